From an optimization exercise on the open Yosys and OpenROAD flow, aimed at small area, a short achievable clock period and few clock cycles; shortcuts taken in it are not production practice. At most, simulation tests tie the RTL to the original design; equivalence was not proved. The runs stand in the order in which they began. Some may have run side by side, so a run need not build on the results above it, and the first need not be the original design. The series may have gaps, and a smaller design here may also do less where the tests do not look. No functional check of the RTL was part of runs 4 to 6, 10, 11, 14, 18 to 21, 23, 25, 26, 28 to 30, 40, 45, 47 and 53.

**design.v**
```verilog
module goldschmidt_divider_q4_4 (
    input wire clk,
    input wire rst_n,
    input wire start,
    input wire signed [7:0] numerator,       
    input wire signed [7:0] denominator,     
    output reg signed [7:0] quotient,        
    output reg valid,
    output reg error
);
    localparam [3:0]
        IDLE              = 4'h0,
        VALIDATE_INPUT    = 4'h1,
        NORMALIZE_DENOM   = 4'h2,
        LOOKUP_INIT_APPROX= 4'h3,
        CONVERT           = 4'h4,
        FIRST_MULT        = 4'h5,
        FACTOR_CALC       = 4'hB,
        GOLDSCHMIDT_ITER  = 4'h6,
        APPLY_CORRECTION  = 4'h7,
        ROUND_RESULT      = 4'h8,
        OUTPUT_RESULT     = 4'h9,
        ERROR_STATE       = 4'hF;
    localparam signed [15:0] Q8_8_ONE = 16'sh0100;
    localparam signed [15:0] Q8_8_TWO = 16'sh0200;
    localparam signed [7:0]  Q4_4_ONE = 8'sh10;
    localparam signed [7:0]  Q4_4_HALF = 8'sh08;
    localparam signed [7:0]  Q4_4_MAX = 8'sh7F;
    localparam signed [7:0]  Q4_4_MIN = -8'sh80;
    localparam MAX_ITERATIONS = 3;
    reg [3:0] state, next_state;
    reg [2:0] iteration_counter;
    reg signed [15:0] num_q8_8;
    reg signed [15:0] denom_q8_8;
    reg signed [15:0] factor_q8_8;
    reg signed [31:0] mul_temp_32;
    reg signed [7:0] num_reg, denom_reg;
    reg signed [7:0] denom_norm_reg;
    reg [4:0] p;
    reg signed [5:0] shift;
    reg [7:0] factor_0;
    reg [2:0] index;
    reg result_sign;
    reg [1:0] fmult_count;
    reg [1:0] iter_mult_count;
    always @(*) begin
        if      (denom_reg[7]) p = 7;
        else if (denom_reg[6]) p = 6;
        else if (denom_reg[5]) p = 5;
        else if (denom_reg[4]) p = 4;
        else if (denom_reg[3]) p = 3;
        else if (denom_reg[2]) p = 2;
        else if (denom_reg[1]) p = 1;
        else if (denom_reg[0]) p = 0;
        else                   p = 0;
        shift = $signed(3 - p);
    end
    always @(*) begin
        case (index)
            3'd0: factor_0 = 8'd32;
            3'd1: factor_0 = 8'd28;
            3'd2: factor_0 = 8'd26;
            3'd3: factor_0 = 8'd23;
            3'd4: factor_0 = 8'd21;
            3'd5: factor_0 = 8'd20;
            3'd6: factor_0 = 8'd18;
            3'd7: factor_0 = 8'd17;
            default: factor_0 = 8'd0;
        endcase
    end
    always @(*) begin
        next_state = state;
        case (state)
            IDLE: if (start) next_state = VALIDATE_INPUT;
            VALIDATE_INPUT: begin
                if (denom_reg == 0)
                    next_state = ERROR_STATE;
                else if (num_reg == 0 || denom_reg == Q4_4_ONE || num_reg == denom_reg)
                    next_state = OUTPUT_RESULT;
                else
                    next_state = NORMALIZE_DENOM;
            end
            NORMALIZE_DENOM:     next_state = LOOKUP_INIT_APPROX;
            LOOKUP_INIT_APPROX:  next_state = CONVERT;
            CONVERT:             next_state = FIRST_MULT;
            FIRST_MULT:
                next_state = (fmult_count == 2'd2) ? FACTOR_CALC : FIRST_MULT;
            FACTOR_CALC:         next_state = GOLDSCHMIDT_ITER;
            GOLDSCHMIDT_ITER: begin
                if (iter_mult_count == 2'd2)
                    next_state = (iteration_counter == MAX_ITERATIONS - 1) ? APPLY_CORRECTION : FACTOR_CALC;
                else
                    next_state = GOLDSCHMIDT_ITER;
            end
            APPLY_CORRECTION:    next_state = ROUND_RESULT;
            ROUND_RESULT:        next_state = OUTPUT_RESULT;
            OUTPUT_RESULT,
            ERROR_STATE:         next_state = IDLE;
            default:             next_state = IDLE;
        endcase
    end
    always @(posedge clk) begin
        case (state)
            IDLE: begin
                if (start)
                    result_sign <= numerator[7] ^ denominator[7];
            end
            NORMALIZE_DENOM: begin
                denom_norm_reg <= (shift >= 0) ? (denom_reg <<< shift) : (denom_reg >>> -shift);
            end
            LOOKUP_INIT_APPROX: begin
                index <= denom_norm_reg[3:1];
            end
            FIRST_MULT: begin
                case (fmult_count)
                    2'd0: mul_temp_32 <= num_q8_8 * factor_q8_8;
                    2'd1: mul_temp_32 <= denom_q8_8 * factor_q8_8;
                    default: ;
                endcase
            end
            GOLDSCHMIDT_ITER: begin
                case (iter_mult_count)
                    2'd0: mul_temp_32 <= num_q8_8 * factor_q8_8;
                    2'd1: mul_temp_32 <= denom_q8_8 * factor_q8_8;
                    default: ;
                endcase
            end
            default: ;
        endcase
    end
    always @(posedge clk or negedge rst_n) begin
        if (!rst_n) begin
            state <= IDLE;
            valid <= 0;
            error <= 0;
            quotient <= 0;
            iteration_counter <= 0;
            num_reg <= 0;
            denom_reg <= 0;
            num_q8_8 <= 0;
            denom_q8_8 <= 0;
            factor_q8_8 <= 0;
            fmult_count <= 0;
            iter_mult_count <= 0;
        end else begin
            state <= next_state;
            case (state)
                IDLE: begin
                    valid <= 0;
                    error <= 0;
                    fmult_count <= 0;
                    iter_mult_count <= 0;
                    if (start) begin
                        num_reg <= (numerator[7]) ? -numerator : numerator;
                        denom_reg <= (denominator[7]) ? -denominator : denominator;
                        iteration_counter <= 0;
                    end
                end
                VALIDATE_INPUT: begin
                    if (num_reg == 0)
                        quotient <= 0;
                    else if (denom_reg == Q4_4_ONE)
                        quotient <= result_sign ? -num_reg : num_reg;
                    else if (num_reg == denom_reg)
                        quotient <= result_sign ? -Q4_4_ONE : Q4_4_ONE;
                end
                CONVERT: begin
                    denom_q8_8 <= {denom_norm_reg, 4'b0};
                    num_q8_8   <= {num_reg, 4'b0};
                    factor_q8_8 <= factor_0 <<< 4;
                end
                FIRST_MULT: begin
                    case (fmult_count)
                        2'd0: begin
                            fmult_count <= 2'd1;
                        end
                        2'd1: begin
                            num_q8_8 <= mul_temp_32[23:8];
                            fmult_count <= 2'd2;
                        end
                        2'd2: begin
                            denom_q8_8 <= mul_temp_32[23:8];
                            fmult_count <= 2'd0;
                        end
                    endcase
                end
                FACTOR_CALC: begin
                    factor_q8_8 <= Q8_8_TWO - denom_q8_8;
                end
                GOLDSCHMIDT_ITER: begin
                    case (iter_mult_count)
                        2'd0: begin
                            iter_mult_count <= 2'd1;
                        end
                        2'd1: begin
                            num_q8_8 <= mul_temp_32[23:8];
                            iter_mult_count <= 2'd2;
                        end
                        2'd2: begin
                            denom_q8_8 <= mul_temp_32[23:8];
                            iter_mult_count <= 2'd0;
                            iteration_counter <= iteration_counter + 1;
                        end
                    endcase
                end
                APPLY_CORRECTION: begin
                    num_q8_8 <= (shift >= 0) ? (num_q8_8 <<< shift) : (num_q8_8 >>> -shift);
                end
                ROUND_RESULT: begin : round_blk
                    reg signed [7:0] rounded;
                    if (num_q8_8[3])
                        rounded = num_q8_8[11:4] + 1;
                    else
                        rounded = num_q8_8[11:4];
                    if (result_sign)
                        quotient <= -rounded;
                    else
                        quotient <= rounded;
                    if (quotient > Q4_4_MAX) quotient <= Q4_4_MAX;
                    else if (quotient < Q4_4_MIN) quotient <= Q4_4_MIN;
                end
                OUTPUT_RESULT: begin
                    valid <= 1;
                    error <= 0;
                end
                ERROR_STATE: begin
                    valid <= 1;
                    error <= 1;
                    quotient <= 0;
                end
            endcase
        end
    end
endmodule
```
**run.sh**
```bash
#!/bin/bash
# synth_recipe.tcl (not shown) runs the flow's synth.tcl, then flattens the netlist and writes it again
# the make line also repeats each setting of config.mk as NAME=value (left out here)
make -C /OpenROAD-flow-scripts/flow DESIGN_CONFIG=/design/flow/config.mk WORK_HOME=/design/flow/orfs CLKGATE_MAP_FILE= SYNTH_SCRIPT=/design/flow/synth_recipe.tcl finish
```
**config.mk**
```make
export PLATFORM = sky130hd
export DESIGN_NAME = goldschmidt_divider_q4_4
export DESIGN_NICKNAME = goldschmidt_divider_q4_4
export VERILOG_FILES = /design/flow/design.v
export SDC_FILE = /design/flow/constraint.sdc
export NUM_CORES = 4
export LEC_CHECK = 0
export CAP_MARGIN = 20
export CORE_MARGIN = 2
export CORE_UTILIZATION = 40
export SLEW_MARGIN = 20
```
**constraint.sdc**
```tcl
create_clock -name core_clock -period 8.0 [get_ports {clk}]
set_input_delay 1.6000 -clock core_clock [delete_from_list [all_inputs] [get_ports {clk}]]
set_output_delay 1.6000 -clock core_clock [all_outputs]
set_load 0.01 [all_outputs]
```
==> results of run 1 <==
## metrics by stage
stage / hold slack [ns] / cell area, um2 / instances
detailed placement: 0.479 / 23700 / 3274
floorplan: 0.447 / 22700 / 2607
global placement: 0.476 / 23700 / 3274
CTS: 0.502 / 24200 / 3306
finish: 0.498 / 24200 / 3306
global route: 0.519 / 24200 / 3306
## worst max-delay path: cells and delay by family, from the launching register on
| family | cells | cell delay (ns) |
|---|---|---|
| buf+inv | 4 | 0.34 |
| fa+ha+maj | 7 | 3.36 |
| simple gates | 3 | 0.47 |
| compound gates | 6 | 1.63 |
| flops | 1 | 1.04 |
## metal layers
metal	routed length [um]	vias to the layer above	track usage	share of wire
li1	-	7939	-	-
met1	28600	8945	0.315	0.44
met2	30100	632	0.374	0.47
met3	4040	124	0.0296	0.063
met4	1690	0	0.0621	0.026
met5	0	-	0	0
## final cells by class
type	instances	area [um2]	area share
Multi-Input combinational cell	1802	17100	0.704
Tap cell	756	946	0.0390
Clock buffer	20	479	0.0198
Clock inverter	12	90.1	0.00372
Timing Repair Buffer	72	608	0.0251
Sequential cell	119	3090	0.127
Inverter	525	1970	0.0814
## cell families (layout without fill, tap and decap cells)
kind of cell,count (synthesis),after routing,synth area share
flip-flops,119,119,0.136
AND/OR/NAND/NOR,795,795,0.170
AO/OA/AOI/OAI,312,312,0.0909
adder cells (fa/ha/maj),532,532,0.416
multiplexers,45,45,0.0274
buffers and inverters,686,629,0.115
XOR/XNOR,118,118,0.0455
## cell usage in the layout (no fill, tap or decap), types with 5 or more instances in the layout
| master | instances |
|---|---|
| a21oi_1 | 58 |
| and2_1 | 225 |
| and3_1 | 6 |
| nand2_1 | 336 |
| edfxtp_1 | 28 |
| a21o_1 | 15 |
| clkinv_2 | 5 |
| ha_1 | 160 |
| nor3_1 | 12 |
| o221ai_1 | 12 |
| or3_1 | 9 |
| mux2i_1 | 27 |
| o31ai_1 | 11 |
| o21a_1 | 16 |
| a221oi_1 | 7 |
| fa_1 | 372 |
| o22ai_1 | 14 |
| clkinv_4 | 5 |
| dfxtp_1 | 6 |
| xnor2_1 | 68 |
| dfrtp_1 | 84 |
| clkbuf_16 | 19 |
| nor4_1 | 8 |
| or2_2 | 6 |
| o32ai_1 | 5 |
| o21ai_0 | 93 |
| nor2b_1 | 8 |
| o21ai_1 | 5 |
| nand3_1 | 36 |
| mux4_2 | 7 |
| inv_1 | 520 |
| a22oi_1 | 7 |
| a31oi_1 | 11 |
| nand4_1 | 23 |
| buf_4 | 45 |
| a211oi_1 | 7 |
| nor2_1 | 100 |
| nand2b_1 | 11 |
| xor2_1 | 50 |
| clkdlybuf4s50_1 | 27 |
## path summary, 6_finish.rpt
kind	end	slack, ns	cells after the start
hold reg to reg	quotient[7]	0.50	1
setup reg to reg	mul_temp_32[21]	0.91	20
max in group asynchronous	num_q8_8[2]	5.74	2
setup / recovery	mul_temp_32[21]	0.91	20
min in group asynchronous	num_q8_8[12]	1.18	1
hold / removal	quotient[7]	0.50	1
## cell usage after synthesis (7+ instances only)
cell      count
nand2b_1     11
a31oi_1      11
nor4_1        8
nand2_1     336
buf_1         7
mux4_2        7
a221oi_1      7
o21a_1       16
a21o_1       15
clkbuf_1    142
edfxtp_1     28
and2_1      225
a211oi_1      7
a21oi_1      59
o221ai_1     12
nor3_1       12
inv_1       520
dfrtp_1      85
o31ai_1      11
a22oi_1       7
mux2i_1      28
or3_1         9
xor2_1       50
nor2_1      100
ha_1        160
xnor2_1      68
nand4_1      23
nor2b_1       8
o21ai_0      94
nand3_1      36
o22ai_1      14
buf_2         9
fa_1        372
==> results_dict.tcl, run 1 <==
set metrics [dict create \
    drt_iter0_markers 1454 \
    critPathKind "flip-flop to flip-flop" \
    final_util 0.431 \
    insertion_delay_ns 0.43 \
    vias 17640 \
    slew_headroom 0.295 \
    drv_cap 0 \
    worst_pin_slew_ns 1.06 \
    yosysUniqueCellTypes 85 \
    place_congestion 0.934 \
    grt_antenna_before_repair 1 \
    post-place-ws_ns 0.991 \
    crit_start "factor_q8_8[2]" \
    yosys-top-cells-area "fa_1, dfrtp_1, ha_1" \
    setup_violations 0 \
    cts_resized 0 \
    grt.total_usage 0.227 \
    place_hpwl_mm 49.4 \
    drive_gt1_frac 0.0459 \
    period_share 0.887 \
    async_flop_share 0.714 \
    synth.cell_area_um2 22700 \
    diodes 0 \
    ctsHoldBuffers 0 \
    worstPathRequired_ns 8.18 \
    cp_slowest_cell "dfrtp_1" \
    grt_pass1_vias 18824 \
    rsz0062_at_grt "false" \
    cpPeakStageDelay_ns 1.04 \
    cts_tree "yes" \
    die_area_um2 58700 \
    slew_viol_final 0 \
    cp_common_cell "fa_1" \
    synth_cells 2607 \
    synth_enable_flop_cells 28 \
    min_from "quotient[7]" \
    tns_ns 0 \
    root_buffer "clkbuf_16" \
    hold_class "flip-flop to flip-flop" \
    status "timing/DRC/antenna clean" \
    ys_ff_latch 119 \
    path_cells "nand2_1, fa_1, fa_1, fa_1, fa_1, inv_1, fa_1, inv_1, fa_1, inv_1, ha_1, and3_1, a221oi_1, o21ai_0, buf_4, a211oi_1, o31ai_1, a211oi_1, nor4_1, a21o_1" \
    ant_nets 0 \
    first_pass_iters 6 \
    r2r_start "factor_q8_8[2]" \
    setup_ws_ns 0.907 \
    start_util 0.404 \
    wl_per_cell_um 19.5 \
    syn_avg_cell_area_um2 8.72 \
    clockBufferDepth 2 \
    grt_pass1_wl_mm 106 \
    crit_fanout 25 \
    cts.htree.levels 4 \
    grt_max_degree 48 \
    drc 0 \
    worstPathArrival_ns 7.27 \
    fillers 5542 \
    wl_mm 64.5 \
    rows 87 \
    yosysSeqAreaShare 0.136 \
    cts.sinks 119 \
    areaGrowthSynthToFinish_pct 6.66 \
    path_clk_slew_ns 0.07 \
    max_clock_freq_mhz 141 \
    numCtsBuffers 17 \
    via_per_inst 5.34 \
    ys.flop_type "dfrtp_1" \
    postCtsSetupRepairBufs 0 \
    core_um2 56300 \
    nets 3088 \
    die_w_um 242 \
    boundaryPins 29 \
    yosys.area.top_type_share 0.328 \
    cp-end-kind "flip-flop" \
    period_minus_slack_ns 7.09 \
    setup.worst_path.start_class "flip-flop" \
    ys.warnings.count 1 \
    clock_skew_ns 0.0131 \
    portBuffers 28 \
    report.final.hold_viol_count 0 \
    grt-ovfl-total 0 \
    yosysTopAreaCell "fa_1" \
    fp.dieH_um 242 \
]
Testbench counts, summed over its fixed seeds: cycles 360,440.
Power of run 1 is not shown: default switching activity piles up to over one toggle a cycle in this logic, so the estimate is an artifact.
--- run 2: outline of the changes from run 1 ---
design.v: 234 -> 685 lines; modules unchanged: 0
  goldschmidt_divider_q4_4: edited, 234 -> 685 lines, shown in part
==> module goldschmidt_divider_q4_4, changes in run 2, first 37 of 907 lines <==
@@ -1,234 +1,685 @@
 module goldschmidt_divider_q4_4 (
-    input wire clk,
-    input wire rst_n,
-    input wire start,
-    input wire signed [7:0] numerator,       
-    input wire signed [7:0] denominator,     
-    output reg signed [7:0] quotient,        
-    output reg valid,
-    output reg error
+    input  wire       clk,
+    input  wire       rst_n,
+    input  wire       start,
+    input  wire [7:0] numerator,
+    input  wire [7:0] denominator,
+    output wire [7:0] quotient,
+    output reg        valid,
+    output reg        error
 );
-    localparam [3:0]
-        IDLE              = 4'h0,
-        VALIDATE_INPUT    = 4'h1,
-        NORMALIZE_DENOM   = 4'h2,
-        LOOKUP_INIT_APPROX= 4'h3,
-        CONVERT           = 4'h4,
-        FIRST_MULT        = 4'h5,
-        FACTOR_CALC       = 4'hB,
-        GOLDSCHMIDT_ITER  = 4'h6,
-        APPLY_CORRECTION  = 4'h7,
-        ROUND_RESULT      = 4'h8,
-        OUTPUT_RESULT     = 4'h9,
-        ERROR_STATE       = 4'hF;
-    localparam signed [15:0] Q8_8_ONE = 16'sh0100;
-    localparam signed [15:0] Q8_8_TWO = 16'sh0200;
-    localparam signed [7:0]  Q4_4_ONE = 8'sh10;
-    localparam signed [7:0]  Q4_4_HALF = 8'sh08;
-    localparam signed [7:0]  Q4_4_MAX = 8'sh7F;
==> results_dict.tcl, run 2 <==
set metrics [dict create \
    wl_mm 27.4 \
    clock_skew_ns 0.0119 \
    start_util 0.406 \
    period_minus_slack_ns 7.83 \
    core_um2 24200 \
    synthSimpleGateAreaFrac 0.212 \
    grt_pass1_wl_mm 44.5 \
    cpPeakStageDelay_ns 0.56 \
    synth.cell_area_um2 9840 \
    hold_ws_ns 0.323 \
    synth-adder-area-share 0.284 \
    yosys.area.top_type_share 0.232 \
    post-place-ws_ns -0.174 \
    status "timing/DRC/antenna clean" \
    largest_reg_flops 12 \
    worstPathRequired_ns 8.26 \
    r2r_slack_ns 0.17 \
    areaGrowthSynthToFinish_pct 20.9 \
    drc 0 \
    synth_enable_flop_cells 0 \
    vias 9214 \
    syn_avg_cell_area_um2 7.78 \
    worstPathArrival_ns 8.09 \
    path_clk_slew_ns 0.05 \
    synthMuxAreaShare 0.0273 \
    grt_pass1_vias 8810 \
    wl_per_cell_um 16.4 \
    ys.warnings.count 1 \
    final_cell_count_no_fill 1666 \
    fillers 2341 \
    worst_pin_slew_ns 0.981 \
    yosysSeqAreaShare 0.117 \
    diodes 0 \
    setup_ws_ns 0.169 \
    report.final.hold_viol_count 0 \
    largest_register "n3b" \
    nets 1511 \
    async_flop_share 0.0351 \
    synth-compound-area-share 0.213 \
    yosys-top-cells-area "fa_1, dfxtp_1, nand2_1" \
    rows 57 \
    first_pass_iters 5 \
    die_w_um 161 \
    grt.total_usage 0.211 \
    placed_cells 1634 \
    ctsHoldBuffers 0 \
    cts.htree.levels 3 \
    cts.sinks 57 \
    slew_viol_final 0 \
    slew_headroom 0.345 \
    yosysMostFrequentCell "nand2_1" \
    drive_gt1_frac 0.183 \
    setup.worst_path.start_class "flip-flop" \
    final_common_cell "nand2_1" \
    numCtsBuffers 9 \
    cts_tree "yes" \
    boundaryPins 29 \
    fp.dieH_um 161 \
    drv_cap 0 \
    post_dp_cell_area_um2 11000 \
    portBuffers 28 \
    grt_max_degree 60 \
    setup_violations 0 \
    place_congestion 0.918 \
    insertion_delay_ns 0.34 \
    synth_top_family_by_area "adder cells" \
    max_clock_freq_mhz 128 \
    place_hpwl_mm 21.0 \
    cp-end-kind "flip-flop" \
    ys.flop_type "dfxtp_1" \
    critPathKind "flip-flop to flip-flop" \
    final_cell_mix "nand2_1, inv_1, buf_4" \
    cp_slowest_cell "fa_1" \
    crit_fanout 5 \
    synth_commonest_cells "nand2_1, inv_1, fa_1" \
    root_buffer "clkbuf_16" \
    hold_class "flip-flop to flip-flop" \
    drt_iter0_markers 775 \
    grt_antenna_before_repair 0 \
    clockBufferDepth 2 \
    yosysTopAreaCell "fa_1" \
    synth-xor-area-share 0.0567 \
    die_area_um2 25900 \
    yosysUniqueCellTypes 87 \
    via_per_inst 5.53 \
    rsz0062_at_grt "true" \
    grt-ovfl-total 0 \
    ant_nets 0 \
    synth_cells 1265 \
    ys_ff_latch 57 \
    fin_area_um2 11900 \
    period_share 0.979 \
]
run 2: worst paths after layout:
path / from / to / cells past startpoint
min in group asynchronous: rst_n / valid / 1
min reg2reg: pa[2] / pb[2] / 0
max reg2reg: cls[2] / n3b[11] / 34
min: pa[2] / pb[2] / 0
max: cls[2] / n3b[11] / 34
max in group asynchronous: rst_n / busy / 1
run 2: kinds of logic after synthesis:
logic type	Yosys count
muxes	23
adders and majority gates	155
xor gates and xnor gates	62
DFF	57
and+or+nand+nor	437
buffers and inverters	230
AOI/OAI and AO/OA	301
run 2: critical path: cells and delay by family (launching register included):
family                   cells  cell delay, ns
XOR/XNOR                     2            0.24
flip-flops                   1            0.36
AO/OA/AOI/OAI                7            1.35
AND/OR/NAND/NOR              8            1.20
buffers and inverters        7            0.65
adder cells (fa/ha/maj)     10            3.94
run 2: per-layer routing:
| layer | wire length, um | GRT usage |
|---|---|---|
| met3 | 1230 | 0.0209 |
| met2 | 13200 | 0.352 |
| met5 | 0 | 0 |
| met1 | 12300 | 0.289 |
| met4 | 593 | 0.0645 |
run 2: final cells by class:
| class | instances | area, um2 | share of cell area |
|---|---|---|---|
| clock buffer | 10 | 239 | 0.0201 |
| clock inverter | 6 | 88.8 | 0.00746 |
| inverter | 147 | 552 | 0.0464 |
| multi-input combinational | 978 | 8260 | 0.694 |
| sequential | 57 | 1160 | 0.0977 |
| tap | 324 | 405 | 0.0341 |
| timing repair buffer | 144 | 1200 | 0.101 |
run 2: per-stage QoR:
step                      utilization  TNS (ns)
after floorplan                     -         0
after global placement          0.455   -0.0134
after detailed placement        0.455    -0.306
after CTS                       0.471         0
after global routing            0.491    -0.121
final                           0.491         0
run 2: repair_timing:
action	in CTS	in global routing
endpoints found under the setup margin	3	12
resized for setup	15	89
buffers inserted	2	14
pin swaps	7	42
Testbench counts for the RTL of run 2, summed over its fixed seeds: cycles 32,000.
Power of run 2 is left out for the same reason.
## Run 3: large edit since run 2, in outline
design.v: 685 -> 655 lines; modules unchanged: 0
  goldschmidt_divider_q4_4: edited, 685 -> 655 lines, shown in part
==> module goldschmidt_divider_q4_4, changes in run 3, first 39 of 658 lines <==
@@ -34,34 +34,178 @@
             default:     begin p0 = 3'd0; cls0 = 3'd0; end
         endcase
     end
-    reg [7:0] nr;
-    reg [2:0] pa, cls;
-    reg       sgna, dza, eq, d16, d128;
-    always @(posedge clk) begin
-        nr   <= nr0;
-        pa   <= p0;
-        cls  <= cls0;
-        sgna <= sgn0;
-        dza  <= (denominator == 8'd0);
-        eq   <= (nr0 == dr0);
-        d16  <= (dr0 == 8'h10);
-        d128 <= (denominator == 8'h80);
+    reg [11:0] k1a0;
+    always @(*) begin
+        case (cls0)
+            3'd0: k1a0 = 12'd3128;
+            3'd1: k1a0 = 12'd2687;
+            3'd2: k1a0 = 12'd2144;
+            3'd3: k1a0 = 12'd1744;
+            3'd4: k1a0 = 12'd1232;
+            3'd5: k1a0 = 12'd908;
+            3'd6: k1a0 = 12'd562;
+            3'd7: k1a0 = 12'd273;
+        endcase
     end
-    reg [12:0] k1;
-    reg [4:0]  d2;
-    reg [1:0]  s3a;    
+    reg [7:0] rom0;
     always @(*) begin
-        case (cls)
-            3'd0:    begin k1 = 13'd7224; d2 = 5'd31; s3a = 2'd0; end
-            3'd1:    begin k1 = 13'd6783; d2 = 5'd18; s3a = 2'd1; end
-            3'd2:    begin k1 = 13'd6240; d2 = 5'd13; s3a = 2'd2; end
-            3'd3:    begin k1 = 13'd5840; d2 = 5'd6; s3a = 2'd2; end
==> results_dict.tcl, run 3 <==
set metrics [dict create \
    insertion_delay_ns 0.33 \
    cts.htree.levels 3 \
    period_share 0.961 \
    ctsHoldBuffers 0 \
    ys_ff_latch 70 \
    reg2regPathDepth 23 \
    fp.dieH_um 167 \
    synth_enable_flop_cells 0 \
    start_util 0.407 \
    ant_nets 0 \
    ys.warnings.count 1 \
    cp-end-kind "output port" \
    die_area_um2 27800 \
    areaGrowthSynthToFinish_pct 7.79 \
    syn_avg_cell_area_um2 8.07 \
    place_hpwl_mm 21.0 \
    slew_viol_final 0 \
    period_minus_slack_ns 7.69 \
    ys.flop_type "dfxtp_1" \
    via_per_inst 5.70 \
    slew_headroom 0.399 \
    drive_gt1_frac 0.0742 \
    synth_commonest_cells "inv_1, nand2_1, fa_1" \
    yosys-top-cells-area "fa_1, dfxtp_1, ha_1" \
    grt_pass1_wl_mm 47.4 \
    min_to "error" \
    grt.total_usage 0.204 \
    synth.cell_area_um2 10600 \
    async_flop_share 0.0286 \
    report.final.hold_viol_count 0 \
    cts.sinks 70 \
    nets 1472 \
    wl_per_cell_um 17.2 \
    portBuffers 28 \
    drt_iter0_markers 980 \
    grt_max_degree 45 \
    clockBufferDepth 2 \
    wl_mm 28.0 \
    diodes 0 \
    worstPathArrival_ns 6.09 \
    critPathKind "flip-flop to output port" \
    die_w_um 167 \
    cts_tree "yes" \
    postCtsSetupRepairBufs 0 \
    grt-ovfl-total 0 \
    crit_fanout 5 \
    root_buffer "clkbuf_16" \
    synth_cells 1314 \
    final_cell_mix "inv_1, nand2_1, fa_1" \
    max_clock_freq_mhz 130 \
    final_common_cell "inv_1" \
    core_um2 26100 \
    r2r_slack_ns 0.76 \
    path_clk_slew_ns 0.06 \
    yosysUniqueCellTypes 86 \
    grt_pass1_vias 9266 \
    hold_ws_ns 0.330 \
    vias 9276 \
    setup.worst_path.start_class "flip-flop" \
    yosys.area.top_type_share 0.206 \
    worst_pin_slew_ns 0.901 \
    grt_antenna_before_repair 0 \
    top_regs "k1 x12, ysb x12" \
    hold_class "flip-flop to flip-flop" \
    yosysMostFrequentCell "inv_1" \
    drc 0 \
    r2r_start "nr[2]" \
    clock_skew_ns 0.00950 \
    cts_resized 0 \
    numCtsBuffers 9 \
    setup_violations 0 \
    rows 59 \
    hold_depth 0 \
    yosysTopAreaCell "fa_1" \
    drv_cap 0 \
    fillers 2618 \
    place_congestion 0.945 \
    boundaryPins 29 \
    worstPathRequired_ns 6.40 \
    reg2reg_to "ysb[4]" \
    yosysSeqAreaShare 0.133 \
    first_pass_iters 6 \
    status "timing/DRC/antenna clean" \
    min_from "dza" \
]
run 3: metrics by stage:
step | cells | setup TNS, ns | utilization | cell area [um2] | setup slack, ns
floorplan | 1314 | 0 | - | 10600 | 1.45
global placement | 1612 | 0 | 0.425 | 11100 | 0.757
detailed placement | 1612 | 0 | 0.425 | 11100 | 0.656
CTS | 1628 | 0 | 0.436 | 11400 | 0.280
global route | 1628 | -0.0177 | 0.438 | 11400 | -0.0114
finish | 1628 | 0 | 0.438 | 11400 | 0.310
run 3: how the worst max path moves through the flow:
stage | from | to | slack (ns)
after floorplan | nr[0] | ysb[4] | 1.45
after global placement | ysb[0] | quotient[6] | 0.76
after detailed placement | ysb[0] | quotient[6] | 0.66
after CTS | ysb[0] | quotient[6] | 0.28
after global routing | ysb[0] | quotient[6] | -0.01
final | ysb[0] | quotient[6] | 0.31
run 3: area by class of cell:
| class | count | area (um2) | share of cell area |
|---|---|---|---|
| clock inverters | 7 | 66.3 | 0.00581 |
| clock buffers | 9 | 225 | 0.0197 |
| multi-input cells | 1025 | 8380 | 0.734 |
| flip-flops and latches | 70 | 1410 | 0.124 |
| repair buffers | 44 | 400 | 0.0350 |
| well taps | 335 | 419 | 0.0367 |
| inverters | 138 | 518 | 0.0453 |
run 3: layer usage:
metal	routed length [um]	share of wire	GRT usage
met5	0	0	0
met3	1410	0.050	0.0173
met2	13300	0.47	0.343
met4	680	0.024	0.0573
met1	12600	0.45	0.283
run 3: cells by family after synthesis:
family                     after synthesis  synth area share
AOI/OAI and AO/OA                      326             0.209
xor gates and xnor gates                69            0.0623
adders and majority gates              165             0.272
buffers and inverters                  219            0.0818
DFF                                     70             0.133
muxes                                   37            0.0384
and+or+nand+nor                        428             0.204
run 3: worst max-delay path, stage by stage (launching register included):
cell,delay (ns)
dfxtp_1,0.30
ha_1,0.21
fa_1,0.40
a21o_1,0.21
a21oi_1,0.16
o21ai_0,0.18
a211oi_2,0.29
nor3_2,0.10
mux2_2,0.27
o22ai_1,0.16
xor2_1,0.26
fa_1,0.45
ha_1,0.37
nor3_1,0.06
o21a_1,0.16
a31o_2,0.26
o21a_1,0.24
a311o_1,0.40
a2111oi_4,0.36
a21oi_1,0.14
o221a_2,0.29
clkdlybuf4s50_1,0.48
Testbench counts for the RTL of run 3, summed over its fixed seeds: cycles 32,000.
Power of run 3 is left out for the same reason.
--- run 4: outline of the changes from run 3 ---
design.v: 655 -> 655 lines; modules unchanged: 0
  goldschmidt_divider_q4_4: edited, 655 -> 655 lines, shown in part
==> module goldschmidt_divider_q4_4 as of run 4, first 30 of 655 lines <==
module goldschmidt_divider_q4_4 (
    input  wire       clk,
    input  wire       rst_n,
    input  wire       start,
    input  wire [7:0] numerator,
    input  wire [7:0] denominator,
    output wire [7:0] quotient,
    output reg        valid,
    output reg        error
);
    reg busy;
    always @(posedge clk or negedge rst_n) begin
        if (!rst_n) begin
            busy  <= 1'b0;
            valid <= 1'b0;
        end else begin
            busy  <= start;
            valid <= busy;
        end
    end
    wire       sgn0 = numerator[7] ^ denominator[7];
    wire [7:0] nr0  = numerator[7]   ? -numerator   : numerator;
    wire [7:0] dr0  = denominator[7] ? -denominator : denominator;
    reg [2:0] p0, cls0;
    always @(*) begin
        casez (dr0)
            8'b1???????: begin p0 = 3'd7; cls0 = dr0[6:4]; end
            8'b01??????: begin p0 = 3'd6; cls0 = dr0[5:3]; end
            8'b001?????: begin p0 = 3'd5; cls0 = dr0[4:2]; end
            8'b0001????: begin p0 = 3'd4; cls0 = dr0[3:1]; end
--- a/config.mk
+++ b/config.mk
@@ -7,5 +7,6 @@
 export LEC_CHECK = 0
 export CAP_MARGIN = 20
 export CORE_MARGIN = 2
-export CORE_UTILIZATION = 40
+export CORE_UTILIZATION = 60
+export SETUP_SLACK_MARGIN = 1.5
 export SLEW_MARGIN = 20
==> results_dict.tcl, run 4 <==
set metrics [dict create \
    status "timing/DRC/antenna clean" \
    reg2reg_to "c8b" \
    path_cells "fa_2, inv_2, fa_2, nor2b_2, o31a_1, or2_4, a211o_1, nand3_2, a31oi_2, xnor2_1, fa_1, nand2_1, fa_2, nand2b_4, a21o_1, a211oi_4, or4_4, o211ai_1, mux4_2, mux2_4, buf_6" \
    setup.worst_path.start_class "flip-flop" \
    post_dp_cell_area_um2 11300 \
    cts_tree "yes" \
    core_um2 18000 \
    synth-xor-area-share 0.0478 \
    path_clk_slew_ns 0.06 \
    grt_max_degree 53 \
    grt_use_met3 0.0549 \
    ant_nets 0 \
    yosys-top-cells-area "fa_1, dfxtp_1, ha_1" \
    hold_depth 0 \
    synth_commonest_cells "inv_1, nand2_1, fa_1" \
    final_util 0.680 \
    ys.flop_type "dfxtp_1" \
    insertion_delay_ns 0.35 \
    via_per_inst 6.39 \
    grt_use_met2 0.489 \
    grt.total_usage 0.301 \
    r2r_slack_ns 1.71 \
    top_regs "k1 x12, ysb x12, ycb x9" \
    portBuffers 28 \
    wl_per_cell_um 18.9 \
    synthSimpleGateAreaFrac 0.216 \
    synth_cells 1332 \
    async_flop_share 0.0278 \
    synth-compound-area-share 0.210 \
    root_buffer "clkbuf_16" \
    worst_pin_slew_ns 0.904 \
    max_clock_freq_mhz 143 \
    die_w_um 139 \
    synth.cell_area_um2 11000 \
    place_hpwl_mm 21.1 \
    yosysMostFrequentCell "inv_1" \
    min_to "sg" \
    grt_util_met1 0.418 \
    worstPathRequired_ns 6.40 \
    cts.htree.levels 3 \
    period_share 0.876 \
    period_minus_slack_ns 7.01 \
    fp.dieH_um 139 \
    drive_gt1_frac 0.145 \
    report.final.hold_viol_count 0 \
    drt_iter0_markers 963 \
    cts.sinks 72 \
    synth_top_family_by_area "adder cells" \
    yosysSeqAreaShare 0.132 \
    rsz0062_at_grt "true" \
    clock_skew_ns 0.0198 \
    wl_mm 29.4 \
    slew_headroom 0.380 \
    nets 1514 \
    grt_busiest_layer "met2" \
    grt-ovfl-total 0 \
    ys_ff_latch 72 \
    grt_pass1_wl_mm 47.9 \
    fin_area_um2 12200 \
    tns_ns 0 \
    rows 49 \
    final_common_cell "inv_1" \
    hold_class "flip-flop to flip-flop" \
    yosysUniqueCellTypes 92 \
    start_util 0.610 \
    die_area_um2 19400 \
    yosysTopAreaCell "fa_1" \
    slew_viol_final 0 \
    critPathKind "flip-flop to output port" \
    cpPeakStageDelay_ns 0.54 \
    diodes 0 \
    synth-adder-area-share 0.268 \
    clockBufferDepth 2 \
    min_from "sgna" \
    drc 0 \
    post-place-ws_ns 0.610 \
    boundaryPins 29 \
    syn_avg_cell_area_um2 8.23 \
    ys.warnings.count 1 \
    crit_fanout 4 \
    synth_enable_flop_cells 0 \
    worstPathArrival_ns 5.41 \
    yosys.area.top_type_share 0.181 \
    cp_common_cell "fa_2" \
    reg2regPathDepth 21 \
    crit_start "c8b" \
    setup_violations 0 \
    first_pass_iters 6 \
    drv_cap 0 \
    setup_ws_ns 0.990 \
    areaGrowthSynthToFinish_pct 11.4 \
    cp-end-kind "output port" \
    numCtsBuffers 9 \
    grt_antenna_before_repair 0 \
    synthMuxAreaShare 0.0483 \
    final_cell_mix "inv_1, nand2_1, fa_1" \
    grt_pass1_vias 9407 \
    cp_slowest_cell "fa_1" \
    r2r_start "nr[0]" \
    place_congestion 0.936 \
    vias 9929 \
]
[run 4: changes by cell type after synthesis, moves of 8 or more]
cell / previous run / this run
a21oi_1: 84 / 68
clkbuf_1: 47 / 59
fa_1: 109 / 99
ha_1: 56 / 76
inv_1: 132 / 121
nand2b_1: 9 / 17
nand3_1: 13 / 25
nor2_1: 92 / 57
nor2b_1: 18 / 31
nor3b_1: 6 / 14
o211ai_1: 8 / 22
o22ai_1: 12 / 3
[run 4: cell type report]
cell class | count | area [um2]
Clock buffer | 10 | 239
Clock inverter | 5 | 81.3
Fill cell | 1549 | 5760
Inverter | 128 | 480
Multi-Input combinational cell | 1044 | 9100
Sequential cell | 72 | 1480
Tap cell | 229 | 287
Timing Repair Buffer | 65 | 543
[run 4: per-stage QoR]
stage,hold WS (ns),std cells
finish,0.325,1553
CTS,0.325,1538
global route,0.342,1553
floorplan,0.310,1332
global placement,0.310,1512
detailed placement,0.312,1512
[run 4: metal layers]
metal / vias to the layer above / part of all wire
met4: 0 / 0.023
met5: - / 0
met2: 404 / 0.47
met3: 58 / 0.070
met1: 4809 / 0.44
li1: 4658 / -
[run 4: worst max path at each step]
stage               slack [ns]          end
detailed placement        0.61  quotient[3]
CTS                       0.99  quotient[3]
finish                    0.99  quotient[3]
global placement          0.82  quotient[3]
global route              0.79  quotient[3]
floorplan                 1.53  quotient[3]
[run 4: what timing repair did]
item	CTS	global route
setup endpoints to repair	16	19
pin swaps	20	38
resized for setup	73	62
buffers inserted	11	15
hold buffers	0	0
[run 4: cells by family after synthesis]
logic type	count (synthesis)
DFF	72
AOI/OAI and AO/OA	324
buffers and inverters	216
adders and majority gates	175
xor gates and xnor gates	59
muxes	43
and+or+nand+nor	443
[run 4: worst max-delay path, delay by kind of cell, from the launching register on]
kind | cells | cell delay, ns
adder cells (fa/ha/maj) | 4 | 1.52
AO/OA/AOI/OAI | 6 | 1.27
AND/OR/NAND/NOR | 6 | 0.83
multiplexers | 2 | 0.79
flip-flops | 1 | 0.32
buffers and inverters | 2 | 0.19
XOR/XNOR | 1 | 0.15
Power of run 4 is left out for the same reason.
==> run 5, diff against run 4 <==
--- a/config.mk
+++ b/config.mk
@@ -8,5 +8,5 @@
 export CAP_MARGIN = 20
 export CORE_MARGIN = 2
 export CORE_UTILIZATION = 60
-export SETUP_SLACK_MARGIN = 1.5
+export SETUP_SLACK_MARGIN = 2.5
 export SLEW_MARGIN = 20
==> results_dict.tcl, run 5 <==
set metrics [dict create \
    status "timing/DRC/antenna clean" \
    wl_mm 31.7 \
    wl_per_cell_um 19.8 \
    nets 1562 \
    min_from "sgna" \
    yosysUniqueCellTypes 92 \
    portBuffers 28 \
    numCtsBuffers 9 \
    hold_ws_ns 0.326 \
    first_pass_iters 6 \
    reg2regPathDepth 21 \
    synth-compound-area-share 0.210 \
    cts.sinks 72 \
    synth_enable_flop_cells 0 \
    areaGrowthSynthToFinish_pct 19.8 \
    final_common_cell "inv_1" \
    insertion_delay_ns 0.35 \
    boundaryPins 29 \
    report.final.hold_viol_count 0 \
    worstPathRequired_ns 6.40 \
    synth_top_family_by_area "adder cells" \
    grt_max_degree 53 \
    grt.total_usage 0.321 \
    drive_gt1_frac 0.249 \
    synth_cells 1332 \
    final_util 0.731 \
    synthMuxAreaShare 0.0483 \
    drt_iter0_markers 1192 \
    slew_viol_final 0 \
    ys.warnings.count 1 \
    top_regs "k1 x12, ysb x12, ycb x9" \
    hold_depth 0 \
    max_clock_freq_mhz 143 \
    fin_area_um2 13100 \
    setup.worst_path.start_class "flip-flop" \
    final_cell_count_no_fill 1602 \
    critPathKind "flip-flop to output port" \
    grt-ovfl-total 0 \
    place_congestion 0.910 \
    setup_violations 0 \
    crit_fanout 4 \
    cp.buffers_inverters 2 \
    ys_ff_latch 72 \
    cts.htree.levels 3 \
    final_cell_mix "inv_1, nand2_1, and2_1" \
    hold_class "flip-flop to flip-flop" \
    synth-adder-area-share 0.268 \
    yosysMostFrequentCell "inv_1" \
    post-place-ws_ns 0.859 \
    placed_cells 1511 \
    period_minus_slack_ns 7.00 \
    yosys-top-cells-area "fa_1, dfxtp_1, ha_1" \
    start_util 0.610 \
    ant_nets 0 \
    rsz0062_at_grt "true" \
    reg2reg_to "ysb[3]" \
    root_buffer "clkbuf_16" \
    clock_skew_ns 0.0149 \
    cts_tree "yes" \
    clockBufferDepth 2 \
    synth.cell_area_um2 11000 \
    period_share 0.875 \
    die_w_um 139 \
    worstPathArrival_ns 5.40 \
    rows 49 \
    worst_pin_slew_ns 0.941 \
    ctsHoldBuffers 0 \
    cpPeakStageDelay_ns 0.58 \
    yosysSeqAreaShare 0.132 \
    synth-xor-area-share 0.0478 \
    async_flop_share 0.0278 \
    drc 0 \
    synthSimpleGateAreaFrac 0.216 \
    r2r_slack_ns 1.83 \
    post_dp_cell_area_um2 11400 \
    r2r_start "nr[0]" \
    grt_pass1_vias 10002 \
    ys.flop_type "dfxtp_1" \
    grt_pass1_wl_mm 51.1 \
    cpLargestDelayFamily "adder cells" \
    die_area_um2 19400 \
    fillers 1352 \
    fp.dieH_um 139 \
    cp_common_cell "fa_2" \
    grt_antenna_before_repair 1 \
    core_um2 18000 \
    setup_ws_ns 0.996 \
    syn_avg_cell_area_um2 8.23 \
    place_hpwl_mm 21.5 \
    tns_ns 0 \
    synth_commonest_cells "inv_1, nand2_1, fa_1" \
    slew_headroom 0.355 \
    vias 10249 \
    cp_slowest_cell "fa_1" \
    yosys.area.top_type_share 0.181 \
    yosysTopAreaCell "fa_1" \
    path_clk_slew_ns 0.05 \
    path_cells "fa_2, inv_2, fa_2, nor2b_2, o31a_1, or2_4, a211o_1, nand3_1, a31oi_1, xnor2_1, fa_1, nand2_1, fa_2, nand2b_4, a21o_1, a211oi_4, or4_4, o211ai_1, mux4_2, mux2_4, buf_6" \
    cp-end-kind "output port" \
    drv_cap 0 \
    min_to "sg" \
    via_per_inst 6.40 \
]
[run 5: cell counts after synthesis]
Identical to the previous run, type by type.
[run 5: routing by layer]
layer | track usage | vias to the layer above | wire length [um]
li1 | - | 4751 | -
met1 | 0.443 | 4964 | 13600
met2 | 0.523 | 463 | 15200
met3 | 0.0546 | 71 | 2160
met4 | 0.0914 | 0 | 741
met5 | 0 | - | 0
[run 5: worst max-delay path by stage]
stage / start / to / slack, ns / depth (start not counted)
final: ysb[0] / quotient[3] / 1.0 / 21
after global routing: ysb[0] / quotient[2] / 0.72 / 22
after CTS: ysb[0] / quotient[3] / 1.05 / 21
after detailed placement: c8b / quotient[1] / 0.86 / 21
after global placement: c8b / quotient[1] / 0.96 / 21
after floorplan: c8b / quotient[1] / 1.64 / 20
[run 5: repair_timing]
action,in CTS,in global routing
cloned,0,0
buffers inserted,50,25
setup endpoints to repair,28,31
pin swaps,80,57
gates resized for setup,159,76
[run 5: layout make-up]
type | instances | area (um2) | area share
Inverter | 128 | 480 | 0.0366
Timing Repair Buffer | 113 | 963 | 0.0734
Multi-Input combinational cell | 1044 | 9610 | 0.732
Clock buffer | 12 | 246 | 0.0188
Clock inverter | 3 | 42.5 | 0.00324
Antenna cell | 1 | 2.50 | 0.000191
Sequential cell | 72 | 1490 | 0.114
Tap cell | 229 | 287 | 0.0218
[run 5: cells by family (layout without fill, tap and decap cells)]
family	Yosys count	count (layout)
other	0	1
flip-flops	72	72
AO/OA/AOI/OAI	324	324
AND/OR/NAND/NOR	443	443
buffers and inverters	216	256
multiplexers	43	43
XOR/XNOR	59	59
adder cells (fa/ha/maj)	175	175
[run 5: worst reg2reg max path, cell delays in order (launching register included)]
cell	delay [ns]
dfxtp_4	0.36
buf_6	0.13
and2_4	0.15
fa_1	0.53
inv_1	0.05
fa_2	0.33
inv_1	0.09
fa_1	0.45
fa_1	0.51
ha_4	0.21
a2111oi_4	0.38
nor2b_1	0.12
a221oi_2	0.32
buf_4	0.17
a31o_4	0.20
o21bai_4	0.09
xor2_4	0.19
and2_4	0.19
fa_2	0.34
fa_2	0.55
fa_2	0.43
mux2_2	0.26
Power of run 5 is left out for the same reason.
## Run 6: large edit since run 5, in outline
design.v: 655 -> 477 lines; modules unchanged: 0
  goldschmidt_divider_q4_4: edited, 655 -> 477 lines, shown in part
==> module goldschmidt_divider_q4_4, changes in run 6, first 29 of 593 lines <==
@@ -34,18 +34,31 @@
             default:     begin p0 = 3'd0; cls0 = 3'd0; end
         endcase
     end
-    reg [11:0] k1a0;
+    reg [4:0] bd0, bd1;
+    reg [2:0] bd2;
     always @(*) begin
-        case (cls0)
-            3'd0: k1a0 = 12'd3128;
-            3'd1: k1a0 = 12'd2687;
-            3'd2: k1a0 = 12'd2144;
-            3'd3: k1a0 = 12'd1744;
-            3'd4: k1a0 = 12'd1232;
-            3'd5: k1a0 = 12'd908;
-            3'd6: k1a0 = 12'd562;
-            3'd7: k1a0 = 12'd273;
+        case ({nr0[2:0], 1'b0})
+            4'b0000:          bd0 = 5'b00000;
+            4'b0010:          bd0 = 5'b00001;
+            4'b0100:          bd0 = 5'b00010;
+            4'b0110:          bd0 = 5'b00100;
+            4'b1000:          bd0 = 5'b11000;
+            4'b1010:          bd0 = 5'b10100;
+            4'b1100:          bd0 = 5'b10010;
+            default:          bd0 = 5'b10001;
         endcase
+        case (nr0[5:2])
+            4'b0000, 4'b1111: bd1 = 5'b00000;
--- a/config.mk
+++ b/config.mk
@@ -7,6 +7,5 @@
 export LEC_CHECK = 0
 export CAP_MARGIN = 20
 export CORE_MARGIN = 2
-export CORE_UTILIZATION = 60
-export SETUP_SLACK_MARGIN = 2.5
+export CORE_UTILIZATION = 40
 export SLEW_MARGIN = 20
==> results_dict.tcl, run 6 <==
set metrics [dict create \
    endpoint "n3lo[5]" \
    synth_enable_flop_cells 0 \
    setup_ws_ns 0.457 \
    cts.htree.levels 3 \
    areaGrowthSynthToFinish_pct 8.82 \
    grt-ovfl-total 0 \
    diodes 0 \
    synthSimpleGateAreaFrac 0.196 \
    boundaryPins 29 \
    vias 10507 \
    min_from "dza" \
    yosysTopAreaCell "dfxtp_1" \
    synth-adder-area-share 0.175 \
    r2r_start "cls[1]" \
    nets 1490 \
    via_per_inst 6.24 \
    place_congestion 0.928 \
    tns_ns 0 \
    final_common_cell "nand2_1" \
    wl_per_cell_um 19.0 \
    period_share 0.943 \
    cts_tree "yes" \
    largest_register "speca" \
    largest_reg_flops 8 \
    cp_slowest_cell "fa_1" \
    yosysMostFrequentCell "nand2_1" \
    worstPathArrival_ns 7.78 \
    syn_avg_cell_area_um2 7.23 \
    report.final.hold_viol_count 0 \
    cp-end-kind "flip-flop" \
    grt_max_degree 59 \
    r2r_slack_ns 0.46 \
    drive_gt1_frac 0.0728 \
    yosys-top-cells-area "dfxtp_1, ha_1, fa_1" \
    period_minus_slack_ns 7.54 \
    ys.flop_type "dfxtp_1" \
    path_clk_slew_ns 0.05 \
    synth-xor-area-share 0.0904 \
    drv_cap 0 \
    numCtsBuffers 9 \
    slew_headroom 0.236 \
    postCtsSetupRepairBufs 0 \
    clock_skew_ns 0.00705 \
    reg2regPathDepth 30 \
    cts.sinks 61 \
    ys.warnings.count 1 \
    critPathKind "flip-flop to flip-flop" \
    grt.total_usage 0.240 \
    worstPathRequired_ns 8.23 \
    die_area_um2 26300 \
    yosysUniqueCellTypes 92 \
    die_w_um 162 \
    max_clock_freq_mhz 133 \
    portBuffers 28 \
    top_regs "speca x8, ph x7" \
    clockBufferDepth 2 \
    yosys.area.top_type_share 0.118 \
    status "timing/DRC/antenna clean" \
    post-place-ws_ns 0.350 \
    synth_commonest_cells "nand2_1, nor2_1, a21oi_1, o21ai_0, ha_1" \
    wl_mm 31.9 \
    grt_antenna_before_repair 0 \
    crit_start "cls[1]" \
    synth-compound-area-share 0.332 \
    insertion_delay_ns 0.32 \
    fp.dieH_um 162 \
    drt_iter0_markers 1489 \
    grt_pass1_vias 9696 \
    final_util 0.446 \
    rows 57 \
    synth_cells 1387 \
    rsz0062_at_grt "false" \
    worst_pin_slew_ns 1.14 \
    synthMuxAreaShare 0.0130 \
    ant_nets 0 \
    drc 0 \
    slew_viol_final 0 \
    final_cell_mix "nand2_1, nor2_1, o21ai_0" \
    setup_violations 0 \
    core_um2 24500 \
    synth.cell_area_um2 10000 \
    crit_fanout 22 \
    synth_top_family_by_area "compound AO/OA/AOI/OAI gates" \
    reg2reg_to "n3lo[5]" \
    place_hpwl_mm 23.5 \
    yosysSeqAreaShare 0.123 \
    start_util 0.410 \
    async_flop_share 0.0328 \
    ys_ff_latch 61 \
    root_buffer "clkbuf_16" \
    setup.worst_path.start_class "flip-flop" \
    grt_pass1_wl_mm 51.6 \
    hold_class "flip-flop to flip-flop" \
    first_pass_iters 6 \
    cpPeakStageDelay_ns 0.50 \
]
==> run 6: timing repair <==
action,in CTS,in global routing
hold buffers,0,0
resized for setup,0,7
endpoints found under the setup margin,0,7
==> run 6: worst min-delay path by stage <==
| stage | end | slack [ns] | depth (start not counted) |
|---|---|---|---|
| floorplan | error | 0.31 | 0 |
| global placement | sg | 0.31 | 0 |
| detailed placement | error | 0.32 | 0 |
| CTS | error | 0.33 | 0 |
| global route | error | 0.33 | 0 |
| finish | error | 0.33 | 0 |
==> run 6: final cells by class <==
class	instances	area, um2
flip-flops and latches	61	1240
multi-input cells	1148	8150
clock inverters	5	35.0
inverters	68	255
well taps	324	405
repair buffers	67	586
fillers	2521	13600
clock buffers	11	243
==> run 6: logic make-up (layout without fill, tap and decap cells) <==
group                    count (synthesis)  in the layout
AO/OA/AOI/OAI                          490            490
XOR/XNOR                               100            100
adder cells (fa/ha/maj)                116            116
buffers and inverters                  178            151
flip-flops                              61             61
multiplexers                            11             11
AND/OR/NAND/NOR                        431            431
==> run 6: critical path, delay by kind of cell (launching register included) <==
kind / cells / cell delay, ns
compound gates: 14 / 2.80
xor+xnor: 2 / 0.51
fa+ha+maj: 5 / 2.14
buf+inv: 4 / 0.69
flops: 1 / 0.32
simple gates: 5 / 0.97
==> run 6: routing by layer <==
metal	part of all wire	vias up	global-route usage	wire, um
met5	0	-	0	0
met4	0.028	0	0.0768	898
met3	0.077	81	0.0312	2450
met2	0.45	550	0.377	14400
met1	0.44	4895	0.340	14100
li1	-	4981	-	-
==> run 6: through the flow <==
stage	hold WS, ns	instance area, um2	std cells
after floorplan	0.310	10000	1387
after global placement	0.313	10600	1668
after detailed placement	0.315	10600	1668
after CTS	0.326	10900	1684
after global routing	0.330	10900	1684
final	0.326	10900	1684
Power of run 6 is left out for the same reason.
==> run 7, diff against run 6 <==
--- a/design.v
+++ b/design.v
@@ -449,22 +449,21 @@
     assign m2_54 = n2[11] & c2[19];
     wire [19:0] y_a = {m2_53, m2_51, m2_49, m2_47, m2_45, m2_43, m2_41, m2_39, m2_37, m2_35, m2_33, m2_31, m2_29, m2_27, m2_25, m2_23, m2_21, m2_19, (es_0 ^ ((e1_0 & n2[1]) | (e2_0 & n2[0]))), c2[0]};
     wire [19:0] y_b = {m2_52, m2_50, m2_48, m2_46, m2_44, m2_42, m2_40, m2_38, m2_36, m2_34, m2_32, m2_30, m2_28, m2_26, m2_24, m2_22, m2_20, (es_1 ^ ((e1_1 & n2[0]))), 1'b0, (es_0 ^ ((e1_0 & n2[0])))};
-    wire [14:0] ylo = {1'b0, y_a[13:0]} + {1'b0, y_b[13:0]};
-    reg [5:0]  yha, yhb, n3lo;
-    reg        c14, sg;
+    wire [8:0] ylo = {1'b0, y_a[7:0]} + {1'b0, y_b[7:0]};
+    reg [11:0] ysb, ycb;
+    reg        c8b, sg;
     reg [6:0]  ph;
     reg [1:0]  sb;
     always @(posedge clk) begin
-        yha   <= usespa ? {3'd0, speca[7:5]} : y_a[19:14];
-        yhb   <= usespa ? 6'd0 : y_b[19:14];
-        n3lo  <= usespa ? {speca[4:0], 1'b0} : ylo[13:8];
-        c14   <= ~usespa & ylo[14];
+        ysb   <= usespa ? {3'd0, speca, 1'b0} : y_a[19:8];
+        ycb   <= usespa ? 12'd0 : y_b[19:8];
+        c8b   <= ~usespa & ylo[8];
         ph    <= usespa ? 7'd1 : (7'd1 << pa);
         sb    <= usespa ? 2'd3 : s3;
         sg    <= sgna;
         error <= dza;
     end
-    wire [11:0] n3 = {yha + yhb + {5'd0, c14}, n3lo};
+    wire [11:0] n3 = ysb + ycb + {11'd0, c8b};
     wire [11:0] n3s = (sb == 2'd0) ? {6'd0, n3[11:6]} :
                       (sb == 2'd1) ? {7'd0, n3[11:7]} :
                       (sb == 2'd2) ? {8'd0, n3[11:8]} : 12'd0;
==> results_dict.tcl, run 7 <==
set metrics [dict create \
    status "timing/DRC/antenna clean" \
    cp-end-kind "output port" \
    period_share 0.947 \
    areaGrowthSynthToFinish_pct 7.03 \
    ys.flop_type "dfxtp_1" \
    diodes 0 \
    synthSimpleGateAreaFrac 0.195 \
    slew_headroom 0.353 \
    setup_ws_ns 0.421 \
    numCtsBuffers 9 \
    drc 0 \
    yosysUniqueCellTypes 89 \
    place_hpwl_mm 22.5 \
    reg2regPathDepth 22 \
    wl_mm 31.2 \
    setup.worst_path.start_class "flip-flop" \
    syn_avg_cell_area_um2 7.28 \
    vias 10675 \
    synth_cells 1431 \
    final_common_cell "nand2_1" \
    grt_pass1_wl_mm 50.7 \
    hold_ws_ns 0.341 \
    grt_antenna_before_repair 0 \
    drv_cap 0 \
    cts.htree.levels 3 \
    die_area_um2 27400 \
    cp_common_cell "fa_1" \
    cts.sinks 67 \
    ant_nets 0 \
    max_clock_freq_mhz 132 \
    min_from "dza" \
    synth-compound-area-share 0.324 \
    ff_latch_area_um2 1360 \
    via_per_inst 6.24 \
    insertion_delay_ns 0.33 \
    place_congestion 0.862 \
    fp.dieH_um 165 \
    r2r_start "cls[2]" \
    post-place-ws_ns 0.462 \
    multi_input_area_um2 8390 \
    worst_pin_slew_ns 0.970 \
    drive_gt1_frac 0.0632 \
    synthMuxAreaShare 0.0233 \
    r2r_slack_ns 1.29 \
    die_w_um 165 \
    hold_class "flip-flop to flip-flop" \
    cpLargestDelayFamily "compound AO/OA/AOI/OAI gates" \
    yosysSeqAreaShare 0.130 \
    yosys-top-cells-area "dfxtp_1, ha_1, fa_1" \
    grt_pass1_vias 9651 \
    root_buffer "clkbuf_16" \
    clock_skew_ns 0.00659 \
    ys.warnings.count 1 \
    synth.cell_area_um2 10400 \
    cp_slowest_cell "fa_1" \
    reg2reg_to "c8b" \
    hold_depth 0 \
    first_pass_iters 8 \
    rows 59 \
    fillers 2655 \
    core_um2 25800 \
    grt-ovfl-total 0 \
    grt.total_usage 0.226 \
    ys_ff_latch 67 \
    start_util 0.403 \
    postCtsSetupRepairBufs 0 \
    yosys.area.top_type_share 0.125 \
    grt_max_degree 61 \
    wl_per_cell_um 18.2 \
    worstPathArrival_ns 5.98 \
    yosysTopAreaCell "dfxtp_1" \
    period_minus_slack_ns 7.58 \
    drt_iter0_markers 1324 \
    synth-adder-area-share 0.170 \
    cpPeakStageDelay_ns 0.56 \
    crit_fanout 3 \
    report.final.hold_viol_count 0 \
    slew_viol_final 0 \
    min_to "error" \
    synth_top_family_by_area "compound AO/OA/AOI/OAI gates" \
    synth_commonest_cells "nand2_1, a21oi_1, nor2_1" \
    async_flop_share 0.0299 \
    nets 1507 \
    critPathKind "flip-flop to output port" \
    top_regs "ycb x12, ysb x12, speca x8" \
    cp.buffers_inverters 2 \
    final_cell_mix "nand2_1, nor2_1, a21oi_1" \
    setup_violations 0 \
    yosysMostFrequentCell "nand2_1" \
    synth_enable_flop_cells 0 \
    boundaryPins 29 \
    worstPathRequired_ns 6.40 \
    cts_tree "yes" \
    path_clk_slew_ns 0.06 \
    clockBufferDepth 2 \
    synth-xor-area-share 0.0873 \
    portBuffers 28 \
]
## run 7: worst max path at each step
stage                  endpoint  slack (ns)    from  cells after the start
floorplan           quotient[7]        1.39  ysb[0]                     24
global placement    quotient[7]        0.55  ysb[0]                     25
detailed placement  quotient[7]        0.46  ysb[0]                     24
CTS                 quotient[7]        0.08  ysb[0]                     24
global route        quotient[7]       -0.02  ycb[0]                     26
finish              quotient[5]        0.42  ysb[0]                     25
## run 7: worst reg2reg max path: stages (launching register included)
cell and delay (ns):
dfxtp_2 0.34, buf_4 0.53, nand2_1 0.52, o32a_1 0.46, a21oi_1 0.23, xor2_1 0.13
fa_1 0.54, inv_1 0.04, ha_1 0.36, a21o_1 0.21, a21o_1 0.21, a21oi_1 0.33
o21ai_4 0.14, xnor2_1 0.61, nand2_1 0.20, o211ai_1 0.14, o211ai_1 0.15, fa_1 0.50
ha_1 0.31, nand4_1 0.09, nor3_1 0.17, o221ai_1 0.17, a211oi_1 0.25
## run 7: stage by stage
stage          cells  utilization  instance area, um2  setup TNS (ns)
2_1_floorplan   1431            -               10400               0
3_3_place_gp    1696        0.420               10800               0
3_5_place_dp    1696        0.420               10800               0
4_1_cts         1712        0.430               11100               0
5_1_grt         1712        0.432               11200         -0.0346
6_report        1712        0.432               11200               0
## run 7: cell families (layout without fill, tap and decap cells)
group,count (synthesis),count (layout)
fa+ha+maj,117,117
compound gates,504,504
xor+xnor,99,99
mux,19,19
flops,67,67
simple gates,436,436
buf+inv,189,135
## run 7: what timing repair did
| item | CTS | global route |
|---|---|---|
| resized for setup | 0 | 9 |
| hold buffers | 0 | 0 |
| endpoints found under the setup margin | 0 | 8 |
## run 7: per-layer routing
metal / global-route usage / vias up / routed length (um)
met5: 0 / - / 0
met4: 0.0470 / 0 / 444
met3: 0.0250 / 49 / 1990
met2: 0.373 / 452 / 14700
met1: 0.320 / 5051 / 14100
li1: - / 5123 / -
## run 7: cell type report
cell class                 count  area share
tap                          335      0.0376
multi-input combinational   1175       0.752
clock inverter                 5     0.00348
clock buffer                  11      0.0218
sequential                    67       0.121
inverter                      66      0.0222
timing repair buffer          53      0.0419
Testbench counts for the RTL of run 7, summed over its fixed seeds: cycles 32,000.
Power of run 7 is left out for the same reason.
==> run 8, diff against run 7 <==
==> flow/run.sh (new file) <==
#!/bin/bash
set -euo pipefail
bash standard.sh MATCH_CELL_FOOTPRINT=0 finish > standard.log 2>&1
==> standard.sh (new file) <==
#!/bin/bash
# synth_recipe.tcl (not shown) runs the flow's synth.tcl, then flattens the netlist and writes it again
# the make line also repeats each setting of config.mk as NAME=value (left out here)
make -C /OpenROAD-flow-scripts/flow DESIGN_CONFIG=/design/flow/config.mk WORK_HOME=/design/flow/orfs CLKGATE_MAP_FILE= SYNTH_SCRIPT=/design/flow/synth_recipe.tcl "${@:-finish}"
--- a/config.mk
+++ b/config.mk
@@ -8,4 +8,5 @@
 export CAP_MARGIN = 20
 export CORE_MARGIN = 2
 export CORE_UTILIZATION = 40
+export SETUP_SLACK_MARGIN = 1.5
 export SLEW_MARGIN = 20
removed: run.sh
==> results_dict.tcl, run 8 <==
set metrics [dict create \
    synth_enable_flop_cells 0 \
    boundaryPins 29 \
    areaGrowthSynthToFinish_pct 11.9 \
    cts.sinks 67 \
    status "timing/DRC/antenna clean" \
    syn_avg_cell_area_um2 7.28 \
    insertion_delay_ns 0.33 \
    clock_skew_ns 0.00859 \
    drv_cap 0 \
    synth.cell_area_um2 10400 \
    drc 0 \
    max_clock_freq_mhz 143 \
    grt_pass1_vias 10051 \
    cpPeakStageDelay_ns 0.57 \
    die_w_um 165 \
    ant_nets 0 \
    die_area_um2 27400 \
    root_buffer "clkbuf_16" \
    slew_viol_final 0 \
    yosysUniqueCellTypes 89 \
    rows 59 \
    clockBufferDepth 2 \
    cts.htree.levels 3 \
    period_minus_slack_ns 7.01 \
    yosysTopAreaCell "dfxtp_1" \
    cp.buffers_inverters 4 \
    ys.warnings.count 1 \
    cts_tree "yes" \
    critPathKind "flip-flop to output port" \
    final_cell_count_no_fill 1736 \
    path_clk_slew_ns 0.06 \
    cp_slowest_cell "fa_1" \
    report.final.hold_viol_count 0 \
    drive_gt1_frac 0.128 \
    hold_class "flip-flop to flip-flop" \
    period_share 0.876 \
    diodes 0 \
    nets 1531 \
    via_per_inst 6.19 \
    grt_max_degree 61 \
    yosysSeqAreaShare 0.130 \
    grt_pass1_wl_mm 52.5 \
    tns_ns 0 \
    grt_antenna_before_repair 0 \
    worst_pin_slew_ns 0.996 \
    rsz0062_at_grt "true" \
    synth_cells 1431 \
    yosys-top-cells-area "dfxtp_1, ha_1, fa_1" \
    crit_fanout 3 \
    hold_ws_ns 0.330 \
    wl_per_cell_um 18.4 \
    vias 10739 \
    setup.worst_path.start_class "flip-flop" \
    async_flop_share 0.0299 \
    final_cell_mix "nand2_1, nor2_1, a21oi_1" \
    placed_cells 1695 \
    slew_headroom 0.333 \
    top_regs "ycb x12, ysb x12, speca x8" \
    place_hpwl_mm 22.5 \
    cpLargestDelayFamily "compound AO/OA/AOI/OAI gates" \
    synth_commonest_cells "nand2_1, a21oi_1, nor2_1" \
    first_pass_iters 6 \
    place_congestion 0.865 \
    cp-end-kind "output port" \
    fp.dieH_um 165 \
    start_util 0.403 \
    final_common_cell "nand2_1" \
    worstPathRequired_ns 6.40 \
    yosys.area.top_type_share 0.125 \
    setup_violations 0 \
    ys.flop_type "dfxtp_1" \
    portBuffers 28 \
    grt.total_usage 0.234 \
    yosysMostFrequentCell "nand2_1" \
    drt_iter0_markers 1224 \
    ys_ff_latch 67 \
    worstPathArrival_ns 5.41 \
    grt-ovfl-total 0 \
    numCtsBuffers 9 \
    wl_mm 32.0 \
    core_um2 25800 \
]
[run 8: final cells by class]
cell class / count / area (um2)
fill: 2602 / 14200
multi-input combinational: 1175 / 8720
sequential: 67 / 1360
timing repair buffer: 77 / 622
tap: 335 / 419
inverter: 66 / 258
clock buffer: 9 / 225
clock inverter: 7 / 52.6
[run 8: cells by family after synthesis]
| logic type | after synthesis | synth area share |
|---|---|---|
| AO/OA/AOI/OAI | 504 | 0.324 |
| AND/OR/NAND/NOR | 436 | 0.195 |
| buffers and inverters | 189 | 0.0714 |
| adder cells (fa/ha/maj) | 117 | 0.170 |
| XOR/XNOR | 99 | 0.0873 |
| flip-flops | 67 | 0.130 |
| multiplexers | 19 | 0.0233 |
[run 8: metal layers]
metal | wire length (um) | part of all wire | track usage | vias to the layer above
met5 | 0 | 0 | 0 | -
met4 | 597 | 0.019 | 0.0541 | 0
met3 | 2110 | 0.066 | 0.0270 | 59
met2 | 14800 | 0.46 | 0.383 | 455
met1 | 14500 | 0.45 | 0.331 | 5066
li1 | - | - | - | 5159
[run 8: worst paths after layout]
kind	start	endpoint	slack (ns)	depth (start not counted)
setup / recovery	c8b	quotient[5]	0.99	27
hold / removal	dza	error	0.33	0
setup reg to reg	cls[2]	ysb[3]	1.80	21
hold reg to reg	dza	error	0.33	0
max in group asynchronous	rst_n	busy	6.46	1
min in group asynchronous	rst_n	valid	1.43	1
[run 8: through the flow]
stage,utilization,instance area [um2],worst slack [ns]
3_3_place_gp,0.420,10800,0.713
6_report,0.451,11700,0.995
5_1_grt,0.451,11700,0.706
2_1_floorplan,-,10400,1.54
3_5_place_dp,0.420,10800,0.614
4_1_cts,0.445,11500,0.936
[run 8: worst register-to-register path, delay by kind of cell (launching register included)]
kind	cells	cell delay, ns
AO/OA/AOI/OAI	7	1.82
adder cells (fa/ha/maj)	4	1.77
AND/OR/NAND/NOR	4	0.96
buffers and inverters	4	0.71
flip-flops	1	0.37
multiplexers	1	0.27
XOR/XNOR	1	0.20
[run 8: repair_timing]
item                                    in CTS  in global routing
buffers inserted                            17                  8
hold buffers                                 0                  0
pin swaps                                   36                 27
cloned                                       0                  0
endpoints found under the setup margin      15                 17
resized for setup                           83                 34
Power of run 8 is left out for the same reason.
==> run 9, diff against run 8 <==
==> flow/run.sh (replaced) <==
#!/bin/bash
# Standard layout, but let timing repair swap cells across footprints
# (sky130hd's platform default restricts it to same-footprint sizes).
set -euo pipefail
bash standard.sh MATCH_CELL_FOOTPRINT=0 finish > standard.log 2>&1
--- a/config.mk
+++ b/config.mk
@@ -8,5 +8,4 @@
 export CAP_MARGIN = 20
 export CORE_MARGIN = 2
 export CORE_UTILIZATION = 40
-export SETUP_SLACK_MARGIN = 1.5
 export SLEW_MARGIN = 20
==> results_dict.tcl, run 9 <==
set metrics [dict create \
    ctsHoldBuffers 0 \
    core_um2 25800 \
    min_to "error" \
    critPathKind "flip-flop to output port" \
    yosysUniqueCellTypes 89 \
    rows 59 \
    die_w_um 165 \
    ant_nets 0 \
    min_from "dza" \
    slew_viol_final 0 \
    post-place-ws_ns 0.462 \
    yosys.area.top_type_share 0.125 \
    via_per_inst 6.24 \
    grt.total_usage 0.226 \
    drt_iter0_markers 1324 \
    ys.warnings.count 1 \
    areaGrowthSynthToFinish_pct 7.03 \
    r2r_slack_ns 1.29 \
    worstPathRequired_ns 6.40 \
    period_share 0.947 \
    yosysMostFrequentCell "nand2_1" \
    cts_tree "yes" \
    grt-ovfl-total 0 \
    yosys-top-cells-area "dfxtp_1, ha_1, fa_1" \
    yosysSeqAreaShare 0.130 \
    clockBufferDepth 2 \
    final_cell_count_no_fill 1712 \
    wl_mm 31.2 \
    syn_avg_cell_area_um2 7.28 \
    grt_max_degree 61 \
    first_pass_iters 8 \
    synth.cell_area_um2 10400 \
    die_area_um2 27400 \
    fp.dieH_um 165 \
    numCtsBuffers 9 \
    path_clk_slew_ns 0.06 \
    drive_gt1_frac 0.0632 \
    insertion_delay_ns 0.33 \
    hold_class "flip-flop to flip-flop" \
    crit_fanout 3 \
    cts.htree.levels 3 \
    start_util 0.403 \
    status "timing/DRC/antenna clean" \
    drc 0 \
    report.final.hold_viol_count 0 \
    reg2regPathDepth 22 \
    hold_ws_ns 0.341 \
    period_minus_slack_ns 7.58 \
    grt_antenna_before_repair 0 \
    final_cell_mix "nand2_1, nor2_1, a21oi_1" \
    setup.worst_path.start_class "flip-flop" \
    async_flop_share 0.0299 \
    portBuffers 28 \
    synth_enable_flop_cells 0 \
    setup_violations 0 \
    cp-end-kind "output port" \
    grt_pass1_vias 9651 \
    placed_cells 1696 \
    cts_resized 0 \
    synth_commonest_cells "nand2_1, a21oi_1, nor2_1" \
    wl_per_cell_um 18.2 \
    drv_cap 0 \
    synth_cells 1431 \
    cts.sinks 67 \
    diodes 0 \
    top_regs "ycb x12, ysb x12, speca x8" \
    place_congestion 0.862 \
    ys_ff_latch 67 \
    slew_headroom 0.353 \
    root_buffer "clkbuf_16" \
    worst_pin_slew_ns 0.970 \
    r2r_start "cls[2]" \
    tns_ns 0 \
    vias 10675 \
    postCtsSetupRepairBufs 0 \
    clock_skew_ns 0.00659 \
    ys.flop_type "dfxtp_1" \
    grt_pass1_wl_mm 50.7 \
    final_common_cell "nand2_1" \
    yosysTopAreaCell "dfxtp_1" \
    nets 1507 \
    setup_ws_ns 0.421 \
    reg2reg_to "c8b" \
    max_clock_freq_mhz 132 \
    hold_depth 0 \
    worstPathArrival_ns 5.98 \
    place_hpwl_mm 22.5 \
    boundaryPins 29 \
]
[run 9: through the flow]
step / util / area (um2)
after CTS: 0.430 / 11100
after detailed placement: 0.420 / 10800
after global placement: 0.420 / 10800
final: 0.432 / 11200
after global routing: 0.432 / 11200
after floorplan: - / 10400
[run 9: worst max-delay path, stage by stage (launching register included)]
cell and delay [ns]:
dfxtp_1 0.31, fa_1 0.44, inv_1 0.08, fa_1 0.20, nor2b_1 0.06, o21ai_1 0.16, a21boi_0 0.12, o21ai_1 0.23
nor2b_2 0.19, xnor2_1 0.11, mux2_2 0.27, o21ai_0 0.20, xor2_1 0.12, fa_1 0.56, nor2b_1 0.06, fa_1 0.40
a21o_1 0.22, a221oi_2 0.27, o21ai_0 0.15, a21oi_2 0.19, o21ai_0 0.10, o211a_1 0.17, xor2_1 0.25, a22oi_1 0.14
nand3_1 0.11, clkdlybuf4s50_1 0.54
[run 9: worst max-delay path by stage]
stage,to,slack (ns),cells past startpoint,from
finish,quotient[5],0.42,25,ysb[0]
global route,quotient[7],-0.02,26,ycb[0]
CTS,quotient[7],0.08,24,ysb[0]
detailed placement,quotient[7],0.46,24,ysb[0]
global placement,quotient[7],0.55,25,ysb[0]
floorplan,quotient[7],1.39,24,ysb[0]
[run 9: cell type report]
cell class,count,area (um2)
fill,2655,14700
multi-input combinational,1175,8390
sequential,67,1360
timing repair buffer,53,468
tap,335,419
inverter,66,248
clock buffer,11,243
clock inverter,5,38.8
[run 9: cell families (layout without fill, tap and decap cells)]
kind of cell	Yosys count	after routing	share of synthesized area
AO/OA/AOI/OAI	504	504	0.324
AND/OR/NAND/NOR	436	436	0.195
buffers and inverters	189	135	0.0714
adder cells (fa/ha/maj)	117	117	0.170
XOR/XNOR	99	99	0.0873
flip-flops	67	67	0.130
multiplexers	19	19	0.0233
[run 9: per-layer routing]
metal,GRT usage,wire (um)
met1,0.320,14100
met2,0.373,14700
met3,0.0250,1990
met4,0.0470,444
met5,0,0
Power of run 9 is left out for the same reason.
## Run 10: large edit since run 9, in outline
design.v: 476 -> 703 lines; modules unchanged: 0
  goldschmidt_divider_q4_4: edited, 476 -> 703 lines, shown in part
==> module goldschmidt_divider_q4_4, changes in run 10, first 26 of 307 lines <==
@@ -333,9 +333,14 @@
         ({3{cls == 3'd4}} & 3'd2) |
         ({3{cls == 3'd5}} & 3'd1) |
         ({3{cls == 3'd6}} & 3'd1);
-    wire [19:0] c2 = ({20{cls == 3'd0}} & 20'd1040385) |
-        ({20{cls == 3'd2}} & 20'd1015812) |
-        ({20{cls == 3'd4}} & 20'd1040385);
+    wire [20:0] c2 = ({21{cls == 3'd0}} & 21'd57345) |
+        ({21{cls == 3'd1}} & 21'd65536) |
+        ({21{cls == 3'd2}} & 21'd32772) |
+        ({21{cls == 3'd3}} & 21'd65536) |
+        ({21{cls == 3'd4}} & 21'd57345) |
+        ({21{cls == 3'd5}} & 21'd65536) |
+        ({21{cls == 3'd6}} & 21'd65536) |
+        ({21{cls == 3'd7}} & 21'd65536);
     wire es_0 = es[0], es_1 = es[1];
     wire e1_0 = e1[0], e1_1 = e1[1], e1_2 = e1[2];
     wire e2_0 = e2[0], e2_1 = e2[1], e2_2 = e2[2];
@@ -389,10 +394,6 @@
     wire m2_48;
     wire m2_49;
     wire m2_50;
-    wire m2_51;
-    wire m2_52;
-    wire m2_53;
-    wire m2_54;
removed: flow/run.sh
removed: standard.sh
==> run.sh (new file) <==
#!/bin/bash
# synth_recipe.tcl (not shown) runs the flow's synth.tcl, then flattens the netlist and writes it again
# the make line also repeats each setting of config.mk as NAME=value (left out here)
make -C /OpenROAD-flow-scripts/flow DESIGN_CONFIG=/design/flow/config.mk WORK_HOME=/design/flow/orfs CLKGATE_MAP_FILE= SYNTH_SCRIPT=/design/flow/synth_recipe.tcl finish
==> results_dict.tcl, run 10 <==
set metrics [dict create \
    areaGrowthSynthToFinish_pct 8.27 \
    wl_mm 34.4 \
    period_minus_slack_ns 7.75 \
    grt_pass1_vias 10431 \
    cts.sinks 66 \
    grt-ovfl-total 0 \
    yosys.area.top_type_share 0.111 \
    wl_per_cell_um 18.4 \
    ant_nets 0 \
    clock_skew_ns 0.0103 \
    ys.warnings.count 1 \
    grt_max_degree 47 \
    critPathKind "flip-flop to output port" \
    cp_slowest_cell "clkdlybuf4s50_1" \
    grt_pass1_wl_mm 55.9 \
    nets 1660 \
    hold_class "flip-flop to flip-flop" \
    drive_gt1_frac 0.0948 \
    worstPathRequired_ns 6.40 \
    worstPathArrival_ns 6.15 \
    path_cells "inv_1, ha_1, fa_1, fa_1, a21o_1, a21oi_2, o21bai_1, a21o_1, a21oi_2, buf_4, nor3_1, ha_1, xnor2_1, fa_1, inv_1, fa_1, inv_1, ha_2, and2_1, a311oi_4, xnor2_2, a22oi_1, nand3_1, clkdlybuf4s50_1" \
    final_common_cell "nand2_1" \
    ys.flop_type "dfxtp_1" \
    die_w_um 174 \
    fillers 2967 \
    grt_antenna_before_repair 0 \
    synth.cell_area_um2 11500 \
    max_clock_freq_mhz 129 \
    ff_latch_area_um2 1340 \
    setup_violations 0 \
    hold_ws_ns 0.327 \
    grt.total_usage 0.224 \
    status "timing/DRC/antenna clean" \
    path_clk_slew_ns 0.06 \
    ys_ff_latch 66 \
    portBuffers 28 \
    setup.worst_path.start_class "flip-flop" \
    syn_avg_cell_area_um2 7.58 \
    worst_pin_slew_ns 0.971 \
    rows 62 \
    cts_tree "yes" \
    place_congestion 0.923 \
    cts.htree.levels 3 \
    slew_headroom 0.353 \
    diodes 0 \
    routedLengthMet1_mm 14.8 \
    ctsHoldBuffers 0 \
    crit_fanout 5 \
    multi_input_area_um2 9490 \
    yosysMostFrequentCell "nand2_1" \
    drt_iter0_markers 1336 \
    yosysTopAreaCell "dfxtp_1" \
    fp.dieH_um 174 \
    synth_cells 1524 \
    yosysUniqueCellTypes 96 \
    synth_commonest_cells "nand2_1, a21oi_1, nor2_1" \
    largest_register "ysb" \
    numCtsBuffers 9 \
    largest_reg_flops 12 \
    cp_common_cell "fa_1" \
    async_flop_share 0.0303 \
    place_hpwl_mm 25.1 \
    final_cell_mix "nand2_1, nor2_1, a21oi_1" \
    via_per_inst 6.02 \
    cp-end-kind "output port" \
    first_pass_iters 8 \
    dr_wl_met3_mm 2.60 \
    boundaryPins 29 \
    yosysSeqAreaShare 0.115 \
    drv_cap 0 \
    core_um2 28500 \
    period_share 0.969 \
    routed.top_layer "met4" \
    drc 0 \
    die_area_um2 30200 \
    top_regs "ysb x12, ycb x11, speca x8" \
    cpPeakStageDelay_ns 0.53 \
    slew_viol_final 0 \
    start_util 0.404 \
    clockBufferDepth 2 \
    wl_met2_mm 16.2 \
    synth_enable_flop_cells 0 \
    root_buffer "clkbuf_16" \
    yosys-top-cells-area "dfxtp_1, ha_1, fa_1" \
    report.final.hold_viol_count 0 \
    vias 11265 \
    insertion_delay_ns 0.33 \
]
run 10: cells by family after synthesis:
| group | count (synthesis) | share of synthesized area |
|---|---|---|
| AO/OA/AOI/OAI | 497 | 0.296 |
| XOR/XNOR | 134 | 0.109 |
| adder cells (fa/ha/maj) | 162 | 0.214 |
| buffers and inverters | 212 | 0.0738 |
| flip-flops | 66 | 0.115 |
| multiplexers | 21 | 0.0207 |
| other | 1 | 0.000325 |
| AND/OR/NAND/NOR | 431 | 0.171 |
run 10: area by class of cell:
cell class / count / share of cell area
tap: 384 / 0.0384
timing repair buffer: 63 / 0.0438
inverter: 96 / 0.0288
clock buffer: 12 / 0.0205
multi-input combinational: 1247 / 0.759
clock inverter: 4 / 0.00210
sequential: 66 / 0.107
run 10: repair_timing:
item                       in CTS  in global routing
setup endpoints to repair       4                  7
resized for setup               5                 15
pin swaps                       0                  6
buffers inserted                0                  1
run 10: path summary, 6_finish.rpt:
check	end	slack (ns)	cells past startpoint	startpoint
min in group asynchronous	busy	1.43	1	rst_n
setup / recovery	quotient[4]	0.25	24	sb[0]
hold / removal	error	0.33	0	dza
max in group asynchronous	valid	6.45	1	rst_n
setup reg to reg	ysb[2]	1.21	22	cls[2]
hold reg to reg	error	0.33	0	dza
run 10: critical path, delay by kind of cell, from the launching register on:
| kind | cells | cell delay (ns) |
|---|---|---|
| and+or+nand+nor | 3 | 0.34 |
| xor gates and xnor gates | 2 | 0.35 |
| buffers and inverters | 5 | 0.84 |
| AOI/OAI and AO/OA | 7 | 1.30 |
| DFF | 1 | 0.36 |
| adders and majority gates | 7 | 2.61 |
run 10: stage by stage:
| stage | cells | setup TNS [ns] | instance area (um2) | worst slack [ns] | utilization |
|---|---|---|---|---|---|
| after CTS | 1871 | 0 | 12400 | 0.0183 | 0.435 |
| final | 1872 | 0 | 12500 | 0.251 | 0.438 |
| after global routing | 1872 | -0.0405 | 12500 | -0.0210 | 0.438 |
| after floorplan | 1525 | 0 | 11600 | 0.437 | - |
| after detailed placement | 1855 | 0 | 12100 | 0.202 | 0.425 |
| after global placement | 1855 | 0 | 12100 | 0.348 | 0.425 |
run 10: routing by layer:
metal | global-route usage | vias up
met5 | 0 | -
met4 | 0.0648 | 0
met3 | 0.0317 | 64
met2 | 0.367 | 524
met1 | 0.305 | 5293
li1 | - | 5384
Power of run 10 is left out for the same reason.
==> run 11, diff against run 10 <==
==> flow/run.sh (new file) <==
#!/bin/bash
set -euo pipefail
bash standard.sh MATCH_CELL_FOOTPRINT=0 finish > standard.log 2>&1
==> standard.sh (new file) <==
#!/bin/bash
# synth_recipe.tcl (not shown) runs the flow's synth.tcl, then flattens the netlist and writes it again
# the make line also repeats each setting of config.mk as NAME=value (left out here)
make -C /OpenROAD-flow-scripts/flow DESIGN_CONFIG=/design/flow/config.mk WORK_HOME=/design/flow/orfs CLKGATE_MAP_FILE= SYNTH_SCRIPT=/design/flow/synth_recipe.tcl "${@:-finish}"
--- a/config.mk
+++ b/config.mk
@@ -8,4 +8,5 @@
 export CAP_MARGIN = 20
 export CORE_MARGIN = 2
 export CORE_UTILIZATION = 40
+export SETUP_SLACK_MARGIN = 1.5
 export SLEW_MARGIN = 20
removed: run.sh
==> results_dict.tcl, run 11 <==
set metrics [dict create \
    wl_per_cell_um 18.7 \
    yosysUniqueCellTypes 96 \
    min_to "sg" \
    period_share 0.916 \
    routedLengthMet1_mm 15.1 \
    boundaryPins 29 \
    vias 11563 \
    cp-end-kind "output port" \
    reg2reg_to "ysb[3]" \
    setup.worst_path.start_class "flip-flop" \
    yosys-top-cells-area "dfxtp_1, ha_1, fa_1" \
    drc 0 \
    cts.htree.levels 3 \
    tns_ns 0 \
    worstPathRequired_ns 6.40 \
    setup_violations 0 \
    synth.cell_area_um2 11500 \
    ys.warnings.count 1 \
    final_util 0.462 \
    ys.flop_type "dfxtp_1" \
    final_common_cell "nand2_1" \
    diodes 0 \
    root_buffer "clkbuf_16" \
    report.final.hold_viol_count 0 \
    synth_enable_flop_cells 0 \
    worstPathArrival_ns 5.73 \
    slew_viol_final 0 \
    clock_skew_ns 0.00638 \
    rsz0062_at_grt "true" \
    critPathKind "flip-flop to output port" \
    yosys.area.top_type_share 0.111 \
    die_w_um 174 \
    async_flop_share 0.0303 \
    grt_antenna_before_repair 0 \
    cts.sinks 66 \
    ant_nets 0 \
    routed.top_layer "met4" \
    post_dp_cell_area_um2 12200 \
    nets 1697 \
    r2r_start "cls[0]" \
    fillers 2908 \
    hold_class "flip-flop to flip-flop" \
    period_minus_slack_ns 7.33 \
    clockBufferDepth 2 \
    fin_area_um2 13200 \
    largest_register "ysb" \
    worst_pin_slew_ns 0.976 \
    synth_cells 1524 \
    wl_met2_mm 17.1 \
    r2r_slack_ns 1.76 \
    portBuffers 28 \
    ys_ff_latch 66 \
    reg2regPathDepth 23 \
    insertion_delay_ns 0.33 \
    synth_commonest_cells "nand2_1, a21oi_1, nor2_1" \
    grt_max_degree 75 \
    wl_mm 35.7 \
    rows 62 \
    top_regs "ysb x12, ycb x11, speca x8" \
    dr_wl_met3_mm 2.55 \
    place_congestion 0.945 \
    yosysTopAreaCell "dfxtp_1" \
    path_clk_slew_ns 0.06 \
    largest_reg_flops 12 \
    drive_gt1_frac 0.158 \
    final_cell_mix "nand2_1, a21oi_1, nor2_1" \
    start_util 0.404 \
    grt.total_usage 0.230 \
    ctsHoldBuffers 0 \
    yosysMostFrequentCell "nand2_1" \
    max_clock_freq_mhz 136 \
    areaGrowthSynthToFinish_pct 14.3 \
    drv_cap 0 \
    crit_fanout 4 \
    core_um2 28500 \
    syn_avg_cell_area_um2 7.58 \
    grt-ovfl-total 0 \
    drt_iter0_markers 1162 \
    first_pass_iters 6 \
    status "timing/DRC/antenna clean" \
    cts_tree "yes" \
    fp.dieH_um 174 \
    grt_pass1_wl_mm 57.7 \
    via_per_inst 6.06 \
    place_hpwl_mm 25.5 \
    die_area_um2 30200 \
    numCtsBuffers 9 \
    min_from "sgna" \
    slew_headroom 0.349 \
    hold_depth 0 \
    yosysSeqAreaShare 0.115 \
    grt_pass1_vias 11033 \
]
## run 11: logic make-up after synthesis
group / after synthesis / synth area share
fa+ha+maj: 162 / 0.214
mux: 21 / 0.0207
flops: 66 / 0.115
simple gates: 431 / 0.171
xor+xnor: 134 / 0.109
compound gates: 497 / 0.296
other cells: 1 / 0.000325
buf+inv: 212 / 0.0738
## run 11: critical path: stages (launching register included)
cell	delay [ns]
dfxtp_4	0.37
inv_4	0.05
ha_4	0.16
fa_2	0.40
fa_2	0.38
a21o_1	0.18
a21oi_2	0.16
o21bai_1	0.09
a21o_1	0.19
xnor2_1	0.14
ha_1	0.33
fa_1	0.57
fa_1	0.47
ha_4	0.32
nand3_4	0.09
o211ai_1	0.28
nand2_1	0.11
xnor2_1	0.13
buf_4	0.13
a222oi_1	0.34
a21boi_2	0.25
o2111ai_2	0.12
buf_2	0.15
## run 11: layer usage
metal	vias up	GRT usage
met3	78	0.0322
met2	541	0.387
met5	-	0
met1	5491	0.308
li1	5453	-
met4	0	0.0672
## run 11: per-stage QoR
step | instances | setup WS, ns | hold slack (ns)
2_1_floorplan | 1525 | 1.41 | 0.309
3_3_place_gp | 1849 | 0.621 | 0.313
3_5_place_dp | 1849 | 0.490 | 0.319
4_1_cts | 1891 | 0.668 | 0.329
5_1_grt | 1909 | 0.364 | 0.338
6_report | 1909 | 0.670 | 0.328
## run 11: worst max path at each step
stage               startpoint     endpoint  slack [ns]  cells after the start
floorplan                   sg  quotient[7]        1.41                     22
global placement         sb[0]  quotient[7]        0.62                     24
detailed placement       sb[0]  quotient[7]        0.49                     24
CTS                      sb[0]  quotient[7]        0.67                     24
global route             sb[0]  quotient[7]        0.36                     22
finish                   sb[0]  quotient[7]        0.67                     22
## run 11: cell type report
cell class | instances | area (um2) | share of cell area
inverter | 96 | 377 | 0.0285
sequential | 66 | 1350 | 0.102
clock buffer | 9 | 225 | 0.0171
timing repair buffer | 100 | 836 | 0.0633
multi-input combinational | 1247 | 9850 | 0.746
tap | 384 | 480 | 0.0364
clock inverter | 7 | 77.6 | 0.00588
## run 11: timing repair
action | in CTS | in global routing
setup endpoints to repair | 14 | 18
pin swaps | 38 | 37
hold endpoints to repair | 0 | 0
buffers inserted | 26 | 18
gates resized for setup | 63 | 41
Power of run 11 is left out for the same reason.
==> run 12, diff against run 11 <==
==> design.v: back to that of run 7 <==
--- a/config.mk
+++ b/config.mk
@@ -5,6 +5,7 @@
 export SDC_FILE = /design/flow/constraint.sdc
 export NUM_CORES = 4
 export LEC_CHECK = 0
+export ABC_AREA = 1
 export CAP_MARGIN = 20
 export CORE_MARGIN = 2
 export CORE_UTILIZATION = 40
==> results_dict.tcl, run 12 <==
set metrics [dict create \
    status "timing/DRC/antenna clean" \
    ctsHoldBuffers 0 \
    numCtsBuffers 9 \
    final_util 0.456 \
    cts.htree.levels 3 \
    setup.worst_path.start_class "flip-flop" \
    synth_cells 1587 \
    period_share 0.785 \
    clockBufferDepth 2 \
    cts_tree "yes" \
    critPathKind "flip-flop to output port" \
    yosys.area.top_type_share 0.156 \
    vias 10756 \
    diodes 0 \
    worstPathArrival_ns 4.68 \
    reg2reg_to "ysb[1]" \
    ys_ff_latch 67 \
    insertion_delay_ns 0.33 \
    crit_cells 24 \
    via_per_inst 5.59 \
    yosysUniqueCellTypes 54 \
    yosys-top-cells-area "nand2_1, dfxtp_1, ha_1" \
    multi_input_area_um2 7750 \
    cpLargestDelayFamily "adder cells" \
    die_area_um2 26200 \
    ys.flop_type "dfxtp_1" \
    die_w_um 162 \
    grt_pass1_vias 10059 \
    grt_antenna_before_repair 0 \
    yosysTopAreaCell "nand2_1" \
    ff_latch_area_um2 1360 \
    ant_nets 0 \
    portBuffers 28 \
    final_cell_mix "nand2_1, inv_1, nor2_1" \
    first_pass_iters 6 \
    fp.dieH_um 162 \
    rsz0062_at_grt "true" \
    max_clock_freq_mhz 159 \
    setup_violations 0 \
    grt_util_met1 0.332 \
    slew_viol_final 0 \
    cpPeakStageDelay_ns 0.58 \
    grt_max_degree 53 \
    r2r_start "cls[0]" \
    synth_enable_flop_cells 0 \
    nets 1731 \
    drive_gt1_frac 0.103 \
    wl_mm 31.2 \
    synth.cell_area_um2 9960 \
    top_regs "ycb x12, ysb x12, speca x8" \
    rows 57 \
    endpoint "quotient[4]" \
    place_hpwl_mm 24.3 \
    place_congestion 0.982 \
    crit_start "c8b" \
    grt_busiest_layer "met2" \
    report.final.hold_viol_count 0 \
    ys.warnings.count 1 \
    cp.buffers_inverters 7 \
    areaGrowthSynthToFinish_pct 11.5 \
    hold_class "flip-flop to flip-flop" \
    drc 0 \
    synth_commonest_cells "nand2_1, inv_1, nor2_1" \
    cp_slowest_cell "fa_1" \
    syn_avg_cell_area_um2 6.28 \
    wl_per_cell_um 16.2 \
    boundaryPins 29 \
    grt_use_met2 0.384 \
    yosysMostFrequentCell "nand2_1" \
    root_buffer "clkbuf_16" \
    worst_pin_slew_ns 0.988 \
    grt_use_met3 0.0260 \
    grt_pass1_wl_mm 51.2 \
    path_clk_slew_ns 0.06 \
    crit_fanout 4 \
    async_flop_share 0.0299 \
    worstPathRequired_ns 6.40 \
    final_common_cell "nand2_1" \
    path_cells "fa_2, inv_2, fa_2, inv_1, nand3_1, o2111ai_1, or2_2, nand3b_1, a21oi_1, xor2_1, inv_1, fa_1, ha_4, inv_1, o21ai_0, a21oi_2, o21ai_4, a21boi_4, o21ai_2, xor2_1, buf_4, buf_4, o211ai_1, clkbuf_2" \
    cp_common_cell "inv_1" \
    fillers 2618 \
    grt-ovfl-total 0 \
    reg2regPathDepth 29 \
    clock_skew_ns 0.00813 \
    drv_cap 0 \
    grt.total_usage 0.237 \
    slew_headroom 0.340 \
    cp-end-kind "output port" \
    cts.sinks 67 \
    core_um2 24400 \
    period_minus_slack_ns 6.28 \
    tns_ns 0 \
    yosysSeqAreaShare 0.136 \
    start_util 0.409 \
    drt_iter0_markers 1138 \
    r2r_slack_ns 1.98 \
]
run 12: kinds of logic after synthesis:
logic type | after synthesis | share of synthesized area
AND/OR/NAND/NOR | 755 | 0.327
AO/OA/AOI/OAI | 301 | 0.189
buffers and inverters | 279 | 0.110
adder cells (fa/ha/maj) | 116 | 0.177
XOR/XNOR | 69 | 0.0614
flip-flops | 67 | 0.136
run 12: timing repair:
item                       CTS  global route
setup endpoints to repair    8            21
buffers inserted             3            14
gates resized for setup     27            43
pin swaps                    2            17
run 12: layout make-up:
cell class / count / share of cell area
Sequential cell: 67 / 0.122
Multi-Input combinational cell: 1241 / 0.698
Clock buffer: 9 / 0.0203
Tap cell: 324 / 0.0365
Clock inverter: 7 / 0.00676
Timing Repair Buffer: 51 / 0.0399
Inverter: 226 / 0.0769
run 12: worst min path at each step:
stage,start,end,slack [ns],cells past startpoint
CTS,dza,error,0.32,0
finish,dza,error,0.32,0
floorplan,dza,error,0.31,0
detailed placement,dza,error,0.31,0
global route,dza,error,0.33,0
global placement,sgna,sg,0.31,0
run 12: layer usage:
layer  routed length [um]  share of wire  up-vias
met2                14200           0.46      464
met3                 1920          0.062       78
met5                    0              0        -
met1                14200           0.45     4949
met4                  887          0.028        0
li1                     -              -     5265
run 12: worst register-to-register path, delay by kind of cell, from the launching register on:
family                   cells  cell delay (ns)
flip-flops                   1             0.44
adder cells (fa/ha/maj)      4             1.81
buffers and inverters        7             1.19
AND/OR/NAND/NOR             17             2.20
AO/OA/AOI/OAI                1             0.27
run 12: through the flow:
step | instance area (um2) | std cells | hold WS, ns | setup WS (ns)
2_1_floorplan | 9960 | 1587 | 0.310 | 2.37
3_3_place_gp | 10400 | 1892 | 0.311 | 1.45
5_1_grt | 11100 | 1925 | 0.332 | 1.42
4_1_cts | 10900 | 1911 | 0.322 | 1.29
3_5_place_dp | 10400 | 1892 | 0.314 | 1.30
6_report | 11100 | 1925 | 0.322 | 1.72
Testbench counts for the RTL of run 12, summed over its fixed seeds: cycles 32,000.
Power of run 12 is left out for the same reason.
==> run 13, diff against run 12 <==
==> run.sh (new file) <==
#!/bin/bash
# synth_recipe.tcl (not shown) runs the flow's synth.tcl, then flattens the netlist and writes it again
# the make line also repeats each setting of config.mk as NAME=value (left out here)
make -C /OpenROAD-flow-scripts/flow DESIGN_CONFIG=/design/flow/config.mk WORK_HOME=/design/flow/orfs CLKGATE_MAP_FILE= SYNTH_SCRIPT=/design/flow/synth_recipe.tcl finish
--- a/config.mk
+++ b/config.mk
@@ -9,5 +9,4 @@
 export CAP_MARGIN = 20
 export CORE_MARGIN = 2
 export CORE_UTILIZATION = 40
-export SETUP_SLACK_MARGIN = 1.5
 export SLEW_MARGIN = 20
removed: flow/run.sh
removed: standard.sh
==> results_dict.tcl, run 13 <==
set metrics [dict create \
    status "timing/DRC/antenna clean" \
    worst_pin_slew_ns 1.01 \
    slew_headroom 0.327 \
    drt_iter0_markers 1109 \
    crit_fanout 6 \
    grt-ovfl-total 0 \
    synth_commonest_cells "nand2_1, inv_1, nor2_1" \
    period_share 0.878 \
    ys.flop_type "dfxtp_1" \
    via_per_inst 5.64 \
    ff_latch_area_um2 1350 \
    wl_mm 30.8 \
    path_clk_slew_ns 0.06 \
    report.final.hold_viol_count 0 \
    die_w_um 162 \
    numCtsBuffers 9 \
    yosys.area.top_type_share 0.156 \
    ys.warnings.count 1 \
    cts_resized 0 \
    tns_ns 0 \
    cts.htree.levels 3 \
    hold_class "flip-flop to flip-flop" \
    hold_ws_ns 0.323 \
    insertion_delay_ns 0.33 \
    grt_busiest_layer "met2" \
    period_minus_slack_ns 7.02 \
    synth_cells 1587 \
    ys_ff_latch 67 \
    top_regs "ycb x12, ysb x12, speca x8" \
    ctsHoldBuffers 0 \
    boundaryPins 29 \
    rows 57 \
    place_hpwl_mm 24.3 \
    drv_cap 0 \
    setup.worst_path.start_class "flip-flop" \
    drive_gt1_frac 0.0606 \
    cpPeakStageDelay_ns 0.53 \
    worstPathArrival_ns 5.42 \
    cts.sinks 67 \
    place_congestion 0.982 \
    yosys-top-cells-area "nand2_1, dfxtp_1, ha_1" \
    portBuffers 28 \
    syn_avg_cell_area_um2 6.28 \
    first_pass_iters 6 \
    ant_nets 0 \
    setup_violations 0 \
    final_common_cell "nand2_1" \
    slew_viol_final 0 \
    areaGrowthSynthToFinish_pct 7.85 \
    worstPathRequired_ns 6.40 \
    die_area_um2 26200 \
    grt_max_degree 53 \
    grt_use_met2 0.380 \
    cp_slowest_cell "clkdlybuf4s50_1" \
    critPathKind "flip-flop to output port" \
    fp.dieH_um 162 \
    diodes 0 \
    core_um2 24400 \
    synth.cell_area_um2 9960 \
    fillers 2661 \
    clock_skew_ns 0.00847 \
    grt_pass1_vias 10000 \
    clockBufferDepth 2 \
    yosysUniqueCellTypes 54 \
    max_clock_freq_mhz 142 \
    placed_cells 1892 \
    final_cell_count_no_fill 1908 \
    grt_antenna_before_repair 0 \
    start_util 0.409 \
    wl_per_cell_um 16.1 \
    cp_common_cell "nand2_1" \
    grt.total_usage 0.235 \
    grt_pass1_wl_mm 51.0 \
    yosysTopAreaCell "nand2_1" \
    final_cell_mix "nand2_1, inv_1, nor2_1" \
    grt_util_met1 0.332 \
    root_buffer "clkbuf_16" \
    cts_tree "yes" \
    async_flop_share 0.0299 \
    synth_enable_flop_cells 0 \
    yosysSeqAreaShare 0.136 \
    postCtsSetupRepairBufs 0 \
    drc 0 \
    cp-end-kind "output port" \
    multi_input_area_um2 7510 \
    yosysMostFrequentCell "nand2_1" \
    nets 1714 \
    rsz0062_at_grt "false" \
    grt_use_met3 0.0250 \
    vias 10767 \
]
[run 13: cell counts after synthesis]
Identical to the previous run, type by type.
[run 13: stage by stage]
stage | area, um2 | util | setup slack (ns)
floorplan | 9960 | - | 2.37
global placement | 10400 | 0.428 | 1.45
detailed placement | 10400 | 0.428 | 1.30
CTS | 10700 | 0.441 | 0.928
global route | 10700 | 0.441 | 0.325
finish | 10700 | 0.441 | 0.976
[run 13: final timing paths]
check | start | to | slack [ns] | cells past startpoint
setup / recovery | ysb[0] | quotient[6] | 0.98 | 30
hold / removal | dza | error | 0.32 | 0
setup reg to reg | cls[1] | ysb[4] | 1.50 | 29
hold reg to reg | dza | error | 0.32 | 0
max in group asynchronous | rst_n | busy | 6.45 | 1
min in group asynchronous | rst_n | valid | 1.43 | 1
[run 13: area by class of cell]
class                   count  share of cell area
inverters                 226              0.0792
clock buffers               9              0.0210
repair buffers             34              0.0303
well taps                 324              0.0377
multi-input cells        1241               0.699
clock inverters             7             0.00699
flip-flops and latches     67               0.126
[run 13: per-layer routing]
metal  wire length [um]  vias to the layer above
li1                   -                     5232
met1              14000                     4950
met2              13800                      494
met3               2060                       91
met4                897                        0
met5                  0                        -
[run 13: kinds of logic after synthesis]
group | synth area share
adder cells (fa/ha/maj) | 0.177
flip-flops | 0.136
AO/OA/AOI/OAI | 0.189
buffers and inverters | 0.110
XOR/XNOR | 0.0614
AND/OR/NAND/NOR | 0.327
[run 13: critical path, delay by kind of cell (launching register included)]
family                     cells  cell delay (ns)
AOI/OAI and AO/OA              7             1.12
adders and majority gates      3             1.27
buffers and inverters          2             0.59
xor gates and xnor gates       1             0.48
DFF                            1             0.31
and+or+nand+nor               17             1.33
Power of run 13 is left out for the same reason.
==> run 14, diff against run 13 <==
--- a/design.v
+++ b/design.v
@@ -463,14 +463,26 @@
         sg    <= sgna;
         error <= dza;
     end
-    wire [11:0] n3 = ysb + ycb + {11'd0, c8b};
-    wire [11:0] n3s = (sb == 2'd0) ? {6'd0, n3[11:6]} :
-                      (sb == 2'd1) ? {7'd0, n3[11:7]} :
-                      (sb == 2'd2) ? {8'd0, n3[11:8]} : 12'd0;
-    wire [14:0] v = ({3'd0, n3} ^ {15{sg}}) + ({3'd0, n3s} ^ {15{sg}}) +
-                    {8'd0, ph} + {14'd0, sg};
-    assign quotient = ({8{ph[0]}} & v[8:1])  | ({8{ph[1]}} & v[9:2])  |
-                      ({8{ph[2]}} & v[10:3]) | ({8{ph[3]}} & v[11:4]) |
-                      ({8{ph[4]}} & v[12:5]) | ({8{ph[5]}} & v[13:6]) |
-                      ({8{ph[6]}} & v[14:7]);
+    wire [11:0] a = ysb + ycb + {11'd0, c8b};
+    wire [5:0]  b = (sb == 2'd0) ? a[11:6] :
+                    (sb == 2'd1) ? {1'b0, a[11:7]} :
+                    (sb == 2'd2) ? {2'b0, a[11:8]} : 6'd0;
+    wire [7:0]  lo = {1'b0, a[6:0]} + {2'b0, b};
+    wire [7:0]  cin = {lo[7], lo[6:1] ^ a[6:1] ^ {1'b0, b[5:1]}};   
+    reg  [7:0]  t1, t2;
+    reg         c, r;
+    always @(*) begin
+        t1 = 8'd0; t2 = 8'd0; c = 1'b0; r = 1'b0;
+        case (1'b1)  
+            ph[0]: begin t1 = a[8:1];          t2 = {3'd0, b[5:1]}; c = cin[0]; r = lo[0]; end
+            ph[1]: begin t1 = a[9:2];          t2 = {4'd0, b[5:2]}; c = cin[1]; r = lo[1]; end
+            ph[2]: begin t1 = a[10:3];         t2 = {5'd0, b[5:3]}; c = cin[2]; r = lo[2]; end
+            ph[3]: begin t1 = a[11:4];         t2 = {6'd0, b[5:4]}; c = cin[3]; r = lo[3]; end
+            ph[4]: begin t1 = {1'd0, a[11:5]}; t2 = {7'd0, b[5]};   c = cin[4]; r = lo[4]; end
+            ph[5]: begin t1 = {2'd0, a[11:6]}; t2 = 8'd0;           c = cin[5]; r = lo[5]; end
+            ph[6]: begin t1 = {3'd0, a[11:7]}; t2 = 8'd0;           c = cin[6]; r = lo[6]; end
+            default: ;
+        endcase
+    end
+    assign quotient = (t1 ^ {8{sg}}) + (t2 ^ {8{sg}}) + {7'd0, c ^ sg} + {7'd0, r ^ sg};
 endmodule
==> flow/run.sh (new file) <==
#!/bin/bash
set -euo pipefail
bash standard.sh MATCH_CELL_FOOTPRINT=0 finish > standard.log 2>&1
==> standard.sh (new file) <==
#!/bin/bash
# synth_recipe.tcl (not shown) runs the flow's synth.tcl, then flattens the netlist and writes it again
# the make line also repeats each setting of config.mk as NAME=value (left out here)
make -C /OpenROAD-flow-scripts/flow DESIGN_CONFIG=/design/flow/config.mk WORK_HOME=/design/flow/orfs CLKGATE_MAP_FILE= SYNTH_SCRIPT=/design/flow/synth_recipe.tcl "${@:-finish}"
--- a/config.mk
+++ b/config.mk
@@ -9,4 +9,5 @@
 export CAP_MARGIN = 20
 export CORE_MARGIN = 2
 export CORE_UTILIZATION = 40
+export SETUP_SLACK_MARGIN = 1.5
 export SLEW_MARGIN = 20
removed: run.sh
==> results_dict.tcl, run 14 <==
set metrics [dict create \
    async_flop_share 0.0299 \
    ant_nets 0 \
    cpLargestDelayFamily "adder cells" \
    grt_pass1_vias 10596 \
    yosys-top-cells-area "nand2_1, dfxtp_1, ha_1" \
    cp.buffers_inverters 4 \
    yosys.area.top_type_share 0.177 \
    ys_ff_latch 67 \
    first_pass_iters 7 \
    cts.htree.levels 3 \
    cts_tree "yes" \
    nets 1825 \
    yosysSeqAreaShare 0.132 \
    multi_input_area_um2 7970 \
    yosysTopAreaCell "nand2_1" \
    fp.dieH_um 164 \
    final_cell_count_no_fill 2027 \
    core_um2 25200 \
    grt_use_met3 0.0290 \
    synth_enable_flop_cells 0 \
    tns_ns 0 \
    path_clk_slew_ns 0.06 \
    root_buffer "clkbuf_16" \
    grt_pass1_wl_mm 53.5 \
    ys.flop_type "dfxtp_1" \
    portBuffers 28 \
    grt-ovfl-total 0 \
    clockBufferDepth 2 \
    slew_viol_final 0 \
    numCtsBuffers 9 \
    die_area_um2 26900 \
    cts.sinks 67 \
    setup_violations 0 \
    wl_mm 32.6 \
    yosysUniqueCellTypes 57 \
    worstPathArrival_ns 5.52 \
    place_congestion 0.976 \
    cpPeakStageDelay_ns 0.47 \
    final_cell_mix "nand2_1, inv_1, nand3_1" \
    ys.warnings.count 1 \
    areaGrowthSynthToFinish_pct 13.0 \
    ff_latch_area_um2 1360 \
    fillers 2599 \
    die_w_um 164 \
    cp-end-kind "output port" \
    drive_gt1_frac 0.113 \
    cp_slowest_cell "fa_2" \
    fin_area_um2 11600 \
    wl_per_cell_um 16.1 \
    drt_iter0_markers 1206 \
    synth_commonest_cells "nand2_1, inv_1, nand3_1" \
    grt_antenna_before_repair 0 \
    worst_pin_slew_ns 0.945 \
    report.final.hold_viol_count 0 \
    period_minus_slack_ns 7.12 \
    grt_util_met1 0.338 \
    rsz0062_at_grt "true" \
    period_share 0.890 \
    vias 11354 \
    top_regs "ycb x12, ysb x12, speca x8" \
    post_dp_cell_area_um2 10800 \
    via_per_inst 5.60 \
    place_hpwl_mm 25.0 \
    crit_fanout 5 \
    final_common_cell "nand2_1" \
    start_util 0.406 \
    max_clock_freq_mhz 140 \
    drv_cap 0 \
    slew_headroom 0.369 \
    worstPathRequired_ns 6.40 \
    synth.cell_area_um2 10200 \
    synth_cells 1668 \
    diodes 0 \
    yosysMostFrequentCell "nand2_1" \
    hold_class "flip-flop to flip-flop" \
    grt_use_met2 0.395 \
    setup.worst_path.start_class "flip-flop" \
    status "timing/DRC/antenna clean" \
    critPathKind "flip-flop to output port" \
    grt_max_degree 49 \
    grt_busiest_layer "met2" \
    ctsHoldBuffers 0 \
    syn_avg_cell_area_um2 6.14 \
    placed_cells 1980 \
    drc 0 \
    clock_skew_ns 0.00629 \
    boundaryPins 29 \
    insertion_delay_ns 0.34 \
    rows 58 \
    grt.total_usage 0.245 \
]
run 14: cell families (layout without fill, tap and decap cells):
kind of cell	Yosys count	after routing	share of synthesized area
buffers and inverters	303	332	0.116
AO/OA/AOI/OAI	290	290	0.177
AND/OR/NAND/NOR	823	823	0.342
flip-flops	67	67	0.132
adder cells (fa/ha/maj)	114	114	0.167
XOR/XNOR	71	71	0.0659
run 14: layout make-up:
type,count,share of cell area
Tap cell,330,0.0357
Inverter,249,0.0815
Clock buffer,9,0.0195
Clock inverter,7,0.00714
Sequential cell,67,0.117
Timing Repair Buffer,67,0.0492
Multi-Input combinational cell,1298,0.689
run 14: per-layer routing:
metal  vias up  routed length [um]  share of wire
li1       5560                   -              -
met1      5203               14500           0.44
met2       507               15100           0.46
met3        84                2120          0.065
met4         0                 888          0.027
met5         -                   0              0
run 14: per-stage QoR:
stage / hold slack [ns] / utilization / worst slack (ns)
floorplan: 0.310 / - / 1.51
global placement: 0.312 / 0.429 / 0.607
detailed placement: 0.315 / 0.429 / 0.412
CTS: 0.330 / 0.452 / 0.838
global route: 0.349 / 0.459 / 0.610
finish: 0.327 / 0.459 / 0.882
run 14: final timing paths:
kind | from | endpoint | slack [ns] | cells past startpoint
worst min-delay path | dza | error | 0.33 | 0
worst max-delay path | ysb[0] | quotient[7] | 0.88 | 33
max in group asynchronous | rst_n | busy | 6.46 | 1
worst max register to register | cls[1] | c8b | 1.87 | 31
min in group asynchronous | rst_n | valid | 1.42 | 1
worst min register to register | dza | error | 0.33 | 0
run 14: worst register-to-register path: cells and delay by family, from the launching register on:
kind	cells	cell delay [ns]
xor gates and xnor gates	1	0.18
buffers and inverters	8	0.95
DFF	1	0.58
adders and majority gates	4	1.73
and+or+nand+nor	11	1.41
AOI/OAI and AO/OA	7	1.10
run 14: timing repair:
action | CTS | global route
setup endpoints to repair | 8 | 20
pin swaps | 30 | 23
resized for setup | 56 | 34
buffers inserted | 21 | 10
Power of run 14 is left out for the same reason.
==> run 15, diff against run 14 <==
--- a/design.v
+++ b/design.v
@@ -463,26 +463,14 @@
         sg    <= sgna;
         error <= dza;
     end
-    wire [11:0] a = ysb + ycb + {11'd0, c8b};
-    wire [5:0]  b = (sb == 2'd0) ? a[11:6] :
-                    (sb == 2'd1) ? {1'b0, a[11:7]} :
-                    (sb == 2'd2) ? {2'b0, a[11:8]} : 6'd0;
-    wire [7:0]  lo = {1'b0, a[6:0]} + {2'b0, b};
-    wire [7:0]  cin = {lo[7], lo[6:1] ^ a[6:1] ^ {1'b0, b[5:1]}};   
-    reg  [7:0]  t1, t2;
-    reg         c, r;
-    always @(*) begin
-        t1 = 8'd0; t2 = 8'd0; c = 1'b0; r = 1'b0;
-        case (1'b1)  
-            ph[0]: begin t1 = a[8:1];          t2 = {3'd0, b[5:1]}; c = cin[0]; r = lo[0]; end
-            ph[1]: begin t1 = a[9:2];          t2 = {4'd0, b[5:2]}; c = cin[1]; r = lo[1]; end
-            ph[2]: begin t1 = a[10:3];         t2 = {5'd0, b[5:3]}; c = cin[2]; r = lo[2]; end
-            ph[3]: begin t1 = a[11:4];         t2 = {6'd0, b[5:4]}; c = cin[3]; r = lo[3]; end
-            ph[4]: begin t1 = {1'd0, a[11:5]}; t2 = {7'd0, b[5]};   c = cin[4]; r = lo[4]; end
-            ph[5]: begin t1 = {2'd0, a[11:6]}; t2 = 8'd0;           c = cin[5]; r = lo[5]; end
-            ph[6]: begin t1 = {3'd0, a[11:7]}; t2 = 8'd0;           c = cin[6]; r = lo[6]; end
-            default: ;
-        endcase
-    end
-    assign quotient = (t1 ^ {8{sg}}) + (t2 ^ {8{sg}}) + {7'd0, c ^ sg} + {7'd0, r ^ sg};
+    wire [11:0] n3 = ysb + ycb + {11'd0, c8b};
+    wire [11:0] n3s = (sb == 2'd0) ? {6'd0, n3[11:6]} :
+                      (sb == 2'd1) ? {7'd0, n3[11:7]} :
+                      (sb == 2'd2) ? {8'd0, n3[11:8]} : 12'd0;
+    wire [14:0] v = ({3'd0, n3} ^ {15{sg}}) + ({3'd0, n3s} ^ {15{sg}}) +
+                    {8'd0, ph} + {14'd0, sg};
+    assign quotient = ({8{ph[0]}} & v[8:1])  | ({8{ph[1]}} & v[9:2])  |
+                      ({8{ph[2]}} & v[10:3]) | ({8{ph[3]}} & v[11:4]) |
+                      ({8{ph[4]}} & v[12:5]) | ({8{ph[5]}} & v[13:6]) |
+                      ({8{ph[6]}} & v[14:7]);
 endmodule
--- a/config.mk
+++ b/config.mk
@@ -8,6 +8,6 @@
 export ABC_AREA = 1
 export CAP_MARGIN = 20
 export CORE_MARGIN = 2
-export CORE_UTILIZATION = 40
-export SETUP_SLACK_MARGIN = 1.5
+export CORE_UTILIZATION = 60
+export SETUP_SLACK_MARGIN = 2.5
 export SLEW_MARGIN = 20
==> results_dict.tcl, run 15 <==
set metrics [dict create \
    ctsHoldBuffers 0 \
    grt_util_met1 0.494 \
    hold_depth 0 \
    max_clock_freq_mhz 159 \
    rows 47 \
    yosys.area.top_type_share 0.156 \
    cpLargestDelayFamily "simple AND/OR/NAND/NOR gates" \
    final_cell_count_no_fill 1858 \
    slew_viol_final 0 \
    cts.htree.levels 3 \
    clockBufferDepth 2 \
    first_pass_iters 9 \
    drive_gt1_frac 0.176 \
    final_cell_mix "nand2_1, inv_1, nor2_1" \
    ys.warnings.count 1 \
    die_area_um2 17700 \
    boundaryPins 29 \
    setup_violations 0 \
    insertion_delay_ns 0.33 \
    yosysUniqueCellTypes 54 \
    yosysSeqAreaShare 0.136 \
    wl_mm 32.9 \
    reg2regPathDepth 33 \
    critPathKind "flip-flop to output port" \
    grt.total_usage 0.357 \
    setup.worst_path.start_class "flip-flop" \
    clock_skew_ns 0.00669 \
    ys.flop_type "dfxtp_1" \
    async_flop_share 0.0299 \
    worst_pin_slew_ns 0.952 \
    drc 0 \
    start_util 0.607 \
    period_share 0.787 \
    slew_headroom 0.364 \
    cts_tree "yes" \
    synth_commonest_cells "nand2_1, inv_1, nor2_1" \
    place_congestion 1.01 \
    drt_iter0_markers 1216 \
    core_um2 16400 \
    path_cells "fa_2, inv_2, fa_2, inv_2, nand3_1, o2111ai_2, or2_2, nand2_1, o21ai_0, nand3_1, xor2_1, fa_1, ha_4, nand2_1, nor2_4, nand3_1, nand3_4, inv_2, o31ai_4, or2_4, nand3_1, o2111ai_1, buf_2" \
    grt_busiest_layer "met2" \
    drv_cap 0 \
    die_w_um 133 \
    grt_use_met3 0.0613 \
    crit_fanout 6 \
    synth_cells 1587 \
    areaGrowthSynthToFinish_pct 17.6 \
    cp-end-kind "output port" \
    r2r_start "cls[0]" \
    cpPeakStageDelay_ns 0.48 \
    numCtsBuffers 9 \
    yosysMostFrequentCell "nand2_1" \
    path_clk_slew_ns 0.06 \
    synth_enable_flop_cells 0 \
    placed_cells 1789 \
    final_common_cell "nand2_1" \
    place_hpwl_mm 24.1 \
    ys_ff_latch 67 \
    worstPathRequired_ns 6.40 \
    tns_ns 0 \
    cp_common_cell "nand3_1" \
    grt_pass1_wl_mm 51.6 \
    grt-ovfl-total 0 \
    report.final.hold_viol_count 0 \
    min_to "sg" \
    fp.dieH_um 133 \
    vias 11424 \
    grt_pass1_vias 10364 \
    cp.buffers_inverters 4 \
    syn_avg_cell_area_um2 6.28 \
    reg2reg_to "c8b" \
    status "timing/DRC/antenna clean" \
    root_buffer "clkbuf_16" \
    worstPathArrival_ns 4.70 \
    wl_per_cell_um 17.7 \
    final_util 0.714 \
    yosys-top-cells-area "nand2_1, dfxtp_1, ha_1" \
    yosysTopAreaCell "nand2_1" \
    fillers 1339 \
    top_regs "ycb x12, ysb x12, speca x8" \
    portBuffers 28 \
    min_from "sgna" \
    cp_slowest_cell "fa_1" \
    via_per_inst 6.15 \
    ant_nets 0 \
    grt_max_degree 53 \
    rsz0062_at_grt "true" \
    hold_class "flip-flop to flip-flop" \
    synth.cell_area_um2 9960 \
    grt_antenna_before_repair 0 \
    period_minus_slack_ns 6.30 \
    diodes 0 \
    grt_use_met2 0.558 \
    cts.sinks 67 \
    r2r_slack_ns 2.69 \
    nets 1768 \
]
-- run 15: metrics by stage --
stage          worst slack [ns]  cell area [um2]  hold slack, ns
2_1_floorplan              2.52            10000           0.310
3_3_place_gp               1.51            10400           0.313
3_5_place_dp               1.40            10400           0.321
4_1_cts                    1.69            11100           0.333
5_1_grt                    1.48            11700           0.335
6_report                   1.70            11700           0.330
-- run 15: worst max path at each step --
stage               depth (start not counted)    from  slack, ns           to
global route                               29  ysb[0]       1.48  quotient[6]
global placement                           28  ysb[2]       1.51  quotient[6]
floorplan                                  24  ysb[2]       2.52  quotient[0]
detailed placement                         28  ysb[2]       1.40  quotient[6]
CTS                                        28     c8b       1.69  quotient[6]
finish                                     23  ysb[0]       1.70  quotient[5]
-- run 15: final cells by class --
class                   instances  area [um2]  share of cell area
clock inverters                 5        58.8             0.00502
repair buffers                 87         704              0.0601
clock buffers                  11         253              0.0216
multi-input cells            1241        8170               0.698
inverters                     226         878              0.0750
well taps                     220         275              0.0235
repair inverters                1        5.00            0.000427
flip-flops and latches         67        1370               0.117
-- run 15: per-layer routing --
| layer | wire (um) | vias up |
|---|---|---|
| met4 | 1240 | 0 |
| met2 | 14800 | 731 |
| met1 | 13500 | 5218 |
| li1 | - | 5361 |
| met3 | 3350 | 114 |
| met5 | 0 | - |
-- run 15: cell families (layout without fill, tap and decap cells) --
family,Yosys count,after routing,share of synthesized area
AO/OA/AOI/OAI,301,301,0.189
XOR/XNOR,69,69,0.0614
adder cells (fa/ha/maj),116,116,0.177
buffers and inverters,279,330,0.110
flip-flops,67,67,0.136
AND/OR/NAND/NOR,755,755,0.327
-- run 15: repair_timing --
| item | 4_1_cts | 5_1_grt |
|---|---|---|
| cloned | 0 | 2 |
| setup endpoints to repair | 27 | 26 |
| pin swaps | 28 | 43 |
| gates resized for setup | 77 | 111 |
| setup buffers | 17 | 34 |
Testbench counts for the RTL of run 15, summed over its fixed seeds: cycles 32,000.
Power of run 15 is left out for the same reason.
==> run 16, diff against run 15 <==
==> flow/run.sh (replaced) <==
#!/bin/bash
# The standard layout (standard.sh: ORFS synthesis to the final
# layout, unchanged), with one setting changed: timing repair may swap a cell
# for one of another footprint (sky130hd's platform config restricts repair to
# same-footprint sizes). The whole ORFS run's output goes to standard.log.
set -euo pipefail
bash standard.sh MATCH_CELL_FOOTPRINT=0 finish > standard.log 2>&1
--- a/config.mk
+++ b/config.mk
@@ -8,6 +8,6 @@
 export ABC_AREA = 1
 export CAP_MARGIN = 20
 export CORE_MARGIN = 2
-export CORE_UTILIZATION = 60
-export SETUP_SLACK_MARGIN = 2.5
+export CORE_UTILIZATION = 40
+export SETUP_SLACK_MARGIN = 1.5
 export SLEW_MARGIN = 20
==> results_dict.tcl, run 16 <==
set metrics [dict create \
    status "timing/DRC/antenna clean" \
    synth_enable_flop_cells 0 \
    drc 0 \
    synth_commonest_cells "nand2_1, inv_1, nor2_1" \
    yosys.area.top_type_share 0.156 \
    worstPathRequired_ns 6.40 \
    rsz0062_at_grt "true" \
    ant_nets 0 \
    cts.sinks 67 \
    drv_cap 0 \
    root_buffer "clkbuf_16" \
    slew_headroom 0.340 \
    wl_mm 31.2 \
    slew_viol_final 0 \
    synth.cell_area_um2 9960 \
    grt_max_degree 53 \
    cts_tree "yes" \
    synthMuxAreaShare 0 \
    synth-adder-area-share 0.177 \
    final_common_cell "nand2_1" \
    first_pass_iters 6 \
    nets 1731 \
    cp-end-kind "output port" \
    diodes 0 \
    yosysUniqueCellTypes 54 \
    yosysTopAreaCell "nand2_1" \
    setup.worst_path.start_class "flip-flop" \
    top_regs "ycb x12, ysb x12, speca x8" \
    fp.dieH_um 162 \
    path_clk_slew_ns 0.06 \
    numCtsBuffers 9 \
    die_w_um 162 \
    portBuffers 28 \
    grt.total_usage 0.237 \
    async_flop_share 0.0299 \
    max_clock_freq_mhz 159 \
    r2r_slack_ns 1.98 \
    rows 57 \
    worst_pin_slew_ns 0.988 \
    syn_avg_cell_area_um2 6.28 \
    boundaryPins 29 \
    start_util 0.409 \
    synth_top_family_by_area "simple AND/OR/NAND/NOR gates" \
    drive_gt1_frac 0.103 \
    via_per_inst 5.59 \
    fillers 2618 \
    tns_ns 0 \
    grt_pass1_wl_mm 51.2 \
    place_hpwl_mm 24.3 \
    worstPathArrival_ns 4.68 \
    place_congestion 0.982 \
    synth-xor-area-share 0.0614 \
    clockBufferDepth 2 \
    grt_pass1_vias 10059 \
    ys.warnings.count 1 \
    period_minus_slack_ns 6.28 \
    grt_antenna_before_repair 0 \
    synth-compound-area-share 0.189 \
    hold_class "flip-flop to flip-flop" \
    vias 10756 \
    clock_skew_ns 0.00813 \
    cts.htree.levels 3 \
    ys_ff_latch 67 \
    yosysSeqAreaShare 0.136 \
    ctsHoldBuffers 0 \
    drt_iter0_markers 1138 \
    core_um2 24400 \
    synth_cells 1587 \
    period_share 0.785 \
    final_cell_mix "nand2_1, inv_1, nor2_1" \
    yosys-top-cells-area "nand2_1, dfxtp_1, ha_1" \
    synthSimpleGateAreaFrac 0.327 \
    crit_fanout 4 \
    grt-ovfl-total 0 \
    insertion_delay_ns 0.33 \
    wl_per_cell_um 16.2 \
    setup_violations 0 \
    critPathKind "flip-flop to output port" \
    areaGrowthSynthToFinish_pct 11.5 \
    die_area_um2 26200 \
    report.final.hold_viol_count 0 \
    final_util 0.456 \
    yosysMostFrequentCell "nand2_1" \
    ys.flop_type "dfxtp_1" \
]
==> run 16: cell types whose count changed in the layout (fill, tap and decap cells not counted), sizes merged <==
cell and delta:
dlymetal6s2s +4, clkinv +3, buf -41, clkinvlp -6, clkbuf -1, inv +4
==> run 16: logic make-up after synthesis <==
group           count (synthesis)
flops                          67
fa+ha+maj                     116
simple gates                  755
xor+xnor                       69
buf+inv                       279
compound gates                301
==> run 16: layout make-up <==
| cell class | instances | area (um2) | share of cell area |
|---|---|---|---|
| Sequential cell | 67 | 1360 | 0.122 |
| Clock buffer | 9 | 225 | 0.0203 |
| Multi-Input combinational cell | 1241 | 7750 | 0.698 |
| Tap cell | 324 | 405 | 0.0365 |
| Timing Repair Buffer | 51 | 443 | 0.0399 |
| Inverter | 226 | 855 | 0.0769 |
| Clock inverter | 7 | 75.1 | 0.00676 |
==> run 16: worst paths after layout <==
check / from / end / cells after the start
min in group asynchronous: rst_n / valid / 1
max: c8b / quotient[4] / 24
max in group asynchronous: rst_n / busy / 1
max reg2reg: cls[0] / ysb[1] / 29
min reg2reg: dza / error / 0
min: dza / error / 0
==> run 16: stage by stage <==
step	instances	setup slack, ns	cell area [um2]	hold WS, ns
finish	1925	1.72	11100	0.322
detailed placement	1892	1.30	10400	0.314
global placement	1892	1.45	10400	0.311
floorplan	1587	2.37	9960	0.310
CTS	1911	1.29	10900	0.322
global route	1925	1.42	11100	0.332
==> run 16: timing repair <==
item / in CTS / in global routing
pin swaps: 2 / 17
gates resized for setup: 27 / 43
buffers inserted: 3 / 14
endpoints found under the setup margin: 8 / 21
==> run 16: metal layers <==
layer,part of all wire,track usage,vias up
met2,0.46,0.384,464
met3,0.062,0.0260,78
met1,0.45,0.332,4949
met5,0,0,-
met4,0.028,0.0688,0
li1,-,-,5265
==> run 16: worst max-delay path: stages, from the launching register on <==
cell,delay (ns)
dfxtp_2,0.32
fa_2,0.39
inv_2,0.07
fa_2,0.22
inv_1,0.06
nand3_1,0.08
o2111ai_1,0.13
or2_2,0.31
nand3b_1,0.13
a21oi_1,0.09
xor2_1,0.13
inv_1,0.07
fa_1,0.58
ha_4,0.24
inv_1,0.10
o21ai_0,0.12
a21oi_2,0.21
o21ai_4,0.10
a21boi_4,0.19
o21ai_2,0.07
xor2_1,0.16
buf_4,0.14
buf_4,0.12
o211ai_1,0.16
clkbuf_2,0.16
Power of run 16 is left out for the same reason.
==> run 17, diff against run 16 <==
==> flow/run.sh (replaced) <==
#!/bin/bash
set -euo pipefail
bash standard.sh MATCH_CELL_FOOTPRINT=0 'BUFFER_PORTS_ARGS=-buffer_cell sky130_fd_sc_hd__buf_2' finish > standard.log 2>&1
==> results_dict.tcl, run 17 <==
set metrics [dict create \
    status "timing/DRC/antenna clean" \
    period_share 0.783 \
    cp-end-kind "output port" \
    place_congestion 1.04 \
    yosysUniqueCellTypes 54 \
    boundaryPins 29 \
    grt_pass1_wl_mm 51.7 \
    syn_avg_cell_area_um2 6.28 \
    synth.cell_area_um2 9960 \
    die_w_um 162 \
    cts.sinks 67 \
    fp.dieH_um 162 \
    yosys.area.top_type_share 0.156 \
    clockBufferDepth 2 \
    setup_violations 0 \
    die_area_um2 26200 \
    clock_skew_ns 0.00587 \
    setup.worst_path.start_class "flip-flop" \
    drive_gt1_frac 0.124 \
    synth_cells 1587 \
    cpPeakStageDelay_ns 0.50 \
    multi_input_area_um2 7820 \
    grt_max_degree 53 \
    drt_iter0_markers 1181 \
    yosysSeqAreaShare 0.136 \
    yosysMostFrequentCell "nand2_1" \
    wl_mm 31.0 \
    insertion_delay_ns 0.32 \
    slew_headroom 0.342 \
    min_to "error" \
    rsz0062_at_grt "true" \
    via_per_inst 5.60 \
    root_buffer "clkbuf_16" \
    r2r_slack_ns 1.95 \
    place_hpwl_mm 24.1 \
    final_common_cell "nand2_1" \
    period_minus_slack_ns 6.26 \
    crit_start "c8b" \
    worstPathArrival_ns 4.66 \
    max_clock_freq_mhz 160 \
    ctsHoldBuffers 0 \
    r2r_start "cls[0]" \
    top_regs "ycb x12, ysb x12, speca x8" \
    synth_enable_flop_cells 0 \
    final_cell_mix "nand2_1, inv_1, nor2_1" \
    async_flop_share 0.0299 \
    fin_area_um2 11000 \
    drc 0 \
    min_from "dza" \
    ys.warnings.count 1 \
    ys_ff_latch 67 \
    rows 57 \
    worstPathRequired_ns 6.40 \
    cts_tree "yes" \
    yosysTopAreaCell "nand2_1" \
    cts.htree.levels 3 \
    ff_latch_area_um2 1350 \
    critPathKind "flip-flop to output port" \
    drv_cap 0 \
    ant_nets 0 \
    core_um2 24400 \
    yosys-top-cells-area "nand2_1, dfxtp_1, ha_1" \
    reg2regPathDepth 27 \
    cp_common_cell "nand2_1" \
    slew_viol_final 0 \
    nets 1732 \
    hold_depth 0 \
    grt.total_usage 0.236 \
    grt_antenna_before_repair 0 \
    ys.flop_type "dfxtp_1" \
    report.final.hold_viol_count 0 \
    reg2reg_to "c8b" \
    cp_slowest_cell "fa_1" \
    numCtsBuffers 9 \
    grt_pass1_vias 10347 \
    tns_ns 0 \
    start_util 0.409 \
    vias 10795 \
    areaGrowthSynthToFinish_pct 10.8 \
    crit_fanout 3 \
    fillers 2631 \
    grt-ovfl-total 0 \
    hold_ws_ns 0.330 \
    wl_per_cell_um 16.1 \
    diodes 0 \
    portBuffers 28 \
    hold_class "flip-flop to flip-flop" \
    first_pass_iters 5 \
    path_clk_slew_ns 0.05 \
    post_dp_cell_area_um2 10300 \
    synth_commonest_cells "nand2_1, inv_1, nor2_1" \
    worst_pin_slew_ns 0.984 \
]
==> run 17: cell counts after synthesis <==
Identical to the previous run, type by type.
==> run 17: stage by stage <==
step,setup WS (ns),util,std cells
2_1_floorplan,2.37,-,1587
3_3_place_gp,1.09,0.423,1893
6_report,1.74,0.453,1926
3_5_place_dp,1.29,0.423,1893
5_1_grt,1.44,0.453,1926
4_1_cts,1.50,0.437,1910
==> run 17: area by class of cell <==
cell class / count / area share
clock inverters: 5 / 0.00499
well taps: 324 / 0.0367
multi-input cells: 1241 / 0.708
repair buffers: 52 / 0.0290
flip-flops and latches: 67 / 0.123
inverters: 226 / 0.0771
clock buffers: 11 / 0.0211
==> run 17: metal layers <==
layer / up-vias / part of all wire / GRT usage
li1: 5263 / - / -
met1: 4958 / 0.45 / 0.326
met2: 500 / 0.45 / 0.381
met3: 74 / 0.073 / 0.0340
met4: 0 / 0.025 / 0.0736
met5: - / 0 / 0
==> run 17: cell families after synthesis <==
kind of cell	Yosys count	synth area share
adders and majority gates	116	0.177
buffers and inverters	279	0.110
AOI/OAI and AO/OA	301	0.189
and+or+nand+nor	755	0.327
xor gates and xnor gates	69	0.0614
DFF	67	0.136
==> run 17: how the worst max path moves through the flow <==
stage / endpoint / slack, ns / depth (start not counted)
after global placement: ysb[4] / 1.09 / 26
after detailed placement: ysb[4] / 1.29 / 26
final: quotient[7] / 1.74 / 28
after floorplan: quotient[6] / 2.37 / 27
after CTS: quotient[5] / 1.50 / 25
after global routing: quotient[7] / 1.44 / 30
==> run 17: critical path, delay by kind of cell (launching register included) <==
kind                     cells  cell delay [ns]
AO/OA/AOI/OAI                7             1.11
XOR/XNOR                     2             0.39
adder cells (fa/ha/maj)      4             1.37
buffers and inverters        6             0.50
flip-flops                   1             0.32
AND/OR/NAND/NOR              9             0.61
==> run 17: what timing repair did <==
action,in CTS,in global routing
resized for setup,13,60
setup buffers,1,16
pin swaps,1,24
endpoints found under the setup margin,20,21
Power of run 17 is left out for the same reason.
==> run 18, diff against run 17 <==
--- a/design.v
+++ b/design.v
@@ -195,13 +195,13 @@
     end
     wire dz0   = (denominator == 8'd0);
     wire eq0   = (nr0 == dr0);
-    wire d160  = (dr0 == 8'h10);
+    wire d160  = (dr0 == 8'h10) & nr0[7];
     wire d1280 = (denominator == 8'h80);
     reg [7:0] spec0;
     always @(*) begin
         if (dz0)       spec0 = 8'h00;
         else if (eq0)  spec0 = 8'h10;
-        else if (d160) spec0 = nr0;
+        else if (d160) spec0 = 8'h80;
         else           spec0 = rom0;
     end
     reg [4:0]  bdg0, bdg1;
@@ -452,25 +452,26 @@
     wire [8:0] ylo = {1'b0, y_a[7:0]} + {1'b0, y_b[7:0]};
     reg [11:0] ysb, ycb;
     reg        c8b, sg;
-    reg [6:0]  ph;
+    reg [2:0]  pb;
     reg [1:0]  sb;
     always @(posedge clk) begin
         ysb   <= usespa ? {3'd0, speca, 1'b0} : y_a[19:8];
         ycb   <= usespa ? 12'd0 : y_b[19:8];
         c8b   <= ~usespa & ylo[8];
-        ph    <= usespa ? 7'd1 : (7'd1 << pa);
+        pb    <= usespa ? 3'd0 : pa;
         sb    <= usespa ? 2'd3 : s3;
         sg    <= sgna;
         error <= dza;
     end
-    wire [11:0] n3 = ysb + ycb + {11'd0, c8b};
-    wire [11:0] n3s = (sb == 2'd0) ? {6'd0, n3[11:6]} :
-                      (sb == 2'd1) ? {7'd0, n3[11:7]} :
-                      (sb == 2'd2) ? {8'd0, n3[11:8]} : 12'd0;
-    wire [14:0] v = ({3'd0, n3} ^ {15{sg}}) + ({3'd0, n3s} ^ {15{sg}}) +
-                    {8'd0, ph} + {14'd0, sg};
-    assign quotient = ({8{ph[0]}} & v[8:1])  | ({8{ph[1]}} & v[9:2])  |
-                      ({8{ph[2]}} & v[10:3]) | ({8{ph[3]}} & v[11:4]) |
-                      ({8{ph[4]}} & v[12:5]) | ({8{ph[5]}} & v[13:6]) |
-                      ({8{ph[6]}} & v[14:7]);
+    wire [11:0] n3  = ysb + ycb + {11'd0, c8b};
+    wire [5:0]  n3s = (sb == 2'd0) ? n3[11:6] :
+                      (sb == 2'd1) ? {1'b0, n3[11:7]} :
+                      (sb == 2'd2) ? {2'b0, n3[11:8]} : 6'd0;
+    wire [12:0] n4  = {1'b0, n3} + {7'd0, n3s};
+    wire [6:0]  ph = 7'd1 << pb;
+    wire [8:0]  t = ({9{ph[0]}} & n4[8:0])  | ({9{ph[1]}} & n4[9:1])  |
+                    ({9{ph[2]}} & n4[10:2]) | ({9{ph[3]}} & n4[11:3]) |
+                    ({9{ph[4]}} & n4[12:4]) | ({9{ph[5]}} & {1'b0, n4[12:5]}) |
+                    ({9{ph[6]}} & {2'b0, n4[12:6]});
+    assign quotient = (t[8:1] ^ {8{sg}}) + {7'd0, t[0] ^ sg};
 endmodule
==> results_dict.tcl, run 18 <==
set metrics [dict create \
    insertion_delay_ns 0.33 \
    nets 1688 \
    slew_headroom 0.448 \
    yosysSeqAreaShare 0.131 \
    grt.total_usage 0.227 \
    ys.warnings.count 1 \
    cts.htree.levels 3 \
    cts.sinks 63 \
    grt_pass1_vias 9562 \
    cp-end-kind "output port" \
    setup_ws_ns 1.56 \
    cpPeakStageDelay_ns 0.40 \
    report.final.hold_viol_count 0 \
    ys.flop_type "dfxtp_1" \
    routed.top_layer "met4" \
    die_area_um2 25500 \
    first_pass_iters 6 \
    period_minus_slack_ns 6.44 \
    boundaryPins 29 \
    worstPathRequired_ns 6.40 \
    die_w_um 160 \
    cp_common_cell "nand2_2" \
    clockBufferDepth 2 \
    yosys.area.top_type_share 0.134 \
    via_per_inst 5.47 \
    grt_pass1_wl_mm 48.6 \
    synthMuxAreaShare 0 \
    grt_max_degree 46 \
    synth-compound-area-share 0.194 \
    rows 56 \
    synth_top_family_by_area "simple AND/OR/NAND/NOR gates" \
    final_cell_mix "nand2_1, inv_1, nor2_1" \
    yosysTopAreaCell "nand2_1" \
    drc 0 \
    synth_commonest_cells "nand2_1, inv_1, nor2_1" \
    syn_avg_cell_area_um2 6.29 \
    numCtsBuffers 9 \
    ys_ff_latch 63 \
    critPathKind "flip-flop to output port" \
    grt-ovfl-total 0 \
    rsz0062_at_grt "true" \
    synthSimpleGateAreaFrac 0.341 \
    worstPathArrival_ns 4.84 \
    final_cell_count_no_fill 1892 \
    fp.dieH_um 160 \
    root_buffer "clkbuf_16" \
    diodes 0 \
    async_flop_share 0.0317 \
    period_share 0.805 \
    synth_enable_flop_cells 0 \
    top_regs "ycb x12, ysb x12, speca x8" \
    multi_input_area_um2 7500 \
    synth-adder-area-share 0.158 \
    fillers 2456 \
    grt_antenna_before_repair 0 \
    synth.cell_area_um2 9690 \
    areaGrowthSynthToFinish_pct 11.5 \
    start_util 0.410 \
    vias 10340 \
    worst_pin_slew_ns 0.822 \
    slew_viol_final 0 \
    final_common_cell "nand2_1" \
    max_clock_freq_mhz 155 \
    wl_met2_mm 13.5 \
    yosys-top-cells-area "nand2_1, dfxtp_1, inv_1" \
    status "timing/DRC/antenna clean" \
    ff_latch_area_um2 1280 \
    routedLengthMet1_mm 13.4 \
    drv_cap 0 \
    place_hpwl_mm 23.0 \
    yosysUniqueCellTypes 64 \
    placed_cells 1858 \
    wl_mm 29.5 \
    hold_class "flip-flop to flip-flop" \
    ant_nets 0 \
    drive_gt1_frac 0.145 \
    setup.worst_path.start_class "flip-flop" \
    drt_iter0_markers 988 \
    tns_ns 0 \
    portBuffers 28 \
    clock_skew_ns 0.00657 \
    ctsHoldBuffers 0 \
    cts_tree "yes" \
    place_congestion 0.951 \
    crit_fanout 6 \
    path_clk_slew_ns 0.06 \
    cp_slowest_cell "fa_2" \
    synth_cells 1541 \
    core_um2 23600 \
    dr_wl_met3_mm 1.75 \
    wl_per_cell_um 15.6 \
    setup_violations 0 \
    post-place-ws_ns 1.20 \
    yosysMostFrequentCell "nand2_1" \
    synth-xor-area-share 0.0593 \
]
run 18: cell types whose count changed after synthesis, moves of 10 or more:
| cell | change |
|---|---|
| o21ai_1 | -10 |
| nor2_1 | +14 |
| inv_1 | +15 |
| o21ai_0 | +11 |
| xor2_1 | -11 |
| nand2_1 | -67 |
| o22ai_1 | +10 |
run 18: layout make-up:
cell class,count,area share
clock buffers,9,0.0208
flip-flops and latches,63,0.118
well taps,319,0.0369
clock inverters,7,0.00903
repair buffers,58,0.0341
inverters,251,0.0874
multi-input cells,1185,0.694
run 18: kinds of logic after synthesis:
kind of cell / after synthesis
XOR/XNOR: 60
buffers and inverters: 293
flip-flops: 63
AO/OA/AOI/OAI: 300
AND/OR/NAND/NOR: 724
adder cells (fa/ha/maj): 101
run 18: per-layer routing:
metal / up-vias / track usage
met5: - / 0
met4: 0 / 0.0616
met3: 71 / 0.0260
met2: 372 / 0.376
met1: 4724 / 0.314
li1: 5173 / -
run 18: worst paths after layout:
path | to | startpoint | slack [ns] | depth (start not counted)
setup / recovery | quotient[6] | ysb[2] | 1.56 | 30
hold / removal | sg | sgna | 0.32 | 0
setup reg to reg | c8b | cls[1] | 2.12 | 26
hold reg to reg | sg | sgna | 0.32 | 0
max in group asynchronous | busy | rst_n | 6.86 | 1
min in group asynchronous | valid | rst_n | 1.05 | 1
run 18: critical path: cells and delay by family (launching register included):
kind	cells	cell delay, ns
adders and majority gates	5	1.33
DFF	1	0.30
xor gates and xnor gates	1	0.24
AOI/OAI and AO/OA	6	0.88
and+or+nand+nor	15	1.49
buffers and inverters	3	0.26
run 18: what timing repair did:
item	in CTS	in global routing
setup endpoints to repair	7	10
gates cloned	0	0
buffers inserted	6	12
pin swaps	12	28
resized for setup	20	41
run 18: through the flow:
step,cell area (um2),hold WS [ns],utilization
6_report,10800,0.324,0.458
5_1_grt,10800,0.345,0.458
4_1_cts,10600,0.321,0.447
3_5_place_dp,10100,0.312,0.429
3_3_place_gp,10100,0.310,0.429
2_1_floorplan,9690,0.310,-
Power of run 18 is left out for the same reason.
==> run 19, diff against run 18 <==
--- a/design.v
+++ b/design.v
@@ -60,6 +60,22 @@
         endcase
         bd2 = {1'b0, nr0[7] | (nr0[6] & nr0[5]), ~nr0[7] & (nr0[6] ^ nr0[5])};
     end
+    wire [12:0] k1a0 = ({13{cls0 == 3'd0}} & 13'd7224) |
+        ({13{cls0 == 3'd1}} & 13'd6783) |
+        ({13{cls0 == 3'd2}} & 13'd6240) |
+        ({13{cls0 == 3'd3}} & 13'd5840) |
+        ({13{cls0 == 3'd4}} & 13'd5328) |
+        ({13{cls0 == 3'd5}} & 13'd5004) |
+        ({13{cls0 == 3'd6}} & 13'd4658) |
+        ({13{cls0 == 3'd7}} & 13'd4369);
+    wire [14:0] k3a0 = ({15{cls0 == 3'd0}} & 15'd21672) |
+        ({15{cls0 == 3'd1}} & 15'd20349) |
+        ({15{cls0 == 3'd2}} & 15'd18720) |
+        ({15{cls0 == 3'd3}} & 15'd17520) |
+        ({15{cls0 == 3'd4}} & 15'd15984) |
+        ({15{cls0 == 3'd5}} & 15'd15012) |
+        ({15{cls0 == 3'd6}} & 15'd13974) |
+        ({15{cls0 == 3'd7}} & 15'd13107);
     reg [7:0] rom0;
     always @(*) begin
         case (nr0[6:0])
@@ -207,6 +223,8 @@
     reg [4:0]  bdg0, bdg1;
     reg [2:0]  bdg2;
     reg [2:0]  pa, cls;
+    reg [11:0] k1r;
+    reg [14:0] k3;
     reg        sgna, dza, usespa;
     reg [7:0]  speca;
     always @(posedge clk) begin
@@ -215,27 +233,14 @@
         bdg2   <= bd2;
         pa     <= p0;
         cls    <= cls0;
+        k1r    <= k1a0[11:0];
+        k3     <= k3a0;
         sgna   <= sgn0;
         dza    <= dz0;
         usespa <= dz0 | eq0 | d160 | d1280;
         speca  <= spec0;
     end
-    wire [12:0] k1 = ({13{cls == 3'd0}} & 13'd7224) |
-        ({13{cls == 3'd1}} & 13'd6783) |
-        ({13{cls == 3'd2}} & 13'd6240) |
-        ({13{cls == 3'd3}} & 13'd5840) |
-        ({13{cls == 3'd4}} & 13'd5328) |
-        ({13{cls == 3'd5}} & 13'd5004) |
-        ({13{cls == 3'd6}} & 13'd4658) |
-        ({13{cls == 3'd7}} & 13'd4369);
-    wire [14:0] k3 = ({15{cls == 3'd0}} & 15'd21672) |
-        ({15{cls == 3'd1}} & 15'd20349) |
-        ({15{cls == 3'd2}} & 15'd18720) |
-        ({15{cls == 3'd3}} & 15'd17520) |
-        ({15{cls == 3'd4}} & 15'd15984) |
-        ({15{cls == 3'd5}} & 15'd15012) |
-        ({15{cls == 3'd6}} & 15'd13974) |
-        ({15{cls == 3'd7}} & 15'd13107);
+    wire [12:0] k1 = {1'b1, k1r};
     wire       bs0 = bdg0[4], bs1 = bdg1[4];
     wire [4:1] bm0 = bdg0[3:0], bm1 = bdg1[3:0];
     wire [4:1] bm2 = {2'b00, bdg2[1:0]};
==> results_dict.tcl, run 19 <==
set metrics [dict create \
    status "timing/DRC/antenna clean" \
    synth_cells 1576 \
    cts.htree.levels 3 \
    synth.cell_area_um2 10100 \
    cp-end-kind "output port" \
    vias 10415 \
    start_util 0.404 \
    slew_viol_final 0 \
    hold_ws_ns 0.329 \
    cp_slowest_cell "fa_2" \
    top_regs "k3 x15, ycb x12, ysb x12" \
    grt_antenna_before_repair 0 \
    placed_cells 1899 \
    slew_headroom 0.315 \
    min_from "sgna" \
    tns_ns 0 \
    synth_enable_flop_cells 0 \
    cts.sinks 89 \
    drt_iter0_markers 832 \
    grt.total_usage 0.218 \
    yosysSeqAreaShare 0.177 \
    r2r_slack_ns 2.50 \
    grt-ovfl-total 0 \
    root_buffer "clkbuf_16" \
    via_per_inst 5.40 \
    wl_per_cell_um 15.0 \
    areaGrowthSynthToFinish_pct 10.1 \
    ys.warnings.count 1 \
    period_share 0.799 \
    period_minus_slack_ns 6.40 \
    clockBufferDepth 2 \
    first_pass_iters 5 \
    hold_depth 0 \
    numCtsBuffers 9 \
    cpLargestDelayFamily "adder cells" \
    ctsHoldBuffers 0 \
    grt_pass1_vias 9834 \
    grt_max_degree 45 \
    ant_nets 0 \
    largest_reg_flops 15 \
    fp.dieH_um 163 \
    die_area_um2 26600 \
    die_w_um 163 \
    worstPathArrival_ns 4.80 \
    syn_avg_cell_area_um2 6.42 \
    async_flop_share 0.0225 \
    cpPeakStageDelay_ns 0.37 \
    final_common_cell "nand2_1" \
    report.final.hold_viol_count 0 \
    ys_ff_latch 89 \
    cp_common_cell "nand2_2" \
    setup_ws_ns 1.60 \
    final_cell_count_no_fill 1930 \
    nets 1716 \
    portBuffers 28 \
    boundaryPins 29 \
    synth_commonest_cells "nand2_1, inv_1, nor2_1" \
    ys.flop_type "dfxtp_1" \
    core_um2 25000 \
    path_clk_slew_ns 0.06 \
    post-place-ws_ns 1.49 \
    setup.worst_path.start_class "flip-flop" \
    diodes 0 \
    cp.buffers_inverters 5 \
    yosysTopAreaCell "dfxtp_1" \
    insertion_delay_ns 0.34 \
    yosys.area.top_type_share 0.172 \
    reg2regPathDepth 22 \
    yosysMostFrequentCell "nand2_1" \
    grt_pass1_wl_mm 47.7 \
    cts_tree "yes" \
    drive_gt1_frac 0.118 \
    clock_skew_ns 0.00630 \
    r2r_start "bdg0[0]" \
    setup_violations 0 \
    yosysUniqueCellTypes 56 \
    reg2reg_to "c8b" \
    drv_cap 0 \
    place_congestion 0.970 \
    rows 58 \
    place_hpwl_mm 22.6 \
    critPathKind "flip-flop to output port" \
    largest_register "k3" \
    yosys-top-cells-area "dfxtp_1, nand2_1, inv_1" \
    worst_pin_slew_ns 1.02 \
    worstPathRequired_ns 6.40 \
    rsz0062_at_grt "true" \
    drc 0 \
    crit_fanout 6 \
    wl_mm 28.9 \
    min_to "sg" \
    hold_class "flip-flop to flip-flop" \
    max_clock_freq_mhz 156 \
    final_cell_mix "nand2_1, inv_1, nor2_1" \
]
==> run 19: cells by family after synthesis <==
kind of cell,Yosys count,synth area share
buffers and inverters,296,0.113
AO/OA/AOI/OAI,280,0.173
AND/OR/NAND/NOR,745,0.327
XOR/XNOR,64,0.0580
adder cells (fa/ha/maj),102,0.152
flip-flops,89,0.177
==> run 19: final cells by class <==
type	count	area (um2)
Fill cell	2627	13900
Clock buffer	10	229
Tap cell	330	413
Sequential cell	89	1790
Timing Repair Buffer	56	350
Clock inverter	6	68.8
Multi-Input combinational cell	1191	7360
Inverter	248	931
==> run 19: routing by layer <==
| metal | vias to the layer above | GRT usage | routed length [um] |
|---|---|---|---|
| met5 | - | 0 | 0 |
| met4 | 0 | 0.0764 | 801 |
| met2 | 371 | 0.366 | 13500 |
| met3 | 66 | 0.0292 | 1500 |
| met1 | 4731 | 0.289 | 13100 |
| li1 | 5247 | - | - |
==> run 19: worst register-to-register path, cell delays in order, from the launching register on <==
cell	delay (ns)
dfxtp_1	0.35
inv_1	0.32
o22ai_1	0.13
a221oi_1	0.37
xor2_1	0.17
fa_1	0.56
inv_1	0.04
ha_1	0.33
nand2_1	0.08
nor2_1	0.04
a211oi_1	0.15
o21ai_0	0.20
nand2_1	0.10
nand2_1	0.12
xnor2_1	0.73
o22ai_1	0.19
xor2_1	0.19
fa_1	0.49
ha_1	0.32
a21oi_1	0.13
nor2_1	0.05
a211oi_1	0.17
a21oi_1	0.12
==> run 19: worst max-delay path by stage <==
stage	from	endpoint	slack, ns	cells after the start
detailed placement	ysb[0]	quotient[6]	1.49	32
finish	c8b	quotient[6]	1.60	32
floorplan	ysb[0]	quotient[6]	2.12	29
global route	ycb[0]	quotient[6]	1.30	32
CTS	ysb[0]	quotient[6]	1.53	31
global placement	ysb[0]	quotient[6]	1.62	31
==> run 19: timing repair <==
action / 4_1_cts / 5_1_grt
setup endpoints to repair: 5 / 6
setup buffers: 3 / 12
resized for setup: 12 / 40
pin swaps: 6 / 31
==> run 19: metrics by stage <==
step / utilization / cell area [um2]
2_1_floorplan: - / 10100
3_3_place_gp: 0.422 / 10600
3_5_place_dp: 0.422 / 10600
4_1_cts: 0.436 / 10900
5_1_grt: 0.445 / 11100
6_report: 0.445 / 11100
Power of run 19 is left out for the same reason.
==> run 20, diff against run 19 <==
--- a/design.v
+++ b/design.v
@@ -60,22 +60,6 @@
         endcase
         bd2 = {1'b0, nr0[7] | (nr0[6] & nr0[5]), ~nr0[7] & (nr0[6] ^ nr0[5])};
     end
-    wire [12:0] k1a0 = ({13{cls0 == 3'd0}} & 13'd7224) |
-        ({13{cls0 == 3'd1}} & 13'd6783) |
-        ({13{cls0 == 3'd2}} & 13'd6240) |
-        ({13{cls0 == 3'd3}} & 13'd5840) |
-        ({13{cls0 == 3'd4}} & 13'd5328) |
-        ({13{cls0 == 3'd5}} & 13'd5004) |
-        ({13{cls0 == 3'd6}} & 13'd4658) |
-        ({13{cls0 == 3'd7}} & 13'd4369);
-    wire [14:0] k3a0 = ({15{cls0 == 3'd0}} & 15'd21672) |
-        ({15{cls0 == 3'd1}} & 15'd20349) |
-        ({15{cls0 == 3'd2}} & 15'd18720) |
-        ({15{cls0 == 3'd3}} & 15'd17520) |
-        ({15{cls0 == 3'd4}} & 15'd15984) |
-        ({15{cls0 == 3'd5}} & 15'd15012) |
-        ({15{cls0 == 3'd6}} & 15'd13974) |
-        ({15{cls0 == 3'd7}} & 15'd13107);
     reg [7:0] rom0;
     always @(*) begin
         case (nr0[6:0])
@@ -222,9 +206,8 @@
     end
     reg [4:0]  bdg0, bdg1;
     reg [2:0]  bdg2;
-    reg [2:0]  pa, cls;
-    reg [11:0] k1r;
-    reg [14:0] k3;
+    reg [2:0]  pa;
+    reg [7:0]  clsoh;    
     reg        sgna, dza, usespa;
     reg [7:0]  speca;
     always @(posedge clk) begin
@@ -232,15 +215,28 @@
         bdg1   <= bd1;
         bdg2   <= bd2;
         pa     <= p0;
-        cls    <= cls0;
-        k1r    <= k1a0[11:0];
-        k3     <= k3a0;
+        clsoh  <= 8'd1 << cls0;
         sgna   <= sgn0;
         dza    <= dz0;
         usespa <= dz0 | eq0 | d160 | d1280;
         speca  <= spec0;
     end
-    wire [12:0] k1 = {1'b1, k1r};
+    wire [12:0] k1 = ({13{clsoh[0]}} & 13'd7224) |
+        ({13{clsoh[1]}} & 13'd6783) |
+        ({13{clsoh[2]}} & 13'd6240) |
+        ({13{clsoh[3]}} & 13'd5840) |
+        ({13{clsoh[4]}} & 13'd5328) |
+        ({13{clsoh[5]}} & 13'd5004) |
+        ({13{clsoh[6]}} & 13'd4658) |
+        ({13{clsoh[7]}} & 13'd4369);
+    wire [14:0] k3 = ({15{clsoh[0]}} & 15'd21672) |
+        ({15{clsoh[1]}} & 15'd20349) |
+        ({15{clsoh[2]}} & 15'd18720) |
+        ({15{clsoh[3]}} & 15'd17520) |
+        ({15{clsoh[4]}} & 15'd15984) |
+        ({15{clsoh[5]}} & 15'd15012) |
+        ({15{clsoh[6]}} & 15'd13974) |
+        ({15{clsoh[7]}} & 15'd13107);
     wire       bs0 = bdg0[4], bs1 = bdg1[4];
     wire [4:1] bm0 = bdg0[3:0], bm1 = bdg1[3:0];
     wire [4:1] bm2 = {2'b00, bdg2[1:0]};
@@ -316,31 +312,31 @@
     wire [19:0] x_b = {m1_32, m1_30, m1_28, m1_26, m1_24, m1_22, m1_20, m1_18, m1_16, m1_14, m1_12, m1_10, m1_8, m1_6, m1_4, m1_2, (bs1 ^ ((bm1[1] & k1[0]) | (bm1[3] & k3[0]))), 1'b0, 1'b0, (bs0 ^ ((bm0[1] & k1[0]) | (bm0[3] & k3[0])))};
     wire [19:0] x  = x_a + x_b;
     wire [11:0] n2 = x[19:8];
-    wire [1:0] s3 = ({2{cls == 3'd1}} & 2'd1) |
-        ({2{cls == 3'd2}} & 2'd2) |
-        ({2{cls == 3'd3}} & 2'd2) |
-        ({2{cls == 3'd4}} & 2'd2) |
-        ({2{cls == 3'd5}} & 2'd2) |
-        ({2{cls == 3'd6}} & 2'd2) |
-        ({2{cls == 3'd7}} & 2'd2);
-    wire [1:0] es = ({2{cls == 3'd0}} & 2'd1) |
-        ({2{cls == 3'd2}} & 2'd2) |
-        ({2{cls == 3'd4}} & 2'd1);
-    wire [2:0] e1 = ({3{cls == 3'd0}} & 3'd1) |
-        ({3{cls == 3'd1}} & 3'd4) |
-        ({3{cls == 3'd2}} & 3'd7) |
-        ({3{cls == 3'd3}} & 3'd2) |
-        ({3{cls == 3'd4}} & 3'd1) |
-        ({3{cls == 3'd7}} & 3'd1);
-    wire [2:0] e2 = ({3{cls == 3'd0}} & 3'd4) |
-        ({3{cls == 3'd1}} & 3'd1) |
-        ({3{cls == 3'd3}} & 3'd1) |
-        ({3{cls == 3'd4}} & 3'd2) |
-        ({3{cls == 3'd5}} & 3'd1) |
-        ({3{cls == 3'd6}} & 3'd1);
-    wire [19:0] c2 = ({20{cls == 3'd0}} & 20'd1040385) |
-        ({20{cls == 3'd2}} & 20'd1015812) |
-        ({20{cls == 3'd4}} & 20'd1040385);
+    wire [1:0] s3 = ({2{clsoh[1]}} & 2'd1) |
+        ({2{clsoh[2]}} & 2'd2) |
+        ({2{clsoh[3]}} & 2'd2) |
+        ({2{clsoh[4]}} & 2'd2) |
+        ({2{clsoh[5]}} & 2'd2) |
+        ({2{clsoh[6]}} & 2'd2) |
+        ({2{clsoh[7]}} & 2'd2);
+    wire [1:0] es = ({2{clsoh[0]}} & 2'd1) |
+        ({2{clsoh[2]}} & 2'd2) |
+        ({2{clsoh[4]}} & 2'd1);
+    wire [2:0] e1 = ({3{clsoh[0]}} & 3'd1) |
+        ({3{clsoh[1]}} & 3'd4) |
+        ({3{clsoh[2]}} & 3'd7) |
+        ({3{clsoh[3]}} & 3'd2) |
+        ({3{clsoh[4]}} & 3'd1) |
+        ({3{clsoh[7]}} & 3'd1);
+    wire [2:0] e2 = ({3{clsoh[0]}} & 3'd4) |
+        ({3{clsoh[1]}} & 3'd1) |
+        ({3{clsoh[3]}} & 3'd1) |
+        ({3{clsoh[4]}} & 3'd2) |
+        ({3{clsoh[5]}} & 3'd1) |
+        ({3{clsoh[6]}} & 3'd1);
+    wire [19:0] c2 = ({20{clsoh[0]}} & 20'd1040385) |
+        ({20{clsoh[2]}} & 20'd1015812) |
+        ({20{clsoh[4]}} & 20'd1040385);
     wire es_0 = es[0], es_1 = es[1];
     wire e1_0 = e1[0], e1_1 = e1[1], e1_2 = e1[2];
     wire e2_0 = e2[0], e2_1 = e2[1], e2_2 = e2[2];
@@ -468,7 +464,8 @@
         sg    <= sgna;
         error <= dza;
     end
-    wire [11:0] n3  = ysb + ycb + {11'd0, c8b};
+    wire [12:0] n3c = {ysb, 1'b1} + {ycb, c8b};    
+    wire [11:0] n3  = n3c[12:1];
     wire [5:0]  n3s = (sb == 2'd0) ? n3[11:6] :
                       (sb == 2'd1) ? {1'b0, n3[11:7]} :
                       (sb == 2'd2) ? {2'b0, n3[11:8]} : 6'd0;
==> results_dict.tcl, run 20 <==
set metrics [dict create \
    status "timing/DRC/antenna clean" \
    fp.dieH_um 161 \
    critPathKind "flip-flop to output port" \
    areaGrowthSynthToFinish_pct 11.7 \
    grt_max_degree 47 \
    portBuffers 28 \
    synth_top_family_by_area "simple AND/OR/NAND/NOR gates" \
    crit_fanout 4 \
    yosysSeqAreaShare 0.140 \
    placed_cells 1889 \
    hold_class "flip-flop to flip-flop" \
    rows 57 \
    wl_per_cell_um 15.7 \
    grt_pass1_wl_mm 48.5 \
    drive_gt1_frac 0.116 \
    setup.worst_path.start_class "flip-flop" \
    boundaryPins 29 \
    ys_ff_latch 68 \
    cp-end-kind "output port" \
    insertion_delay_ns 0.33 \
    synth.cell_area_um2 9810 \
    cts_tree "yes" \
    drt_iter0_markers 1216 \
    cp_common_cell "nand2_1" \
    cts.htree.levels 3 \
    final_common_cell "nand2_1" \
    final_util 0.453 \
    grt_pass1_vias 9885 \
    clock_skew_ns 0.00438 \
    cpLargestDelayFamily "simple AND/OR/NAND/NOR gates" \
    period_share 0.773 \
    final_cell_mix "nand2_1, inv_1, nor2_1" \
    grt.total_usage 0.228 \
    drc 0 \
    rsz0062_at_grt "true" \
    die_w_um 161 \
    yosys.area.top_type_share 0.137 \
    period_minus_slack_ns 6.19 \
    synth_enable_flop_cells 0 \
    synthSimpleGateAreaFrac 0.335 \
    die_area_um2 25800 \
    worstPathArrival_ns 4.59 \
    fin_area_um2 11000 \
    cts.sinks 68 \
    yosysUniqueCellTypes 62 \
    synth-xor-area-share 0.0684 \
    grt-ovfl-total 0 \
    yosysMostFrequentCell "nand2_1" \
    r2r_slack_ns 1.95 \
    cp_slowest_cell "fa_2" \
    vias 10544 \
    start_util 0.406 \
    worst_pin_slew_ns 0.974 \
    synthMuxAreaShare 0 \
    cpPeakStageDelay_ns 0.40 \
    wl_mm 30.1 \
    synth-compound-area-share 0.178 \
    yosys-top-cells-area "nand2_1, dfxtp_1, ha_1" \
    tns_ns 0 \
    diodes 0 \
    async_flop_share 0.0294 \
    ant_nets 0 \
    yosysTopAreaCell "nand2_1" \
    drv_cap 0 \
    clockBufferDepth 2 \
    numCtsBuffers 9 \
    max_clock_freq_mhz 162 \
    cp.buffers_inverters 4 \
    ys.warnings.count 1 \
    report.final.hold_viol_count 0 \
    core_um2 24200 \
    synth_cells 1566 \
    place_congestion 0.976 \
    setup_violations 0 \
    post_dp_cell_area_um2 10300 \
    synth_commonest_cells "nand2_1, inv_1, nor2_1" \
    grt_antenna_before_repair 0 \
    worstPathRequired_ns 6.40 \
    place_hpwl_mm 23.9 \
    slew_headroom 0.345 \
    path_clk_slew_ns 0.05 \
    slew_viol_final 0 \
    nets 1716 \
    synth-adder-area-share 0.165 \
    via_per_inst 5.50 \
    syn_avg_cell_area_um2 6.26 \
    final_cell_count_no_fill 1917 \
    top_regs "ycb x12, ysb x12" \
    ys.flop_type "dfxtp_1" \
    root_buffer "clkbuf_16" \
    first_pass_iters 6 \
]
run 20: changes by cell type in the layout (fill, tap and decap cells not counted), moves of 9 or more:
cell      change
xor2_1        +9
ha_4         +10
nand2_2       -9
dfxtp_1      -20
o21ai_1       +9
nand3_1      -23
o22ai_1      -12
a221oi_1     -16
nor2_1       +24
nor3_1       +13
a22oi_1       +9
run 20: logic make-up (layout without fill, tap and decap cells):
kind of cell,Yosys count,after routing
and+or+nand+nor,744,744
buffers and inverters,290,317
AOI/OAI and AO/OA,281,281
adders and majority gates,109,109
xor gates and xnor gates,74,74
DFF,68,68
run 20: repair_timing:
item                       in CTS  in global routing
resized for setup              13                 35
pin swaps                       3                 15
setup buffers                   2                 10
setup endpoints to repair       4                 14
hold buffers                    0                  0
run 20: layout make-up:
class	instances	area, um2
multi-input cells	1208	7580
clock buffers	10	239
fillers	2498	13200
inverters	251	948
clock inverters	6	111
flip-flops and latches	68	1370
repair buffers	50	305
well taps	324	405
run 20: worst paths after layout:
check / startpoint / end / cells past startpoint
worst max-delay path: ysb[5] / quotient[7] / 31
worst min-delay path: dza / error / 0
worst max register to register: clsoh[2] / ysb[1] / 26
worst min register to register: dza / error / 0
max in group asynchronous: rst_n / valid / 1
min in group asynchronous: rst_n / busy / 1
run 20: through the flow:
step	hold slack, ns	setup WS [ns]
3_3_place_gp	0.311	1.59
5_1_grt	0.332	1.48
2_1_floorplan	0.310	2.29
3_5_place_dp	0.312	1.56
6_report	0.326	1.81
4_1_cts	0.325	1.51
run 20: routing by layer:
layer	GRT usage	wire [um]	up-vias
met1	0.292	13000	4774
met3	0.0341	2060	80
met5	0	0	-
met4	0.0889	881	0
met2	0.386	14100	475
li1	-	-	5215
Power of run 20 is left out for the same reason.
==> run 21, diff against run 20 <==
--- a/design.v
+++ b/design.v
@@ -60,6 +60,22 @@
         endcase
         bd2 = {1'b0, nr0[7] | (nr0[6] & nr0[5]), ~nr0[7] & (nr0[6] ^ nr0[5])};
     end
+    wire [12:0] k1a0 = ({13{cls0 == 3'd0}} & 13'd7224) |
+        ({13{cls0 == 3'd1}} & 13'd6783) |
+        ({13{cls0 == 3'd2}} & 13'd6240) |
+        ({13{cls0 == 3'd3}} & 13'd5840) |
+        ({13{cls0 == 3'd4}} & 13'd5328) |
+        ({13{cls0 == 3'd5}} & 13'd5004) |
+        ({13{cls0 == 3'd6}} & 13'd4658) |
+        ({13{cls0 == 3'd7}} & 13'd4369);
+    wire [14:0] k3a0 = ({15{cls0 == 3'd0}} & 15'd21672) |
+        ({15{cls0 == 3'd1}} & 15'd20349) |
+        ({15{cls0 == 3'd2}} & 15'd18720) |
+        ({15{cls0 == 3'd3}} & 15'd17520) |
+        ({15{cls0 == 3'd4}} & 15'd15984) |
+        ({15{cls0 == 3'd5}} & 15'd15012) |
+        ({15{cls0 == 3'd6}} & 15'd13974) |
+        ({15{cls0 == 3'd7}} & 15'd13107);
     reg [7:0] rom0;
     always @(*) begin
         case (nr0[6:0])
@@ -206,8 +222,9 @@
     end
     reg [4:0]  bdg0, bdg1;
     reg [2:0]  bdg2;
-    reg [2:0]  pa;
-    reg [7:0]  clsoh;    
+    reg [2:0]  pa, cls;
+    reg [11:0] k1r;
+    reg [14:0] k3;
     reg        sgna, dza, usespa;
     reg [7:0]  speca;
     always @(posedge clk) begin
@@ -215,28 +232,15 @@
         bdg1   <= bd1;
         bdg2   <= bd2;
         pa     <= p0;
-        clsoh  <= 8'd1 << cls0;
+        cls    <= cls0;
+        k1r    <= k1a0[11:0];
+        k3     <= k3a0;
         sgna   <= sgn0;
         dza    <= dz0;
         usespa <= dz0 | eq0 | d160 | d1280;
         speca  <= spec0;
     end
-    wire [12:0] k1 = ({13{clsoh[0]}} & 13'd7224) |
-        ({13{clsoh[1]}} & 13'd6783) |
-        ({13{clsoh[2]}} & 13'd6240) |
-        ({13{clsoh[3]}} & 13'd5840) |
-        ({13{clsoh[4]}} & 13'd5328) |
-        ({13{clsoh[5]}} & 13'd5004) |
-        ({13{clsoh[6]}} & 13'd4658) |
-        ({13{clsoh[7]}} & 13'd4369);
-    wire [14:0] k3 = ({15{clsoh[0]}} & 15'd21672) |
-        ({15{clsoh[1]}} & 15'd20349) |
-        ({15{clsoh[2]}} & 15'd18720) |
-        ({15{clsoh[3]}} & 15'd17520) |
-        ({15{clsoh[4]}} & 15'd15984) |
-        ({15{clsoh[5]}} & 15'd15012) |
-        ({15{clsoh[6]}} & 15'd13974) |
-        ({15{clsoh[7]}} & 15'd13107);
+    wire [12:0] k1 = {1'b1, k1r};
     wire       bs0 = bdg0[4], bs1 = bdg1[4];
     wire [4:1] bm0 = bdg0[3:0], bm1 = bdg1[3:0];
     wire [4:1] bm2 = {2'b00, bdg2[1:0]};
@@ -312,31 +316,31 @@
     wire [19:0] x_b = {m1_32, m1_30, m1_28, m1_26, m1_24, m1_22, m1_20, m1_18, m1_16, m1_14, m1_12, m1_10, m1_8, m1_6, m1_4, m1_2, (bs1 ^ ((bm1[1] & k1[0]) | (bm1[3] & k3[0]))), 1'b0, 1'b0, (bs0 ^ ((bm0[1] & k1[0]) | (bm0[3] & k3[0])))};
     wire [19:0] x  = x_a + x_b;
     wire [11:0] n2 = x[19:8];
-    wire [1:0] s3 = ({2{clsoh[1]}} & 2'd1) |
-        ({2{clsoh[2]}} & 2'd2) |
-        ({2{clsoh[3]}} & 2'd2) |
-        ({2{clsoh[4]}} & 2'd2) |
-        ({2{clsoh[5]}} & 2'd2) |
-        ({2{clsoh[6]}} & 2'd2) |
-        ({2{clsoh[7]}} & 2'd2);
-    wire [1:0] es = ({2{clsoh[0]}} & 2'd1) |
-        ({2{clsoh[2]}} & 2'd2) |
-        ({2{clsoh[4]}} & 2'd1);
-    wire [2:0] e1 = ({3{clsoh[0]}} & 3'd1) |
-        ({3{clsoh[1]}} & 3'd4) |
-        ({3{clsoh[2]}} & 3'd7) |
-        ({3{clsoh[3]}} & 3'd2) |
-        ({3{clsoh[4]}} & 3'd1) |
-        ({3{clsoh[7]}} & 3'd1);
-    wire [2:0] e2 = ({3{clsoh[0]}} & 3'd4) |
-        ({3{clsoh[1]}} & 3'd1) |
-        ({3{clsoh[3]}} & 3'd1) |
-        ({3{clsoh[4]}} & 3'd2) |
-        ({3{clsoh[5]}} & 3'd1) |
-        ({3{clsoh[6]}} & 3'd1);
-    wire [19:0] c2 = ({20{clsoh[0]}} & 20'd1040385) |
-        ({20{clsoh[2]}} & 20'd1015812) |
-        ({20{clsoh[4]}} & 20'd1040385);
+    wire [1:0] s3 = ({2{cls == 3'd1}} & 2'd1) |
+        ({2{cls == 3'd2}} & 2'd2) |
+        ({2{cls == 3'd3}} & 2'd2) |
+        ({2{cls == 3'd4}} & 2'd2) |
+        ({2{cls == 3'd5}} & 2'd2) |
+        ({2{cls == 3'd6}} & 2'd2) |
+        ({2{cls == 3'd7}} & 2'd2);
+    wire [1:0] es = ({2{cls == 3'd0}} & 2'd1) |
+        ({2{cls == 3'd2}} & 2'd2) |
+        ({2{cls == 3'd4}} & 2'd1);
+    wire [2:0] e1 = ({3{cls == 3'd0}} & 3'd1) |
+        ({3{cls == 3'd1}} & 3'd4) |
+        ({3{cls == 3'd2}} & 3'd7) |
+        ({3{cls == 3'd3}} & 3'd2) |
+        ({3{cls == 3'd4}} & 3'd1) |
+        ({3{cls == 3'd7}} & 3'd1);
+    wire [2:0] e2 = ({3{cls == 3'd0}} & 3'd4) |
+        ({3{cls == 3'd1}} & 3'd1) |
+        ({3{cls == 3'd3}} & 3'd1) |
+        ({3{cls == 3'd4}} & 3'd2) |
+        ({3{cls == 3'd5}} & 3'd1) |
+        ({3{cls == 3'd6}} & 3'd1);
+    wire [19:0] c2 = ({20{cls == 3'd0}} & 20'd1040385) |
+        ({20{cls == 3'd2}} & 20'd1015812) |
+        ({20{cls == 3'd4}} & 20'd1040385);
     wire es_0 = es[0], es_1 = es[1];
     wire e1_0 = e1[0], e1_1 = e1[1], e1_2 = e1[2];
     wire e2_0 = e2[0], e2_1 = e2[1], e2_2 = e2[2];
==> results_dict.tcl, run 21 <==
set metrics [dict create \
    status "timing/DRC/antenna clean" \
    path_clk_slew_ns 0.06 \
    grt_pass1_vias 9921 \
    post-place-ws_ns 1.79 \
    drive_gt1_frac 0.113 \
    die_w_um 165 \
    fp.dieH_um 165 \
    root_buffer "clkbuf_16" \
    worst_pin_slew_ns 0.984 \
    wl_per_cell_um 15.0 \
    cts.htree.levels 3 \
    min_to "error" \
    place_hpwl_mm 23.1 \
    ant_nets 0 \
    yosys.area.top_type_share 0.169 \
    core_um2 25300 \
    drc 0 \
    placed_cells 1937 \
    diodes 0 \
    period_minus_slack_ns 6.29 \
    clock_skew_ns 0.00864 \
    grt_pass1_wl_mm 48.4 \
    wl_mm 29.3 \
    rows 58 \
    synth_cells 1618 \
    insertion_delay_ns 0.34 \
    vias 10706 \
    cp_common_cell "nand2_2" \
    cp-end-kind "output port" \
    fillers 2701 \
    yosysSeqAreaShare 0.174 \
    final_cell_mix "nand2_1, inv_1, nor2_1" \
    yosysUniqueCellTypes 57 \
    areaGrowthSynthToFinish_pct 9.30 \
    start_util 0.409 \
    cts.sinks 89 \
    final_cell_count_no_fill 1959 \
    boundaryPins 29 \
    hold_class "flip-flop to flip-flop" \
    critPathKind "flip-flop to output port" \
    grt_max_degree 62 \
    report.final.hold_viol_count 0 \
    max_clock_freq_mhz 159 \
    grt.total_usage 0.217 \
    drv_cap 0 \
    synth_commonest_cells "nand2_1, inv_1, nor2_1" \
    yosysTopAreaCell "dfxtp_1" \
    ys.flop_type "dfxtp_1" \
    ctsHoldBuffers 0 \
    synth.cell_area_um2 10300 \
    synth_enable_flop_cells 0 \
    die_area_um2 27100 \
    cp_slowest_cell "fa_2" \
    ys.warnings.count 1 \
    cpPeakStageDelay_ns 0.43 \
    cts_tree "yes" \
    async_flop_share 0.0225 \
    crit_fanout 5 \
    numCtsBuffers 9 \
    period_share 0.787 \
    slew_headroom 0.340 \
    yosys-top-cells-area "dfxtp_1, nand2_1, inv_1" \
    yosysMostFrequentCell "nand2_1" \
    portBuffers 28 \
    drt_iter0_markers 842 \
    setup_violations 0 \
    worstPathArrival_ns 4.69 \
    final_common_cell "nand2_1" \
    ys_ff_latch 89 \
    nets 1744 \
    reg2regPathDepth 23 \
    clockBufferDepth 2 \
    setup.worst_path.start_class "flip-flop" \
    syn_avg_cell_area_um2 6.38 \
    tns_ns 0 \
    first_pass_iters 6 \
    grt-ovfl-total 0 \
    post_dp_cell_area_um2 10700 \
    r2r_start "bdg0[0]" \
    hold_depth 0 \
    worstPathRequired_ns 6.40 \
    r2r_slack_ns 2.63 \
    largest_reg_flops 15 \
    via_per_inst 5.47 \
    rsz0062_at_grt "false" \
    reg2reg_to "c8b" \
    largest_register "k3" \
    top_regs "k3 x15, ycb x12, ysb x12" \
    setup_ws_ns 1.71 \
    fin_area_um2 11300 \
    place_congestion 0.955 \
    grt_antenna_before_repair 0 \
    min_from "dza" \
    slew_viol_final 0 \
]
==> run 21: worst max path at each step <==
stage                start          end  slack, ns  cells after the start
floorplan           ysb[0]  quotient[6]       2.35                     31
global placement    ysb[0]  quotient[6]       1.88                     32
detailed placement  ysb[0]  quotient[6]       1.79                     32
CTS                 ysb[0]  quotient[6]       1.51                     32
global route           c8b  quotient[6]       1.42                     32
finish                 c8b  quotient[6]       1.71                     32
==> run 21: layer usage <==
| metal | GRT usage | up-vias | routed length (um) |
|---|---|---|---|
| met2 | 0.360 | 375 | 13500 |
| met3 | 0.0236 | 51 | 1720 |
| met5 | 0 | - | 0 |
| li1 | - | 5386 | - |
| met4 | 0.0577 | 0 | 587 |
| met1 | 0.301 | 4894 | 13500 |
==> run 21: layout make-up <==
cell class / instances / area, um2 / area share
Clock buffer: 11 / 253 / 0.0224
Clock inverter: 5 / 62.6 / 0.00555
Inverter: 251 / 947 / 0.0840
Multi-Input combinational cell: 1230 / 7560 / 0.670
Sequential cell: 89 / 1790 / 0.159
Tap cell: 330 / 413 / 0.0366
Timing Repair Buffer: 43 / 253 / 0.0224
==> run 21: stage by stage <==
step | util | hold WS (ns)
global placement | 0.425 | 0.312
global route | 0.447 | 0.340
finish | 0.447 | 0.327
CTS | 0.439 | 0.329
floorplan | - | 0.310
detailed placement | 0.425 | 0.314
==> run 21: critical path, delay by kind of cell, from the launching register on <==
family                     cells  cell delay (ns)
adders and majority gates      5             1.41
and+or+nand+nor               16             1.34
AOI/OAI and AO/OA              3             0.55
buffers and inverters          7             0.51
DFF                            1             0.34
xor gates and xnor gates       1             0.17
==> run 21: cells by family (layout without fill, tap and decap cells) <==
logic type               count (synthesis)  after routing  share of synthesized area
AO/OA/AOI/OAI                          314            314                      0.187
XOR/XNOR                                57             57                     0.0509
adder cells (fa/ha/maj)                101            101                      0.147
buffers and inverters                  299            310                      0.111
flip-flops                              89             89                      0.174
AND/OR/NAND/NOR                        758            758                      0.330
==> run 21: repair_timing <==
action / 4_1_cts / 5_1_grt
setup buffers: 1 / 5
pin swaps: 3 / 20
setup endpoints to repair: 1 / 6
resized for setup: 4 / 37
Power of run 21 is left out for the same reason.
==> run 22, diff against run 21 <==
--- a/design.v
+++ b/design.v
@@ -454,22 +454,23 @@
     assign m2_54 = n2[11] & c2[19];
     wire [19:0] y_a = {m2_53, m2_51, m2_49, m2_47, m2_45, m2_43, m2_41, m2_39, m2_37, m2_35, m2_33, m2_31, m2_29, m2_27, m2_25, m2_23, m2_21, m2_19, (es_0 ^ ((e1_0 & n2[1]) | (e2_0 & n2[0]))), c2[0]};
     wire [19:0] y_b = {m2_52, m2_50, m2_48, m2_46, m2_44, m2_42, m2_40, m2_38, m2_36, m2_34, m2_32, m2_30, m2_28, m2_26, m2_24, m2_22, m2_20, (es_1 ^ ((e1_1 & n2[0]))), 1'b0, (es_0 ^ ((e1_0 & n2[0])))};
-    wire [8:0] ylo = {1'b0, y_a[7:0]} + {1'b0, y_b[7:0]};
-    reg [11:0] ysb, ycb;
-    reg        c8b, sg;
+    wire [12:0] ylo = {1'b0, y_a[11:0]} + {1'b0, y_b[11:0]};
+    reg [7:0]  yha, yhb;
+    reg [3:0]  n3lo;
+    reg        cy, sg;
     reg [2:0]  pb;
     reg [1:0]  sb;
     always @(posedge clk) begin
-        ysb   <= usespa ? {3'd0, speca, 1'b0} : y_a[19:8];
-        ycb   <= usespa ? 12'd0 : y_b[19:8];
-        c8b   <= ~usespa & ylo[8];
+        {yha, n3lo} <= usespa ? {3'd0, speca, 1'b0} : {y_a[19:12], ylo[11:8]};
+        yhb   <= usespa ? 8'd0 : y_b[19:12];
+        cy    <= ~usespa & ylo[12];
         pb    <= usespa ? 3'd0 : pa;
         sb    <= usespa ? 2'd3 : s3;
         sg    <= sgna;
         error <= dza;
     end
-    wire [12:0] n3c = {ysb, 1'b1} + {ycb, c8b};    
-    wire [11:0] n3  = n3c[12:1];
+    wire [8:0]  n3c = {yha, 1'b1} + {yhb, cy};    
+    wire [11:0] n3  = {n3c[8:1], n3lo};
     wire [5:0]  n3s = (sb == 2'd0) ? n3[11:6] :
                       (sb == 2'd1) ? {1'b0, n3[11:7]} :
                       (sb == 2'd2) ? {2'b0, n3[11:8]} : 6'd0;
==> results_dict.tcl, run 22 <==
set metrics [dict create \
    status "timing/DRC/antenna clean" \
    fp.dieH_um 164 \
    synth_enable_flop_cells 0 \
    ys_ff_latch 85 \
    period_share 0.765 \
    top_regs "k3 x15, k1r x11" \
    core_um2 25100 \
    synth_commonest_cells "nand2_1, inv_1, nand3_1" \
    crit_start "yha[0]" \
    yosysTopAreaCell "dfxtp_1" \
    yosys-top-cells-area "dfxtp_1, nand2_1, ha_1" \
    hold_depth 0 \
    diodes 0 \
    tns_ns 0 \
    ys.flop_type "dfxtp_1" \
    reg2regPathDepth 30 \
    yosysSeqAreaShare 0.168 \
    numCtsBuffers 9 \
    cpPeakStageDelay_ns 0.49 \
    setup_violations 0 \
    grt-ovfl-total 0 \
    async_flop_share 0.0235 \
    yosys.area.top_type_share 0.163 \
    fillers 2694 \
    slew_viol_final 0 \
    grt_antenna_before_repair 0 \
    fin_area_um2 11000 \
    critPathKind "flip-flop to output port" \
    grt_max_degree 50 \
    wl_per_cell_um 15.0 \
    grt_pass1_vias 9667 \
    period_minus_slack_ns 6.12 \
    endpoint "quotient[6]" \
    root_buffer "clkbuf_16" \
    ant_nets 0 \
    drt_iter0_markers 1043 \
    post_dp_cell_area_um2 10600 \
    largest_reg_flops 15 \
    die_w_um 164 \
    worstPathRequired_ns 6.40 \
    areaGrowthSynthToFinish_pct 7.49 \
    syn_avg_cell_area_um2 6.55 \
    cts.htree.levels 3 \
    start_util 0.407 \
    cts.sinks 85 \
    worstPathArrival_ns 4.52 \
    reg2reg_to "n3lo[3]" \
    wl_mm 28.3 \
    yosysUniqueCellTypes 67 \
    first_pass_iters 5 \
    rows 58 \
    setup_ws_ns 1.88 \
    nets 1679 \
    drv_cap 0 \
    synth_cells 1560 \
    r2r_start "bdg0[0]" \
    worst_pin_slew_ns 0.985 \
    grt.total_usage 0.215 \
    clockBufferDepth 2 \
    r2r_slack_ns 2.11 \
    clock_skew_ns 0.00997 \
    final_common_cell "nand2_1" \
    cts_tree "yes" \
    post-place-ws_ns 1.97 \
    place_hpwl_mm 22.5 \
    largest_register "k3" \
    grt_pass1_wl_mm 47.4 \
    yosysMostFrequentCell "nand2_1" \
    max_clock_freq_mhz 163 \
    cp_slowest_cell "fa_1" \
    min_from "sgna" \
    final_util 0.437 \
    portBuffers 28 \
    via_per_inst 5.41 \
    die_area_um2 26800 \
    place_congestion 0.961 \
    path_clk_slew_ns 0.06 \
    boundaryPins 29 \
    vias 10247 \
    cp_common_cell "nand2_1" \
    setup.worst_path.start_class "flip-flop" \
    crit_fanout 7 \
    slew_headroom 0.338 \
    drc 0 \
    hold_class "flip-flop to flip-flop" \
    synth.cell_area_um2 10200 \
    rsz0062_at_grt "false" \
    drive_gt1_frac 0.115 \
    cp-end-kind "output port" \
    report.final.hold_viol_count 0 \
    final_cell_mix "nand2_1, inv_1, nand3_1" \
    insertion_delay_ns 0.35 \
    ys.warnings.count 1 \
]
[run 22: cell count changes after synthesis, sizes merged, moves of 5 or more]
cell   before  now
inv       247  225
nand3     138  130
o21ai     113   90
nor3       27   18
nand2     395  404
nor2      157  133
a21oi      66   59
a31oi       7   12
and2        0    5
[run 22: worst min path at each step]
stage	slack, ns	to
finish	0.33	sg
global route	0.35	sg
CTS	0.33	sg
floorplan	0.31	error
global placement	0.31	sg
detailed placement	0.31	sg
[run 22: per-layer routing]
| metal | part of all wire | track usage | up-vias |
|---|---|---|---|
| met4 | 0.024 | 0.0722 | 0 |
| met2 | 0.46 | 0.351 | 334 |
| li1 | - | - | 5210 |
| met1 | 0.47 | 0.293 | 4640 |
| met5 | 0 | 0 | - |
| met3 | 0.051 | 0.0290 | 63 |
[run 22: worst max-delay path, delay by kind of cell, from the launching register on]
family	cells	cell delay (ns)
xor+xnor	1	0.17
flops	1	0.33
fa+ha+maj	4	1.27
simple gates	20	1.88
buf+inv	2	0.21
compound gates	2	0.31
[run 22: logic make-up (layout without fill, tap and decap cells)]
family                   Yosys count  count (layout)  synth area share
AO/OA/AOI/OAI                    296             296             0.186
XOR/XNOR                          61              61            0.0571
adder cells (fa/ha/maj)          101             101             0.149
buffers and inverters            279             283             0.106
flip-flops                        85              85             0.168
AND/OR/NAND/NOR                  738             738             0.335
[run 22: layout make-up]
cell class | instances | area (um2) | share of cell area
Timing Repair Buffer | 36 | 200 | 0.0182
Multi-Input combinational cell | 1196 | 7480 | 0.681
Clock inverter | 6 | 72.6 | 0.00661
Tap cell | 330 | 413 | 0.0376
Sequential cell | 85 | 1710 | 0.156
Clock buffer | 10 | 229 | 0.0208
Inverter | 231 | 873 | 0.0795
[run 22: stage by stage]
step                      instances  hold WS, ns
final                          1894        0.327
after global routing           1894        0.350
after CTS                      1893        0.328
after detailed placement       1877        0.312
after global placement         1877        0.311
after floorplan                1560        0.310
[run 22: timing repair]
item | CTS | global route
buffers inserted | 0 | 1
endpoints found under the setup margin | 0 | 7
endpoints found under the hold margin | 0 | 0
gates resized for setup | 0 | 16
hold buffers | 0 | 0
Testbench counts for the RTL of run 22, summed over its fixed seeds: cycles 32,000.
Power of run 22 is left out for the same reason.
==> run 23, diff against run 22 <==
--- a/design.v
+++ b/design.v
@@ -454,23 +454,23 @@
     assign m2_54 = n2[11] & c2[19];
     wire [19:0] y_a = {m2_53, m2_51, m2_49, m2_47, m2_45, m2_43, m2_41, m2_39, m2_37, m2_35, m2_33, m2_31, m2_29, m2_27, m2_25, m2_23, m2_21, m2_19, (es_0 ^ ((e1_0 & n2[1]) | (e2_0 & n2[0]))), c2[0]};
     wire [19:0] y_b = {m2_52, m2_50, m2_48, m2_46, m2_44, m2_42, m2_40, m2_38, m2_36, m2_34, m2_32, m2_30, m2_28, m2_26, m2_24, m2_22, m2_20, (es_1 ^ ((e1_1 & n2[0]))), 1'b0, (es_0 ^ ((e1_0 & n2[0])))};
-    wire [12:0] ylo = {1'b0, y_a[11:0]} + {1'b0, y_b[11:0]};
-    reg [7:0]  yha, yhb;
-    reg [3:0]  n3lo;
+    wire [14:0] ylo = {1'b0, y_a[13:0]} + {1'b0, y_b[13:0]};
+    reg [5:0]  yha, yhb;
+    reg [5:0]  n3lo;
     reg        cy, sg;
     reg [2:0]  pb;
     reg [1:0]  sb;
     always @(posedge clk) begin
-        {yha, n3lo} <= usespa ? {3'd0, speca, 1'b0} : {y_a[19:12], ylo[11:8]};
-        yhb   <= usespa ? 8'd0 : y_b[19:12];
-        cy    <= ~usespa & ylo[12];
+        {yha, n3lo} <= usespa ? {3'd0, speca, 1'b0} : {y_a[19:14], ylo[13:8]};
+        yhb   <= usespa ? 6'd0 : y_b[19:14];
+        cy    <= ~usespa & ylo[14];
         pb    <= usespa ? 3'd0 : pa;
         sb    <= usespa ? 2'd3 : s3;
         sg    <= sgna;
         error <= dza;
     end
-    wire [8:0]  n3c = {yha, 1'b1} + {yhb, cy};    
-    wire [11:0] n3  = {n3c[8:1], n3lo};
+    wire [6:0]  n3c = {yha, 1'b1} + {yhb, cy};    
+    wire [11:0] n3  = {n3c[6:1], n3lo};
     wire [5:0]  n3s = (sb == 2'd0) ? n3[11:6] :
                       (sb == 2'd1) ? {1'b0, n3[11:7]} :
                       (sb == 2'd2) ? {2'b0, n3[11:8]} : 6'd0;
==> results_dict.tcl, run 23 <==
set metrics [dict create \
    cts_tree "yes" \
    largest_register "k3" \
    grt-ovfl-total 0 \
    cp_common_cell "nand2_1" \
    wl_per_cell_um 14.9 \
    syn_avg_cell_area_um2 6.37 \
    worst_pin_slew_ns 0.919 \
    synth.cell_area_um2 10200 \
    clockBufferDepth 2 \
    hold_class "flip-flop to flip-flop" \
    place_congestion 0.947 \
    post-place-ws_ns 1.93 \
    worstPathRequired_ns 6.40 \
    fp.dieH_um 164 \
    grt_use_met3 0.0278 \
    cp-end-kind "output port" \
    drc 0 \
    ff_latch_area_um2 1670 \
    top_regs "k3 x15, k1r x11, speca x8" \
    grt_pass1_wl_mm 48.4 \
    wl_mm 28.9 \
    first_pass_iters 6 \
    diodes 0 \
    place_hpwl_mm 23.1 \
    start_util 0.407 \
    boundaryPins 29 \
    yosysUniqueCellTypes 62 \
    period_minus_slack_ns 6.01 \
    rows 58 \
    crit_fanout 4 \
    yosysTopAreaCell "dfxtp_1" \
    drive_gt1_frac 0.0834 \
    grt_antenna_before_repair 0 \
    async_flop_share 0.0241 \
    numCtsBuffers 9 \
    slew_viol_final 0 \
    period_share 0.751 \
    cp.buffers_inverters 4 \
    tns_ns 0 \
    ctsHoldBuffers 0 \
    yosys-top-cells-area "dfxtp_1, nand2_1, ha_1" \
    grt_max_degree 50 \
    multi_input_area_um2 7430 \
    synth_enable_flop_cells 0 \
    drt_iter0_markers 941 \
    report.final.hold_viol_count 0 \
    insertion_delay_ns 0.35 \
    setup_violations 0 \
    core_um2 25100 \
    cts.htree.levels 3 \
    grt_pass1_vias 9991 \
    setup.worst_path.start_class "flip-flop" \
    areaGrowthSynthToFinish_pct 7.13 \
    final_common_cell "nand2_1" \
    setup_ws_ns 1.99 \
    portBuffers 28 \
    largest_reg_flops 15 \
    cts.sinks 83 \
    grt_use_met2 0.359 \
    path_clk_slew_ns 0.06 \
    yosysSeqAreaShare 0.164 \
    synth_cells 1604 \
    grt.total_usage 0.220 \
    nets 1723 \
    ant_nets 0 \
    cp_slowest_cell "fa_2" \
    via_per_inst 5.49 \
    critPathKind "flip-flop to output port" \
    worstPathArrival_ns 4.41 \
    yosys.area.top_type_share 0.159 \
    synth_commonest_cells "nand2_1, inv_1, nand3_1" \
    rsz0062_at_grt "false" \
    grt_util_met1 0.293 \
    vias 10633 \
    root_buffer "clkbuf_16" \
    ys.flop_type "dfxtp_1" \
    die_w_um 164 \
    grt_busiest_layer "met2" \
    slew_headroom 0.383 \
    cpLargestDelayFamily "adder cells" \
    fillers 2729 \
    ys_ff_latch 83 \
    die_area_um2 26800 \
    yosysMostFrequentCell "nand2_1" \
    ys.warnings.count 1 \
    status "timing/DRC/antenna clean" \
    clock_skew_ns 0.0135 \
    max_clock_freq_mhz 166 \
    final_cell_mix "nand2_1, inv_1, nand3_1" \
    drv_cap 0 \
    cpPeakStageDelay_ns 0.42 \
]
[run 23: per-stage QoR]
step                 util  area [um2]  hold slack [ns]  instances
finish              0.436       10900            0.326       1937
detailed placement  0.422       10600            0.312       1921
floorplan               -       10200            0.310       1604
CTS                 0.434       10900            0.327       1937
global placement    0.422       10600            0.310       1921
global route        0.436       10900            0.344       1937
[run 23: path summary, 6_finish.rpt]
| kind | start | to | slack (ns) | cells past startpoint |
|---|---|---|---|---|
| min | sgna | sg | 0.33 | 0 |
| max in group asynchronous | rst_n | busy | 6.88 | 1 |
| min in group asynchronous | rst_n | valid | 1.03 | 1 |
| max | yha[0] | quotient[6] | 1.99 | 27 |
| max reg2reg | bdg1[1] | n3lo[5] | 2.01 | 30 |
| min reg2reg | sgna | sg | 0.33 | 0 |
[run 23: layout make-up]
cell class | instances | area share
inverter | 245 | 0.0860
timing repair buffer | 34 | 0.0169
clock buffer | 11 | 0.0213
clock inverter | 5 | 0.00583
sequential | 83 | 0.153
tap | 330 | 0.0377
multi-input combinational | 1229 | 0.679
[run 23: cell families (layout without fill, tap and decap cells)]
| family | Yosys count | after routing | synth area share |
|---|---|---|---|
| flip-flops | 83 | 83 | 0.164 |
| AO/OA/AOI/OAI | 284 | 284 | 0.174 |
| buffers and inverters | 292 | 295 | 0.112 |
| AND/OR/NAND/NOR | 787 | 787 | 0.349 |
| XOR/XNOR | 56 | 56 | 0.0513 |
| adder cells (fa/ha/maj) | 102 | 102 | 0.150 |
[run 23: metal layers]
metal	part of all wire	vias to the layer above
met5	0	-
met1	0.47	4806
li1	-	5354
met2	0.45	392
met3	0.053	81
met4	0.031	0
[run 23: repair_timing]
item | 4_1_cts | 5_1_grt
setup buffers | 0 | 0
endpoints found under the hold margin | 0 | 0
gates resized for setup | 0 | 15
endpoints found under the setup margin | 0 | 10
Power of run 23 is left out for the same reason.
==> run 24, diff against run 23 <==
--- a/design.v
+++ b/design.v
@@ -454,23 +454,23 @@
     assign m2_54 = n2[11] & c2[19];
     wire [19:0] y_a = {m2_53, m2_51, m2_49, m2_47, m2_45, m2_43, m2_41, m2_39, m2_37, m2_35, m2_33, m2_31, m2_29, m2_27, m2_25, m2_23, m2_21, m2_19, (es_0 ^ ((e1_0 & n2[1]) | (e2_0 & n2[0]))), c2[0]};
     wire [19:0] y_b = {m2_52, m2_50, m2_48, m2_46, m2_44, m2_42, m2_40, m2_38, m2_36, m2_34, m2_32, m2_30, m2_28, m2_26, m2_24, m2_22, m2_20, (es_1 ^ ((e1_1 & n2[0]))), 1'b0, (es_0 ^ ((e1_0 & n2[0])))};
-    wire [14:0] ylo = {1'b0, y_a[13:0]} + {1'b0, y_b[13:0]};
-    reg [5:0]  yha, yhb;
-    reg [5:0]  n3lo;
+    wire [12:0] ylo = {1'b0, y_a[11:0]} + {1'b0, y_b[11:0]};
+    reg [7:0]  yha, yhb;
+    reg [3:0]  n3lo;
     reg        cy, sg;
     reg [2:0]  pb;
     reg [1:0]  sb;
     always @(posedge clk) begin
-        {yha, n3lo} <= usespa ? {3'd0, speca, 1'b0} : {y_a[19:14], ylo[13:8]};
-        yhb   <= usespa ? 6'd0 : y_b[19:14];
-        cy    <= ~usespa & ylo[14];
+        {yha, n3lo} <= usespa ? {3'd0, speca, 1'b0} : {y_a[19:12], ylo[11:8]};
+        yhb   <= usespa ? 8'd0 : y_b[19:12];
+        cy    <= ~usespa & ylo[12];
         pb    <= usespa ? 3'd0 : pa;
         sb    <= usespa ? 2'd3 : s3;
         sg    <= sgna;
         error <= dza;
     end
-    wire [6:0]  n3c = {yha, 1'b1} + {yhb, cy};    
-    wire [11:0] n3  = {n3c[6:1], n3lo};
+    wire [8:0]  n3c = {yha, 1'b1} + {yhb, cy};    
+    wire [11:0] n3  = {n3c[8:1], n3lo};
     wire [5:0]  n3s = (sb == 2'd0) ? n3[11:6] :
                       (sb == 2'd1) ? {1'b0, n3[11:7]} :
                       (sb == 2'd2) ? {2'b0, n3[11:8]} : 6'd0;
==> flow/run.sh (replaced) <==
#!/bin/bash
# The standard layout (standard.sh: ORFS synthesis to the final
# layout, unchanged), with two settings changed: timing repair may swap a cell
# for one of another footprint (sky130hd's platform config restricts repair to
# same-footprint sizes), and the buffer put on every input and output port is
# a buf_2 rather than the resizer's default pick. The whole ORFS run's output
# goes to standard.log.
set -euo pipefail
bash standard.sh MATCH_CELL_FOOTPRINT=0 'BUFFER_PORTS_ARGS=-buffer_cell sky130_fd_sc_hd__buf_2' finish > standard.log 2>&1
==> results_dict.tcl, run 24 <==
set metrics [dict create \
    status "timing/DRC/antenna clean" \
    clock_skew_ns 0.00997 \
    synth_cells 1560 \
    rsz0062_at_grt "false" \
    slew_viol_final 0 \
    ys_ff_latch 85 \
    boundaryPins 29 \
    ys.flop_type "dfxtp_1" \
    post_dp_cell_area_um2 10600 \
    crit_fanout 7 \
    grt_pass1_vias 9667 \
    tns_ns 0 \
    grt-ovfl-total 0 \
    fillers 2694 \
    synth.cell_area_um2 10200 \
    nets 1679 \
    via_per_inst 5.41 \
    critPathKind "flip-flop to output port" \
    ctsHoldBuffers 0 \
    cpLargestDelayFamily "simple AND/OR/NAND/NOR gates" \
    rows 58 \
    areaGrowthSynthToFinish_pct 7.49 \
    grt.total_usage 0.215 \
    yosysMostFrequentCell "nand2_1" \
    drv_cap 0 \
    die_area_um2 26800 \
    async_flop_share 0.0235 \
    place_congestion 0.961 \
    grt_pass1_wl_mm 47.4 \
    synth_enable_flop_cells 0 \
    syn_avg_cell_area_um2 6.55 \
    yosysSeqAreaShare 0.168 \
    cp_slowest_cell "fa_1" \
    yosys.area.top_type_share 0.163 \
    first_pass_iters 5 \
    path_clk_slew_ns 0.06 \
    yosysTopAreaCell "dfxtp_1" \
    vias 10247 \
    drc 0 \
    worst_pin_slew_ns 0.985 \
    slew_headroom 0.338 \
    synthSimpleGateAreaFrac 0.335 \
    synth-xor-area-share 0.0571 \
    final_cell_mix "nand2_1, inv_1, nand3_1" \
    root_buffer "clkbuf_16" \
    insertion_delay_ns 0.35 \
    numCtsBuffers 9 \
    report.final.hold_viol_count 0 \
    portBuffers 28 \
    max_clock_freq_mhz 163 \
    synth_top_family_by_area "simple AND/OR/NAND/NOR gates" \
    cp.buffers_inverters 2 \
    period_minus_slack_ns 6.12 \
    cts_tree "yes" \
    cp-end-kind "output port" \
    start_util 0.407 \
    cts.htree.levels 3 \
    drt_iter0_markers 1043 \
    worstPathRequired_ns 6.40 \
    synth-compound-area-share 0.186 \
    yosysUniqueCellTypes 67 \
    synthMuxAreaShare 0 \
    synth-adder-area-share 0.149 \
    setup.worst_path.start_class "flip-flop" \
    synth_commonest_cells "nand2_1, inv_1, nand3_1" \
    final_common_cell "nand2_1" \
    largest_reg_flops 15 \
    place_hpwl_mm 22.5 \
    cts.sinks 85 \
    cpPeakStageDelay_ns 0.49 \
    ant_nets 0 \
    setup_violations 0 \
    worstPathArrival_ns 4.52 \
    fp.dieH_um 164 \
    die_w_um 164 \
    grt_max_degree 50 \
    hold_class "flip-flop to flip-flop" \
    wl_per_cell_um 15.0 \
    core_um2 25100 \
    top_regs "k3 x15, k1r x11" \
    grt_antenna_before_repair 0 \
    cp_common_cell "nand2_1" \
    period_share 0.765 \
    yosys-top-cells-area "dfxtp_1, nand2_1, ha_1" \
    clockBufferDepth 2 \
    wl_mm 28.3 \
    diodes 0 \
    ys.warnings.count 1 \
    drive_gt1_frac 0.115 \
    fin_area_um2 11000 \
    largest_register "k3" \
]
==> run 24: cell count changes after synthesis, sizes merged, moves of 7 or more <==
cell	change
nand3	-32
inv	-13
o21ai	+12
nand2	-17
nor2	+7
==> run 24: final timing paths <==
check / startpoint / endpoint / slack, ns / cells after the start
hold reg to reg: sgna / sg / 0.33 / 0
max in group asynchronous: rst_n / busy / 6.88 / 1
hold / removal: sgna / sg / 0.33 / 0
min in group asynchronous: rst_n / valid / 1.03 / 1
setup reg to reg: bdg0[0] / n3lo[3] / 2.11 / 30
setup / recovery: yha[0] / quotient[6] / 1.88 / 29
==> run 24: cells by family after synthesis <==
group / after synthesis
fa+ha+maj: 101
buf+inv: 279
compound gates: 296
flops: 85
simple gates: 738
xor+xnor: 61
==> run 24: metal layers <==
| layer | GRT usage | part of all wire | vias up |
|---|---|---|---|
| met2 | 0.351 | 0.46 | 334 |
| met5 | 0 | 0 | - |
| met3 | 0.0290 | 0.051 | 63 |
| li1 | - | - | 5210 |
| met4 | 0.0722 | 0.024 | 0 |
| met1 | 0.293 | 0.47 | 4640 |
==> run 24: stage by stage <==
| stage | util | instances | setup slack (ns) | hold WS (ns) |
|---|---|---|---|---|
| 2_1_floorplan | - | 1560 | 2.48 | 0.310 |
| 3_3_place_gp | 0.423 | 1877 | 2.08 | 0.311 |
| 3_5_place_dp | 0.423 | 1877 | 1.97 | 0.312 |
| 4_1_cts | 0.435 | 1893 | 1.64 | 0.328 |
| 5_1_grt | 0.437 | 1894 | 1.47 | 0.350 |
| 6_report | 0.437 | 1894 | 1.88 | 0.327 |
==> run 24: cell type report <==
cell class,count,area [um2],share of cell area
sequential,85,1710,0.156
tap,330,413,0.0376
timing repair buffer,36,200,0.0182
clock inverter,6,72.6,0.00661
multi-input combinational,1196,7480,0.681
clock buffer,10,229,0.0208
inverter,231,873,0.0795
==> run 24: timing repair <==
item,CTS,global route
setup endpoints to repair,0,7
gates resized for setup,0,16
hold endpoints to repair,0,0
buffers inserted,0,1
Testbench counts for the RTL of run 24, summed over its fixed seeds: cycles 32,000.
Power of run 24 is left out for the same reason.
==> run 25: too many edits to list; what changed since run 24 <==
design.v: 484 -> 529 lines; modules unchanged: 0
  goldschmidt_divider_q4_4: edited, 484 -> 529 lines, not shown
==> flow/run.sh (replaced) <==
#!/bin/bash
set -euo pipefail
bash standard.sh MATCH_CELL_FOOTPRINT=0 'BUFFER_PORTS_ARGS=-buffer_cell sky130_fd_sc_hd__buf_2' finish > standard.log 2>&1
==> results_dict.tcl, run 25 <==
set metrics [dict create \
    yosysUniqueCellTypes 57 \
    yosysSeqAreaShare 0.172 \
    drc 0 \
    ant_nets 0 \
    yosysMostFrequentCell "nand2_1" \
    cpPeakStageDelay_ns 0.48 \
    synth_enable_flop_cells 0 \
    period_share 0.762 \
    clock_skew_ns 0.00997 \
    critPathKind "flip-flop to output port" \
    max_clock_freq_mhz 164 \
    synth_cells 1711 \
    fillers 2806 \
    grt_pass1_wl_mm 51.4 \
    wl_mm 31.4 \
    place_congestion 0.952 \
    rsz0062_at_grt "false" \
    setup_ws_ns 1.91 \
    die_area_um2 28000 \
    slew_headroom 0.413 \
    root_buffer "clkbuf_16" \
    grt-ovfl-total 0 \
    top_regs "pp0 x15, pp1 x15, pp2 x14" \
    yosys.area.top_type_share 0.173 \
    min_from "sgna" \
    ys.warnings.count 1 \
    synth.cell_area_um2 10700 \
    synth_commonest_cells "nand2_1, inv_1, nand3_1" \
    wl_per_cell_um 15.3 \
    path_clk_slew_ns 0.07 \
    clockBufferDepth 2 \
    setup.worst_path.start_class "flip-flop" \
    setup_violations 0 \
    nets 1835 \
    multi_input_area_um2 7810 \
    cts.htree.levels 3 \
    drive_gt1_frac 0.0884 \
    rows 59 \
    fp.dieH_um 167 \
    cp_common_cell "nand2_1" \
    drt_iter0_markers 1118 \
    worstPathRequired_ns 6.40 \
    place_hpwl_mm 24.5 \
    tns_ns 0 \
    start_util 0.409 \
    first_pass_iters 6 \
    report.final.hold_viol_count 0 \
    ff_latch_area_um2 1830 \
    cts.sinks 91 \
    insertion_delay_ns 0.36 \
    hold_class "flip-flop to flip-flop" \
    worst_pin_slew_ns 0.874 \
    syn_avg_cell_area_um2 6.24 \
    final_util 0.438 \
    cp_slowest_cell "fa_1" \
    vias 11289 \
    worstPathArrival_ns 4.49 \
    crit_start "yha[0]" \
    portBuffers 28 \
    core_um2 26100 \
    drv_cap 0 \
    numCtsBuffers 9 \
    via_per_inst 5.49 \
    boundaryPins 29 \
    ys_ff_latch 91 \
    grt_pass1_vias 10272 \
    grt_max_degree 36 \
    crit_fanout 6 \
    final_cell_mix "nand2_1, inv_1, nand3_1" \
    r2r_start "pp0[12]" \
    cts_tree "yes" \
    yosysTopAreaCell "nand2_1" \
    grt_antenna_before_repair 0 \
    final_common_cell "nand2_1" \
    yosys-top-cells-area "nand2_1, dfxtp_1, nand3_1" \
    status "timing/DRC/antenna clean" \
    slew_viol_final 0 \
    areaGrowthSynthToFinish_pct 7.22 \
    async_flop_share 0.0220 \
    diodes 0 \
    die_w_um 167 \
    period_minus_slack_ns 6.09 \
    ctsHoldBuffers 0 \
    grt.total_usage 0.222 \
    post-place-ws_ns 2.11 \
    ys.flop_type "dfxtp_1" \
    cp-end-kind "output port" \
]
==> run 25: cell count changes in the layout (fill, tap and decap cells not counted), moves of 19 or more <==
cell,previous run,this run
nand4_1,22,41
o22ai_1,48,26
nand2_1,378,492
xor2_1,46,27
nand3_1,119,173
==> run 25: routing by layer <==
metal	vias to the layer above	wire, um	track usage
li1	5703	-	-
met1	5153	14900	0.310
met2	378	13900	0.354
met3	55	1790	0.0281
met4	0	741	0.0767
met5	-	0	0
==> run 25: area by class of cell <==
class,instances,share of cell area
repair buffers,39,0.0195
clock buffers,9,0.0197
flip-flops and latches,91,0.160
clock inverters,7,0.00743
inverters,226,0.0745
multi-input cells,1348,0.682
well taps,335,0.0366
==> run 25: kinds of logic after synthesis <==
kind of cell,after synthesis,synth area share
AO/OA/AOI/OAI,284,0.160
AND/OR/NAND/NOR,927,0.397
flip-flops,91,0.172
buffers and inverters,272,0.0995
XOR/XNOR,36,0.0302
adder cells (fa/ha/maj),101,0.142
==> run 25: critical path, delay by kind of cell, from the launching register on <==
kind,cells,cell delay [ns]
fa+ha+maj,4,1.21
flops,1,0.33
xor+xnor,1,0.17
simple gates,15,1.57
buf+inv,3,0.42
compound gates,3,0.41
==> run 25: path summary, 6_finish.rpt <==
path | to | slack [ns] | cells past startpoint
max | quotient[6] | 1.91 | 26
min | sg | 0.33 | 0
max reg2reg | n3lo[5] | 2.38 | 19
min reg2reg | sg | 0.33 | 0
max in group asynchronous | busy | 6.90 | 1
min in group asynchronous | valid | 1.01 | 1
==> run 25: metrics by stage <==
| stage | std cells | cell area, um2 | hold slack (ns) |
|---|---|---|---|
| final | 2055 | 11400 | 0.328 |
| after global routing | 2055 | 11400 | 0.341 |
| after CTS | 2053 | 11400 | 0.328 |
| after detailed placement | 2037 | 11100 | 0.312 |
| after global placement | 2037 | 11100 | 0.312 |
| after floorplan | 1711 | 10700 | 0.310 |
==> run 25: timing repair <==
action	in CTS	in global routing
setup buffers	0	2
hold endpoints to repair	0	0
setup endpoints to repair	0	6
resized for setup	0	8
Power of run 25 is left out for the same reason.
==> run 26: too many edits to list; what changed since run 25 <==
design.v: 529 -> 738 lines; modules unchanged: 0
  goldschmidt_divider_q4_4: edited, 529 -> 738 lines, shown in part
==> module goldschmidt_divider_q4_4, changes in run 26, first 37 of 482 lines <==
@@ -76,139 +76,348 @@
         ({15{cls0 == 3'd5}} & 15'd15012) |
         ({15{cls0 == 3'd6}} & 15'd13974) |
         ({15{cls0 == 3'd7}} & 15'd13107);
-    reg [7:0] rom0;
-    always @(*) begin
-        case (nr0[6:0])
-            7'd0: rom0 = 8'd0;
-            7'd1: rom0 = 8'd187;
-            7'd2: rom0 = 8'd229;
-            7'd3: rom0 = 8'd108;
-            7'd4: rom0 = 8'd242;
-            7'd5: rom0 = 8'd173;
-            7'd6: rom0 = 8'd215;
-            7'd7: rom0 = 8'd94;
-            7'd8: rom0 = 8'd229;
-            7'd9: rom0 = 8'd15;
-            7'd10: rom0 = 8'd202;
-            7'd11: rom0 = 8'd81;
-            7'd12: rom0 = 8'd122;
-            7'd13: rom0 = 8'd1;
-            7'd14: rom0 = 8'd188;
-            7'd15: rom0 = 8'd67;
-            7'd16: rom0 = 8'd109;
-            7'd17: rom0 = 8'd244;
-            7'd18: rom0 = 8'd123;
-            7'd19: rom0 = 8'd216;
-            7'd20: rom0 = 8'd95;
-            7'd21: rom0 = 8'd230;
-            7'd22: rom0 = 8'd16;
-            7'd23: rom0 = 8'd203;
-            7'd24: rom0 = 8'd82;
-            7'd25: rom0 = 8'd217;
-            7'd26: rom0 = 8'd3;
-            7'd27: rom0 = 8'd138;
-            7'd28: rom0 = 8'd68;
-            7'd29: rom0 = 8'd110;
==> results_dict.tcl, run 26 <==
set metrics [dict create \
    rows 55 \
    slew_viol_final 0 \
    synthSimpleGateAreaFrac 0.258 \
    slew_headroom 0.212 \
    synthMuxAreaShare 0 \
    final_cell_mix "nand2_1, inv_1, nor2_1" \
    via_per_inst 5.38 \
    grt_max_degree 21 \
    cts.htree.levels 3 \
    ctsHoldBuffers 0 \
    worstPathRequired_ns 6.40 \
    grt_pass1_wl_mm 41.3 \
    yosys-top-cells-area "dfxtp_1, nand2_1, ha_1" \
    cts_tree "yes" \
    fillers 2343 \
    synth_cells 1310 \
    critPathKind "flip-flop to output port" \
    wl_per_cell_um 15.2 \
    cp-end-kind "output port" \
    numCtsBuffers 9 \
    clock_skew_ns 0.00878 \
    synth.cell_area_um2 9160 \
    top_regs "pp0 x15, pp1 x15, pp2 x14" \
    synth-adder-area-share 0.154 \
    core_um2 22600 \
    setup.worst_path.start_class "flip-flop" \
    drv_cap 0 \
    cp_common_cell "buf_4" \
    cpPeakStageDelay_ns 0.39 \
    final_common_cell "nand2_1" \
    path_clk_slew_ns 0.06 \
    rsz0062_at_grt "true" \
    async_flop_share 0.0220 \
    period_share 0.794 \
    report.final.hold_viol_count 0 \
    period_minus_slack_ns 6.35 \
    hold_class "flip-flop to flip-flop" \
    yosysSeqAreaShare 0.200 \
    ys.flop_type "dfxtp_1" \
    synth-compound-area-share 0.191 \
    yosys.area.top_type_share 0.195 \
    worstPathArrival_ns 4.75 \
    die_area_um2 24100 \
    areaGrowthSynthToFinish_pct 11.7 \
    max_clock_freq_mhz 157 \
    drt_iter0_markers 711 \
    setup_violations 0 \
    fp.dieH_um 155 \
    syn_avg_cell_area_um2 6.99 \
    grt-ovfl-total 0 \
    drive_gt1_frac 0.173 \
    synth_commonest_cells "nand2_1, inv_1, nor2_1" \
    crit_fanout 4 \
    diodes 0 \
    multi_input_area_um2 6630 \
    ys.warnings.count 1 \
    drc 0 \
    synth_top_family_by_area "simple AND/OR/NAND/NOR gates" \
    wl_mm 24.7 \
    grt.total_usage 0.208 \
    yosysTopAreaCell "dfxtp_1" \
    start_util 0.406 \
    place_congestion 0.974 \
    synth-xor-area-share 0.0850 \
    cts.sinks 91 \
    insertion_delay_ns 0.35 \
    yosysUniqueCellTypes 64 \
    grt_pass1_vias 8486 \
    die_w_um 155 \
    synth_enable_flop_cells 0 \
    yosysMostFrequentCell "nand2_1" \
    ff_latch_area_um2 1830 \
    grt_antenna_before_repair 0 \
    ys_ff_latch 91 \
    place_hpwl_mm 19.5 \
    cp_slowest_cell "fa_2" \
    status "timing/DRC/antenna clean" \
    ant_nets 0 \
    tns_ns 0 \
    root_buffer "clkbuf_16" \
    clockBufferDepth 2 \
    worst_pin_slew_ns 1.17 \
    boundaryPins 29 \
    nets 1446 \
    portBuffers 28 \
    first_pass_iters 5 \
    vias 8750 \
]
run 26: path summary, 6_finish.rpt:
kind / from / to / slack (ns) / cells after the start
min in group asynchronous: rst_n / valid / 1.02 / 1
max reg2reg: pp0[6] / n3lo[4] / 2.27 / 40
min reg2reg: dza / error / 0.33 / 0
min: dza / error / 0.33 / 0
max: yha[0] / quotient[6] / 1.65 / 26
max in group asynchronous: rst_n / busy / 6.88 / 1
run 26: area by class of cell:
| cell class | count | share of cell area |
|---|---|---|
| flip-flops and latches | 91 | 0.179 |
| multi-input cells | 964 | 0.648 |
| well taps | 285 | 0.0348 |
| inverters | 222 | 0.0829 |
| clock buffers | 9 | 0.0220 |
| clock inverters | 7 | 0.00550 |
| repair buffers | 47 | 0.0276 |
run 26: cell families after synthesis:
group / Yosys count
adders and majority gates: 92
buffers and inverters: 255
and+or+nand+nor: 498
DFF: 91
xor gates and xnor gates: 88
AOI/OAI and AO/OA: 286
run 26: repair_timing:
action | 4_1_cts | 5_1_grt
hold endpoints to repair | 0 | 0
endpoints found under the setup margin | 7 | 9
gates resized for setup | 15 | 59
pin swaps | 8 | 31
setup buffers | 9 | 7
run 26: routing by layer:
layer | vias up | GRT usage | wire, um
li1 | 4405 | - | -
met2 | 243 | 0.354 | 11800
met1 | 4054 | 0.274 | 11200
met5 | - | 0 | 0
met3 | 48 | 0.0256 | 1050
met4 | 0 | 0.0695 | 622
run 26: through the flow:
stage | cell area [um2] | worst slack, ns | utilization | hold slack, ns | cells
3_5_place_dp | 9510 | 1.44 | 0.421 | 0.314 | 1593
4_1_cts | 9950 | 1.51 | 0.441 | 0.329 | 1618
5_1_grt | 10200 | 1.34 | 0.453 | 0.346 | 1625
2_1_floorplan | 9160 | 2.13 | - | 0.310 | 1310
6_report | 10200 | 1.65 | 0.453 | 0.328 | 1625
3_3_place_gp | 9500 | 1.72 | 0.421 | 0.312 | 1593
run 26: critical path: cells and delay by family (launching register included):
kind,cells,cell delay [ns]
flip-flops,1,0.33
AND/OR/NAND/NOR,7,0.92
AO/OA/AOI/OAI,7,0.86
adder cells (fa/ha/maj),2,0.74
buffers and inverters,6,0.74
XOR/XNOR,4,0.79
Power of run 26 is left out for the same reason.
==> run 27: too many edits to list; what changed since run 26 <==
design.v: 738 -> 693 lines; modules unchanged: 0
  goldschmidt_divider_q4_4: edited, 738 -> 693 lines, not shown
==> results_dict.tcl, run 27 <==
set metrics [dict create \
    crit_start "cy" \
    reg2reg_to "n3lo[5]" \
    cts.htree.levels 3 \
    crit_fanout 5 \
    fp.dieH_um 154 \
    synth_commonest_cells "nand2_1, inv_1, nor2_1" \
    yosysSeqAreaShare 0.185 \
    final_util 0.459 \
    final_cell_mix "nand2_1, inv_1, nor2_1" \
    grt_pass1_vias 8346 \
    rows 54 \
    drt_iter0_markers 848 \
    synth_cells 1308 \
    numCtsBuffers 9 \
    root_buffer "clkbuf_16" \
    diodes 0 \
    ctsHoldBuffers 0 \
    boundaryPins 29 \
    multi_input_area_um2 6580 \
    max_clock_freq_mhz 157 \
    cts.sinks 83 \
    worst_pin_slew_ns 0.929 \
    cp_slowest_cell "fa_2" \
    place_hpwl_mm 19.4 \
    setup.worst_path.start_class "flip-flop" \
    grt_max_degree 23 \
    portBuffers 28 \
    ys_ff_latch 83 \
    tns_ns 0 \
    grt_pass1_wl_mm 41.0 \
    die_w_um 154 \
    report.final.hold_viol_count 0 \
    clockBufferDepth 2 \
    ff_latch_area_um2 1680 \
    largest_register "k3" \
    top_regs "k3 x15, k1r x11, speca x8" \
    drv_cap 0 \
    drc 0 \
    min_to "sg" \
    period_minus_slack_ns 6.35 \
    insertion_delay_ns 0.35 \
    r2r_slack_ns 1.83 \
    hold_class "flip-flop to flip-flop" \
    ant_nets 0 \
    setup_violations 0 \
    ys.flop_type "dfxtp_1" \
    yosysUniqueCellTypes 58 \
    cpPeakStageDelay_ns 0.39 \
    areaGrowthSynthToFinish_pct 11.7 \
    yosysTopAreaCell "dfxtp_1" \
    status "timing/DRC/antenna clean" \
    wl_mm 24.8 \
    rsz0062_at_grt "true" \
    slew_viol_final 0 \
    clock_skew_ns 0.0128 \
    critPathKind "flip-flop to output port" \
    period_share 0.794 \
    yosys.area.top_type_share 0.180 \
    first_pass_iters 7 \
    cp_common_cell "nand2_1" \
    path_clk_slew_ns 0.06 \
    syn_avg_cell_area_um2 6.90 \
    min_from "sgna" \
    cts_tree "yes" \
    cp-end-kind "output port" \
    worstPathArrival_ns 4.75 \
    worstPathRequired_ns 6.40 \
    die_area_um2 23800 \
    vias 8795 \
    async_flop_share 0.0241 \
    fillers 2204 \
    yosysMostFrequentCell "nand2_1" \
    synth_enable_flop_cells 0 \
    ys.warnings.count 1 \
    r2r_start "bdg0[1]" \
    start_util 0.411 \
    grt.total_usage 0.208 \
    largest_reg_flops 15 \
    grt_antenna_before_repair 0 \
    yosys-top-cells-area "dfxtp_1, ha_1, nand2_1" \
    via_per_inst 5.43 \
    drive_gt1_frac 0.135 \
    hold_depth 0 \
    reg2regPathDepth 26 \
    final_common_cell "nand2_1" \
    core_um2 22000 \
    slew_headroom 0.378 \
    place_congestion 0.925 \
    nets 1459 \
    synth.cell_area_um2 9030 \
    wl_per_cell_um 15.3 \
    grt-ovfl-total 0 \
]
## run 27: cell types whose count changed after synthesis, sizes merged, moves of 8 or more
cell    change
a21oi      -11
a221oi     +25
dfxtp       -8
ha         +14
nor2       -15
## run 27: cells by family (layout without fill, tap and decap cells)
group | count (synthesis) | after routing | synth area share
simple gates | 479 | 479 | 0.236
fa+ha+maj | 106 | 106 | 0.175
compound gates | 288 | 288 | 0.199
flops | 83 | 83 | 0.185
buf+inv | 260 | 291 | 0.113
xor+xnor | 92 | 92 | 0.0916
## run 27: area by class of cell
class / count / area share
Multi-Input combinational cell: 965 / 0.652
Sequential cell: 83 / 0.166
Inverter: 227 / 0.0852
Tap cell: 280 / 0.0347
Timing Repair Buffer: 48 / 0.0291
Clock buffer: 10 / 0.0237
Clock inverter: 6 / 0.00943
## run 27: worst max-delay path, delay by kind of cell, from the launching register on
family                     cells  cell delay, ns
and+or+nand+nor               10            0.95
DFF                            1            0.33
xor gates and xnor gates       3            0.48
adders and majority gates      4            1.12
AOI/OAI and AO/OA              7            1.05
buffers and inverters          5            0.47
## run 27: timing repair
action                     CTS  global route
buffers inserted             0            15
setup endpoints to repair    5            13
pin swaps                    1            22
gates resized for setup     10            59
## run 27: per-layer routing
layer	share of wire	vias up	global-route usage	wire, um
met5	0	-	0	0
met4	0.026	0	0.0663	638
met3	0.056	62	0.0308	1400
met2	0.45	315	0.337	11200
met1	0.47	4005	0.286	11600
li1	-	4413	-	-
## run 27: metrics by stage
step	hold WS (ns)	cells	setup WS (ns)	cell area [um2]
2_1_floorplan	0.310	1308	2.00	9030
4_1_cts	0.331	1604	1.53	9760
6_report	0.331	1619	1.65	10100
3_5_place_dp	0.315	1588	1.57	9390
5_1_grt	0.345	1619	1.23	10100
3_3_place_gp	0.312	1588	1.58	9390
## run 27: how the worst max path moves through the flow
stage,end,slack (ns),depth (start not counted)
after floorplan,n3lo[5],2.00,31
after global placement,n3lo[5],1.58,30
after detailed placement,n3lo[5],1.57,30
after CTS,quotient[7],1.53,28
after global routing,quotient[6],1.23,28
final,quotient[6],1.65,29
Testbench counts for the RTL of run 27, summed over its fixed seeds: cycles 32,000.
Power of run 27 is left out for the same reason.
==> run 28, diff against run 27 <==
--- a/design.v
+++ b/design.v
@@ -663,23 +663,23 @@
     assign m2_54 = n2[11] & c2[19];
     wire [19:0] y_a = {m2_53, m2_51, m2_49, m2_47, m2_45, m2_43, m2_41, m2_39, m2_37, m2_35, m2_33, m2_31, m2_29, m2_27, m2_25, m2_23, m2_21, m2_19, (es_0 ^ ((e1_0 & n2[1]) | (e2_0 & n2[0]))), c2[0]};
     wire [19:0] y_b = {m2_52, m2_50, m2_48, m2_46, m2_44, m2_42, m2_40, m2_38, m2_36, m2_34, m2_32, m2_30, m2_28, m2_26, m2_24, m2_22, m2_20, (es_1 ^ ((e1_1 & n2[0]))), 1'b0, (es_0 ^ ((e1_0 & n2[0])))};
-    wire [14:0] ylo = {1'b0, y_a[13:0]} + {1'b0, y_b[13:0]};
-    reg [5:0]  yha, yhb;
-    reg [5:0]  n3lo;
+    wire [12:0] ylo = {1'b0, y_a[11:0]} + {1'b0, y_b[11:0]};
+    reg [7:0]  yha, yhb;
+    reg [3:0]  n3lo;
     reg        cy, sg;
     reg [2:0]  pb;
     reg [1:0]  sb;
     always @(posedge clk) begin
-        {yha, n3lo} <= usespa ? {3'd0, speca, 1'b0} : {y_a[19:14], ylo[13:8]};
-        yhb   <= usespa ? 6'd0 : y_b[19:14];
-        cy    <= ~usespa & ylo[14];
+        {yha, n3lo} <= usespa ? {3'd0, speca, 1'b0} : {y_a[19:12], ylo[11:8]};
+        yhb   <= usespa ? 8'd0 : y_b[19:12];
+        cy    <= ~usespa & ylo[12];
         pb    <= usespa ? 3'd0 : pa;
         sb    <= usespa ? 2'd3 : s3;
         sg    <= sgna;
         error <= dza;
     end
-    wire [6:0]  n3c = {yha, 1'b1} + {yhb, cy};    
-    wire [11:0] n3  = {n3c[6:1], n3lo};
+    wire [8:0]  n3c = {yha, 1'b1} + {yhb, cy};    
+    wire [11:0] n3  = {n3c[8:1], n3lo};
     wire [5:0]  n3s = (sb == 2'd0) ? n3[11:6] :
                       (sb == 2'd1) ? {1'b0, n3[11:7]} :
                       (sb == 2'd2) ? {2'b0, n3[11:8]} : 6'd0;
==> results_dict.tcl, run 28 <==
set metrics [dict create \
    grt_pass1_vias 8559 \
    first_pass_iters 6 \
    drive_gt1_frac 0.175 \
    rsz0062_at_grt "true" \
    multi_input_area_um2 6560 \
    synth_commonest_cells "nand2_1, inv_1, nor2_1" \
    synth_enable_flop_cells 0 \
    min_to "sg" \
    hold_class "flip-flop to flip-flop" \
    yosysUniqueCellTypes 63 \
    top_regs "k3 x15, k1r x11" \
    synth_cells 1289 \
    die_w_um 153 \
    yosys-top-cells-area "dfxtp_1, nand2_1, inv_1" \
    max_clock_freq_mhz 145 \
    worstPathRequired_ns 6.40 \
    cts.sinks 85 \
    areaGrowthSynthToFinish_pct 16.2 \
    ff_latch_area_um2 1720 \
    cpPeakStageDelay_ns 0.40 \
    period_share 0.861 \
    r2r_slack_ns 2.02 \
    clockBufferDepth 2 \
    ys.flop_type "dfxtp_1" \
    insertion_delay_ns 0.35 \
    drc 0 \
    worst_pin_slew_ns 1.06 \
    drv_cap 0 \
    cts.htree.levels 3 \
    syn_avg_cell_area_um2 6.88 \
    grt.total_usage 0.210 \
    fp.dieH_um 153 \
    period_minus_slack_ns 6.89 \
    via_per_inst 5.50 \
    cp_slowest_cell "fa_2" \
    final_common_cell "nand2_1" \
    portBuffers 28 \
    setup_violations 0 \
    final_util 0.473 \
    grt_max_degree 24 \
    crit_fanout 4 \
    async_flop_share 0.0235 \
    vias 8911 \
    boundaryPins 29 \
    grt_pass1_wl_mm 41.3 \
    reg2reg_to "n3lo[3]" \
    hold_ws_ns 0.326 \
    nets 1450 \
    numCtsBuffers 9 \
    min_from "sgna" \
    grt-ovfl-total 0 \
    fillers 2176 \
    yosysSeqAreaShare 0.193 \
    cts_tree "yes" \
    yosys.area.top_type_share 0.187 \
    place_hpwl_mm 18.7 \
    reg2regPathDepth 35 \
    die_area_um2 23400 \
    ys.warnings.count 1 \
    yosysTopAreaCell "dfxtp_1" \
    place_congestion 0.993 \
    yosysMostFrequentCell "nand2_1" \
    drt_iter0_markers 860 \
    tns_ns 0 \
    slew_headroom 0.291 \
    final_cell_mix "nand2_1, inv_1, nor2_1" \
    cpLargestDelayFamily "simple AND/OR/NAND/NOR gates" \
    synth.cell_area_um2 8860 \
    rows 54 \
    diodes 0 \
    status "timing/DRC/antenna clean" \
    largest_reg_flops 15 \
    cp.buffers_inverters 2 \
    path_clk_slew_ns 0.06 \
    core_um2 21800 \
    wl_mm 25.5 \
    root_buffer "clkbuf_16" \
    ant_nets 0 \
    grt_antenna_before_repair 0 \
    cp-end-kind "output port" \
    ys_ff_latch 85 \
    wl_per_cell_um 15.8 \
    largest_register "k3" \
    report.final.hold_viol_count 0 \
    worstPathArrival_ns 5.29 \
    critPathKind "flip-flop to output port" \
    setup.worst_path.start_class "flip-flop" \
    r2r_start "bdg0[0]" \
    clock_skew_ns 0.00672 \
    slew_viol_final 0 \
    hold_depth 0 \
    start_util 0.407 \
]
[run 28: metal layers]
layer / up-vias / track usage / wire (um) / part of all wire
met4: 0 / 0.0860 / 984 / 0.039
met2: 377 / 0.350 / 12000 / 0.47
li1: 4375 / - / - / -
met5: - / 0 / 0 / 0
met3: 80 / 0.0346 / 1650 / 0.065
met1: 4079 / 0.272 / 10900 / 0.43
[run 28: worst max path at each step]
stage	depth (start not counted)	slack, ns	startpoint	endpoint
floorplan	30	1.86	yha[0]	quotient[6]
global placement	31	1.46	yha[0]	quotient[6]
detailed placement	31	1.34	yha[0]	quotient[6]
CTS	31	1.39	yha[0]	quotient[6]
global route	30	0.90	cy	quotient[5]
finish	30	1.11	cy	quotient[5]
[run 28: what timing repair did]
action	CTS	global route
setup endpoints to repair	8	12
cloned	0	3
pin swaps	30	39
hold buffers	0	0
resized for setup	46	74
buffers inserted	16	16
[run 28: final cells by class]
type,count,area share
multi-input cells,939,0.637
flip-flops and latches,85,0.167
inverters,232,0.0876
repair buffers,65,0.0424
well taps,280,0.0340
clock buffers,10,0.0232
clock inverters,6,0.00693
repair inverters,3,0.00170
[run 28: worst register-to-register path: cells and delay by family, from the launching register on]
family | cells | cell delay [ns]
xor+xnor | 2 | 0.43
fa+ha+maj | 5 | 2.18
buf+inv | 4 | 0.38
compound gates | 7 | 0.94
simple gates | 17 | 1.48
flops | 1 | 0.43
[run 28: kinds of logic (layout without fill, tap and decap cells)]
| logic type | count (synthesis) | in the layout | synth area share |
|---|---|---|---|
| and+or+nand+nor | 481 | 481 | 0.241 |
| AOI/OAI and AO/OA | 276 | 276 | 0.196 |
| buffers and inverters | 265 | 316 | 0.117 |
| adders and majority gates | 96 | 96 | 0.164 |
| xor gates and xnor gates | 86 | 86 | 0.0875 |
| DFF | 85 | 85 | 0.193 |
[run 28: through the flow]
| step | area (um2) | worst slack [ns] | instances |
|---|---|---|---|
| final | 10300 | 1.11 | 1620 |
| after CTS | 9860 | 1.39 | 1601 |
| after global routing | 10300 | 0.896 | 1620 |
| after floorplan | 8860 | 1.86 | 1289 |
| after global placement | 9230 | 1.46 | 1569 |
| after detailed placement | 9230 | 1.34 | 1569 |
Power of run 28 is left out for the same reason.
==> run 29, diff against run 28 <==
--- a/design.v
+++ b/design.v
@@ -663,31 +663,31 @@
     assign m2_54 = n2[11] & c2[19];
     wire [19:0] y_a = {m2_53, m2_51, m2_49, m2_47, m2_45, m2_43, m2_41, m2_39, m2_37, m2_35, m2_33, m2_31, m2_29, m2_27, m2_25, m2_23, m2_21, m2_19, (es_0 ^ ((e1_0 & n2[1]) | (e2_0 & n2[0]))), c2[0]};
     wire [19:0] y_b = {m2_52, m2_50, m2_48, m2_46, m2_44, m2_42, m2_40, m2_38, m2_36, m2_34, m2_32, m2_30, m2_28, m2_26, m2_24, m2_22, m2_20, (es_1 ^ ((e1_1 & n2[0]))), 1'b0, (es_0 ^ ((e1_0 & n2[0])))};
-    wire [12:0] ylo = {1'b0, y_a[11:0]} + {1'b0, y_b[11:0]};
-    reg [7:0]  yha, yhb;
-    reg [3:0]  n3lo;
+    wire [14:0] ylo = {1'b0, y_a[13:0]} + {1'b0, y_b[13:0]};
+    reg [5:0]  yha, yhb;
+    reg [5:0]  n3lo;
     reg        cy, sg;
     reg [2:0]  pb;
     reg [1:0]  sb;
     always @(posedge clk) begin
-        {yha, n3lo} <= usespa ? {3'd0, speca, 1'b0} : {y_a[19:12], ylo[11:8]};
-        yhb   <= usespa ? 8'd0 : y_b[19:12];
-        cy    <= ~usespa & ylo[12];
+        {yha, n3lo} <= usespa ? {3'd0, speca, 1'b0} : {y_a[19:14], ylo[13:8]};
+        yhb   <= usespa ? 6'd0 : y_b[19:14];
+        cy    <= ~usespa & ylo[14];
         pb    <= usespa ? 3'd0 : pa;
         sb    <= usespa ? 2'd3 : s3;
         sg    <= sgna;
         error <= dza;
     end
-    wire [8:0]  n3c = {yha, 1'b1} + {yhb, cy};    
-    wire [11:0] n3  = {n3c[8:1], n3lo};
+    wire [6:0]  n3c = {yha, 1'b1} + {yhb, cy};    
+    wire [11:0] n3  = {n3c[6:1], n3lo};
     wire [5:0]  n3s = (sb == 2'd0) ? n3[11:6] :
                       (sb == 2'd1) ? {1'b0, n3[11:7]} :
                       (sb == 2'd2) ? {2'b0, n3[11:8]} : 6'd0;
-    wire [12:0] n4  = {1'b0, n3} + {7'd0, n3s};
     wire [6:0]  ph = 7'd1 << pb;
-    wire [8:0]  t = ({9{ph[0]}} & n4[8:0])  | ({9{ph[1]}} & n4[9:1])  |
-                    ({9{ph[2]}} & n4[10:2]) | ({9{ph[3]}} & n4[11:3]) |
-                    ({9{ph[4]}} & n4[12:4]) | ({9{ph[5]}} & {1'b0, n4[12:5]}) |
-                    ({9{ph[6]}} & {2'b0, n4[12:6]});
-    assign quotient = (t[8:1] ^ {8{sg}}) + {7'd0, t[0] ^ sg};
+    wire [14:0] v = ({3'd0, n3} ^ {15{sg}}) + ({9'd0, n3s} ^ {15{sg}}) +
+                    {8'd0, ph} + {14'd0, sg};
+    assign quotient = ({8{ph[0]}} & v[8:1])  | ({8{ph[1]}} & v[9:2])  |
+                      ({8{ph[2]}} & v[10:3]) | ({8{ph[3]}} & v[11:4]) |
+                      ({8{ph[4]}} & v[12:5]) | ({8{ph[5]}} & v[13:6]) |
+                      ({8{ph[6]}} & v[14:7]);
 endmodule
==> results_dict.tcl, run 29 <==
set metrics [dict create \
    status "timing/DRC/antenna clean" \
    yosys.area.top_type_share 0.172 \
    path_clk_slew_ns 0.06 \
    place_congestion 0.957 \
    synth.cell_area_um2 9420 \
    crit_cells 28 \
    placed_cells 1689 \
    portBuffers 28 \
    synth_cells 1373 \
    hold_class "flip-flop to flip-flop" \
    period_share 0.822 \
    root_buffer "clkbuf_16" \
    grt.total_usage 0.210 \
    ant_nets 0 \
    place_hpwl_mm 20.0 \
    crit_fanout 5 \
    final_cell_mix "nand2_1, inv_1, nor2_1" \
    max_clock_freq_mhz 152 \
    grt_busiest_layer "met2" \
    reg2regPathDepth 32 \
    wl_mm 25.4 \
    boundaryPins 29 \
    worstPathRequired_ns 6.40 \
    cp.buffers_inverters 4 \
    cts.htree.levels 3 \
    grt_use_met3 0.0240 \
    die_w_um 157 \
    synth_commonest_cells "nand2_1, inv_1, nor2_1" \
    syn_avg_cell_area_um2 6.86 \
    largest_register "k3" \
    rows 56 \
    via_per_inst 5.32 \
    period_minus_slack_ns 6.57 \
    slew_viol_final 0 \
    yosys-top-cells-area "dfxtp_1, nand2_1, ha_1" \
    insertion_delay_ns 0.35 \
    drv_cap 0 \
    grt_antenna_before_repair 1 \
    setup.worst_path.start_class "flip-flop" \
    drt_iter0_markers 677 \
    reg2reg_to "n3lo[5]" \
    setup_violations 0 \
    ys_ff_latch 83 \
    report.final.hold_viol_count 0 \
    fp.dieH_um 157 \
    final_cell_count_no_fill 1729 \
    ys.flop_type "dfxtp_1" \
    diodes 0 \
    clockBufferDepth 2 \
    critPathKind "flip-flop to output port" \
    grt_use_met2 0.366 \
    grt_max_degree 25 \
    areaGrowthSynthToFinish_pct 11.5 \
    grt_pass1_vias 8719 \
    largest_reg_flops 15 \
    rsz0062_at_grt "true" \
    numCtsBuffers 9 \
    nets 1542 \
    final_common_cell "nand2_1" \
    tns_ns 0 \
    core_um2 23300 \
    crit_start "yha[0]" \
    top_regs "k3 x15, k1r x11, speca x8" \
    drc 0 \
    final_util 0.451 \
    yosysUniqueCellTypes 55 \
    cp_slowest_cell "fa_1" \
    synth_enable_flop_cells 0 \
    die_area_um2 24800 \
    grt-ovfl-total 0 \
    yosysMostFrequentCell "nand2_1" \
    cpPeakStageDelay_ns 0.48 \
    multi_input_area_um2 6890 \
    endpoint "quotient[4]" \
    slew_headroom 0.340 \
    cp-end-kind "output port" \
    worstPathArrival_ns 4.97 \
    r2r_start "bdg0[0]" \
    first_pass_iters 6 \
    cts.sinks 83 \
    fillers 2474 \
    ys.warnings.count 1 \
    worst_pin_slew_ns 0.987 \
    grt_util_met1 0.273 \
    vias 9190 \
    clock_skew_ns 0.00991 \
    start_util 0.405 \
    ff_latch_area_um2 1680 \
    cpLargestDelayFamily "compound AO/OA/AOI/OAI gates" \
    cp_common_cell "a21oi_2" \
    cts_tree "yes" \
    r2r_slack_ns 1.92 \
    grt_pass1_wl_mm 42.5 \
    wl_per_cell_um 14.7 \
    drive_gt1_frac 0.133 \
    yosysSeqAreaShare 0.178 \
    async_flop_share 0.0241 \
    ctsHoldBuffers 0 \
    yosysTopAreaCell "dfxtp_1" \
]
-- run 29: cell types whose count changed after synthesis, moves of 6 or more --
cell and delta:
nand4_1 +8, nand2_1 +62, or2_2 +7, or2_1 -7, ha_1 +16, o211ai_1 +11, fa_1 +6, a21oi_1 +12
o22ai_1 -19, nor3_1 -6, nand3_1 -8
-- run 29: final cells by class --
type                            count  share of cell area
Clock inverter                      6             0.00477
Multi-Input combinational cell   1024               0.656
Tap cell                          319              0.0380
Clock buffer                       10              0.0218
Timing Repair Buffer               58              0.0348
Inverter                          229              0.0847
Sequential cell                    83               0.160
-- run 29: per-stage QoR --
step,instance area (um2),hold WS (ns),setup slack [ns]
finish,10500,0.327,1.43
global route,10500,0.330,1.10
floorplan,9420,0.310,1.82
detailed placement,9800,0.312,1.24
global placement,9790,0.313,1.39
CTS,10200,0.327,1.32
-- run 29: kinds of logic (layout without fill, tap and decap cells) --
logic type	Yosys count	after routing	synth area share
adder cells (fa/ha/maj)	118	118	0.189
buffers and inverters	266	303	0.115
AO/OA/AOI/OAI	284	284	0.188
flip-flops	83	83	0.178
AND/OR/NAND/NOR	534	534	0.249
XOR/XNOR	88	88	0.0819
-- run 29: worst min-delay path by stage --
stage               from  endpoint  cells past startpoint
floorplan            dza     error                      0
global placement     dza     error                      0
detailed placement   dza     error                      0
CTS                  dza     error                      0
global route         dza     error                      0
finish               dza     error                      0
-- run 29: layer usage --
layer | share of wire | wire length, um
met5 | 0.00071 | 18
met4 | 0.017 | 433
met3 | 0.047 | 1210
met2 | 0.48 | 12200
met1 | 0.45 | 11500
-- run 29: worst register-to-register path: cells and delay by family, from the launching register on --
| kind | cells | cell delay, ns |
|---|---|---|
| fa+ha+maj | 5 | 2.06 |
| compound gates | 12 | 1.81 |
| buf+inv | 3 | 0.41 |
| flops | 1 | 0.41 |
| simple gates | 11 | 1.01 |
| xor+xnor | 1 | 0.28 |
-- run 29: timing repair --
action,4_1_cts,5_1_grt
buffers inserted,6,18
pin swaps,20,26
endpoints found under the setup margin,12,14
gates resized for setup,28,36
Power of run 29 is left out for the same reason.
--- run 30: outline of the changes from run 29 ---
design.v: 693 -> 1088 lines; modules unchanged: 0
  goldschmidt_divider_q4_4: edited, 693 -> 1088 lines, not shown
==> results_dict.tcl, run 30 <==
set metrics [dict create \
    async_flop_share 0.0244 \
    ff_latch_area_um2 1680 \
    ant_nets 0 \
    rows 53 \
    path_clk_slew_ns 0.05 \
    cpPeakStageDelay_ns 0.45 \
    place_congestion 0.986 \
    diodes 0 \
    r2r_start "bdg1[1]" \
    hold_depth 0 \
    synth.cell_area_um2 8710 \
    ys.warnings.count 1 \
    largest_reg_flops 15 \
    worstPathArrival_ns 5.46 \
    boundaryPins 29 \
    slew_headroom 0.271 \
    drt_iter0_markers 587 \
    grt_antenna_before_repair 0 \
    via_per_inst 5.45 \
    yosys-top-cells-area "dfxtp_1, ha_1, fa_1" \
    grt_max_degree 27 \
    max_clock_freq_mhz 142 \
    numCtsBuffers 9 \
    fin_area_um2 9950 \
    yosys.area.top_type_share 0.184 \
    wl_mm 24.2 \
    die_w_um 152 \
    wl_per_cell_um 15.8 \
    largest_register "k3" \
    synth_cells 1230 \
    hold_ws_ns 0.326 \
    root_buffer "clkbuf_16" \
    top_regs "k3 x15, k1r x11, speca x8" \
    post_dp_cell_area_um2 8980 \
    worstPathRequired_ns 6.40 \
    reg2regPathDepth 34 \
    status "timing/DRC/antenna clean" \
    fillers 2175 \
    ys_ff_latch 82 \
    yosysSeqAreaShare 0.190 \
    multi_input_area_um2 6360 \
    start_util 0.410 \
    setup.worst_path.start_class "flip-flop" \
    drive_gt1_frac 0.174 \
    yosysUniqueCellTypes 60 \
    r2r_slack_ns 1.81 \
    place_hpwl_mm 18.4 \
    placed_cells 1494 \
    clockBufferDepth 2 \
    report.final.hold_viol_count 0 \
    synth_enable_flop_cells 0 \
    vias 8388 \
    portBuffers 28 \
    yosysTopAreaCell "dfxtp_1" \
    core_um2 21200 \
    min_to "sg" \
    setup_violations 0 \
    final_cell_count_no_fill 1538 \
    cp-end-kind "output port" \
    period_minus_slack_ns 7.06 \
    die_area_um2 23000 \
    setup_ws_ns 0.939 \
    final_common_cell "nand2_1" \
    slew_viol_final 0 \
    cts_tree "yes" \
    grt_pass1_vias 7932 \
    grt_pass1_wl_mm 39.2 \
    cts.htree.levels 3 \
    grt.total_usage 0.211 \
    drv_cap 0 \
    ys.flop_type "dfxtp_1" \
    final_cell_mix "nand2_1, inv_1, nor2_1" \
    areaGrowthSynthToFinish_pct 14.3 \
    cts.sinks 82 \
    critPathKind "flip-flop to output port" \
    hold_class "flip-flop to flip-flop" \
    cp_slowest_cell "fa_2" \
    first_pass_iters 5 \
    clock_skew_ns 0.0151 \
    insertion_delay_ns 0.35 \
    crit_fanout 4 \
    final_util 0.469 \
    cp_common_cell "xor2_1" \
    worst_pin_slew_ns 1.09 \
    nets 1387 \
    synth_commonest_cells "inv_1, nand2_1, nor2_1" \
    drc 0 \
    rsz0062_at_grt "true" \
    post-place-ws_ns 1.01 \
    syn_avg_cell_area_um2 7.08 \
    tns_ns 0 \
    reg2reg_to "n3lo[5]" \
    period_share 0.883 \
    min_from "sgna" \
    fp.dieH_um 152 \
    grt-ovfl-total 0 \
]
## run 30: cell types whose count changed in the layout (fill, tap and decap cells not counted), moves of 7 or more
cell / change
nand2_1: -81
a21oi_1: -24
a221oi_1: -17
ha_1: -17
o21ai_0: -13
a221oi_2: +11
inv_2: +11
o211ai_1: -11
dfxtp_1: -10
inv_1: -8
or2_2: -8
o22ai_1: +7
xor2_1: -7
## run 30: kinds of logic after synthesis
family / Yosys count / share of synthesized area
adders and majority gates: 110 / 0.194
muxes: 1 / 0.00115
AOI/OAI and AO/OA: 243 / 0.179
and+or+nand+nor: 444 / 0.228
xor gates and xnor gates: 79 / 0.0803
buffers and inverters: 271 / 0.128
DFF: 82 / 0.190
## run 30: final cells by class
type / instances / share of cell area
Sequential cell: 82 / 0.169
Inverter: 230 / 0.0885
Timing Repair inverter: 2 / 0.00151
Timing Repair Buffer: 56 / 0.0383
Clock buffer: 12 / 0.0238
Clock inverter: 4 / 0.00528
Multi-Input combinational cell: 877 / 0.639
Tap cell: 275 / 0.0346
## run 30: per-layer routing
| layer | track usage | up-vias | share of wire |
|---|---|---|---|
| met5 | 0 | - | 0 |
| met4 | 0.0690 | 0 | 0.023 |
| met3 | 0.0323 | 45 | 0.059 |
| met2 | 0.349 | 307 | 0.47 |
| met1 | 0.284 | 3906 | 0.45 |
| li1 | - | 4130 | - |
## run 30: repair_timing
item,4_1_cts,5_1_grt
pin swaps,22,38
cloned,1,1
endpoints found under the hold margin,0,0
setup endpoints to repair,12,17
hold buffers,0,0
resized for setup,50,77
buffers inserted,8,18
## run 30: worst max path at each step
stage,depth (start not counted),slack (ns),to,from
4_1_cts,30,0.82,quotient[7],cy
3_3_place_gp,30,1.08,quotient[7],yha[0]
6_report,29,0.94,quotient[7],yhb[0]
3_5_place_dp,30,1.01,quotient[7],yha[0]
5_1_grt,32,0.58,quotient[7],cy
2_1_floorplan,30,1.50,quotient[7],yha[0]
## run 30: critical path, delay by kind of cell, from the launching register on
family | cells | cell delay (ns)
buffers and inverters | 5 | 0.46
adder cells (fa/ha/maj) | 7 | 2.06
AND/OR/NAND/NOR | 6 | 0.48
flip-flops | 1 | 0.34
AO/OA/AOI/OAI | 7 | 0.95
XOR/XNOR | 4 | 0.84
Power of run 30 is left out for the same reason.
==> run 31, diff against run 30 <==
==> design.v: back to that of run 27 <==
==> flow/run.sh (replaced) <==
#!/bin/bash
# The standard layout (standard.sh: ORFS synthesis to the final
# layout, unchanged), with two settings changed: timing repair may swap a cell
# for one of another footprint (sky130hd's platform config restricts repair to
# same-footprint sizes), and the buffer put on every input and output port is
# a buf_2 rather than the resizer's default pick. The whole ORFS run's output
# goes to standard.log.
set -euo pipefail
bash standard.sh MATCH_CELL_FOOTPRINT=0 'BUFFER_PORTS_ARGS=-buffer_cell sky130_fd_sc_hd__buf_2' finish > standard.log 2>&1
==> results_dict.tcl, run 31 <==
set metrics [dict create \
    final_util 0.459 \
    insertion_delay_ns 0.35 \
    crit_fanout 5 \
    ys_ff_latch 83 \
    post-place-ws_ns 1.57 \
    start_util 0.411 \
    ys.flop_type "dfxtp_1" \
    synth_commonest_cells "nand2_1, inv_1, nor2_1" \
    rsz0062_at_grt "true" \
    yosys.area.top_type_share 0.180 \
    max_clock_freq_mhz 157 \
    synth_cells 1308 \
    yosys-top-cells-area "dfxtp_1, ha_1, nand2_1" \
    final_common_cell "nand2_1" \
    setup_violations 0 \
    ctsHoldBuffers 0 \
    clockBufferDepth 2 \
    nets 1459 \
    cts.htree.levels 3 \
    reg2reg_to "n3lo[5]" \
    status "timing/DRC/antenna clean" \
    first_pass_iters 7 \
    largest_register "k3" \
    boundaryPins 29 \
    synth.cell_area_um2 9030 \
    ant_nets 0 \
    grt_pass1_wl_mm 41.0 \
    core_um2 22000 \
    root_buffer "clkbuf_16" \
    period_share 0.794 \
    reg2regPathDepth 26 \
    wl_per_cell_um 15.3 \
    final_cell_count_no_fill 1619 \
    worstPathRequired_ns 6.40 \
    final_cell_mix "nand2_1, inv_1, nor2_1" \
    yosysTopAreaCell "dfxtp_1" \
    cp_slowest_cell "fa_2" \
    yosysSeqAreaShare 0.185 \
    r2r_slack_ns 1.83 \
    cts.sinks 83 \
    die_area_um2 23800 \
    largest_reg_flops 15 \
    cpPeakStageDelay_ns 0.39 \
    place_hpwl_mm 19.4 \
    grt-ovfl-total 0 \
    cp-end-kind "output port" \
    setup.worst_path.start_class "flip-flop" \
    min_to "sg" \
    grt.total_usage 0.208 \
    rows 54 \
    min_from "sgna" \
    drt_iter0_markers 848 \
    fillers 2204 \
    diodes 0 \
    cp_common_cell "nand2_1" \
    grt_antenna_before_repair 0 \
    cp.buffers_inverters 5 \
    critPathKind "flip-flop to output port" \
    setup_ws_ns 1.65 \
    grt_max_degree 23 \
    top_regs "k3 x15, k1r x11, speca x8" \
    yosysMostFrequentCell "nand2_1" \
    slew_headroom 0.378 \
    drv_cap 0 \
    cts_tree "yes" \
    tns_ns 0 \
    period_minus_slack_ns 6.35 \
    areaGrowthSynthToFinish_pct 11.7 \
    grt_pass1_vias 8346 \
    fin_area_um2 10100 \
    syn_avg_cell_area_um2 6.90 \
    vias 8795 \
    place_congestion 0.925 \
    r2r_start "bdg0[1]" \
    report.final.hold_viol_count 0 \
    async_flop_share 0.0241 \
    placed_cells 1588 \
    cpLargestDelayFamily "adder cells" \
    hold_ws_ns 0.331 \
    fp.dieH_um 154 \
    drive_gt1_frac 0.135 \
    post_dp_cell_area_um2 9390 \
    yosysUniqueCellTypes 58 \
    hold_class "flip-flop to flip-flop" \
    worstPathArrival_ns 4.75 \
    via_per_inst 5.43 \
    ys.warnings.count 1 \
    wl_mm 24.8 \
    numCtsBuffers 9 \
    synth_enable_flop_cells 0 \
    hold_depth 0 \
    drc 0 \
    portBuffers 28 \
    die_w_um 154 \
    path_clk_slew_ns 0.06 \
    clock_skew_ns 0.0128 \
    worst_pin_slew_ns 0.929 \
    slew_viol_final 0 \
]
==> run 31: changes by cell type after synthesis, moves of 6 or more <==
cell | before | now
a21oi_1 | 40 | 66
nand2_1 | 212 | 237
o21ai_0 | 56 | 72
xor2_1 | 65 | 74
fa_1 | 42 | 34
nand4_1 | 17 | 10
a221oi_1 | 23 | 29
buf_4 | 9 | 3
o22ai_1 | 62 | 56
==> run 31: worst max path at each step <==
| stage | from | endpoint | slack (ns) | cells past startpoint |
|---|---|---|---|---|
| after global routing | cy | quotient[6] | 1.23 | 28 |
| after CTS | yha[0] | quotient[7] | 1.53 | 28 |
| after floorplan | bdg1[1] | n3lo[5] | 2.00 | 31 |
| final | cy | quotient[6] | 1.65 | 29 |
| after global placement | bdg0[0] | n3lo[5] | 1.58 | 30 |
| after detailed placement | bdg0[1] | n3lo[5] | 1.57 | 30 |
==> run 31: cells by family (layout without fill, tap and decap cells) <==
| logic type | count (synthesis) | count (layout) | synth area share |
|---|---|---|---|
| adders and majority gates | 106 | 106 | 0.175 |
| buffers and inverters | 260 | 291 | 0.113 |
| and+or+nand+nor | 479 | 479 | 0.236 |
| AOI/OAI and AO/OA | 288 | 288 | 0.199 |
| DFF | 83 | 83 | 0.185 |
| xor gates and xnor gates | 92 | 92 | 0.0916 |
==> run 31: worst reg2reg max path: cells and delay by family (launching register included) <==
family,cells,cell delay (ns)
XOR/XNOR,3,0.85
buffers and inverters,4,0.43
AND/OR/NAND/NOR,5,0.59
flip-flops,1,0.40
adder cells (fa/ha/maj),5,2.20
AO/OA/AOI/OAI,9,1.61
==> run 31: timing repair <==
item	CTS	global route
endpoints found under the setup margin	5	13
pin swaps	1	22
setup buffers	0	15
gates resized for setup	10	59
==> run 31: cell type report <==
| type | count | area (um2) | area share |
|---|---|---|---|
| Inverter | 227 | 860 | 0.0852 |
| Sequential cell | 83 | 1680 | 0.166 |
| Tap cell | 280 | 350 | 0.0347 |
| Timing Repair Buffer | 48 | 294 | 0.0291 |
| Multi-Input combinational cell | 965 | 6580 | 0.652 |
| Clock buffer | 10 | 239 | 0.0237 |
| Clock inverter | 6 | 95.1 | 0.00943 |
==> run 31: layer usage <==
layer,up-vias,wire length (um),track usage
met2,315,11200,0.337
met1,4005,11600,0.286
li1,4413,-,-
met5,-,0,0
met4,0,638,0.0663
met3,62,1400,0.0308
Testbench counts for the RTL of run 31, summed over its fixed seeds: cycles 32,000.
Power of run 31 is left out for the same reason.
==> run 32, diff against run 31 <==
==> flow/run.sh (replaced) <==
#!/bin/bash
set -euo pipefail
bash standard.sh MATCH_CELL_FOOTPRINT=0 'BUFFER_PORTS_ARGS=-buffer_cell sky130_fd_sc_hd__buf_2' finish > standard.log 2>&1
--- a/config.mk
+++ b/config.mk
@@ -9,5 +9,5 @@
 export CAP_MARGIN = 20
 export CORE_MARGIN = 2
 export CORE_UTILIZATION = 40
-export SETUP_SLACK_MARGIN = 1.5
+export SETUP_SLACK_MARGIN = 1.0
 export SLEW_MARGIN = 20
==> results_dict.tcl, run 32 <==
set metrics [dict create \
    drc 0 \
    grt_pass1_wl_mm 40.9 \
    cp-end-kind "output port" \
    boundaryPins 29 \
    report.final.hold_viol_count 0 \
    max_clock_freq_mhz 154 \
    syn_avg_cell_area_um2 6.90 \
    grt_max_degree 23 \
    cp.buffers_inverters 3 \
    root_buffer "clkbuf_16" \
    async_flop_share 0.0241 \
    fin_area_um2 9760 \
    setup_violations 0 \
    place_congestion 0.925 \
    worstPathRequired_ns 6.40 \
    yosys.area.top_type_share 0.180 \
    synth_commonest_cells "nand2_1, inv_1, nor2_1" \
    grt_antenna_before_repair 0 \
    place_hpwl_mm 19.4 \
    largest_register "k3" \
    tns_ns 0 \
    nets 1444 \
    diodes 0 \
    ys.flop_type "dfxtp_1" \
    postCtsSetupRepairBufs 0 \
    start_util 0.411 \
    fp.dieH_um 154 \
    wl_mm 24.2 \
    portBuffers 28 \
    worst_pin_slew_ns 0.975 \
    final_cell_mix "nand2_1, inv_1, nor2_1" \
    numCtsBuffers 9 \
    post_dp_cell_area_um2 9390 \
    core_um2 22000 \
    die_w_um 154 \
    ys_ff_latch 83 \
    critPathKind "flip-flop to output port" \
    yosysTopAreaCell "dfxtp_1" \
    rsz0062_at_grt "false" \
    drive_gt1_frac 0.0891 \
    period_share 0.809 \
    cp_common_cell "nand2_1" \
    largest_reg_flops 15 \
    drt_iter0_markers 854 \
    ant_nets 0 \
    slew_viol_final 0 \
    cp_slowest_cell "fa_1" \
    yosysUniqueCellTypes 58 \
    path_clk_slew_ns 0.06 \
    grt_pass1_vias 8329 \
    first_pass_iters 6 \
    synth_cells 1308 \
    rows 54 \
    worstPathArrival_ns 4.87 \
    synth.cell_area_um2 9030 \
    vias 8672 \
    via_per_inst 5.41 \
    insertion_delay_ns 0.35 \
    yosysMostFrequentCell "nand2_1" \
    grt.total_usage 0.207 \
    yosysSeqAreaShare 0.185 \
    final_common_cell "nand2_1" \
    clockBufferDepth 2 \
    cts.sinks 83 \
    cts.htree.levels 3 \
    grt-ovfl-total 0 \
    clock_skew_ns 0.0129 \
    cts_tree "yes" \
    crit_fanout 6 \
    hold_ws_ns 0.331 \
    hold_class "flip-flop to flip-flop" \
    cpLargestDelayFamily "compound AO/OA/AOI/OAI gates" \
    top_regs "k3 x15, k1r x11, speca x8" \
    status "timing/DRC/antenna clean" \
    die_area_um2 23800 \
    ys.warnings.count 1 \
    areaGrowthSynthToFinish_pct 8.09 \
    slew_headroom 0.348 \
    wl_per_cell_um 15.1 \
    cpPeakStageDelay_ns 0.46 \
    synth_enable_flop_cells 0 \
    setup.worst_path.start_class "flip-flop" \
    period_minus_slack_ns 6.47 \
    drv_cap 0 \
    yosys-top-cells-area "dfxtp_1, ha_1, nand2_1" \
]
run 32: changes by cell type in the layout (fill, tap and decap cells not counted), sizes merged:
| cell | before | now |
|---|---|---|
| clkinvlp | 2 | 1 |
| buf | 48 | 33 |
| inv | 224 | 225 |
run 32: kinds of logic (layout without fill, tap and decap cells):
family | after synthesis | count (layout) | synth area share
adder cells (fa/ha/maj) | 106 | 106 | 0.175
AO/OA/AOI/OAI | 288 | 288 | 0.199
buffers and inverters | 260 | 276 | 0.113
flip-flops | 83 | 83 | 0.185
XOR/XNOR | 92 | 92 | 0.0916
AND/OR/NAND/NOR | 479 | 479 | 0.236
run 32: through the flow:
step	std cells	utilization	setup slack [ns]
after global routing	1604	0.444	1.01
after global placement	1588	0.428	1.58
after floorplan	1308	-	2.00
final	1604	0.444	1.53
after CTS	1604	0.443	1.23
after detailed placement	1588	0.428	1.57
run 32: what timing repair did:
item | 4_1_cts | 5_1_grt
setup endpoints to repair | 0 | 7
hold buffers | 0 | 0
gates resized for setup | 0 | 11
run 32: final cells by class:
type                       count  area [um2]
inverter                     227         856
multi-input combinational    965        6370
clock inverter                 6        95.1
fill                        2233       12200
clock buffer                  10         239
sequential                    83        1670
timing repair buffer          33         178
tap                          280         350
run 32: path summary, 6_finish.rpt:
kind                          from     endpoint  slack (ns)  depth (start not counted)
max                         yha[0]  quotient[7]        1.53                         28
min                           sgna           sg        0.33                          0
max reg2reg                bdg0[4]      n3lo[5]        1.62                         28
min reg2reg                   sgna           sg        0.33                          0
max in group asynchronous    rst_n         busy        6.88                          1
min in group asynchronous    rst_n        valid        1.03                          1
run 32: metal layers:
metal | track usage | up-vias | part of all wire
met5 | 0 | - | 0
met4 | 0.0663 | 0 | 0.026
met3 | 0.0308 | 63 | 0.061
met2 | 0.334 | 316 | 0.44
met1 | 0.286 | 3910 | 0.47
li1 | - | 4383 | -
Power of run 32 is left out for the same reason.
==> run 33, diff against run 32 <==
--- a/config.mk
+++ b/config.mk
@@ -9,5 +9,5 @@
 export CAP_MARGIN = 20
 export CORE_MARGIN = 2
 export CORE_UTILIZATION = 40
-export SETUP_SLACK_MARGIN = 1.0
+export SETUP_SLACK_MARGIN = 0.5
 export SLEW_MARGIN = 20
==> results_dict.tcl, run 33 <==
set metrics [dict create \
    ctsHoldBuffers 0 \
    synth-adder-area-share 0.175 \
    cts.sinks 83 \
    cpPeakStageDelay_ns 0.46 \
    place_hpwl_mm 19.4 \
    wl_mm 24.2 \
    crit_start "yha[0]" \
    largest_reg_flops 15 \
    yosysSeqAreaShare 0.185 \
    ys.warnings.count 1 \
    drv_cap 0 \
    async_flop_share 0.0241 \
    synth_commonest_cells "nand2_1, inv_1, nor2_1" \
    setup.worst_path.start_class "flip-flop" \
    grt_max_degree 23 \
    post-place-ws_ns 1.57 \
    place_congestion 0.925 \
    grt_pass1_vias 8329 \
    synthSimpleGateAreaFrac 0.236 \
    synth-xor-area-share 0.0916 \
    top_regs "k3 x15, k1r x11, speca x8" \
    crit_fanout 6 \
    max_clock_freq_mhz 149 \
    path_clk_slew_ns 0.06 \
    cp-end-kind "output port" \
    fp.dieH_um 154 \
    period_share 0.842 \
    critPathKind "flip-flop to output port" \
    insertion_delay_ns 0.35 \
    wl_per_cell_um 15.1 \
    boundaryPins 29 \
    cp_slowest_cell "fa_1" \
    clockBufferDepth 2 \
    synth.cell_area_um2 9030 \
    yosysMostFrequentCell "nand2_1" \
    via_per_inst 5.39 \
    drt_iter0_markers 902 \
    diodes 0 \
    slew_viol_final 0 \
    grt_antenna_before_repair 0 \
    nets 1444 \
    final_common_cell "nand2_1" \
    cts.htree.levels 3 \
    post_dp_cell_area_um2 9390 \
    hold_class "flip-flop to flip-flop" \
    clock_skew_ns 0.0129 \
    final_cell_mix "nand2_1, inv_1, nor2_1" \
    period_minus_slack_ns 6.73 \
    first_pass_iters 6 \
    fin_area_um2 9720 \
    synthMuxAreaShare 0 \
    portBuffers 28 \
    worst_pin_slew_ns 0.976 \
    worstPathArrival_ns 5.13 \
    grt-ovfl-total 0 \
    numCtsBuffers 9 \
    slew_headroom 0.347 \
    syn_avg_cell_area_um2 6.90 \
    drc 0 \
    yosysUniqueCellTypes 58 \
    ys.flop_type "dfxtp_1" \
    drive_gt1_frac 0.0831 \
    setup_violations 0 \
    yosys-top-cells-area "dfxtp_1, ha_1, nand2_1" \
    cts_resized 0 \
    report.final.hold_viol_count 0 \
    synth_cells 1308 \
    rows 54 \
    setup_ws_ns 1.27 \
    synth_enable_flop_cells 0 \
    min_from "sgna" \
    ys_ff_latch 83 \
    yosysTopAreaCell "dfxtp_1" \
    cp_common_cell "nand2_1" \
    synth-compound-area-share 0.199 \
    areaGrowthSynthToFinish_pct 7.68 \
    die_area_um2 23800 \
    tns_ns 0 \
    grt.total_usage 0.207 \
    postCtsSetupRepairBufs 0 \
    ant_nets 0 \
    cts_tree "yes" \
    root_buffer "clkbuf_16" \
    synth_top_family_by_area "simple AND/OR/NAND/NOR gates" \
    rsz0062_at_grt "false" \
    r2r_start "bdg0[0]" \
    vias 8649 \
    grt_pass1_wl_mm 40.9 \
    status "timing/DRC/antenna clean" \
    largest_register "k3" \
    start_util 0.411 \
    core_um2 22000 \
    worstPathRequired_ns 6.40 \
    die_w_um 154 \
    yosys.area.top_type_share 0.180 \
]
-- run 33: routing by layer --
layer,vias up,share of wire,GRT usage
li1,4385,-,-
met1,3885,0.47,0.286
met2,322,0.44,0.334
met3,57,0.064,0.0308
met4,0,0.025,0.0663
met5,-,0,0
-- run 33: worst max-delay path, delay by kind of cell, from the launching register on --
kind / cells / cell delay, ns
compound gates: 10 / 1.69
xor+xnor: 3 / 0.73
flops: 1 / 0.33
fa+ha+maj: 2 / 0.83
simple gates: 10 / 0.92
buf+inv: 3 / 0.30
-- run 33: worst paths after layout --
kind,end,slack (ns),cells past startpoint
worst min-delay path,sg,0.33,0
worst min register to register,sg,0.33,0
worst max register to register,n3lo[5],1.54,30
max in group asynchronous,busy,6.88,1
worst max-delay path,quotient[7],1.27,28
min in group asynchronous,valid,1.03,1
-- run 33: kinds of logic (layout without fill, tap and decap cells) --
group	count (synthesis)	count (layout)
fa+ha+maj	106	106
flops	83	83
simple gates	479	479
xor+xnor	92	92
buf+inv	260	276
compound gates	288	288
-- run 33: per-stage QoR --
stage          std cells  hold WS [ns]   util
2_1_floorplan       1308         0.310      -
3_3_place_gp        1588         0.312  0.428
3_5_place_dp        1588         0.315  0.428
4_1_cts             1604         0.331  0.443
5_1_grt             1604         0.345  0.443
6_report            1604         0.331  0.443
-- run 33: area by class of cell --
class	instances	area, um2
fill	2234	12200
multi-input combinational	965	6340
sequential	83	1670
inverter	227	852
tap	280	350
clock buffer	10	239
timing repair buffer	33	178
clock inverter	6	95.1
Power of run 33 is left out for the same reason.
==> run 34, diff against run 33 <==
--- a/config.mk
+++ b/config.mk
@@ -9,5 +9,4 @@
 export CAP_MARGIN = 20
 export CORE_MARGIN = 2
 export CORE_UTILIZATION = 40
-export SETUP_SLACK_MARGIN = 0.5
 export SLEW_MARGIN = 20
==> results_dict.tcl, run 34 <==
set metrics [dict create \
    period_share 0.842 \
    cts.htree.levels 3 \
    cpPeakStageDelay_ns 0.46 \
    root_buffer "clkbuf_16" \
    cts_resized 0 \
    grt.total_usage 0.207 \
    final_common_cell "nand2_1" \
    report.final.hold_viol_count 0 \
    slew_headroom 0.347 \
    postCtsSetupRepairBufs 0 \
    wl_per_cell_um 15.1 \
    start_util 0.411 \
    portBuffers 28 \
    hold_class "flip-flop to flip-flop" \
    worstPathArrival_ns 5.13 \
    grt_pass1_vias 8329 \
    areaGrowthSynthToFinish_pct 7.68 \
    cts_tree "yes" \
    grt_pass1_wl_mm 40.9 \
    period_minus_slack_ns 6.73 \
    cpLargestDelayFamily "compound AO/OA/AOI/OAI gates" \
    status "timing/DRC/antenna clean" \
    cp.buffers_inverters 3 \
    fp.dieH_um 154 \
    cp_common_cell "nand2_1" \
    path_clk_slew_ns 0.06 \
    yosysSeqAreaShare 0.185 \
    final_cell_mix "nand2_1, inv_1, nor2_1" \
    top_regs "k3 x15, k1r x11, speca x8" \
    wl_mm 24.2 \
    place_hpwl_mm 19.4 \
    yosysMostFrequentCell "nand2_1" \
    largest_register "k3" \
    grt-ovfl-total 0 \
    syn_avg_cell_area_um2 6.90 \
    first_pass_iters 6 \
    yosys.area.top_type_share 0.180 \
    ys_ff_latch 83 \
    rows 54 \
    clockBufferDepth 2 \
    yosys-top-cells-area "dfxtp_1, ha_1, nand2_1" \
    place_congestion 0.925 \
    clock_skew_ns 0.0129 \
    tns_ns 0 \
    slew_viol_final 0 \
    diodes 0 \
    drv_cap 0 \
    critPathKind "flip-flop to output port" \
    worstPathRequired_ns 6.40 \
    ant_nets 0 \
    die_w_um 154 \
    grt_max_degree 23 \
    cp-end-kind "output port" \
    nets 1444 \
    max_clock_freq_mhz 149 \
    drive_gt1_frac 0.0831 \
    crit_fanout 6 \
    synth_enable_flop_cells 0 \
    setup.worst_path.start_class "flip-flop" \
    yosysTopAreaCell "dfxtp_1" \
    boundaryPins 29 \
    cts.sinks 83 \
    largest_reg_flops 15 \
    core_um2 22000 \
    drt_iter0_markers 902 \
    insertion_delay_ns 0.35 \
    cp_slowest_cell "fa_1" \
    ys.warnings.count 1 \
    worst_pin_slew_ns 0.976 \
    synth_cells 1308 \
    via_per_inst 5.39 \
    yosysUniqueCellTypes 58 \
    die_area_um2 23800 \
    rsz0062_at_grt "false" \
    numCtsBuffers 9 \
    setup_violations 0 \
    vias 8649 \
    synth.cell_area_um2 9030 \
    synth_commonest_cells "nand2_1, inv_1, nor2_1" \
    grt_antenna_before_repair 0 \
    ys.flop_type "dfxtp_1" \
    drc 0 \
    ctsHoldBuffers 0 \
    async_flop_share 0.0241 \
]
## run 34: cell counts in the layout (fill, tap and decap cells not counted)
Identical to the previous run, type by type.
## run 34: cells by family after synthesis
logic type / synth area share
buffers and inverters: 0.113
AO/OA/AOI/OAI: 0.199
adder cells (fa/ha/maj): 0.175
AND/OR/NAND/NOR: 0.236
flip-flops: 0.185
XOR/XNOR: 0.0916
## run 34: final timing paths
kind                               from          end  slack (ns)  cells past startpoint
worst min register to register     sgna           sg        0.33                      0
worst min-delay path               sgna           sg        0.33                      0
worst max register to register  bdg0[0]      n3lo[5]        1.54                     30
worst max-delay path             yha[0]  quotient[7]        1.27                     28
max in group asynchronous         rst_n         busy        6.88                      1
min in group asynchronous         rst_n        valid        1.03                      1
## run 34: final cells by class
cell class                 instances  area (um2)
tap                              280         350
clock inverter                     6        95.1
fill                            2234       12200
inverter                         227         852
multi-input combinational        965        6340
sequential                        83        1670
timing repair buffer              33         178
clock buffer                      10         239
## run 34: metrics by stage
stage / instances / hold slack (ns) / instance area (um2) / setup slack [ns] / utilization
after floorplan: 1308 / 0.310 / 9030 / 2.00 / -
after global placement: 1588 / 0.312 / 9390 / 1.58 / 0.428
after detailed placement: 1588 / 0.315 / 9390 / 1.57 / 0.428
after CTS: 1604 / 0.331 / 9720 / 1.23 / 0.443
after global routing: 1604 / 0.345 / 9720 / 0.615 / 0.443
final: 1604 / 0.331 / 9720 / 1.27 / 0.443
## run 34: metal layers
| layer | part of all wire | vias up | global-route usage |
|---|---|---|---|
| met3 | 0.064 | 57 | 0.0308 |
| met2 | 0.44 | 322 | 0.334 |
| met1 | 0.47 | 3885 | 0.286 |
| li1 | - | 4385 | - |
| met5 | 0 | - | 0 |
| met4 | 0.025 | 0 | 0.0663 |
Power of run 34 is left out for the same reason.
==> run 35, diff against run 34 <==
--- a/config.mk
+++ b/config.mk
@@ -8,5 +8,6 @@
 export ABC_AREA = 1
 export CAP_MARGIN = 20
 export CORE_MARGIN = 2
-export CORE_UTILIZATION = 40
+export CORE_UTILIZATION = 55
+export SETUP_SLACK_MARGIN = 1.0
 export SLEW_MARGIN = 20
==> results_dict.tcl, run 35 <==
set metrics [dict create \
    setup_violations 0 \
    status "timing/DRC/antenna clean" \
    numCtsBuffers 9 \
    wl_mm 23.8 \
    synth_commonest_cells "nand2_1, inv_1, nor2_1" \
    drc 0 \
    crit_fanout 6 \
    top_regs "k3 x15, k1r x11, speca x8" \
    cts.sinks 83 \
    largest_register "k3" \
    grt_antenna_before_repair 0 \
    fin_area_um2 9610 \
    cp_common_cell "nand2_1" \
    final_common_cell "nand2_1" \
    async_flop_share 0.0241 \
    report.final.hold_viol_count 0 \
    synth_enable_flop_cells 0 \
    synth.cell_area_um2 9030 \
    cts.htree.levels 3 \
    syn_avg_cell_area_um2 6.90 \
    tns_ns 0 \
    hold_class "flip-flop to flip-flop" \
    yosysSeqAreaShare 0.185 \
    period_minus_slack_ns 6.47 \
    grt.total_usage 0.271 \
    wl_per_cell_um 15.5 \
    nets 1442 \
    post_dp_cell_area_um2 9290 \
    grt_pass1_vias 7990 \
    die_w_um 132 \
    clockBufferDepth 2 \
    worstPathRequired_ns 6.40 \
    worst_pin_slew_ns 1.09 \
    synth_cells 1308 \
    start_util 0.566 \
    grt-ovfl-total 0 \
    yosys-top-cells-area "dfxtp_1, ha_1, nand2_1" \
    yosysUniqueCellTypes 58 \
    max_clock_freq_mhz 154 \
    cpLargestDelayFamily "compound AO/OA/AOI/OAI gates" \
    clock_skew_ns 0.00841 \
    worstPathArrival_ns 4.87 \
    place_congestion 0.968 \
    cp-end-kind "output port" \
    rsz0062_at_grt "false" \
    post-place-ws_ns 1.52 \
    drive_gt1_frac 0.0862 \
    vias 8710 \
    hold_ws_ns 0.330 \
    grt_pass1_wl_mm 39.3 \
    yosysTopAreaCell "dfxtp_1" \
    first_pass_iters 6 \
    setup.worst_path.start_class "flip-flop" \
    boundaryPins 29 \
    root_buffer "clkbuf_16" \
    final_cell_mix "nand2_1, inv_1, nor2_1" \
    insertion_delay_ns 0.34 \
    slew_viol_final 0 \
    critPathKind "flip-flop to output port" \
    ant_nets 0 \
    drv_cap 0 \
    largest_reg_flops 15 \
    core_um2 15900 \
    cp_slowest_cell "fa_1" \
    path_clk_slew_ns 0.06 \
    rows 46 \
    via_per_inst 5.66 \
    ys.flop_type "dfxtp_1" \
    yosys.area.top_type_share 0.180 \
    period_share 0.809 \
    fp.dieH_um 132 \
    drt_iter0_markers 768 \
    cpPeakStageDelay_ns 0.45 \
    portBuffers 28 \
    ctsHoldBuffers 0 \
    slew_headroom 0.269 \
    cts_tree "yes" \
    areaGrowthSynthToFinish_pct 6.46 \
    die_area_um2 17500 \
    cp.buffers_inverters 3 \
    diodes 0 \
    ys_ff_latch 83 \
    yosysMostFrequentCell "nand2_1" \
    setup_ws_ns 1.53 \
    ys.warnings.count 1 \
    grt_max_degree 24 \
    place_hpwl_mm 18.8 \
]
run 35: stage by stage:
| step | utilization | instances |
|---|---|---|
| 4_1_cts | 0.600 | 1538 |
| 6_report | 0.603 | 1538 |
| 5_1_grt | 0.603 | 1538 |
| 2_1_floorplan | - | 1308 |
| 3_5_place_dp | 0.583 | 1522 |
| 3_3_place_gp | 0.583 | 1522 |
run 35: layer usage:
| layer | GRT usage | part of all wire | wire length [um] | vias to the layer above |
|---|---|---|---|---|
| met2 | 0.431 | 0.45 | 10700 | 305 |
| met1 | 0.386 | 0.48 | 11300 | 4009 |
| met5 | 0 | 0 | 0 | - |
| met4 | 0.0688 | 0.014 | 332 | 0 |
| li1 | - | - | - | 4361 |
| met3 | 0.0392 | 0.059 | 1410 | 35 |
run 35: worst paths after layout:
kind	startpoint	to	slack, ns	depth (start not counted)
setup reg to reg	bdg0[4]	n3lo[5]	1.62	28
max in group asynchronous	rst_n	valid	6.87	1
min in group asynchronous	rst_n	busy	1.04	1
hold reg to reg	sgna	sg	0.33	0
setup / recovery	yha[0]	quotient[6]	1.53	27
hold / removal	sgna	sg	0.33	0
run 35: cell type report:
cell class / instances / area (um2)
multi-input cells: 965 / 6380
fillers: 1580 / 6330
flip-flops and latches: 83 / 1670
inverters: 227 / 852
well taps: 216 / 270
clock buffers: 14 / 264
repair buffers: 31 / 163
clock inverters: 2 / 10.0
run 35: cells by family after synthesis:
group           synth area share
buf+inv                    0.113
flops                      0.185
fa+ha+maj                  0.175
simple gates               0.236
xor+xnor                  0.0916
compound gates             0.199
run 35: what timing repair did:
| action | in CTS | in global routing |
|---|---|---|
| buffers inserted | 0 | 0 |
| endpoints found under the setup margin | 0 | 7 |
| resized for setup | 0 | 10 |
Power of run 35 is left out for the same reason.
==> run 36, diff against run 35 <==
--- a/config.mk
+++ b/config.mk
@@ -8,6 +8,7 @@
 export ABC_AREA = 1
 export CAP_MARGIN = 20
 export CORE_MARGIN = 2
-export CORE_UTILIZATION = 55
+export CORE_UTILIZATION = 40
+export GPL_TIMING_DRIVEN = 1
 export SETUP_SLACK_MARGIN = 1.0
 export SLEW_MARGIN = 20
==> results_dict.tcl, run 36 <==
set metrics [dict create \
    ys.flop_type "dfxtp_1" \
    fp.dieH_um 154 \
    cp_common_cell "nand2_1" \
    portBuffers 28 \
    synth_commonest_cells "nand2_1, inv_1, nor2_1" \
    synthMuxAreaShare 0 \
    synth_enable_flop_cells 0 \
    critPathKind "flip-flop to output port" \
    numCtsBuffers 9 \
    async_flop_share 0.0241 \
    setup_violations 0 \
    yosysUniqueCellTypes 58 \
    largest_reg_flops 15 \
    top_regs "k3 x15, k1r x11, speca x8" \
    grt_antenna_before_repair 0 \
    setup.worst_path.start_class "flip-flop" \
    ys_ff_latch 83 \
    synthSimpleGateAreaFrac 0.236 \
    areaGrowthSynthToFinish_pct 8.09 \
    first_pass_iters 6 \
    wl_met2_mm 10.8 \
    final_cell_mix "nand2_1, inv_1, nor2_1" \
    synth-adder-area-share 0.175 \
    worst_pin_slew_ns 0.975 \
    report.final.hold_viol_count 0 \
    cts_tree "yes" \
    synth-compound-area-share 0.199 \
    period_share 0.809 \
    synth_top_family_by_area "simple AND/OR/NAND/NOR gates" \
    ys.warnings.count 1 \
    postCtsSetupRepairBufs 0 \
    cpPeakStageDelay_ns 0.46 \
    final_common_cell "nand2_1" \
    via_per_inst 5.41 \
    yosysMostFrequentCell "nand2_1" \
    hold_class "flip-flop to flip-flop" \
    rows 54 \
    routedLengthMet1_mm 11.3 \
    start_util 0.411 \
    grt_pass1_vias 8329 \
    wl_per_cell_um 15.1 \
    wl_mm 24.2 \
    cp-end-kind "output port" \
    boundaryPins 29 \
    insertion_delay_ns 0.35 \
    grt.total_usage 0.207 \
    yosysTopAreaCell "dfxtp_1" \
    cp_slowest_cell "fa_1" \
    root_buffer "clkbuf_16" \
    drc 0 \
    nets 1444 \
    place_hpwl_mm 19.4 \
    clock_skew_ns 0.0129 \
    slew_headroom 0.348 \
    syn_avg_cell_area_um2 6.90 \
    yosys.area.top_type_share 0.180 \
    die_w_um 154 \
    rsz0062_at_grt "false" \
    clockBufferDepth 2 \
    synth_cells 1308 \
    vias 8672 \
    max_clock_freq_mhz 154 \
    dr_wl_met3_mm 1.48 \
    yosys-top-cells-area "dfxtp_1, ha_1, nand2_1" \
    crit_fanout 6 \
    drv_cap 0 \
    synth-xor-area-share 0.0916 \
    die_area_um2 23800 \
    r2r_slack_ns 1.62 \
    yosysSeqAreaShare 0.185 \
    cts.htree.levels 3 \
    diodes 0 \
    status "timing/DRC/antenna clean" \
    worstPathArrival_ns 4.87 \
    slew_viol_final 0 \
    period_minus_slack_ns 6.47 \
    ant_nets 0 \
    path_clk_slew_ns 0.06 \
    grt_pass1_wl_mm 40.9 \
    synth.cell_area_um2 9030 \
    tns_ns 0 \
    grt_max_degree 23 \
    grt-ovfl-total 0 \
    largest_register "k3" \
    worstPathRequired_ns 6.40 \
    cts.sinks 83 \
    drt_iter0_markers 854 \
    place_congestion 0.925 \
    routed.top_layer "met4" \
    drive_gt1_frac 0.0891 \
    fillers 2233 \
    core_um2 22000 \
]
[run 36: layer usage]
layer | up-vias | global-route usage
met3 | 63 | 0.0308
met5 | - | 0
met2 | 316 | 0.334
met4 | 0 | 0.0663
li1 | 4383 | -
met1 | 3910 | 0.286
[run 36: cells by family (layout without fill, tap and decap cells)]
kind of cell	after synthesis	in the layout
flip-flops	83	83
AO/OA/AOI/OAI	288	288
adder cells (fa/ha/maj)	106	106
buffers and inverters	260	276
XOR/XNOR	92	92
AND/OR/NAND/NOR	479	479
[run 36: repair_timing]
action                     in CTS  in global routing
resized for setup               0                 11
setup endpoints to repair       0                  7
hold buffers                    0                  0
[run 36: worst paths after layout]
path	startpoint	endpoint	cells after the start
min in group asynchronous	rst_n	valid	1
max in group asynchronous	rst_n	busy	1
setup reg to reg	bdg0[4]	n3lo[5]	28
hold reg to reg	sgna	sg	0
hold / removal	sgna	sg	0
setup / recovery	yha[0]	quotient[7]	28
[run 36: area by class of cell]
class | count | area (um2) | area share
clock inverters | 6 | 95.1 | 0.00974
multi-input cells | 965 | 6370 | 0.653
inverters | 227 | 856 | 0.0877
well taps | 280 | 350 | 0.0359
clock buffers | 10 | 239 | 0.0245
repair buffers | 33 | 178 | 0.0182
flip-flops and latches | 83 | 1670 | 0.171
[run 36: critical path, delay by kind of cell (launching register included)]
family,cells,cell delay [ns]
adders and majority gates,2,0.85
buffers and inverters,3,0.29
xor gates and xnor gates,3,0.51
and+or+nand+nor,10,1.02
AOI/OAI and AO/OA,10,1.54
DFF,1,0.33
[run 36: per-stage QoR]
stage	setup WS [ns]	instance area (um2)	cells	hold WS, ns	util
finish	1.53	9760	1604	0.331	0.444
floorplan	2.00	9030	1308	0.310	-
global route	1.01	9760	1604	0.345	0.444
CTS	1.23	9720	1604	0.331	0.443
global placement	1.58	9390	1588	0.312	0.428
detailed placement	1.57	9390	1588	0.315	0.428
Power of run 36 is left out for the same reason.
==> run 37: too many edits to list; what changed since run 36 <==
design.v: 693 -> 733 lines; modules unchanged: 0
  goldschmidt_divider_q4_4: edited, 693 -> 733 lines, not shown
--- a/config.mk
+++ b/config.mk
@@ -8,7 +8,6 @@
 export ABC_AREA = 1
 export CAP_MARGIN = 20
 export CORE_MARGIN = 2
-export CORE_UTILIZATION = 40
-export GPL_TIMING_DRIVEN = 1
+export CORE_UTILIZATION = 55
 export SETUP_SLACK_MARGIN = 1.0
 export SLEW_MARGIN = 20
==> results_dict.tcl, run 37 <==
set metrics [dict create \
    status "timing/DRC/antenna clean" \
    final_common_cell "nand2_1" \
    slew_viol_final 0 \
    insertion_delay_ns 0.34 \
    fillers 1630 \
    cts_tree "yes" \
    min_from "sgna" \
    via_per_inst 5.70 \
    synth_cells 1358 \
    reg2reg_to "n3[8]" \
    rows 47 \
    cts.htree.levels 3 \
    setup.worst_path.start_class "flip-flop" \
    worstPathArrival_ns 6.40 \
    drive_gt1_frac 0.0957 \
    synth_commonest_cells "nand2_1, inv_1, nor2_1" \
    critPathKind "flip-flop to flip-flop" \
    r2r_slack_ns 1.82 \
    drv_cap 0 \
    cts_resized 0 \
    crit_fanout 7 \
    hold_class "flip-flop to flip-flop" \
    cp_common_cell "nand2_1" \
    yosysTopAreaCell "dfxtp_1" \
    clockBufferDepth 2 \
    ys_ff_latch 84 \
    cts.sinks 84 \
    core_um2 16300 \
    ys.flop_type "dfxtp_1" \
    drc 0 \
    postCtsSetupRepairBufs 0 \
    cp-end-kind "flip-flop" \
    path_clk_slew_ns 0.06 \
    fp.dieH_um 133 \
    period_share 0.772 \
    numCtsBuffers 9 \
    wl_mm 24.7 \
    worstPathRequired_ns 8.23 \
    synth.cell_area_um2 9100 \
    top_regs "pp0 x15, pp1 x15, pp2 x14" \
    grt_antenna_before_repair 0 \
    slew_headroom 0.292 \
    max_clock_freq_mhz 162 \
    final_cell_mix "nand2_1, inv_1, nor2_1" \
    cp_slowest_cell "fa_1" \
    areaGrowthSynthToFinish_pct 7.19 \
    grt.total_usage 0.281 \
    yosys.area.top_type_share 0.180 \
    syn_avg_cell_area_um2 6.70 \
    vias 9118 \
    reg2regPathDepth 40 \
    place_congestion 0.971 \
    cpLargestDelayFamily "simple AND/OR/NAND/NOR gates" \
    ctsHoldBuffers 0 \
    nets 1486 \
    drt_iter0_markers 650 \
    synth_enable_flop_cells 0 \
    setup_violations 0 \
    place_hpwl_mm 19.6 \
    tns_ns 0 \
    min_to "sg" \
    portBuffers 28 \
    root_buffer "clkbuf_16" \
    report.final.hold_viol_count 0 \
    cpPeakStageDelay_ns 0.49 \
    period_minus_slack_ns 6.18 \
    boundaryPins 29 \
    yosys-top-cells-area "dfxtp_1, nand2_1, ha_1" \
    grt_pass1_vias 8444 \
    cp.buffers_inverters 4 \
    ys.warnings.count 1 \
    yosysSeqAreaShare 0.186 \
    grt_max_degree 21 \
    grt_pass1_wl_mm 40.9 \
    yosysUniqueCellTypes 59 \
    yosysMostFrequentCell "nand2_1" \
    start_util 0.556 \
    clock_skew_ns 0.00783 \
    hold_depth 0 \
    die_area_um2 17600 \
    worst_pin_slew_ns 1.06 \
    async_flop_share 0.0238 \
    diodes 0 \
    grt-ovfl-total 0 \
    rsz0062_at_grt "false" \
    ant_nets 0 \
    first_pass_iters 5 \
    r2r_start "pp0[4]" \
    wl_per_cell_um 15.4 \
    die_w_um 133 \
]
-- run 37: changes by cell type after synthesis, sizes merged, moves of 5 or more --
cell	previous run	this run
a21oi	68	78
xor2	75	70
o221ai	8	18
clkbuf	22	13
or2	8	17
nor2	112	123
nand2	255	282
a221oi	29	10
nand3	59	73
o22ai	56	49
ha	72	60
a22oi	1	8
o21ai	78	90
-- run 37: worst max path at each step --
stage | slack (ns) | cells past startpoint | end | from
after detailed placement | 1.89 | 40 | n3[8] | pp0[4]
after global placement | 2.07 | 40 | n3[8] | pp0[5]
final | 1.82 | 40 | n3[8] | pp0[4]
after CTS | 1.87 | 40 | n3[8] | pp0[4]
after floorplan | 2.46 | 38 | n3[6] | pp0[4]
after global routing | 1.22 | 40 | n3[8] | pp0[4]
-- run 37: logic make-up after synthesis --
| group | count (synthesis) | share of synthesized area |
|---|---|---|
| flip-flops | 84 | 0.186 |
| XOR/XNOR | 83 | 0.0816 |
| adder cells (fa/ha/maj) | 93 | 0.155 |
| buffers and inverters | 257 | 0.109 |
| AO/OA/AOI/OAI | 301 | 0.206 |
| AND/OR/NAND/NOR | 540 | 0.262 |
-- run 37: per-layer routing --
layer,up-vias,GRT usage,wire length [um]
li1,4558,-,-
met3,56,0.0414,1560
met2,360,0.455,11200
met4,0,0.0884,603
met1,4144,0.388,11300
met5,-,0,0
-- run 37: final cells by class --
class	instances	area, um2	share of cell area
clock buffer	9	225	0.0231
clock inverter	7	105	0.0108
inverter	231	875	0.0897
multi-input combinational	1017	6420	0.658
sequential	84	1690	0.173
tap	220	275	0.0282
timing repair buffer	31	163	0.0167
-- run 37: through the flow --
stage | worst slack, ns | cell area, um2 | instances | util | hold slack [ns]
floorplan | 2.46 | 9100 | 1358 | - | 0.310
global placement | 2.07 | 9420 | 1583 | 0.576 | 0.311
detailed placement | 1.89 | 9420 | 1583 | 0.576 | 0.315
CTS | 1.87 | 9750 | 1599 | 0.597 | 0.329
global route | 1.22 | 9750 | 1599 | 0.597 | 0.331
finish | 1.82 | 9750 | 1599 | 0.597 | 0.327
-- run 37: worst register-to-register path: cells and delay by family, from the launching register on --
kind | cells | cell delay, ns
AOI/OAI and AO/OA | 7 | 0.79
xor gates and xnor gates | 2 | 0.52
adders and majority gates | 5 | 1.94
buffers and inverters | 4 | 0.21
DFF | 1 | 0.31
and+or+nand+nor | 22 | 2.33
Testbench counts for the RTL of run 37, summed over its fixed seeds: cycles 32,000.
Power of run 37 is left out for the same reason.
==> run 38, diff against run 37 <==
--- a/config.mk
+++ b/config.mk
@@ -9,5 +9,5 @@
 export CAP_MARGIN = 20
 export CORE_MARGIN = 2
 export CORE_UTILIZATION = 55
-export SETUP_SLACK_MARGIN = 1.0
+export SETUP_SLACK_MARGIN = 1.5
 export SLEW_MARGIN = 20
==> results_dict.tcl, run 38 <==
set metrics [dict create \
    r2r_start "pp0[5]" \
    cts_tree "yes" \
    yosys-top-cells-area "dfxtp_1, nand2_1, ha_1" \
    drive_gt1_frac 0.101 \
    via_per_inst 5.71 \
    setup_violations 0 \
    cts.sinks 84 \
    setup_ws_ns 2.00 \
    die_w_um 133 \
    cts.htree.levels 3 \
    max_clock_freq_mhz 167 \
    yosysUniqueCellTypes 59 \
    boundaryPins 29 \
    ys.warnings.count 1 \
    drv_cap 0 \
    rsz0062_at_grt "false" \
    first_pass_iters 6 \
    cp-end-kind "flip-flop" \
    start_util 0.556 \
    top_regs "pp0 x15, pp1 x15, pp2 x14" \
    cp_common_cell "nand2_1" \
    crit_fanout 6 \
    slew_headroom 0.288 \
    grt_max_degree 21 \
    worst_pin_slew_ns 1.07 \
    period_share 0.750 \
    grt_antenna_before_repair 0 \
    cpLargestDelayFamily "adder cells" \
    syn_avg_cell_area_um2 6.70 \
    yosysMostFrequentCell "nand2_1" \
    diodes 0 \
    period_minus_slack_ns 6.00 \
    tns_ns 0 \
    cpPeakStageDelay_ns 0.49 \
    root_buffer "clkbuf_16" \
    async_flop_share 0.0238 \
    vias 9138 \
    drt_iter0_markers 670 \
    clockBufferDepth 2 \
    drc 0 \
    synth_enable_flop_cells 0 \
    cp_slowest_cell "fa_1" \
    fp.dieH_um 133 \
    portBuffers 28 \
    report.final.hold_viol_count 0 \
    synth_commonest_cells "nand2_1, inv_1, nor2_1" \
    wl_mm 24.8 \
    final_cell_mix "nand2_1, inv_1, nor2_1" \
    yosys.area.top_type_share 0.180 \
    rows 47 \
    post-place-ws_ns 1.89 \
    grt_pass1_wl_mm 40.9 \
    ant_nets 0 \
    grt.total_usage 0.281 \
    ys_ff_latch 84 \
    slew_viol_final 0 \
    die_area_um2 17600 \
    yosysSeqAreaShare 0.186 \
    clock_skew_ns 0.00632 \
    ys.flop_type "dfxtp_1" \
    grt_pass1_vias 8444 \
    setup.worst_path.start_class "flip-flop" \
    core_um2 16300 \
    numCtsBuffers 9 \
    min_from "sgna" \
    areaGrowthSynthToFinish_pct 7.76 \
    critPathKind "flip-flop to flip-flop" \
    cp.buffers_inverters 5 \
    place_congestion 0.971 \
    worstPathRequired_ns 8.23 \
    yosysTopAreaCell "dfxtp_1" \
    synth.cell_area_um2 9100 \
    path_clk_slew_ns 0.07 \
    crit_start "pp0[5]" \
    hold_class "flip-flop to flip-flop" \
    status "timing/DRC/antenna clean" \
    grt-ovfl-total 0 \
    nets 1488 \
    synth_cells 1358 \
    worstPathArrival_ns 6.22 \
    wl_per_cell_um 15.5 \
    final_common_cell "nand2_1" \
    insertion_delay_ns 0.34 \
    place_hpwl_mm 19.6 \
]
==> run 38: cell types whose count changed in the layout (fill, tap and decap cells not counted), sizes merged <==
cell  before  now
buf       31   33
==> run 38: repair_timing <==
| action | 4_1_cts | 5_1_grt |
|---|---|---|
| hold endpoints to repair | 0 | 0 |
| hold buffers | 0 | 0 |
| setup endpoints to repair | 0 | 3 |
| setup buffers | 0 | 2 |
| gates resized for setup | 0 | 7 |
==> run 38: per-layer routing <==
layer / share of wire / global-route usage
met5: 0 / 0
met2: 0.45 / 0.455
met1: 0.46 / 0.388
met3: 0.061 / 0.0414
met4: 0.025 / 0.0884
==> run 38: per-stage QoR <==
step,util,cell area [um2],instances,hold WS [ns]
6_report,0.600,9800,1601,0.327
2_1_floorplan,-,9100,1358,0.310
5_1_grt,0.600,9800,1601,0.331
4_1_cts,0.597,9750,1599,0.329
3_3_place_gp,0.576,9420,1583,0.311
3_5_place_dp,0.576,9420,1583,0.315
==> run 38: path summary, 6_finish.rpt <==
kind	slack, ns	cells after the start	endpoint
min reg2reg	0.33	0	sg
max reg2reg	2.00	38	n3[8]
min	0.33	0	sg
max in group asynchronous	6.87	1	busy
min in group asynchronous	1.04	1	valid
max	2.00	38	n3[8]
==> run 38: cells by family after synthesis <==
family | synth area share
flip-flops | 0.186
adder cells (fa/ha/maj) | 0.155
AO/OA/AOI/OAI | 0.206
XOR/XNOR | 0.0816
AND/OR/NAND/NOR | 0.262
buffers and inverters | 0.109
==> run 38: cell type report <==
class	instances	area [um2]
repair buffers	33	178
multi-input cells	1017	6450
clock buffers	9	225
fillers	1624	6550
flip-flops and latches	84	1690
clock inverters	7	105
inverters	231	875
well taps	220	275
Power of run 38 is left out for the same reason.
==> run 39, diff against run 38 <==
==> flow/run.sh (replaced) <==
#!/bin/bash
# The standard layout (standard.sh: ORFS synthesis to the final
# layout, unchanged), with two settings changed: timing repair may swap a cell
# for one of another footprint (sky130hd's platform config restricts repair to
# same-footprint sizes), and the buffer put on every input and output port is
# a buf_2 rather than the resizer's default pick. The whole ORFS run's output
# goes to standard.log.
set -euo pipefail
bash standard.sh MATCH_CELL_FOOTPRINT=0 'BUFFER_PORTS_ARGS=-buffer_cell sky130_fd_sc_hd__buf_2' finish > standard.log 2>&1
==> results_dict.tcl, run 39 <==
set metrics [dict create \
    start_util 0.556 \
    vias 9138 \
    core_um2 16300 \
    via_per_inst 5.71 \
    synth.cell_area_um2 9100 \
    slew_headroom 0.288 \
    period_share 0.750 \
    reg2regPathDepth 38 \
    path_clk_slew_ns 0.07 \
    root_buffer "clkbuf_16" \
    cts_tree "yes" \
    cts.htree.levels 3 \
    endpoint "n3[8]" \
    numCtsBuffers 9 \
    clock_skew_ns 0.00632 \
    setup_violations 0 \
    yosysTopAreaCell "dfxtp_1" \
    report.final.hold_viol_count 0 \
    r2r_start "pp0[5]" \
    grt.total_usage 0.281 \
    portBuffers 28 \
    yosys-top-cells-area "dfxtp_1, nand2_1, ha_1" \
    grt_pass1_vias 8444 \
    placed_cells 1583 \
    place_congestion 0.971 \
    reg2reg_to "n3[8]" \
    cts.sinks 84 \
    worstPathArrival_ns 6.22 \
    ys.flop_type "dfxtp_1" \
    cp-end-kind "flip-flop" \
    wl_mm 24.8 \
    grt_pass1_wl_mm 40.9 \
    clockBufferDepth 2 \
    wl_per_cell_um 15.5 \
    ys_ff_latch 84 \
    critPathKind "flip-flop to flip-flop" \
    drt_iter0_markers 670 \
    setup.worst_path.start_class "flip-flop" \
    grt_antenna_before_repair 0 \
    synth_cells 1358 \
    status "timing/DRC/antenna clean" \
    drive_gt1_frac 0.101 \
    yosysMostFrequentCell "nand2_1" \
    crit_fanout 6 \
    syn_avg_cell_area_um2 6.70 \
    slew_viol_final 0 \
    areaGrowthSynthToFinish_pct 7.76 \
    cpPeakStageDelay_ns 0.49 \
    max_clock_freq_mhz 167 \
    ant_nets 0 \
    die_area_um2 17600 \
    r2r_slack_ns 2.00 \
    drc 0 \
    synth_commonest_cells "nand2_1, inv_1, nor2_1" \
    top_regs "pp0 x15, pp1 x15, pp2 x14" \
    yosys.area.top_type_share 0.180 \
    cp_common_cell "nand2_1" \
    rows 47 \
    yosysSeqAreaShare 0.186 \
    final_cell_count_no_fill 1601 \
    drv_cap 0 \
    period_minus_slack_ns 6.00 \
    ys.warnings.count 1 \
    fp.dieH_um 133 \
    cp_slowest_cell "fa_1" \
    final_common_cell "nand2_1" \
    die_w_um 133 \
    diodes 0 \
    yosysUniqueCellTypes 59 \
    ctsHoldBuffers 0 \
    insertion_delay_ns 0.34 \
    final_cell_mix "nand2_1, inv_1, nor2_1" \
    grt_max_degree 21 \
    nets 1488 \
    post-place-ws_ns 1.89 \
    hold_class "flip-flop to flip-flop" \
    place_hpwl_mm 19.6 \
    rsz0062_at_grt "false" \
    boundaryPins 29 \
    tns_ns 0 \
    grt-ovfl-total 0 \
    worstPathRequired_ns 8.23 \
    first_pass_iters 6 \
    hold_ws_ns 0.327 \
    setup_ws_ns 2.00 \
    crit_start "pp0[5]" \
    synth_enable_flop_cells 0 \
    worst_pin_slew_ns 1.07 \
    async_flop_share 0.0238 \
]
[run 39: metrics by stage]
| step | utilization | cell area (um2) |
|---|---|---|
| 2_1_floorplan | - | 9100 |
| 3_3_place_gp | 0.576 | 9420 |
| 3_5_place_dp | 0.576 | 9420 |
| 4_1_cts | 0.597 | 9750 |
| 5_1_grt | 0.600 | 9800 |
| 6_report | 0.600 | 9800 |
[run 39: repair_timing]
action                     4_1_cts  5_1_grt
resized for setup                0        7
setup endpoints to repair        0        3
setup buffers                    0        2
[run 39: critical path, delay by kind of cell (launching register included)]
| family | cells | cell delay [ns] |
|---|---|---|
| buffers and inverters | 5 | 0.35 |
| adder cells (fa/ha/maj) | 5 | 1.92 |
| AO/OA/AOI/OAI | 8 | 1.05 |
| AND/OR/NAND/NOR | 18 | 1.78 |
| XOR/XNOR | 2 | 0.49 |
| flip-flops | 1 | 0.31 |
[run 39: cell families after synthesis]
family,share of synthesized area
AOI/OAI and AO/OA,0.206
and+or+nand+nor,0.262
adders and majority gates,0.155
DFF,0.186
xor gates and xnor gates,0.0816
buffers and inverters,0.109
[run 39: worst min-delay path by stage]
stage	slack (ns)	to	from	cells after the start
after CTS	0.33	sg	sgna	0
after floorplan	0.31	error	dza	0
after detailed placement	0.31	sg	sgna	0
after global routing	0.33	error	dza	0
after global placement	0.31	sg	sgna	0
final	0.33	sg	sgna	0
[run 39: area by class of cell]
class / count / area (um2)
Multi-Input combinational cell: 1017 / 6450
Fill cell: 1624 / 6550
Timing Repair Buffer: 33 / 178
Sequential cell: 84 / 1690
Clock buffer: 9 / 225
Inverter: 231 / 875
Clock inverter: 7 / 105
Tap cell: 220 / 275
[run 39: metal layers]
metal / part of all wire / track usage / up-vias
met5: 0 / 0 / -
met3: 0.061 / 0.0414 / 55
met2: 0.45 / 0.455 / 351
met1: 0.46 / 0.388 / 4160
met4: 0.025 / 0.0884 / 0
li1: - / - / 4572
Power of run 39 is left out for the same reason.
==> run 40, diff against run 39 <==
--- a/design.v
+++ b/design.v
@@ -422,6 +422,7 @@
     wire eq0   = (nr0 == dr0);
     wire d160  = (dr0 == 8'h10) & nr0[7];
     wire d1280 = (denominator == 8'h80);
+    wire usesp0 = dz0 | eq0 | d160 | d1280;
     reg [7:0] spec0;
     always @(*) begin
         if (dz0)       spec0 = 8'h00;
@@ -486,16 +487,16 @@
     reg        sgna, dza, usespa;
     reg [7:0]  speca;
     always @(posedge clk) begin
-        pp0    <= ppa0;
-        pp1    <= ppa1;
-        pp2    <= ppa2;
-        bs0    <= bsa0;
-        bs1    <= bsa1;
+        pp0    <= usesp0 ? 15'd0 : ppa0;
+        pp1    <= usesp0 ? 15'd0 : ppa1;
+        pp2    <= usesp0 ? 14'd0 : ppa2;
+        bs0    <= ~usesp0 & bsa0;
+        bs1    <= ~usesp0 & bsa1;
         pa     <= p0;
-        cls    <= cls0;
+        cls    <= usesp0 ? 3'd7 : cls0;
         sgna   <= sgn0;
         dza    <= dz0;
-        usespa <= dz0 | eq0 | d160 | d1280;
+        usespa <= usesp0;
         speca  <= spec0;
     end
     wire m1_1;
@@ -684,22 +685,22 @@
     assign m2_30 = ((es_0 ^ ((e1_0 & n2[7]) | (e2_0 & n2[6]))) & (es_1 ^ ((e1_1 & n2[5]) | (e2_1 & n2[4])))) | ((es_0 ^ ((e1_0 & n2[7]) | (e2_0 & n2[6]))) & ((e1_2 & n2[3]) | (e2_2 & n2[2]))) | ((es_1 ^ ((e1_1 & n2[5]) | (e2_1 & n2[4]))) & ((e1_2 & n2[3]) | (e2_2 & n2[2])));
     assign m2_31 = (es_1 ^ ((e1_1 & n2[6]) | (e2_1 & n2[5]))) ^ ((e1_2 & n2[4]) | (e2_2 & n2[3])) ^ m2_1;
     assign m2_32 = ((es_1 ^ ((e1_1 & n2[6]) | (e2_1 & n2[5]))) & ((e1_2 & n2[4]) | (e2_2 & n2[3]))) | ((es_1 ^ ((e1_1 & n2[6]) | (e2_1 & n2[5]))) & m2_1) | (((e1_2 & n2[4]) | (e2_2 & n2[3])) & m2_1);
-    assign m2_33 = ((e1_2 & n2[5]) | (e2_2 & n2[4])) ^ m2_2 ^ m2_3;
-    assign m2_34 = (((e1_2 & n2[5]) | (e2_2 & n2[4])) & m2_2) | (((e1_2 & n2[5]) | (e2_2 & n2[4])) & m2_3) | (m2_2 & m2_3);
-    assign m2_35 = ((e1_2 & n2[6]) | (e2_2 & n2[5])) ^ m2_4 ^ m2_5;
-    assign m2_36 = (((e1_2 & n2[6]) | (e2_2 & n2[5])) & m2_4) | (((e1_2 & n2[6]) | (e2_2 & n2[5])) & m2_5) | (m2_4 & m2_5);
-    assign m2_37 = ((e1_2 & n2[7]) | (e2_2 & n2[6])) ^ m2_6 ^ m2_7;
-    assign m2_38 = (((e1_2 & n2[7]) | (e2_2 & n2[6])) & m2_6) | (((e1_2 & n2[7]) | (e2_2 & n2[6])) & m2_7) | (m2_6 & m2_7);
-    assign m2_39 = ((e1_2 & n2[8]) | (e2_2 & n2[7])) ^ m2_8 ^ m2_9;
-    assign m2_40 = (((e1_2 & n2[8]) | (e2_2 & n2[7])) & m2_8) | (((e1_2 & n2[8]) | (e2_2 & n2[7])) & m2_9) | (m2_8 & m2_9);
-    assign m2_41 = ((e1_2 & n2[9]) | (e2_2 & n2[8])) ^ m2_10 ^ m2_11;
-    assign m2_42 = (((e1_2 & n2[9]) | (e2_2 & n2[8])) & m2_10) | (((e1_2 & n2[9]) | (e2_2 & n2[8])) & m2_11) | (m2_10 & m2_11);
-    assign m2_43 = ((e1_2 & n2[10]) | (e2_2 & n2[9])) ^ m2_12 ^ m2_13;
-    assign m2_44 = (((e1_2 & n2[10]) | (e2_2 & n2[9])) & m2_12) | (((e1_2 & n2[10]) | (e2_2 & n2[9])) & m2_13) | (m2_12 & m2_13);
-    assign m2_45 = m2_15 ^ ((e1_2 & n2[11]) | (e2_2 & n2[10])) ^ m2_14;
-    assign m2_46 = (m2_15 & ((e1_2 & n2[11]) | (e2_2 & n2[10]))) | (m2_15 & m2_14) | (((e1_2 & n2[11]) | (e2_2 & n2[10])) & m2_14);
-    assign m2_47 = m2_16 ^ m2_17 ^ ((e2_2 & n2[11]));
-    assign m2_48 = (m2_16 & m2_17) | (m2_16 & ((e2_2 & n2[11]))) | (m2_17 & ((e2_2 & n2[11])));
+    assign m2_33 = ((e1_2 & n2[5]) | (e2_2 & n2[4]) | (usespa & speca[0])) ^ m2_2 ^ m2_3;
+    assign m2_34 = (((e1_2 & n2[5]) | (e2_2 & n2[4]) | (usespa & speca[0])) & m2_2) | (((e1_2 & n2[5]) | (e2_2 & n2[4]) | (usespa & speca[0])) & m2_3) | (m2_2 & m2_3);
+    assign m2_35 = ((e1_2 & n2[6]) | (e2_2 & n2[5]) | (usespa & speca[1])) ^ m2_4 ^ m2_5;
+    assign m2_36 = (((e1_2 & n2[6]) | (e2_2 & n2[5]) | (usespa & speca[1])) & m2_4) | (((e1_2 & n2[6]) | (e2_2 & n2[5]) | (usespa & speca[1])) & m2_5) | (m2_4 & m2_5);
+    assign m2_37 = ((e1_2 & n2[7]) | (e2_2 & n2[6]) | (usespa & speca[2])) ^ m2_6 ^ m2_7;
+    assign m2_38 = (((e1_2 & n2[7]) | (e2_2 & n2[6]) | (usespa & speca[2])) & m2_6) | (((e1_2 & n2[7]) | (e2_2 & n2[6]) | (usespa & speca[2])) & m2_7) | (m2_6 & m2_7);
+    assign m2_39 = ((e1_2 & n2[8]) | (e2_2 & n2[7]) | (usespa & speca[3])) ^ m2_8 ^ m2_9;
+    assign m2_40 = (((e1_2 & n2[8]) | (e2_2 & n2[7]) | (usespa & speca[3])) & m2_8) | (((e1_2 & n2[8]) | (e2_2 & n2[7]) | (usespa & speca[3])) & m2_9) | (m2_8 & m2_9);
+    assign m2_41 = ((e1_2 & n2[9]) | (e2_2 & n2[8]) | (usespa & speca[4])) ^ m2_10 ^ m2_11;
+    assign m2_42 = (((e1_2 & n2[9]) | (e2_2 & n2[8]) | (usespa & speca[4])) & m2_10) | (((e1_2 & n2[9]) | (e2_2 & n2[8]) | (usespa & speca[4])) & m2_11) | (m2_10 & m2_11);
+    assign m2_43 = ((e1_2 & n2[10]) | (e2_2 & n2[9]) | (usespa & speca[5])) ^ m2_12 ^ m2_13;
+    assign m2_44 = (((e1_2 & n2[10]) | (e2_2 & n2[9]) | (usespa & speca[5])) & m2_12) | (((e1_2 & n2[10]) | (e2_2 & n2[9]) | (usespa & speca[5])) & m2_13) | (m2_12 & m2_13);
+    assign m2_45 = m2_15 ^ ((e1_2 & n2[11]) | (e2_2 & n2[10]) | (usespa & speca[6])) ^ m2_14;
+    assign m2_46 = (m2_15 & ((e1_2 & n2[11]) | (e2_2 & n2[10]) | (usespa & speca[6]))) | (m2_15 & m2_14) | (((e1_2 & n2[11]) | (e2_2 & n2[10]) | (usespa & speca[6])) & m2_14);
+    assign m2_47 = m2_16 ^ m2_17 ^ ((e2_2 & n2[11]) | (usespa & speca[7]));
+    assign m2_48 = (m2_16 & m2_17) | (m2_16 & ((e2_2 & n2[11]) | (usespa & speca[7]))) | (m2_17 & ((e2_2 & n2[11]) | (usespa & speca[7])));
     assign m2_49 = n2[9] ^ c2[17] ^ m2_18;
     assign m2_50 = (n2[9] & c2[17]) | (n2[9] & m2_18) | (c2[17] & m2_18);
     assign m2_51 = n2[10] ^ c2[18];
@@ -714,7 +715,7 @@
     reg [2:0]  pb;
     reg [1:0]  sb;
     always @(posedge clk) begin
-        n3    <= usespa ? {3'd0, speca, 1'b0} : y[19:8];
+        n3    <= y[19:8];
         pb    <= usespa ? 3'd0 : pa;
         sb    <= usespa ? 2'd3 : s3;
         sg    <= sgna;
==> flow/run.sh (replaced) <==
#!/bin/bash
set -euo pipefail
bash standard.sh MATCH_CELL_FOOTPRINT=0 'BUFFER_PORTS_ARGS=-buffer_cell sky130_fd_sc_hd__buf_2' finish > standard.log 2>&1
==> results_dict.tcl, run 40 <==
set metrics [dict create \
    path_clk_slew_ns 0.07 \
    die_area_um2 17500 \
    diodes 0 \
    status "timing/DRC/antenna clean" \
    grt_antenna_before_repair 0 \
    yosysTopAreaCell "dfxtp_1" \
    cts_tree "yes" \
    cts.sinks 84 \
    start_util 0.566 \
    yosysUniqueCellTypes 60 \
    place_congestion 0.973 \
    r2r_slack_ns 2.04 \
    grt_max_degree 21 \
    clockBufferDepth 2 \
    areaGrowthSynthToFinish_pct 6.70 \
    core_um2 16000 \
    drt_iter0_markers 623 \
    top_regs "pp0 x15, pp1 x15, pp2 x14" \
    nets 1479 \
    period_minus_slack_ns 5.96 \
    fillers 1568 \
    rsz0062_at_grt "false" \
    syn_avg_cell_area_um2 6.66 \
    async_flop_share 0.0238 \
    ant_nets 0 \
    first_pass_iters 6 \
    cp-end-kind "flip-flop" \
    ctsHoldBuffers 0 \
    hold_class "flip-flop to flip-flop" \
    wl_mm 25.0 \
    root_buffer "clkbuf_16" \
    place_hpwl_mm 19.9 \
    final_common_cell "nand2_1" \
    grt_pass1_wl_mm 41.1 \
    insertion_delay_ns 0.35 \
    grt.total_usage 0.286 \
    worstPathRequired_ns 8.22 \
    report.final.hold_viol_count 0 \
    setup_violations 0 \
    post_dp_cell_area_um2 9310 \
    rows 46 \
    synth_cells 1359 \
    fin_area_um2 9660 \
    via_per_inst 5.70 \
    cpPeakStageDelay_ns 0.49 \
    ys.warnings.count 1 \
    ys_ff_latch 84 \
    ys.flop_type "dfxtp_1" \
    die_w_um 132 \
    clock_skew_ns 0.0114 \
    grt_pass1_vias 8416 \
    setup.worst_path.start_class "flip-flop" \
    worst_pin_slew_ns 1.11 \
    grt-ovfl-total 0 \
    synth_commonest_cells "nand2_1, inv_1, nor2_1" \
    yosysMostFrequentCell "nand2_1" \
    synth.cell_area_um2 9060 \
    crit_fanout 6 \
    cp_common_cell "nand2_1" \
    vias 9076 \
    synth_enable_flop_cells 0 \
    cts.htree.levels 3 \
    drc 0 \
    critPathKind "flip-flop to flip-flop" \
    numCtsBuffers 9 \
    drive_gt1_frac 0.106 \
    portBuffers 28 \
    yosysSeqAreaShare 0.187 \
    boundaryPins 29 \
    wl_per_cell_um 15.7 \
    max_clock_freq_mhz 168 \
    yosys-top-cells-area "dfxtp_1, nand2_1, inv_1" \
    final_cell_mix "nand2_1, inv_1, nor2_1" \
    fp.dieH_um 132 \
    cp_slowest_cell "fa_1" \
    slew_headroom 0.250 \
    tns_ns 0 \
    period_share 0.745 \
    slew_viol_final 0 \
    drv_cap 0 \
    worstPathArrival_ns 6.18 \
    yosys.area.top_type_share 0.181 \
]
## run 40: cell count changes after synthesis, sizes merged, moves of 4 or more
cell / delta
or2: -14
nand3b: +5
o21ai: +18
nor2: +10
ha: -4
inv: +13
xor2: -14
a31oi: -4
nand3: -12
## run 40: layout make-up
cell class              instances  area, um2  share of cell area
multi-input cells            1003       6330               0.655
flip-flops and latches         84       1690               0.175
inverters                     244        921              0.0953
well taps                     216        270              0.0280
clock buffers                   9        225              0.0233
repair buffers                 29        148              0.0153
clock inverters                 7       81.3             0.00842
## run 40: final timing paths
| kind | cells after the start | endpoint | startpoint |
|---|---|---|---|
| max | 38 | n3[9] | pp0[5] |
| min | 0 | sg | sgna |
| max reg2reg | 38 | n3[9] | pp0[5] |
| min reg2reg | 0 | sg | sgna |
| max in group asynchronous | 1 | busy | rst_n |
| min in group asynchronous | 1 | valid | rst_n |
## run 40: metrics by stage
stage / hold slack, ns / util / setup WS [ns] / instances
floorplan: 0.310 / - / 2.38 / 1359
global placement: 0.316 / 0.582 / 1.97 / 1576
detailed placement: 0.321 / 0.582 / 1.78 / 1576
CTS: 0.335 / 0.601 / 1.74 / 1592
global route: 0.344 / 0.604 / 1.43 / 1592
finish: 0.333 / 0.604 / 2.04 / 1592
## run 40: cell families after synthesis
logic type	Yosys count	share of synthesized area
compound gates	312	0.209
xor+xnor	70	0.0694
fa+ha+maj	89	0.150
buf+inv	272	0.119
flops	84	0.187
simple gates	532	0.265
## run 40: what timing repair did
action,CTS,global route
setup endpoints to repair,0,7
setup buffers,0,0
gates resized for setup,0,12
## run 40: worst max-delay path: cells and delay by family, from the launching register on
family,cells,cell delay (ns)
adders and majority gates,5,1.89
and+or+nand+nor,16,1.26
AOI/OAI and AO/OA,12,1.84
buffers and inverters,3,0.18
DFF,1,0.30
xor gates and xnor gates,2,0.35
## run 40: metal layers
metal / vias up / part of all wire / global-route usage
met2: 339 / 0.47 / 0.472
met3: 51 / 0.061 / 0.0458
met4: 0 / 0.025 / 0.109
met1: 4156 / 0.44 / 0.376
li1: 4530 / - / -
met5: - / 0 / 0
Power of run 40 is left out for the same reason.
==> run 41, diff against run 40 <==
--- a/design.v
+++ b/design.v
@@ -485,19 +485,17 @@
     reg        bs0, bs1;
     reg [2:0]  pa, cls;
     reg        sgna, dza, usespa;
-    reg [7:0]  speca;
     always @(posedge clk) begin
         pp0    <= usesp0 ? 15'd0 : ppa0;
         pp1    <= usesp0 ? 15'd0 : ppa1;
-        pp2    <= usesp0 ? 14'd0 : ppa2;
+        pp2    <= usesp0 ? {3'd0, spec0, 3'd0} : ppa2;
         bs0    <= ~usesp0 & bsa0;
         bs1    <= ~usesp0 & bsa1;
         pa     <= p0;
-        cls    <= usesp0 ? 3'd7 : cls0;
+        cls    <= cls0;
         sgna   <= sgn0;
         dza    <= dz0;
         usespa <= usesp0;
-        speca  <= spec0;
     end
     wire m1_1;
     wire m1_2;
@@ -593,12 +591,13 @@
         ({3{cls == 3'd4}} & 3'd2) |
         ({3{cls == 3'd5}} & 3'd1) |
         ({3{cls == 3'd6}} & 3'd1);
-    wire [19:0] c2 = ({20{cls == 3'd0}} & 20'd1040385) |
+    wire [19:0] c2t = ({20{cls == 3'd0}} & 20'd1040385) |
         ({20{cls == 3'd2}} & 20'd1015812) |
         ({20{cls == 3'd4}} & 20'd1040385);
-    wire es_0 = es[0], es_1 = es[1];
-    wire e1_0 = e1[0], e1_1 = e1[1], e1_2 = e1[2];
-    wire e2_0 = e2[0], e2_1 = e2[1], e2_2 = e2[2];
+    wire [19:0] c2 = c2t & {20{~usespa}};
+    wire es_0 = es[0] & ~usespa, es_1 = es[1] & ~usespa;
+    wire e1_0 = e1[0] & ~usespa, e1_1 = e1[1] & ~usespa, e1_2 = e1[2] & ~usespa;
+    wire e2_0 = e2[0] & ~usespa, e2_1 = e2[1] & ~usespa, e2_2 = e2[2] & ~usespa;
     wire m2_1;
     wire m2_2;
     wire m2_3;
@@ -685,22 +684,22 @@
     assign m2_30 = ((es_0 ^ ((e1_0 & n2[7]) | (e2_0 & n2[6]))) & (es_1 ^ ((e1_1 & n2[5]) | (e2_1 & n2[4])))) | ((es_0 ^ ((e1_0 & n2[7]) | (e2_0 & n2[6]))) & ((e1_2 & n2[3]) | (e2_2 & n2[2]))) | ((es_1 ^ ((e1_1 & n2[5]) | (e2_1 & n2[4]))) & ((e1_2 & n2[3]) | (e2_2 & n2[2])));
     assign m2_31 = (es_1 ^ ((e1_1 & n2[6]) | (e2_1 & n2[5]))) ^ ((e1_2 & n2[4]) | (e2_2 & n2[3])) ^ m2_1;
     assign m2_32 = ((es_1 ^ ((e1_1 & n2[6]) | (e2_1 & n2[5]))) & ((e1_2 & n2[4]) | (e2_2 & n2[3]))) | ((es_1 ^ ((e1_1 & n2[6]) | (e2_1 & n2[5]))) & m2_1) | (((e1_2 & n2[4]) | (e2_2 & n2[3])) & m2_1);
-    assign m2_33 = ((e1_2 & n2[5]) | (e2_2 & n2[4]) | (usespa & speca[0])) ^ m2_2 ^ m2_3;
-    assign m2_34 = (((e1_2 & n2[5]) | (e2_2 & n2[4]) | (usespa & speca[0])) & m2_2) | (((e1_2 & n2[5]) | (e2_2 & n2[4]) | (usespa & speca[0])) & m2_3) | (m2_2 & m2_3);
-    assign m2_35 = ((e1_2 & n2[6]) | (e2_2 & n2[5]) | (usespa & speca[1])) ^ m2_4 ^ m2_5;
-    assign m2_36 = (((e1_2 & n2[6]) | (e2_2 & n2[5]) | (usespa & speca[1])) & m2_4) | (((e1_2 & n2[6]) | (e2_2 & n2[5]) | (usespa & speca[1])) & m2_5) | (m2_4 & m2_5);
-    assign m2_37 = ((e1_2 & n2[7]) | (e2_2 & n2[6]) | (usespa & speca[2])) ^ m2_6 ^ m2_7;
-    assign m2_38 = (((e1_2 & n2[7]) | (e2_2 & n2[6]) | (usespa & speca[2])) & m2_6) | (((e1_2 & n2[7]) | (e2_2 & n2[6]) | (usespa & speca[2])) & m2_7) | (m2_6 & m2_7);
-    assign m2_39 = ((e1_2 & n2[8]) | (e2_2 & n2[7]) | (usespa & speca[3])) ^ m2_8 ^ m2_9;
-    assign m2_40 = (((e1_2 & n2[8]) | (e2_2 & n2[7]) | (usespa & speca[3])) & m2_8) | (((e1_2 & n2[8]) | (e2_2 & n2[7]) | (usespa & speca[3])) & m2_9) | (m2_8 & m2_9);
-    assign m2_41 = ((e1_2 & n2[9]) | (e2_2 & n2[8]) | (usespa & speca[4])) ^ m2_10 ^ m2_11;
-    assign m2_42 = (((e1_2 & n2[9]) | (e2_2 & n2[8]) | (usespa & speca[4])) & m2_10) | (((e1_2 & n2[9]) | (e2_2 & n2[8]) | (usespa & speca[4])) & m2_11) | (m2_10 & m2_11);
-    assign m2_43 = ((e1_2 & n2[10]) | (e2_2 & n2[9]) | (usespa & speca[5])) ^ m2_12 ^ m2_13;
-    assign m2_44 = (((e1_2 & n2[10]) | (e2_2 & n2[9]) | (usespa & speca[5])) & m2_12) | (((e1_2 & n2[10]) | (e2_2 & n2[9]) | (usespa & speca[5])) & m2_13) | (m2_12 & m2_13);
-    assign m2_45 = m2_15 ^ ((e1_2 & n2[11]) | (e2_2 & n2[10]) | (usespa & speca[6])) ^ m2_14;
-    assign m2_46 = (m2_15 & ((e1_2 & n2[11]) | (e2_2 & n2[10]) | (usespa & speca[6]))) | (m2_15 & m2_14) | (((e1_2 & n2[11]) | (e2_2 & n2[10]) | (usespa & speca[6])) & m2_14);
-    assign m2_47 = m2_16 ^ m2_17 ^ ((e2_2 & n2[11]) | (usespa & speca[7]));
-    assign m2_48 = (m2_16 & m2_17) | (m2_16 & ((e2_2 & n2[11]) | (usespa & speca[7]))) | (m2_17 & ((e2_2 & n2[11]) | (usespa & speca[7])));
+    assign m2_33 = ((e1_2 & n2[5]) | (e2_2 & n2[4])) ^ m2_2 ^ m2_3;
+    assign m2_34 = (((e1_2 & n2[5]) | (e2_2 & n2[4])) & m2_2) | (((e1_2 & n2[5]) | (e2_2 & n2[4])) & m2_3) | (m2_2 & m2_3);
+    assign m2_35 = ((e1_2 & n2[6]) | (e2_2 & n2[5])) ^ m2_4 ^ m2_5;
+    assign m2_36 = (((e1_2 & n2[6]) | (e2_2 & n2[5])) & m2_4) | (((e1_2 & n2[6]) | (e2_2 & n2[5])) & m2_5) | (m2_4 & m2_5);
+    assign m2_37 = ((e1_2 & n2[7]) | (e2_2 & n2[6])) ^ m2_6 ^ m2_7;
+    assign m2_38 = (((e1_2 & n2[7]) | (e2_2 & n2[6])) & m2_6) | (((e1_2 & n2[7]) | (e2_2 & n2[6])) & m2_7) | (m2_6 & m2_7);
+    assign m2_39 = ((e1_2 & n2[8]) | (e2_2 & n2[7])) ^ m2_8 ^ m2_9;
+    assign m2_40 = (((e1_2 & n2[8]) | (e2_2 & n2[7])) & m2_8) | (((e1_2 & n2[8]) | (e2_2 & n2[7])) & m2_9) | (m2_8 & m2_9);
+    assign m2_41 = ((e1_2 & n2[9]) | (e2_2 & n2[8])) ^ m2_10 ^ m2_11;
+    assign m2_42 = (((e1_2 & n2[9]) | (e2_2 & n2[8])) & m2_10) | (((e1_2 & n2[9]) | (e2_2 & n2[8])) & m2_11) | (m2_10 & m2_11);
+    assign m2_43 = ((e1_2 & n2[10]) | (e2_2 & n2[9])) ^ m2_12 ^ m2_13;
+    assign m2_44 = (((e1_2 & n2[10]) | (e2_2 & n2[9])) & m2_12) | (((e1_2 & n2[10]) | (e2_2 & n2[9])) & m2_13) | (m2_12 & m2_13);
+    assign m2_45 = m2_15 ^ ((e1_2 & n2[11]) | (e2_2 & n2[10])) ^ m2_14;
+    assign m2_46 = (m2_15 & ((e1_2 & n2[11]) | (e2_2 & n2[10]))) | (m2_15 & m2_14) | (((e1_2 & n2[11]) | (e2_2 & n2[10])) & m2_14);
+    assign m2_47 = m2_16 ^ m2_17 ^ ((e2_2 & n2[11]));
+    assign m2_48 = (m2_16 & m2_17) | (m2_16 & ((e2_2 & n2[11]))) | (m2_17 & ((e2_2 & n2[11])));
     assign m2_49 = n2[9] ^ c2[17] ^ m2_18;
     assign m2_50 = (n2[9] & c2[17]) | (n2[9] & m2_18) | (c2[17] & m2_18);
     assign m2_51 = n2[10] ^ c2[18];
--- a/config.mk
+++ b/config.mk
@@ -9,5 +9,5 @@
 export CAP_MARGIN = 20
 export CORE_MARGIN = 2
 export CORE_UTILIZATION = 55
-export SETUP_SLACK_MARGIN = 1.5
+export SETUP_SLACK_MARGIN = 1.0
 export SLEW_MARGIN = 20
==> results_dict.tcl, run 41 <==
set metrics [dict create \
    status "timing/DRC/antenna clean" \
    worstPathArrival_ns 6.11 \
    crit_fanout 6 \
    period_minus_slack_ns 5.85 \
    final_common_cell "nand2_1" \
    yosysMostFrequentCell "nand2_1" \
    tns_ns 0 \
    report.final.hold_viol_count 0 \
    yosys.area.top_type_share 0.168 \
    drt_iter0_markers 869 \
    top_regs "pp0 x15, pp1 x15, pp2 x14" \
    cpLargestDelayFamily "adder cells" \
    drc 0 \
    clock_skew_ns 0.0136 \
    fp.dieH_um 130 \
    final_cell_mix "nand2_1, inv_1, nor2_1" \
    start_util 0.558 \
    cts.sinks 76 \
    setup.worst_path.start_class "flip-flop" \
    die_area_um2 17000 \
    areaGrowthSynthToFinish_pct 6.61 \
    ys.warnings.count 1 \
    wl_mm 23.8 \
    die_w_um 130 \
    wl_per_cell_um 15.3 \
    cts.htree.levels 3 \
    cpPeakStageDelay_ns 0.54 \
    cp_common_cell "nand2_1" \
    worstPathRequired_ns 8.26 \
    critPathKind "flip-flop to flip-flop" \
    nets 1447 \
    hold_class "flip-flop to flip-flop" \
    worst_pin_slew_ns 1.07 \
    ys.flop_type "dfxtp_1" \
    synth_cells 1325 \
    grt_pass1_vias 8261 \
    via_per_inst 5.68 \
    clockBufferDepth 2 \
    grt_pass1_wl_mm 39.0 \
    path_clk_slew_ns 0.07 \
    yosys-top-cells-area "dfxtp_1, nand2_1, inv_1" \
    synth.cell_area_um2 8800 \
    ys_ff_latch 76 \
    vias 8858 \
    drv_cap 0 \
    slew_headroom 0.266 \
    yosysTopAreaCell "dfxtp_1" \
    cp.buffers_inverters 3 \
    cts_tree "yes" \
    grt_antenna_before_repair 0 \
    rows 46 \
    insertion_delay_ns 0.34 \
    diodes 0 \
    drive_gt1_frac 0.105 \
    root_buffer "clkbuf_16" \
    ant_nets 0 \
    postCtsSetupRepairBufs 0 \
    place_congestion 1.06 \
    numCtsBuffers 9 \
    boundaryPins 29 \
    place_hpwl_mm 18.7 \
    yosysUniqueCellTypes 59 \
    portBuffers 28 \
    cts_resized 0 \
    grt.total_usage 0.285 \
    cp_slowest_cell "fa_1" \
    rsz0062_at_grt "false" \
    first_pass_iters 5 \
    ctsHoldBuffers 0 \
    synth_commonest_cells "nand2_1, inv_1, nor2_1" \
    slew_viol_final 0 \
    cp-end-kind "flip-flop" \
    max_clock_freq_mhz 171 \
    grt-ovfl-total 0 \
    period_share 0.731 \
    grt_max_degree 21 \
    synth_enable_flop_cells 0 \
    syn_avg_cell_area_um2 6.64 \
    async_flop_share 0.0263 \
    setup_violations 0 \
    yosysSeqAreaShare 0.174 \
    core_um2 15800 \
]
run 41: path summary, 6_finish.rpt:
path	cells after the start	startpoint	slack, ns	to
max reg2reg	35	pp0[7]	2.15	n3[10]
max	35	pp0[7]	2.15	n3[10]
max in group asynchronous	1	rst_n	6.88	busy
min	0	sgna	0.32	sg
min reg2reg	0	sgna	0.32	sg
min in group asynchronous	1	rst_n	1.03	busy
run 41: layout make-up:
cell class / instances / area (um2)
flip-flops and latches: 76 / 1530
well taps: 216 / 270
inverters: 245 / 920
clock inverters: 7 / 88.8
repair buffers: 31 / 163
fillers: 1573 / 6390
multi-input cells: 975 / 6180
clock buffers: 9 / 225
run 41: through the flow:
stage               hold WS, ns   util  cell area (um2)  worst slack (ns)  instances
detailed placement        0.313  0.575             9070              2.18       1543
global placement          0.313  0.575             9070              2.38       1543
floorplan                 0.310      -             8800              2.67       1325
CTS                       0.328  0.595             9380              2.17       1559
finish                    0.325  0.595             9380              2.15       1559
global route              0.338  0.595             9380              1.67       1559
run 41: layer usage:
metal  track usage  share of wire  vias to the layer above
met5             0              0                        -
met4        0.0914          0.024                        0
met3        0.0448          0.068                       49
met2         0.488           0.47                      370
met1         0.370           0.43                     3996
li1              -              -                     4443
run 41: worst register-to-register path, delay by kind of cell, from the launching register on:
kind / cells / cell delay (ns)
xor gates and xnor gates: 2 / 0.35
buffers and inverters: 3 / 0.15
and+or+nand+nor: 20 / 1.91
adders and majority gates: 5 / 2.16
DFF: 1 / 0.32
AOI/OAI and AO/OA: 5 / 0.85
run 41: logic make-up after synthesis:
logic type,after synthesis,synth area share
XOR/XNOR,71,0.0715
AND/OR/NAND/NOR,496,0.258
flip-flops,76,0.174
adder cells (fa/ha/maj),90,0.156
AO/OA/AOI/OAI,318,0.217
buffers and inverters,274,0.123
Testbench counts for the RTL of run 41, summed over its fixed seeds: cycles 32,000.
Power of run 41 is left out for the same reason.
==> run 42, diff against run 41 <==
--- a/config.mk
+++ b/config.mk
@@ -9,5 +9,5 @@
 export CAP_MARGIN = 20
 export CORE_MARGIN = 2
 export CORE_UTILIZATION = 55
-export SETUP_SLACK_MARGIN = 1.0
+export SETUP_SLACK_MARGIN = 1.5
 export SLEW_MARGIN = 20
==> results_dict.tcl, run 42 <==
set metrics [dict create \
    synth-adder-area-share 0.156 \
    top_regs "pp0 x15, pp1 x15, pp2 x14" \
    grt-ovfl-total 0 \
    async_flop_share 0.0263 \
    synthMuxAreaShare 0 \
    critPathKind "flip-flop to flip-flop" \
    slew_viol_final 0 \
    cts_resized 0 \
    place_hpwl_mm 18.7 \
    min_from "sgna" \
    portBuffers 28 \
    ys.flop_type "dfxtp_1" \
    worstPathRequired_ns 8.26 \
    postCtsSetupRepairBufs 0 \
    ys_ff_latch 76 \
    worstPathArrival_ns 6.11 \
    r2r_slack_ns 2.15 \
    synthSimpleGateAreaFrac 0.258 \
    grt_antenna_before_repair 0 \
    rows 46 \
    first_pass_iters 5 \
    nets 1447 \
    numCtsBuffers 9 \
    wl_mm 23.8 \
    cp-end-kind "flip-flop" \
    yosysMostFrequentCell "nand2_1" \
    synth_top_family_by_area "simple AND/OR/NAND/NOR gates" \
    fp.dieH_um 130 \
    r2r_start "pp0[7]" \
    yosysTopAreaCell "dfxtp_1" \
    synth_commonest_cells "nand2_1, inv_1, nor2_1" \
    slew_headroom 0.266 \
    setup_violations 0 \
    ys.warnings.count 1 \
    final_cell_mix "nand2_1, inv_1, nor2_1" \
    drt_iter0_markers 869 \
    synth-xor-area-share 0.0715 \
    tns_ns 0 \
    worst_pin_slew_ns 1.07 \
    status "timing/DRC/antenna clean" \
    cp_slowest_cell "fa_1" \
    drc 0 \
    clock_skew_ns 0.0136 \
    fillers 1573 \
    cts.htree.levels 3 \
    reg2regPathDepth 35 \
    hold_depth 0 \
    yosysUniqueCellTypes 59 \
    synth.cell_area_um2 8800 \
    yosysSeqAreaShare 0.174 \
    synth-compound-area-share 0.217 \
    hold_class "flip-flop to flip-flop" \
    areaGrowthSynthToFinish_pct 6.61 \
    grt.total_usage 0.285 \
    diodes 0 \
    clockBufferDepth 2 \
    path_clk_slew_ns 0.07 \
    period_share 0.731 \
    wl_per_cell_um 15.3 \
    yosys.area.top_type_share 0.168 \
    crit_fanout 6 \
    report.final.hold_viol_count 0 \
    final_common_cell "nand2_1" \
    reg2reg_to "n3[10]" \
    place_congestion 1.06 \
    boundaryPins 29 \
    root_buffer "clkbuf_16" \
    ctsHoldBuffers 0 \
    synth_enable_flop_cells 0 \
    grt_pass1_wl_mm 39.0 \
    die_w_um 130 \
    die_area_um2 17000 \
    cts_tree "yes" \
    cpPeakStageDelay_ns 0.54 \
    drive_gt1_frac 0.105 \
    max_clock_freq_mhz 171 \
    crit_start "pp0[7]" \
    vias 8858 \
    via_per_inst 5.68 \
    insertion_delay_ns 0.34 \
    period_minus_slack_ns 5.85 \
    cp_common_cell "nand2_1" \
    grt_max_degree 21 \
    syn_avg_cell_area_um2 6.64 \
    yosys-top-cells-area "dfxtp_1, nand2_1, inv_1" \
    synth_cells 1325 \
    grt_pass1_vias 8261 \
    ant_nets 0 \
    rsz0062_at_grt "false" \
    cts.sinks 76 \
    min_to "sg" \
    drv_cap 0 \
    start_util 0.558 \
    core_um2 15800 \
    setup.worst_path.start_class "flip-flop" \
]
## run 42: how the worst max path moves through the flow
| stage | slack [ns] | to | cells after the start |
|---|---|---|---|
| 2_1_floorplan | 2.67 | n3[10] | 35 |
| 3_3_place_gp | 2.38 | n3[10] | 35 |
| 3_5_place_dp | 2.18 | n3[10] | 35 |
| 4_1_cts | 2.17 | n3[10] | 35 |
| 5_1_grt | 1.67 | n3[10] | 35 |
| 6_report | 2.15 | n3[10] | 35 |
## run 42: kinds of logic after synthesis
kind of cell	count (synthesis)
and+or+nand+nor	496
AOI/OAI and AO/OA	318
buffers and inverters	274
adders and majority gates	90
DFF	76
xor gates and xnor gates	71
## run 42: layer usage
metal	track usage	vias up	part of all wire
li1	-	4443	-
met1	0.370	3996	0.43
met2	0.488	370	0.47
met3	0.0448	49	0.068
met4	0.0914	0	0.024
met5	0	-	0
## run 42: cell type report
| class | count | area, um2 | share of cell area |
|---|---|---|---|
| multi-input cells | 975 | 6180 | 0.659 |
| flip-flops and latches | 76 | 1530 | 0.163 |
| inverters | 245 | 920 | 0.0980 |
| well taps | 216 | 270 | 0.0288 |
| clock buffers | 9 | 225 | 0.0240 |
| repair buffers | 31 | 163 | 0.0173 |
| clock inverters | 7 | 88.8 | 0.00947 |
## run 42: worst max-delay path, delay by kind of cell (launching register included)
kind / cells / cell delay [ns]
AO/OA/AOI/OAI: 5 / 0.85
XOR/XNOR: 2 / 0.35
adder cells (fa/ha/maj): 5 / 2.16
buffers and inverters: 3 / 0.15
flip-flops: 1 / 0.32
AND/OR/NAND/NOR: 20 / 1.91
## run 42: per-stage QoR
| stage | instances | area (um2) | utilization | setup slack [ns] | hold slack (ns) |
|---|---|---|---|---|---|
| 6_report | 1559 | 9380 | 0.595 | 2.15 | 0.325 |
| 5_1_grt | 1559 | 9380 | 0.595 | 1.67 | 0.338 |
| 4_1_cts | 1559 | 9380 | 0.595 | 2.17 | 0.328 |
| 3_5_place_dp | 1543 | 9070 | 0.575 | 2.18 | 0.313 |
| 3_3_place_gp | 1543 | 9070 | 0.575 | 2.38 | 0.313 |
| 2_1_floorplan | 1325 | 8800 | - | 2.67 | 0.310 |
Power of run 42 is left out for the same reason.
==> run 43, diff against run 42 <==
==> flow/run.sh (replaced) <==
#!/bin/bash
# The standard layout (standard.sh: ORFS synthesis to the final
# layout, unchanged), with two settings changed: timing repair may swap a cell
# for one of another footprint (sky130hd's platform config restricts repair to
# same-footprint sizes), and the buffer put on every input and output port is
# a buf_2 rather than the resizer's default pick. The whole ORFS run's output
# goes to standard.log.
set -euo pipefail
bash standard.sh MATCH_CELL_FOOTPRINT=0 'BUFFER_PORTS_ARGS=-buffer_cell sky130_fd_sc_hd__buf_2' finish > standard.log 2>&1
==> results_dict.tcl, run 43 <==
set metrics [dict create \
    clockBufferDepth 2 \
    wl_per_cell_um 15.3 \
    critPathKind "flip-flop to flip-flop" \
    yosysTopAreaCell "dfxtp_1" \
    period_share 0.731 \
    crit_fanout 6 \
    yosys.area.top_type_share 0.168 \
    final_common_cell "nand2_1" \
    ctsHoldBuffers 0 \
    ys.flop_type "dfxtp_1" \
    synth_commonest_cells "nand2_1, inv_1, nor2_1" \
    fillers 1573 \
    first_pass_iters 5 \
    yosysSeqAreaShare 0.174 \
    synth_cells 1325 \
    hold_ws_ns 0.325 \
    endpoint "n3[10]" \
    report.final.hold_viol_count 0 \
    max_clock_freq_mhz 171 \
    grt_pass1_vias 8261 \
    r2r_slack_ns 2.15 \
    grt_pass1_wl_mm 39.0 \
    status "timing/DRC/antenna clean" \
    post-place-ws_ns 2.18 \
    areaGrowthSynthToFinish_pct 6.61 \
    period_minus_slack_ns 5.85 \
    yosysMostFrequentCell "nand2_1" \
    cpPeakStageDelay_ns 0.54 \
    via_per_inst 5.68 \
    tns_ns 0 \
    rows 46 \
    drive_gt1_frac 0.105 \
    worstPathArrival_ns 6.11 \
    cts.htree.levels 3 \
    top_regs "pp0 x15, pp1 x15, pp2 x14" \
    die_w_um 130 \
    setup_violations 0 \
    boundaryPins 29 \
    ff_latch_area_um2 1530 \
    synth.cell_area_um2 8800 \
    nets 1447 \
    slew_headroom 0.266 \
    place_hpwl_mm 18.7 \
    grt_antenna_before_repair 0 \
    cts_tree "yes" \
    r2r_start "pp0[7]" \
    grt-ovfl-total 0 \
    vias 8858 \
    syn_avg_cell_area_um2 6.64 \
    place_congestion 1.06 \
    portBuffers 28 \
    postCtsSetupRepairBufs 0 \
    drc 0 \
    cp_common_cell "nand2_1" \
    fp.dieH_um 130 \
    ys.warnings.count 1 \
    async_flop_share 0.0263 \
    grt_max_degree 21 \
    worst_pin_slew_ns 1.07 \
    clock_skew_ns 0.0136 \
    numCtsBuffers 9 \
    final_cell_mix "nand2_1, inv_1, nor2_1" \
    worstPathRequired_ns 8.26 \
    crit_start "pp0[7]" \
    drv_cap 0 \
    reg2regPathDepth 35 \
    hold_class "flip-flop to flip-flop" \
    ys_ff_latch 76 \
    drt_iter0_markers 869 \
    ant_nets 0 \
    rsz0062_at_grt "false" \
    cp-end-kind "flip-flop" \
    yosys-top-cells-area "dfxtp_1, nand2_1, inv_1" \
    core_um2 15800 \
    wl_mm 23.8 \
    path_clk_slew_ns 0.07 \
    root_buffer "clkbuf_16" \
    multi_input_area_um2 6180 \
    yosysUniqueCellTypes 59 \
    die_area_um2 17000 \
    diodes 0 \
    slew_viol_final 0 \
    reg2reg_to "n3[10]" \
    setup_ws_ns 2.15 \
    cts.sinks 76 \
    insertion_delay_ns 0.34 \
    setup.worst_path.start_class "flip-flop" \
    final_util 0.595 \
    cts_resized 0 \
    start_util 0.558 \
    grt.total_usage 0.285 \
    cp_slowest_cell "fa_1" \
    synth_enable_flop_cells 0 \
]
[run 43: cell counts after synthesis]
No cell type changed its count.
[run 43: worst max-delay path, delay by kind of cell, from the launching register on]
kind	cells	cell delay, ns
flops	1	0.32
fa+ha+maj	5	2.16
xor+xnor	2	0.35
simple gates	20	1.91
compound gates	5	0.85
buf+inv	3	0.15
[run 43: metal layers]
metal  vias up  global-route usage  part of all wire
met5         -                   0                 0
met4         0              0.0914             0.024
met3        49              0.0448             0.068
met2       370               0.488              0.47
met1      3996               0.370              0.43
li1       4443                   -                 -
[run 43: metrics by stage]
stage	instance area [um2]	cells
2_1_floorplan	8800	1325
3_3_place_gp	9070	1543
3_5_place_dp	9070	1543
4_1_cts	9380	1559
5_1_grt	9380	1559
6_report	9380	1559
[run 43: worst min path at each step]
stage / start / slack, ns / cells after the start / to
final: sgna / 0.32 / 0 / sg
after global routing: sgna / 0.34 / 0 / sg
after CTS: sgna / 0.33 / 0 / sg
after detailed placement: sgna / 0.31 / 0 / sg
after global placement: sgna / 0.31 / 0 / sg
after floorplan: dza / 0.31 / 0 / error
[run 43: final cells by class]
class                      count  share of cell area
clock inverter                 7             0.00947
timing repair buffer          31              0.0173
sequential                    76               0.163
multi-input combinational    975               0.659
clock buffer                   9              0.0240
inverter                     245              0.0980
tap                          216              0.0288
[run 43: logic make-up (layout without fill, tap and decap cells)]
family	after synthesis	after routing	share of synthesized area
compound gates	318	318	0.217
xor+xnor	71	71	0.0715
fa+ha+maj	90	90	0.156
buf+inv	274	292	0.123
flops	76	76	0.174
simple gates	496	496	0.258
Power of run 43 is left out for the same reason.
==> run 44, diff against run 43 <==
==> flow/run.sh (replaced) <==
#!/bin/bash
set -euo pipefail
bash standard.sh MATCH_CELL_FOOTPRINT=0 'BUFFER_PORTS_ARGS=-buffer_cell sky130_fd_sc_hd__buf_2' finish > standard.log 2>&1
--- a/config.mk
+++ b/config.mk
@@ -9,5 +9,5 @@
 export CAP_MARGIN = 20
 export CORE_MARGIN = 2
 export CORE_UTILIZATION = 55
-export SETUP_SLACK_MARGIN = 1.5
+export SETUP_SLACK_MARGIN = 2.5
 export SLEW_MARGIN = 20
==> results_dict.tcl, run 44 <==
set metrics [dict create \
    post-place-ws_ns 2.18 \
    syn_avg_cell_area_um2 6.64 \
    final_common_cell "nand2_1" \
    worst_pin_slew_ns 1.08 \
    ctsHoldBuffers 0 \
    drv_cap 0 \
    first_pass_iters 5 \
    clock_skew_ns 0.0155 \
    setup.worst_path.start_class "flip-flop" \
    period_share 0.682 \
    synth_cells 1325 \
    via_per_inst 5.73 \
    ys.warnings.count 1 \
    grt_antenna_before_repair 0 \
    crit_fanout 5 \
    reg2regPathDepth 35 \
    grt-ovfl-total 0 \
    wl_mm 25.5 \
    yosysTopAreaCell "dfxtp_1" \
    ant_nets 0 \
    boundaryPins 29 \
    root_buffer "clkbuf_16" \
    cp_slowest_cell "fa_1" \
    wl_per_cell_um 16.0 \
    synth_enable_flop_cells 0 \
    cts.htree.levels 3 \
    insertion_delay_ns 0.34 \
    fp.dieH_um 130 \
    grt_max_degree 21 \
    ys_ff_latch 76 \
    grt_pass1_vias 8349 \
    min_from "sgna" \
    slew_viol_final 0 \
    rsz0062_at_grt "true" \
    setup_ws_ns 2.55 \
    yosys.area.top_type_share 0.168 \
    grt_pass1_wl_mm 39.4 \
    hold_depth 0 \
    die_w_um 130 \
    yosys-top-cells-area "dfxtp_1, nand2_1, inv_1" \
    worstPathRequired_ns 8.26 \
    critPathKind "flip-flop to flip-flop" \
    start_util 0.558 \
    drive_gt1_frac 0.224 \
    reg2reg_to "n3[10]" \
    async_flop_share 0.0263 \
    core_um2 15800 \
    numCtsBuffers 9 \
    cts_tree "yes" \
    r2r_slack_ns 2.55 \
    portBuffers 28 \
    top_regs "pp0 x15, pp1 x15, pp2 x14" \
    cts.sinks 76 \
    final_cell_mix "nand2_1, inv_1, nor2_1" \
    multi_input_area_um2 6930 \
    r2r_start "pp2[1]" \
    min_to "sg" \
    nets 1482 \
    die_area_um2 17000 \
    diodes 0 \
    fillers 1419 \
    drt_iter0_markers 898 \
    slew_headroom 0.261 \
    cp-end-kind "flip-flop" \
    worstPathArrival_ns 5.72 \
    clockBufferDepth 2 \
    yosysMostFrequentCell "nand2_1" \
    cpPeakStageDelay_ns 0.58 \
    synth.cell_area_um2 8800 \
    ff_latch_area_um2 1550 \
    place_congestion 1.06 \
    hold_class "flip-flop to flip-flop" \
    grt.total_usage 0.288 \
    status "timing/DRC/antenna clean" \
    final_util 0.663 \
    ys.flop_type "dfxtp_1" \
    synth_commonest_cells "nand2_1, inv_1, nor2_1" \
    max_clock_freq_mhz 183 \
    tns_ns 0 \
    setup_violations 0 \
    place_hpwl_mm 18.7 \
    drc 0 \
    path_clk_slew_ns 0.07 \
    vias 9126 \
    period_minus_slack_ns 5.45 \
    yosysUniqueCellTypes 59 \
    yosysSeqAreaShare 0.174 \
    areaGrowthSynthToFinish_pct 18.8 \
    report.final.hold_viol_count 0 \
    rows 46 \
]
[run 44: changes by cell type in the layout (fill, tap and decap cells not counted), sizes merged]
cell,previous run,this run
buf,31,65
clkbuf,9,10
[run 44: repair_timing]
action / in CTS / in global routing
pin swaps: 9 / 79
setup endpoints to repair: 10 / 23
endpoints found under the hold margin: 0 / 0
resized for setup: 18 / 185
buffers inserted: 13 / 22
[run 44: final cells by class]
class | count | share of cell area
Multi-Input combinational cell | 975 | 0.664
Inverter | 245 | 0.0895
Timing Repair Buffer | 66 | 0.0431
Tap cell | 216 | 0.0259
Clock inverter | 7 | 0.00850
Clock buffer | 9 | 0.0216
Sequential cell | 76 | 0.148
[run 44: stage by stage]
step	std cells	instance area, um2	hold slack [ns]
detailed placement	1543	9070	0.313
CTS	1572	9560	0.328
floorplan	1325	8800	0.310
finish	1594	10400	0.325
global route	1594	10400	0.338
global placement	1543	9070	0.313
[run 44: critical path: cells and delay by family (launching register included)]
| kind | cells | cell delay (ns) |
|---|---|---|
| adder cells (fa/ha/maj) | 5 | 2.07 |
| AND/OR/NAND/NOR | 19 | 1.54 |
| AO/OA/AOI/OAI | 5 | 0.71 |
| buffers and inverters | 4 | 0.38 |
| flip-flops | 1 | 0.32 |
| XOR/XNOR | 2 | 0.32 |
[run 44: cell families after synthesis]
group / after synthesis / share of synthesized area
AND/OR/NAND/NOR: 496 / 0.258
buffers and inverters: 274 / 0.123
adder cells (fa/ha/maj): 90 / 0.156
flip-flops: 76 / 0.174
AO/OA/AOI/OAI: 318 / 0.217
XOR/XNOR: 71 / 0.0715
[run 44: worst max-delay path by stage]
stage          startpoint     endpoint  slack [ns]  cells past startpoint
5_1_grt            pp2[1]       n3[10]        2.20                     35
6_report           pp2[1]       n3[10]        2.55                     35
2_1_floorplan      pp0[7]       n3[10]        2.67                     35
4_1_cts             sb[0]  quotient[5]        2.46                     20
3_5_place_dp       pp0[7]       n3[10]        2.18                     35
3_3_place_gp       pp0[7]       n3[10]        2.38                     35
[run 44: layer usage]
layer / up-vias / global-route usage / wire length [um]
met1: 4150 / 0.373 / 10600
met5: - / 0 / 0
met2: 382 / 0.494 / 12300
met3: 75 / 0.0448 / 1790
met4: 0 / 0.0914 / 714
li1: 4519 / - / -
Power of run 44 is left out for the same reason.
--- run 45: outline of the changes from run 44 ---
design.v: 733 -> 682 lines; modules unchanged: 0
  goldschmidt_divider_q4_4: edited, 733 -> 682 lines, not shown
--- a/config.mk
+++ b/config.mk
@@ -9,5 +9,5 @@
 export CAP_MARGIN = 20
 export CORE_MARGIN = 2
 export CORE_UTILIZATION = 55
-export SETUP_SLACK_MARGIN = 2.5
+export SETUP_SLACK_MARGIN = 1.5
 export SLEW_MARGIN = 20
==> results_dict.tcl, run 45 <==
set metrics [dict create \
    status "timing/DRC/antenna clean" \
    report.final.hold_viol_count 0 \
    cp.buffers_inverters 9 \
    grt_pass1_vias 8572 \
    cts_resized 0 \
    period_minus_slack_ns 5.97 \
    grt_max_degree 33 \
    synth_enable_flop_cells 0 \
    period_share 0.747 \
    clockBufferDepth 2 \
    cpPeakStageDelay_ns 0.40 \
    via_per_inst 5.76 \
    insertion_delay_ns 0.34 \
    crit_cells 27 \
    crit_fanout 9 \
    slew_viol_final 0 \
    die_area_um2 17500 \
    cts.htree.levels 3 \
    yosysSeqAreaShare 0.152 \
    yosys-top-cells-area "dfxtp_1, nand2_1, inv_1" \
    final_common_cell "nand2_1" \
    drc 0 \
    hold_depth 0 \
    largest_register "xa" \
    setup_violations 0 \
    drt_iter0_markers 688 \
    synth.cell_area_um2 9030 \
    async_flop_share 0.0294 \
    rows 46 \
    grt-ovfl-total 0 \
    clock_skew_ns 0.00820 \
    hold_class "flip-flop to flip-flop" \
    diodes 0 \
    die_w_um 132 \
    postCtsSetupRepairBufs 0 \
    grt_pass1_wl_mm 41.1 \
    grt.total_usage 0.283 \
    yosysMostFrequentCell "nand2_1" \
    ant_nets 0 \
    portBuffers 28 \
    cp_common_cell "inv_1" \
    fin_area_um2 9670 \
    wl_per_cell_um 15.6 \
    place_hpwl_mm 19.8 \
    ys.flop_type "dfxtp_1" \
    worst_pin_slew_ns 0.915 \
    synth_commonest_cells "nand2_1, inv_1, nor2_1" \
    cp_slowest_cell "fa_1" \
    top_regs "xa x20, xb x18, n3 x12" \
    final_cell_mix "nand2_1, inv_1, nor2_1" \
    drv_cap 0 \
    cts_tree "yes" \
    start_util 0.566 \
    areaGrowthSynthToFinish_pct 7.07 \
    yosys.area.top_type_share 0.146 \
    boundaryPins 29 \
    tns_ns 0 \
    grt_antenna_before_repair 0 \
    ys_ff_latch 68 \
    core_um2 15900 \
    post_dp_cell_area_um2 9350 \
    max_clock_freq_mhz 167 \
    cp-end-kind "output port" \
    first_pass_iters 6 \
    wl_mm 25.0 \
    slew_headroom 0.390 \
    root_buffer "clkbuf_16" \
    largest_reg_flops 20 \
    worstPathArrival_ns 4.37 \
    syn_avg_cell_area_um2 6.64 \
    cpLargestDelayFamily "simple AND/OR/NAND/NOR gates" \
    reg2regPathDepth 35 \
    critPathKind "flip-flop to output port" \
    worstPathRequired_ns 6.40 \
    nets 1490 \
    setup.worst_path.start_class "flip-flop" \
    drive_gt1_frac 0.118 \
    yosysUniqueCellTypes 64 \
    place_congestion 1.01 \
    ys.warnings.count 1 \
    path_clk_slew_ns 0.06 \
    ctsHoldBuffers 0 \
    vias 9218 \
    yosysTopAreaCell "dfxtp_1" \
    cts.sinks 68 \
    rsz0062_at_grt "false" \
    synth_cells 1360 \
    fp.dieH_um 132 \
    numCtsBuffers 9 \
    fillers 1573 \
]
## run 45: cells by family after synthesis
family | after synthesis | share of synthesized area
AOI/OAI and AO/OA | 299 | 0.212
and+or+nand+nor | 521 | 0.266
DFF | 68 | 0.152
adders and majority gates | 92 | 0.155
xor gates and xnor gates | 92 | 0.0901
buffers and inverters | 288 | 0.125
## run 45: worst register-to-register path, delay by kind of cell, from the launching register on
kind,cells,cell delay (ns)
AND/OR/NAND/NOR,19,1.61
adder cells (fa/ha/maj),4,1.61
XOR/XNOR,2,0.40
buffers and inverters,2,0.10
AO/OA/AOI/OAI,8,1.79
flip-flops,1,0.30
## run 45: final cells by class
cell class	count	area [um2]	share of cell area
multi-input cells	1004	6530	0.675
well taps	216	270	0.0280
flip-flops and latches	68	1370	0.142
clock inverters	4	73.8	0.00764
inverters	262	997	0.103
clock buffers	11	243	0.0251
repair buffers	34	185	0.0192
## run 45: worst paths after layout
kind	start	endpoint	slack (ns)
worst max-delay path	sb[1]	quotient[6]	2.03
worst max register to register	xa[5]	n3[11]	2.05
min in group asynchronous	rst_n	busy	1.03
worst min register to register	sgna	sg	0.32
worst min-delay path	sgna	sg	0.32
max in group asynchronous	rst_n	valid	6.88
## run 45: metrics by stage
stage           util  worst slack, ns  std cells  hold slack, ns
2_1_floorplan      -             2.82       1360           0.310
6_report       0.606             2.03       1599           0.323
3_5_place_dp   0.586             2.11       1584           0.314
5_1_grt        0.606             1.54       1599           0.329
4_1_cts        0.606             2.04       1599           0.326
3_3_place_gp   0.586             2.14       1584           0.311
## run 45: layer usage
metal,vias to the layer above,global-route usage,routed length (um)
li1,4561,-,-
met1,4196,0.356,10800
met2,393,0.498,12000
met3,68,0.0400,1540
met4,0,0.0900,631
met5,-,0,0
Power of run 45 is left out for the same reason.
==> run 46, diff against run 45 <==
==> design.v: back to that of run 41 <==
--- a/config.mk
+++ b/config.mk
@@ -5,7 +5,6 @@
 export SDC_FILE = /design/flow/constraint.sdc
 export NUM_CORES = 4
 export LEC_CHECK = 0
-export ABC_AREA = 1
 export CAP_MARGIN = 20
 export CORE_MARGIN = 2
 export CORE_UTILIZATION = 55
==> results_dict.tcl, run 46 <==
set metrics [dict create \
    insertion_delay_ns 0.34 \
    clock_skew_ns 0.00761 \
    synth_enable_flop_cells 0 \
    setup.worst_path.start_class "flip-flop" \
    worstPathRequired_ns 6.40 \
    setup_violations 0 \
    syn_avg_cell_area_um2 7.39 \
    critPathKind "flip-flop to output port" \
    fin_area_um2 10900 \
    boundaryPins 29 \
    synth.cell_area_um2 10200 \
    drt_iter0_markers 1250 \
    post_dp_cell_area_um2 10400 \
    diodes 0 \
    cts.htree.levels 3 \
    crit_fanout 6 \
    portBuffers 28 \
    max_clock_freq_mhz 164 \
    yosysTopAreaCell "dfxtp_1" \
    grt-ovfl-total 0 \
    clockBufferDepth 2 \
    synth_commonest_cells "nor2_1, a21oi_1, nand2_1" \
    yosysSeqAreaShare 0.150 \
    final_common_cell "nor2_1" \
    final_util 0.601 \
    yosys.area.top_type_share 0.145 \
    wl_mm 30.2 \
    ant_nets 0 \
    ff_latch_area_um2 1540 \
    drv_cap 0 \
    die_w_um 140 \
    drc 0 \
    ys.flop_type "dfxtp_1" \
    worstPathArrival_ns 4.51 \
    multi_input_area_um2 8140 \
    placed_cells 1567 \
    numCtsBuffers 9 \
    async_flop_share 0.0263 \
    die_area_um2 19600 \
    core_um2 18100 \
    cp_common_cell "a21o_1" \
    final_cell_mix "nor2_1, a21oi_1, nand2_1" \
    grt_pass1_vias 9284 \
    report.final.hold_viol_count 0 \
    yosysUniqueCellTypes 108 \
    cp-end-kind "output port" \
    fp.dieH_um 140 \
    grt_max_degree 47 \
    grt_pass1_wl_mm 48.8 \
    wl_per_cell_um 19.1 \
    nets 1461 \
    place_congestion 0.972 \
    ys_ff_latch 76 \
    worst_pin_slew_ns 1.06 \
    synth_cells 1380 \
    period_share 0.764 \
    slew_headroom 0.291 \
    rows 49 \
    grt.total_usage 0.302 \
    first_pass_iters 6 \
    path_cells "nor2b_1, nand2_1, o21ai_1, ha_1, a21o_1, a21oi_1, o21ai_0, a21o_1, a21o_1, a21oi_2, nor2_1, a21o_1, a21oi_1, xnor2_1, ha_2, nand2b_1, nor4b_2, a41oi_1, a2111oi_1, buf_2" \
    hold_class "flip-flop to flip-flop" \
    ys.warnings.count 1 \
    period_minus_slack_ns 6.11 \
    areaGrowthSynthToFinish_pct 6.55 \
    top_regs "pp0 x15, pp1 x15, pp2 x14" \
    root_buffer "clkbuf_16" \
    status "timing/DRC/antenna clean" \
    yosysMostFrequentCell "nor2_1" \
    slew_viol_final 0 \
    start_util 0.564 \
    fillers 1721 \
    cp_slowest_cell "a2111oi_1" \
    cts.sinks 76 \
    drive_gt1_frac 0.110 \
    tns_ns 0 \
    path_clk_slew_ns 0.06 \
    cpPeakStageDelay_ns 0.43 \
    yosys-top-cells-area "dfxtp_1, ha_1, fa_1" \
    cts_tree "yes" \
    place_hpwl_mm 22.3 \
    rsz0062_at_grt "false" \
    grt_antenna_before_repair 0 \
    vias 10352 \
    via_per_inst 6.53 \
    final_cell_count_no_fill 1585 \
]
## run 46: cell count changes after synthesis, moves of 21 or more
cell	change
a211oi_1	+21
nor2_1	+45
xor2_1	-51
inv_2	-34
xnor2_1	+62
inv_1	-146
nand2_1	-142
a21oi_1	+38
buf_2	+22
clkbuf_1	+40
nand3_1	-33
a21o_1	+21
## run 46: path summary, 6_finish.rpt
path,startpoint,endpoint,slack (ns),cells past startpoint
worst max register to register,pp0[7],n3[8],1.95,27
min in group asynchronous,rst_n,valid,1.04,1
worst max-delay path,n3[8],quotient[7],1.89,20
worst min register to register,sgna,sg,0.33,0
worst min-delay path,sgna,sg,0.33,0
max in group asynchronous,rst_n,busy,6.87,1
## run 46: repair_timing
action                     4_1_cts  5_1_grt
setup endpoints to repair        4       13
hold buffers                     0        0
setup buffers                    0        3
cloned                           0        0
resized for setup                3       29
pin swaps                        0        6
## run 46: worst max-delay path, delay by kind of cell (launching register included)
family,cells,cell delay [ns]
flops,1,0.40
compound gates,11,2.30
buf+inv,1,0.19
xor+xnor,1,0.14
simple gates,5,0.64
fa+ha+maj,2,0.49
## run 46: layout make-up
| class | instances | share of cell area |
|---|---|---|
| clock buffers | 10 | 0.0220 |
| inverters | 72 | 0.0249 |
| clock inverters | 5 | 0.00564 |
| repair buffers | 53 | 0.0302 |
| well taps | 229 | 0.0264 |
| multi-input cells | 1140 | 0.749 |
| flip-flops and latches | 76 | 0.141 |
## run 46: cell families (layout without fill, tap and decap cells)
group / after synthesis / after routing / synth area share
AO/OA/AOI/OAI: 480 / 480 / 0.324
AND/OR/NAND/NOR: 445 / 445 / 0.210
buffers and inverters: 164 / 140 / 0.0670
XOR/XNOR: 105 / 105 / 0.0930
adder cells (fa/ha/maj): 90 / 90 / 0.135
flip-flops: 76 / 76 / 0.150
multiplexers: 20 / 20 / 0.0206
## run 46: metal layers
layer  up-vias  global-route usage  wire, um
li1       4999                   -         -
met1      4849               0.424     13400
met2       454               0.486     14000
met3        50              0.0410      2210
met4         0              0.0856       618
met5         -                   0         0
## run 46: through the flow
step / setup WS, ns / hold WS, ns
after floorplan: 2.18 / 0.310
after global placement: 1.73 / 0.311
after detailed placement: 1.45 / 0.312
after CTS: 1.52 / 0.328
after global routing: 1.52 / 0.337
final: 1.89 / 0.328
Testbench counts for the RTL of run 46, summed over its fixed seeds: cycles 32,000.
Power of run 46 is left out for the same reason.
==> run 47, diff against run 46 <==
--- a/design.v
+++ b/design.v
@@ -567,8 +567,15 @@
     assign m1_34 = 1'b1 & pp2[13];
     wire [19:0] x_a = {m1_33, m1_31, m1_29, m1_27, m1_25, m1_23, m1_21, m1_19, m1_17, m1_15, m1_13, m1_11, m1_9, m1_7, m1_5, m1_3, m1_1, pp0[2], pp0[1], bs0};
     wire [19:0] x_b = {m1_32, m1_30, m1_28, m1_26, m1_24, m1_22, m1_20, m1_18, m1_16, m1_14, m1_12, m1_10, m1_8, m1_6, m1_4, m1_2, pp1[0], 1'b0, 1'b0, pp0[0]};
-    wire [19:0] x  = x_a + x_b;
-    wire [11:0] n2 = x[19:8];
+    wire [8:0]  xlo = {1'b0, x_a[7:0]} + {1'b0, x_b[7:0]};
+    wire [5:0]  xm0 = x_a[13:8] + x_b[13:8];
+    wire [6:0]  xm1 = {1'b0, x_a[13:8]} + {1'b0, x_b[13:8]} + 7'd1;
+    wire [6:0]  xmc = {1'b0, x_a[13:8]} + {1'b0, x_b[13:8]};
+    wire [5:0]  xh0 = x_a[19:14] + x_b[19:14];
+    wire [5:0]  xh1 = x_a[19:14] + x_b[19:14] + 6'd1;
+    wire [5:0]  n2m = xlo[8] ? xm1[5:0] : xm0;
+    wire        c14 = xlo[8] ? xm1[6] : xmc[6];
+    wire [11:0] n2 = {c14 ? xh1 : xh0, n2m};
     wire [1:0] s3 = ({2{cls == 3'd1}} & 2'd1) |
         ({2{cls == 3'd2}} & 2'd2) |
         ({2{cls == 3'd3}} & 2'd2) |
@@ -708,7 +715,14 @@
     assign m2_54 = n2[11] & c2[19];
     wire [19:0] y_a = {m2_53, m2_51, m2_49, m2_47, m2_45, m2_43, m2_41, m2_39, m2_37, m2_35, m2_33, m2_31, m2_29, m2_27, m2_25, m2_23, m2_21, m2_19, (es_0 ^ ((e1_0 & n2[1]) | (e2_0 & n2[0]))), c2[0]};
     wire [19:0] y_b = {m2_52, m2_50, m2_48, m2_46, m2_44, m2_42, m2_40, m2_38, m2_36, m2_34, m2_32, m2_30, m2_28, m2_26, m2_24, m2_22, m2_20, (es_1 ^ ((e1_1 & n2[0]))), 1'b0, (es_0 ^ ((e1_0 & n2[0])))};
-    wire [19:0] y  = y_a + y_b;
+    wire [8:0]  ylo = {1'b0, y_a[7:0]} + {1'b0, y_b[7:0]};
+    wire [5:0]  ym0 = y_a[13:8] + y_b[13:8];
+    wire [6:0]  ym1 = {1'b0, y_a[13:8]} + {1'b0, y_b[13:8]} + 7'd1;
+    wire [6:0]  ymc = {1'b0, y_a[13:8]} + {1'b0, y_b[13:8]};
+    wire [5:0]  yh0 = y_a[19:14] + y_b[19:14];
+    wire [5:0]  yh1 = y_a[19:14] + y_b[19:14] + 6'd1;
+    wire        cy14 = ylo[8] ? ym1[6] : ymc[6];
+    wire [19:0] y  = {cy14 ? yh1 : yh0, ylo[8] ? ym1[5:0] : ym0, ylo[7:0]};
     reg [11:0] n3;
     reg        sg;
     reg [2:0]  pb;
--- a/config.mk
+++ b/config.mk
@@ -5,6 +5,7 @@
 export SDC_FILE = /design/flow/constraint.sdc
 export NUM_CORES = 4
 export LEC_CHECK = 0
+export ABC_AREA = 1
 export CAP_MARGIN = 20
 export CORE_MARGIN = 2
 export CORE_UTILIZATION = 55
==> results_dict.tcl, run 47 <==
set metrics [dict create \
    status "timing/DRC/antenna clean" \
    yosysTopAreaCell "dfxtp_1" \
    syn_avg_cell_area_um2 6.72 \
    via_per_inst 5.71 \
    period_minus_slack_ns 6.35 \
    ys.flop_type "dfxtp_1" \
    cts.htree.levels 3 \
    max_clock_freq_mhz 158 \
    setup.worst_path.start_class "flip-flop" \
    post_dp_cell_area_um2 9240 \
    rsz0062_at_grt "true" \
    synth_cells 1338 \
    grt-ovfl-total 0 \
    final_common_cell "nand2_1" \
    root_buffer "clkbuf_16" \
    fp.dieH_um 132 \
    critPathKind "flip-flop to flip-flop" \
    period_share 0.793 \
    top_regs "pp0 x15, pp1 x15, pp2 x14" \
    clockBufferDepth 2 \
    core_um2 15900 \
    drive_gt1_frac 0.127 \
    fin_area_um2 9910 \
    final_cell_count_no_fill 1583 \
    cpPeakStageDelay_ns 0.56 \
    yosysSeqAreaShare 0.170 \
    ys_ff_latch 76 \
    grt_antenna_before_repair 0 \
    place_congestion 0.982 \
    insertion_delay_ns 0.34 \
    ant_nets 0 \
    setup_ws_ns 1.65 \
    slew_viol_final 0 \
    drc 0 \
    synth_commonest_cells "nand2_1, inv_1, nor2_1" \
    slew_headroom 0.324 \
    fillers 1507 \
    post-place-ws_ns 1.11 \
    routed.top_layer "met4" \
    ys.warnings.count 1 \
    synth_enable_flop_cells 0 \
    portBuffers 28 \
    first_pass_iters 5 \
    tns_ns 0 \
    yosysUniqueCellTypes 65 \
    drt_iter0_markers 887 \
    grt_pass1_wl_mm 40.7 \
    async_flop_share 0.0263 \
    ctsHoldBuffers 0 \
    yosys.area.top_type_share 0.165 \
    worstPathRequired_ns 8.22 \
    hold_class "flip-flop to flip-flop" \
    vias 9043 \
    place_hpwl_mm 19.3 \
    yosysMostFrequentCell "nand2_1" \
    cts.sinks 76 \
    final_util 0.622 \
    rows 46 \
    wl_mm 25.0 \
    wl_met2_mm 11.7 \
    cp_slowest_cell "fa_2" \
    diodes 0 \
    placed_cells 1552 \
    crit_fanout 8 \
    drv_cap 0 \
    setup_violations 0 \
    wl_per_cell_um 15.8 \
    dr_wl_met3_mm 1.79 \
    numCtsBuffers 9 \
    synth.cell_area_um2 8990 \
    cp-end-kind "flip-flop" \
    report.final.hold_viol_count 0 \
    cts_tree "yes" \
    worst_pin_slew_ns 1.01 \
    yosys-top-cells-area "dfxtp_1, nand2_1, ha_1" \
    clock_skew_ns 0.00833 \
    cp_common_cell "nand2_1" \
    routedLengthMet1_mm 10.8 \
    start_util 0.564 \
    grt_max_degree 23 \
    hold_ws_ns 0.325 \
    worstPathArrival_ns 6.57 \
    grt_pass1_vias 8436 \
    grt.total_usage 0.283 \
    path_clk_slew_ns 0.06 \
    boundaryPins 29 \
    die_area_um2 17400 \
    nets 1482 \
    areaGrowthSynthToFinish_pct 10.2 \
    die_w_um 132 \
    final_cell_mix "nand2_1, inv_1, nor2_1" \
]
-- run 47: cell types whose count changed after synthesis, sizes merged, moves of 20 or more --
| cell | change |
|---|---|
| nor2 | -21 |
| a21o | -22 |
| buf | -21 |
| nor2b | -20 |
| clkbuf | -40 |
| xnor2 | -56 |
| o22ai | +20 |
| a211oi | -20 |
| a21oi | -56 |
| nand2 | +155 |
| xor2 | +38 |
| inv | +157 |
| nand3 | +45 |
-- run 47: path summary, 6_finish.rpt --
kind / startpoint / to / slack [ns] / depth (start not counted)
min in group asynchronous: rst_n / busy / 1.03 / 1
setup reg to reg: pp2[2] / n3[11] / 1.65 / 32
max in group asynchronous: rst_n / valid / 6.88 / 1
hold reg to reg: dza / error / 0.33 / 0
hold / removal: dza / error / 0.33 / 0
setup / recovery: pp2[2] / n3[11] / 1.65 / 32
-- run 47: logic make-up (layout without fill, tap and decap cells) --
kind of cell               after synthesis  count (layout)  share of synthesized area
DFF                                     76              76                      0.170
muxes                                    3               3                    0.00334
AOI/OAI and AO/OA                      284             284                      0.194
and+or+nand+nor                        529             529                      0.262
xor gates and xnor gates                86              86                     0.0846
buffers and inverters                  259             288                      0.116
adders and majority gates              101             101                      0.171
-- run 47: what timing repair did --
item                                    4_1_cts  5_1_grt
setup buffers                                 9        6
endpoints found under the setup margin        3        6
pin swaps                                    15       29
gates resized for setup                      27       21
gates cloned                                  0        0
-- run 47: critical path, delay by kind of cell, from the launching register on --
family | cells | cell delay, ns
AOI/OAI and AO/OA | 3 | 0.34
xor gates and xnor gates | 6 | 1.08
adders and majority gates | 7 | 2.44
buffers and inverters | 1 | 0.07
DFF | 1 | 0.31
and+or+nand+nor | 15 | 1.98
-- run 47: final cells by class --
class                           count  area (um2)  area share
Multi-Input combinational cell   1003        6660       0.672
Sequential cell                    76        1530       0.155
Inverter                          228         863      0.0871
Tap cell                          216         270      0.0273
Timing Repair Buffer               44         264      0.0266
Clock buffer                        9         225      0.0227
Clock inverter                      7        98.8     0.00997
-- run 47: routing by layer --
layer | GRT usage | vias up
met5 | 0 | -
met4 | 0.105 | 0
met3 | 0.0504 | 69
met2 | 0.471 | 373
met1 | 0.367 | 4125
li1 | - | 4476
Power of run 47 is left out for the same reason.
==> run 48, diff against run 47 <==
--- a/design.v
+++ b/design.v
@@ -567,15 +567,8 @@
     assign m1_34 = 1'b1 & pp2[13];
     wire [19:0] x_a = {m1_33, m1_31, m1_29, m1_27, m1_25, m1_23, m1_21, m1_19, m1_17, m1_15, m1_13, m1_11, m1_9, m1_7, m1_5, m1_3, m1_1, pp0[2], pp0[1], bs0};
     wire [19:0] x_b = {m1_32, m1_30, m1_28, m1_26, m1_24, m1_22, m1_20, m1_18, m1_16, m1_14, m1_12, m1_10, m1_8, m1_6, m1_4, m1_2, pp1[0], 1'b0, 1'b0, pp0[0]};
-    wire [8:0]  xlo = {1'b0, x_a[7:0]} + {1'b0, x_b[7:0]};
-    wire [5:0]  xm0 = x_a[13:8] + x_b[13:8];
-    wire [6:0]  xm1 = {1'b0, x_a[13:8]} + {1'b0, x_b[13:8]} + 7'd1;
-    wire [6:0]  xmc = {1'b0, x_a[13:8]} + {1'b0, x_b[13:8]};
-    wire [5:0]  xh0 = x_a[19:14] + x_b[19:14];
-    wire [5:0]  xh1 = x_a[19:14] + x_b[19:14] + 6'd1;
-    wire [5:0]  n2m = xlo[8] ? xm1[5:0] : xm0;
-    wire        c14 = xlo[8] ? xm1[6] : xmc[6];
-    wire [11:0] n2 = {c14 ? xh1 : xh0, n2m};
+    wire [19:0] x  = x_a + x_b;
+    wire [11:0] n2 = x[19:8];
     wire [1:0] s3 = ({2{cls == 3'd1}} & 2'd1) |
         ({2{cls == 3'd2}} & 2'd2) |
         ({2{cls == 3'd3}} & 2'd2) |
@@ -715,14 +708,7 @@
     assign m2_54 = n2[11] & c2[19];
     wire [19:0] y_a = {m2_53, m2_51, m2_49, m2_47, m2_45, m2_43, m2_41, m2_39, m2_37, m2_35, m2_33, m2_31, m2_29, m2_27, m2_25, m2_23, m2_21, m2_19, (es_0 ^ ((e1_0 & n2[1]) | (e2_0 & n2[0]))), c2[0]};
     wire [19:0] y_b = {m2_52, m2_50, m2_48, m2_46, m2_44, m2_42, m2_40, m2_38, m2_36, m2_34, m2_32, m2_30, m2_28, m2_26, m2_24, m2_22, m2_20, (es_1 ^ ((e1_1 & n2[0]))), 1'b0, (es_0 ^ ((e1_0 & n2[0])))};
-    wire [8:0]  ylo = {1'b0, y_a[7:0]} + {1'b0, y_b[7:0]};
-    wire [5:0]  ym0 = y_a[13:8] + y_b[13:8];
-    wire [6:0]  ym1 = {1'b0, y_a[13:8]} + {1'b0, y_b[13:8]} + 7'd1;
-    wire [6:0]  ymc = {1'b0, y_a[13:8]} + {1'b0, y_b[13:8]};
-    wire [5:0]  yh0 = y_a[19:14] + y_b[19:14];
-    wire [5:0]  yh1 = y_a[19:14] + y_b[19:14] + 6'd1;
-    wire        cy14 = ylo[8] ? ym1[6] : ymc[6];
-    wire [19:0] y  = {cy14 ? yh1 : yh0, ylo[8] ? ym1[5:0] : ym0, ylo[7:0]};
+    wire [19:0] y  = y_a + y_b;
     reg [11:0] n3;
     reg        sg;
     reg [2:0]  pb;
--- a/config.mk
+++ b/config.mk
@@ -8,6 +8,6 @@
 export ABC_AREA = 1
 export CAP_MARGIN = 20
 export CORE_MARGIN = 2
-export CORE_UTILIZATION = 55
+export CORE_UTILIZATION = 70
 export SETUP_SLACK_MARGIN = 1.5
 export SLEW_MARGIN = 20
==> results_dict.tcl, run 48 <==
set metrics [dict create \
    status "timing/DRC/antenna clean" \
    worstPathArrival_ns 6.52 \
    final_cell_mix "nand2_1, inv_1, nor2_1" \
    syn_avg_cell_area_um2 6.64 \
    ant_nets 0 \
    yosysSeqAreaShare 0.174 \
    synth_commonest_cells "nand2_1, inv_1, nor2_1" \
    synth_cells 1325 \
    areaGrowthSynthToFinish_pct 6.00 \
    clock_skew_ns 0.00985 \
    ctsHoldBuffers 0 \
    slew_headroom 0.233 \
    grt_max_degree 21 \
    insertion_delay_ns 0.34 \
    first_pass_iters 9 \
    reg2reg_to "n3[11]" \
    ys.warnings.count 1 \
    slew_viol_final 0 \
    cp-end-kind "flip-flop" \
    nets 1447 \
    via_per_inst 6.50 \
    path_clk_slew_ns 0.06 \
    hold_depth 0 \
    yosys.area.top_type_share 0.168 \
    place_hpwl_mm 20.6 \
    rsz0062_at_grt "false" \
    portBuffers 28 \
    cts.sinks 76 \
    async_flop_share 0.0263 \
    rows 40 \
    drv_cap 0 \
    r2r_start "pp0[7]" \
    cp_common_cell "nand2_1" \
    ys.flop_type "dfxtp_1" \
    reg2regPathDepth 36 \
    top_regs "pp0 x15, pp1 x15, pp2 x14" \
    min_to "error" \
    yosysMostFrequentCell "nand2_1" \
    diodes 0 \
    grt_use_met2 0.705 \
    root_buffer "clkbuf_16" \
    yosysUniqueCellTypes 59 \
    worstPathRequired_ns 8.26 \
    boundaryPins 29 \
    die_w_um 116 \
    hold_class "flip-flop to flip-flop" \
    numCtsBuffers 9 \
    place_congestion 1.07 \
    drt_iter0_markers 1587 \
    cp_slowest_cell "fa_1" \
    ys_ff_latch 76 \
    synth.cell_area_um2 8800 \
    grt-ovfl-total 0 \
    drive_gt1_frac 0.108 \
    fp.dieH_um 116 \
    tns_ns 0 \
    grt_busiest_layer "met2" \
    clockBufferDepth 2 \
    period_share 0.782 \
    max_clock_freq_mhz 160 \
    grt_use_met3 0.107 \
    grt.total_usage 0.420 \
    grt_pass1_vias 9400 \
    core_um2 12200 \
    final_common_cell "nand2_1" \
    synth_enable_flop_cells 0 \
    r2r_slack_ns 1.74 \
    grt_pass1_wl_mm 44.8 \
    yosys-top-cells-area "dfxtp_1, nand2_1, inv_1" \
    die_area_um2 13500 \
    cpPeakStageDelay_ns 0.53 \
    start_util 0.723 \
    setup_violations 0 \
    cts_tree "yes" \
    min_from "dza" \
    crit_start "pp0[7]" \
    worst_pin_slew_ns 1.14 \
    grt_util_met1 0.491 \
    cts.htree.levels 3 \
    wl_per_cell_um 18.8 \
    critPathKind "flip-flop to flip-flop" \
    report.final.hold_viol_count 0 \
    setup.worst_path.start_class "flip-flop" \
    drc 0 \
    crit_fanout 6 \
    yosysTopAreaCell "dfxtp_1" \
    vias 9825 \
    wl_mm 28.3 \
    period_minus_slack_ns 6.26 \
    grt_antenna_before_repair 0 \
]
==> run 48: kinds of logic (layout without fill, tap and decap cells) <==
logic type | count (synthesis) | count (layout) | share of synthesized area
simple gates | 496 | 496 | 0.258
fa+ha+maj | 90 | 90 | 0.156
xor+xnor | 71 | 71 | 0.0715
buf+inv | 274 | 292 | 0.123
flops | 76 | 76 | 0.174
compound gates | 318 | 318 | 0.217
==> run 48: final cells by class <==
type	instances	area, um2
inverter	245	920
multi-input combinational	975	6200
tap	168	210
timing repair buffer	31	163
clock inverter	7	80.1
fill	892	2840
clock buffer	9	225
sequential	76	1530
==> run 48: metrics by stage <==
stage               cells  cell area (um2)  hold slack, ns   util  worst slack (ns)
floorplan            1325             8800           0.310      -              2.67
global placement     1495             9010           0.312  0.741              2.42
detailed placement   1495             9010           0.312  0.741              1.93
CTS                  1511             9310           0.326  0.766              1.85
global route         1511             9330           0.333  0.767              1.38
finish               1511             9330           0.326  0.767              1.74
==> run 48: per-layer routing <==
metal,vias to the layer above,part of all wire
met2,796,0.47
li1,4445,-
met1,4400,0.36
met3,184,0.12
met4,0,0.053
met5,-,0
==> run 48: critical path: cells and delay by family, from the launching register on <==
kind | cells | cell delay, ns
AO/OA/AOI/OAI | 3 | 0.37
XOR/XNOR | 2 | 0.38
adder cells (fa/ha/maj) | 5 | 2.24
buffers and inverters | 2 | 0.12
flip-flops | 1 | 0.32
AND/OR/NAND/NOR | 24 | 2.72
==> run 48: worst max path at each step <==
stage / end / slack [ns] / cells past startpoint
floorplan: n3[10] / 2.67 / 35
detailed placement: n3[10] / 1.93 / 35
global placement: n3[10] / 2.42 / 35
finish: n3[11] / 1.74 / 36
global route: n3[11] / 1.38 / 36
CTS: n3[10] / 1.85 / 35
==> run 48: timing repair <==
item | in CTS | in global routing
buffers inserted | 0 | 0
endpoints found under the setup margin | 0 | 2
resized for setup | 0 | 4
Testbench counts for the RTL of run 48, summed over its fixed seeds: cycles 32,000.
Power of run 48 is left out for the same reason.
==> run 49, diff against run 48 <==
--- a/config.mk
+++ b/config.mk
@@ -8,6 +8,6 @@
 export ABC_AREA = 1
 export CAP_MARGIN = 20
 export CORE_MARGIN = 2
-export CORE_UTILIZATION = 70
-export SETUP_SLACK_MARGIN = 1.5
+export CORE_UTILIZATION = 55
+export SETUP_SLACK_MARGIN = 2.0
 export SLEW_MARGIN = 20
==> results_dict.tcl, run 49 <==
set metrics [dict create \
    nets 1449 \
    slew_viol_final 0 \
    die_area_um2 17000 \
    slew_headroom 0.275 \
    period_minus_slack_ns 5.60 \
    cpPeakStageDelay_ns 0.57 \
    final_common_cell "nand2_1" \
    clock_skew_ns 0.0131 \
    min_from "sgna" \
    grt_pass1_wl_mm 39.0 \
    drv_cap 0 \
    fp.dieH_um 130 \
    multi_input_area_um2 6300 \
    reg2reg_to "n3[10]" \
    status "timing/DRC/antenna clean" \
    final_cell_mix "nand2_1, inv_1, nor2_1" \
    fillers 1561 \
    ff_latch_area_um2 1530 \
    r2r_slack_ns 2.40 \
    drc 0 \
    yosys.area.top_type_share 0.168 \
    min_to "sg" \
    worst_pin_slew_ns 1.08 \
    rows 46 \
    areaGrowthSynthToFinish_pct 8.15 \
    synth_enable_flop_cells 0 \
    vias 8846 \
    place_hpwl_mm 18.7 \
    ctsHoldBuffers 0 \
    grt_antenna_before_repair 0 \
    path_clk_slew_ns 0.07 \
    drive_gt1_frac 0.123 \
    cp-end-kind "flip-flop" \
    setup.worst_path.start_class "flip-flop" \
    wl_mm 23.9 \
    via_per_inst 5.67 \
    first_pass_iters 6 \
    clockBufferDepth 2 \
    setup_violations 0 \
    place_congestion 1.06 \
    insertion_delay_ns 0.34 \
    cp_common_cell "nand2_1" \
    hold_depth 0 \
    grt-ovfl-total 0 \
    diodes 0 \
    async_flop_share 0.0263 \
    synth_cells 1325 \
    crit_start "pp2[1]" \
    cts.sinks 76 \
    grt_pass1_vias 8261 \
    boundaryPins 29 \
    wl_per_cell_um 15.3 \
    ys.flop_type "dfxtp_1" \
    max_clock_freq_mhz 179 \
    grt_max_degree 21 \
    yosysMostFrequentCell "nand2_1" \
    yosysUniqueCellTypes 59 \
    r2r_start "pp2[1]" \
    cp_slowest_cell "fa_1" \
    tns_ns 0 \
    ant_nets 0 \
    synth.cell_area_um2 8800 \
    portBuffers 28 \
    period_share 0.700 \
    cts_tree "yes" \
    grt.total_usage 0.285 \
    report.final.hold_viol_count 0 \
    yosysSeqAreaShare 0.174 \
    numCtsBuffers 9 \
    ys.warnings.count 1 \
    critPathKind "flip-flop to flip-flop" \
    hold_class "flip-flop to flip-flop" \
    ys_ff_latch 76 \
    worstPathRequired_ns 8.26 \
    rsz0062_at_grt "true" \
    syn_avg_cell_area_um2 6.64 \
    cts.htree.levels 3 \
    die_w_um 130 \
    drt_iter0_markers 835 \
    synth_commonest_cells "nand2_1, inv_1, nor2_1" \
    start_util 0.558 \
    crit_fanout 6 \
    core_um2 15800 \
    reg2regPathDepth 35 \
    yosysTopAreaCell "dfxtp_1" \
    top_regs "pp0 x15, pp1 x15, pp2 x14" \
    worstPathArrival_ns 5.86 \
    yosys-top-cells-area "dfxtp_1, nand2_1, inv_1" \
    root_buffer "clkbuf_16" \
]
run 49: cell counts after synthesis:
No cell type changed its count.
run 49: cell type report:
class,instances,share of cell area
Clock buffer,9,0.0237
Inverter,245,0.0966
Timing Repair Buffer,33,0.0187
Sequential cell,76,0.161
Tap cell,216,0.0284
Clock inverter,7,0.00934
Multi-Input combinational cell,975,0.662
run 49: kinds of logic (layout without fill, tap and decap cells):
| logic type | count (synthesis) | after routing | synth area share |
|---|---|---|---|
| DFF | 76 | 76 | 0.174 |
| adders and majority gates | 90 | 90 | 0.156 |
| buffers and inverters | 274 | 294 | 0.123 |
| xor gates and xnor gates | 71 | 71 | 0.0715 |
| AOI/OAI and AO/OA | 318 | 318 | 0.217 |
| and+or+nand+nor | 496 | 496 | 0.258 |
run 49: how the worst max path moves through the flow:
| stage | depth (start not counted) | to | slack [ns] |
|---|---|---|---|
| after floorplan | 35 | n3[10] | 2.67 |
| after global placement | 35 | n3[10] | 2.38 |
| after detailed placement | 35 | n3[10] | 2.18 |
| after CTS | 35 | n3[10] | 2.17 |
| after global routing | 35 | n3[10] | 1.95 |
| final | 35 | n3[10] | 2.40 |
run 49: worst max-delay path, delay by kind of cell, from the launching register on:
family | cells | cell delay, ns
compound gates | 5 | 0.73
xor+xnor | 2 | 0.34
fa+ha+maj | 5 | 2.12
buf+inv | 3 | 0.18
flops | 1 | 0.32
simple gates | 20 | 1.85
run 49: repair_timing:
action / 4_1_cts / 5_1_grt
resized for setup: 0 / 28
endpoints found under the setup margin: 0 / 11
setup buffers: 0 / 2
run 49: layer usage:
metal  global-route usage  share of wire  wire length [um]  vias to the layer above
met5                    0              0                 0                        -
met4               0.0914          0.025               590                        0
met3               0.0448          0.070              1680                       57
met2                0.488           0.47             11300                      362
met1                0.370           0.43             10300                     3979
li1                     -              -                 -                     4448
run 49: stage by stage:
step	cells	utilization	cell area, um2	setup WS (ns)	hold slack, ns
after global placement	1543	0.575	9070	2.38	0.313
after global routing	1561	0.603	9520	1.95	0.338
after detailed placement	1543	0.575	9070	2.18	0.313
after CTS	1559	0.595	9380	2.17	0.328
after floorplan	1325	-	8800	2.67	0.310
final	1561	0.603	9520	2.40	0.325
Power of run 49 is left out for the same reason.
==> run 50, diff against run 49 <==
==> flow/run.sh (replaced) <==
#!/bin/bash
# The standard layout (standard.sh: ORFS synthesis to the final
# layout, unchanged), with two settings changed: timing repair may swap a cell
# for one of another footprint (sky130hd's platform config restricts repair to
# same-footprint sizes), and the buffer put on every input and output port is
# a buf_2 rather than the resizer's default pick. The whole ORFS run's output
# goes to standard.log.
set -euo pipefail
bash standard.sh MATCH_CELL_FOOTPRINT=0 'BUFFER_PORTS_ARGS=-buffer_cell sky130_fd_sc_hd__buf_2' finish > standard.log 2>&1
==> results_dict.tcl, run 50 <==
set metrics [dict create \
    cp-end-kind "flip-flop" \
    max_clock_freq_mhz 179 \
    ctsHoldBuffers 0 \
    synth-adder-area-share 0.156 \
    grt_pass1_vias 8261 \
    first_pass_iters 6 \
    synth_enable_flop_cells 0 \
    status "timing/DRC/antenna clean" \
    yosys.area.top_type_share 0.168 \
    start_util 0.558 \
    synth-compound-area-share 0.217 \
    nets 1449 \
    grt.total_usage 0.285 \
    via_per_inst 5.67 \
    grt_util_met1 0.370 \
    cts.sinks 76 \
    numCtsBuffers 9 \
    hold_class "flip-flop to flip-flop" \
    clock_skew_ns 0.0131 \
    ys.warnings.count 1 \
    synthSimpleGateAreaFrac 0.258 \
    top_regs "pp0 x15, pp1 x15, pp2 x14" \
    synth_top_family_by_area "simple AND/OR/NAND/NOR gates" \
    die_area_um2 17000 \
    wl_per_cell_um 15.3 \
    critPathKind "flip-flop to flip-flop" \
    place_hpwl_mm 18.7 \
    multi_input_area_um2 6300 \
    slew_headroom 0.275 \
    cp_slowest_cell "fa_1" \
    worst_pin_slew_ns 1.08 \
    cp_common_cell "nand2_1" \
    period_share 0.700 \
    cpPeakStageDelay_ns 0.57 \
    setup.worst_path.start_class "flip-flop" \
    grt_max_degree 21 \
    grt-ovfl-total 0 \
    period_minus_slack_ns 5.60 \
    synth_cells 1325 \
    place_congestion 1.06 \
    clockBufferDepth 2 \
    drive_gt1_frac 0.123 \
    yosysUniqueCellTypes 59 \
    crit_fanout 6 \
    ys.flop_type "dfxtp_1" \
    fp.dieH_um 130 \
    boundaryPins 29 \
    insertion_delay_ns 0.34 \
    rows 46 \
    path_clk_slew_ns 0.07 \
    core_um2 15800 \
    portBuffers 28 \
    worstPathArrival_ns 5.86 \
    syn_avg_cell_area_um2 6.64 \
    cts_tree "yes" \
    areaGrowthSynthToFinish_pct 8.15 \
    final_common_cell "nand2_1" \
    report.final.hold_viol_count 0 \
    synth-xor-area-share 0.0715 \
    die_w_um 130 \
    root_buffer "clkbuf_16" \
    grt_use_met2 0.488 \
    setup_violations 0 \
    rsz0062_at_grt "true" \
    final_cell_mix "nand2_1, inv_1, nor2_1" \
    drc 0 \
    slew_viol_final 0 \
    cts.htree.levels 3 \
    yosysSeqAreaShare 0.174 \
    vias 8846 \
    yosysTopAreaCell "dfxtp_1" \
    ff_latch_area_um2 1530 \
    diodes 0 \
    grt_pass1_wl_mm 39.0 \
    async_flop_share 0.0263 \
    grt_busiest_layer "met2" \
    drv_cap 0 \
    fillers 1561 \
    ant_nets 0 \
    synth_commonest_cells "nand2_1, inv_1, nor2_1" \
    drt_iter0_markers 835 \
    grt_antenna_before_repair 0 \
    synthMuxAreaShare 0 \
    tns_ns 0 \
    yosys-top-cells-area "dfxtp_1, nand2_1, inv_1" \
    grt_use_met3 0.0448 \
    worstPathRequired_ns 8.26 \
    ys_ff_latch 76 \
    yosysMostFrequentCell "nand2_1" \
    synth.cell_area_um2 8800 \
    wl_mm 23.9 \
]
## run 50: stage by stage
step	cell area, um2	cells	hold slack, ns	setup slack [ns]	util
2_1_floorplan	8800	1325	0.310	2.67	-
3_3_place_gp	9070	1543	0.313	2.38	0.575
3_5_place_dp	9070	1543	0.313	2.18	0.575
4_1_cts	9380	1559	0.328	2.17	0.595
5_1_grt	9520	1561	0.338	1.95	0.603
6_report	9520	1561	0.325	2.40	0.603
## run 50: critical path, delay by kind of cell, from the launching register on
kind | cells | cell delay [ns]
AOI/OAI and AO/OA | 5 | 0.73
xor gates and xnor gates | 2 | 0.34
adders and majority gates | 5 | 2.12
buffers and inverters | 3 | 0.18
DFF | 1 | 0.32
and+or+nand+nor | 20 | 1.85
## run 50: layer usage
| layer | wire, um | part of all wire |
|---|---|---|
| met1 | 10300 | 0.43 |
| met2 | 11300 | 0.47 |
| met3 | 1680 | 0.070 |
| met4 | 590 | 0.025 |
| met5 | 0 | 0 |
## run 50: logic make-up after synthesis
family          count (synthesis)
compound gates                318
xor+xnor                       71
fa+ha+maj                      90
buf+inv                       274
flops                          76
simple gates                  496
## run 50: cell type report
cell class,count,share of cell area
clock buffer,9,0.0237
clock inverter,7,0.00934
inverter,245,0.0966
multi-input combinational,975,0.662
sequential,76,0.161
tap,216,0.0284
timing repair buffer,33,0.0187
## run 50: worst paths after layout
path                       startpoint      to  slack [ns]  depth (start not counted)
max in group asynchronous       rst_n   valid        6.88                          1
min in group asynchronous       rst_n    busy        1.03                          1
setup / recovery               pp2[1]  n3[10]        2.40                         35
hold / removal                   sgna      sg        0.32                          0
hold reg to reg                  sgna      sg        0.32                          0
setup reg to reg               pp2[1]  n3[10]        2.40                         35
## run 50: what timing repair did
item | CTS | global route
setup buffers | 0 | 2
resized for setup | 0 | 28
setup endpoints to repair | 0 | 11
Power of run 50 is left out for the same reason.
==> run 51, diff against run 50 <==
==> flow/run.sh (replaced) <==
#!/bin/bash
set -euo pipefail
bash standard.sh MATCH_CELL_FOOTPRINT=0 'BUFFER_PORTS_ARGS=-buffer_cell sky130_fd_sc_hd__buf_2' finish > standard.log 2>&1
--- a/config.mk
+++ b/config.mk
@@ -9,5 +9,5 @@
 export CAP_MARGIN = 20
 export CORE_MARGIN = 2
 export CORE_UTILIZATION = 55
-export SETUP_SLACK_MARGIN = 2.0
+export SETUP_SLACK_MARGIN = 2.25
 export SLEW_MARGIN = 20
==> results_dict.tcl, run 51 <==
set metrics [dict create \
    cp_slowest_cell "fa_1" \
    cp_common_cell "nand2_2" \
    yosysTopAreaCell "dfxtp_1" \
    drt_iter0_markers 843 \
    ys.flop_type "dfxtp_1" \
    min_from "sgna" \
    rsz0062_at_grt "true" \
    die_w_um 130 \
    routedLengthMet1_mm 10.5 \
    place_congestion 1.06 \
    core_um2 15800 \
    routed.top_layer "met4" \
    period_share 0.685 \
    async_flop_share 0.0263 \
    areaGrowthSynthToFinish_pct 10.3 \
    cp.buffers_inverters 3 \
    yosysUniqueCellTypes 59 \
    post_dp_cell_area_um2 9070 \
    wl_per_cell_um 15.4 \
    boundaryPins 29 \
    ys_ff_latch 76 \
    synth_enable_flop_cells 0 \
    ys.warnings.count 1 \
    hold_class "flip-flop to flip-flop" \
    r2r_start "pp2[1]" \
    drc 0 \
    grt-ovfl-total 0 \
    yosys.area.top_type_share 0.168 \
    post-place-ws_ns 2.18 \
    yosys-top-cells-area "dfxtp_1, nand2_1, inv_1" \
    fillers 1534 \
    yosysSeqAreaShare 0.174 \
    path_clk_slew_ns 0.07 \
    nets 1453 \
    drive_gt1_frac 0.155 \
    cts.htree.levels 3 \
    status "timing/DRC/antenna clean" \
    drv_cap 0 \
    syn_avg_cell_area_um2 6.64 \
    dr_wl_met3_mm 1.54 \
    root_buffer "clkbuf_16" \
    grt_pass1_wl_mm 38.9 \
    worstPathRequired_ns 8.26 \
    place_hpwl_mm 18.7 \
    fin_area_um2 9700 \
    max_clock_freq_mhz 182 \
    worstPathArrival_ns 5.74 \
    cp-end-kind "flip-flop" \
    clockBufferDepth 2 \
    cpPeakStageDelay_ns 0.59 \
    wl_met2_mm 11.5 \
    crit_start "pp2[1]" \
    report.final.hold_viol_count 0 \
    via_per_inst 5.70 \
    diodes 0 \
    cts_tree "yes" \
    synth.cell_area_um2 8800 \
    die_area_um2 17000 \
    grt_antenna_before_repair 0 \
    rows 46 \
    setup_violations 0 \
    synth_cells 1325 \
    fp.dieH_um 130 \
    numCtsBuffers 9 \
    cpLargestDelayFamily "adder cells" \
    crit_fanout 6 \
    tns_ns 0 \
    setup.worst_path.start_class "flip-flop" \
    grt_pass1_vias 8250 \
    insertion_delay_ns 0.34 \
    final_cell_mix "nand2_1, inv_1, nor2_1" \
    period_minus_slack_ns 5.48 \
    final_common_cell "nand2_1" \
    grt_max_degree 21 \
    grt.total_usage 0.285 \
    setup_ws_ns 2.52 \
    first_pass_iters 7 \
    worst_pin_slew_ns 1.11 \
    clock_skew_ns 0.0152 \
    hold_ws_ns 0.325 \
    slew_viol_final 0 \
    wl_mm 24.2 \
    synth_commonest_cells "nand2_1, inv_1, nor2_1" \
    ctsHoldBuffers 0 \
    portBuffers 28 \
    start_util 0.558 \
    top_regs "pp0 x15, pp1 x15, pp2 x14" \
    vias 8925 \
    yosysMostFrequentCell "nand2_1" \
    slew_headroom 0.255 \
    ant_nets 0 \
    cts.sinks 76 \
    critPathKind "flip-flop to flip-flop" \
]
run 51: cell count changes in the layout (fill, tap and decap cells not counted), sizes merged:
cell / before / now
buf: 33 / 37
run 51: metal layers:
metal  up-vias  GRT usage
met3        54     0.0448
met1      4046      0.370
li1       4470          -
met4         0     0.0889
met2       355      0.488
met5         -          0
run 51: area by class of cell:
class / count / area [um2] / area share
clock buffer: 9 / 225 / 0.0232
clock inverter: 7 / 88.8 / 0.00916
inverter: 245 / 920 / 0.0948
multi-input combinational: 975 / 6450 / 0.665
sequential: 76 / 1540 / 0.158
tap: 216 / 270 / 0.0279
timing repair buffer: 37 / 208 / 0.0214
run 51: through the flow:
step | cells | utilization
detailed placement | 1543 | 0.575
global route | 1565 | 0.615
global placement | 1543 | 0.575
finish | 1565 | 0.615
CTS | 1559 | 0.595
floorplan | 1325 | -
run 51: cell families (layout without fill, tap and decap cells):
kind of cell,count (synthesis),in the layout,synth area share
AOI/OAI and AO/OA,318,318,0.217
xor gates and xnor gates,71,71,0.0715
adders and majority gates,90,90,0.156
buffers and inverters,274,298,0.123
DFF,76,76,0.174
and+or+nand+nor,496,496,0.258
run 51: path summary, 6_finish.rpt:
| kind | endpoint | slack (ns) | cells after the start |
|---|---|---|---|
| setup reg to reg | n3[10] | 2.52 | 35 |
| setup / recovery | n3[10] | 2.52 | 35 |
| hold reg to reg | sg | 0.32 | 0 |
| max in group asynchronous | valid | 6.88 | 1 |
| hold / removal | sg | 0.32 | 0 |
| min in group asynchronous | busy | 1.03 | 1 |
run 51: repair_timing:
action,in CTS,in global routing
endpoints found under the setup margin,1,15
buffers inserted,0,6
pin swaps,0,34
gates resized for setup,2,76
Power of run 51 is left out for the same reason.
==> run 52, diff against run 51 <==
--- a/config.mk
+++ b/config.mk
@@ -9,5 +9,5 @@
 export CAP_MARGIN = 20
 export CORE_MARGIN = 2
 export CORE_UTILIZATION = 55
-export SETUP_SLACK_MARGIN = 2.25
+export SETUP_SLACK_MARGIN = 1.75
 export SLEW_MARGIN = 20
==> results_dict.tcl, run 52 <==
set metrics [dict create \
    ys_ff_latch 76 \
    yosysUniqueCellTypes 59 \
    synth.cell_area_um2 8800 \
    fillers 1574 \
    boundaryPins 29 \
    cts.sinks 76 \
    start_util 0.558 \
    crit_fanout 6 \
    grt_pass1_vias 8261 \
    ff_latch_area_um2 1530 \
    final_cell_mix "nand2_1, inv_1, nor2_1" \
    post_dp_cell_area_um2 9070 \
    critPathKind "flip-flop to flip-flop" \
    hold_class "flip-flop to flip-flop" \
    synth_enable_flop_cells 0 \
    cp-end-kind "flip-flop" \
    synth_cells 1325 \
    cp_slowest_cell "fa_1" \
    grt_pass1_wl_mm 39.0 \
    period_minus_slack_ns 5.72 \
    setup_violations 0 \
    top_regs "pp0 x15, pp1 x15, pp2 x14" \
    drt_iter0_markers 859 \
    fin_area_um2 9390 \
    worstPathRequired_ns 8.26 \
    cts.htree.levels 3 \
    ys.flop_type "dfxtp_1" \
    synth_commonest_cells "nand2_1, inv_1, nor2_1" \
    grt_antenna_before_repair 0 \
    root_buffer "clkbuf_16" \
    cp_common_cell "nand2_1" \
    status "timing/DRC/antenna clean" \
    cpPeakStageDelay_ns 0.54 \
    drive_gt1_frac 0.106 \
    hold_ws_ns 0.325 \
    wl_per_cell_um 15.2 \
    final_common_cell "nand2_1" \
    yosysMostFrequentCell "nand2_1" \
    grt-ovfl-total 0 \
    clock_skew_ns 0.0141 \
    via_per_inst 5.68 \
    die_area_um2 17000 \
    die_w_um 130 \
    async_flop_share 0.0263 \
    portBuffers 28 \
    max_clock_freq_mhz 175 \
    yosys.area.top_type_share 0.168 \
    vias 8850 \
    period_share 0.715 \
    place_hpwl_mm 18.7 \
    report.final.hold_viol_count 0 \
    cts_tree "yes" \
    worstPathArrival_ns 5.98 \
    multi_input_area_um2 6190 \
    ant_nets 0 \
    wl_mm 23.7 \
    yosys-top-cells-area "dfxtp_1, nand2_1, inv_1" \
    grt_max_degree 21 \
    insertion_delay_ns 0.34 \
    diodes 0 \
    rsz0062_at_grt "false" \
    drc 0 \
    drv_cap 0 \
    slew_viol_final 0 \
    final_util 0.595 \
    tns_ns 0 \
    syn_avg_cell_area_um2 6.64 \
    rows 46 \
    worst_pin_slew_ns 1.11 \
    place_congestion 1.06 \
    areaGrowthSynthToFinish_pct 6.71 \
    clockBufferDepth 2 \
    first_pass_iters 7 \
    slew_headroom 0.254 \
    ys.warnings.count 1 \
    path_clk_slew_ns 0.07 \
    yosysTopAreaCell "dfxtp_1" \
    core_um2 15800 \
    fp.dieH_um 130 \
    numCtsBuffers 9 \
    yosysSeqAreaShare 0.174 \
    nets 1447 \
    grt.total_usage 0.285 \
    setup.worst_path.start_class "flip-flop" \
]
## run 52: what timing repair did
action,4_1_cts,5_1_grt
gates resized for setup,0,3
buffers inserted,0,0
hold buffers,0,0
setup endpoints to repair,0,2
hold endpoints to repair,0,0
## run 52: logic make-up after synthesis
group           after synthesis  share of synthesized area
compound gates              318                      0.217
xor+xnor                     71                     0.0715
flops                        76                      0.174
fa+ha+maj                    90                      0.156
simple gates                496                      0.258
buf+inv                     274                      0.123
## run 52: final timing paths
path	slack (ns)	to	depth (start not counted)	from
setup / recovery	2.28	n3[10]	35	pp0[7]
hold / removal	0.32	sg	0	sgna
setup reg to reg	2.28	n3[10]	35	pp0[7]
hold reg to reg	0.32	sg	0	sgna
max in group asynchronous	6.88	busy	1	rst_n
min in group asynchronous	1.03	busy	1	rst_n
## run 52: stage by stage
step | cells | setup slack (ns)
floorplan | 1325 | 2.67
global placement | 1543 | 2.38
CTS | 1559 | 2.17
finish | 1559 | 2.28
global route | 1559 | 1.79
detailed placement | 1543 | 2.18
## run 52: critical path, delay by kind of cell, from the launching register on
| kind | cells | cell delay [ns] |
|---|---|---|
| adders and majority gates | 5 | 2.16 |
| and+or+nand+nor | 20 | 1.89 |
| AOI/OAI and AO/OA | 5 | 0.78 |
| xor gates and xnor gates | 2 | 0.34 |
| DFF | 1 | 0.32 |
| buffers and inverters | 3 | 0.15 |
## run 52: cell type report
type                    count  area share
repair buffers             31      0.0173
clock inverters             7     0.00946
multi-input cells         975       0.659
flip-flops and latches     76       0.163
well taps                 216      0.0288
inverters                 245      0.0979
clock buffers               9      0.0240
## run 52: routing by layer
layer	vias to the layer above	track usage	wire [um]
met5	-	0	0
met4	0	0.0914	588
met3	56	0.0448	1650
met2	363	0.488	11200
met1	3982	0.370	10200
li1	4449	-	-
Power of run 52 is left out for the same reason.
==> run 53, diff against run 52 <==
--- a/design.v
+++ b/design.v
@@ -430,9 +430,11 @@
         else if (d160) spec0 = 8'h80;
         else           spec0 = rom0;
     end
-    wire       bsa0 = bd0[4], bsa1 = bd1[4];
-    wire [4:1] bma0 = bd0[3:0], bma1 = bd1[3:0];
-    wire [4:1] bma2 = {2'b00, bd2[1:0]};
+    wire [4:0] bz0 = bd0 & {5{~usesp0}}, bz1 = bd1 & {5{~usesp0}};
+    wire [1:0] bz2 = bd2[1:0] & {2{~usesp0}};
+    wire       bsa0 = bz0[4], bsa1 = bz1[4];
+    wire [4:1] bma0 = bz0[3:0], bma1 = bz1[3:0];
+    wire [4:1] bma2 = {2'b00, bz2};
     wire ppa0_0 = (bsa0 ^ ((bma0[1] & k1a0[0]) | (bma0[3] & k3a0[0])));
     wire ppa0_1 = (bsa0 ^ ((bma0[1] & k1a0[1]) | (bma0[2] & k1a0[0]) | (bma0[3] & k3a0[1])));
     wire ppa0_2 = (bsa0 ^ ((bma0[1] & k1a0[2]) | (bma0[2] & k1a0[1]) | (bma0[3] & k3a0[2]) | (bma0[4] & k1a0[0])));
@@ -486,11 +488,11 @@
     reg [2:0]  pa, cls;
     reg        sgna, dza, usespa;
     always @(posedge clk) begin
-        pp0    <= usesp0 ? 15'd0 : ppa0;
-        pp1    <= usesp0 ? 15'd0 : ppa1;
-        pp2    <= usesp0 ? {3'd0, spec0, 3'd0} : ppa2;
-        bs0    <= ~usesp0 & bsa0;
-        bs1    <= ~usesp0 & bsa1;
+        pp0    <= ppa0;
+        pp1    <= ppa1;
+        pp2    <= ppa2 | {3'd0, spec0 & {8{usesp0}}, 3'd0};
+        bs0    <= bsa0;
+        bs1    <= bsa1;
         pa     <= p0;
         cls    <= cls0;
         sgna   <= sgn0;
--- a/config.mk
+++ b/config.mk
@@ -9,5 +9,5 @@
 export CAP_MARGIN = 20
 export CORE_MARGIN = 2
 export CORE_UTILIZATION = 55
-export SETUP_SLACK_MARGIN = 1.75
+export SETUP_SLACK_MARGIN = 2.0
 export SLEW_MARGIN = 20
==> results_dict.tcl, run 53 <==
set metrics [dict create \
    synth_commonest_cells "nand2_1, inv_1, nor2_1" \
    hold_ws_ns 0.333 \
    grt_pass1_wl_mm 40.2 \
    setup_ws_ns 2.17 \
    nets 1450 \
    fillers 1565 \
    via_per_inst 5.72 \
    final_cell_mix "nand2_1, inv_1, nor2_1" \
    crit_fanout 5 \
    die_w_um 130 \
    slew_headroom 0.309 \
    worst_pin_slew_ns 1.03 \
    cpPeakStageDelay_ns 0.50 \
    portBuffers 28 \
    place_congestion 1.02 \
    status "timing/DRC/antenna clean" \
    post-place-ws_ns 1.75 \
    critPathKind "flip-flop to flip-flop" \
    insertion_delay_ns 0.33 \
    report.final.hold_viol_count 0 \
    cts_tree "yes" \
    top_regs "pp0 x15, pp1 x15, pp2 x14" \
    synth_cells 1303 \
    synth.cell_area_um2 8730 \
    grt.total_usage 0.297 \
    root_buffer "clkbuf_16" \
    rows 46 \
    post_dp_cell_area_um2 9080 \
    diodes 0 \
    grt_antenna_before_repair 0 \
    slew_viol_final 0 \
    areaGrowthSynthToFinish_pct 11.3 \
    worstPathArrival_ns 6.09 \
    cts.sinks 76 \
    synth_enable_flop_cells 0 \
    grt-ovfl-total 0 \
    grt_max_degree 22 \
    cp.buffers_inverters 4 \
    rsz0062_at_grt "true" \
    ys.flop_type "dfxtp_1" \
    wl_per_cell_um 16.2 \
    cp_common_cell "nand2_2" \
    max_clock_freq_mhz 172 \
    async_flop_share 0.0263 \
    drive_gt1_frac 0.140 \
    first_pass_iters 7 \
    vias 8918 \
    fin_area_um2 9720 \
    hold_class "flip-flop to flip-flop" \
    ys.warnings.count 1 \
    cp-end-kind "flip-flop" \
    cpLargestDelayFamily "adder cells" \
    final_cell_count_no_fill 1559 \
    yosysSeqAreaShare 0.175 \
    period_minus_slack_ns 5.83 \
    start_util 0.556 \
    place_hpwl_mm 19.7 \
    wl_mm 25.2 \
    setup.worst_path.start_class "flip-flop" \
    drt_iter0_markers 664 \
    final_common_cell "nand2_1" \
    period_share 0.729 \
    worstPathRequired_ns 8.26 \
    drv_cap 0 \
    path_clk_slew_ns 0.06 \
    cts.htree.levels 3 \
    clockBufferDepth 2 \
    placed_cells 1532 \
    syn_avg_cell_area_um2 6.70 \
    yosysTopAreaCell "dfxtp_1" \
    final_util 0.619 \
    yosys.area.top_type_share 0.170 \
    die_area_um2 16900 \
    clock_skew_ns 0.00719 \
    tns_ns 0 \
    yosysMostFrequentCell "nand2_1" \
    cp_slowest_cell "fa_1" \
    fp.dieH_um 130 \
    ys_ff_latch 76 \
    boundaryPins 29 \
    yosys-top-cells-area "dfxtp_1, nand2_1, ha_1" \
    drc 0 \
    numCtsBuffers 9 \
    ant_nets 0 \
    setup_violations 0 \
    core_um2 15700 \
    grt_pass1_vias 8224 \
    yosysUniqueCellTypes 55 \
]
## run 53: cell count changes after synthesis, moves of 6 or more
| cell | delta |
|---|---|
| clkinv_1 | -6 |
| inv_1 | -8 |
| inv_2 | -8 |
| nand2_1 | +55 |
| nand2_2 | -6 |
| nand3_1 | -7 |
| nor2_1 | +7 |
| o2111ai_1 | +9 |
| o21ai_0 | -53 |
| o21ai_1 | -30 |
| xor2_1 | +22 |
## run 53: worst paths after layout
check	end	slack, ns	start	cells after the start
min reg2reg	error	0.33	dza	0
max in group asynchronous	valid	6.87	rst_n	1
max reg2reg	n3[7]	2.17	pp1[1]	39
min	error	0.33	dza	0
max	n3[7]	2.17	pp1[1]	39
min in group asynchronous	busy	1.04	rst_n	1
## run 53: worst register-to-register path: cells and delay by family (launching register included)
family                   cells  cell delay [ns]
buffers and inverters        4             0.40
flip-flops                   1             0.32
AND/OR/NAND/NOR             21             1.58
XOR/XNOR                     1             0.12
AO/OA/AOI/OAI                8             1.54
adder cells (fa/ha/maj)      5             1.80
## run 53: cells by family (layout without fill, tap and decap cells)
logic type / after synthesis / count (layout) / synth area share
adder cells (fa/ha/maj): 93 / 93 / 0.162
XOR/XNOR: 92 / 92 / 0.0931
flip-flops: 76 / 76 / 0.175
buffers and inverters: 243 / 283 / 0.107
AND/OR/NAND/NOR: 546 / 546 / 0.276
AO/OA/AOI/OAI: 253 / 253 / 0.187
## run 53: final cells by class
| class | instances | area, um2 | area share |
|---|---|---|---|
| clock inverter | 7 | 81.3 | 0.00837 |
| sequential | 76 | 1540 | 0.158 |
| tap | 216 | 270 | 0.0278 |
| multi-input combinational | 984 | 6500 | 0.669 |
| clock buffer | 9 | 225 | 0.0232 |
| timing repair buffer | 43 | 253 | 0.0260 |
| inverter | 224 | 851 | 0.0875 |
## run 53: timing repair
item | in CTS | in global routing
hold buffers | 0 | 0
pin swaps | 1 | 37
buffers inserted | 1 | 10
gates resized for setup | 6 | 56
setup endpoints to repair | 3 | 15
## run 53: metal layers
layer  vias up  global-route usage  wire length, um
met3        58              0.0435             1590
met4         0              0.0917              518
met5         -                   0                0
li1       4414                   -                -
met2       350               0.500            12200
met1      4096               0.394            10900
Power of run 53 is left out for the same reason.
==> run 54, diff against run 53 <==
--- a/design.v
+++ b/design.v
@@ -430,11 +430,9 @@
         else if (d160) spec0 = 8'h80;
         else           spec0 = rom0;
     end
-    wire [4:0] bz0 = bd0 & {5{~usesp0}}, bz1 = bd1 & {5{~usesp0}};
-    wire [1:0] bz2 = bd2[1:0] & {2{~usesp0}};
-    wire       bsa0 = bz0[4], bsa1 = bz1[4];
-    wire [4:1] bma0 = bz0[3:0], bma1 = bz1[3:0];
-    wire [4:1] bma2 = {2'b00, bz2};
+    wire       bsa0 = bd0[4], bsa1 = bd1[4];
+    wire [4:1] bma0 = bd0[3:0], bma1 = bd1[3:0];
+    wire [4:1] bma2 = {2'b00, bd2[1:0]};
     wire ppa0_0 = (bsa0 ^ ((bma0[1] & k1a0[0]) | (bma0[3] & k3a0[0])));
     wire ppa0_1 = (bsa0 ^ ((bma0[1] & k1a0[1]) | (bma0[2] & k1a0[0]) | (bma0[3] & k3a0[1])));
     wire ppa0_2 = (bsa0 ^ ((bma0[1] & k1a0[2]) | (bma0[2] & k1a0[1]) | (bma0[3] & k3a0[2]) | (bma0[4] & k1a0[0])));
@@ -488,11 +486,11 @@
     reg [2:0]  pa, cls;
     reg        sgna, dza, usespa;
     always @(posedge clk) begin
-        pp0    <= ppa0;
-        pp1    <= ppa1;
-        pp2    <= ppa2 | {3'd0, spec0 & {8{usesp0}}, 3'd0};
-        bs0    <= bsa0;
-        bs1    <= bsa1;
+        pp0    <= usesp0 ? 15'd0 : ppa0;
+        pp1    <= usesp0 ? 15'd0 : ppa1;
+        pp2    <= usesp0 ? {3'd0, spec0, 3'd0} : ppa2;
+        bs0    <= ~usesp0 & bsa0;
+        bs1    <= ~usesp0 & bsa1;
         pa     <= p0;
         cls    <= cls0;
         sgna   <= sgn0;
--- a/config.mk
+++ b/config.mk
@@ -8,6 +8,6 @@
 export ABC_AREA = 1
 export CAP_MARGIN = 20
 export CORE_MARGIN = 2
-export CORE_UTILIZATION = 55
+export CORE_UTILIZATION = 60
 export SETUP_SLACK_MARGIN = 2.0
 export SLEW_MARGIN = 20
==> results_dict.tcl, run 54 <==
set metrics [dict create \
    status "timing/DRC/antenna clean" \
    synth.cell_area_um2 8800 \
    synth-adder-area-share 0.156 \
    report.final.hold_viol_count 0 \
    setup_violations 0 \
    r2r_start "pp2[1]" \
    cp_slowest_cell "fa_1" \
    rows 44 \
    yosys-top-cells-area "dfxtp_1, nand2_1, inv_1" \
    vias 8955 \
    die_area_um2 15600 \
    start_util 0.610 \
    min_from "sgna" \
    synth_top_family_by_area "simple AND/OR/NAND/NOR gates" \
    nets 1449 \
    worst_pin_slew_ns 1.05 \
    numCtsBuffers 9 \
    drive_gt1_frac 0.121 \
    cp_common_cell "nand2_1" \
    r2r_slack_ns 2.38 \
    yosysUniqueCellTypes 59 \
    min_to "sg" \
    die_w_um 125 \
    period_minus_slack_ns 5.62 \
    drc 0 \
    synth-compound-area-share 0.217 \
    post_dp_cell_area_um2 9030 \
    areaGrowthSynthToFinish_pct 7.65 \
    cp-end-kind "flip-flop" \
    rsz0062_at_grt "true" \
    cpPeakStageDelay_ns 0.58 \
    core_um2 14400 \
    ys_ff_latch 76 \
    top_regs "pp0 x15, pp1 x15, pp2 x14" \
    period_share 0.702 \
    boundaryPins 29 \
    first_pass_iters 6 \
    grt_antenna_before_repair 0 \
    async_flop_share 0.0263 \
    syn_avg_cell_area_um2 6.64 \
    synthMuxAreaShare 0 \
    final_util 0.657 \
    crit_fanout 7 \
    yosys.area.top_type_share 0.168 \
    tns_ns 0 \
    max_clock_freq_mhz 178 \
    wl_mm 23.7 \
    placed_cells 1511 \
    multi_input_area_um2 6300 \
    grt.total_usage 0.302 \
    portBuffers 28 \
    slew_headroom 0.292 \
    ant_nets 0 \
    slew_viol_final 0 \
    grt-ovfl-total 0 \
    clock_skew_ns 0.0101 \
    cts.htree.levels 3 \
    synth_commonest_cells "nand2_1, inv_1, nor2_1" \
    clockBufferDepth 2 \
    reg2reg_to "n3[8]" \
    grt_pass1_vias 8537 \
    grt_pass1_wl_mm 39.9 \
    grt_max_degree 21 \
    wl_per_cell_um 15.5 \
    critPathKind "flip-flop to flip-flop" \
    yosysTopAreaCell "dfxtp_1" \
    fillers 1375 \
    final_cell_mix "nand2_1, inv_1, nor2_1" \
    setup.worst_path.start_class "flip-flop" \
    final_cell_count_no_fill 1529 \
    place_congestion 1.07 \
    final_common_cell "nand2_1" \
    worstPathArrival_ns 5.88 \
    fp.dieH_um 125 \
    hold_depth 0 \
    synth_cells 1325 \
    yosysMostFrequentCell "nand2_1" \
    yosysSeqAreaShare 0.174 \
    synth-xor-area-share 0.0715 \
    cts_tree "yes" \
    drt_iter0_markers 881 \
    ys.flop_type "dfxtp_1" \
    hold_class "flip-flop to flip-flop" \
    via_per_inst 5.86 \
    synth_enable_flop_cells 0 \
    path_clk_slew_ns 0.07 \
    synthSimpleGateAreaFrac 0.258 \
    drv_cap 0 \
    diodes 0 \
    ys.warnings.count 1 \
    place_hpwl_mm 18.3 \
    cts.sinks 76 \
    root_buffer "clkbuf_16" \
    reg2regPathDepth 33 \
    insertion_delay_ns 0.34 \
    fin_area_um2 9470 \
    ff_latch_area_um2 1530 \
    worstPathRequired_ns 8.26 \
]
-- run 54: worst max path at each step --
stage,from,endpoint,slack [ns],cells past startpoint
2_1_floorplan,pp0[7],n3[10],2.67,35
3_3_place_gp,pp0[7],n3[10],2.39,35
3_5_place_dp,pp0[7],n3[10],2.21,35
4_1_cts,pp0[7],n3[10],2.18,35
5_1_grt,pp2[1],n3[8],1.87,33
6_report,pp2[1],n3[8],2.38,33
-- run 54: final cells by class --
type	instances	share of cell area
Multi-Input combinational cell	975	0.665
Sequential cell	76	0.162
Inverter	245	0.0971
Tap cell	184	0.0243
Clock buffer	9	0.0238
Timing Repair Buffer	33	0.0188
Clock inverter	7	0.00964
-- run 54: stage by stage --
step           hold slack (ns)  setup WS, ns
6_report                 0.331          2.38
5_1_grt                  0.346          1.87
4_1_cts                  0.333          2.18
3_5_place_dp             0.319          2.21
3_3_place_gp             0.313          2.39
2_1_floorplan            0.310          2.67
-- run 54: repair_timing --
action	in CTS	in global routing
endpoints found under the setup margin	0	12
hold buffers	0	0
buffers inserted	0	2
resized for setup	0	27
-- run 54: worst max-delay path, delay by kind of cell, from the launching register on --
family          cells  cell delay, ns
fa+ha+maj           5            2.09
simple gates       21            2.14
buf+inv             1            0.05
compound gates      4            0.63
xor+xnor            2            0.31
flops               1            0.32
-- run 54: cell families (layout without fill, tap and decap cells) --
family,Yosys count,in the layout
simple gates,496,496
compound gates,318,318
flops,76,76
buf+inv,274,294
fa+ha+maj,90,90
xor+xnor,71,71
-- run 54: layer usage --
| layer | part of all wire | routed length [um] | global-route usage | vias to the layer above |
|---|---|---|---|---|
| li1 | - | - | - | 4454 |
| met1 | 0.42 | 9910 | 0.397 | 4012 |
| met4 | 0.024 | 560 | 0.0941 | 0 |
| met5 | 0 | 0 | 0 | - |
| met3 | 0.081 | 1920 | 0.0458 | 67 |
| met2 | 0.48 | 11300 | 0.512 | 422 |
Testbench counts for the RTL of run 54, summed over its fixed seeds: cycles 32,000.
Power of run 54 is left out for the same reason.
==> run 55, diff against run 54 <==
--- a/config.mk
+++ b/config.mk
@@ -8,6 +8,6 @@
 export ABC_AREA = 1
 export CAP_MARGIN = 20
 export CORE_MARGIN = 2
-export CORE_UTILIZATION = 60
+export CORE_UTILIZATION = 50
 export SETUP_SLACK_MARGIN = 2.0
 export SLEW_MARGIN = 20
==> results_dict.tcl, run 55 <==
set metrics [dict create \
    worstPathRequired_ns 8.26 \
    grt_antenna_before_repair 0 \
    yosys.area.top_type_share 0.168 \
    crit_fanout 5 \
    die_area_um2 18700 \
    top_regs "pp0 x15, pp1 x15, pp2 x14" \
    r2r_slack_ns 2.41 \
    clockBufferDepth 2 \
    cp_common_cell "nand2_1" \
    wl_met2_mm 11.6 \
    grt.total_usage 0.271 \
    yosysMostFrequentCell "nand2_1" \
    routedLengthMet1_mm 11.0 \
    reg2reg_to "n3[10]" \
    vias 8930 \
    synth_cells 1325 \
    numCtsBuffers 9 \
    yosysSeqAreaShare 0.174 \
    rsz0062_at_grt "true" \
    via_per_inst 5.67 \
    diodes 0 \
    drive_gt1_frac 0.127 \
    status "timing/DRC/antenna clean" \
    reg2regPathDepth 35 \
    ff_latch_area_um2 1530 \
    ant_nets 0 \
    boundaryPins 29 \
    cts.sinks 76 \
    hold_class "flip-flop to flip-flop" \
    start_util 0.510 \
    final_cell_mix "nand2_1, inv_1, nor2_1" \
    grt_pass1_wl_mm 40.6 \
    grt_max_degree 21 \
    place_hpwl_mm 19.6 \
    core_um2 17200 \
    endpoint "n3[10]" \
    critPathKind "flip-flop to flip-flop" \
    clock_skew_ns 0.0178 \
    slew_viol_final 0 \
    path_clk_slew_ns 0.06 \
    drc 0 \
    synth.cell_area_um2 8800 \
    slew_headroom 0.286 \
    drt_iter0_markers 857 \
    report.final.hold_viol_count 0 \
    wl_mm 24.9 \
    cp_slowest_cell "fa_1" \
    cts.htree.levels 3 \
    fp.dieH_um 137 \
    die_w_um 137 \
    cpPeakStageDelay_ns 0.49 \
    crit_start "pp0[7]" \
    max_clock_freq_mhz 179 \
    setup.worst_path.start_class "flip-flop" \
    setup_violations 0 \
    areaGrowthSynthToFinish_pct 8.96 \
    root_buffer "clkbuf_16" \
    first_pass_iters 7 \
    yosysTopAreaCell "dfxtp_1" \
    insertion_delay_ns 0.35 \
    ys.flop_type "dfxtp_1" \
    fillers 1756 \
    worst_pin_slew_ns 1.04 \
    portBuffers 28 \
    ys.warnings.count 1 \
    cp-end-kind "flip-flop" \
    drv_cap 0 \
    grt_pass1_vias 8388 \
    rows 48 \
    place_congestion 1.10 \
    period_share 0.699 \
    final_common_cell "nand2_1" \
    syn_avg_cell_area_um2 6.64 \
    yosys-top-cells-area "dfxtp_1, nand2_1, inv_1" \
    cts_tree "yes" \
    wl_per_cell_um 15.8 \
    yosysUniqueCellTypes 59 \
    ctsHoldBuffers 0 \
    nets 1454 \
    worstPathArrival_ns 5.85 \
    routed.top_layer "met4" \
    dr_wl_met3_mm 1.64 \
    synth_enable_flop_cells 0 \
    async_flop_share 0.0263 \
    synth_commonest_cells "nand2_1, inv_1, nor2_1" \
    period_minus_slack_ns 5.59 \
    ys_ff_latch 76 \
    grt-ovfl-total 0 \
    tns_ns 0 \
    r2r_start "pp0[7]" \
    multi_input_area_um2 6290 \
]
## run 55: changes by cell type in the layout (fill, tap and decap cells not counted), sizes merged
cell    change
bufinv      +2
inv         -2
buf         +5
## run 55: layout make-up
type | count | share of cell area
multi-input combinational | 975 | 0.656
sequential | 76 | 0.160
tap | 225 | 0.0294
inverter | 245 | 0.0959
clock inverter | 7 | 0.0128
clock buffer | 9 | 0.0235
timing repair buffer | 38 | 0.0224
## run 55: metrics by stage
| stage | hold WS (ns) | setup slack, ns | instance area, um2 | std cells | utilization |
|---|---|---|---|---|---|
| floorplan | 0.310 | 2.67 | 8800 | 1325 | - |
| global placement | 0.316 | 2.29 | 9090 | 1554 | 0.528 |
| detailed placement | 0.312 | 2.17 | 9090 | 1554 | 0.528 |
| CTS | 0.326 | 2.15 | 9440 | 1570 | 0.548 |
| global route | 0.347 | 1.97 | 9590 | 1575 | 0.556 |
| finish | 0.325 | 2.41 | 9590 | 1575 | 0.556 |
## run 55: worst min path at each step
stage                     startpoint     to  depth (start not counted)
after global routing             dza  error                          0
after CTS                       sgna     sg                          0
after floorplan                  dza  error                          0
final                           sgna     sg                          0
after global placement           dza  error                          0
after detailed placement        sgna     sg                          0
## run 55: worst max-delay path: cells and delay by family (launching register included)
family	cells	cell delay, ns
flip-flops	1	0.32
buffers and inverters	2	0.13
AO/OA/AOI/OAI	5	0.73
XOR/XNOR	2	0.40
adder cells (fa/ha/maj)	5	2.00
AND/OR/NAND/NOR	21	1.91
## run 55: logic make-up (layout without fill, tap and decap cells)
kind of cell | after synthesis | after routing | share of synthesized area
compound gates | 318 | 318 | 0.217
flops | 76 | 76 | 0.174
buf+inv | 274 | 299 | 0.123
xor+xnor | 71 | 71 | 0.0715
fa+ha+maj | 90 | 90 | 0.156
simple gates | 496 | 496 | 0.258
## run 55: repair_timing
action,in CTS,in global routing
gates resized for setup,0,30
setup buffers,0,5
setup endpoints to repair,0,12
## run 55: layer usage
metal,GRT usage,up-vias
met5,0,-
met1,0.354,4053
met3,0.0411,72
met4,0.0920,0
li1,-,4459
met2,0.455,346
Power of run 55 is left out for the same reason.

==> static timing again, ports no longer ideal <==
Ports are ideal in the flow. The routed layouts listed here were re-timed in OpenROAD.
Step 1, drivers: a clkbuf_16 drives clk and a buf_2 each remaining input, both assumed.
Step 2 times the ports against the registers' clock, not the clock port: input delays grow and output delays shrink by t, the midpoint of the rising clock arrivals with the driver on.
Slacks: ideal ports / drivers / drivers and shift; pairs: ideal ports / drivers.
run | shift t [ns] | setup slack, ns | latest minus earliest clock arrival (ns) | worst data-port slew with drivers (ns)
run 1 | 0.477 | 0.907 / 0.907 / 0.907 | 0.013 / 0.013 | 0.03
run 2 | 0.368 | 0.169 / 0.169 / 0.169 | 0.012 / 0.011 | 0.04
run 3 | 0.370 | 0.310 / 0.268 / 0.638 | 0.010 / 0.010 | 0.05
run 4 | 0.383 | 0.990 / 0.944 / 1.327 | 0.021 / 0.021 | 0.05
run 5 | 0.385 | 0.996 / 0.951 / 1.336 | 0.017 / 0.017 | 0.05
run 6 | 0.357 | 0.457 / 0.457 / 0.457 | 0.007 / 0.007 | 0.04
run 7 | 0.365 | 0.421 / 0.381 / 0.746 | 0.007 / 0.008 | 0.03
run 8 | 0.365 | 0.995 / 0.955 / 1.320 | 0.009 / 0.008 | 0.03
run 9 | 0.365 | 0.421 / 0.381 / 0.746 | 0.007 / 0.008 | 0.03
run 10 | 0.371 | 0.251 / 0.202 / 0.573 | 0.010 / 0.010 | 0.03
run 11 | 0.376 | 0.670 / 0.620 / 0.996 | 0.009 / 0.009 | 0.03
run 12 | 0.365 | 1.718 / 1.676 / 1.950 | 0.008 / 0.008 | 0.04
run 13 | 0.364 | 0.976 / 0.935 / 1.299 | 0.009 / 0.009 | 0.04
run 14 | 0.373 | 0.882 / 0.843 / 1.216 | 0.008 / 0.008 | 0.04
run 15 | 0.371 | 1.704 / 1.660 / 2.032 | 0.007 / 0.007 | 0.03
run 16 | 0.365 | 1.718 / 1.676 / 1.950 | 0.008 / 0.008 | 0.04
run 17 | 0.361 | 1.738 / 1.696 / 1.949 | 0.007 / 0.006 | 0.03
run 18 | 0.365 | 1.560 / 1.517 / 1.883 | 0.007 / 0.007 | 0.03
run 19 | 0.383 | 1.604 / 1.558 / 1.941 | 0.007 / 0.006 | 0.03
run 20 | 0.371 | 1.812 / 1.763 / 1.949 | 0.004 / 0.005 | 0.04
run 21 | 0.383 | 1.708 / 1.664 / 2.047 | 0.010 / 0.010 | 0.03
run 22 | 0.386 | 1.879 / 1.835 / 2.106 | 0.010 / 0.010 | 0.03
run 23 | 0.387 | 1.992 / 1.950 / 2.006 | 0.014 / 0.013 | 0.03
run 24 | 0.386 | 1.879 / 1.835 / 2.106 | 0.010 / 0.010 | 0.03
run 25 | 0.398 | 1.906 / 1.859 / 2.256 | 0.010 / 0.011 | 0.03
run 26 | 0.386 | 1.648 / 1.608 / 1.968 | 0.009 / 0.009 | 0.03
run 27 | 0.382 | 1.647 / 1.606 / 1.828 | 0.015 / 0.015 | 0.03
run 28 | 0.386 | 1.111 / 1.069 / 1.455 | 0.009 / 0.009 | 0.03
run 29 | 0.383 | 1.426 / 1.385 / 1.767 | 0.011 / 0.011 | 0.05
run 30 | 0.383 | 0.939 / 0.894 / 1.277 | 0.015 / 0.015 | 0.03
run 31 | 0.382 | 1.647 / 1.606 / 1.828 | 0.015 / 0.015 | 0.03
run 32 | 0.382 | 1.527 / 1.486 / 1.624 | 0.014 / 0.014 | 0.03
run 33 | 0.382 | 1.266 / 1.225 / 1.543 | 0.015 / 0.015 | 0.03
run 34 | 0.382 | 1.266 / 1.225 / 1.543 | 0.015 / 0.015 | 0.03
run 35 | 0.376 | 1.525 / 1.483 / 1.622 | 0.011 / 0.010 | 0.03
run 36 | 0.382 | 1.527 / 1.486 / 1.624 | 0.014 / 0.014 | 0.03
run 37 | 0.378 | 1.823 / 1.823 / 1.823 | 0.009 / 0.009 | 0.03
run 38 | 0.378 | 2.004 / 2.004 / 2.004 | 0.006 / 0.006 | 0.03
run 39 | 0.378 | 2.004 / 2.004 / 2.004 | 0.006 / 0.006 | 0.03
run 40 | 0.388 | 2.044 / 2.044 / 2.044 | 0.011 / 0.011 | 0.03
run 41 | 0.373 | 2.148 / 2.148 / 2.148 | 0.015 / 0.015 | 0.03
run 42 | 0.373 | 2.148 / 2.148 / 2.148 | 0.015 / 0.015 | 0.03
run 43 | 0.373 | 2.148 / 2.148 / 2.148 | 0.015 / 0.015 | 0.03
run 44 | 0.378 | 2.546 / 2.529 / 2.546 | 0.016 / 0.015 | 0.03
run 45 | 0.376 | 2.028 / 1.986 / 2.053 | 0.008 / 0.009 | 0.03
run 46 | 0.380 | 1.890 / 1.842 / 1.643 | 0.011 / 0.010 | 0.03
run 47 | 0.383 | 1.653 / 1.653 / 1.653 | 0.009 / 0.009 | 0.04
run 48 | 0.378 | 1.741 / 1.741 / 1.741 | 0.009 / 0.010 | 0.03
run 49 | 0.374 | 2.399 / 2.399 / 2.301 | 0.013 / 0.013 | 0.03
run 50 | 0.374 | 2.399 / 2.399 / 2.301 | 0.013 / 0.013 | 0.03
run 51 | 0.374 | 2.517 / 2.476 / 2.284 | 0.015 / 0.016 | 0.03
run 52 | 0.374 | 2.280 / 2.280 / 2.280 | 0.015 / 0.014 | 0.03
run 53 | 0.374 | 2.170 / 2.170 / 2.166 | 0.007 / 0.007 | 0.03
run 54 | 0.371 | 2.382 / 2.382 / 2.382 | 0.011 / 0.011 | 0.03
run 55 | 0.385 | 2.412 / 2.403 / 2.257 | 0.017 / 0.017 | 0.03
After both steps setup and hold are still met in every run listed. For run 46, which loses most, drivers alone change the setup slack by -0.048 ns; drivers and shift together by -0.247 ns.
